This is an optimization exercise on Yosys and OpenROAD, whose aim is small area, a short achievable clock period and few clock cycles per item, not a production implementation. At most, simulation tests tie the RTL to the original design; equivalence was not proved. The runs stand in the order in which they began. Some may have run side by side, so a run need not build on the results above it, and the first need not be the original design. Not every run is shown, and edits may drop behaviour that the tests do not exercise. For runs 2 to 8, 12 to 15, 17, 20 and 21, only the layout was checked, not whether the RTL still works.

`design/flow/design.v`:
```
module xtea_enc(
    input clock, reset, en, start,
    input[127:0] data_i, key,
    output ready,
    output[127:0] data_o
);
reg[127:0] d, k, result;
wire[31:0] y0, z0, y1, z1;
assign y0 = d[127:96], z0 = d[95:64],
       y1 = d[ 63:32], z1 = d[31:0];
reg[31:0] sum, delta;
wire[1:0] idx;
wire[31:0] key_at_idx;
reg[6:0] i;
reg[2:0] EA, PE;
always @(posedge clock, posedge reset)
begin
    if(reset) begin
        EA <= 3'b000;
    end
    else begin
        EA <= PE;
    end
end
always @*
begin
case(EA)
        3'b000:
            if(start && en) PE <= 3'b001;
            else            PE <= 3'b000;
        3'b001:
            if(i<32)    PE <= 3'b010;
            else        PE <= 3'b101;
        3'b010:      PE <= 3'b011;
        3'b011:      PE <= 3'b001;
        3'b101:          PE <= 3'b000;
        default:        PE <= 3'b000;
    endcase
end
always @(posedge clock, posedge reset)
begin
    if(reset) begin
        d <= 0;
        k <= 0;
        result <= 0;
        sum <= 0;
        delta <= 32'h9E3779B9;
        i <= 0;
    end
    else
        case(EA)
            3'b000:
            begin
                d <= {data_i[31:0], data_i[63:32], data_i[95:64], data_i[127:96]};
                k <= {key[31:0], key[63:32], key[95:64], key[127:96]};
                sum <= 0;
                delta <= 32'h9E3779B9;
                i <= 0;
            end
            3'b011:
            begin
                d[95:64] <= z0 + ((((y0 << 4) ^ (y0 >> 5)) + y0) ^ (sum + key_at_idx));
                d[31:0] <= z1 + ((((y1 << 4) ^ (y1 >> 5)) + y1) ^ (sum + key_at_idx));
                i <= i + 1;
            end
            3'b010:
            begin
                d[127:96] <= y0 + ((((z0 << 4) ^ (z0 >> 5)) + z0) ^ (sum + key_at_idx));
                d[63:32] <= y1 + ((((z1 << 4) ^ (z1 >> 5)) + z1) ^ (sum + key_at_idx));
                sum <= sum + delta;
            end
            3'b101:
                result <= d;
            default: begin 
            end
        endcase
end
assign ready = (EA == 3'b101) ? 1 : 0;
assign data_o = {result[31:0], result[63:32], result[95:64], result[127:96]};
assign idx = (EA == 3'b010) ? sum & 3 :
             (EA == 3'b011) ? (sum>>11) & 3 : 0;
assign key_at_idx = (idx == 0) ? k[127:96] :
                    (idx == 1) ? k[ 95:64] : 
                    (idx == 2) ? k[ 63:32] : k[31:0];
endmodule
module xtea_dec(
    input clock, reset, en, start,
    input[127:0] data_i, key,
    output ready,
    output[127:0] data_o
);
reg[127:0] d, k, result;
wire[31:0] y0, z0, y1, z1;
assign y0 = d[127:96], z0 = d[95:64],
       y1 = d[ 63:32], z1 = d[31:0];
reg[31:0] sum, delta;
wire[1:0] idx;
wire[31:0] key_at_idx;
reg[6:0] i;
reg[2:0] EA, PE;
always @(posedge clock, posedge reset)
begin
    if(reset) begin
        EA <= 3'b000;
    end
    else begin
        EA <= PE;
    end
end
always @*
begin
case(EA)
        3'b000:
            if(start && !en) PE <= 3'b001;
            else             PE <= 3'b000;
        3'b001:
            if(i<32)    PE <= 3'b011;
            else        PE <= 3'b101;
        3'b011:      PE <= 3'b010;
        3'b010:      PE <= 3'b001;
        3'b101:          PE <= 3'b000;
        default:        PE <= 3'b000;
    endcase
end
always @(posedge clock, posedge reset)
begin
    if(reset) begin
        d <= 0;
        k <= 0;
        result <= 0;
        sum <= 32'hC6EF3720;
        delta <= 32'h9E3779B9;
        i <= 0;
    end
    else
        case(EA)
            3'b000:
            begin
                d <= {data_i[31:0], data_i[63:32], data_i[95:64], data_i[127:96]};
                k <= {key[31:0], key[63:32], key[95:64], key[127:96]};
                sum <= 32'hC6EF3720;
                delta <= 32'h9E3779B9;
                i <= 0;
            end
            3'b010:
            begin
                d[127:96] <= y0 - ((((z0 << 4) ^ (z0 >> 5)) + z0) ^ (sum + key_at_idx));
                d[63:32] <= y1 - ((((z1 << 4) ^ (z1 >> 5)) + z1) ^ (sum + key_at_idx));
                i <= i + 1;
            end
            3'b011:
            begin
                d[95:64] <= z0 - ((((y0 << 4) ^ (y0 >> 5)) + y0) ^ (sum + key_at_idx));
                d[31:0] <= z1 - ((((y1 << 4) ^ (y1 >> 5)) + y1) ^ (sum + key_at_idx));
                sum <= sum - delta;
            end
            3'b101:
            begin
                result <= d;
            end
            default: begin 
            end
        endcase
end
assign ready = (EA == 3'b101) ? 1 : 0;
assign data_o = {result[31:0], result[63:32], result[95:64], result[127:96]};
assign idx = (EA == 3'b010) ? sum & 3 :
             (EA == 3'b011) ? (sum>>11) & 3 : 0;
assign key_at_idx = (idx == 0) ? k[127:96] :
                    (idx == 1) ? k[ 95:64] : 
                    (idx == 2) ? k[ 63:32] : k[31:0];
endmodule
module xtea_top(
    input clock, reset, cfg, start,
    input[127:0] data_i, key,
    output busy, ready,
    output[127:0] data_o
);
reg[2:0] EA, PE;
wire[127:0] enc_out, dec_out;
wire enc_r, dec_r;
always @(posedge clock, posedge reset)
begin
    if(reset) begin
        EA <= 3'b000;
    end
    else begin
        EA <= PE;
    end
end
always @*
begin
    case(EA)
        3'b000:
        begin
            if(start && cfg)   
                PE <= 3'b001;
            else if(start && !cfg) 
                    PE <= 3'b010;
                 else 
                    PE <= 3'b000;
        end
        3'b001:
            if(enc_r)   PE <= 3'b011;
            else        PE <= 3'b001;
        3'b010:
            if(dec_r)   PE <= 3'b100;
            else        PE <= 3'b010;
        3'b011:      PE <= 3'b000;
        3'b100:      PE <= 3'b000;
        default:        PE <= 3'b000;
    endcase
end
xtea_enc ENC_DRIVER(
    .clock(clock), .reset(reset), .en(cfg),
    .start(start && (EA == 3'b000)), .data_i(data_i), .key(key), 
    .ready(enc_r), .data_o(enc_out)
);
xtea_dec DEC_DRIVER(
    .clock(clock), .reset(reset), .en(cfg),
    .start(start && (EA == 3'b000)), .data_i(data_i), .key(key), 
    .ready(dec_r), .data_o(dec_out)
);
assign data_o = (EA == 3'b011) ? enc_out :
                (EA == 3'b100) ? dec_out : 0;
assign ready = (EA == 3'b011) || (EA == 3'b100);
assign busy = (EA != 3'b000) ? 1 : 0; 
endmodule
```
`design/flow/config.mk`:
```
export PLATFORM = sky130hd
export DESIGN_NAME = xtea_top
export DESIGN_NICKNAME = xtea_top
export VERILOG_FILES = /design/flow/design.v
export SDC_FILE = /design/flow/constraint.sdc
export NUM_CORES = 4
export LEC_CHECK = 0
export CAP_MARGIN = 20
export CORE_MARGIN = 2
export CORE_UTILIZATION = 40
export SLEW_MARGIN = 20
```
`design/flow/run.sh`:
```
#!/bin/bash
# synth_recipe.tcl (not shown) runs the flow's synth.tcl, then flattens the netlist and writes it again
# the make line also repeats each setting of config.mk as NAME=value (left out here)
make -C /OpenROAD-flow-scripts/flow DESIGN_CONFIG=/design/flow/config.mk WORK_HOME=/design/flow/orfs CLKGATE_MAP_FILE= SYNTH_SCRIPT=/design/flow/synth_recipe.tcl finish
```
`design/flow/constraint.sdc`:
```
create_clock -name core_clock -period 10.0 [get_ports {clock}]
set_input_delay 2.0000 -clock core_clock [delete_from_list [all_inputs] [get_ports {clock}]]
set_output_delay 2.0000 -clock core_clock [all_outputs]
set_load 0.01 [all_outputs]
```
==> results of run 1 <==
[metal layers]
layer | routed length [um] | track usage, % | vias to the layer above
li1 | - | - | 27200
met1 | 120000 | 42.9 | 29500
met2 | 118000 | 47.3 | 2325
met3 | 18700 | 4.68 | 488
met4 | 15100 | 15.4 | 2
met5 | 13 | 0 | -
[worst max-delay path by stage]
stage / slack (ns) / to / startpoint / depth (start not counted)
2_1_floorplan: -3.74 / DEC_DRIVER.EA[0]$_DFF_PP0_ / reset / 1
6_report: 1.35 / DEC_DRIVER.d[127]$_DFFE_PP0P_ / DEC_DRIVER.EA[0]$_DFF_PP0_ / 32
5_1_grt: 0.86 / DEC_DRIVER.d[127]$_DFFE_PP0P_ / DEC_DRIVER.EA[0]$_DFF_PP0_ / 32
4_1_cts: 1.53 / DEC_DRIVER.d[127]$_DFFE_PP0P_ / DEC_DRIVER.EA[0]$_DFF_PP0_ / 32
3_5_place_dp: 1.64 / DEC_DRIVER.d[127]$_DFFE_PP0P_ / DEC_DRIVER.EA[0]$_DFF_PP0_ / 32
3_3_place_gp: 1.72 / DEC_DRIVER.d[127]$_DFFE_PP0P_ / DEC_DRIVER.EA[0]$_DFF_PP0_ / 32
[per-stage QoR]
stage | setup WS [ns] | instances | hold slack (ns)
floorplan | -3.74 | 7339 | 0.437
global placement | 1.72 | 9755 | 0.451
detailed placement | 1.64 | 9755 | 0.454
CTS | 1.53 | 9947 | 0.469
global route | 0.859 | 9947 | 0.492
finish | 1.35 | 9951 | 0.469
[cell usage in the layout, fill, tap and decap left out, types with 318 or more instances in the layout]
master           instances
dfrtp_1                836
a21oi_1                497
mux2_2                 377
ha_1                   582
xor2_1                 402
nand2_1                925
xnor2_1                526
nor2_1                 318
clkdlybuf4s50_1        389
o21ai_0                505
[Yosys cell counts (all sizes together) (24+ instances only)]
cell / count
mux2: 377
nor2: 329
o21bai: 67
o211ai: 36
nor3: 79
inv: 134
a22oi: 114
nand4: 43
ha: 582
a22o: 148
nand3: 81
buf: 29
and3: 60
nand2: 929
nor2b: 64
clkbuf: 236
dfrtp: 838
or3: 24
o21ai: 526
nand2b: 92
o31ai: 34
a31oi: 111
xor2: 411
xnor2: 543
a21oi: 500
a21o: 247
and2: 86
a211oi: 126
o21a: 74
mux2i: 105
[area by class of cell]
| cell class | count | area share, % |
|---|---|---|
| multi-input cells | 6084 | 57.3 |
| flip-flops and latches | 855 | 27.7 |
| repair buffers | 477 | 5.97 |
| clock buffers | 149 | 3.81 |
| well taps | 2204 | 3.56 |
| clock inverters | 43 | 0.984 |
| inverters | 135 | 0.659 |
| diodes | 4 | 0.0129 |
[registers in the layout (all words and copies together) (netlist names), 7 cells and up]
| signal | count |
|---|---|
| ENC_DRIVER.result | 128 |
| DEC_DRIVER.d | 128 |
| DEC_DRIVER.sum | 32 |
| DEC_DRIVER.k | 128 |
| DEC_DRIVER.result | 128 |
| ENC_DRIVER.d | 128 |
| DEC_DRIVER.i | 7 |
| ENC_DRIVER.sum | 32 |
| ENC_DRIVER.k | 128 |
| ENC_DRIVER.i | 7 |
[kinds of logic after synthesis]
group / Yosys count / share of synthesized area (%)
XOR/XNOR: 955 / 12.5
AND/OR/NAND/NOR: 1871 / 12.6
flip-flops: 855 / 32.0
AO/OA/AOI/OAI: 2176 / 21.3
adder cells (fa/ha/maj): 600 / 11.4
buffers and inverters: 400 / 2.25
multiplexers: 482 / 7.91
[worst max-delay path: cells and delay by family, from the launching register on]
kind	cells	cell delay (ns)
AO/OA/AOI/OAI	16	3.24
flip-flops	1	0.54
multiplexers	1	0.40
XOR/XNOR	4	1.46
buffers and inverters	1	0.08
AND/OR/NAND/NOR	7	1.58
adder cells (fa/ha/maj)	3	1.09
==> impl_metrics.yaml, run 1 <==
clock_network:
  path_clk_slew_ns: 0.07
  cts_hold_buf: 0
  root_buffer: "clkbuf_16"
  max-clock-path-buffers: 3
  post_cts_buffers: 0
  clk_latency_ns: 0.79
  numCtsBuffers: 102
  cts_resized: 0
  clock_sinks: 855
  cts_tree: "built"
  ctsHtreeMaxLevel: 3
cells_and_area:
  area_growth_pct: 15.6
  multiInputGateArea_um2: 44400
  drive_above_1_share_pct: 9.91
  fill_cells: 16200
  regArea_um2: 21400
  finish.utilization_pct: 46.4
  fin_nets: 8515
  fin_area_um2: 77400
sta:
  tightest_slew_ns: 1.26
  finalClockSkew_ns: 0.0642
  timing.slew.headroom_pct: 15.2
  fin_crit_sh_pct: 86.5
  min_period_ns: 8.65
  grt_setup_unrepaired: "false"
  hold_viol_final: 0
  setup_tns_ns: 0
  fmax_mhz: 116
  slew_viol_final: 0
  setup_viol: 0
global_route:
  grt_pass1_wl_um: 392000
  grt_pass1_vias: 57000
  grt_overflow: 0
  antenna_found_initial: 6
  grt.total_usage_pct: 31.1
  grt_max_degree: 189
floorplan:
  ioPinCount: 390
  start_util_pct: 40.2
  core_um2: 167000
  die_x_um: 413
  dieArea_um2: 171000
  fp.dieH_um: 413
  placementRows: 150
synthesis:
  ys_seq_area_share_pct: 32.0
  ys_ff_latch: 855
  yosysWarnings: 3
  yosysTopAreaCell: "dfrtp_1"
  synthArstFlopShare_pct: 100
  netlist.area_leader.share_pct: 31.3
  syn_avg_cell_area_um2: 9.12
  synth_area_leaders: "dfrtp_1 (31%), ha_1 (11%), xnor2_1 (7.1%), mux2_2 (6.3%), xor2_1 (5.4%)"
  synth_area_um2: 67000
  synth_cell_types: 93
  synthCells: 7339
  synth-edff-count: 0
  synth_flop_cell: "dfrtp_1"
critical_path:
  end_kind: "register"
  regToRegEndpoint: "DEC_DRIVER.d[127]$_DFFE_PP0P_"
  critPathArrivalTime_ns: 9.22
  reg2reg_depth: 32
  slowest_delay_ns: 0.82
  critical_path_class: "reg -> reg"
  cp_slowest_cell: "xor2_2"
  reg2reg_setup_slack_ns: 1.35
  cp_max_fo: 34
  reg2reg_from: "DEC_DRIVER.EA[0]$_DFF_PP0_"
  setup.worst_path.start_class: "register"
  required_ns: 10.58
flow_run:
  drv_cap: 0
hold_path:
  holdPathStages: 2
  hp-class: "reg -> reg"
  hold_path_startpoint: "DEC_DRIVER.k[98]$_DFFE_PP0P_"
  holdPathEnd: "DEC_DRIVER.k[98]$_DFFE_PP0P_"
route:
  drcViolationCount: 0
  drtIter0Drc: 5803
  dr.pass1.iters: 6
  ant_nets: 0
  vias: 59500
  avgViaCountPerCell: 5.98
  totalWireLength_um: 271000
  wire_per_inst_um: 27.3
placement:
  port_buffers: 389
  gp_congestion: 1.02
  dp_hpwl_um: 209000
  placed_area_um2: 73700
status:
  status: "timing/DRC/antenna clean"
Testbench counts, summed over its fixed seeds: cycles 32,000, ops 320.
Power of run 1 is not shown: default switching activity piles up to over one toggle a cycle in this logic, so the estimate is an artifact.
==> run 2, diff against run 1 <==
==> design/flow/design.v (replaced) <==
module xtea_top(
    input clock, reset, cfg, start,
    input[127:0] data_i, key,
    output busy, ready,
    output[127:0] data_o
);
localparam [31:0] DELTA = 32'h9E3779B9;
reg        busy_r, ready_r;
reg        dec;
reg [6:0]  cnt;
reg [31:0] a0, b0, a1, b1;
reg [127:0] k;
reg [31:0] s;     
reg [31:0] skr;   
always @(posedge clock, posedge reset)
begin
    if(reset) begin
        busy_r  <= 1'b0;
        ready_r <= 1'b0;
    end
    else begin
        busy_r  <= busy_r ? !ready_r : start;
        ready_r <= busy_r && !ready_r && (cnt == 7'd64);
    end
end
assign busy  = busy_r;
assign ready = ready_r;
wire swp = dec ? (cnt == 7'd0) : (cnt == 7'd64);
wire [1:0]  idx = cnt[0] ? s[1:0] : s[12:11];
wire [31:0] kx  = (idx == 2'd0) ? k[ 31: 0] :
                  (idx == 2'd1) ? k[ 63:32] :
                  (idx == 2'd2) ? k[ 95:64] : k[127:96];
wire [31:0] sk_next = (s + kx) ^ {32{dec}};
wire        s_upd = cnt[0] ^ dec;
function [31:0] mix(input [31:0] v);
    mix = ((v << 4) ^ (v >> 5)) + v;
endfunction
wire [31:0] n0 = a0 + (mix(b0) ^ skr) + {31'd0, dec};
wire [31:0] n1 = a1 + (mix(b1) ^ skr) + {31'd0, dec};
always @(posedge clock)
begin
    if(!busy_r) begin
        a0  <= data_i[ 31: 0];
        b0  <= data_i[ 63:32];
        a1  <= data_i[ 95:64];
        b1  <= data_i[127:96];
        k   <= key;
        dec <= !cfg;
        cnt <= 7'd0;
        s   <= cfg ? DELTA : 32'hC6EF3720;
        skr <= key[31:0];
    end
    else begin
        a0  <= b0;
        a1  <= b1;
        b0  <= swp ? a0 : n0;
        b1  <= swp ? a1 : n1;
        cnt <= cnt + 7'd1;
        skr <= sk_next;
        if(s_upd)
            s <= dec ? s - DELTA : s + DELTA;
    end
end
assign data_o = {a1, b1, a0, b0};
endmodule
==> impl_metrics.yaml, run 2 <==
critical_path:
  setup.worst_path.start_class: "register"
  critical_path_class: "reg -> reg"
  cp_slowest_cell: "a2111oi_1"
  critPathArrivalTime_ns: 6.20
  reg2reg_depth: 22
  cp.depth: 22
  cp_max_fo: 6
  crit_family: "compound AO/OA/AOI/OAI gates"
  path_cells: "ha_1 -> fa_1 -> a21o_1 -> a21oi_1 -> o21ai_1 -> a2111oi_1 -> o31ai_1 -> a21oi_1 -> o21bai_1 -> a21oi_1 -> xnor2_1 -> ha_1 -> nand2_1 -> nor3_1 -> nand3_1 -> nor3_1 -> and3b_1 -> o31ai_1 -> xnor3_1 -> nand2_1 -> xor2_1 -> a21oi_1"
  cpMostUsedCell: "a21oi_1"
  end_kind: "register"
  cp_num_buf_inv: 0
  required_ns: 10.43
  slowest_delay_ns: 0.79
route:
  vias: 18300
  dr.pass1.iters: 5
  totalWireLength_um: 69400
  ant_nets: 0
  avgViaCountPerCell: 5.40
  drcViolationCount: 0
  drtIter0Drc: 1143
  wire_per_inst_um: 20.5
sta:
  finalClockSkew_ns: 0.0318
  hold_viol_final: 0
  grt_setup_unrepaired: "false"
  setup_viol: 0
  min_period_ns: 5.77
  tightest_slew_ns: 1.02
  timing.slew.headroom_pct: 32.1
  fmax_mhz: 173
  slew_viol_final: 0
  fin_crit_sh_pct: 57.7
  setup_tns_ns: 0
synthesis:
  syn_avg_cell_area_um2: 9.93
  synth_flop_cell: "dfxtp_1"
  yosysTopAreaCell: "edfxtp_1"
  ys_seq_area_share_pct: 37.1
  synth_area_um2: 22200
  synthArstFlopShare_pct: 0.606
  yosysWarnings: 1
  synth_area_leaders: "edfxtp_1 (22%), dfxtp_1 (15%), ha_1 (11%), xnor2_1 (7.1%), a21oi_1 (5.9%)"
  synth_cell_types: 93
  ys_ff_latch: 330
  synth-edff-count: 161
  netlist.area_leader.share_pct: 21.8
  yosys.cell_count.top_type: "a21oi_1"
  synthTopCellsByCount: "a21oi_1 (261), ha_1 (199), nor2_1 (199)"
  synthCells: 2233
clock_network:
  max-clock-path-buffers: 3
  clock_sinks: 330
  root_buffer: "clkbuf_16"
  cts_tree: "built"
  clk_latency_ns: 0.59
  ctsHtreeMaxLevel: 2
  path_clk_slew_ns: 0.06
  cts_resized: 0
  numCtsBuffers: 42
  post_cts_buffers: 0
  cts_hold_buf: 0
hold_path:
  hp-class: "reg -> reg"
  holdPathStages: 2
global_route:
  grt_overflow: 0
  grt.total_usage_pct: 23.5
  grt_max_degree: 98
  antenna_found_initial: 2
  grt_pass1_wl_um: 104000
  grt_pass1_vias: 18200
cells_and_area:
  drive_above_1_share_pct: 8.48
  fin_area_um2: 28200
  fill_cells: 5050
  largest_reg_flops: 128
  regMostFlops: "k"
  fin_nets: 3077
  final_cell_mix: "clkdlybuf4s50_1 (389), a21oi_1 (261), nor2_1 (199), ha_1 (199), xnor2_1 (179)"
  area_growth_pct: 27.3
  final_common_cell: "clkdlybuf4s50_1"
floorplan:
  core_um2: 55000
  dieArea_um2: 57300
  start_util_pct: 40.3
  placementRows: 86
  fp.dieH_um: 239
  ioPinCount: 390
  die_x_um: 239
flow_run:
  drv_cap: 0
placement:
  port_buffers: 389
  dp_hpwl_um: 53800
  gp_congestion: 0.921
  placed_area_um2: 26900
status:
  status: "timing/DRC/antenna clean"
## run 2: cell types whose count changed after synthesis, sizes merged, moves of 161 or more
cell    delta
edfxtp   +161
dfrtp    -836
xor2     -276
a21oi    -235
mux2     -301
dfxtp    +167
nand2    -813
ha       -383
o21ai    -430
xnor2    -364
clkbuf   -174
## run 2: worst reg2reg max path: cells and delay by family (launching register included)
kind | cells | cell delay, ns
compound gates | 10 | 2.60
simple gates | 6 | 1.09
fa+ha+maj | 3 | 1.05
xor+xnor | 3 | 0.52
flops | 1 | 0.38
## run 2: layer usage
layer | up-vias | part of all wire, % | global-route usage [%] | wire (um)
met5 | - | 0 | 0 | 0
met4 | 0 | 2.2 | 6.06 | 1540
li1 | 8967 | - | - | -
met1 | 8754 | 46 | 31.5 | 31600
met2 | 510 | 47 | 39.7 | 32700
met3 | 100 | 5.1 | 3.32 | 3570
## run 2: metrics by stage
stage	hold WS, ns	setup WS (ns)	utilization [%]	std cells
floorplan	0.502	5.22	-	2233
global placement	0.489	4.28	48.9	3314
detailed placement	0.500	4.24	48.9	3314
CTS	0.509	4.20	51.3	3390
global route	0.536	3.84	51.3	3392
finish	0.507	4.23	51.3	3392
## run 2: area by class of cell
class	count	area [um2]	area share [%]
clock inverter	23	206	0.732
antenna	2	5.00	0.0177
inverter	50	193	0.683
multi-input combinational	1787	13500	48.0
timing repair buffer	399	3970	14.1
clock buffer	53	1140	4.05
sequential	330	8230	29.2
tap	748	936	3.32
## run 2: cells by family after synthesis
group                      after synthesis  synth area share [%]
and+or+nand+nor                        511                  10.8
AOI/OAI and AO/OA                      642                  18.4
xor gates and xnor gates               315                  12.5
adders and majority gates              207                  11.9
DFF                                    330                  37.1
buffers and inverters                  116                  2.00
muxes                                  112                  7.29
## run 2: path summary, 6_finish.rpt
path	start	endpoint	slack (ns)
worst max-delay path	b0[5]$_DFF_P_	b0[31]$_DFF_P_	4.23
worst min-delay path	a0[0]$_DFF_P_	b0[0]$_DFF_P_	0.51
worst max register to register	b0[5]$_DFF_P_	b0[31]$_DFF_P_	4.23
worst min register to register	a0[0]$_DFF_P_	b0[0]$_DFF_P_	0.51
max in group asynchronous	reset	busy_r$_DFF_PP0_	8.24
min in group asynchronous	reset	ready_r$_DFF_PP0_	1.59
Power of run 2 is left out for the same reason.
==> run 3, diff against run 2 <==
--- a/design/flow/design.v
+++ b/design/flow/design.v
@@ -12,6 +12,7 @@
 reg [127:0] k;
 reg [31:0] s;     
 reg [31:0] skr;   
+reg [1:0]  idx;   
 always @(posedge clock, posedge reset)
 begin
     if(reset) begin
@@ -26,12 +27,13 @@
 assign busy  = busy_r;
 assign ready = ready_r;
 wire swp = dec ? (cnt == 7'd0) : (cnt == 7'd64);
-wire [1:0]  idx = cnt[0] ? s[1:0] : s[12:11];
 wire [31:0] kx  = (idx == 2'd0) ? k[ 31: 0] :
                   (idx == 2'd1) ? k[ 63:32] :
                   (idx == 2'd2) ? k[ 95:64] : k[127:96];
 wire [31:0] sk_next = (s + kx) ^ {32{dec}};
 wire        s_upd = cnt[0] ^ dec;
+wire [12:0] s_nx  = !s_upd ? s[12:0] : dec ? s[12:0] - DELTA[12:0] : s[12:0] + DELTA[12:0];
+wire [1:0]  idx_next = cnt[0] ? s_nx[12:11] : s_nx[1:0];
 function [31:0] mix(input [31:0] v);
     mix = ((v << 4) ^ (v >> 5)) + v;
 endfunction
@@ -49,6 +51,7 @@
         cnt <= 7'd0;
         s   <= cfg ? DELTA : 32'hC6EF3720;
         skr <= key[31:0];
+        idx <= {1'b1, cfg};
     end
     else begin
         a0  <= b0;
@@ -57,6 +60,7 @@
         b1  <= swp ? a1 : n1;
         cnt <= cnt + 7'd1;
         skr <= sk_next;
+        idx <= idx_next;
         if(s_upd)
             s <= dec ? s - DELTA : s + DELTA;
     end
--- a/design/flow/config.mk
+++ b/design/flow/config.mk
@@ -7,5 +7,6 @@
 export LEC_CHECK = 0
 export CAP_MARGIN = 20
 export CORE_MARGIN = 2
-export CORE_UTILIZATION = 40
+export CORE_UTILIZATION = 70
+export SETUP_SLACK_MARGIN = 5
 export SLEW_MARGIN = 20
==> impl_metrics.yaml, run 3 <==
cells_and_area:
  final_common_cell: "clkdlybuf4s50_1"
  regMostFlops: "k"
  drive_above_1_share_pct: 12.6
  largest_reg_flops: 128
  fin_nets: 3110
  area_growth_pct: 28.8
  finish.utilization_pct: 92.0
  fill_cells: 1110
  final_cell_mix: "clkdlybuf4s50_1 (389), a21oi_1 (219), ha_1 (186), nor2_1 (182), xnor2_1 (166)"
sta:
  setup_tns_ns: 0
  fin_crit_sh_pct: 51.6
  hold_viol_final: 0
  slew_viol_final: 0
  timing.slew.headroom_pct: 29.6
  tightest_slew_ns: 1.06
  fmax_mhz: 194
  min_period_ns: 5.16
  finalClockSkew_ns: 0.0269
  hold_ws_ns: 0.504
  setup_viol: 0
  setup_slack_ns: 4.84
  grt_setup_unrepaired: "true"
synthesis:
  yosys.cell_count.top_type: "a21oi_1"
  yosysTopAreaCell: "edfxtp_1"
  synth_flop_cell: "dfxtp_1"
  synth_area_um2: 22000
  ys_ff_latch: 332
  synthCells: 2230
  synthArstFlopShare_pct: 0.602
  synth_area_leaders: "edfxtp_1 (22%), dfxtp_1 (15%), ha_1 (11%), xnor2_1 (6.9%), xor2_1 (5.4%)"
  synth-edff-count: 161
  synth_cell_types: 71
  ys_seq_area_share_pct: 37.6
  netlist.area_leader.share_pct: 22.0
  yosysWarnings: 1
  synthTopCellsByCount: "a21oi_1 (235), ha_1 (199), nor2_1 (187)"
  syn_avg_cell_area_um2: 9.85
placement:
  pre_cts_ws_ns: 4.38
  gp_congestion: 0.963
  port_buffers: 389
  dp_hpwl_um: 52100
clock_network:
  ctsHtreeMaxLevel: 2
  cts_tree: "built"
  clock_sinks: 332
  clk_latency_ns: 0.55
  root_buffer: "clkbuf_16"
  path_clk_slew_ns: 0.06
  cts_hold_buf: 0
  numCtsBuffers: 37
  max-clock-path-buffers: 3
floorplan:
  fp.dieH_um: 181
  placementRows: 64
  die_x_um: 181
  dieArea_um2: 32800
  ioPinCount: 390
  core_um2: 30700
  start_util_pct: 71.4
route:
  ant_nets: 0
  wire_per_inst_um: 26.9
  dr.pass1.iters: 10
  avgViaCountPerCell: 7.10
  drtIter0Drc: 3538
  drcViolationCount: 0
  totalWireLength_um: 82500
  vias: 21800
global_route:
  grt_max_degree: 93
  grt_pass1_vias: 21600
  grt_overflow: 0
  antenna_found_initial: 2
  grt_pass1_wl_um: 120000
  grt.total_usage_pct: 46.5
critical_path:
  critical_path_class: "reg -> reg"
  setup.worst_path.start_class: "register"
  cp_max_fo: 5
  required_ns: 10.42
  critPathArrivalTime_ns: 5.58
  end_kind: "register"
flow_run:
  drv_cap: 0
status:
  status: "timing/DRC/antenna clean"
hold_path:
  hp-class: "reg -> reg"
-- run 3: metrics by stage --
step           std cells  instance area, um2
2_1_floorplan       2230               22000
3_3_place_gp        2955               26200
3_5_place_dp        2955               26200
4_1_cts             3033               27600
5_1_grt             3067               28300
6_report            3068               28300
-- run 3: worst paths after layout --
| kind | start | endpoint | slack, ns | cells after the start |
|---|---|---|---|---|
| min in group asynchronous | reset | busy_r$_DFF_PP0_ | 1.64 | 2 |
| min | a1[4]$_DFF_P_ | b1[4]$_DFF_P_ | 0.50 | 2 |
| min reg2reg | a1[4]$_DFF_P_ | b1[4]$_DFF_P_ | 0.50 | 2 |
| max in group asynchronous | reset | busy_r$_DFF_PP0_ | 8.21 | 2 |
| max | b0[8]$_DFF_P_ | b0[24]$_DFF_P_ | 4.84 | 20 |
| max reg2reg | b0[8]$_DFF_P_ | b0[24]$_DFF_P_ | 4.84 | 20 |
-- run 3: cell families after synthesis --
kind of cell	Yosys count	synth area share, %
compound gates	625	17.8
simple gates	523	10.8
flops	332	37.6
xor+xnor	310	12.4
fa+ha+maj	207	12.1
buf+inv	124	2.12
mux	109	7.20
-- run 3: repair_timing --
item,in CTS,in global routing
pin swaps,21,82
endpoints found under the setup margin,21,27
gates resized for setup,40,99
setup buffers,12,33
-- run 3: final cells by class --
cell class	instances	area (um2)	share of cell area [%]
Antenna cell	2	5.00	0.0177
Clock buffer	53	1060	3.74
Clock inverter	13	148	0.522
Inverter	52	200	0.708
Multi-Input combinational cell	1774	13700	48.5
Sequential cell	332	8330	29.5
Tap cell	396	495	1.75
Timing Repair Buffer	446	4330	15.3
-- run 3: critical path: stages (launching register included) --
cell and delay (ns):
dfxtp_2 0.36, ha_1 0.38, a21o_1 0.23, a31oi_2 0.25, o21bai_2 0.14, a21o_1 0.21, a21oi_1 0.24, xnor2_1 0.15
ha_1 0.39, a21oi_1 0.20, nor2b_1 0.08, o21ai_1 0.14, nand2b_1 0.08, a21o_1 0.23, o31a_1 0.41, a2111oi_4 0.32
nor2_1 0.13, or4b_4 0.53, a311o_1 0.33, a21oi_1 0.15, nor2_1 0.07
-- run 3: routing by layer --
metal	part of all wire, %	up-vias	wire length, um	global-route usage (%)
li1	-	8956	-	-
met4	9.3	2	7670	31.0
met2	46	2103	37900	77.9
met3	13	738	10500	10.8
met1	32	9997	26400	53.4
met5	0.013	-	11	0
Power of run 3 is left out for the same reason.
==> run 4, diff against run 3 <==
==> design/flow/flow/run.sh (new file) <==
#!/bin/bash
# Standard layout, except that the port buffers are the smallest buffer.
set -euo pipefail
export BUFFER_PORTS_ARGS="-buffer_cell sky130_fd_sc_hd__buf_1"
bash standard.sh > standard.log 2>&1
==> design/flow/standard.sh (new file) <==
#!/bin/bash
# synth_recipe.tcl (not shown) runs the flow's synth.tcl, then flattens the netlist and writes it again
# the make line also repeats each setting of config.mk as NAME=value (left out here)
make -C /OpenROAD-flow-scripts/flow DESIGN_CONFIG=/design/flow/config.mk WORK_HOME=/design/flow/orfs CLKGATE_MAP_FILE= SYNTH_SCRIPT=/design/flow/synth_recipe.tcl "${@:-finish}"
--- a/design/flow/config.mk
+++ b/design/flow/config.mk
@@ -8,5 +8,4 @@
 export CAP_MARGIN = 20
 export CORE_MARGIN = 2
 export CORE_UTILIZATION = 70
-export SETUP_SLACK_MARGIN = 5
 export SLEW_MARGIN = 20
removed: design/flow/run.sh
==> impl_metrics.yaml, run 4 <==
synthesis:
  synthCells: 2230
  netlist.area_leader.share_pct: 22.0
  yosysWarnings: 1
  yosys.cell_count.top_type: "a21oi_1"
  synth_flop_cell: "dfxtp_1"
  synth_cell_types: 71
  synthArstFlopShare_pct: 0.602
  yosysTopAreaCell: "edfxtp_1"
  ys_ff_latch: 332
  syn_avg_cell_area_um2: 9.85
  synth_area_um2: 22000
  synthTopCellsByCount: "a21oi_1 (235), ha_1 (199), nor2_1 (187)"
  ys_seq_area_share_pct: 37.6
  synth_area_leaders: "edfxtp_1 (22%), dfxtp_1 (15%), ha_1 (11%), xnor2_1 (6.9%), xor2_1 (5.4%)"
  synth-edff-count: 161
route:
  drcViolationCount: 0
  vias: 19200
  totalWireLength_um: 63100
  avgViaCountPerCell: 6.37
  wire_per_inst_um: 20.9
  ant_nets: 0
  dr.pass1.iters: 5
  drtIter0Drc: 1501
placement:
  pre_cts_ws_ns: 4.32
  port_buffers: 389
  dp_hpwl_um: 47000
  gp_congestion: 1.01
clock_network:
  cts_hold_buf: 0
  clk_latency_ns: 0.54
  root_buffer: "clkbuf_16"
  post_cts_buffers: 0
  max-clock-path-buffers: 3
  ctsHtreeMaxLevel: 2
  cts_tree: "built"
  cts_resized: 0
  clock_sinks: 332
  numCtsBuffers: 36
  path_clk_slew_ns: 0.06
cells_and_area:
  fin_nets: 3064
  largest_reg_flops: 128
  regMostFlops: "k"
  final_cell_mix: "buf_1 (389), a21oi_1 (235), ha_1 (199), nor2_1 (187), xnor2_1 (173)"
  n_antenna_cell: 0
  drive_above_1_share_pct: 7.16
  regArea_um2: 8270
  multiInputGateArea_um2: 13200
  area_growth_pct: 13.7
  fill_cells: 1927
  final_common_cell: "buf_1"
sta:
  fmax_mhz: 172
  setup_viol: 0
  tightest_slew_ns: 0.971
  fin_crit_sh_pct: 58.2
  finalClockSkew_ns: 0.0158
  hold_viol_final: 0
  grt_setup_unrepaired: "false"
  min_period_ns: 5.82
  setup_slack_ns: 4.18
  slew_viol_final: 0
  timing.slew.headroom_pct: 35.3
  setup_tns_ns: 0
hold_path:
  hp-class: "reg -> reg"
global_route:
  grt_pass1_wl_um: 97500
  antenna_found_initial: 3
  grt_pass1_vias: 19000
  grt_overflow: 0
  grt.total_usage_pct: 37.3
  grt_max_degree: 94
floorplan:
  die_x_um: 181
  fp.dieH_um: 181
  placementRows: 64
  ioPinCount: 390
  dieArea_um2: 32800
  core_um2: 30700
  start_util_pct: 71.4
critical_path:
  critical_path_class: "reg -> reg"
  required_ns: 10.45
  setup.worst_path.start_class: "register"
  critPathArrivalTime_ns: 6.27
  cp_max_fo: 6
  end_kind: "register"
flow_run:
  drv_cap: 0
status:
  status: "timing/DRC/antenna clean"
run 4: cell counts after synthesis:
Identical to the previous run, type by type.
run 4: critical path: stages (launching register included):
cell and delay (ns):
dfxtp_1 0.48, ha_1 0.29, a21o_1 0.18, a21o_1 0.20, a21o_1 0.20, a2111oi_0 0.66
nor2_1 0.21, a221oi_1 0.46, nor2_1 0.07, o21ai_1 0.11, and2_1 0.19, o21bai_1 0.09
a21oi_1 0.18, xnor2_1 0.09, ha_1 0.38, and2_1 0.18, nand2_1 0.07, or3_1 0.34
o21ai_1 0.33, a31oi_1 0.19, a211o_1 0.30, xnor2_1 0.19, xnor2_1 0.16, nand2_1 0.08
o211ai_1 0.09
run 4: cell families (layout without fill, tap and decap cells):
| group | after synthesis | in the layout | share of synthesized area (%) |
|---|---|---|---|
| fa+ha+maj | 207 | 207 | 12.1 |
| xor+xnor | 310 | 310 | 12.4 |
| mux | 109 | 109 | 7.20 |
| simple gates | 523 | 523 | 10.8 |
| compound gates | 625 | 625 | 17.8 |
| buf+inv | 124 | 518 | 2.12 |
| flops | 332 | 332 | 37.6 |
run 4: worst paths after layout:
path,cells past startpoint,slack (ns),end,startpoint
worst max-delay path,24,4.18,b1[31]$_DFF_P_,b1[6]$_DFF_P_
worst min-delay path,2,0.50,b1[27]$_DFF_P_,a1[27]$_DFF_P_
worst max register to register,24,4.18,b1[31]$_DFF_P_,b1[6]$_DFF_P_
worst min register to register,2,0.50,b1[27]$_DFF_P_,a1[27]$_DFF_P_
max in group asynchronous,2,8.57,busy_r$_DFF_PP0_,reset
min in group asynchronous,2,1.30,busy_r$_DFF_PP0_,reset
run 4: metrics by stage:
stage	area, um2	utilization, %	hold WS [ns]	std cells
after floorplan	22000	-	0.502	2230
after global placement	23800	77.2	0.482	2955
after detailed placement	23800	77.2	0.492	2955
after CTS	25000	81.2	0.500	3020
after global routing	25000	81.2	0.522	3020
final	25000	81.2	0.499	3020
run 4: metal layers:
metal	share of wire (%)	global-route usage, %	up-vias
met5	0.054	0	-
met4	4.7	17.0	6
met3	9.1	6.31	217
met2	48	63.7	1087
met1	39	46.4	9036
li1	-	-	8880
run 4: final cells by class:
type	instances	share of cell area, %
Multi-Input combinational cell	1774	53.0
Sequential cell	332	33.1
Timing Repair Buffer	401	6.21
Clock buffer	46	4.03
Tap cell	396	1.98
Clock inverter	19	0.847
Inverter	52	0.802
Power of run 4 is left out for the same reason.
==> run 5, diff against run 4 <==
--- a/design/flow/design.v
+++ b/design/flow/design.v
@@ -26,7 +26,8 @@
 end
 assign busy  = busy_r;
 assign ready = ready_r;
-wire swp = dec ? (cnt == 7'd0) : (cnt == 7'd64);
+reg swp;
+wire run = !swp;
 wire [31:0] kx  = (idx == 2'd0) ? k[ 31: 0] :
                   (idx == 2'd1) ? k[ 63:32] :
                   (idx == 2'd2) ? k[ 95:64] : k[127:96];
@@ -37,8 +38,8 @@
 function [31:0] mix(input [31:0] v);
     mix = ((v << 4) ^ (v >> 5)) + v;
 endfunction
-wire [31:0] n0 = a0 + (mix(b0) ^ skr) + {31'd0, dec};
-wire [31:0] n1 = a1 + (mix(b1) ^ skr) + {31'd0, dec};
+wire [31:0] n0 = a0 + ((mix(b0) ^ skr) & {32{run}}) + {31'd0, dec & run};
+wire [31:0] n1 = a1 + ((mix(b1) ^ skr) & {32{run}}) + {31'd0, dec & run};
 always @(posedge clock)
 begin
     if(!busy_r) begin
@@ -52,12 +53,14 @@
         s   <= cfg ? DELTA : 32'hC6EF3720;
         skr <= key[31:0];
         idx <= {1'b1, cfg};
+        swp <= !cfg;
     end
     else begin
         a0  <= b0;
         a1  <= b1;
-        b0  <= swp ? a0 : n0;
-        b1  <= swp ? a1 : n1;
+        b0  <= n0;
+        b1  <= n1;
+        swp <= !dec && (cnt == 7'd63);
         cnt <= cnt + 7'd1;
         skr <= sk_next;
         idx <= idx_next;
==> design/flow/flow/run.sh (replaced) <==
#!/bin/bash
# Standard layout, except that the port buffers are the smallest buffer and
# timing repair aims well below the clock period.
set -euo pipefail
export BUFFER_PORTS_ARGS="-buffer_cell sky130_fd_sc_hd__buf_1"
bash standard.sh SETUP_SLACK_MARGIN=6.5 finish > standard.log 2>&1
--- a/design/flow/config.mk
+++ b/design/flow/config.mk
@@ -7,5 +7,5 @@
 export LEC_CHECK = 0
 export CAP_MARGIN = 20
 export CORE_MARGIN = 2
-export CORE_UTILIZATION = 70
+export CORE_UTILIZATION = 60
 export SLEW_MARGIN = 20
==> impl_metrics.yaml, run 5 <==
synthesis:
  ys_ff_latch: 333
  synth_area_um2: 21500
  yosysTopAreaCell: "edfxtp_1"
  synth_flop_cell: "dfxtp_1"
  synthXorXnorAreaFrac_pct: 12.7
  yosysWarnings: 1
  synth_cell_types: 68
  ys_seq_area_share_pct: 38.6
  synthMuxAreaShare_pct: 9.59
  netlist.area_leader.share_pct: 22.5
  synthSimpleGateAreaFrac_pct: 9.40
  synthTopCellsByCount: "xnor2_1 (197), ha_1 (191), dfxtp_1 (170)"
  synth_top_family_by_area: "compound AO/OA/AOI/OAI gates"
  synthAdderAreaFrac_pct: 11.9
  synth_compound_area_share_pct: 16.2
  synth-edff-count: 161
  synthArstFlopShare_pct: 0.601
  yosys.cell_count.top_type: "xnor2_1"
  synthCells: 2055
  synth_area_leaders: "edfxtp_1 (23%), dfxtp_1 (16%), ha_1 (11%), xnor2_1 (8.0%), mux2_2 (6.1%)"
  syn_avg_cell_area_um2: 10.4
critical_path:
  critPathLaunch: "b0[0]$_DFF_P_"
  reg2reg_depth: 23
  setup.worst_path.start_class: "register"
  cp_max_fo: 4
  regToRegEndpoint: "b0[30]$_DFF_P_"
  critPathArrivalTime_ns: 5.71
  critical_path_class: "reg -> reg"
  reg2reg_from: "b0[0]$_DFF_P_"
  crit_path_end: "b0[30]$_DFF_P_"
  end_kind: "register"
  reg2reg_setup_slack_ns: 4.74
  required_ns: 10.45
sta:
  slew_viol_final: 0
  grt_setup_unrepaired: "true"
  hold_viol_final: 0
  finalClockSkew_ns: 0.0230
  fmax_mhz: 190
  setup_tns_ns: 0
  fin_crit_sh_pct: 52.6
  min_period_ns: 5.26
  timing.slew.headroom_pct: 22.9
  tightest_slew_ns: 1.15
  setup_viol: 0
clock_network:
  path_clk_slew_ns: 0.06
  numCtsBuffers: 39
  root_buffer: "clkbuf_16"
  ctsHtreeMaxLevel: 2
  clock_sinks: 333
  max-clock-path-buffers: 3
  cts_tree: "built"
  clk_latency_ns: 0.58
cells_and_area:
  final_common_cell: "buf_1"
  largest_reg_flops: 128
  area_growth_pct: 28.6
  regMostFlops: "k"
  final_cell_mix: "buf_1 (389), xnor2_1 (187), nor2_1 (161), edfxtp_1 (161), ha_1 (154)"
  drive_above_1_share_pct: 23.9
  fin_nets: 3038
hold_path:
  holdPathStages: 2
  hp-class: "reg -> reg"
route:
  dr.pass1.iters: 5
  ant_nets: 0
  vias: 18500
  drtIter0Drc: 1167
  avgViaCountPerCell: 6.01
  totalWireLength_um: 66500
  drcViolationCount: 0
  wire_per_inst_um: 21.6
placement:
  port_buffers: 389
  gp_congestion: 0.990
  dp_hpwl_um: 47300
global_route:
  antenna_found_initial: 7
  grt_pass1_vias: 17800
  grt_pass1_wl_um: 96300
  grt.total_usage_pct: 33.9
  grt_overflow: 0
  grt_max_degree: 117
floorplan:
  die_x_um: 193
  start_util_pct: 60.6
  fp.dieH_um: 193
  ioPinCount: 390
  placementRows: 69
  dieArea_um2: 37300
  core_um2: 35400
flow_run:
  drv_cap: 0
status:
  status: "timing/DRC/antenna clean"
## run 5: cell count changes after synthesis, sizes merged, moves of 13 or more
cell	before	now
a21oi	235	164
clkbuf	61	39
inv	52	39
mux2	72	117
nand2	152	104
nor2	187	169
o21ai	102	81
xnor2	173	197
xor2	136	114
## run 5: how the worst min path moves through the flow
stage / endpoint / slack (ns) / startpoint
after floorplan: ready_r$_DFF_PP0_ / 0.44 / cnt[6]$_SDFF_PN0_
after global placement: ready_r$_DFF_PP0_ / 0.48 / cnt[6]$_SDFF_PN0_
after detailed placement: ready_r$_DFF_PP0_ / 0.48 / cnt[6]$_SDFF_PN0_
after CTS: ready_r$_DFF_PP0_ / 0.49 / cnt[6]$_SDFF_PN0_
after global routing: ready_r$_DFF_PP0_ / 0.51 / cnt[6]$_SDFF_PN0_
final: ready_r$_DFF_PP0_ / 0.49 / cnt[6]$_SDFF_PN0_
## run 5: repair_timing
action,CTS,global route
pin swaps,129,110
setup buffers,92,43
gates resized for setup,184,119
cloned,3,1
endpoints found under the setup margin,79,73
hold buffers,0,0
## run 5: worst max-delay path, stage by stage, from the launching register on
cell,delay [ns]
dfxtp_2,0.39
xor2_1,0.21
ha_1,0.28
and2_4,0.19
a221oi_4,0.27
a211oi_2,0.13
or4b_4,0.58
a31oi_4,0.14
o21bai_1,0.10
a21o_1,0.17
a21oi_2,0.12
xnor2_1,0.12
nor2_1,0.07
ha_2,0.30
or2_1,0.23
a21o_1,0.16
a31o_2,0.19
a21o_1,0.15
a41o_1,0.21
a221o_1,0.35
a41o_1,0.21
o41a_1,0.33
xnor2_1,0.17
a21oi_1,0.08
## run 5: layer usage
metal	GRT usage, %	share of wire, %	vias to the layer above
li1	-	-	8698
met1	41.2	40	8939
met2	59.1	49	686
met3	4.67	5.8	174
met4	16.5	5.0	0
met5	0	0	-
## run 5: kinds of logic (layout without fill, tap and decap cells)
| kind of cell | Yosys count | after routing |
|---|---|---|
| AND/OR/NAND/NOR | 437 | 437 |
| XOR/XNOR | 311 | 311 |
| multiplexers | 151 | 151 |
| other | 0 | 7 |
| adder cells (fa/ha/maj) | 199 | 199 |
| buffers and inverters | 92 | 645 |
| flip-flops | 333 | 333 |
| AO/OA/AOI/OAI | 532 | 532 |
## run 5: layout make-up
type,count,area [um2]
clock buffers,52,1040
well taps,461,577
fillers,2354,7820
clock inverters,18,250
flip-flops and latches,333,8370
inverters,39,155
repair inverters,1,7.51
diodes,7,17.5
multi-input cells,1630,14400
repair buffers,535,2790
## run 5: metrics by stage
| stage | instance area [um2] | worst slack (ns) | std cells | hold WS [ns] | util (%) |
|---|---|---|---|---|---|
| global placement | 23700 | 4.56 | 2860 | 0.475 | 67.1 |
| global route | 27600 | 4.54 | 3076 | 0.513 | 77.9 |
| floorplan | 21900 | 4.87 | 2055 | 0.437 | - |
| CTS | 26700 | 4.89 | 3025 | 0.491 | 75.3 |
| finish | 27600 | 4.74 | 3076 | 0.490 | 77.9 |
| detailed placement | 23700 | 4.52 | 2860 | 0.479 | 67.1 |
Power of run 5 is left out for the same reason.
==> run 6, diff against run 5 <==
==> design/flow/design.v (replaced) <==
module xtea_sx(input [31:0] b, k, output [31:0] s, bk);
assign s[0] = b[5];
assign s[1] = b[6];
assign s[2] = b[7];
assign s[3] = b[8];
assign s[4] = b[0] ^ b[9];
assign s[5] = b[1] ^ b[10];
assign s[6] = b[2] ^ b[11];
assign s[7] = b[3] ^ b[12];
assign s[8] = b[4] ^ b[13];
assign s[9] = b[5] ^ b[14];
assign s[10] = b[6] ^ b[15];
assign s[11] = b[7] ^ b[16];
assign s[12] = b[8] ^ b[17];
assign s[13] = b[9] ^ b[18];
assign s[14] = b[10] ^ b[19];
assign s[15] = b[11] ^ b[20];
assign s[16] = b[12] ^ b[21];
assign s[17] = b[13] ^ b[22];
assign s[18] = b[14] ^ b[23];
assign s[19] = b[15] ^ b[24];
assign s[20] = b[16] ^ b[25];
assign s[21] = b[17] ^ b[26];
assign s[22] = b[18] ^ b[27];
assign s[23] = b[19] ^ b[28];
assign s[24] = b[20] ^ b[29];
assign s[25] = b[21] ^ b[30];
assign s[26] = b[22] ^ b[31];
assign s[27] = b[23];
assign s[28] = b[24];
assign s[29] = b[25];
assign s[30] = b[26];
assign s[31] = b[27];
assign bk = b ^ k;
endmodule
module xtea_pg1(input [31:0] s, b, bk, input go, output [30:0] gn, pn, output [31:0] hk);
assign gn = ~(s[30:0] & b[30:0] & {31{go}});
assign pn = ~(s[30:0] ^ b[30:0]);
assign hk = s ^ bk;
endmodule
module xtea_euv(input [31:0] a, hk, input go, output [31:0] e, u, v);
wire [31:0] hg = hk & {32{go}};
assign e = a ^ hg;
assign u = a & hg;
assign v = a & ~hg;
endmodule
module xtea_pg2(input [30:0] c, input [31:0] e, u, v, input cin, output [30:0] gn, pn, output p31);
assign pn[0] = ~e[0];
assign gn[0] = ~(u[0] | (e[0] & cin));
assign pn[1] = e[1] ^ c[0];
assign gn[1] = ~(c[0] ? u[1] : v[1]);
assign pn[2] = ~(e[2] ^ c[1]);
assign gn[2] = ~(c[1] ? v[2] : u[2]);
assign pn[3] = ~(e[3] ^ c[2]);
assign gn[3] = ~(c[2] ? v[3] : u[3]);
assign pn[4] = e[4] ^ c[3];
assign gn[4] = ~(c[3] ? u[4] : v[4]);
assign pn[5] = ~(e[5] ^ c[4]);
assign gn[5] = ~(c[4] ? v[5] : u[5]);
assign pn[6] = ~(e[6] ^ c[5]);
assign gn[6] = ~(c[5] ? v[6] : u[6]);
assign pn[7] = ~(e[7] ^ c[6]);
assign gn[7] = ~(c[6] ? v[7] : u[7]);
assign pn[8] = ~(e[8] ^ c[7]);
assign gn[8] = ~(c[7] ? v[8] : u[8]);
assign pn[9] = ~(e[9] ^ c[8]);
assign gn[9] = ~(c[8] ? v[9] : u[9]);
assign pn[10] = e[10] ^ c[9];
assign gn[10] = ~(c[9] ? u[10] : v[10]);
assign pn[11] = ~(e[11] ^ c[10]);
assign gn[11] = ~(c[10] ? v[11] : u[11]);
assign pn[12] = e[12] ^ c[11];
assign gn[12] = ~(c[11] ? u[12] : v[12]);
assign pn[13] = ~(e[13] ^ c[12]);
assign gn[13] = ~(c[12] ? v[13] : u[13]);
assign pn[14] = e[14] ^ c[13];
assign gn[14] = ~(c[13] ? u[14] : v[14]);
assign pn[15] = ~(e[15] ^ c[14]);
assign gn[15] = ~(c[14] ? v[15] : u[15]);
assign pn[16] = e[16] ^ c[15];
assign gn[16] = ~(c[15] ? u[16] : v[16]);
assign pn[17] = ~(e[17] ^ c[16]);
assign gn[17] = ~(c[16] ? v[17] : u[17]);
assign pn[18] = ~(e[18] ^ c[17]);
assign gn[18] = ~(c[17] ? v[18] : u[18]);
assign pn[19] = ~(e[19] ^ c[18]);
assign gn[19] = ~(c[18] ? v[19] : u[19]);
assign pn[20] = ~(e[20] ^ c[19]);
assign gn[20] = ~(c[19] ? v[20] : u[20]);
assign pn[21] = ~(e[21] ^ c[20]);
assign gn[21] = ~(c[20] ? v[21] : u[21]);
assign pn[22] = ~(e[22] ^ c[21]);
assign gn[22] = ~(c[21] ? v[22] : u[22]);
assign pn[23] = ~(e[23] ^ c[22]);
assign gn[23] = ~(c[22] ? v[23] : u[23]);
assign pn[24] = ~(e[24] ^ c[23]);
assign gn[24] = ~(c[23] ? v[24] : u[24]);
assign pn[25] = ~(e[25] ^ c[24]);
assign gn[25] = ~(c[24] ? v[25] : u[25]);
assign pn[26] = ~(e[26] ^ c[25]);
assign gn[26] = ~(c[25] ? v[26] : u[26]);
assign pn[27] = ~(e[27] ^ c[26]);
assign gn[27] = ~(c[26] ? v[27] : u[27]);
assign pn[28] = ~(e[28] ^ c[27]);
assign gn[28] = ~(c[27] ? v[28] : u[28]);
assign pn[29] = ~(e[29] ^ c[28]);
assign gn[29] = ~(c[28] ? v[29] : u[29]);
assign pn[30] = ~(e[30] ^ c[29]);
assign gn[30] = ~(c[29] ? v[30] : u[30]);
assign p31 = e[31] ^ c[30];
endmodule
module xtea_q(input [30:0] pn, input p31, input [31:0] d, input busy, output [31:0] q);
assign q[0] = busy ? ~pn[0] : d[0];
assign q[1] = busy ? ~pn[1] : d[1];
assign q[2] = busy ? ~pn[2] : d[2];
assign q[3] = busy ? ~pn[3] : d[3];
assign q[4] = busy ? ~pn[4] : d[4];
assign q[5] = busy ? ~pn[5] : d[5];
assign q[6] = busy ? ~pn[6] : d[6];
assign q[7] = busy ? ~pn[7] : d[7];
assign q[8] = busy ? ~pn[8] : d[8];
assign q[9] = busy ? ~pn[9] : d[9];
assign q[10] = busy ? ~pn[10] : d[10];
assign q[11] = busy ? ~pn[11] : d[11];
assign q[12] = busy ? ~pn[12] : d[12];
assign q[13] = busy ? ~pn[13] : d[13];
assign q[14] = busy ? ~pn[14] : d[14];
assign q[15] = busy ? ~pn[15] : d[15];
assign q[16] = busy ? ~pn[16] : d[16];
assign q[17] = busy ? ~pn[17] : d[17];
assign q[18] = busy ? ~pn[18] : d[18];
assign q[19] = busy ? ~pn[19] : d[19];
assign q[20] = busy ? ~pn[20] : d[20];
assign q[21] = busy ? ~pn[21] : d[21];
assign q[22] = busy ? ~pn[22] : d[22];
assign q[23] = busy ? ~pn[23] : d[23];
assign q[24] = busy ? ~pn[24] : d[24];
assign q[25] = busy ? ~pn[25] : d[25];
assign q[26] = busy ? ~pn[26] : d[26];
assign q[27] = busy ? ~pn[27] : d[27];
assign q[28] = busy ? ~pn[28] : d[28];
assign q[29] = busy ? ~pn[29] : d[29];
assign q[30] = busy ? ~pn[30] : d[30];
assign q[31] = busy ? p31 : d[31];
endmodule
module xtea_sum(input [31:0] q, input [30:0] C, input cin, output [31:0] n);
assign n[0] = q[0] ^ cin;
assign n[1] = ~(q[1] ^ C[0]);
assign n[2] = q[2] ^ C[1];
assign n[3] = q[3] ^ C[2];
assign n[4] = ~(q[4] ^ C[3]);
assign n[5] = q[5] ^ C[4];
assign n[6] = q[6] ^ C[5];
assign n[7] = q[7] ^ C[6];
assign n[8] = q[8] ^ C[7];
assign n[9] = q[9] ^ C[8];
assign n[10] = ~(q[10] ^ C[9]);
assign n[11] = q[11] ^ C[10];
assign n[12] = ~(q[12] ^ C[11]);
assign n[13] = q[13] ^ C[12];
assign n[14] = ~(q[14] ^ C[13]);
assign n[15] = q[15] ^ C[14];
assign n[16] = ~(q[16] ^ C[15]);
assign n[17] = q[17] ^ C[16];
assign n[18] = q[18] ^ C[17];
assign n[19] = q[19] ^ C[18];
assign n[20] = q[20] ^ C[19];
assign n[21] = q[21] ^ C[20];
assign n[22] = q[22] ^ C[21];
assign n[23] = q[23] ^ C[22];
assign n[24] = q[24] ^ C[23];
assign n[25] = q[25] ^ C[24];
assign n[26] = q[26] ^ C[25];
assign n[27] = q[27] ^ C[26];
assign n[28] = q[28] ^ C[27];
assign n[29] = q[29] ^ C[28];
assign n[30] = q[30] ^ C[29];
assign n[31] = q[31] ^ C[30];
endmodule
module xtea_step(input [31:0] a, b, k, d, input go, cin, busy, output [31:0] n);
wire [31:0] s, bk, hk, e, u, v, q;
wire [30:0] g1n, p1n, c, g2n, p2n, C;
wire p31;
xtea_sx  SX  (.b(b), .k(k), .s(s), .bk(bk));
xtea_pg1 PG1 (.s(s), .b(b), .bk(bk), .go(go), .gn(g1n), .pn(p1n), .hk(hk));
xtea_pfx_hc PF (.g(g1n), .p(p1n), .G(c));
xtea_euv EUV (.a(a), .hk(hk), .go(go), .e(e), .u(u), .v(v));
xtea_pg2 PG2 (.c(c), .e(e), .u(u), .v(v), .cin(cin), .gn(g2n), .pn(p2n), .p31(p31));
xtea_pfx_hc PS (.g(g2n), .p(p2n), .G(C));
xtea_q   Q   (.pn(p2n), .p31(p31), .d(d), .busy(busy), .q(q));
xtea_sum SUM (.q(q), .C(C), .cin(cin), .n(n));
endmodule
module xtea_add(input [31:0] x, y, input inv, output [31:0] r);
wire [30:0] gn = ~(x[30:0] & y[30:0]);
wire [30:0] pn = ~(x[30:0] ^ y[30:0]);
wire [30:0] G;
xtea_pfx_hc PF (.g(gn), .p(pn), .G(G));
assign r[0] = x[0] ^ y[0] ^ inv;
assign r[1] = ~(x[1] ^ y[1] ^ inv ^ G[0]);
assign r[2] = x[2] ^ y[2] ^ inv ^ G[1];
assign r[3] = x[3] ^ y[3] ^ inv ^ G[2];
assign r[4] = ~(x[4] ^ y[4] ^ inv ^ G[3]);
assign r[5] = x[5] ^ y[5] ^ inv ^ G[4];
assign r[6] = x[6] ^ y[6] ^ inv ^ G[5];
assign r[7] = x[7] ^ y[7] ^ inv ^ G[6];
assign r[8] = x[8] ^ y[8] ^ inv ^ G[7];
assign r[9] = x[9] ^ y[9] ^ inv ^ G[8];
assign r[10] = ~(x[10] ^ y[10] ^ inv ^ G[9]);
assign r[11] = x[11] ^ y[11] ^ inv ^ G[10];
assign r[12] = ~(x[12] ^ y[12] ^ inv ^ G[11]);
assign r[13] = x[13] ^ y[13] ^ inv ^ G[12];
assign r[14] = ~(x[14] ^ y[14] ^ inv ^ G[13]);
assign r[15] = x[15] ^ y[15] ^ inv ^ G[14];
assign r[16] = ~(x[16] ^ y[16] ^ inv ^ G[15]);
assign r[17] = x[17] ^ y[17] ^ inv ^ G[16];
assign r[18] = x[18] ^ y[18] ^ inv ^ G[17];
assign r[19] = x[19] ^ y[19] ^ inv ^ G[18];
assign r[20] = x[20] ^ y[20] ^ inv ^ G[19];
assign r[21] = x[21] ^ y[21] ^ inv ^ G[20];
assign r[22] = x[22] ^ y[22] ^ inv ^ G[21];
assign r[23] = x[23] ^ y[23] ^ inv ^ G[22];
assign r[24] = x[24] ^ y[24] ^ inv ^ G[23];
assign r[25] = x[25] ^ y[25] ^ inv ^ G[24];
assign r[26] = x[26] ^ y[26] ^ inv ^ G[25];
assign r[27] = x[27] ^ y[27] ^ inv ^ G[26];
assign r[28] = x[28] ^ y[28] ^ inv ^ G[27];
assign r[29] = x[29] ^ y[29] ^ inv ^ G[28];
assign r[30] = x[30] ^ y[30] ^ inv ^ G[29];
assign r[31] = x[31] ^ y[31] ^ inv ^ G[30];
endmodule
module xtea_top(
    input clock, reset, cfg, start,
    input[127:0] data_i, key,
    output busy, ready,
    output[127:0] data_o
);
localparam [31:0] DELTA = 32'h9E3779B9;
reg        busy_r, ready_r;
reg        dec;
reg        go;       
reg [6:0]  cnt;
reg [31:0] a0, b0, a1, b1;
reg [127:0] k;
reg [31:0] s;        
reg [31:0] skr;      
reg [3:0]  ksel;     
always @(posedge clock, posedge reset)
begin
    if(reset) begin
        busy_r  <= 1'b0;
        ready_r <= 1'b0;
        go      <= 1'b0;
    end
    else begin
        busy_r  <= busy_r ? !ready_r : start;
        ready_r <= busy_r && !ready_r && (cnt == 7'd64);
        go      <= busy_r ? !ready_r && !(!dec && cnt == 7'd63) : start && cfg;
    end
end
assign busy  = busy_r;
assign ready = ready_r;
wire cin = dec & go;
wire [31:0] kx = (k[ 31: 0] & {32{ksel[0]}}) | (k[ 63:32] & {32{ksel[1]}}) |
                 (k[ 95:64] & {32{ksel[2]}}) | (k[127:96] & {32{ksel[3]}});
wire [31:0] sk_next;
xtea_add SKA (.x(s), .y(kx), .inv(dec), .r(sk_next));
wire        s_upd = cnt[0] ^ dec;
wire [31:0] s_add;
xtea_add SDA (.x(s), .y(dec ? 32'h61C88647 : DELTA), .inv(1'b0), .r(s_add));
wire [31:0] s_nx = s_upd ? s_add : s;
wire [1:0]  idx_next = cnt[0] ? s_nx[12:11] : s_nx[1:0];
wire [31:0] n0, n1;
xtea_step STEP0 (.a(a0), .b(b0), .k(skr), .d(data_i[ 63:32]), .go(go), .cin(cin), .busy(busy_r), .n(n0));
xtea_step STEP1 (.a(a1), .b(b1), .k(skr), .d(data_i[127:96]), .go(go), .cin(cin), .busy(busy_r), .n(n1));
always @(posedge clock)
begin
    b0 <= n0;
    b1 <= n1;
    if(!busy_r) begin
        a0   <= data_i[ 31: 0];
        a1   <= data_i[ 95:64];
        k    <= key;
        dec  <= !cfg;
        cnt  <= 7'd0;
        s    <= cfg ? DELTA : 32'hC6EF3720;
        skr  <= key[31:0];
        ksel <= cfg ? 4'b1000 : 4'b0100;
    end
    else begin
        a0   <= b0;
        a1   <= b1;
        cnt  <= cnt + 7'd1;
        skr  <= sk_next;
        s    <= s_nx;
        ksel <= 4'b0001 << idx_next;
    end
end
assign data_o = {a1, b1, a0, b0};
endmodule
module xtea_pfx_hc_l1(
    input gh_1,
    input ph_1,
    input gl_1,
    output go_1,
    input gh_3,
    input ph_3,
    input gl_3,
    input pl_3,
    output go_3,
    output po_3,
    input gh_5,
    input ph_5,
    input gl_5,
    input pl_5,
    output go_5,
    output po_5,
    input gh_7,
    input ph_7,
    input gl_7,
    input pl_7,
    output go_7,
    output po_7,
    input gh_9,
    input ph_9,
    input gl_9,
    input pl_9,
    output go_9,
    output po_9,
    input gh_11,
    input ph_11,
    input gl_11,
    input pl_11,
    output go_11,
    output po_11,
    input gh_13,
    input ph_13,
    input gl_13,
    input pl_13,
    output go_13,
    output po_13,
    input gh_15,
    input ph_15,
    input gl_15,
    input pl_15,
    output go_15,
    output po_15,
    input gh_17,
    input ph_17,
    input gl_17,
    input pl_17,
    output go_17,
    output po_17,
    input gh_19,
    input ph_19,
    input gl_19,
    input pl_19,
    output go_19,
    output po_19,
    input gh_21,
    input ph_21,
    input gl_21,
    input pl_21,
    output go_21,
    output po_21,
    input gh_23,
    input ph_23,
    input gl_23,
    input pl_23,
    output go_23,
    output po_23,
    input gh_25,
    input ph_25,
    input gl_25,
    input pl_25,
    output go_25,
    output po_25,
    input gh_27,
    input ph_27,
    input gl_27,
    input pl_27,
    output go_27,
    output po_27,
    input gh_29,
    input ph_29,
    input gl_29,
    input pl_29,
    output go_29,
    output po_29
);
assign go_1 = (~gh_1 | (~ph_1 & ~gl_1));
assign go_3 = (~gh_3 | (~ph_3 & ~gl_3));
assign po_3 = (~ph_3 & ~pl_3);
assign go_5 = (~gh_5 | (~ph_5 & ~gl_5));
assign po_5 = (~ph_5 & ~pl_5);
assign go_7 = (~gh_7 | (~ph_7 & ~gl_7));
assign po_7 = (~ph_7 & ~pl_7);
assign go_9 = (~gh_9 | (~ph_9 & ~gl_9));
assign po_9 = (~ph_9 & ~pl_9);
assign go_11 = (~gh_11 | (~ph_11 & ~gl_11));
assign po_11 = (~ph_11 & ~pl_11);
assign go_13 = (~gh_13 | (~ph_13 & ~gl_13));
assign po_13 = (~ph_13 & ~pl_13);
assign go_15 = (~gh_15 | (~ph_15 & ~gl_15));
assign po_15 = (~ph_15 & ~pl_15);
assign go_17 = (~gh_17 | (~ph_17 & ~gl_17));
assign po_17 = (~ph_17 & ~pl_17);
assign go_19 = (~gh_19 | (~ph_19 & ~gl_19));
assign po_19 = (~ph_19 & ~pl_19);
assign go_21 = (~gh_21 | (~ph_21 & ~gl_21));
assign po_21 = (~ph_21 & ~pl_21);
assign go_23 = (~gh_23 | (~ph_23 & ~gl_23));
assign po_23 = (~ph_23 & ~pl_23);
assign go_25 = (~gh_25 | (~ph_25 & ~gl_25));
assign po_25 = (~ph_25 & ~pl_25);
assign go_27 = (~gh_27 | (~ph_27 & ~gl_27));
assign po_27 = (~ph_27 & ~pl_27);
assign go_29 = (~gh_29 | (~ph_29 & ~gl_29));
assign po_29 = (~ph_29 & ~pl_29);
endmodule
module xtea_pfx_hc_l2(
    input gh_3,
    input ph_3,
    input gl_3,
    output go_3,
    input gh_5,
    input ph_5,
    input gl_5,
    input pl_5,
    output go_5,
    output po_5,
    input gh_7,
    input ph_7,
    input gl_7,
    input pl_7,
    output go_7,
    output po_7,
    input gh_9,
    input ph_9,
    input gl_9,
    input pl_9,
    output go_9,
    output po_9,
    input gh_11,
    input ph_11,
    input gl_11,
    input pl_11,
    output go_11,
    output po_11,
    input gh_13,
    input ph_13,
    input gl_13,
    input pl_13,
    output go_13,
    output po_13,
    input gh_15,
    input ph_15,
    input gl_15,
    input pl_15,
    output go_15,
    output po_15,
    input gh_17,
    input ph_17,
    input gl_17,
    input pl_17,
    output go_17,
    output po_17,
    input gh_19,
    input ph_19,
    input gl_19,
    input pl_19,
    output go_19,
    output po_19,
    input gh_21,
    input ph_21,
    input gl_21,
    input pl_21,
    output go_21,
    output po_21,
    input gh_23,
    input ph_23,
    input gl_23,
    input pl_23,
    output go_23,
    output po_23,
    input gh_25,
    input ph_25,
    input gl_25,
    input pl_25,
    output go_25,
    output po_25,
    input gh_27,
    input ph_27,
    input gl_27,
    input pl_27,
    output go_27,
    output po_27,
    input gh_29,
    input ph_29,
    input gl_29,
    input pl_29,
    output go_29,
    output po_29
);
assign go_3 = ~(gh_3 | (ph_3 & gl_3));
assign go_5 = ~(gh_5 | (ph_5 & gl_5));
assign po_5 = ~(ph_5 & pl_5);
assign go_7 = ~(gh_7 | (ph_7 & gl_7));
assign po_7 = ~(ph_7 & pl_7);
assign go_9 = ~(gh_9 | (ph_9 & gl_9));
assign po_9 = ~(ph_9 & pl_9);
assign go_11 = ~(gh_11 | (ph_11 & gl_11));
assign po_11 = ~(ph_11 & pl_11);
assign go_13 = ~(gh_13 | (ph_13 & gl_13));
assign po_13 = ~(ph_13 & pl_13);
assign go_15 = ~(gh_15 | (ph_15 & gl_15));
assign po_15 = ~(ph_15 & pl_15);
assign go_17 = ~(gh_17 | (ph_17 & gl_17));
assign po_17 = ~(ph_17 & pl_17);
assign go_19 = ~(gh_19 | (ph_19 & gl_19));
assign po_19 = ~(ph_19 & pl_19);
assign go_21 = ~(gh_21 | (ph_21 & gl_21));
assign po_21 = ~(ph_21 & pl_21);
assign go_23 = ~(gh_23 | (ph_23 & gl_23));
assign po_23 = ~(ph_23 & pl_23);
assign go_25 = ~(gh_25 | (ph_25 & gl_25));
assign po_25 = ~(ph_25 & pl_25);
assign go_27 = ~(gh_27 | (ph_27 & gl_27));
assign po_27 = ~(ph_27 & pl_27);
assign go_29 = ~(gh_29 | (ph_29 & gl_29));
assign po_29 = ~(ph_29 & pl_29);
endmodule
module xtea_pfx_hc_l3(
    input gh_5,
    input ph_5,
    input gl_5,
    output go_5,
    input gh_7,
    input ph_7,
    input gl_7,
    output go_7,
    input gh_9,
    input ph_9,
    input gl_9,
    input pl_9,
    output go_9,
    output po_9,
    input gh_11,
    input ph_11,
    input gl_11,
    input pl_11,
    output go_11,
    output po_11,
    input gh_13,
    input ph_13,
    input gl_13,
    input pl_13,
    output go_13,
    output po_13,
    input gh_15,
    input ph_15,
    input gl_15,
    input pl_15,
    output go_15,
    output po_15,
    input gh_17,
    input ph_17,
    input gl_17,
    input pl_17,
    output go_17,
    output po_17,
    input gh_19,
    input ph_19,
    input gl_19,
    input pl_19,
    output go_19,
    output po_19,
    input gh_21,
    input ph_21,
    input gl_21,
    input pl_21,
    output go_21,
    output po_21,
    input gh_23,
    input ph_23,
    input gl_23,
    input pl_23,
    output go_23,
    output po_23,
    input gh_25,
    input ph_25,
    input gl_25,
    input pl_25,
    output go_25,
    output po_25,
    input gh_27,
    input ph_27,
    input gl_27,
    input pl_27,
    output go_27,
    output po_27,
    input gh_29,
    input ph_29,
    input gl_29,
    input pl_29,
    output go_29,
    output po_29
);
assign go_5 = (~gh_5 | (~ph_5 & gl_5));
assign go_7 = (~gh_7 | (~ph_7 & ~gl_7));
assign go_9 = (~gh_9 | (~ph_9 & ~gl_9));
assign po_9 = (~ph_9 & ~pl_9);
assign go_11 = (~gh_11 | (~ph_11 & ~gl_11));
assign po_11 = (~ph_11 & ~pl_11);
assign go_13 = (~gh_13 | (~ph_13 & ~gl_13));
assign po_13 = (~ph_13 & ~pl_13);
assign go_15 = (~gh_15 | (~ph_15 & ~gl_15));
assign po_15 = (~ph_15 & ~pl_15);
assign go_17 = (~gh_17 | (~ph_17 & ~gl_17));
assign po_17 = (~ph_17 & ~pl_17);
assign go_19 = (~gh_19 | (~ph_19 & ~gl_19));
assign po_19 = (~ph_19 & ~pl_19);
assign go_21 = (~gh_21 | (~ph_21 & ~gl_21));
assign po_21 = (~ph_21 & ~pl_21);
assign go_23 = (~gh_23 | (~ph_23 & ~gl_23));
assign po_23 = (~ph_23 & ~pl_23);
assign go_25 = (~gh_25 | (~ph_25 & ~gl_25));
assign po_25 = (~ph_25 & ~pl_25);
assign go_27 = (~gh_27 | (~ph_27 & ~gl_27));
assign po_27 = (~ph_27 & ~pl_27);
assign go_29 = (~gh_29 | (~ph_29 & ~gl_29));
assign po_29 = (~ph_29 & ~pl_29);
endmodule
module xtea_pfx_hc_l4(
    input gh_9,
    input ph_9,
    input gl_9,
    output go_9,
    input gh_11,
    input ph_11,
    input gl_11,
    output go_11,
    input gh_13,
    input ph_13,
    input gl_13,
    output go_13,
    input gh_15,
    input ph_15,
    input gl_15,
    output go_15,
    input gh_17,
    input ph_17,
    input gl_17,
    input pl_17,
    output go_17,
    output po_17,
    input gh_19,
    input ph_19,
    input gl_19,
    input pl_19,
    output go_19,
    output po_19,
    input gh_21,
    input ph_21,
    input gl_21,
    input pl_21,
    output go_21,
    output po_21,
    input gh_23,
    input ph_23,
    input gl_23,
    input pl_23,
    output go_23,
    output po_23,
    input gh_25,
    input ph_25,
    input gl_25,
    input pl_25,
    output go_25,
    output po_25,
    input gh_27,
    input ph_27,
    input gl_27,
    input pl_27,
    output go_27,
    output po_27,
    input gh_29,
    input ph_29,
    input gl_29,
    input pl_29,
    output go_29,
    output po_29
);
assign go_9 = ~(gh_9 | (ph_9 & gl_9));
assign go_11 = ~(gh_11 | (ph_11 & ~gl_11));
assign go_13 = ~(gh_13 | (ph_13 & gl_13));
assign go_15 = ~(gh_15 | (ph_15 & gl_15));
assign go_17 = ~(gh_17 | (ph_17 & gl_17));
assign po_17 = ~(ph_17 & pl_17);
assign go_19 = ~(gh_19 | (ph_19 & gl_19));
assign po_19 = ~(ph_19 & pl_19);
assign go_21 = ~(gh_21 | (ph_21 & gl_21));
assign po_21 = ~(ph_21 & pl_21);
assign go_23 = ~(gh_23 | (ph_23 & gl_23));
assign po_23 = ~(ph_23 & pl_23);
assign go_25 = ~(gh_25 | (ph_25 & gl_25));
assign po_25 = ~(ph_25 & pl_25);
assign go_27 = ~(gh_27 | (ph_27 & gl_27));
assign po_27 = ~(ph_27 & pl_27);
assign go_29 = ~(gh_29 | (ph_29 & gl_29));
assign po_29 = ~(ph_29 & pl_29);
endmodule
module xtea_pfx_hc_l5(
    input gh_17,
    input ph_17,
    input gl_17,
    output go_17,
    input gh_19,
    input ph_19,
    input gl_19,
    output go_19,
    input gh_21,
    input ph_21,
    input gl_21,
    output go_21,
    input gh_23,
    input ph_23,
    input gl_23,
    output go_23,
    input gh_25,
    input ph_25,
    input gl_25,
    output go_25,
    input gh_27,
    input ph_27,
    input gl_27,
    output go_27,
    input gh_29,
    input ph_29,
    input gl_29,
    output go_29
);
assign go_17 = (~gh_17 | (~ph_17 & gl_17));
assign go_19 = (~gh_19 | (~ph_19 & ~gl_19));
assign go_21 = (~gh_21 | (~ph_21 & gl_21));
assign go_23 = (~gh_23 | (~ph_23 & gl_23));
assign go_25 = (~gh_25 | (~ph_25 & ~gl_25));
assign go_27 = (~gh_27 | (~ph_27 & ~gl_27));
assign go_29 = (~gh_29 | (~ph_29 & ~gl_29));
endmodule
module xtea_pfx_hc_l6(
    input gh_2,
    input ph_2,
    input gl_2,
    output go_2,
    input gh_4,
    input ph_4,
    input gl_4,
    output go_4,
    input gh_6,
    input ph_6,
    input gl_6,
    output go_6,
    input gh_8,
    input ph_8,
    input gl_8,
    output go_8,
    input gh_10,
    input ph_10,
    input gl_10,
    output go_10,
    input gh_12,
    input ph_12,
    input gl_12,
    output go_12,
    input gh_14,
    input ph_14,
    input gl_14,
    output go_14,
    input gh_16,
    input ph_16,
    input gl_16,
    output go_16,
    input gh_18,
    input ph_18,
    input gl_18,
    output go_18,
    input gh_20,
    input ph_20,
    input gl_20,
    output go_20,
    input gh_22,
    input ph_22,
    input gl_22,
    output go_22,
    input gh_24,
    input ph_24,
    input gl_24,
    output go_24,
    input gh_26,
    input ph_26,
    input gl_26,
    output go_26,
    input gh_28,
    input ph_28,
    input gl_28,
    output go_28,
    input gh_30,
    input ph_30,
    input gl_30,
    output go_30
);
assign go_2 = (~gh_2 | (~ph_2 & gl_2));
assign go_4 = (~gh_4 | (~ph_4 & ~gl_4));
assign go_6 = (~gh_6 | (~ph_6 & gl_6));
assign go_8 = (~gh_8 | (~ph_8 & gl_8));
assign go_10 = (~gh_10 | (~ph_10 & ~gl_10));
assign go_12 = (~gh_12 | (~ph_12 & ~gl_12));
assign go_14 = (~gh_14 | (~ph_14 & ~gl_14));
assign go_16 = (~gh_16 | (~ph_16 & ~gl_16));
assign go_18 = (~gh_18 | (~ph_18 & gl_18));
assign go_20 = (~gh_20 | (~ph_20 & gl_20));
assign go_22 = (~gh_22 | (~ph_22 & gl_22));
assign go_24 = (~gh_24 | (~ph_24 & gl_24));
assign go_26 = (~gh_26 | (~ph_26 & gl_26));
assign go_28 = (~gh_28 | (~ph_28 & gl_28));
assign go_30 = (~gh_30 | (~ph_30 & gl_30));
endmodule
module xtea_pfx_hc(input [30:0] g, p, output [30:0] G);
wire G1_1, G1_3, G1_5, G1_7, G1_9, G1_11, G1_13, G1_15, G1_17, G1_19, G1_21, G1_23, G1_25, G1_27, G1_29, P1_3, P1_5, P1_7, P1_9, P1_11, P1_13, P1_15, P1_17, P1_19, P1_21, P1_23, P1_25, P1_27, P1_29, G2_3, G2_5, G2_7, G2_9, G2_11, G2_13, G2_15, G2_17, G2_19, G2_21, G2_23, G2_25, G2_27, G2_29, P2_5, P2_7, P2_9, P2_11, P2_13, P2_15, P2_17, P2_19, P2_21, P2_23, P2_25, P2_27, P2_29, G3_5, G3_7, G3_9, G3_11, G3_13, G3_15, G3_17, G3_19, G3_21, G3_23, G3_25, G3_27, G3_29, P3_9, P3_11, P3_13, P3_15, P3_17, P3_19, P3_21, P3_23, P3_25, P3_27, P3_29, G4_9, G4_11, G4_13, G4_15, G4_17, G4_19, G4_21, G4_23, G4_25, G4_27, G4_29, P4_17, P4_19, P4_21, P4_23, P4_25, P4_27, P4_29, G5_17, G5_19, G5_21, G5_23, G5_25, G5_27, G5_29, G6_2, G6_4, G6_6, G6_8, G6_10, G6_12, G6_14, G6_16, G6_18, G6_20, G6_22, G6_24, G6_26, G6_28, G6_30;
xtea_pfx_hc_l1 L1 (.gh_1(g[1]), .ph_1(p[1]), .gl_1(g[0]), .go_1(G1_1), .gh_3(g[3]), .ph_3(p[3]), .gl_3(g[2]), .pl_3(p[2]), .go_3(G1_3), .po_3(P1_3), .gh_5(g[5]), .ph_5(p[5]), .gl_5(g[4]), .pl_5(p[4]), .go_5(G1_5), .po_5(P1_5), .gh_7(g[7]), .ph_7(p[7]), .gl_7(g[6]), .pl_7(p[6]), .go_7(G1_7), .po_7(P1_7), .gh_9(g[9]), .ph_9(p[9]), .gl_9(g[8]), .pl_9(p[8]), .go_9(G1_9), .po_9(P1_9), .gh_11(g[11]), .ph_11(p[11]), .gl_11(g[10]), .pl_11(p[10]), .go_11(G1_11), .po_11(P1_11), .gh_13(g[13]), .ph_13(p[13]), .gl_13(g[12]), .pl_13(p[12]), .go_13(G1_13), .po_13(P1_13), .gh_15(g[15]), .ph_15(p[15]), .gl_15(g[14]), .pl_15(p[14]), .go_15(G1_15), .po_15(P1_15), .gh_17(g[17]), .ph_17(p[17]), .gl_17(g[16]), .pl_17(p[16]), .go_17(G1_17), .po_17(P1_17), .gh_19(g[19]), .ph_19(p[19]), .gl_19(g[18]), .pl_19(p[18]), .go_19(G1_19), .po_19(P1_19), .gh_21(g[21]), .ph_21(p[21]), .gl_21(g[20]), .pl_21(p[20]), .go_21(G1_21), .po_21(P1_21), .gh_23(g[23]), .ph_23(p[23]), .gl_23(g[22]), .pl_23(p[22]), .go_23(G1_23), .po_23(P1_23), .gh_25(g[25]), .ph_25(p[25]), .gl_25(g[24]), .pl_25(p[24]), .go_25(G1_25), .po_25(P1_25), .gh_27(g[27]), .ph_27(p[27]), .gl_27(g[26]), .pl_27(p[26]), .go_27(G1_27), .po_27(P1_27), .gh_29(g[29]), .ph_29(p[29]), .gl_29(g[28]), .pl_29(p[28]), .go_29(G1_29), .po_29(P1_29));
xtea_pfx_hc_l2 L2 (.gh_3(G1_3), .ph_3(P1_3), .gl_3(G1_1), .go_3(G2_3), .gh_5(G1_5), .ph_5(P1_5), .gl_5(G1_3), .pl_5(P1_3), .go_5(G2_5), .po_5(P2_5), .gh_7(G1_7), .ph_7(P1_7), .gl_7(G1_5), .pl_7(P1_5), .go_7(G2_7), .po_7(P2_7), .gh_9(G1_9), .ph_9(P1_9), .gl_9(G1_7), .pl_9(P1_7), .go_9(G2_9), .po_9(P2_9), .gh_11(G1_11), .ph_11(P1_11), .gl_11(G1_9), .pl_11(P1_9), .go_11(G2_11), .po_11(P2_11), .gh_13(G1_13), .ph_13(P1_13), .gl_13(G1_11), .pl_13(P1_11), .go_13(G2_13), .po_13(P2_13), .gh_15(G1_15), .ph_15(P1_15), .gl_15(G1_13), .pl_15(P1_13), .go_15(G2_15), .po_15(P2_15), .gh_17(G1_17), .ph_17(P1_17), .gl_17(G1_15), .pl_17(P1_15), .go_17(G2_17), .po_17(P2_17), .gh_19(G1_19), .ph_19(P1_19), .gl_19(G1_17), .pl_19(P1_17), .go_19(G2_19), .po_19(P2_19), .gh_21(G1_21), .ph_21(P1_21), .gl_21(G1_19), .pl_21(P1_19), .go_21(G2_21), .po_21(P2_21), .gh_23(G1_23), .ph_23(P1_23), .gl_23(G1_21), .pl_23(P1_21), .go_23(G2_23), .po_23(P2_23), .gh_25(G1_25), .ph_25(P1_25), .gl_25(G1_23), .pl_25(P1_23), .go_25(G2_25), .po_25(P2_25), .gh_27(G1_27), .ph_27(P1_27), .gl_27(G1_25), .pl_27(P1_25), .go_27(G2_27), .po_27(P2_27), .gh_29(G1_29), .ph_29(P1_29), .gl_29(G1_27), .pl_29(P1_27), .go_29(G2_29), .po_29(P2_29));
xtea_pfx_hc_l3 L3 (.gh_5(G2_5), .ph_5(P2_5), .gl_5(G1_1), .go_5(G3_5), .gh_7(G2_7), .ph_7(P2_7), .gl_7(G2_3), .go_7(G3_7), .gh_9(G2_9), .ph_9(P2_9), .gl_9(G2_5), .pl_9(P2_5), .go_9(G3_9), .po_9(P3_9), .gh_11(G2_11), .ph_11(P2_11), .gl_11(G2_7), .pl_11(P2_7), .go_11(G3_11), .po_11(P3_11), .gh_13(G2_13), .ph_13(P2_13), .gl_13(G2_9), .pl_13(P2_9), .go_13(G3_13), .po_13(P3_13), .gh_15(G2_15), .ph_15(P2_15), .gl_15(G2_11), .pl_15(P2_11), .go_15(G3_15), .po_15(P3_15), .gh_17(G2_17), .ph_17(P2_17), .gl_17(G2_13), .pl_17(P2_13), .go_17(G3_17), .po_17(P3_17), .gh_19(G2_19), .ph_19(P2_19), .gl_19(G2_15), .pl_19(P2_15), .go_19(G3_19), .po_19(P3_19), .gh_21(G2_21), .ph_21(P2_21), .gl_21(G2_17), .pl_21(P2_17), .go_21(G3_21), .po_21(P3_21), .gh_23(G2_23), .ph_23(P2_23), .gl_23(G2_19), .pl_23(P2_19), .go_23(G3_23), .po_23(P3_23), .gh_25(G2_25), .ph_25(P2_25), .gl_25(G2_21), .pl_25(P2_21), .go_25(G3_25), .po_25(P3_25), .gh_27(G2_27), .ph_27(P2_27), .gl_27(G2_23), .pl_27(P2_23), .go_27(G3_27), .po_27(P3_27), .gh_29(G2_29), .ph_29(P2_29), .gl_29(G2_25), .pl_29(P2_25), .go_29(G3_29), .po_29(P3_29));
xtea_pfx_hc_l4 L4 (.gh_9(G3_9), .ph_9(P3_9), .gl_9(G1_1), .go_9(G4_9), .gh_11(G3_11), .ph_11(P3_11), .gl_11(G2_3), .go_11(G4_11), .gh_13(G3_13), .ph_13(P3_13), .gl_13(G3_5), .go_13(G4_13), .gh_15(G3_15), .ph_15(P3_15), .gl_15(G3_7), .go_15(G4_15), .gh_17(G3_17), .ph_17(P3_17), .gl_17(G3_9), .pl_17(P3_9), .go_17(G4_17), .po_17(P4_17), .gh_19(G3_19), .ph_19(P3_19), .gl_19(G3_11), .pl_19(P3_11), .go_19(G4_19), .po_19(P4_19), .gh_21(G3_21), .ph_21(P3_21), .gl_21(G3_13), .pl_21(P3_13), .go_21(G4_21), .po_21(P4_21), .gh_23(G3_23), .ph_23(P3_23), .gl_23(G3_15), .pl_23(P3_15), .go_23(G4_23), .po_23(P4_23), .gh_25(G3_25), .ph_25(P3_25), .gl_25(G3_17), .pl_25(P3_17), .go_25(G4_25), .po_25(P4_25), .gh_27(G3_27), .ph_27(P3_27), .gl_27(G3_19), .pl_27(P3_19), .go_27(G4_27), .po_27(P4_27), .gh_29(G3_29), .ph_29(P3_29), .gl_29(G3_21), .pl_29(P3_21), .go_29(G4_29), .po_29(P4_29));
xtea_pfx_hc_l5 L5 (.gh_17(G4_17), .ph_17(P4_17), .gl_17(G1_1), .go_17(G5_17), .gh_19(G4_19), .ph_19(P4_19), .gl_19(G2_3), .go_19(G5_19), .gh_21(G4_21), .ph_21(P4_21), .gl_21(G3_5), .go_21(G5_21), .gh_23(G4_23), .ph_23(P4_23), .gl_23(G3_7), .go_23(G5_23), .gh_25(G4_25), .ph_25(P4_25), .gl_25(G4_9), .go_25(G5_25), .gh_27(G4_27), .ph_27(P4_27), .gl_27(G4_11), .go_27(G5_27), .gh_29(G4_29), .ph_29(P4_29), .gl_29(G4_13), .go_29(G5_29));
xtea_pfx_hc_l6 L6 (.gh_2(g[2]), .ph_2(p[2]), .gl_2(G1_1), .go_2(G6_2), .gh_4(g[4]), .ph_4(p[4]), .gl_4(G2_3), .go_4(G6_4), .gh_6(g[6]), .ph_6(p[6]), .gl_6(G3_5), .go_6(G6_6), .gh_8(g[8]), .ph_8(p[8]), .gl_8(G3_7), .go_8(G6_8), .gh_10(g[10]), .ph_10(p[10]), .gl_10(G4_9), .go_10(G6_10), .gh_12(g[12]), .ph_12(p[12]), .gl_12(G4_11), .go_12(G6_12), .gh_14(g[14]), .ph_14(p[14]), .gl_14(G4_13), .go_14(G6_14), .gh_16(g[16]), .ph_16(p[16]), .gl_16(G4_15), .go_16(G6_16), .gh_18(g[18]), .ph_18(p[18]), .gl_18(G5_17), .go_18(G6_18), .gh_20(g[20]), .ph_20(p[20]), .gl_20(G5_19), .go_20(G6_20), .gh_22(g[22]), .ph_22(p[22]), .gl_22(G5_21), .go_22(G6_22), .gh_24(g[24]), .ph_24(p[24]), .gl_24(G5_23), .go_24(G6_24), .gh_26(g[26]), .ph_26(p[26]), .gl_26(G5_25), .go_26(G6_26), .gh_28(g[28]), .ph_28(p[28]), .gl_28(G5_27), .go_28(G6_28), .gh_30(g[30]), .ph_30(p[30]), .gl_30(G5_29), .go_30(G6_30));
assign G[0] = g[0];
assign G[1] = G1_1;
assign G[2] = G6_2;
assign G[3] = G2_3;
assign G[4] = G6_4;
assign G[5] = G3_5;
assign G[6] = G6_6;
assign G[7] = G3_7;
assign G[8] = G6_8;
assign G[9] = G4_9;
assign G[10] = G6_10;
assign G[11] = G4_11;
assign G[12] = G6_12;
assign G[13] = G4_13;
assign G[14] = G6_14;
assign G[15] = G4_15;
assign G[16] = G6_16;
assign G[17] = G5_17;
assign G[18] = G6_18;
assign G[19] = G5_19;
assign G[20] = G6_20;
assign G[21] = G5_21;
assign G[22] = G6_22;
assign G[23] = G5_23;
assign G[24] = G6_24;
assign G[25] = G5_25;
assign G[26] = G6_26;
assign G[27] = G5_27;
assign G[28] = G6_28;
assign G[29] = G5_29;
assign G[30] = G6_30;
endmodule
==> design/flow/flow/run.sh (replaced) <==
#!/bin/bash
# Standard layout, except that the port buffers are the smallest buffer.
set -euo pipefail
export BUFFER_PORTS_ARGS="-buffer_cell sky130_fd_sc_hd__buf_1"
bash standard.sh finish > standard.log 2>&1
--- a/design/flow/config.mk
+++ b/design/flow/config.mk
@@ -9,3 +9,4 @@
 export CORE_MARGIN = 2
 export CORE_UTILIZATION = 60
 export SLEW_MARGIN = 20
+export SYNTH_HIERARCHICAL = 1
==> impl_metrics.yaml, run 6 <==
status:
  status: "timing/DRC/antenna clean"
placement:
  gp_congestion: 1.02
  place_inst: 3736
  pre_cts_ws_ns: 4.80
  dp_hpwl_um: 60800
  port_buffers: 389
floorplan:
  dieArea_um2: 47200
  start_util_pct: 60.5
  ioPinCount: 390
  placementRows: 78
  die_x_um: 217
  core_um2: 45100
  fp.dieH_um: 217
critical_path:
  critical_path_class: "reg -> reg"
  required_ns: 10.51
  end_kind: "register"
  critPathArrivalTime_ns: 5.92
  critPathLaunch: "go$_DFF_PP0_"
  crit_path_end: "b1[31]$_DFF_P_"
  reg2reg_from: "go$_DFF_PP0_"
  setup.worst_path.start_class: "register"
  reg2reg_depth: 16
  cp_max_fo: 81
  reg2reg_setup_slack_ns: 4.59
  regToRegEndpoint: "b1[31]$_DFF_P_"
route:
  ant_nets: 0
  avgViaCountPerCell: 5.42
  drcViolationCount: 0
  totalWireLength_um: 76800
  dr.pass1.iters: 6
  vias: 20600
  drtIter0Drc: 1380
  wire_per_inst_um: 20.2
sta:
  grt_setup_unrepaired: "false"
  slew_viol_final: 0
  finalClockSkew_ns: 0.0207
  setup_viol: 0
  min_period_ns: 5.41
  hold_viol_final: 0
  fmax_mhz: 185
  setup_slack_ns: 4.59
  fin_crit_sh_pct: 54.1
  setup_tns_ns: 0
  tightest_slew_ns: 1.11
  timing.slew.headroom_pct: 25.5
clock_network:
  clock_sinks: 335
  path_clk_slew_ns: 0.06
  max-clock-path-buffers: 3
  post_cts_buffers: 0
  cts_hold_buf: 0
  ctsHtreeMaxLevel: 2
  cts_tree: "built"
  root_buffer: "clkbuf_16"
  clk_latency_ns: 0.59
  cts_resized: 0
  numCtsBuffers: 40
global_route:
  grt.total_usage_pct: 32.1
  grt_overflow: 0
  antenna_found_initial: 0
  grt_max_degree: 144
  grt_pass1_wl_um: 115000
  grt_pass1_vias: 20400
hold_path:
  hp-class: "reg -> reg"
cells_and_area:
  fin_cells: 3806
  final_cell_mix: "inv_1 (407), buf_1 (389), nand2_1 (303), ha_1 (252), xor2_1 (245)"
  largest_reg_flops: 128
  fin_nets: 3690
  drive_above_1_share_pct: 12.1
  n_antenna_cell: 0
  regMostFlops: "k"
  area_growth_pct: 5.55
  fill_cells: 3936
  final_common_cell: "inv_1"
synthesis:
  syn_avg_cell_area_um2: 9.06
  synth_area_um2: 27300
  yosysWarnings: 7
  synthCells: 3008
flow_run:
  drv_cap: 0
## run 6: worst max-delay path, stage by stage, from the launching register on
cell and delay, ns:
dfrtp_4 0.61, buf_4 0.68, nand2_1 0.26, o21ai_1 0.59, a21oi_1 0.36, o21ai_1 0.54, a21oi_1 0.30, o21ai_1 0.30
xnor2_1 0.14, nor2_1 0.33, nand2_1 0.16, nor2_1 0.24, nand2_1 0.08, o21ai_1 0.30, inv_1 0.10, o21ai_2 0.13
xor2_1 0.13
## run 6: stage by stage
step	util, %	cell area [um2]	hold WS, ns
floorplan	-	27300	0.457
global placement	60.9	27500	0.479
detailed placement	60.9	27500	0.488
CTS	63.8	28800	0.504
global route	63.8	28800	0.538
finish	63.8	28800	0.509
## run 6: cell type report
| type | count | area [um2] | area share, % |
|---|---|---|---|
| Clock inverter | 14 | 221 | 0.770 |
| Sequential cell | 335 | 8300 | 28.8 |
| Tap cell | 600 | 751 | 2.61 |
| Timing Repair Buffer | 400 | 1560 | 5.40 |
| Multi-Input combinational cell | 1993 | 15300 | 53.2 |
| Inverter | 408 | 1530 | 5.33 |
| Clock buffer | 56 | 1090 | 3.79 |
## run 6: how the worst min path moves through the flow
stage / from / endpoint / slack (ns) / cells after the start
after floorplan: cnt[4]$_SDFF_PN0_ / ready_r$_DFF_PP0_ / 0.46 / 1
after detailed placement: cnt[4]$_SDFF_PN0_ / ready_r$_DFF_PP0_ / 0.49 / 1
final: cnt[4]$_SDFF_PN0_ / ready_r$_DFF_PP0_ / 0.51 / 1
after global routing: cnt[6]$_SDFF_PN0_ / cnt[6]$_SDFF_PN0_ / 0.54 / 2
after global placement: cnt[5]$_SDFF_PN0_ / cnt[5]$_SDFF_PN0_ / 0.48 / 2
after CTS: cnt[4]$_SDFF_PN0_ / ready_r$_DFF_PP0_ / 0.50 / 1
## run 6: layer usage
metal	routed length (um)	up-vias	global-route usage (%)	share of wire, %
li1	-	9997	-	-
met1	32300	9889	40.2	42
met2	37500	598	55.9	49
met3	4110	153	4.74	5.3
met4	2950	0	12.0	3.8
met5	0	-	0	0
Power of run 6 is left out for the same reason.
==> run 7, diff against run 6 <==
==> design/flow/design.v (replaced) <==
module xtea_sx(input [31:0] b, k, output [31:0] s, bk);
assign s[0] = b[5];
assign s[1] = b[6];
assign s[2] = b[7];
assign s[3] = b[8];
assign s[4] = b[0] ^ b[9];
assign s[5] = b[1] ^ b[10];
assign s[6] = b[2] ^ b[11];
assign s[7] = b[3] ^ b[12];
assign s[8] = b[4] ^ b[13];
assign s[9] = b[5] ^ b[14];
assign s[10] = b[6] ^ b[15];
assign s[11] = b[7] ^ b[16];
assign s[12] = b[8] ^ b[17];
assign s[13] = b[9] ^ b[18];
assign s[14] = b[10] ^ b[19];
assign s[15] = b[11] ^ b[20];
assign s[16] = b[12] ^ b[21];
assign s[17] = b[13] ^ b[22];
assign s[18] = b[14] ^ b[23];
assign s[19] = b[15] ^ b[24];
assign s[20] = b[16] ^ b[25];
assign s[21] = b[17] ^ b[26];
assign s[22] = b[18] ^ b[27];
assign s[23] = b[19] ^ b[28];
assign s[24] = b[20] ^ b[29];
assign s[25] = b[21] ^ b[30];
assign s[26] = b[22] ^ b[31];
assign s[27] = b[23];
assign s[28] = b[24];
assign s[29] = b[25];
assign s[30] = b[26];
assign s[31] = b[27];
assign bk = b ^ k;
endmodule
module xtea_pg1(input [31:0] s, b, bk, input go, output [30:0] gn, pn, output [31:0] hk);
assign gn = ~(s[30:0] & b[30:0] & {31{go}});
assign pn = ~(s[30:0] ^ b[30:0]);
assign hk = s ^ bk;
endmodule
module xtea_euv(input [31:0] a, hk, input go, output [31:0] e, u, v);
wire [31:0] hg = hk & {32{go}};
assign e = a ^ hg;
assign u = a & hg;
assign v = a & ~hg;
endmodule
module xtea_pg2(input [30:0] c, input [31:0] e, u, v, input cin, output [30:0] gn, pn, output p31);
assign pn[0] = ~e[0];
assign gn[0] = ~(u[0] | (e[0] & cin));
assign pn[1] = e[1] ^ c[0];
assign gn[1] = ~(c[0] ? u[1] : v[1]);
assign pn[2] = ~(e[2] ^ c[1]);
assign gn[2] = ~(c[1] ? v[2] : u[2]);
assign pn[3] = ~(e[3] ^ c[2]);
assign gn[3] = ~(c[2] ? v[3] : u[3]);
assign pn[4] = e[4] ^ c[3];
assign gn[4] = ~(c[3] ? u[4] : v[4]);
assign pn[5] = ~(e[5] ^ c[4]);
assign gn[5] = ~(c[4] ? v[5] : u[5]);
assign pn[6] = e[6] ^ c[5];
assign gn[6] = ~(c[5] ? u[6] : v[6]);
assign pn[7] = ~(e[7] ^ c[6]);
assign gn[7] = ~(c[6] ? v[7] : u[7]);
assign pn[8] = ~(e[8] ^ c[7]);
assign gn[8] = ~(c[7] ? v[8] : u[8]);
assign pn[9] = ~(e[9] ^ c[8]);
assign gn[9] = ~(c[8] ? v[9] : u[9]);
assign pn[10] = e[10] ^ c[9];
assign gn[10] = ~(c[9] ? u[10] : v[10]);
assign pn[11] = ~(e[11] ^ c[10]);
assign gn[11] = ~(c[10] ? v[11] : u[11]);
assign pn[12] = ~(e[12] ^ c[11]);
assign gn[12] = ~(c[11] ? v[12] : u[12]);
assign pn[13] = ~(e[13] ^ c[12]);
assign gn[13] = ~(c[12] ? v[13] : u[13]);
assign pn[14] = e[14] ^ c[13];
assign gn[14] = ~(c[13] ? u[14] : v[14]);
assign pn[15] = ~(e[15] ^ c[14]);
assign gn[15] = ~(c[14] ? v[15] : u[15]);
assign pn[16] = e[16] ^ c[15];
assign gn[16] = ~(c[15] ? u[16] : v[16]);
assign pn[17] = ~(e[17] ^ c[16]);
assign gn[17] = ~(c[16] ? v[17] : u[17]);
assign pn[18] = e[18] ^ c[17];
assign gn[18] = ~(c[17] ? u[18] : v[18]);
assign pn[19] = ~(e[19] ^ c[18]);
assign gn[19] = ~(c[18] ? v[19] : u[19]);
assign pn[20] = ~(e[20] ^ c[19]);
assign gn[20] = ~(c[19] ? v[20] : u[20]);
assign pn[21] = ~(e[21] ^ c[20]);
assign gn[21] = ~(c[20] ? v[21] : u[21]);
assign pn[22] = e[22] ^ c[21];
assign gn[22] = ~(c[21] ? u[22] : v[22]);
assign pn[23] = ~(e[23] ^ c[22]);
assign gn[23] = ~(c[22] ? v[23] : u[23]);
assign pn[24] = e[24] ^ c[23];
assign gn[24] = ~(c[23] ? u[24] : v[24]);
assign pn[25] = ~(e[25] ^ c[24]);
assign gn[25] = ~(c[24] ? v[25] : u[25]);
assign pn[26] = e[26] ^ c[25];
assign gn[26] = ~(c[25] ? u[26] : v[26]);
assign pn[27] = ~(e[27] ^ c[26]);
assign gn[27] = ~(c[26] ? v[27] : u[27]);
assign pn[28] = ~(e[28] ^ c[27]);
assign gn[28] = ~(c[27] ? v[28] : u[28]);
assign pn[29] = ~(e[29] ^ c[28]);
assign gn[29] = ~(c[28] ? v[29] : u[29]);
assign pn[30] = e[30] ^ c[29];
assign gn[30] = ~(c[29] ? u[30] : v[30]);
assign p31 = e[31] ^ c[30];
endmodule
module xtea_q(input [30:0] pn, input p31, input [31:0] d, input busy, output [31:0] q);
assign q[0] = busy ? ~pn[0] : d[0];
assign q[1] = busy ? ~pn[1] : d[1];
assign q[2] = busy ? ~pn[2] : d[2];
assign q[3] = busy ? ~pn[3] : d[3];
assign q[4] = busy ? ~pn[4] : d[4];
assign q[5] = busy ? ~pn[5] : d[5];
assign q[6] = busy ? ~pn[6] : d[6];
assign q[7] = busy ? ~pn[7] : d[7];
assign q[8] = busy ? ~pn[8] : d[8];
assign q[9] = busy ? ~pn[9] : d[9];
assign q[10] = busy ? ~pn[10] : d[10];
assign q[11] = busy ? ~pn[11] : d[11];
assign q[12] = busy ? ~pn[12] : d[12];
assign q[13] = busy ? ~pn[13] : d[13];
assign q[14] = busy ? ~pn[14] : d[14];
assign q[15] = busy ? ~pn[15] : d[15];
assign q[16] = busy ? ~pn[16] : d[16];
assign q[17] = busy ? ~pn[17] : d[17];
assign q[18] = busy ? ~pn[18] : d[18];
assign q[19] = busy ? ~pn[19] : d[19];
assign q[20] = busy ? ~pn[20] : d[20];
assign q[21] = busy ? ~pn[21] : d[21];
assign q[22] = busy ? ~pn[22] : d[22];
assign q[23] = busy ? ~pn[23] : d[23];
assign q[24] = busy ? ~pn[24] : d[24];
assign q[25] = busy ? ~pn[25] : d[25];
assign q[26] = busy ? ~pn[26] : d[26];
assign q[27] = busy ? ~pn[27] : d[27];
assign q[28] = busy ? ~pn[28] : d[28];
assign q[29] = busy ? ~pn[29] : d[29];
assign q[30] = busy ? ~pn[30] : d[30];
assign q[31] = busy ? p31 : d[31];
endmodule
module xtea_sum(input [31:0] q, input [30:0] C, input cin, output [31:0] n);
assign n[0] = q[0] ^ cin;
assign n[1] = ~(q[1] ^ C[0]);
assign n[2] = q[2] ^ C[1];
assign n[3] = q[3] ^ C[2];
assign n[4] = ~(q[4] ^ C[3]);
assign n[5] = q[5] ^ C[4];
assign n[6] = ~(q[6] ^ C[5]);
assign n[7] = q[7] ^ C[6];
assign n[8] = q[8] ^ C[7];
assign n[9] = q[9] ^ C[8];
assign n[10] = ~(q[10] ^ C[9]);
assign n[11] = q[11] ^ C[10];
assign n[12] = q[12] ^ C[11];
assign n[13] = q[13] ^ C[12];
assign n[14] = ~(q[14] ^ C[13]);
assign n[15] = q[15] ^ C[14];
assign n[16] = ~(q[16] ^ C[15]);
assign n[17] = q[17] ^ C[16];
assign n[18] = ~(q[18] ^ C[17]);
assign n[19] = q[19] ^ C[18];
assign n[20] = q[20] ^ C[19];
assign n[21] = q[21] ^ C[20];
assign n[22] = ~(q[22] ^ C[21]);
assign n[23] = q[23] ^ C[22];
assign n[24] = ~(q[24] ^ C[23]);
assign n[25] = q[25] ^ C[24];
assign n[26] = ~(q[26] ^ C[25]);
assign n[27] = q[27] ^ C[26];
assign n[28] = q[28] ^ C[27];
assign n[29] = q[29] ^ C[28];
assign n[30] = ~(q[30] ^ C[29]);
assign n[31] = q[31] ^ C[30];
endmodule
module xtea_step(input [31:0] a, b, k, d, input go, cin, busy, output [31:0] n);
wire [31:0] s, bk, hk, e, u, v, q;
wire [30:0] g1n, p1n, c, g2n, p2n, C;
wire p31;
xtea_sx  SX  (.b(b), .k(k), .s(s), .bk(bk));
xtea_pg1 PG1 (.s(s), .b(b), .bk(bk), .go(go), .gn(g1n), .pn(p1n), .hk(hk));
xtea_pfx_bk PF (.g(g1n), .p(p1n), .G(c));
xtea_euv EUV (.a(a), .hk(hk), .go(go), .e(e), .u(u), .v(v));
xtea_pg2 PG2 (.c(c), .e(e), .u(u), .v(v), .cin(cin), .gn(g2n), .pn(p2n), .p31(p31));
xtea_pfx_bk PS (.g(g2n), .p(p2n), .G(C));
xtea_q   Q   (.pn(p2n), .p31(p31), .d(d), .busy(busy), .q(q));
xtea_sum SUM (.q(q), .C(C), .cin(cin), .n(n));
endmodule
module xtea_add(input [31:0] x, y, input inv, output [31:0] r);
wire [30:0] gn = ~(x[30:0] & y[30:0]);
wire [30:0] pn = ~(x[30:0] ^ y[30:0]);
wire [30:0] G;
xtea_pfx_bk PF (.g(gn), .p(pn), .G(G));
assign r[0] = x[0] ^ y[0] ^ inv;
assign r[1] = ~(x[1] ^ y[1] ^ inv ^ G[0]);
assign r[2] = x[2] ^ y[2] ^ inv ^ G[1];
assign r[3] = x[3] ^ y[3] ^ inv ^ G[2];
assign r[4] = ~(x[4] ^ y[4] ^ inv ^ G[3]);
assign r[5] = x[5] ^ y[5] ^ inv ^ G[4];
assign r[6] = ~(x[6] ^ y[6] ^ inv ^ G[5]);
assign r[7] = x[7] ^ y[7] ^ inv ^ G[6];
assign r[8] = x[8] ^ y[8] ^ inv ^ G[7];
assign r[9] = x[9] ^ y[9] ^ inv ^ G[8];
assign r[10] = ~(x[10] ^ y[10] ^ inv ^ G[9]);
assign r[11] = x[11] ^ y[11] ^ inv ^ G[10];
assign r[12] = x[12] ^ y[12] ^ inv ^ G[11];
assign r[13] = x[13] ^ y[13] ^ inv ^ G[12];
assign r[14] = ~(x[14] ^ y[14] ^ inv ^ G[13]);
assign r[15] = x[15] ^ y[15] ^ inv ^ G[14];
assign r[16] = ~(x[16] ^ y[16] ^ inv ^ G[15]);
assign r[17] = x[17] ^ y[17] ^ inv ^ G[16];
assign r[18] = ~(x[18] ^ y[18] ^ inv ^ G[17]);
assign r[19] = x[19] ^ y[19] ^ inv ^ G[18];
assign r[20] = x[20] ^ y[20] ^ inv ^ G[19];
assign r[21] = x[21] ^ y[21] ^ inv ^ G[20];
assign r[22] = ~(x[22] ^ y[22] ^ inv ^ G[21]);
assign r[23] = x[23] ^ y[23] ^ inv ^ G[22];
assign r[24] = ~(x[24] ^ y[24] ^ inv ^ G[23]);
assign r[25] = x[25] ^ y[25] ^ inv ^ G[24];
assign r[26] = ~(x[26] ^ y[26] ^ inv ^ G[25]);
assign r[27] = x[27] ^ y[27] ^ inv ^ G[26];
assign r[28] = x[28] ^ y[28] ^ inv ^ G[27];
assign r[29] = x[29] ^ y[29] ^ inv ^ G[28];
assign r[30] = ~(x[30] ^ y[30] ^ inv ^ G[29]);
assign r[31] = x[31] ^ y[31] ^ inv ^ G[30];
endmodule
module xtea_top(
    input clock, reset, cfg, start,
    input[127:0] data_i, key,
    output busy, ready,
    output[127:0] data_o
);
localparam [31:0] DELTA = 32'h9E3779B9;
reg        busy_r, ready_r;
reg        dec;
reg        go;       
reg [6:0]  cnt;
reg [31:0] a0, b0, a1, b1;
reg [127:0] k;
reg [31:0] s;        
reg [31:0] skr;      
reg [3:0]  ksel;     
always @(posedge clock, posedge reset)
begin
    if(reset) begin
        busy_r  <= 1'b0;
        ready_r <= 1'b0;
        go      <= 1'b0;
    end
    else begin
        busy_r  <= busy_r ? !ready_r : start;
        ready_r <= busy_r && !ready_r && (cnt == 7'd64);
        go      <= busy_r ? !ready_r && !(!dec && cnt == 7'd63) : start && cfg;
    end
end
assign busy  = busy_r;
assign ready = ready_r;
wire cin = dec & go;
wire [31:0] kx = (k[ 31: 0] & {32{ksel[0]}}) | (k[ 63:32] & {32{ksel[1]}}) |
                 (k[ 95:64] & {32{ksel[2]}}) | (k[127:96] & {32{ksel[3]}});
wire [31:0] sk_next;
xtea_add SKA (.x(s), .y(kx), .inv(dec), .r(sk_next));
wire        s_upd = cnt[0] ^ dec;
wire [31:0] s_add;
xtea_add SDA (.x(s), .y(dec ? 32'h61C88647 : DELTA), .inv(1'b0), .r(s_add));
wire [31:0] s_nx = s_upd ? s_add : s;
wire [1:0]  idx_next = cnt[0] ? s_nx[12:11] : s_nx[1:0];
wire [31:0] n0, n1;
xtea_step STEP0 (.a(a0), .b(b0), .k(skr), .d(data_i[ 63:32]), .go(go), .cin(cin), .busy(busy_r), .n(n0));
xtea_step STEP1 (.a(a1), .b(b1), .k(skr), .d(data_i[127:96]), .go(go), .cin(cin), .busy(busy_r), .n(n1));
always @(posedge clock)
begin
    b0 <= n0;
    b1 <= n1;
    if(!busy_r) begin
        a0   <= data_i[ 31: 0];
        a1   <= data_i[ 95:64];
        k    <= key;
        dec  <= !cfg;
        cnt  <= 7'd0;
        s    <= cfg ? DELTA : 32'hC6EF3720;
        skr  <= key[31:0];
        ksel <= cfg ? 4'b1000 : 4'b0100;
    end
    else begin
        a0   <= b0;
        a1   <= b1;
        cnt  <= cnt + 7'd1;
        skr  <= sk_next;
        s    <= s_nx;
        ksel <= 4'b0001 << idx_next;
    end
end
assign data_o = {a1, b1, a0, b0};
endmodule
module xtea_pfx_bk_l1(
    input gh_1,
    input ph_1,
    input gl_1,
    output go_1,
    input gh_3,
    input ph_3,
    input gl_3,
    input pl_3,
    output go_3,
    output po_3,
    input gh_5,
    input ph_5,
    input gl_5,
    input pl_5,
    output go_5,
    output po_5,
    input gh_7,
    input ph_7,
    input gl_7,
    input pl_7,
    output go_7,
    output po_7,
    input gh_9,
    input ph_9,
    input gl_9,
    input pl_9,
    output go_9,
    output po_9,
    input gh_11,
    input ph_11,
    input gl_11,
    input pl_11,
    output go_11,
    output po_11,
    input gh_13,
    input ph_13,
    input gl_13,
    input pl_13,
    output go_13,
    output po_13,
    input gh_15,
    input ph_15,
    input gl_15,
    input pl_15,
    output go_15,
    output po_15,
    input gh_17,
    input ph_17,
    input gl_17,
    input pl_17,
    output go_17,
    output po_17,
    input gh_19,
    input ph_19,
    input gl_19,
    input pl_19,
    output go_19,
    output po_19,
    input gh_21,
    input ph_21,
    input gl_21,
    input pl_21,
    output go_21,
    output po_21,
    input gh_23,
    input ph_23,
    input gl_23,
    input pl_23,
    output go_23,
    output po_23,
    input gh_25,
    input ph_25,
    input gl_25,
    input pl_25,
    output go_25,
    output po_25,
    input gh_27,
    input ph_27,
    input gl_27,
    input pl_27,
    output go_27,
    output po_27,
    input gh_29,
    input ph_29,
    input gl_29,
    input pl_29,
    output go_29,
    output po_29
);
assign go_1 = (~gh_1 | (~ph_1 & ~gl_1));
assign go_3 = (~gh_3 | (~ph_3 & ~gl_3));
assign po_3 = (~ph_3 & ~pl_3);
assign go_5 = (~gh_5 | (~ph_5 & ~gl_5));
assign po_5 = (~ph_5 & ~pl_5);
assign go_7 = (~gh_7 | (~ph_7 & ~gl_7));
assign po_7 = (~ph_7 & ~pl_7);
assign go_9 = (~gh_9 | (~ph_9 & ~gl_9));
assign po_9 = (~ph_9 & ~pl_9);
assign go_11 = (~gh_11 | (~ph_11 & ~gl_11));
assign po_11 = (~ph_11 & ~pl_11);
assign go_13 = (~gh_13 | (~ph_13 & ~gl_13));
assign po_13 = (~ph_13 & ~pl_13);
assign go_15 = (~gh_15 | (~ph_15 & ~gl_15));
assign po_15 = (~ph_15 & ~pl_15);
assign go_17 = (~gh_17 | (~ph_17 & ~gl_17));
assign po_17 = (~ph_17 & ~pl_17);
assign go_19 = (~gh_19 | (~ph_19 & ~gl_19));
assign po_19 = (~ph_19 & ~pl_19);
assign go_21 = (~gh_21 | (~ph_21 & ~gl_21));
assign po_21 = (~ph_21 & ~pl_21);
assign go_23 = (~gh_23 | (~ph_23 & ~gl_23));
assign po_23 = (~ph_23 & ~pl_23);
assign go_25 = (~gh_25 | (~ph_25 & ~gl_25));
assign po_25 = (~ph_25 & ~pl_25);
assign go_27 = (~gh_27 | (~ph_27 & ~gl_27));
assign po_27 = (~ph_27 & ~pl_27);
assign go_29 = (~gh_29 | (~ph_29 & ~gl_29));
assign po_29 = (~ph_29 & ~pl_29);
endmodule
module xtea_pfx_bk_l2(
    input gh_3,
    input ph_3,
    input gl_3,
    output go_3,
    input gh_7,
    input ph_7,
    input gl_7,
    input pl_7,
    output go_7,
    output po_7,
    input gh_11,
    input ph_11,
    input gl_11,
    input pl_11,
    output go_11,
    output po_11,
    input gh_15,
    input ph_15,
    input gl_15,
    input pl_15,
    output go_15,
    output po_15,
    input gh_19,
    input ph_19,
    input gl_19,
    input pl_19,
    output go_19,
    output po_19,
    input gh_23,
    input ph_23,
    input gl_23,
    input pl_23,
    output go_23,
    output po_23,
    input gh_27,
    input ph_27,
    input gl_27,
    input pl_27,
    output go_27,
    output po_27
);
assign go_3 = ~(gh_3 | (ph_3 & gl_3));
assign go_7 = ~(gh_7 | (ph_7 & gl_7));
assign po_7 = ~(ph_7 & pl_7);
assign go_11 = ~(gh_11 | (ph_11 & gl_11));
assign po_11 = ~(ph_11 & pl_11);
assign go_15 = ~(gh_15 | (ph_15 & gl_15));
assign po_15 = ~(ph_15 & pl_15);
assign go_19 = ~(gh_19 | (ph_19 & gl_19));
assign po_19 = ~(ph_19 & pl_19);
assign go_23 = ~(gh_23 | (ph_23 & gl_23));
assign po_23 = ~(ph_23 & pl_23);
assign go_27 = ~(gh_27 | (ph_27 & gl_27));
assign po_27 = ~(ph_27 & pl_27);
endmodule
module xtea_pfx_bk_l3(
    input gh_7,
    input ph_7,
    input gl_7,
    output go_7,
    input gh_15,
    input ph_15,
    input gl_15,
    input pl_15,
    output go_15,
    output po_15,
    input gh_23,
    input ph_23,
    input gl_23,
    input pl_23,
    output go_23,
    output po_23
);
assign go_7 = (~gh_7 | (~ph_7 & ~gl_7));
assign go_15 = (~gh_15 | (~ph_15 & ~gl_15));
assign po_15 = (~ph_15 & ~pl_15);
assign go_23 = (~gh_23 | (~ph_23 & ~gl_23));
assign po_23 = (~ph_23 & ~pl_23);
endmodule
module xtea_pfx_bk_l4(
    input gh_15,
    input ph_15,
    input gl_15,
    output go_15
);
assign go_15 = ~(gh_15 | (ph_15 & gl_15));
endmodule
module xtea_pfx_bk_l5(
    input gh_23,
    input ph_23,
    input gl_23,
    output go_23
);
assign go_23 = ~(gh_23 | (ph_23 & ~gl_23));
endmodule
module xtea_pfx_bk_l6(
    input gh_11,
    input ph_11,
    input gl_11,
    output go_11,
    input gh_19,
    input ph_19,
    input gl_19,
    output go_19,
    input gh_27,
    input ph_27,
    input gl_27,
    output go_27
);
assign go_11 = (~gh_11 | (~ph_11 & gl_11));
assign go_19 = (~gh_19 | (~ph_19 & ~gl_19));
assign go_27 = (~gh_27 | (~ph_27 & ~gl_27));
endmodule
module xtea_pfx_bk_l7(
    input gh_5,
    input ph_5,
    input gl_5,
    output go_5,
    input gh_9,
    input ph_9,
    input gl_9,
    output go_9,
    input gh_13,
    input ph_13,
    input gl_13,
    output go_13,
    input gh_17,
    input ph_17,
    input gl_17,
    output go_17,
    input gh_21,
    input ph_21,
    input gl_21,
    output go_21,
    input gh_25,
    input ph_25,
    input gl_25,
    output go_25,
    input gh_29,
    input ph_29,
    input gl_29,
    output go_29
);
assign go_5 = ~(gh_5 | (ph_5 & ~gl_5));
assign go_9 = ~(gh_9 | (ph_9 & gl_9));
assign go_13 = ~(gh_13 | (ph_13 & gl_13));
assign go_17 = ~(gh_17 | (ph_17 & ~gl_17));
assign go_21 = ~(gh_21 | (ph_21 & gl_21));
assign go_25 = ~(gh_25 | (ph_25 & ~gl_25));
assign go_29 = ~(gh_29 | (ph_29 & gl_29));
endmodule
module xtea_pfx_bk_l8(
    input gh_2,
    input ph_2,
    input gl_2,
    output go_2,
    input gh_4,
    input ph_4,
    input gl_4,
    output go_4,
    input gh_6,
    input ph_6,
    input gl_6,
    output go_6,
    input gh_8,
    input ph_8,
    input gl_8,
    output go_8,
    input gh_10,
    input ph_10,
    input gl_10,
    output go_10,
    input gh_12,
    input ph_12,
    input gl_12,
    output go_12,
    input gh_14,
    input ph_14,
    input gl_14,
    output go_14,
    input gh_16,
    input ph_16,
    input gl_16,
    output go_16,
    input gh_18,
    input ph_18,
    input gl_18,
    output go_18,
    input gh_20,
    input ph_20,
    input gl_20,
    output go_20,
    input gh_22,
    input ph_22,
    input gl_22,
    output go_22,
    input gh_24,
    input ph_24,
    input gl_24,
    output go_24,
    input gh_26,
    input ph_26,
    input gl_26,
    output go_26,
    input gh_28,
    input ph_28,
    input gl_28,
    output go_28,
    input gh_30,
    input ph_30,
    input gl_30,
    output go_30
);
assign go_2 = (~gh_2 | (~ph_2 & gl_2));
assign go_4 = (~gh_4 | (~ph_4 & ~gl_4));
assign go_6 = (~gh_6 | (~ph_6 & ~gl_6));
assign go_8 = (~gh_8 | (~ph_8 & gl_8));
assign go_10 = (~gh_10 | (~ph_10 & ~gl_10));
assign go_12 = (~gh_12 | (~ph_12 & gl_12));
assign go_14 = (~gh_14 | (~ph_14 & ~gl_14));
assign go_16 = (~gh_16 | (~ph_16 & ~gl_16));
assign go_18 = (~gh_18 | (~ph_18 & ~gl_18));
assign go_20 = (~gh_20 | (~ph_20 & gl_20));
assign go_22 = (~gh_22 | (~ph_22 & ~gl_22));
assign go_24 = (~gh_24 | (~ph_24 & ~gl_24));
assign go_26 = (~gh_26 | (~ph_26 & ~gl_26));
assign go_28 = (~gh_28 | (~ph_28 & gl_28));
assign go_30 = (~gh_30 | (~ph_30 & ~gl_30));
endmodule
module xtea_pfx_bk(input [30:0] g, p, output [30:0] G);
wire G1_1, G1_3, G1_5, G1_7, G1_9, G1_11, G1_13, G1_15, G1_17, G1_19, G1_21, G1_23, G1_25, G1_27, G1_29, P1_3, P1_5, P1_7, P1_9, P1_11, P1_13, P1_15, P1_17, P1_19, P1_21, P1_23, P1_25, P1_27, P1_29, G2_3, G2_7, G2_11, G2_15, G2_19, G2_23, G2_27, P2_7, P2_11, P2_15, P2_19, P2_23, P2_27, G3_7, G3_15, G3_23, P3_15, P3_23, G4_15, G5_23, G6_11, G6_19, G6_27, G7_5, G7_9, G7_13, G7_17, G7_21, G7_25, G7_29, G8_2, G8_4, G8_6, G8_8, G8_10, G8_12, G8_14, G8_16, G8_18, G8_20, G8_22, G8_24, G8_26, G8_28, G8_30;
xtea_pfx_bk_l1 L1 (.gh_1(g[1]), .ph_1(p[1]), .gl_1(g[0]), .go_1(G1_1), .gh_3(g[3]), .ph_3(p[3]), .gl_3(g[2]), .pl_3(p[2]), .go_3(G1_3), .po_3(P1_3), .gh_5(g[5]), .ph_5(p[5]), .gl_5(g[4]), .pl_5(p[4]), .go_5(G1_5), .po_5(P1_5), .gh_7(g[7]), .ph_7(p[7]), .gl_7(g[6]), .pl_7(p[6]), .go_7(G1_7), .po_7(P1_7), .gh_9(g[9]), .ph_9(p[9]), .gl_9(g[8]), .pl_9(p[8]), .go_9(G1_9), .po_9(P1_9), .gh_11(g[11]), .ph_11(p[11]), .gl_11(g[10]), .pl_11(p[10]), .go_11(G1_11), .po_11(P1_11), .gh_13(g[13]), .ph_13(p[13]), .gl_13(g[12]), .pl_13(p[12]), .go_13(G1_13), .po_13(P1_13), .gh_15(g[15]), .ph_15(p[15]), .gl_15(g[14]), .pl_15(p[14]), .go_15(G1_15), .po_15(P1_15), .gh_17(g[17]), .ph_17(p[17]), .gl_17(g[16]), .pl_17(p[16]), .go_17(G1_17), .po_17(P1_17), .gh_19(g[19]), .ph_19(p[19]), .gl_19(g[18]), .pl_19(p[18]), .go_19(G1_19), .po_19(P1_19), .gh_21(g[21]), .ph_21(p[21]), .gl_21(g[20]), .pl_21(p[20]), .go_21(G1_21), .po_21(P1_21), .gh_23(g[23]), .ph_23(p[23]), .gl_23(g[22]), .pl_23(p[22]), .go_23(G1_23), .po_23(P1_23), .gh_25(g[25]), .ph_25(p[25]), .gl_25(g[24]), .pl_25(p[24]), .go_25(G1_25), .po_25(P1_25), .gh_27(g[27]), .ph_27(p[27]), .gl_27(g[26]), .pl_27(p[26]), .go_27(G1_27), .po_27(P1_27), .gh_29(g[29]), .ph_29(p[29]), .gl_29(g[28]), .pl_29(p[28]), .go_29(G1_29), .po_29(P1_29));
xtea_pfx_bk_l2 L2 (.gh_3(G1_3), .ph_3(P1_3), .gl_3(G1_1), .go_3(G2_3), .gh_7(G1_7), .ph_7(P1_7), .gl_7(G1_5), .pl_7(P1_5), .go_7(G2_7), .po_7(P2_7), .gh_11(G1_11), .ph_11(P1_11), .gl_11(G1_9), .pl_11(P1_9), .go_11(G2_11), .po_11(P2_11), .gh_15(G1_15), .ph_15(P1_15), .gl_15(G1_13), .pl_15(P1_13), .go_15(G2_15), .po_15(P2_15), .gh_19(G1_19), .ph_19(P1_19), .gl_19(G1_17), .pl_19(P1_17), .go_19(G2_19), .po_19(P2_19), .gh_23(G1_23), .ph_23(P1_23), .gl_23(G1_21), .pl_23(P1_21), .go_23(G2_23), .po_23(P2_23), .gh_27(G1_27), .ph_27(P1_27), .gl_27(G1_25), .pl_27(P1_25), .go_27(G2_27), .po_27(P2_27));
xtea_pfx_bk_l3 L3 (.gh_7(G2_7), .ph_7(P2_7), .gl_7(G2_3), .go_7(G3_7), .gh_15(G2_15), .ph_15(P2_15), .gl_15(G2_11), .pl_15(P2_11), .go_15(G3_15), .po_15(P3_15), .gh_23(G2_23), .ph_23(P2_23), .gl_23(G2_19), .pl_23(P2_19), .go_23(G3_23), .po_23(P3_23));
xtea_pfx_bk_l4 L4 (.gh_15(G3_15), .ph_15(P3_15), .gl_15(G3_7), .go_15(G4_15));
xtea_pfx_bk_l5 L5 (.gh_23(G3_23), .ph_23(P3_23), .gl_23(G4_15), .go_23(G5_23));
xtea_pfx_bk_l6 L6 (.gh_11(G2_11), .ph_11(P2_11), .gl_11(G3_7), .go_11(G6_11), .gh_19(G2_19), .ph_19(P2_19), .gl_19(G4_15), .go_19(G6_19), .gh_27(G2_27), .ph_27(P2_27), .gl_27(G5_23), .go_27(G6_27));
xtea_pfx_bk_l7 L7 (.gh_5(G1_5), .ph_5(P1_5), .gl_5(G2_3), .go_5(G7_5), .gh_9(G1_9), .ph_9(P1_9), .gl_9(G3_7), .go_9(G7_9), .gh_13(G1_13), .ph_13(P1_13), .gl_13(G6_11), .go_13(G7_13), .gh_17(G1_17), .ph_17(P1_17), .gl_17(G4_15), .go_17(G7_17), .gh_21(G1_21), .ph_21(P1_21), .gl_21(G6_19), .go_21(G7_21), .gh_25(G1_25), .ph_25(P1_25), .gl_25(G5_23), .go_25(G7_25), .gh_29(G1_29), .ph_29(P1_29), .gl_29(G6_27), .go_29(G7_29));
xtea_pfx_bk_l8 L8 (.gh_2(g[2]), .ph_2(p[2]), .gl_2(G1_1), .go_2(G8_2), .gh_4(g[4]), .ph_4(p[4]), .gl_4(G2_3), .go_4(G8_4), .gh_6(g[6]), .ph_6(p[6]), .gl_6(G7_5), .go_6(G8_6), .gh_8(g[8]), .ph_8(p[8]), .gl_8(G3_7), .go_8(G8_8), .gh_10(g[10]), .ph_10(p[10]), .gl_10(G7_9), .go_10(G8_10), .gh_12(g[12]), .ph_12(p[12]), .gl_12(G6_11), .go_12(G8_12), .gh_14(g[14]), .ph_14(p[14]), .gl_14(G7_13), .go_14(G8_14), .gh_16(g[16]), .ph_16(p[16]), .gl_16(G4_15), .go_16(G8_16), .gh_18(g[18]), .ph_18(p[18]), .gl_18(G7_17), .go_18(G8_18), .gh_20(g[20]), .ph_20(p[20]), .gl_20(G6_19), .go_20(G8_20), .gh_22(g[22]), .ph_22(p[22]), .gl_22(G7_21), .go_22(G8_22), .gh_24(g[24]), .ph_24(p[24]), .gl_24(G5_23), .go_24(G8_24), .gh_26(g[26]), .ph_26(p[26]), .gl_26(G7_25), .go_26(G8_26), .gh_28(g[28]), .ph_28(p[28]), .gl_28(G6_27), .go_28(G8_28), .gh_30(g[30]), .ph_30(p[30]), .gl_30(G7_29), .go_30(G8_30));
assign G[0] = g[0];
assign G[1] = G1_1;
assign G[2] = G8_2;
assign G[3] = G2_3;
assign G[4] = G8_4;
assign G[5] = G7_5;
assign G[6] = G8_6;
assign G[7] = G3_7;
assign G[8] = G8_8;
assign G[9] = G7_9;
assign G[10] = G8_10;
assign G[11] = G6_11;
assign G[12] = G8_12;
assign G[13] = G7_13;
assign G[14] = G8_14;
assign G[15] = G4_15;
assign G[16] = G8_16;
assign G[17] = G7_17;
assign G[18] = G8_18;
assign G[19] = G6_19;
assign G[20] = G8_20;
assign G[21] = G7_21;
assign G[22] = G8_22;
assign G[23] = G5_23;
assign G[24] = G8_24;
assign G[25] = G7_25;
assign G[26] = G8_26;
assign G[27] = G6_27;
assign G[28] = G8_28;
assign G[29] = G7_29;
assign G[30] = G8_30;
endmodule
==> impl_metrics.yaml, run 7 <==
status:
  status: "timing/DRC/antenna clean"
cells_and_area:
  area_growth_pct: 5.64
  drive_above_1_share_pct: 9.59
  regArea_um2: 8300
  n_antenna_cell: 0
  fill_cells: 3701
  finish.utilization_pct: 64.3
  final_cell_mix: "buf_1 (389), inv_1 (377), ha_1 (252), xor2_1 (245), nand2_1 (219)"
  multiInputGateArea_um2: 13700
  largest_reg_flops: 128
  final_common_cell: "buf_1"
  fin_nets: 3383
  regMostFlops: "k"
route:
  dr.pass1.iters: 5
  totalWireLength_um: 59200
  ant_nets: 0
  avgViaCountPerCell: 5.13
  vias: 17700
  drcViolationCount: 0
  drtIter0Drc: 844
  wire_per_inst_um: 17.2
global_route:
  grt_pass1_vias: 17400
  grtUsageMet2_pct: 45.0
  grt_overflow: 0
  grt.total_usage_pct: 26.6
  busiest_layer: "met2"
  grt_max_degree: 150
  grt_pass1_wl_um: 92100
  antenna_found_initial: 2
  grtUsageMet3_pct: 3.43
  met1_usage_pct: 35.8
placement:
  dp_hpwl_um: 45900
  port_buffers: 389
  pre_cts_ws_ns: 4.92
  gp_congestion: 0.905
clock_network:
  cts_tree: "built"
  ctsHtreeMaxLevel: 2
  cts_hold_buf: 0
  numCtsBuffers: 39
  path_clk_slew_ns: 0.06
  root_buffer: "clkbuf_16"
  clock_sinks: 335
  post_cts_buffers: 0
  cts_resized: 0
  max-clock-path-buffers: 3
  clk_latency_ns: 0.57
synthesis:
  syn_avg_cell_area_um2: 9.45
  synthCells: 2702
  synth_area_um2: 25500
  yosysWarnings: 7
floorplan:
  placementRows: 75
  start_util_pct: 60.9
  die_x_um: 210
  core_um2: 41900
  fp.dieH_um: 210
  dieArea_um2: 44200
  ioPinCount: 390
sta:
  hold_viol_final: 0
  fmax_mhz: 196
  timing.slew.headroom_pct: 24.1
  min_period_ns: 5.10
  setup_slack_ns: 4.90
  tightest_slew_ns: 1.14
  slew_viol_final: 0
  setup_tns_ns: 0
  finalClockSkew_ns: 0.0147
  fin_crit_sh_pct: 51.0
  hold_ws_ns: 0.499
  setup_viol: 0
  grt_setup_unrepaired: "false"
critical_path:
  setup.worst_path.start_class: "register"
  critPathArrivalTime_ns: 5.55
  critical_path_class: "reg -> reg"
  cp_max_fo: 68
  end_kind: "register"
  required_ns: 10.45
flow_run:
  drv_cap: 0
hold_path:
  hp-class: "reg -> reg"
run 7: path summary, 6_finish.rpt:
| check | start | to | slack, ns | depth (start not counted) |
|---|---|---|---|---|
| setup / recovery | go$_DFF_PP0_ | b0[31]$_DFF_P_ | 4.90 | 19 |
| hold / removal | cnt[5]$_SDFF_PN0_ | cnt[5]$_SDFF_PN0_ | 0.50 | 2 |
| setup reg to reg | go$_DFF_PP0_ | b0[31]$_DFF_P_ | 4.90 | 19 |
| max in group asynchronous | reset | busy_r$_DFF_PP0_ | 8.45 | 2 |
| min in group asynchronous | reset | go$_DFF_PP0_ | 1.33 | 2 |
| hold reg to reg | cnt[5]$_SDFF_PN0_ | cnt[5]$_SDFF_PN0_ | 0.50 | 2 |
run 7: metal layers:
metal	vias to the layer above	part of all wire, %
met5	-	0
met4	0	2.2
met3	80	4.7
met2	406	47
met1	8207	46
li1	8958	-
run 7: area by class of cell:
| class | instances | area share (%) |
|---|---|---|
| multi-input cells | 1717 | 50.8 |
| flip-flops and latches | 335 | 30.8 |
| repair buffers | 400 | 5.78 |
| inverters | 378 | 5.28 |
| clock buffers | 58 | 4.23 |
| well taps | 539 | 2.50 |
| clock inverters | 11 | 0.626 |
run 7: worst max-delay path: stages, from the launching register on:
cell     delay [ns]
dfrtp_4        0.84
nand2_1        0.24
o21ai_1        0.39
a21oi_1        0.26
o21ai_1        0.52
inv_1          0.12
o21ai_2        0.24
a21oi_1        0.18
o21ai_1        0.29
xnor2_1        0.21
nor2_1         0.11
a21oi_2        0.13
o21ai_1        0.08
a21oi_2        0.23
inv_1          0.08
a21oi_2        0.26
o21ai_1        0.19
a21oi_1        0.27
o21ai_1        0.14
xor2_1         0.17
run 7: through the flow:
stage,std cells,area (um2)
after global routing,3438,27000
after global placement,3369,25700
final,3438,27000
after detailed placement,3369,25700
after floorplan,2702,25500
after CTS,3438,27000
Power of run 7 is left out for the same reason.
==> run 8, diff against run 7 <==
--- a/design/flow/design.v
+++ b/design/flow/design.v
@@ -1,4 +1,4 @@
-module xtea_sx(input [31:0] b, k, output [31:0] s, bk);
+module xtea_sx(input [31:0] b, output [31:0] s);
 assign s[0] = b[5];
 assign s[1] = b[6];
 assign s[2] = b[7];
@@ -31,82 +31,79 @@
 assign s[29] = b[25];
 assign s[30] = b[26];
 assign s[31] = b[27];
-assign bk = b ^ k;
 endmodule
-module xtea_pg1(input [31:0] s, b, bk, input go, output [30:0] gn, pn, output [31:0] hk);
+module xtea_pg1(input [31:0] s, b, input go, output [30:0] gn, pn, output p31);
 assign gn = ~(s[30:0] & b[30:0] & {31{go}});
 assign pn = ~(s[30:0] ^ b[30:0]);
-assign hk = s ^ bk;
+assign p31 = s[31] ^ b[31];
 endmodule
-module xtea_euv(input [31:0] a, hk, input go, output [31:0] e, u, v);
-wire [31:0] hg = hk & {32{go}};
+module xtea_e(input [31:0] a, k, input [30:0] pn, input p31, go, output [31:0] e);
+wire [31:0] hg = ({p31, ~pn} ^ k) & {32{go}};
 assign e = a ^ hg;
-assign u = a & hg;
-assign v = a & ~hg;
 endmodule
-module xtea_pg2(input [30:0] c, input [31:0] e, u, v, input cin, output [30:0] gn, pn, output p31);
+module xtea_pg2(input [30:0] c, input [31:0] e, a, input cin, output [30:0] gn, pn, output p31);
 assign pn[0] = ~e[0];
-assign gn[0] = ~(u[0] | (e[0] & cin));
+assign gn[0] = ~((a[0] & ~e[0]) | (e[0] & cin));
 assign pn[1] = e[1] ^ c[0];
-assign gn[1] = ~(c[0] ? u[1] : v[1]);
+assign gn[1] = ~(a[1] & pn[1]);
 assign pn[2] = ~(e[2] ^ c[1]);
-assign gn[2] = ~(c[1] ? v[2] : u[2]);
+assign gn[2] = ~(a[2] & pn[2]);
 assign pn[3] = ~(e[3] ^ c[2]);
-assign gn[3] = ~(c[2] ? v[3] : u[3]);
+assign gn[3] = ~(a[3] & pn[3]);
 assign pn[4] = e[4] ^ c[3];
-assign gn[4] = ~(c[3] ? u[4] : v[4]);
+assign gn[4] = ~(a[4] & pn[4]);
 assign pn[5] = ~(e[5] ^ c[4]);
-assign gn[5] = ~(c[4] ? v[5] : u[5]);
-assign pn[6] = e[6] ^ c[5];
-assign gn[6] = ~(c[5] ? u[6] : v[6]);
+assign gn[5] = ~(a[5] & pn[5]);
+assign pn[6] = ~(e[6] ^ c[5]);
+assign gn[6] = ~(a[6] & pn[6]);
 assign pn[7] = ~(e[7] ^ c[6]);
-assign gn[7] = ~(c[6] ? v[7] : u[7]);
+assign gn[7] = ~(a[7] & pn[7]);
 assign pn[8] = ~(e[8] ^ c[7]);
-assign gn[8] = ~(c[7] ? v[8] : u[8]);
+assign gn[8] = ~(a[8] & pn[8]);
 assign pn[9] = ~(e[9] ^ c[8]);
-assign gn[9] = ~(c[8] ? v[9] : u[9]);
+assign gn[9] = ~(a[9] & pn[9]);
 assign pn[10] = e[10] ^ c[9];
-assign gn[10] = ~(c[9] ? u[10] : v[10]);
+assign gn[10] = ~(a[10] & pn[10]);
 assign pn[11] = ~(e[11] ^ c[10]);
-assign gn[11] = ~(c[10] ? v[11] : u[11]);
-assign pn[12] = ~(e[12] ^ c[11]);
-assign gn[12] = ~(c[11] ? v[12] : u[12]);
+assign gn[11] = ~(a[11] & pn[11]);
+assign pn[12] = e[12] ^ c[11];
+assign gn[12] = ~(a[12] & pn[12]);
 assign pn[13] = ~(e[13] ^ c[12]);
-assign gn[13] = ~(c[12] ? v[13] : u[13]);
+assign gn[13] = ~(a[13] & pn[13]);
 assign pn[14] = e[14] ^ c[13];
-assign gn[14] = ~(c[13] ? u[14] : v[14]);
+assign gn[14] = ~(a[14] & pn[14]);
 assign pn[15] = ~(e[15] ^ c[14]);
-assign gn[15] = ~(c[14] ? v[15] : u[15]);
+assign gn[15] = ~(a[15] & pn[15]);
 assign pn[16] = e[16] ^ c[15];
-assign gn[16] = ~(c[15] ? u[16] : v[16]);
+assign gn[16] = ~(a[16] & pn[16]);
 assign pn[17] = ~(e[17] ^ c[16]);
-assign gn[17] = ~(c[16] ? v[17] : u[17]);
-assign pn[18] = e[18] ^ c[17];
-assign gn[18] = ~(c[17] ? u[18] : v[18]);
+assign gn[17] = ~(a[17] & pn[17]);
+assign pn[18] = ~(e[18] ^ c[17]);
+assign gn[18] = ~(a[18] & pn[18]);
 assign pn[19] = ~(e[19] ^ c[18]);
-assign gn[19] = ~(c[18] ? v[19] : u[19]);
+assign gn[19] = ~(a[19] & pn[19]);
 assign pn[20] = ~(e[20] ^ c[19]);
-assign gn[20] = ~(c[19] ? v[20] : u[20]);
+assign gn[20] = ~(a[20] & pn[20]);
 assign pn[21] = ~(e[21] ^ c[20]);
-assign gn[21] = ~(c[20] ? v[21] : u[21]);
-assign pn[22] = e[22] ^ c[21];
-assign gn[22] = ~(c[21] ? u[22] : v[22]);
+assign gn[21] = ~(a[21] & pn[21]);
+assign pn[22] = ~(e[22] ^ c[21]);
+assign gn[22] = ~(a[22] & pn[22]);
 assign pn[23] = ~(e[23] ^ c[22]);
-assign gn[23] = ~(c[22] ? v[23] : u[23]);
-assign pn[24] = e[24] ^ c[23];
-assign gn[24] = ~(c[23] ? u[24] : v[24]);
+assign gn[23] = ~(a[23] & pn[23]);
+assign pn[24] = ~(e[24] ^ c[23]);
+assign gn[24] = ~(a[24] & pn[24]);
 assign pn[25] = ~(e[25] ^ c[24]);
-assign gn[25] = ~(c[24] ? v[25] : u[25]);
-assign pn[26] = e[26] ^ c[25];
-assign gn[26] = ~(c[25] ? u[26] : v[26]);
+assign gn[25] = ~(a[25] & pn[25]);
+assign pn[26] = ~(e[26] ^ c[25]);
+assign gn[26] = ~(a[26] & pn[26]);
 assign pn[27] = ~(e[27] ^ c[26]);
-assign gn[27] = ~(c[26] ? v[27] : u[27]);
+assign gn[27] = ~(a[27] & pn[27]);
 assign pn[28] = ~(e[28] ^ c[27]);
-assign gn[28] = ~(c[27] ? v[28] : u[28]);
+assign gn[28] = ~(a[28] & pn[28]);
 assign pn[29] = ~(e[29] ^ c[28]);
-assign gn[29] = ~(c[28] ? v[29] : u[29]);
-assign pn[30] = e[30] ^ c[29];
-assign gn[30] = ~(c[29] ? u[30] : v[30]);
+assign gn[29] = ~(a[29] & pn[29]);
+assign pn[30] = ~(e[30] ^ c[29]);
+assign gn[30] = ~(a[30] & pn[30]);
 assign p31 = e[31] ^ c[30];
 endmodule
 module xtea_q(input [30:0] pn, input p31, input [31:0] d, input busy, output [31:0] q);
@@ -150,83 +147,124 @@
 assign n[3] = q[3] ^ C[2];
 assign n[4] = ~(q[4] ^ C[3]);
 assign n[5] = q[5] ^ C[4];
-assign n[6] = ~(q[6] ^ C[5]);
+assign n[6] = q[6] ^ C[5];
 assign n[7] = q[7] ^ C[6];
 assign n[8] = q[8] ^ C[7];
 assign n[9] = q[9] ^ C[8];
 assign n[10] = ~(q[10] ^ C[9]);
 assign n[11] = q[11] ^ C[10];
-assign n[12] = q[12] ^ C[11];
+assign n[12] = ~(q[12] ^ C[11]);
 assign n[13] = q[13] ^ C[12];
 assign n[14] = ~(q[14] ^ C[13]);
 assign n[15] = q[15] ^ C[14];
 assign n[16] = ~(q[16] ^ C[15]);
 assign n[17] = q[17] ^ C[16];
-assign n[18] = ~(q[18] ^ C[17]);
+assign n[18] = q[18] ^ C[17];
 assign n[19] = q[19] ^ C[18];
 assign n[20] = q[20] ^ C[19];
 assign n[21] = q[21] ^ C[20];
-assign n[22] = ~(q[22] ^ C[21]);
+assign n[22] = q[22] ^ C[21];
 assign n[23] = q[23] ^ C[22];
-assign n[24] = ~(q[24] ^ C[23]);
+assign n[24] = q[24] ^ C[23];
 assign n[25] = q[25] ^ C[24];
-assign n[26] = ~(q[26] ^ C[25]);
+assign n[26] = q[26] ^ C[25];
 assign n[27] = q[27] ^ C[26];
 assign n[28] = q[28] ^ C[27];
 assign n[29] = q[29] ^ C[28];
-assign n[30] = ~(q[30] ^ C[29]);
+assign n[30] = q[30] ^ C[29];
 assign n[31] = q[31] ^ C[30];
 endmodule
 module xtea_step(input [31:0] a, b, k, d, input go, cin, busy, output [31:0] n);
-wire [31:0] s, bk, hk, e, u, v, q;
+wire [31:0] s, e, q;
 wire [30:0] g1n, p1n, c, g2n, p2n, C;
-wire p31;
-xtea_sx  SX  (.b(b), .k(k), .s(s), .bk(bk));
-xtea_pg1 PG1 (.s(s), .b(b), .bk(bk), .go(go), .gn(g1n), .pn(p1n), .hk(hk));
-xtea_pfx_bk PF (.g(g1n), .p(p1n), .G(c));
-xtea_euv EUV (.a(a), .hk(hk), .go(go), .e(e), .u(u), .v(v));
-xtea_pg2 PG2 (.c(c), .e(e), .u(u), .v(v), .cin(cin), .gn(g2n), .pn(p2n), .p31(p31));
-xtea_pfx_bk PS (.g(g2n), .p(p2n), .G(C));
+wire p31, f31;
+xtea_sx  SX  (.b(b), .s(s));
+xtea_pg1 PG1 (.s(s), .b(b), .go(go), .gn(g1n), .pn(p1n), .p31(f31));
+xtea_pfx_hc PF (.g(g1n), .p(p1n), .G(c));
+xtea_e   E   (.a(a), .k(k), .pn(p1n), .p31(f31), .go(go), .e(e));
+xtea_pg2 PG2 (.c(c), .e(e), .a(a), .cin(cin), .gn(g2n), .pn(p2n), .p31(p31));
+xtea_pfx_hc PS (.g(g2n), .p(p2n), .G(C));
 xtea_q   Q   (.pn(p2n), .p31(p31), .d(d), .busy(busy), .q(q));
 xtea_sum SUM (.q(q), .C(C), .cin(cin), .n(n));
 endmodule
 module xtea_add(input [31:0] x, y, input inv, output [31:0] r);
+wire [31:0] h = x ^ y ^ {32{inv}};
 wire [30:0] gn = ~(x[30:0] & y[30:0]);
 wire [30:0] pn = ~(x[30:0] ^ y[30:0]);
 wire [30:0] G;
 xtea_pfx_bk PF (.g(gn), .p(pn), .G(G));
-assign r[0] = x[0] ^ y[0] ^ inv;
-assign r[1] = ~(x[1] ^ y[1] ^ inv ^ G[0]);
-assign r[2] = x[2] ^ y[2] ^ inv ^ G[1];
-assign r[3] = x[3] ^ y[3] ^ inv ^ G[2];
-assign r[4] = ~(x[4] ^ y[4] ^ inv ^ G[3]);
-assign r[5] = x[5] ^ y[5] ^ inv ^ G[4];
-assign r[6] = ~(x[6] ^ y[6] ^ inv ^ G[5]);
-assign r[7] = x[7] ^ y[7] ^ inv ^ G[6];
-assign r[8] = x[8] ^ y[8] ^ inv ^ G[7];
-assign r[9] = x[9] ^ y[9] ^ inv ^ G[8];
-assign r[10] = ~(x[10] ^ y[10] ^ inv ^ G[9]);
-assign r[11] = x[11] ^ y[11] ^ inv ^ G[10];
-assign r[12] = x[12] ^ y[12] ^ inv ^ G[11];
-assign r[13] = x[13] ^ y[13] ^ inv ^ G[12];
-assign r[14] = ~(x[14] ^ y[14] ^ inv ^ G[13]);
-assign r[15] = x[15] ^ y[15] ^ inv ^ G[14];
-assign r[16] = ~(x[16] ^ y[16] ^ inv ^ G[15]);
-assign r[17] = x[17] ^ y[17] ^ inv ^ G[16];
-assign r[18] = ~(x[18] ^ y[18] ^ inv ^ G[17]);
-assign r[19] = x[19] ^ y[19] ^ inv ^ G[18];
-assign r[20] = x[20] ^ y[20] ^ inv ^ G[19];
-assign r[21] = x[21] ^ y[21] ^ inv ^ G[20];
-assign r[22] = ~(x[22] ^ y[22] ^ inv ^ G[21]);
-assign r[23] = x[23] ^ y[23] ^ inv ^ G[22];
-assign r[24] = ~(x[24] ^ y[24] ^ inv ^ G[23]);
-assign r[25] = x[25] ^ y[25] ^ inv ^ G[24];
-assign r[26] = ~(x[26] ^ y[26] ^ inv ^ G[25]);
-assign r[27] = x[27] ^ y[27] ^ inv ^ G[26];
-assign r[28] = x[28] ^ y[28] ^ inv ^ G[27];
-assign r[29] = x[29] ^ y[29] ^ inv ^ G[28];
-assign r[30] = ~(x[30] ^ y[30] ^ inv ^ G[29]);
-assign r[31] = x[31] ^ y[31] ^ inv ^ G[30];
+assign r[0] = h[0];
+assign r[1] = ~(h[1] ^ G[0]);
+assign r[2] = h[2] ^ G[1];
+assign r[3] = h[3] ^ G[2];
+assign r[4] = ~(h[4] ^ G[3]);
+assign r[5] = h[5] ^ G[4];
+assign r[6] = ~(h[6] ^ G[5]);
+assign r[7] = h[7] ^ G[6];
+assign r[8] = h[8] ^ G[7];
+assign r[9] = h[9] ^ G[8];
+assign r[10] = ~(h[10] ^ G[9]);
+assign r[11] = h[11] ^ G[10];
+assign r[12] = h[12] ^ G[11];
+assign r[13] = h[13] ^ G[12];
+assign r[14] = ~(h[14] ^ G[13]);
+assign r[15] = h[15] ^ G[14];
+assign r[16] = ~(h[16] ^ G[15]);
+assign r[17] = h[17] ^ G[16];
+assign r[18] = ~(h[18] ^ G[17]);
+assign r[19] = h[19] ^ G[18];
+assign r[20] = h[20] ^ G[19];
+assign r[21] = h[21] ^ G[20];
+assign r[22] = ~(h[22] ^ G[21]);
+assign r[23] = h[23] ^ G[22];
+assign r[24] = ~(h[24] ^ G[23]);
+assign r[25] = h[25] ^ G[24];
+assign r[26] = ~(h[26] ^ G[25]);
+assign r[27] = h[27] ^ G[26];
+assign r[28] = h[28] ^ G[27];
+assign r[29] = h[29] ^ G[28];
+assign r[30] = ~(h[30] ^ G[29]);
+assign r[31] = h[31] ^ G[30];
+endmodule
+module xtea_sadd(input [31:0] x, input dec, output [31:0] r);
+wire [31:0] y = dec ? 32'h61C88647 : 32'h9E3779B9;
+wire [31:0] h = x ^ y;
+wire [30:0] gn = ~(x[30:0] & y[30:0]);
+wire [30:0] pn = ~(x[30:0] ^ y[30:0]);
+wire [30:0] G;
+xtea_pfx_bk PF (.g(gn), .p(pn), .G(G));
+assign r[0] = h[0];
+assign r[1] = ~(h[1] ^ G[0]);
+assign r[2] = h[2] ^ G[1];
+assign r[3] = h[3] ^ G[2];
+assign r[4] = ~(h[4] ^ G[3]);
+assign r[5] = h[5] ^ G[4];
+assign r[6] = ~(h[6] ^ G[5]);
+assign r[7] = h[7] ^ G[6];
+assign r[8] = h[8] ^ G[7];
+assign r[9] = h[9] ^ G[8];
+assign r[10] = ~(h[10] ^ G[9]);
+assign r[11] = h[11] ^ G[10];
+assign r[12] = h[12] ^ G[11];
+assign r[13] = h[13] ^ G[12];
+assign r[14] = ~(h[14] ^ G[13]);
+assign r[15] = h[15] ^ G[14];
+assign r[16] = ~(h[16] ^ G[15]);
+assign r[17] = h[17] ^ G[16];
+assign r[18] = ~(h[18] ^ G[17]);
+assign r[19] = h[19] ^ G[18];
+assign r[20] = h[20] ^ G[19];
+assign r[21] = h[21] ^ G[20];
+assign r[22] = ~(h[22] ^ G[21]);
+assign r[23] = h[23] ^ G[22];
+assign r[24] = ~(h[24] ^ G[23]);
+assign r[25] = h[25] ^ G[24];
+assign r[26] = ~(h[26] ^ G[25]);
+assign r[27] = h[27] ^ G[26];
+assign r[28] = h[28] ^ G[27];
+assign r[29] = h[29] ^ G[28];
+assign r[30] = ~(h[30] ^ G[29]);
+assign r[31] = h[31] ^ G[30];
 endmodule
 module xtea_top(
     input clock, reset, cfg, start,
@@ -266,7 +304,7 @@
 xtea_add SKA (.x(s), .y(kx), .inv(dec), .r(sk_next));
 wire        s_upd = cnt[0] ^ dec;
 wire [31:0] s_add;
-xtea_add SDA (.x(s), .y(dec ? 32'h61C88647 : DELTA), .inv(1'b0), .r(s_add));
+xtea_sadd SDA (.x(s), .dec(dec), .r(s_add));
 wire [31:0] s_nx = s_upd ? s_add : s;
 wire [1:0]  idx_next = cnt[0] ? s_nx[12:11] : s_nx[1:0];
 wire [31:0] n0, n1;
@@ -297,6 +335,574 @@
 end
 assign data_o = {a1, b1, a0, b0};
 endmodule
+module xtea_pfx_hc_l1(
+    input gh_1,
+    input ph_1,
+    input gl_1,
+    output go_1,
+    input gh_3,
+    input ph_3,
+    input gl_3,
+    input pl_3,
+    output go_3,
+    output po_3,
+    input gh_5,
+    input ph_5,
+    input gl_5,
+    input pl_5,
+    output go_5,
+    output po_5,
+    input gh_7,
+    input ph_7,
+    input gl_7,
+    input pl_7,
+    output go_7,
+    output po_7,
+    input gh_9,
+    input ph_9,
+    input gl_9,
+    input pl_9,
+    output go_9,
+    output po_9,
+    input gh_11,
+    input ph_11,
+    input gl_11,
+    input pl_11,
+    output go_11,
+    output po_11,
+    input gh_13,
+    input ph_13,
+    input gl_13,
+    input pl_13,
+    output go_13,
+    output po_13,
+    input gh_15,
+    input ph_15,
+    input gl_15,
+    input pl_15,
+    output go_15,
+    output po_15,
+    input gh_17,
+    input ph_17,
+    input gl_17,
+    input pl_17,
+    output go_17,
+    output po_17,
+    input gh_19,
+    input ph_19,
+    input gl_19,
+    input pl_19,
+    output go_19,
+    output po_19,
+    input gh_21,
+    input ph_21,
+    input gl_21,
+    input pl_21,
+    output go_21,
+    output po_21,
+    input gh_23,
+    input ph_23,
+    input gl_23,
+    input pl_23,
+    output go_23,
+    output po_23,
+    input gh_25,
+    input ph_25,
+    input gl_25,
+    input pl_25,
+    output go_25,
+    output po_25,
+    input gh_27,
+    input ph_27,
+    input gl_27,
+    input pl_27,
+    output go_27,
+    output po_27,
+    input gh_29,
+    input ph_29,
+    input gl_29,
+    input pl_29,
+    output go_29,
+    output po_29
+);
+assign go_1 = (~gh_1 | (~ph_1 & ~gl_1));
+assign go_3 = (~gh_3 | (~ph_3 & ~gl_3));
+assign po_3 = (~ph_3 & ~pl_3);
+assign go_5 = (~gh_5 | (~ph_5 & ~gl_5));
+assign po_5 = (~ph_5 & ~pl_5);
+assign go_7 = (~gh_7 | (~ph_7 & ~gl_7));
+assign po_7 = (~ph_7 & ~pl_7);
+assign go_9 = (~gh_9 | (~ph_9 & ~gl_9));
+assign po_9 = (~ph_9 & ~pl_9);
+assign go_11 = (~gh_11 | (~ph_11 & ~gl_11));
+assign po_11 = (~ph_11 & ~pl_11);
+assign go_13 = (~gh_13 | (~ph_13 & ~gl_13));
+assign po_13 = (~ph_13 & ~pl_13);
+assign go_15 = (~gh_15 | (~ph_15 & ~gl_15));
+assign po_15 = (~ph_15 & ~pl_15);
+assign go_17 = (~gh_17 | (~ph_17 & ~gl_17));
+assign po_17 = (~ph_17 & ~pl_17);
+assign go_19 = (~gh_19 | (~ph_19 & ~gl_19));
+assign po_19 = (~ph_19 & ~pl_19);
+assign go_21 = (~gh_21 | (~ph_21 & ~gl_21));
+assign po_21 = (~ph_21 & ~pl_21);
+assign go_23 = (~gh_23 | (~ph_23 & ~gl_23));
+assign po_23 = (~ph_23 & ~pl_23);
+assign go_25 = (~gh_25 | (~ph_25 & ~gl_25));
+assign po_25 = (~ph_25 & ~pl_25);
+assign go_27 = (~gh_27 | (~ph_27 & ~gl_27));
+assign po_27 = (~ph_27 & ~pl_27);
+assign go_29 = (~gh_29 | (~ph_29 & ~gl_29));
+assign po_29 = (~ph_29 & ~pl_29);
+endmodule
+module xtea_pfx_hc_l2(
+    input gh_3,
+    input ph_3,
+    input gl_3,
+    output go_3,
+    input gh_5,
+    input ph_5,
+    input gl_5,
+    input pl_5,
+    output go_5,
+    output po_5,
+    input gh_7,
+    input ph_7,
+    input gl_7,
+    input pl_7,
+    output go_7,
+    output po_7,
+    input gh_9,
+    input ph_9,
+    input gl_9,
+    input pl_9,
+    output go_9,
+    output po_9,
+    input gh_11,
+    input ph_11,
+    input gl_11,
+    input pl_11,
+    output go_11,
+    output po_11,
+    input gh_13,
+    input ph_13,
+    input gl_13,
+    input pl_13,
+    output go_13,
+    output po_13,
+    input gh_15,
+    input ph_15,
+    input gl_15,
+    input pl_15,
+    output go_15,
+    output po_15,
+    input gh_17,
+    input ph_17,
+    input gl_17,
+    input pl_17,
+    output go_17,
+    output po_17,
+    input gh_19,
+    input ph_19,
+    input gl_19,
+    input pl_19,
+    output go_19,
+    output po_19,
+    input gh_21,
+    input ph_21,
+    input gl_21,
+    input pl_21,
+    output go_21,
+    output po_21,
+    input gh_23,
+    input ph_23,
+    input gl_23,
+    input pl_23,
+    output go_23,
+    output po_23,
+    input gh_25,
+    input ph_25,
+    input gl_25,
+    input pl_25,
+    output go_25,
+    output po_25,
+    input gh_27,
+    input ph_27,
+    input gl_27,
+    input pl_27,
+    output go_27,
+    output po_27,
+    input gh_29,
+    input ph_29,
+    input gl_29,
+    input pl_29,
+    output go_29,
+    output po_29
+);
+assign go_3 = ~(gh_3 | (ph_3 & gl_3));
+assign go_5 = ~(gh_5 | (ph_5 & gl_5));
+assign po_5 = ~(ph_5 & pl_5);
+assign go_7 = ~(gh_7 | (ph_7 & gl_7));
+assign po_7 = ~(ph_7 & pl_7);
+assign go_9 = ~(gh_9 | (ph_9 & gl_9));
+assign po_9 = ~(ph_9 & pl_9);
+assign go_11 = ~(gh_11 | (ph_11 & gl_11));
+assign po_11 = ~(ph_11 & pl_11);
+assign go_13 = ~(gh_13 | (ph_13 & gl_13));
+assign po_13 = ~(ph_13 & pl_13);
+assign go_15 = ~(gh_15 | (ph_15 & gl_15));
+assign po_15 = ~(ph_15 & pl_15);
+assign go_17 = ~(gh_17 | (ph_17 & gl_17));
+assign po_17 = ~(ph_17 & pl_17);
+assign go_19 = ~(gh_19 | (ph_19 & gl_19));
+assign po_19 = ~(ph_19 & pl_19);
+assign go_21 = ~(gh_21 | (ph_21 & gl_21));
+assign po_21 = ~(ph_21 & pl_21);
+assign go_23 = ~(gh_23 | (ph_23 & gl_23));
+assign po_23 = ~(ph_23 & pl_23);
+assign go_25 = ~(gh_25 | (ph_25 & gl_25));
+assign po_25 = ~(ph_25 & pl_25);
+assign go_27 = ~(gh_27 | (ph_27 & gl_27));
+assign po_27 = ~(ph_27 & pl_27);
+assign go_29 = ~(gh_29 | (ph_29 & gl_29));
+assign po_29 = ~(ph_29 & pl_29);
+endmodule
+module xtea_pfx_hc_l3(
+    input gh_5,
+    input ph_5,
+    input gl_5,
+    output go_5,
+    input gh_7,
+    input ph_7,
+    input gl_7,
+    output go_7,
+    input gh_9,
+    input ph_9,
+    input gl_9,
+    input pl_9,
+    output go_9,
+    output po_9,
+    input gh_11,
+    input ph_11,
+    input gl_11,
+    input pl_11,
+    output go_11,
+    output po_11,
+    input gh_13,
+    input ph_13,
+    input gl_13,
+    input pl_13,
+    output go_13,
+    output po_13,
+    input gh_15,
+    input ph_15,
+    input gl_15,
+    input pl_15,
+    output go_15,
+    output po_15,
+    input gh_17,
+    input ph_17,
+    input gl_17,
+    input pl_17,
+    output go_17,
+    output po_17,
+    input gh_19,
+    input ph_19,
+    input gl_19,
+    input pl_19,
+    output go_19,
+    output po_19,
+    input gh_21,
+    input ph_21,
+    input gl_21,
+    input pl_21,
+    output go_21,
+    output po_21,
+    input gh_23,
+    input ph_23,
+    input gl_23,
+    input pl_23,
+    output go_23,
+    output po_23,
+    input gh_25,
+    input ph_25,
+    input gl_25,
+    input pl_25,
+    output go_25,
+    output po_25,
+    input gh_27,
+    input ph_27,
+    input gl_27,
+    input pl_27,
+    output go_27,
+    output po_27,
+    input gh_29,
+    input ph_29,
+    input gl_29,
+    input pl_29,
+    output go_29,
+    output po_29
+);
+assign go_5 = (~gh_5 | (~ph_5 & gl_5));
+assign go_7 = (~gh_7 | (~ph_7 & ~gl_7));
+assign go_9 = (~gh_9 | (~ph_9 & ~gl_9));
+assign po_9 = (~ph_9 & ~pl_9);
+assign go_11 = (~gh_11 | (~ph_11 & ~gl_11));
+assign po_11 = (~ph_11 & ~pl_11);
+assign go_13 = (~gh_13 | (~ph_13 & ~gl_13));
+assign po_13 = (~ph_13 & ~pl_13);
+assign go_15 = (~gh_15 | (~ph_15 & ~gl_15));
+assign po_15 = (~ph_15 & ~pl_15);
+assign go_17 = (~gh_17 | (~ph_17 & ~gl_17));
+assign po_17 = (~ph_17 & ~pl_17);
+assign go_19 = (~gh_19 | (~ph_19 & ~gl_19));
+assign po_19 = (~ph_19 & ~pl_19);
+assign go_21 = (~gh_21 | (~ph_21 & ~gl_21));
+assign po_21 = (~ph_21 & ~pl_21);
+assign go_23 = (~gh_23 | (~ph_23 & ~gl_23));
+assign po_23 = (~ph_23 & ~pl_23);
+assign go_25 = (~gh_25 | (~ph_25 & ~gl_25));
+assign po_25 = (~ph_25 & ~pl_25);
+assign go_27 = (~gh_27 | (~ph_27 & ~gl_27));
+assign po_27 = (~ph_27 & ~pl_27);
+assign go_29 = (~gh_29 | (~ph_29 & ~gl_29));
+assign po_29 = (~ph_29 & ~pl_29);
+endmodule
+module xtea_pfx_hc_l4(
+    input gh_9,
+    input ph_9,
+    input gl_9,
+    output go_9,
+    input gh_11,
+    input ph_11,
+    input gl_11,
+    output go_11,
+    input gh_13,
+    input ph_13,
+    input gl_13,
+    output go_13,
+    input gh_15,
+    input ph_15,
+    input gl_15,
+    output go_15,
+    input gh_17,
+    input ph_17,
+    input gl_17,
+    input pl_17,
+    output go_17,
+    output po_17,
+    input gh_19,
+    input ph_19,
+    input gl_19,
+    input pl_19,
+    output go_19,
+    output po_19,
+    input gh_21,
+    input ph_21,
+    input gl_21,
+    input pl_21,
+    output go_21,
+    output po_21,
+    input gh_23,
+    input ph_23,
+    input gl_23,
+    input pl_23,
+    output go_23,
+    output po_23,
+    input gh_25,
+    input ph_25,
+    input gl_25,
+    input pl_25,
+    output go_25,
+    output po_25,
+    input gh_27,
+    input ph_27,
+    input gl_27,
+    input pl_27,
+    output go_27,
+    output po_27,
+    input gh_29,
+    input ph_29,
+    input gl_29,
+    input pl_29,
+    output go_29,
+    output po_29
+);
+assign go_9 = ~(gh_9 | (ph_9 & gl_9));
+assign go_11 = ~(gh_11 | (ph_11 & ~gl_11));
+assign go_13 = ~(gh_13 | (ph_13 & gl_13));
+assign go_15 = ~(gh_15 | (ph_15 & gl_15));
+assign go_17 = ~(gh_17 | (ph_17 & gl_17));
+assign po_17 = ~(ph_17 & pl_17);
+assign go_19 = ~(gh_19 | (ph_19 & gl_19));
+assign po_19 = ~(ph_19 & pl_19);
+assign go_21 = ~(gh_21 | (ph_21 & gl_21));
+assign po_21 = ~(ph_21 & pl_21);
+assign go_23 = ~(gh_23 | (ph_23 & gl_23));
+assign po_23 = ~(ph_23 & pl_23);
+assign go_25 = ~(gh_25 | (ph_25 & gl_25));
+assign po_25 = ~(ph_25 & pl_25);
+assign go_27 = ~(gh_27 | (ph_27 & gl_27));
+assign po_27 = ~(ph_27 & pl_27);
+assign go_29 = ~(gh_29 | (ph_29 & gl_29));
+assign po_29 = ~(ph_29 & pl_29);
+endmodule
+module xtea_pfx_hc_l5(
+    input gh_17,
+    input ph_17,
+    input gl_17,
+    output go_17,
+    input gh_19,
+    input ph_19,
+    input gl_19,
+    output go_19,
+    input gh_21,
+    input ph_21,
+    input gl_21,
+    output go_21,
+    input gh_23,
+    input ph_23,
+    input gl_23,
+    output go_23,
+    input gh_25,
+    input ph_25,
+    input gl_25,
+    output go_25,
+    input gh_27,
+    input ph_27,
+    input gl_27,
+    output go_27,
+    input gh_29,
+    input ph_29,
+    input gl_29,
+    output go_29
+);
+assign go_17 = (~gh_17 | (~ph_17 & gl_17));
+assign go_19 = (~gh_19 | (~ph_19 & ~gl_19));
+assign go_21 = (~gh_21 | (~ph_21 & gl_21));
+assign go_23 = (~gh_23 | (~ph_23 & gl_23));
+assign go_25 = (~gh_25 | (~ph_25 & ~gl_25));
+assign go_27 = (~gh_27 | (~ph_27 & ~gl_27));
+assign go_29 = (~gh_29 | (~ph_29 & ~gl_29));
+endmodule
+module xtea_pfx_hc_l6(
+    input gh_2,
+    input ph_2,
+    input gl_2,
+    output go_2,
+    input gh_4,
+    input ph_4,
+    input gl_4,
+    output go_4,
+    input gh_6,
+    input ph_6,
+    input gl_6,
+    output go_6,
+    input gh_8,
+    input ph_8,
+    input gl_8,
+    output go_8,
+    input gh_10,
+    input ph_10,
+    input gl_10,
+    output go_10,
+    input gh_12,
+    input ph_12,
+    input gl_12,
+    output go_12,
+    input gh_14,
+    input ph_14,
+    input gl_14,
+    output go_14,
+    input gh_16,
+    input ph_16,
+    input gl_16,
+    output go_16,
+    input gh_18,
+    input ph_18,
+    input gl_18,
+    output go_18,
+    input gh_20,
+    input ph_20,
+    input gl_20,
+    output go_20,
+    input gh_22,
+    input ph_22,
+    input gl_22,
+    output go_22,
+    input gh_24,
+    input ph_24,
+    input gl_24,
+    output go_24,
+    input gh_26,
+    input ph_26,
+    input gl_26,
+    output go_26,
+    input gh_28,
+    input ph_28,
+    input gl_28,
+    output go_28,
+    input gh_30,
+    input ph_30,
+    input gl_30,
+    output go_30
+);
+assign go_2 = (~gh_2 | (~ph_2 & gl_2));
+assign go_4 = (~gh_4 | (~ph_4 & ~gl_4));
+assign go_6 = (~gh_6 | (~ph_6 & gl_6));
+assign go_8 = (~gh_8 | (~ph_8 & gl_8));
+assign go_10 = (~gh_10 | (~ph_10 & ~gl_10));
+assign go_12 = (~gh_12 | (~ph_12 & ~gl_12));
+assign go_14 = (~gh_14 | (~ph_14 & ~gl_14));
+assign go_16 = (~gh_16 | (~ph_16 & ~gl_16));
+assign go_18 = (~gh_18 | (~ph_18 & gl_18));
+assign go_20 = (~gh_20 | (~ph_20 & gl_20));
+assign go_22 = (~gh_22 | (~ph_22 & gl_22));
+assign go_24 = (~gh_24 | (~ph_24 & gl_24));
+assign go_26 = (~gh_26 | (~ph_26 & gl_26));
+assign go_28 = (~gh_28 | (~ph_28 & gl_28));
+assign go_30 = (~gh_30 | (~ph_30 & gl_30));
+endmodule
+module xtea_pfx_hc(input [30:0] g, p, output [30:0] G);
+wire G1_1, G1_3, G1_5, G1_7, G1_9, G1_11, G1_13, G1_15, G1_17, G1_19, G1_21, G1_23, G1_25, G1_27, G1_29, P1_3, P1_5, P1_7, P1_9, P1_11, P1_13, P1_15, P1_17, P1_19, P1_21, P1_23, P1_25, P1_27, P1_29, G2_3, G2_5, G2_7, G2_9, G2_11, G2_13, G2_15, G2_17, G2_19, G2_21, G2_23, G2_25, G2_27, G2_29, P2_5, P2_7, P2_9, P2_11, P2_13, P2_15, P2_17, P2_19, P2_21, P2_23, P2_25, P2_27, P2_29, G3_5, G3_7, G3_9, G3_11, G3_13, G3_15, G3_17, G3_19, G3_21, G3_23, G3_25, G3_27, G3_29, P3_9, P3_11, P3_13, P3_15, P3_17, P3_19, P3_21, P3_23, P3_25, P3_27, P3_29, G4_9, G4_11, G4_13, G4_15, G4_17, G4_19, G4_21, G4_23, G4_25, G4_27, G4_29, P4_17, P4_19, P4_21, P4_23, P4_25, P4_27, P4_29, G5_17, G5_19, G5_21, G5_23, G5_25, G5_27, G5_29, G6_2, G6_4, G6_6, G6_8, G6_10, G6_12, G6_14, G6_16, G6_18, G6_20, G6_22, G6_24, G6_26, G6_28, G6_30;
+xtea_pfx_hc_l1 L1 (.gh_1(g[1]), .ph_1(p[1]), .gl_1(g[0]), .go_1(G1_1), .gh_3(g[3]), .ph_3(p[3]), .gl_3(g[2]), .pl_3(p[2]), .go_3(G1_3), .po_3(P1_3), .gh_5(g[5]), .ph_5(p[5]), .gl_5(g[4]), .pl_5(p[4]), .go_5(G1_5), .po_5(P1_5), .gh_7(g[7]), .ph_7(p[7]), .gl_7(g[6]), .pl_7(p[6]), .go_7(G1_7), .po_7(P1_7), .gh_9(g[9]), .ph_9(p[9]), .gl_9(g[8]), .pl_9(p[8]), .go_9(G1_9), .po_9(P1_9), .gh_11(g[11]), .ph_11(p[11]), .gl_11(g[10]), .pl_11(p[10]), .go_11(G1_11), .po_11(P1_11), .gh_13(g[13]), .ph_13(p[13]), .gl_13(g[12]), .pl_13(p[12]), .go_13(G1_13), .po_13(P1_13), .gh_15(g[15]), .ph_15(p[15]), .gl_15(g[14]), .pl_15(p[14]), .go_15(G1_15), .po_15(P1_15), .gh_17(g[17]), .ph_17(p[17]), .gl_17(g[16]), .pl_17(p[16]), .go_17(G1_17), .po_17(P1_17), .gh_19(g[19]), .ph_19(p[19]), .gl_19(g[18]), .pl_19(p[18]), .go_19(G1_19), .po_19(P1_19), .gh_21(g[21]), .ph_21(p[21]), .gl_21(g[20]), .pl_21(p[20]), .go_21(G1_21), .po_21(P1_21), .gh_23(g[23]), .ph_23(p[23]), .gl_23(g[22]), .pl_23(p[22]), .go_23(G1_23), .po_23(P1_23), .gh_25(g[25]), .ph_25(p[25]), .gl_25(g[24]), .pl_25(p[24]), .go_25(G1_25), .po_25(P1_25), .gh_27(g[27]), .ph_27(p[27]), .gl_27(g[26]), .pl_27(p[26]), .go_27(G1_27), .po_27(P1_27), .gh_29(g[29]), .ph_29(p[29]), .gl_29(g[28]), .pl_29(p[28]), .go_29(G1_29), .po_29(P1_29));
+xtea_pfx_hc_l2 L2 (.gh_3(G1_3), .ph_3(P1_3), .gl_3(G1_1), .go_3(G2_3), .gh_5(G1_5), .ph_5(P1_5), .gl_5(G1_3), .pl_5(P1_3), .go_5(G2_5), .po_5(P2_5), .gh_7(G1_7), .ph_7(P1_7), .gl_7(G1_5), .pl_7(P1_5), .go_7(G2_7), .po_7(P2_7), .gh_9(G1_9), .ph_9(P1_9), .gl_9(G1_7), .pl_9(P1_7), .go_9(G2_9), .po_9(P2_9), .gh_11(G1_11), .ph_11(P1_11), .gl_11(G1_9), .pl_11(P1_9), .go_11(G2_11), .po_11(P2_11), .gh_13(G1_13), .ph_13(P1_13), .gl_13(G1_11), .pl_13(P1_11), .go_13(G2_13), .po_13(P2_13), .gh_15(G1_15), .ph_15(P1_15), .gl_15(G1_13), .pl_15(P1_13), .go_15(G2_15), .po_15(P2_15), .gh_17(G1_17), .ph_17(P1_17), .gl_17(G1_15), .pl_17(P1_15), .go_17(G2_17), .po_17(P2_17), .gh_19(G1_19), .ph_19(P1_19), .gl_19(G1_17), .pl_19(P1_17), .go_19(G2_19), .po_19(P2_19), .gh_21(G1_21), .ph_21(P1_21), .gl_21(G1_19), .pl_21(P1_19), .go_21(G2_21), .po_21(P2_21), .gh_23(G1_23), .ph_23(P1_23), .gl_23(G1_21), .pl_23(P1_21), .go_23(G2_23), .po_23(P2_23), .gh_25(G1_25), .ph_25(P1_25), .gl_25(G1_23), .pl_25(P1_23), .go_25(G2_25), .po_25(P2_25), .gh_27(G1_27), .ph_27(P1_27), .gl_27(G1_25), .pl_27(P1_25), .go_27(G2_27), .po_27(P2_27), .gh_29(G1_29), .ph_29(P1_29), .gl_29(G1_27), .pl_29(P1_27), .go_29(G2_29), .po_29(P2_29));
+xtea_pfx_hc_l3 L3 (.gh_5(G2_5), .ph_5(P2_5), .gl_5(G1_1), .go_5(G3_5), .gh_7(G2_7), .ph_7(P2_7), .gl_7(G2_3), .go_7(G3_7), .gh_9(G2_9), .ph_9(P2_9), .gl_9(G2_5), .pl_9(P2_5), .go_9(G3_9), .po_9(P3_9), .gh_11(G2_11), .ph_11(P2_11), .gl_11(G2_7), .pl_11(P2_7), .go_11(G3_11), .po_11(P3_11), .gh_13(G2_13), .ph_13(P2_13), .gl_13(G2_9), .pl_13(P2_9), .go_13(G3_13), .po_13(P3_13), .gh_15(G2_15), .ph_15(P2_15), .gl_15(G2_11), .pl_15(P2_11), .go_15(G3_15), .po_15(P3_15), .gh_17(G2_17), .ph_17(P2_17), .gl_17(G2_13), .pl_17(P2_13), .go_17(G3_17), .po_17(P3_17), .gh_19(G2_19), .ph_19(P2_19), .gl_19(G2_15), .pl_19(P2_15), .go_19(G3_19), .po_19(P3_19), .gh_21(G2_21), .ph_21(P2_21), .gl_21(G2_17), .pl_21(P2_17), .go_21(G3_21), .po_21(P3_21), .gh_23(G2_23), .ph_23(P2_23), .gl_23(G2_19), .pl_23(P2_19), .go_23(G3_23), .po_23(P3_23), .gh_25(G2_25), .ph_25(P2_25), .gl_25(G2_21), .pl_25(P2_21), .go_25(G3_25), .po_25(P3_25), .gh_27(G2_27), .ph_27(P2_27), .gl_27(G2_23), .pl_27(P2_23), .go_27(G3_27), .po_27(P3_27), .gh_29(G2_29), .ph_29(P2_29), .gl_29(G2_25), .pl_29(P2_25), .go_29(G3_29), .po_29(P3_29));
+xtea_pfx_hc_l4 L4 (.gh_9(G3_9), .ph_9(P3_9), .gl_9(G1_1), .go_9(G4_9), .gh_11(G3_11), .ph_11(P3_11), .gl_11(G2_3), .go_11(G4_11), .gh_13(G3_13), .ph_13(P3_13), .gl_13(G3_5), .go_13(G4_13), .gh_15(G3_15), .ph_15(P3_15), .gl_15(G3_7), .go_15(G4_15), .gh_17(G3_17), .ph_17(P3_17), .gl_17(G3_9), .pl_17(P3_9), .go_17(G4_17), .po_17(P4_17), .gh_19(G3_19), .ph_19(P3_19), .gl_19(G3_11), .pl_19(P3_11), .go_19(G4_19), .po_19(P4_19), .gh_21(G3_21), .ph_21(P3_21), .gl_21(G3_13), .pl_21(P3_13), .go_21(G4_21), .po_21(P4_21), .gh_23(G3_23), .ph_23(P3_23), .gl_23(G3_15), .pl_23(P3_15), .go_23(G4_23), .po_23(P4_23), .gh_25(G3_25), .ph_25(P3_25), .gl_25(G3_17), .pl_25(P3_17), .go_25(G4_25), .po_25(P4_25), .gh_27(G3_27), .ph_27(P3_27), .gl_27(G3_19), .pl_27(P3_19), .go_27(G4_27), .po_27(P4_27), .gh_29(G3_29), .ph_29(P3_29), .gl_29(G3_21), .pl_29(P3_21), .go_29(G4_29), .po_29(P4_29));
+xtea_pfx_hc_l5 L5 (.gh_17(G4_17), .ph_17(P4_17), .gl_17(G1_1), .go_17(G5_17), .gh_19(G4_19), .ph_19(P4_19), .gl_19(G2_3), .go_19(G5_19), .gh_21(G4_21), .ph_21(P4_21), .gl_21(G3_5), .go_21(G5_21), .gh_23(G4_23), .ph_23(P4_23), .gl_23(G3_7), .go_23(G5_23), .gh_25(G4_25), .ph_25(P4_25), .gl_25(G4_9), .go_25(G5_25), .gh_27(G4_27), .ph_27(P4_27), .gl_27(G4_11), .go_27(G5_27), .gh_29(G4_29), .ph_29(P4_29), .gl_29(G4_13), .go_29(G5_29));
+xtea_pfx_hc_l6 L6 (.gh_2(g[2]), .ph_2(p[2]), .gl_2(G1_1), .go_2(G6_2), .gh_4(g[4]), .ph_4(p[4]), .gl_4(G2_3), .go_4(G6_4), .gh_6(g[6]), .ph_6(p[6]), .gl_6(G3_5), .go_6(G6_6), .gh_8(g[8]), .ph_8(p[8]), .gl_8(G3_7), .go_8(G6_8), .gh_10(g[10]), .ph_10(p[10]), .gl_10(G4_9), .go_10(G6_10), .gh_12(g[12]), .ph_12(p[12]), .gl_12(G4_11), .go_12(G6_12), .gh_14(g[14]), .ph_14(p[14]), .gl_14(G4_13), .go_14(G6_14), .gh_16(g[16]), .ph_16(p[16]), .gl_16(G4_15), .go_16(G6_16), .gh_18(g[18]), .ph_18(p[18]), .gl_18(G5_17), .go_18(G6_18), .gh_20(g[20]), .ph_20(p[20]), .gl_20(G5_19), .go_20(G6_20), .gh_22(g[22]), .ph_22(p[22]), .gl_22(G5_21), .go_22(G6_22), .gh_24(g[24]), .ph_24(p[24]), .gl_24(G5_23), .go_24(G6_24), .gh_26(g[26]), .ph_26(p[26]), .gl_26(G5_25), .go_26(G6_26), .gh_28(g[28]), .ph_28(p[28]), .gl_28(G5_27), .go_28(G6_28), .gh_30(g[30]), .ph_30(p[30]), .gl_30(G5_29), .go_30(G6_30));
+assign G[0] = g[0];
+assign G[1] = G1_1;
+assign G[2] = G6_2;
+assign G[3] = G2_3;
+assign G[4] = G6_4;
+assign G[5] = G3_5;
+assign G[6] = G6_6;
+assign G[7] = G3_7;
+assign G[8] = G6_8;
+assign G[9] = G4_9;
+assign G[10] = G6_10;
+assign G[11] = G4_11;
+assign G[12] = G6_12;
+assign G[13] = G4_13;
+assign G[14] = G6_14;
+assign G[15] = G4_15;
+assign G[16] = G6_16;
+assign G[17] = G5_17;
+assign G[18] = G6_18;
+assign G[19] = G5_19;
+assign G[20] = G6_20;
+assign G[21] = G5_21;
+assign G[22] = G6_22;
+assign G[23] = G5_23;
+assign G[24] = G6_24;
+assign G[25] = G5_25;
+assign G[26] = G6_26;
+assign G[27] = G5_27;
+assign G[28] = G6_28;
+assign G[29] = G5_29;
+assign G[30] = G6_30;
+endmodule
 module xtea_pfx_bk_l1(
     input gh_1,
     input ph_1,
==> design/flow/flow/run.sh (replaced) <==
#!/bin/bash
# Standard layout, except that the port buffers are the smallest buffer and
# timing repair aims well below the clock period.
set -euo pipefail
export BUFFER_PORTS_ARGS="-buffer_cell sky130_fd_sc_hd__buf_1"
bash standard.sh SETUP_SLACK_MARGIN=7 finish > standard.log 2>&1
==> impl_metrics.yaml, run 8 <==
clock_network:
  root_buffer: "clkbuf_16"
  ctsHtreeMaxLevel: 2
  cts_hold_buf: 0
  cts_tree: "built"
  max-clock-path-buffers: 3
  path_clk_slew_ns: 0.06
  clock_sinks: 335
  clk_latency_ns: 0.59
  numCtsBuffers: 38
cells_and_area:
  final_cell_mix: "buf_4 (269), buf_1 (259), inv_1 (254), nand2_1 (239), xnor2_1 (200)"
  final_common_cell: "buf_4"
  fin_nets: 3515
  n_antenna_cell: 0
  regMostFlops: "k"
  drive_above_1_share_pct: 48.8
  area_growth_pct: 42.0
  largest_reg_flops: 128
flow_run:
  drv_cap: 0
global_route:
  grt_overflow: 0
  grt_max_degree: 83
  grt_pass1_vias: 20300
  grt.total_usage_pct: 34.7
  grt_pass1_wl_um: 110000
  antenna_found_initial: 0
synthesis:
  synthCells: 2612
  yosysWarnings: 7
  synth_area_um2: 23700
  syn_avg_cell_area_um2: 9.08
sta:
  setup_viol: 0
  min_period_ns: 3.69
  finalClockSkew_ns: 0.0326
  fmax_mhz: 271
  setup_tns_ns: 0
  fin_crit_sh_pct: 36.9
  tightest_slew_ns: 1.04
  timing.slew.headroom_pct: 30.8
  grt_setup_unrepaired: "true"
  slew_viol_final: 0
  hold_viol_final: 0
critical_path:
  critPathArrivalTime_ns: 4.19
  critical_path_class: "reg -> reg"
  reg2reg_depth: 18
  required_ns: 10.50
  end_kind: "register"
  cp_max_fo: 4
  setup.worst_path.start_class: "register"
route:
  totalWireLength_um: 84800
  drtIter0Drc: 1515
  drcViolationCount: 0
  ant_nets: 0
  dr.pass1.iters: 5
  vias: 21300
  wire_per_inst_um: 23.1
  avgViaCountPerCell: 5.80
hold_path:
  holdPathStages: 2
  hp-class: "reg -> reg"
floorplan:
  start_util_pct: 61.1
  fp.dieH_um: 203
  ioPinCount: 390
  die_x_um: 203
  dieArea_um2: 41100
  placementRows: 72
  core_um2: 38800
placement:
  gp_congestion: 0.952
  dp_hpwl_um: 50300
  port_buffers: 389
status:
  status: "timing/DRC/antenna clean"
-- run 8: timing repair --
action,CTS,global route
endpoints found under the setup margin,233,201
pin swaps,189,248
gates resized for setup,922,410
cloned,5,4
endpoints found under the hold margin,0,0
setup buffers,199,130
-- run 8: final timing paths --
path	from	end	slack, ns
max	b1[12]$_DFF_P_	b1[29]$_DFF_P_	6.31
min	cnt[5]$_SDFF_PN0_	cnt[5]$_SDFF_PN0_	0.50
max reg2reg	b1[12]$_DFF_P_	b1[29]$_DFF_P_	6.31
min reg2reg	cnt[5]$_SDFF_PN0_	cnt[5]$_SDFF_PN0_	0.50
max in group asynchronous	reset	busy_r$_DFF_PP0_	8.46
min in group asynchronous	reset	go$_DFF_PP0_	1.29
-- run 8: cell type report --
type                       count  area, um2
multi-input combinational   1680      16100
sequential                   335       8690
timing repair buffer         739       5680
fill                        1885       5160
inverter                     336       1280
clock buffer                  47        995
tap                          518        648
clock inverter                20        226
-- run 8: through the flow --
stage	area, um2	utilization, %	setup slack, ns	cells	hold WS [ns]
2_1_floorplan	24100	-	6.53	2612	0.456
3_3_place_gp	24300	62.5	5.55	3270	0.482
3_5_place_dp	24300	62.5	5.56	3270	0.488
4_1_cts	30600	78.8	6.76	3541	0.499
5_1_grt	33700	86.7	6.24	3675	0.516
6_report	33700	86.7	6.31	3675	0.499
-- run 8: layer usage --
metal / up-vias / GRT usage, % / part of all wire (%)
met5: - / 0 / 0
met4: 0 / 20.7 / 8.2
met3: 454 / 5.23 / 7.5
met2: 1157 / 60.9 / 49
met1: 10300 / 40.2 / 35
li1: 9430 / - / -
-- run 8: worst max-delay path, stage by stage (launching register included) --
cell,delay [ns]
dfxtp_4,0.38
xor2_2,0.16
ha_1,0.31
inv_2,0.13
nor2_4,0.08
buf_6,0.13
a21oi_4,0.25
o21ai_4,0.15
a21oi_4,0.36
o21ai_2,0.11
xnor2_2,0.21
nor2_4,0.20
nand2_2,0.15
nor2_4,0.19
nand2_1,0.10
o21ai_2,0.26
inv_1,0.10
o21ai_2,0.16
xor2_1,0.16
Power of run 8 is left out for the same reason.
==> run 9, diff against run 8 <==
--- a/design/flow/design.v
+++ b/design/flow/design.v
@@ -54,7 +54,7 @@
 assign gn[4] = ~(a[4] & pn[4]);
 assign pn[5] = ~(e[5] ^ c[4]);
 assign gn[5] = ~(a[5] & pn[5]);
-assign pn[6] = ~(e[6] ^ c[5]);
+assign pn[6] = e[6] ^ c[5];
 assign gn[6] = ~(a[6] & pn[6]);
 assign pn[7] = ~(e[7] ^ c[6]);
 assign gn[7] = ~(a[7] & pn[7]);
@@ -66,7 +66,7 @@
 assign gn[10] = ~(a[10] & pn[10]);
 assign pn[11] = ~(e[11] ^ c[10]);
 assign gn[11] = ~(a[11] & pn[11]);
-assign pn[12] = e[12] ^ c[11];
+assign pn[12] = ~(e[12] ^ c[11]);
 assign gn[12] = ~(a[12] & pn[12]);
 assign pn[13] = ~(e[13] ^ c[12]);
 assign gn[13] = ~(a[13] & pn[13]);
@@ -78,7 +78,7 @@
 assign gn[16] = ~(a[16] & pn[16]);
 assign pn[17] = ~(e[17] ^ c[16]);
 assign gn[17] = ~(a[17] & pn[17]);
-assign pn[18] = ~(e[18] ^ c[17]);
+assign pn[18] = e[18] ^ c[17];
 assign gn[18] = ~(a[18] & pn[18]);
 assign pn[19] = ~(e[19] ^ c[18]);
 assign gn[19] = ~(a[19] & pn[19]);
@@ -86,15 +86,15 @@
 assign gn[20] = ~(a[20] & pn[20]);
 assign pn[21] = ~(e[21] ^ c[20]);
 assign gn[21] = ~(a[21] & pn[21]);
-assign pn[22] = ~(e[22] ^ c[21]);
+assign pn[22] = e[22] ^ c[21];
 assign gn[22] = ~(a[22] & pn[22]);
 assign pn[23] = ~(e[23] ^ c[22]);
 assign gn[23] = ~(a[23] & pn[23]);
-assign pn[24] = ~(e[24] ^ c[23]);
+assign pn[24] = e[24] ^ c[23];
 assign gn[24] = ~(a[24] & pn[24]);
 assign pn[25] = ~(e[25] ^ c[24]);
 assign gn[25] = ~(a[25] & pn[25]);
-assign pn[26] = ~(e[26] ^ c[25]);
+assign pn[26] = e[26] ^ c[25];
 assign gn[26] = ~(a[26] & pn[26]);
 assign pn[27] = ~(e[27] ^ c[26]);
 assign gn[27] = ~(a[27] & pn[27]);
@@ -102,7 +102,7 @@
 assign gn[28] = ~(a[28] & pn[28]);
 assign pn[29] = ~(e[29] ^ c[28]);
 assign gn[29] = ~(a[29] & pn[29]);
-assign pn[30] = ~(e[30] ^ c[29]);
+assign pn[30] = e[30] ^ c[29];
 assign gn[30] = ~(a[30] & pn[30]);
 assign p31 = e[31] ^ c[30];
 endmodule
@@ -147,31 +147,31 @@
 assign n[3] = q[3] ^ C[2];
 assign n[4] = ~(q[4] ^ C[3]);
 assign n[5] = q[5] ^ C[4];
-assign n[6] = q[6] ^ C[5];
+assign n[6] = ~(q[6] ^ C[5]);
 assign n[7] = q[7] ^ C[6];
 assign n[8] = q[8] ^ C[7];
 assign n[9] = q[9] ^ C[8];
 assign n[10] = ~(q[10] ^ C[9]);
 assign n[11] = q[11] ^ C[10];
-assign n[12] = ~(q[12] ^ C[11]);
+assign n[12] = q[12] ^ C[11];
 assign n[13] = q[13] ^ C[12];
 assign n[14] = ~(q[14] ^ C[13]);
 assign n[15] = q[15] ^ C[14];
 assign n[16] = ~(q[16] ^ C[15]);
 assign n[17] = q[17] ^ C[16];
-assign n[18] = q[18] ^ C[17];
+assign n[18] = ~(q[18] ^ C[17]);
 assign n[19] = q[19] ^ C[18];
 assign n[20] = q[20] ^ C[19];
 assign n[21] = q[21] ^ C[20];
-assign n[22] = q[22] ^ C[21];
+assign n[22] = ~(q[22] ^ C[21]);
 assign n[23] = q[23] ^ C[22];
-assign n[24] = q[24] ^ C[23];
+assign n[24] = ~(q[24] ^ C[23]);
 assign n[25] = q[25] ^ C[24];
-assign n[26] = q[26] ^ C[25];
+assign n[26] = ~(q[26] ^ C[25]);
 assign n[27] = q[27] ^ C[26];
 assign n[28] = q[28] ^ C[27];
 assign n[29] = q[29] ^ C[28];
-assign n[30] = q[30] ^ C[29];
+assign n[30] = ~(q[30] ^ C[29]);
 assign n[31] = q[31] ^ C[30];
 endmodule
 module xtea_step(input [31:0] a, b, k, d, input go, cin, busy, output [31:0] n);
@@ -180,10 +180,10 @@
 wire p31, f31;
 xtea_sx  SX  (.b(b), .s(s));
 xtea_pg1 PG1 (.s(s), .b(b), .go(go), .gn(g1n), .pn(p1n), .p31(f31));
-xtea_pfx_hc PF (.g(g1n), .p(p1n), .G(c));
+xtea_pfx_bk PF (.g(g1n), .p(p1n), .G(c));
 xtea_e   E   (.a(a), .k(k), .pn(p1n), .p31(f31), .go(go), .e(e));
 xtea_pg2 PG2 (.c(c), .e(e), .a(a), .cin(cin), .gn(g2n), .pn(p2n), .p31(p31));
-xtea_pfx_hc PS (.g(g2n), .p(p2n), .G(C));
+xtea_pfx_bk PS (.g(g2n), .p(p2n), .G(C));
 xtea_q   Q   (.pn(p2n), .p31(p31), .d(d), .busy(busy), .q(q));
 xtea_sum SUM (.q(q), .C(C), .cin(cin), .n(n));
 endmodule
@@ -335,574 +335,6 @@
 end
 assign data_o = {a1, b1, a0, b0};
 endmodule
-module xtea_pfx_hc_l1(
-    input gh_1,
-    input ph_1,
-    input gl_1,
-    output go_1,
-    input gh_3,
-    input ph_3,
-    input gl_3,
-    input pl_3,
-    output go_3,
-    output po_3,
-    input gh_5,
-    input ph_5,
-    input gl_5,
-    input pl_5,
-    output go_5,
-    output po_5,
-    input gh_7,
-    input ph_7,
-    input gl_7,
-    input pl_7,
-    output go_7,
-    output po_7,
-    input gh_9,
-    input ph_9,
-    input gl_9,
-    input pl_9,
-    output go_9,
-    output po_9,
-    input gh_11,
-    input ph_11,
-    input gl_11,
-    input pl_11,
-    output go_11,
-    output po_11,
-    input gh_13,
-    input ph_13,
-    input gl_13,
-    input pl_13,
-    output go_13,
-    output po_13,
-    input gh_15,
-    input ph_15,
-    input gl_15,
-    input pl_15,
-    output go_15,
-    output po_15,
-    input gh_17,
-    input ph_17,
-    input gl_17,
-    input pl_17,
-    output go_17,
-    output po_17,
-    input gh_19,
-    input ph_19,
-    input gl_19,
-    input pl_19,
-    output go_19,
-    output po_19,
-    input gh_21,
-    input ph_21,
-    input gl_21,
-    input pl_21,
-    output go_21,
-    output po_21,
-    input gh_23,
-    input ph_23,
-    input gl_23,
-    input pl_23,
-    output go_23,
-    output po_23,
-    input gh_25,
-    input ph_25,
-    input gl_25,
-    input pl_25,
-    output go_25,
-    output po_25,
-    input gh_27,
-    input ph_27,
-    input gl_27,
-    input pl_27,
-    output go_27,
-    output po_27,
-    input gh_29,
-    input ph_29,
-    input gl_29,
-    input pl_29,
-    output go_29,
-    output po_29
-);
-assign go_1 = (~gh_1 | (~ph_1 & ~gl_1));
-assign go_3 = (~gh_3 | (~ph_3 & ~gl_3));
-assign po_3 = (~ph_3 & ~pl_3);
-assign go_5 = (~gh_5 | (~ph_5 & ~gl_5));
-assign po_5 = (~ph_5 & ~pl_5);
-assign go_7 = (~gh_7 | (~ph_7 & ~gl_7));
-assign po_7 = (~ph_7 & ~pl_7);
-assign go_9 = (~gh_9 | (~ph_9 & ~gl_9));
-assign po_9 = (~ph_9 & ~pl_9);
-assign go_11 = (~gh_11 | (~ph_11 & ~gl_11));
-assign po_11 = (~ph_11 & ~pl_11);
-assign go_13 = (~gh_13 | (~ph_13 & ~gl_13));
-assign po_13 = (~ph_13 & ~pl_13);
-assign go_15 = (~gh_15 | (~ph_15 & ~gl_15));
-assign po_15 = (~ph_15 & ~pl_15);
-assign go_17 = (~gh_17 | (~ph_17 & ~gl_17));
-assign po_17 = (~ph_17 & ~pl_17);
-assign go_19 = (~gh_19 | (~ph_19 & ~gl_19));
-assign po_19 = (~ph_19 & ~pl_19);
-assign go_21 = (~gh_21 | (~ph_21 & ~gl_21));
-assign po_21 = (~ph_21 & ~pl_21);
-assign go_23 = (~gh_23 | (~ph_23 & ~gl_23));
-assign po_23 = (~ph_23 & ~pl_23);
-assign go_25 = (~gh_25 | (~ph_25 & ~gl_25));
-assign po_25 = (~ph_25 & ~pl_25);
-assign go_27 = (~gh_27 | (~ph_27 & ~gl_27));
-assign po_27 = (~ph_27 & ~pl_27);
-assign go_29 = (~gh_29 | (~ph_29 & ~gl_29));
-assign po_29 = (~ph_29 & ~pl_29);
-endmodule
-module xtea_pfx_hc_l2(
-    input gh_3,
-    input ph_3,
-    input gl_3,
-    output go_3,
-    input gh_5,
-    input ph_5,
-    input gl_5,
-    input pl_5,
-    output go_5,
-    output po_5,
-    input gh_7,
-    input ph_7,
-    input gl_7,
-    input pl_7,
-    output go_7,
-    output po_7,
-    input gh_9,
-    input ph_9,
-    input gl_9,
-    input pl_9,
-    output go_9,
-    output po_9,
-    input gh_11,
-    input ph_11,
-    input gl_11,
-    input pl_11,
-    output go_11,
-    output po_11,
-    input gh_13,
-    input ph_13,
-    input gl_13,
-    input pl_13,
-    output go_13,
-    output po_13,
-    input gh_15,
-    input ph_15,
-    input gl_15,
-    input pl_15,
-    output go_15,
-    output po_15,
-    input gh_17,
-    input ph_17,
-    input gl_17,
-    input pl_17,
-    output go_17,
-    output po_17,
-    input gh_19,
-    input ph_19,
-    input gl_19,
-    input pl_19,
-    output go_19,
-    output po_19,
-    input gh_21,
-    input ph_21,
-    input gl_21,
-    input pl_21,
-    output go_21,
-    output po_21,
-    input gh_23,
-    input ph_23,
-    input gl_23,
-    input pl_23,
-    output go_23,
-    output po_23,
-    input gh_25,
-    input ph_25,
-    input gl_25,
-    input pl_25,
-    output go_25,
-    output po_25,
-    input gh_27,
-    input ph_27,
-    input gl_27,
-    input pl_27,
-    output go_27,
-    output po_27,
-    input gh_29,
-    input ph_29,
-    input gl_29,
-    input pl_29,
-    output go_29,
-    output po_29
-);
-assign go_3 = ~(gh_3 | (ph_3 & gl_3));
-assign go_5 = ~(gh_5 | (ph_5 & gl_5));
-assign po_5 = ~(ph_5 & pl_5);
-assign go_7 = ~(gh_7 | (ph_7 & gl_7));
-assign po_7 = ~(ph_7 & pl_7);
-assign go_9 = ~(gh_9 | (ph_9 & gl_9));
-assign po_9 = ~(ph_9 & pl_9);
-assign go_11 = ~(gh_11 | (ph_11 & gl_11));
-assign po_11 = ~(ph_11 & pl_11);
-assign go_13 = ~(gh_13 | (ph_13 & gl_13));
-assign po_13 = ~(ph_13 & pl_13);
-assign go_15 = ~(gh_15 | (ph_15 & gl_15));
-assign po_15 = ~(ph_15 & pl_15);
-assign go_17 = ~(gh_17 | (ph_17 & gl_17));
-assign po_17 = ~(ph_17 & pl_17);
-assign go_19 = ~(gh_19 | (ph_19 & gl_19));
-assign po_19 = ~(ph_19 & pl_19);
-assign go_21 = ~(gh_21 | (ph_21 & gl_21));
-assign po_21 = ~(ph_21 & pl_21);
-assign go_23 = ~(gh_23 | (ph_23 & gl_23));
-assign po_23 = ~(ph_23 & pl_23);
-assign go_25 = ~(gh_25 | (ph_25 & gl_25));
-assign po_25 = ~(ph_25 & pl_25);
-assign go_27 = ~(gh_27 | (ph_27 & gl_27));
-assign po_27 = ~(ph_27 & pl_27);
-assign go_29 = ~(gh_29 | (ph_29 & gl_29));
-assign po_29 = ~(ph_29 & pl_29);
-endmodule
-module xtea_pfx_hc_l3(
-    input gh_5,
-    input ph_5,
-    input gl_5,
-    output go_5,
-    input gh_7,
-    input ph_7,
-    input gl_7,
-    output go_7,
-    input gh_9,
-    input ph_9,
-    input gl_9,
-    input pl_9,
-    output go_9,
-    output po_9,
-    input gh_11,
-    input ph_11,
-    input gl_11,
-    input pl_11,
-    output go_11,
-    output po_11,
-    input gh_13,
-    input ph_13,
-    input gl_13,
-    input pl_13,
-    output go_13,
-    output po_13,
-    input gh_15,
-    input ph_15,
-    input gl_15,
-    input pl_15,
-    output go_15,
-    output po_15,
-    input gh_17,
-    input ph_17,
-    input gl_17,
-    input pl_17,
-    output go_17,
-    output po_17,
-    input gh_19,
-    input ph_19,
-    input gl_19,
-    input pl_19,
-    output go_19,
-    output po_19,
-    input gh_21,
-    input ph_21,
-    input gl_21,
-    input pl_21,
-    output go_21,
-    output po_21,
-    input gh_23,
-    input ph_23,
-    input gl_23,
-    input pl_23,
-    output go_23,
-    output po_23,
-    input gh_25,
-    input ph_25,
-    input gl_25,
-    input pl_25,
-    output go_25,
-    output po_25,
-    input gh_27,
-    input ph_27,
-    input gl_27,
-    input pl_27,
-    output go_27,
-    output po_27,
-    input gh_29,
-    input ph_29,
-    input gl_29,
-    input pl_29,
-    output go_29,
-    output po_29
-);
-assign go_5 = (~gh_5 | (~ph_5 & gl_5));
-assign go_7 = (~gh_7 | (~ph_7 & ~gl_7));
-assign go_9 = (~gh_9 | (~ph_9 & ~gl_9));
-assign po_9 = (~ph_9 & ~pl_9);
-assign go_11 = (~gh_11 | (~ph_11 & ~gl_11));
-assign po_11 = (~ph_11 & ~pl_11);
-assign go_13 = (~gh_13 | (~ph_13 & ~gl_13));
-assign po_13 = (~ph_13 & ~pl_13);
-assign go_15 = (~gh_15 | (~ph_15 & ~gl_15));
-assign po_15 = (~ph_15 & ~pl_15);
-assign go_17 = (~gh_17 | (~ph_17 & ~gl_17));
-assign po_17 = (~ph_17 & ~pl_17);
-assign go_19 = (~gh_19 | (~ph_19 & ~gl_19));
-assign po_19 = (~ph_19 & ~pl_19);
-assign go_21 = (~gh_21 | (~ph_21 & ~gl_21));
-assign po_21 = (~ph_21 & ~pl_21);
-assign go_23 = (~gh_23 | (~ph_23 & ~gl_23));
-assign po_23 = (~ph_23 & ~pl_23);
-assign go_25 = (~gh_25 | (~ph_25 & ~gl_25));
-assign po_25 = (~ph_25 & ~pl_25);
-assign go_27 = (~gh_27 | (~ph_27 & ~gl_27));
-assign po_27 = (~ph_27 & ~pl_27);
-assign go_29 = (~gh_29 | (~ph_29 & ~gl_29));
-assign po_29 = (~ph_29 & ~pl_29);
-endmodule
-module xtea_pfx_hc_l4(
-    input gh_9,
-    input ph_9,
-    input gl_9,
-    output go_9,
-    input gh_11,
-    input ph_11,
-    input gl_11,
-    output go_11,
-    input gh_13,
-    input ph_13,
-    input gl_13,
-    output go_13,
-    input gh_15,
-    input ph_15,
-    input gl_15,
-    output go_15,
-    input gh_17,
-    input ph_17,
-    input gl_17,
-    input pl_17,
-    output go_17,
-    output po_17,
-    input gh_19,
-    input ph_19,
-    input gl_19,
-    input pl_19,
-    output go_19,
-    output po_19,
-    input gh_21,
-    input ph_21,
-    input gl_21,
-    input pl_21,
-    output go_21,
-    output po_21,
-    input gh_23,
-    input ph_23,
-    input gl_23,
-    input pl_23,
-    output go_23,
-    output po_23,
-    input gh_25,
-    input ph_25,
-    input gl_25,
-    input pl_25,
-    output go_25,
-    output po_25,
-    input gh_27,
-    input ph_27,
-    input gl_27,
-    input pl_27,
-    output go_27,
-    output po_27,
-    input gh_29,
-    input ph_29,
-    input gl_29,
-    input pl_29,
-    output go_29,
-    output po_29
-);
-assign go_9 = ~(gh_9 | (ph_9 & gl_9));
-assign go_11 = ~(gh_11 | (ph_11 & ~gl_11));
-assign go_13 = ~(gh_13 | (ph_13 & gl_13));
-assign go_15 = ~(gh_15 | (ph_15 & gl_15));
-assign go_17 = ~(gh_17 | (ph_17 & gl_17));
-assign po_17 = ~(ph_17 & pl_17);
-assign go_19 = ~(gh_19 | (ph_19 & gl_19));
-assign po_19 = ~(ph_19 & pl_19);
-assign go_21 = ~(gh_21 | (ph_21 & gl_21));
-assign po_21 = ~(ph_21 & pl_21);
-assign go_23 = ~(gh_23 | (ph_23 & gl_23));
-assign po_23 = ~(ph_23 & pl_23);
-assign go_25 = ~(gh_25 | (ph_25 & gl_25));
-assign po_25 = ~(ph_25 & pl_25);
-assign go_27 = ~(gh_27 | (ph_27 & gl_27));
-assign po_27 = ~(ph_27 & pl_27);
-assign go_29 = ~(gh_29 | (ph_29 & gl_29));
-assign po_29 = ~(ph_29 & pl_29);
-endmodule
-module xtea_pfx_hc_l5(
-    input gh_17,
-    input ph_17,
-    input gl_17,
-    output go_17,
-    input gh_19,
-    input ph_19,
-    input gl_19,
-    output go_19,
-    input gh_21,
-    input ph_21,
-    input gl_21,
-    output go_21,
-    input gh_23,
-    input ph_23,
-    input gl_23,
-    output go_23,
-    input gh_25,
-    input ph_25,
-    input gl_25,
-    output go_25,
-    input gh_27,
-    input ph_27,
-    input gl_27,
-    output go_27,
-    input gh_29,
-    input ph_29,
-    input gl_29,
-    output go_29
-);
-assign go_17 = (~gh_17 | (~ph_17 & gl_17));
-assign go_19 = (~gh_19 | (~ph_19 & ~gl_19));
-assign go_21 = (~gh_21 | (~ph_21 & gl_21));
-assign go_23 = (~gh_23 | (~ph_23 & gl_23));
-assign go_25 = (~gh_25 | (~ph_25 & ~gl_25));
-assign go_27 = (~gh_27 | (~ph_27 & ~gl_27));
-assign go_29 = (~gh_29 | (~ph_29 & ~gl_29));
-endmodule
-module xtea_pfx_hc_l6(
-    input gh_2,
-    input ph_2,
-    input gl_2,
-    output go_2,
-    input gh_4,
-    input ph_4,
-    input gl_4,
-    output go_4,
-    input gh_6,
-    input ph_6,
-    input gl_6,
-    output go_6,
-    input gh_8,
-    input ph_8,
-    input gl_8,
-    output go_8,
-    input gh_10,
-    input ph_10,
-    input gl_10,
-    output go_10,
-    input gh_12,
-    input ph_12,
-    input gl_12,
-    output go_12,
-    input gh_14,
-    input ph_14,
-    input gl_14,
-    output go_14,
-    input gh_16,
-    input ph_16,
-    input gl_16,
-    output go_16,
-    input gh_18,
-    input ph_18,
-    input gl_18,
-    output go_18,
-    input gh_20,
-    input ph_20,
-    input gl_20,
-    output go_20,
-    input gh_22,
-    input ph_22,
-    input gl_22,
-    output go_22,
-    input gh_24,
-    input ph_24,
-    input gl_24,
-    output go_24,
-    input gh_26,
-    input ph_26,
-    input gl_26,
-    output go_26,
-    input gh_28,
-    input ph_28,
-    input gl_28,
-    output go_28,
-    input gh_30,
-    input ph_30,
-    input gl_30,
-    output go_30
-);
-assign go_2 = (~gh_2 | (~ph_2 & gl_2));
-assign go_4 = (~gh_4 | (~ph_4 & ~gl_4));
-assign go_6 = (~gh_6 | (~ph_6 & gl_6));
-assign go_8 = (~gh_8 | (~ph_8 & gl_8));
-assign go_10 = (~gh_10 | (~ph_10 & ~gl_10));
-assign go_12 = (~gh_12 | (~ph_12 & ~gl_12));
-assign go_14 = (~gh_14 | (~ph_14 & ~gl_14));
-assign go_16 = (~gh_16 | (~ph_16 & ~gl_16));
-assign go_18 = (~gh_18 | (~ph_18 & gl_18));
-assign go_20 = (~gh_20 | (~ph_20 & gl_20));
-assign go_22 = (~gh_22 | (~ph_22 & gl_22));
-assign go_24 = (~gh_24 | (~ph_24 & gl_24));
-assign go_26 = (~gh_26 | (~ph_26 & gl_26));
-assign go_28 = (~gh_28 | (~ph_28 & gl_28));
-assign go_30 = (~gh_30 | (~ph_30 & gl_30));
-endmodule
-module xtea_pfx_hc(input [30:0] g, p, output [30:0] G);
-wire G1_1, G1_3, G1_5, G1_7, G1_9, G1_11, G1_13, G1_15, G1_17, G1_19, G1_21, G1_23, G1_25, G1_27, G1_29, P1_3, P1_5, P1_7, P1_9, P1_11, P1_13, P1_15, P1_17, P1_19, P1_21, P1_23, P1_25, P1_27, P1_29, G2_3, G2_5, G2_7, G2_9, G2_11, G2_13, G2_15, G2_17, G2_19, G2_21, G2_23, G2_25, G2_27, G2_29, P2_5, P2_7, P2_9, P2_11, P2_13, P2_15, P2_17, P2_19, P2_21, P2_23, P2_25, P2_27, P2_29, G3_5, G3_7, G3_9, G3_11, G3_13, G3_15, G3_17, G3_19, G3_21, G3_23, G3_25, G3_27, G3_29, P3_9, P3_11, P3_13, P3_15, P3_17, P3_19, P3_21, P3_23, P3_25, P3_27, P3_29, G4_9, G4_11, G4_13, G4_15, G4_17, G4_19, G4_21, G4_23, G4_25, G4_27, G4_29, P4_17, P4_19, P4_21, P4_23, P4_25, P4_27, P4_29, G5_17, G5_19, G5_21, G5_23, G5_25, G5_27, G5_29, G6_2, G6_4, G6_6, G6_8, G6_10, G6_12, G6_14, G6_16, G6_18, G6_20, G6_22, G6_24, G6_26, G6_28, G6_30;
-xtea_pfx_hc_l1 L1 (.gh_1(g[1]), .ph_1(p[1]), .gl_1(g[0]), .go_1(G1_1), .gh_3(g[3]), .ph_3(p[3]), .gl_3(g[2]), .pl_3(p[2]), .go_3(G1_3), .po_3(P1_3), .gh_5(g[5]), .ph_5(p[5]), .gl_5(g[4]), .pl_5(p[4]), .go_5(G1_5), .po_5(P1_5), .gh_7(g[7]), .ph_7(p[7]), .gl_7(g[6]), .pl_7(p[6]), .go_7(G1_7), .po_7(P1_7), .gh_9(g[9]), .ph_9(p[9]), .gl_9(g[8]), .pl_9(p[8]), .go_9(G1_9), .po_9(P1_9), .gh_11(g[11]), .ph_11(p[11]), .gl_11(g[10]), .pl_11(p[10]), .go_11(G1_11), .po_11(P1_11), .gh_13(g[13]), .ph_13(p[13]), .gl_13(g[12]), .pl_13(p[12]), .go_13(G1_13), .po_13(P1_13), .gh_15(g[15]), .ph_15(p[15]), .gl_15(g[14]), .pl_15(p[14]), .go_15(G1_15), .po_15(P1_15), .gh_17(g[17]), .ph_17(p[17]), .gl_17(g[16]), .pl_17(p[16]), .go_17(G1_17), .po_17(P1_17), .gh_19(g[19]), .ph_19(p[19]), .gl_19(g[18]), .pl_19(p[18]), .go_19(G1_19), .po_19(P1_19), .gh_21(g[21]), .ph_21(p[21]), .gl_21(g[20]), .pl_21(p[20]), .go_21(G1_21), .po_21(P1_21), .gh_23(g[23]), .ph_23(p[23]), .gl_23(g[22]), .pl_23(p[22]), .go_23(G1_23), .po_23(P1_23), .gh_25(g[25]), .ph_25(p[25]), .gl_25(g[24]), .pl_25(p[24]), .go_25(G1_25), .po_25(P1_25), .gh_27(g[27]), .ph_27(p[27]), .gl_27(g[26]), .pl_27(p[26]), .go_27(G1_27), .po_27(P1_27), .gh_29(g[29]), .ph_29(p[29]), .gl_29(g[28]), .pl_29(p[28]), .go_29(G1_29), .po_29(P1_29));
-xtea_pfx_hc_l2 L2 (.gh_3(G1_3), .ph_3(P1_3), .gl_3(G1_1), .go_3(G2_3), .gh_5(G1_5), .ph_5(P1_5), .gl_5(G1_3), .pl_5(P1_3), .go_5(G2_5), .po_5(P2_5), .gh_7(G1_7), .ph_7(P1_7), .gl_7(G1_5), .pl_7(P1_5), .go_7(G2_7), .po_7(P2_7), .gh_9(G1_9), .ph_9(P1_9), .gl_9(G1_7), .pl_9(P1_7), .go_9(G2_9), .po_9(P2_9), .gh_11(G1_11), .ph_11(P1_11), .gl_11(G1_9), .pl_11(P1_9), .go_11(G2_11), .po_11(P2_11), .gh_13(G1_13), .ph_13(P1_13), .gl_13(G1_11), .pl_13(P1_11), .go_13(G2_13), .po_13(P2_13), .gh_15(G1_15), .ph_15(P1_15), .gl_15(G1_13), .pl_15(P1_13), .go_15(G2_15), .po_15(P2_15), .gh_17(G1_17), .ph_17(P1_17), .gl_17(G1_15), .pl_17(P1_15), .go_17(G2_17), .po_17(P2_17), .gh_19(G1_19), .ph_19(P1_19), .gl_19(G1_17), .pl_19(P1_17), .go_19(G2_19), .po_19(P2_19), .gh_21(G1_21), .ph_21(P1_21), .gl_21(G1_19), .pl_21(P1_19), .go_21(G2_21), .po_21(P2_21), .gh_23(G1_23), .ph_23(P1_23), .gl_23(G1_21), .pl_23(P1_21), .go_23(G2_23), .po_23(P2_23), .gh_25(G1_25), .ph_25(P1_25), .gl_25(G1_23), .pl_25(P1_23), .go_25(G2_25), .po_25(P2_25), .gh_27(G1_27), .ph_27(P1_27), .gl_27(G1_25), .pl_27(P1_25), .go_27(G2_27), .po_27(P2_27), .gh_29(G1_29), .ph_29(P1_29), .gl_29(G1_27), .pl_29(P1_27), .go_29(G2_29), .po_29(P2_29));
-xtea_pfx_hc_l3 L3 (.gh_5(G2_5), .ph_5(P2_5), .gl_5(G1_1), .go_5(G3_5), .gh_7(G2_7), .ph_7(P2_7), .gl_7(G2_3), .go_7(G3_7), .gh_9(G2_9), .ph_9(P2_9), .gl_9(G2_5), .pl_9(P2_5), .go_9(G3_9), .po_9(P3_9), .gh_11(G2_11), .ph_11(P2_11), .gl_11(G2_7), .pl_11(P2_7), .go_11(G3_11), .po_11(P3_11), .gh_13(G2_13), .ph_13(P2_13), .gl_13(G2_9), .pl_13(P2_9), .go_13(G3_13), .po_13(P3_13), .gh_15(G2_15), .ph_15(P2_15), .gl_15(G2_11), .pl_15(P2_11), .go_15(G3_15), .po_15(P3_15), .gh_17(G2_17), .ph_17(P2_17), .gl_17(G2_13), .pl_17(P2_13), .go_17(G3_17), .po_17(P3_17), .gh_19(G2_19), .ph_19(P2_19), .gl_19(G2_15), .pl_19(P2_15), .go_19(G3_19), .po_19(P3_19), .gh_21(G2_21), .ph_21(P2_21), .gl_21(G2_17), .pl_21(P2_17), .go_21(G3_21), .po_21(P3_21), .gh_23(G2_23), .ph_23(P2_23), .gl_23(G2_19), .pl_23(P2_19), .go_23(G3_23), .po_23(P3_23), .gh_25(G2_25), .ph_25(P2_25), .gl_25(G2_21), .pl_25(P2_21), .go_25(G3_25), .po_25(P3_25), .gh_27(G2_27), .ph_27(P2_27), .gl_27(G2_23), .pl_27(P2_23), .go_27(G3_27), .po_27(P3_27), .gh_29(G2_29), .ph_29(P2_29), .gl_29(G2_25), .pl_29(P2_25), .go_29(G3_29), .po_29(P3_29));
-xtea_pfx_hc_l4 L4 (.gh_9(G3_9), .ph_9(P3_9), .gl_9(G1_1), .go_9(G4_9), .gh_11(G3_11), .ph_11(P3_11), .gl_11(G2_3), .go_11(G4_11), .gh_13(G3_13), .ph_13(P3_13), .gl_13(G3_5), .go_13(G4_13), .gh_15(G3_15), .ph_15(P3_15), .gl_15(G3_7), .go_15(G4_15), .gh_17(G3_17), .ph_17(P3_17), .gl_17(G3_9), .pl_17(P3_9), .go_17(G4_17), .po_17(P4_17), .gh_19(G3_19), .ph_19(P3_19), .gl_19(G3_11), .pl_19(P3_11), .go_19(G4_19), .po_19(P4_19), .gh_21(G3_21), .ph_21(P3_21), .gl_21(G3_13), .pl_21(P3_13), .go_21(G4_21), .po_21(P4_21), .gh_23(G3_23), .ph_23(P3_23), .gl_23(G3_15), .pl_23(P3_15), .go_23(G4_23), .po_23(P4_23), .gh_25(G3_25), .ph_25(P3_25), .gl_25(G3_17), .pl_25(P3_17), .go_25(G4_25), .po_25(P4_25), .gh_27(G3_27), .ph_27(P3_27), .gl_27(G3_19), .pl_27(P3_19), .go_27(G4_27), .po_27(P4_27), .gh_29(G3_29), .ph_29(P3_29), .gl_29(G3_21), .pl_29(P3_21), .go_29(G4_29), .po_29(P4_29));
-xtea_pfx_hc_l5 L5 (.gh_17(G4_17), .ph_17(P4_17), .gl_17(G1_1), .go_17(G5_17), .gh_19(G4_19), .ph_19(P4_19), .gl_19(G2_3), .go_19(G5_19), .gh_21(G4_21), .ph_21(P4_21), .gl_21(G3_5), .go_21(G5_21), .gh_23(G4_23), .ph_23(P4_23), .gl_23(G3_7), .go_23(G5_23), .gh_25(G4_25), .ph_25(P4_25), .gl_25(G4_9), .go_25(G5_25), .gh_27(G4_27), .ph_27(P4_27), .gl_27(G4_11), .go_27(G5_27), .gh_29(G4_29), .ph_29(P4_29), .gl_29(G4_13), .go_29(G5_29));
-xtea_pfx_hc_l6 L6 (.gh_2(g[2]), .ph_2(p[2]), .gl_2(G1_1), .go_2(G6_2), .gh_4(g[4]), .ph_4(p[4]), .gl_4(G2_3), .go_4(G6_4), .gh_6(g[6]), .ph_6(p[6]), .gl_6(G3_5), .go_6(G6_6), .gh_8(g[8]), .ph_8(p[8]), .gl_8(G3_7), .go_8(G6_8), .gh_10(g[10]), .ph_10(p[10]), .gl_10(G4_9), .go_10(G6_10), .gh_12(g[12]), .ph_12(p[12]), .gl_12(G4_11), .go_12(G6_12), .gh_14(g[14]), .ph_14(p[14]), .gl_14(G4_13), .go_14(G6_14), .gh_16(g[16]), .ph_16(p[16]), .gl_16(G4_15), .go_16(G6_16), .gh_18(g[18]), .ph_18(p[18]), .gl_18(G5_17), .go_18(G6_18), .gh_20(g[20]), .ph_20(p[20]), .gl_20(G5_19), .go_20(G6_20), .gh_22(g[22]), .ph_22(p[22]), .gl_22(G5_21), .go_22(G6_22), .gh_24(g[24]), .ph_24(p[24]), .gl_24(G5_23), .go_24(G6_24), .gh_26(g[26]), .ph_26(p[26]), .gl_26(G5_25), .go_26(G6_26), .gh_28(g[28]), .ph_28(p[28]), .gl_28(G5_27), .go_28(G6_28), .gh_30(g[30]), .ph_30(p[30]), .gl_30(G5_29), .go_30(G6_30));
-assign G[0] = g[0];
-assign G[1] = G1_1;
-assign G[2] = G6_2;
-assign G[3] = G2_3;
-assign G[4] = G6_4;
-assign G[5] = G3_5;
-assign G[6] = G6_6;
-assign G[7] = G3_7;
-assign G[8] = G6_8;
-assign G[9] = G4_9;
-assign G[10] = G6_10;
-assign G[11] = G4_11;
-assign G[12] = G6_12;
-assign G[13] = G4_13;
-assign G[14] = G6_14;
-assign G[15] = G4_15;
-assign G[16] = G6_16;
-assign G[17] = G5_17;
-assign G[18] = G6_18;
-assign G[19] = G5_19;
-assign G[20] = G6_20;
-assign G[21] = G5_21;
-assign G[22] = G6_22;
-assign G[23] = G5_23;
-assign G[24] = G6_24;
-assign G[25] = G5_25;
-assign G[26] = G6_26;
-assign G[27] = G5_27;
-assign G[28] = G6_28;
-assign G[29] = G5_29;
-assign G[30] = G6_30;
-endmodule
 module xtea_pfx_bk_l1(
     input gh_1,
     input ph_1,
==> impl_metrics.yaml, run 9 <==
sta:
  grt_setup_unrepaired: "true"
  timing.slew.headroom_pct: 30.5
  fmax_mhz: 283
  fin_crit_sh_pct: 35.3
  tightest_slew_ns: 1.04
  hold_viol_final: 0
  slew_viol_final: 0
  setup_tns_ns: 0
  min_period_ns: 3.53
  finalClockSkew_ns: 0.0248
  setup_viol: 0
placement:
  gp_congestion: 0.909
  place_inst: 3020
  placed_area_um2: 22900
  port_buffers: 389
  dp_hpwl_um: 42400
cells_and_area:
  regMostFlops: "k"
  area_growth_pct: 31.9
  final_cell_mix: "buf_1 (260), inv_1 (259), nand2_1 (249), buf_4 (221), xnor2_1 (214)"
  fin_area_um2: 29700
  finish.utilization_pct: 79.7
  fill_cells: 2346
  fin_cells: 3374
  largest_reg_flops: 128
  fin_nets: 3250
  drive_above_1_share_pct: 39.6
  final_common_cell: "buf_1"
synthesis:
  synthCells: 2408
  synth_area_um2: 22600
  syn_avg_cell_area_um2: 9.37
  yosysWarnings: 7
critical_path:
  critPathArrivalTime_ns: 4.00
  cp_max_fo: 4
  critical_path_class: "reg -> reg"
  setup.worst_path.start_class: "register"
  reg2reg_from: "b0[10]$_DFF_P_"
  end_kind: "register"
  required_ns: 10.47
  critPathLaunch: "b0[10]$_DFF_P_"
global_route:
  antenna_found_initial: 6
  grt_max_degree: 88
  grt_pass1_vias: 17500
  grt_overflow: 0
  grt.total_usage_pct: 31.4
  grt_pass1_wl_um: 94100
floorplan:
  ioPinCount: 390
  die_x_um: 198
  placementRows: 71
  fp.dieH_um: 198
  core_um2: 37300
  start_util_pct: 60.5
  dieArea_um2: 39200
route:
  wire_per_inst_um: 19.7
  vias: 18200
  drcViolationCount: 0
  totalWireLength_um: 66500
  dr.pass1.iters: 5
  ant_nets: 0
  avgViaCountPerCell: 5.38
  drtIter0Drc: 841
hold_path:
  hold_path_startpoint: "cnt[6]$_SDFF_PN0_"
  hp-class: "reg -> reg"
clock_network:
  path_clk_slew_ns: 0.06
  max-clock-path-buffers: 3
  clk_latency_ns: 0.58
  cts_tree: "built"
  root_buffer: "clkbuf_16"
  ctsHtreeMaxLevel: 2
  numCtsBuffers: 39
  cts_hold_buf: 0
  clock_sinks: 335
flow_run:
  drv_cap: 0
status:
  status: "timing/DRC/antenna clean"
-- run 9: worst max-delay path, cell delays in order (launching register included) --
cell and delay [ns]:
dfxtp_4 0.36, xor2_1 0.16, ha_1 0.29, inv_2 0.06, o21ai_2 0.23, a21oi_2 0.11
o21ai_4 0.12, inv_2 0.08, o21ai_4 0.19, a21oi_4 0.11, buf_12 0.14, xor2_4 0.16
nand2_2 0.12, o21ai_2 0.06, a21oi_2 0.14, o21ai_2 0.08, a21oi_2 0.20, inv_2 0.07
a21oi_4 0.24, o21ai_4 0.10, a21oi_2 0.14, o21ai_1 0.08, xor2_1 0.17
-- run 9: routing by layer --
layer / global-route usage [%] / routed length [um] / vias to the layer above
met2: 55.9 / 33900 / 608
met5: 0 / 0 / -
met1: 38.0 / 26000 / 8754
li1: - / - / 8617
met3: 4.04 / 3550 / 189
met4: 14.1 / 3060 / 0
-- run 9: repair_timing --
| item | 4_1_cts | 5_1_grt |
|---|---|---|
| cloned | 4 | 1 |
| pin swaps | 122 | 145 |
| setup buffers | 196 | 77 |
| setup endpoints to repair | 268 | 206 |
| gates resized for setup | 642 | 263 |
-- run 9: through the flow --
| step | hold slack, ns | setup WS (ns) |
|---|---|---|
| floorplan | 0.456 | 6.52 |
| global placement | 0.482 | 5.73 |
| detailed placement | 0.490 | 5.65 |
| CTS | 0.504 | 6.61 |
| global route | 0.520 | 6.30 |
| finish | 0.501 | 6.47 |
-- run 9: final timing paths --
kind	end	slack [ns]	cells past startpoint
hold / removal	cnt[6]$_SDFF_PN0_	0.50	2
min in group asynchronous	ready_r$_DFF_PP0_	1.34	2
setup / recovery	b0[31]$_DFF_P_	6.47	22
max in group asynchronous	go$_DFF_PP0_	8.46	2
setup reg to reg	b0[31]$_DFF_P_	6.47	22
hold reg to reg	cnt[6]$_SDFF_PN0_	0.50	2
-- run 9: cell type report --
class | instances | area (um2) | share of cell area (%)
multi-input combinational | 1496 | 13100 | 43.9
sequential | 335 | 8660 | 29.1
timing repair buffer | 677 | 4980 | 16.8
inverter | 316 | 1200 | 4.05
clock buffer | 51 | 1060 | 3.57
tap | 474 | 593 | 1.99
clock inverter | 19 | 174 | 0.585
antenna | 6 | 15.0 | 0.0505
Testbench counts for the RTL of run 9, summed over its fixed seeds: cycles 21,440, ops 320.
Power of run 9 is left out for the same reason.
==> run 10, diff against run 9 <==
==> design/flow/flow/run.sh (replaced) <==
#!/bin/bash
# Standard layout, except that the port buffers are the smallest buffer and
# timing repair aims well below the clock period.
set -euo pipefail
export BUFFER_PORTS_ARGS="-buffer_cell sky130_fd_sc_hd__buf_1"
bash standard.sh SETUP_SLACK_MARGIN=6.3 finish > standard.log 2>&1
==> impl_metrics.yaml, run 10 <==
placement:
  port_buffers: 389
  gp_congestion: 0.896
  dp_hpwl_um: 40800
floorplan:
  core_um2: 37300
  dieArea_um2: 39200
  die_x_um: 198
  ioPinCount: 390
  fp.dieH_um: 198
  start_util_pct: 60.5
  placementRows: 71
status:
  status: "timing/DRC/antenna clean"
cells_and_area:
  fin_nets: 3006
  area_growth_pct: 10.9
  regMostFlops: "k"
  final_common_cell: "buf_1"
  largest_reg_flops: 128
  fill_cells: 3129
  multiInputGateArea_um2: 11600
  regArea_um2: 8370
  final_cell_mix: "buf_1 (389), inv_1 (306), nand2_1 (277), xnor2_1 (236), edfxtp_1 (157)"
  drive_above_1_share_pct: 16.7
sta:
  fin_crit_sh_pct: 35.6
  finalClockSkew_ns: 0.0221
  fmax_mhz: 281
  timing.slew.headroom_pct: 34.1
  setup_viol: 0
  slew_viol_final: 0
  grt_setup_unrepaired: "true"
  hold_viol_final: 0
  setup_tns_ns: 0
  tightest_slew_ns: 0.987
  min_period_ns: 3.56
global_route:
  grt_max_degree: 90
  grt_overflow: 0
  grt_pass1_vias: 15500
  grt_pass1_wl_um: 82400
  grt.total_usage_pct: 27.2
  antenna_found_initial: 2
route:
  dr.pass1.iters: 5
  avgViaCountPerCell: 5.17
  totalWireLength_um: 54600
  wire_per_inst_um: 17.5
  vias: 16200
  ant_nets: 0
  drtIter0Drc: 633
  drcViolationCount: 0
synthesis:
  synthCells: 2408
  syn_avg_cell_area_um2: 9.37
  synth_area_um2: 22600
  yosysWarnings: 7
clock_network:
  clock_sinks: 335
  max-clock-path-buffers: 3
  clk_latency_ns: 0.57
  ctsHtreeMaxLevel: 2
  path_clk_slew_ns: 0.06
  root_buffer: "clkbuf_16"
  cts_tree: "built"
  numCtsBuffers: 38
critical_path:
  reg2reg_setup_slack_ns: 6.44
  required_ns: 10.46
  end_kind: "register"
  critPathArrivalTime_ns: 4.02
  setup.worst_path.start_class: "register"
  cp_max_fo: 5
  critical_path_class: "reg -> reg"
hold_path:
  hp-class: "reg -> reg"
flow_run:
  drv_cap: 0
==> run 10: area by class of cell <==
cell class | count | area share, %
Antenna cell | 3 | 0.0300
Clock buffer | 53 | 4.53
Clock inverter | 16 | 0.825
Inverter | 316 | 4.78
Multi-Input combinational cell | 1496 | 46.6
Sequential cell | 335 | 33.5
Tap cell | 474 | 2.37
Timing Repair Buffer | 434 | 7.45
==> run 10: repair_timing <==
action                                  CTS  global route
hold endpoints to repair                  0             0
hold buffers                              0             0
cloned                                    0             1
endpoints found under the setup margin   68            27
pin swaps                                 4            38
buffers inserted                          9            26
gates resized for setup                  48           121
==> run 10: final timing paths <==
check | endpoint | from | cells after the start
setup / recovery | b0[31]$_DFF_P_ | b0[10]$_DFF_P_ | 21
hold / removal | ready_r$_DFF_PP0_ | cnt[4]$_SDFF_PN0_ | 1
setup reg to reg | b0[31]$_DFF_P_ | b0[10]$_DFF_P_ | 21
hold reg to reg | ready_r$_DFF_PP0_ | cnt[4]$_SDFF_PN0_ | 1
max in group asynchronous | go$_DFF_PP0_ | reset | 2
min in group asynchronous | busy_r$_DFF_PP0_ | reset | 2
==> run 10: critical path, cell delays in order, from the launching register on <==
cell and delay [ns]:
dfxtp_2 0.36, xor2_1 0.18, ha_1 0.28, inv_1 0.08
nor2_2 0.16, nand2_2 0.09, o21ai_4 0.27, inv_2 0.08
o21ai_4 0.25, a21oi_4 0.11, o21ai_2 0.16, xnor2_2 0.17
nor2_2 0.08, a21oi_2 0.13, o21ai_1 0.08, a21oi_2 0.17
inv_2 0.07, a21oi_4 0.23, o21ai_4 0.11, a21oi_2 0.17
o21ai_1 0.10, xor2_1 0.16
==> run 10: per-stage QoR <==
stage | hold slack [ns] | worst slack (ns) | cells | utilization (%) | cell area (um2)
floorplan | 0.456 | 6.42 | 2408 | - | 22600
global placement | 0.481 | 5.66 | 3019 | 60.8 | 22700
detailed placement | 0.490 | 5.51 | 3019 | 60.8 | 22700
CTS | 0.493 | 6.22 | 3097 | 65.1 | 24300
global route | 0.523 | 6.21 | 3124 | 67.0 | 25000
finish | 0.498 | 6.44 | 3127 | 67.0 | 25000
==> run 10: per-layer routing <==
layer	global-route usage, %	routed length [um]
met1	37.0	24900
met2	45.6	25900
met3	3.22	2650
met4	8.10	1260
met5	0	0
Power of run 10 is left out for the same reason.
==> run 11, diff against run 10 <==
==> design/flow/flow/run.sh (replaced) <==
#!/bin/bash
# Standard layout, except that the port buffers are the smallest buffer and
# timing repair aims well below the clock period.
set -euo pipefail
export BUFFER_PORTS_ARGS="-buffer_cell sky130_fd_sc_hd__buf_1"
bash standard.sh SETUP_SLACK_MARGIN=6.6 finish > standard.log 2>&1
==> impl_metrics.yaml, run 11 <==
route:
  wire_per_inst_um: 18.4
  avgViaCountPerCell: 5.28
  dr.pass1.iters: 4
  totalWireLength_um: 58400
  drcViolationCount: 0
  vias: 16700
  ant_nets: 0
  drtIter0Drc: 650
clock_network:
  ctsHtreeMaxLevel: 2
  path_clk_slew_ns: 0.06
  clk_latency_ns: 0.57
  cts_tree: "built"
  root_buffer: "clkbuf_16"
  clock_sinks: 335
  max-clock-path-buffers: 3
  numCtsBuffers: 37
floorplan:
  dieArea_um2: 39200
  placementRows: 71
  fp.dieH_um: 198
  ioPinCount: 390
  start_util_pct: 60.5
  die_x_um: 198
  core_um2: 37300
global_route:
  grt_pass1_vias: 16100
  grt_overflow: 0
  grt_pass1_wl_um: 86700
  grt.total_usage_pct: 28.9
  antenna_found_initial: 2
  grt_max_degree: 75
cells_and_area:
  area_growth_pct: 14.7
  fin_nets: 3050
  fill_cells: 3048
  drive_above_1_share_pct: 21.0
  fin_cells: 3168
  final_cell_mix: "buf_1 (389), inv_1 (293), nand2_1 (273), xnor2_1 (226), edfxtp_1 (157)"
  final_common_cell: "buf_1"
  largest_reg_flops: 128
  regMostFlops: "k"
  n_antenna_cell: 0
critical_path:
  required_ns: 10.45
  cp_num_buf_inv: 4
  critPathArrivalTime_ns: 3.96
  slowest_delay_ns: 0.52
  critical_path_class: "reg -> reg"
  regToRegEndpoint: "b1[31]$_DFF_P_"
  end_kind: "register"
  reg2reg_depth: 20
  cp_slowest_cell: "dfrtp_4"
  crit_family: "compound AO/OA/AOI/OAI gates"
  cp_max_fo: 5
  reg2reg_setup_slack_ns: 6.49
  path_cells: "buf_6 -> buf_4 -> nand2_1 -> o21ai_4 -> a21oi_2 -> o21ai_4 -> buf_6 -> a21oi_4 -> inv_2 -> a21oi_4 -> o21ai_2 -> xnor2_2 -> nor2_2 -> a21oi_2 -> o21ai_2 -> a21oi_4 -> o21ai_4 -> a21oi_2 -> o21ai_1 -> xor2_1"
  setup.worst_path.start_class: "register"
  reg2reg_from: "go$_DFF_PP0_"
sta:
  fmax_mhz: 285
  hold_viol_final: 0
  min_period_ns: 3.51
  setup_tns_ns: 0
  finalClockSkew_ns: 0.0167
  grt_setup_unrepaired: "true"
  slew_viol_final: 0
  setup_slack_ns: 6.49
  setup_viol: 0
  timing.slew.headroom_pct: 34.8
  fin_crit_sh_pct: 35.1
  tightest_slew_ns: 0.978
synthesis:
  synthCells: 2408
  yosysWarnings: 7
  syn_avg_cell_area_um2: 9.37
  synth_area_um2: 22600
hold_path:
  hold_path_startpoint: "cnt[6]$_SDFF_PN0_"
  holdPathStages: 2
  hp-class: "reg -> reg"
  holdPathEnd: "cnt[6]$_SDFF_PN0_"
status:
  status: "timing/DRC/antenna clean"
placement:
  pre_cts_ws_ns: 5.61
  place_inst: 3022
  gp_congestion: 0.871
  port_buffers: 389
  dp_hpwl_um: 42500
flow_run:
  drv_cap: 0
-- run 11: cell types whose count changed in the layout (fill, tap and decap cells not counted), moves of 7 or more --
cell | before | now
dfxtp_2 | 32 | 22
o21ai_1 | 152 | 126
dfxtp_4 | 8 | 21
o21ai_2 | 56 | 74
xnor2_2 | 20 | 30
nor2_2 | 12 | 19
xnor2_1 | 236 | 226
a21oi_4 | 13 | 20
o21ai_4 | 8 | 16
inv_2 | 8 | 20
inv_1 | 306 | 293
nor2_1 | 91 | 80
a21oi_1 | 24 | 17
buf_4 | 37 | 70
-- run 11: layout make-up --
cell class	count	area (um2)	share of cell area, %
multi-input cells	1496	12100	46.7
flip-flops and latches	335	8410	32.5
repair buffers	479	2310	8.94
inverters	316	1190	4.62
clock buffers	56	1110	4.29
well taps	474	593	2.29
clock inverters	12	185	0.716
-- run 11: worst max-delay path by stage --
stage	start	slack, ns	depth (start not counted)	end
floorplan	dec$_DFFE_PN_	6.52	16	s[31]$_SDFFCE_PN1P_
global placement	go$_DFF_PP0_	5.75	18	b0[31]$_DFF_P_
detailed placement	go$_DFF_PP0_	5.61	18	b0[31]$_DFF_P_
CTS	b0[11]$_DFF_P_	6.54	22	b0[31]$_DFF_P_
global route	b1[10]$_DFF_P_	6.33	20	b1[31]$_DFF_P_
finish	go$_DFF_PP0_	6.49	20	b1[31]$_DFF_P_
-- run 11: what timing repair did --
item / 4_1_cts / 5_1_grt
buffers inserted: 44 / 32
hold buffers: 0 / 0
setup endpoints to repair: 70 / 38
resized for setup: 141 / 143
gates cloned: 0 / 1
pin swaps: 40 / 71
-- run 11: through the flow --
step                hold slack [ns]  area [um2]  util (%)
global placement              0.484       22800      61.1
finish                        0.503       25900      69.3
detailed placement            0.491       22800      61.1
floorplan                     0.456       22600         -
global route                  0.533       25900      69.3
CTS                           0.502       25000      67.0
-- run 11: worst register-to-register path: stages (launching register included) --
cell	delay, ns
dfrtp_4	0.52
buf_6	0.16
buf_4	0.16
nand2_1	0.10
o21ai_4	0.07
a21oi_2	0.17
o21ai_4	0.10
buf_6	0.13
a21oi_4	0.26
inv_2	0.08
a21oi_4	0.20
o21ai_2	0.10
xnor2_2	0.27
nor2_2	0.09
a21oi_2	0.19
o21ai_2	0.09
a21oi_4	0.20
o21ai_4	0.09
a21oi_2	0.18
o21ai_1	0.09
xor2_1	0.16
-- run 11: routing by layer --
layer | track usage [%] | wire length, um
met1 | 37.3 | 25200
met4 | 9.52 | 1850
met5 | 0 | 13
met2 | 49.6 | 28300
met3 | 4.31 | 3030
Power of run 11 is left out for the same reason.
==> run 12, diff against run 11 <==
--- a/design/flow/design.v
+++ b/design/flow/design.v
@@ -32,79 +32,79 @@
 assign s[30] = b[26];
 assign s[31] = b[27];
 endmodule
-module xtea_pg1(input [31:0] s, b, input go, output [30:0] gn, pn, output p31);
-assign gn = ~(s[30:0] & b[30:0] & {31{go}});
-assign pn = ~(s[30:0] ^ b[30:0]);
+module xtea_pg1(input [31:0] s, b, input go, output [30:0] g, p, output p31);
+assign g = s[30:0] & b[30:0] & {31{go}};
+assign p = s[30:0] ^ b[30:0];
 assign p31 = s[31] ^ b[31];
 endmodule
-module xtea_e(input [31:0] a, k, input [30:0] pn, input p31, go, output [31:0] e);
-wire [31:0] hg = ({p31, ~pn} ^ k) & {32{go}};
+module xtea_e(input [31:0] a, k, input [30:0] p, input p31, go, output [31:0] e);
+wire [31:0] hg = ({p31, p} ^ k) & {32{go}};
 assign e = a ^ hg;
 endmodule
 module xtea_pg2(input [30:0] c, input [31:0] e, a, input cin, output [30:0] gn, pn, output p31);
 assign pn[0] = ~e[0];
 assign gn[0] = ~((a[0] & ~e[0]) | (e[0] & cin));
-assign pn[1] = e[1] ^ c[0];
+assign pn[1] = ~(e[1] ^ c[0]);
 assign gn[1] = ~(a[1] & pn[1]);
-assign pn[2] = ~(e[2] ^ c[1]);
+assign pn[2] = e[2] ^ c[1];
 assign gn[2] = ~(a[2] & pn[2]);
-assign pn[3] = ~(e[3] ^ c[2]);
+assign pn[3] = e[3] ^ c[2];
 assign gn[3] = ~(a[3] & pn[3]);
-assign pn[4] = e[4] ^ c[3];
+assign pn[4] = ~(e[4] ^ c[3]);
 assign gn[4] = ~(a[4] & pn[4]);
-assign pn[5] = ~(e[5] ^ c[4]);
+assign pn[5] = e[5] ^ c[4];
 assign gn[5] = ~(a[5] & pn[5]);
-assign pn[6] = e[6] ^ c[5];
+assign pn[6] = ~(e[6] ^ c[5]);
 assign gn[6] = ~(a[6] & pn[6]);
-assign pn[7] = ~(e[7] ^ c[6]);
+assign pn[7] = e[7] ^ c[6];
 assign gn[7] = ~(a[7] & pn[7]);
-assign pn[8] = ~(e[8] ^ c[7]);
+assign pn[8] = e[8] ^ c[7];
 assign gn[8] = ~(a[8] & pn[8]);
-assign pn[9] = ~(e[9] ^ c[8]);
+assign pn[9] = e[9] ^ c[8];
 assign gn[9] = ~(a[9] & pn[9]);
-assign pn[10] = e[10] ^ c[9];
+assign pn[10] = ~(e[10] ^ c[9]);
 assign gn[10] = ~(a[10] & pn[10]);
-assign pn[11] = ~(e[11] ^ c[10]);
+assign pn[11] = e[11] ^ c[10];
 assign gn[11] = ~(a[11] & pn[11]);
-assign pn[12] = ~(e[12] ^ c[11]);
+assign pn[12] = e[12] ^ c[11];
 assign gn[12] = ~(a[12] & pn[12]);
-assign pn[13] = ~(e[13] ^ c[12]);
+assign pn[13] = e[13] ^ c[12];
 assign gn[13] = ~(a[13] & pn[13]);
-assign pn[14] = e[14] ^ c[13];
+assign pn[14] = ~(e[14] ^ c[13]);
 assign gn[14] = ~(a[14] & pn[14]);
-assign pn[15] = ~(e[15] ^ c[14]);
+assign pn[15] = e[15] ^ c[14];
 assign gn[15] = ~(a[15] & pn[15]);
-assign pn[16] = e[16] ^ c[15];
+assign pn[16] = ~(e[16] ^ c[15]);
 assign gn[16] = ~(a[16] & pn[16]);
-assign pn[17] = ~(e[17] ^ c[16]);
+assign pn[17] = e[17] ^ c[16];
 assign gn[17] = ~(a[17] & pn[17]);
-assign pn[18] = e[18] ^ c[17];
+assign pn[18] = ~(e[18] ^ c[17]);
 assign gn[18] = ~(a[18] & pn[18]);
-assign pn[19] = ~(e[19] ^ c[18]);
+assign pn[19] = e[19] ^ c[18];
 assign gn[19] = ~(a[19] & pn[19]);
-assign pn[20] = ~(e[20] ^ c[19]);
+assign pn[20] = e[20] ^ c[19];
 assign gn[20] = ~(a[20] & pn[20]);
-assign pn[21] = ~(e[21] ^ c[20]);
+assign pn[21] = e[21] ^ c[20];
 assign gn[21] = ~(a[21] & pn[21]);
-assign pn[22] = e[22] ^ c[21];
+assign pn[22] = ~(e[22] ^ c[21]);
 assign gn[22] = ~(a[22] & pn[22]);
-assign pn[23] = ~(e[23] ^ c[22]);
+assign pn[23] = e[23] ^ c[22];
 assign gn[23] = ~(a[23] & pn[23]);
-assign pn[24] = e[24] ^ c[23];
+assign pn[24] = ~(e[24] ^ c[23]);
 assign gn[24] = ~(a[24] & pn[24]);
-assign pn[25] = ~(e[25] ^ c[24]);
+assign pn[25] = e[25] ^ c[24];
 assign gn[25] = ~(a[25] & pn[25]);
-assign pn[26] = e[26] ^ c[25];
+assign pn[26] = ~(e[26] ^ c[25]);
 assign gn[26] = ~(a[26] & pn[26]);
-assign pn[27] = ~(e[27] ^ c[26]);
+assign pn[27] = e[27] ^ c[26];
 assign gn[27] = ~(a[27] & pn[27]);
-assign pn[28] = ~(e[28] ^ c[27]);
+assign pn[28] = e[28] ^ c[27];
 assign gn[28] = ~(a[28] & pn[28]);
-assign pn[29] = ~(e[29] ^ c[28]);
+assign pn[29] = e[29] ^ c[28];
 assign gn[29] = ~(a[29] & pn[29]);
-assign pn[30] = e[30] ^ c[29];
+assign pn[30] = ~(e[30] ^ c[29]);
 assign gn[30] = ~(a[30] & pn[30]);
-assign p31 = e[31] ^ c[30];
+assign p31 = ~(e[31] ^ c[30]);
 endmodule
 module xtea_q(input [30:0] pn, input p31, input [31:0] d, input busy, output [31:0] q);
 assign q[0] = busy ? ~pn[0] : d[0];
@@ -176,95 +176,95 @@
 endmodule
 module xtea_step(input [31:0] a, b, k, d, input go, cin, busy, output [31:0] n);
 wire [31:0] s, e, q;
-wire [30:0] g1n, p1n, c, g2n, p2n, C;
+wire [30:0] g1, p1, c, g2n, p2n, C;
 wire p31, f31;
 xtea_sx  SX  (.b(b), .s(s));
-xtea_pg1 PG1 (.s(s), .b(b), .go(go), .gn(g1n), .pn(p1n), .p31(f31));
-xtea_pfx_bk PF (.g(g1n), .p(p1n), .G(c));
-xtea_e   E   (.a(a), .k(k), .pn(p1n), .p31(f31), .go(go), .e(e));
+xtea_pg1 PG1 (.s(s), .b(b), .go(go), .g(g1), .p(p1), .p31(f31));
+xtea_pfx_bk_p0 PF (.g(g1), .p(p1), .G(c));
+xtea_e   E   (.a(a), .k(k), .p(p1), .p31(f31), .go(go), .e(e));
 xtea_pg2 PG2 (.c(c), .e(e), .a(a), .cin(cin), .gn(g2n), .pn(p2n), .p31(p31));
-xtea_pfx_bk PS (.g(g2n), .p(p2n), .G(C));
+xtea_pfx_bk_p1 PS (.g(g2n), .p(p2n), .G(C));
 xtea_q   Q   (.pn(p2n), .p31(p31), .d(d), .busy(busy), .q(q));
 xtea_sum SUM (.q(q), .C(C), .cin(cin), .n(n));
 endmodule
 module xtea_add(input [31:0] x, y, input inv, output [31:0] r);
 wire [31:0] h = x ^ y ^ {32{inv}};
-wire [30:0] gn = ~(x[30:0] & y[30:0]);
-wire [30:0] pn = ~(x[30:0] ^ y[30:0]);
+wire [30:0] g = x[30:0] & y[30:0];
+wire [30:0] p = x[30:0] ^ y[30:0];
 wire [30:0] G;
-xtea_pfx_bk PF (.g(gn), .p(pn), .G(G));
+xtea_pfx_bk_p0 PF (.g(g), .p(p), .G(G));
 assign r[0] = h[0];
-assign r[1] = ~(h[1] ^ G[0]);
-assign r[2] = h[2] ^ G[1];
-assign r[3] = h[3] ^ G[2];
-assign r[4] = ~(h[4] ^ G[3]);
-assign r[5] = h[5] ^ G[4];
-assign r[6] = ~(h[6] ^ G[5]);
-assign r[7] = h[7] ^ G[6];
-assign r[8] = h[8] ^ G[7];
-assign r[9] = h[9] ^ G[8];
-assign r[10] = ~(h[10] ^ G[9]);
-assign r[11] = h[11] ^ G[10];
-assign r[12] = h[12] ^ G[11];
-assign r[13] = h[13] ^ G[12];
-assign r[14] = ~(h[14] ^ G[13]);
-assign r[15] = h[15] ^ G[14];
-assign r[16] = ~(h[16] ^ G[15]);
-assign r[17] = h[17] ^ G[16];
-assign r[18] = ~(h[18] ^ G[17]);
-assign r[19] = h[19] ^ G[18];
-assign r[20] = h[20] ^ G[19];
-assign r[21] = h[21] ^ G[20];
-assign r[22] = ~(h[22] ^ G[21]);
-assign r[23] = h[23] ^ G[22];
-assign r[24] = ~(h[24] ^ G[23]);
-assign r[25] = h[25] ^ G[24];
-assign r[26] = ~(h[26] ^ G[25]);
-assign r[27] = h[27] ^ G[26];
-assign r[28] = h[28] ^ G[27];
-assign r[29] = h[29] ^ G[28];
-assign r[30] = ~(h[30] ^ G[29]);
-assign r[31] = h[31] ^ G[30];
+assign r[1] = h[1] ^ G[0];
+assign r[2] = ~(h[2] ^ G[1]);
+assign r[3] = ~(h[3] ^ G[2]);
+assign r[4] = h[4] ^ G[3];
+assign r[5] = ~(h[5] ^ G[4]);
+assign r[6] = h[6] ^ G[5];
+assign r[7] = ~(h[7] ^ G[6]);
+assign r[8] = ~(h[8] ^ G[7]);
+assign r[9] = ~(h[9] ^ G[8]);
+assign r[10] = h[10] ^ G[9];
+assign r[11] = ~(h[11] ^ G[10]);
+assign r[12] = ~(h[12] ^ G[11]);
+assign r[13] = ~(h[13] ^ G[12]);
+assign r[14] = h[14] ^ G[13];
+assign r[15] = ~(h[15] ^ G[14]);
+assign r[16] = h[16] ^ G[15];
+assign r[17] = ~(h[17] ^ G[16]);
+assign r[18] = h[18] ^ G[17];
+assign r[19] = ~(h[19] ^ G[18]);
+assign r[20] = ~(h[20] ^ G[19]);
+assign r[21] = ~(h[21] ^ G[20]);
+assign r[22] = h[22] ^ G[21];
+assign r[23] = ~(h[23] ^ G[22]);
+assign r[24] = h[24] ^ G[23];
+assign r[25] = ~(h[25] ^ G[24]);
+assign r[26] = h[26] ^ G[25];
+assign r[27] = ~(h[27] ^ G[26]);
+assign r[28] = ~(h[28] ^ G[27]);
+assign r[29] = ~(h[29] ^ G[28]);
+assign r[30] = h[30] ^ G[29];
+assign r[31] = ~(h[31] ^ G[30]);
 endmodule
 module xtea_sadd(input [31:0] x, input dec, output [31:0] r);
 wire [31:0] y = dec ? 32'h61C88647 : 32'h9E3779B9;
 wire [31:0] h = x ^ y;
-wire [30:0] gn = ~(x[30:0] & y[30:0]);
-wire [30:0] pn = ~(x[30:0] ^ y[30:0]);
+wire [30:0] g = x[30:0] & y[30:0];
+wire [30:0] p = x[30:0] ^ y[30:0];
 wire [30:0] G;
-xtea_pfx_bk PF (.g(gn), .p(pn), .G(G));
+xtea_pfx_bk_p0 PF (.g(g), .p(p), .G(G));
 assign r[0] = h[0];
-assign r[1] = ~(h[1] ^ G[0]);
-assign r[2] = h[2] ^ G[1];
-assign r[3] = h[3] ^ G[2];
-assign r[4] = ~(h[4] ^ G[3]);
-assign r[5] = h[5] ^ G[4];
-assign r[6] = ~(h[6] ^ G[5]);
-assign r[7] = h[7] ^ G[6];
-assign r[8] = h[8] ^ G[7];
-assign r[9] = h[9] ^ G[8];
-assign r[10] = ~(h[10] ^ G[9]);
-assign r[11] = h[11] ^ G[10];
-assign r[12] = h[12] ^ G[11];
-assign r[13] = h[13] ^ G[12];
-assign r[14] = ~(h[14] ^ G[13]);
-assign r[15] = h[15] ^ G[14];
-assign r[16] = ~(h[16] ^ G[15]);
-assign r[17] = h[17] ^ G[16];
-assign r[18] = ~(h[18] ^ G[17]);
-assign r[19] = h[19] ^ G[18];
-assign r[20] = h[20] ^ G[19];
-assign r[21] = h[21] ^ G[20];
-assign r[22] = ~(h[22] ^ G[21]);
-assign r[23] = h[23] ^ G[22];
-assign r[24] = ~(h[24] ^ G[23]);
-assign r[25] = h[25] ^ G[24];
-assign r[26] = ~(h[26] ^ G[25]);
-assign r[27] = h[27] ^ G[26];
-assign r[28] = h[28] ^ G[27];
-assign r[29] = h[29] ^ G[28];
-assign r[30] = ~(h[30] ^ G[29]);
-assign r[31] = h[31] ^ G[30];
+assign r[1] = h[1] ^ G[0];
+assign r[2] = ~(h[2] ^ G[1]);
+assign r[3] = ~(h[3] ^ G[2]);
+assign r[4] = h[4] ^ G[3];
+assign r[5] = ~(h[5] ^ G[4]);
+assign r[6] = h[6] ^ G[5];
+assign r[7] = ~(h[7] ^ G[6]);
+assign r[8] = ~(h[8] ^ G[7]);
+assign r[9] = ~(h[9] ^ G[8]);
+assign r[10] = h[10] ^ G[9];
+assign r[11] = ~(h[11] ^ G[10]);
+assign r[12] = ~(h[12] ^ G[11]);
+assign r[13] = ~(h[13] ^ G[12]);
+assign r[14] = h[14] ^ G[13];
+assign r[15] = ~(h[15] ^ G[14]);
+assign r[16] = h[16] ^ G[15];
+assign r[17] = ~(h[17] ^ G[16]);
+assign r[18] = h[18] ^ G[17];
+assign r[19] = ~(h[19] ^ G[18]);
+assign r[20] = ~(h[20] ^ G[19]);
+assign r[21] = ~(h[21] ^ G[20]);
+assign r[22] = h[22] ^ G[21];
+assign r[23] = ~(h[23] ^ G[22]);
+assign r[24] = h[24] ^ G[23];
+assign r[25] = ~(h[25] ^ G[24]);
+assign r[26] = h[26] ^ G[25];
+assign r[27] = ~(h[27] ^ G[26]);
+assign r[28] = ~(h[28] ^ G[27]);
+assign r[29] = ~(h[29] ^ G[28]);
+assign r[30] = h[30] ^ G[29];
+assign r[31] = ~(h[31] ^ G[30]);
 endmodule
 module xtea_top(
     input clock, reset, cfg, start,
@@ -335,7 +335,399 @@
 end
 assign data_o = {a1, b1, a0, b0};
 endmodule
-module xtea_pfx_bk_l1(
+module xtea_pfx_bk_p0_l1(
+    input gh_1,
+    input ph_1,
+    input gl_1,
+    output go_1,
+    input gh_3,
+    input ph_3,
+    input gl_3,
+    input pl_3,
+    output go_3,
+    output po_3,
+    input gh_5,
+    input ph_5,
+    input gl_5,
+    input pl_5,
+    output go_5,
+    output po_5,
+    input gh_7,
+    input ph_7,
+    input gl_7,
+    input pl_7,
+    output go_7,
+    output po_7,
+    input gh_9,
+    input ph_9,
+    input gl_9,
+    input pl_9,
+    output go_9,
+    output po_9,
+    input gh_11,
+    input ph_11,
+    input gl_11,
+    input pl_11,
+    output go_11,
+    output po_11,
+    input gh_13,
+    input ph_13,
+    input gl_13,
+    input pl_13,
+    output go_13,
+    output po_13,
+    input gh_15,
+    input ph_15,
+    input gl_15,
+    input pl_15,
+    output go_15,
+    output po_15,
+    input gh_17,
+    input ph_17,
+    input gl_17,
+    input pl_17,
+    output go_17,
+    output po_17,
+    input gh_19,
+    input ph_19,
+    input gl_19,
+    input pl_19,
+    output go_19,
+    output po_19,
+    input gh_21,
+    input ph_21,
+    input gl_21,
+    input pl_21,
+    output go_21,
+    output po_21,
+    input gh_23,
+    input ph_23,
+    input gl_23,
+    input pl_23,
+    output go_23,
+    output po_23,
+    input gh_25,
+    input ph_25,
+    input gl_25,
+    input pl_25,
+    output go_25,
+    output po_25,
+    input gh_27,
+    input ph_27,
+    input gl_27,
+    input pl_27,
+    output go_27,
+    output po_27,
+    input gh_29,
+    input ph_29,
+    input gl_29,
+    input pl_29,
+    output go_29,
+    output po_29
+);
+assign go_1 = ~(gh_1 | (ph_1 & gl_1));
+assign go_3 = ~(gh_3 | (ph_3 & gl_3));
+assign po_3 = ~(ph_3 & pl_3);
+assign go_5 = ~(gh_5 | (ph_5 & gl_5));
+assign po_5 = ~(ph_5 & pl_5);
+assign go_7 = ~(gh_7 | (ph_7 & gl_7));
+assign po_7 = ~(ph_7 & pl_7);
+assign go_9 = ~(gh_9 | (ph_9 & gl_9));
+assign po_9 = ~(ph_9 & pl_9);
+assign go_11 = ~(gh_11 | (ph_11 & gl_11));
+assign po_11 = ~(ph_11 & pl_11);
+assign go_13 = ~(gh_13 | (ph_13 & gl_13));
+assign po_13 = ~(ph_13 & pl_13);
+assign go_15 = ~(gh_15 | (ph_15 & gl_15));
+assign po_15 = ~(ph_15 & pl_15);
+assign go_17 = ~(gh_17 | (ph_17 & gl_17));
+assign po_17 = ~(ph_17 & pl_17);
+assign go_19 = ~(gh_19 | (ph_19 & gl_19));
+assign po_19 = ~(ph_19 & pl_19);
+assign go_21 = ~(gh_21 | (ph_21 & gl_21));
+assign po_21 = ~(ph_21 & pl_21);
+assign go_23 = ~(gh_23 | (ph_23 & gl_23));
+assign po_23 = ~(ph_23 & pl_23);
+assign go_25 = ~(gh_25 | (ph_25 & gl_25));
+assign po_25 = ~(ph_25 & pl_25);
+assign go_27 = ~(gh_27 | (ph_27 & gl_27));
+assign po_27 = ~(ph_27 & pl_27);
+assign go_29 = ~(gh_29 | (ph_29 & gl_29));
+assign po_29 = ~(ph_29 & pl_29);
+endmodule
+module xtea_pfx_bk_p0_l2(
+    input gh_3,
+    input ph_3,
+    input gl_3,
+    output go_3,
+    input gh_7,
+    input ph_7,
+    input gl_7,
+    input pl_7,
+    output go_7,
+    output po_7,
+    input gh_11,
+    input ph_11,
+    input gl_11,
+    input pl_11,
+    output go_11,
+    output po_11,
+    input gh_15,
+    input ph_15,
+    input gl_15,
+    input pl_15,
+    output go_15,
+    output po_15,
+    input gh_19,
+    input ph_19,
+    input gl_19,
+    input pl_19,
+    output go_19,
+    output po_19,
+    input gh_23,
+    input ph_23,
+    input gl_23,
+    input pl_23,
+    output go_23,
+    output po_23,
+    input gh_27,
+    input ph_27,
+    input gl_27,
+    input pl_27,
+    output go_27,
+    output po_27
+);
+assign go_3 = (~gh_3 | (~ph_3 & ~gl_3));
+assign go_7 = (~gh_7 | (~ph_7 & ~gl_7));
+assign po_7 = (~ph_7 & ~pl_7);
+assign go_11 = (~gh_11 | (~ph_11 & ~gl_11));
+assign po_11 = (~ph_11 & ~pl_11);
+assign go_15 = (~gh_15 | (~ph_15 & ~gl_15));
+assign po_15 = (~ph_15 & ~pl_15);
+assign go_19 = (~gh_19 | (~ph_19 & ~gl_19));
+assign po_19 = (~ph_19 & ~pl_19);
+assign go_23 = (~gh_23 | (~ph_23 & ~gl_23));
+assign po_23 = (~ph_23 & ~pl_23);
+assign go_27 = (~gh_27 | (~ph_27 & ~gl_27));
+assign po_27 = (~ph_27 & ~pl_27);
+endmodule
+module xtea_pfx_bk_p0_l3(
+    input gh_7,
+    input ph_7,
+    input gl_7,
+    output go_7,
+    input gh_15,
+    input ph_15,
+    input gl_15,
+    input pl_15,
+    output go_15,
+    output po_15,
+    input gh_23,
+    input ph_23,
+    input gl_23,
+    input pl_23,
+    output go_23,
+    output po_23
+);
+assign go_7 = ~(gh_7 | (ph_7 & gl_7));
+assign go_15 = ~(gh_15 | (ph_15 & gl_15));
+assign po_15 = ~(ph_15 & pl_15);
+assign go_23 = ~(gh_23 | (ph_23 & gl_23));
+assign po_23 = ~(ph_23 & pl_23);
+endmodule
+module xtea_pfx_bk_p0_l4(
+    input gh_15,
+    input ph_15,
+    input gl_15,
+    output go_15
+);
+assign go_15 = (~gh_15 | (~ph_15 & ~gl_15));
+endmodule
+module xtea_pfx_bk_p0_l5(
+    input gh_23,
+    input ph_23,
+    input gl_23,
+    output go_23
+);
+assign go_23 = (~gh_23 | (~ph_23 & gl_23));
+endmodule
+module xtea_pfx_bk_p0_l6(
+    input gh_11,
+    input ph_11,
+    input gl_11,
+    output go_11,
+    input gh_19,
+    input ph_19,
+    input gl_19,
+    output go_19,
+    input gh_27,
+    input ph_27,
+    input gl_27,
+    output go_27
+);
+assign go_11 = ~(gh_11 | (ph_11 & ~gl_11));
+assign go_19 = ~(gh_19 | (ph_19 & gl_19));
+assign go_27 = ~(gh_27 | (ph_27 & gl_27));
+endmodule
+module xtea_pfx_bk_p0_l7(
+    input gh_5,
+    input ph_5,
+    input gl_5,
+    output go_5,
+    input gh_9,
+    input ph_9,
+    input gl_9,
+    output go_9,
+    input gh_13,
+    input ph_13,
+    input gl_13,
+    output go_13,
+    input gh_17,
+    input ph_17,
+    input gl_17,
+    output go_17,
+    input gh_21,
+    input ph_21,
+    input gl_21,
+    output go_21,
+    input gh_25,
+    input ph_25,
+    input gl_25,
+    output go_25,
+    input gh_29,
+    input ph_29,
+    input gl_29,
+    output go_29
+);
+assign go_5 = (~gh_5 | (~ph_5 & gl_5));
+assign go_9 = (~gh_9 | (~ph_9 & ~gl_9));
+assign go_13 = (~gh_13 | (~ph_13 & ~gl_13));
+assign go_17 = (~gh_17 | (~ph_17 & gl_17));
+assign go_21 = (~gh_21 | (~ph_21 & ~gl_21));
+assign go_25 = (~gh_25 | (~ph_25 & gl_25));
+assign go_29 = (~gh_29 | (~ph_29 & ~gl_29));
+endmodule
+module xtea_pfx_bk_p0_l8(
+    input gh_2,
+    input ph_2,
+    input gl_2,
+    output go_2,
+    input gh_4,
+    input ph_4,
+    input gl_4,
+    output go_4,
+    input gh_6,
+    input ph_6,
+    input gl_6,
+    output go_6,
+    input gh_8,
+    input ph_8,
+    input gl_8,
+    output go_8,
+    input gh_10,
+    input ph_10,
+    input gl_10,
+    output go_10,
+    input gh_12,
+    input ph_12,
+    input gl_12,
+    output go_12,
+    input gh_14,
+    input ph_14,
+    input gl_14,
+    output go_14,
+    input gh_16,
+    input ph_16,
+    input gl_16,
+    output go_16,
+    input gh_18,
+    input ph_18,
+    input gl_18,
+    output go_18,
+    input gh_20,
+    input ph_20,
+    input gl_20,
+    output go_20,
+    input gh_22,
+    input ph_22,
+    input gl_22,
+    output go_22,
+    input gh_24,
+    input ph_24,
+    input gl_24,
+    output go_24,
+    input gh_26,
+    input ph_26,
+    input gl_26,
+    output go_26,
+    input gh_28,
+    input ph_28,
+    input gl_28,
+    output go_28,
+    input gh_30,
+    input ph_30,
+    input gl_30,
+    output go_30
+);
+assign go_2 = ~(gh_2 | (ph_2 & ~gl_2));
+assign go_4 = ~(gh_4 | (ph_4 & gl_4));
+assign go_6 = ~(gh_6 | (ph_6 & gl_6));
+assign go_8 = ~(gh_8 | (ph_8 & ~gl_8));
+assign go_10 = ~(gh_10 | (ph_10 & gl_10));
+assign go_12 = ~(gh_12 | (ph_12 & ~gl_12));
+assign go_14 = ~(gh_14 | (ph_14 & gl_14));
+assign go_16 = ~(gh_16 | (ph_16 & gl_16));
+assign go_18 = ~(gh_18 | (ph_18 & gl_18));
+assign go_20 = ~(gh_20 | (ph_20 & ~gl_20));
+assign go_22 = ~(gh_22 | (ph_22 & gl_22));
+assign go_24 = ~(gh_24 | (ph_24 & gl_24));
+assign go_26 = ~(gh_26 | (ph_26 & gl_26));
+assign go_28 = ~(gh_28 | (ph_28 & ~gl_28));
+assign go_30 = ~(gh_30 | (ph_30 & gl_30));
+endmodule
+module xtea_pfx_bk_p0(input [30:0] g, p, output [30:0] G);
+wire G1_1, G1_3, G1_5, G1_7, G1_9, G1_11, G1_13, G1_15, G1_17, G1_19, G1_21, G1_23, G1_25, G1_27, G1_29, P1_3, P1_5, P1_7, P1_9, P1_11, P1_13, P1_15, P1_17, P1_19, P1_21, P1_23, P1_25, P1_27, P1_29, G2_3, G2_7, G2_11, G2_15, G2_19, G2_23, G2_27, P2_7, P2_11, P2_15, P2_19, P2_23, P2_27, G3_7, G3_15, G3_23, P3_15, P3_23, G4_15, G5_23, G6_11, G6_19, G6_27, G7_5, G7_9, G7_13, G7_17, G7_21, G7_25, G7_29, G8_2, G8_4, G8_6, G8_8, G8_10, G8_12, G8_14, G8_16, G8_18, G8_20, G8_22, G8_24, G8_26, G8_28, G8_30;
+xtea_pfx_bk_p0_l1 L1 (.gh_1(g[1]), .ph_1(p[1]), .gl_1(g[0]), .go_1(G1_1), .gh_3(g[3]), .ph_3(p[3]), .gl_3(g[2]), .pl_3(p[2]), .go_3(G1_3), .po_3(P1_3), .gh_5(g[5]), .ph_5(p[5]), .gl_5(g[4]), .pl_5(p[4]), .go_5(G1_5), .po_5(P1_5), .gh_7(g[7]), .ph_7(p[7]), .gl_7(g[6]), .pl_7(p[6]), .go_7(G1_7), .po_7(P1_7), .gh_9(g[9]), .ph_9(p[9]), .gl_9(g[8]), .pl_9(p[8]), .go_9(G1_9), .po_9(P1_9), .gh_11(g[11]), .ph_11(p[11]), .gl_11(g[10]), .pl_11(p[10]), .go_11(G1_11), .po_11(P1_11), .gh_13(g[13]), .ph_13(p[13]), .gl_13(g[12]), .pl_13(p[12]), .go_13(G1_13), .po_13(P1_13), .gh_15(g[15]), .ph_15(p[15]), .gl_15(g[14]), .pl_15(p[14]), .go_15(G1_15), .po_15(P1_15), .gh_17(g[17]), .ph_17(p[17]), .gl_17(g[16]), .pl_17(p[16]), .go_17(G1_17), .po_17(P1_17), .gh_19(g[19]), .ph_19(p[19]), .gl_19(g[18]), .pl_19(p[18]), .go_19(G1_19), .po_19(P1_19), .gh_21(g[21]), .ph_21(p[21]), .gl_21(g[20]), .pl_21(p[20]), .go_21(G1_21), .po_21(P1_21), .gh_23(g[23]), .ph_23(p[23]), .gl_23(g[22]), .pl_23(p[22]), .go_23(G1_23), .po_23(P1_23), .gh_25(g[25]), .ph_25(p[25]), .gl_25(g[24]), .pl_25(p[24]), .go_25(G1_25), .po_25(P1_25), .gh_27(g[27]), .ph_27(p[27]), .gl_27(g[26]), .pl_27(p[26]), .go_27(G1_27), .po_27(P1_27), .gh_29(g[29]), .ph_29(p[29]), .gl_29(g[28]), .pl_29(p[28]), .go_29(G1_29), .po_29(P1_29));
+xtea_pfx_bk_p0_l2 L2 (.gh_3(G1_3), .ph_3(P1_3), .gl_3(G1_1), .go_3(G2_3), .gh_7(G1_7), .ph_7(P1_7), .gl_7(G1_5), .pl_7(P1_5), .go_7(G2_7), .po_7(P2_7), .gh_11(G1_11), .ph_11(P1_11), .gl_11(G1_9), .pl_11(P1_9), .go_11(G2_11), .po_11(P2_11), .gh_15(G1_15), .ph_15(P1_15), .gl_15(G1_13), .pl_15(P1_13), .go_15(G2_15), .po_15(P2_15), .gh_19(G1_19), .ph_19(P1_19), .gl_19(G1_17), .pl_19(P1_17), .go_19(G2_19), .po_19(P2_19), .gh_23(G1_23), .ph_23(P1_23), .gl_23(G1_21), .pl_23(P1_21), .go_23(G2_23), .po_23(P2_23), .gh_27(G1_27), .ph_27(P1_27), .gl_27(G1_25), .pl_27(P1_25), .go_27(G2_27), .po_27(P2_27));
+xtea_pfx_bk_p0_l3 L3 (.gh_7(G2_7), .ph_7(P2_7), .gl_7(G2_3), .go_7(G3_7), .gh_15(G2_15), .ph_15(P2_15), .gl_15(G2_11), .pl_15(P2_11), .go_15(G3_15), .po_15(P3_15), .gh_23(G2_23), .ph_23(P2_23), .gl_23(G2_19), .pl_23(P2_19), .go_23(G3_23), .po_23(P3_23));
+xtea_pfx_bk_p0_l4 L4 (.gh_15(G3_15), .ph_15(P3_15), .gl_15(G3_7), .go_15(G4_15));
+xtea_pfx_bk_p0_l5 L5 (.gh_23(G3_23), .ph_23(P3_23), .gl_23(G4_15), .go_23(G5_23));
+xtea_pfx_bk_p0_l6 L6 (.gh_11(G2_11), .ph_11(P2_11), .gl_11(G3_7), .go_11(G6_11), .gh_19(G2_19), .ph_19(P2_19), .gl_19(G4_15), .go_19(G6_19), .gh_27(G2_27), .ph_27(P2_27), .gl_27(G5_23), .go_27(G6_27));
+xtea_pfx_bk_p0_l7 L7 (.gh_5(G1_5), .ph_5(P1_5), .gl_5(G2_3), .go_5(G7_5), .gh_9(G1_9), .ph_9(P1_9), .gl_9(G3_7), .go_9(G7_9), .gh_13(G1_13), .ph_13(P1_13), .gl_13(G6_11), .go_13(G7_13), .gh_17(G1_17), .ph_17(P1_17), .gl_17(G4_15), .go_17(G7_17), .gh_21(G1_21), .ph_21(P1_21), .gl_21(G6_19), .go_21(G7_21), .gh_25(G1_25), .ph_25(P1_25), .gl_25(G5_23), .go_25(G7_25), .gh_29(G1_29), .ph_29(P1_29), .gl_29(G6_27), .go_29(G7_29));
+xtea_pfx_bk_p0_l8 L8 (.gh_2(g[2]), .ph_2(p[2]), .gl_2(G1_1), .go_2(G8_2), .gh_4(g[4]), .ph_4(p[4]), .gl_4(G2_3), .go_4(G8_4), .gh_6(g[6]), .ph_6(p[6]), .gl_6(G7_5), .go_6(G8_6), .gh_8(g[8]), .ph_8(p[8]), .gl_8(G3_7), .go_8(G8_8), .gh_10(g[10]), .ph_10(p[10]), .gl_10(G7_9), .go_10(G8_10), .gh_12(g[12]), .ph_12(p[12]), .gl_12(G6_11), .go_12(G8_12), .gh_14(g[14]), .ph_14(p[14]), .gl_14(G7_13), .go_14(G8_14), .gh_16(g[16]), .ph_16(p[16]), .gl_16(G4_15), .go_16(G8_16), .gh_18(g[18]), .ph_18(p[18]), .gl_18(G7_17), .go_18(G8_18), .gh_20(g[20]), .ph_20(p[20]), .gl_20(G6_19), .go_20(G8_20), .gh_22(g[22]), .ph_22(p[22]), .gl_22(G7_21), .go_22(G8_22), .gh_24(g[24]), .ph_24(p[24]), .gl_24(G5_23), .go_24(G8_24), .gh_26(g[26]), .ph_26(p[26]), .gl_26(G7_25), .go_26(G8_26), .gh_28(g[28]), .ph_28(p[28]), .gl_28(G6_27), .go_28(G8_28), .gh_30(g[30]), .ph_30(p[30]), .gl_30(G7_29), .go_30(G8_30));
+assign G[0] = g[0];
+assign G[1] = G1_1;
+assign G[2] = G8_2;
+assign G[3] = G2_3;
+assign G[4] = G8_4;
+assign G[5] = G7_5;
+assign G[6] = G8_6;
+assign G[7] = G3_7;
+assign G[8] = G8_8;
+assign G[9] = G7_9;
+assign G[10] = G8_10;
+assign G[11] = G6_11;
+assign G[12] = G8_12;
+assign G[13] = G7_13;
+assign G[14] = G8_14;
+assign G[15] = G4_15;
+assign G[16] = G8_16;
+assign G[17] = G7_17;
+assign G[18] = G8_18;
+assign G[19] = G6_19;
+assign G[20] = G8_20;
+assign G[21] = G7_21;
+assign G[22] = G8_22;
+assign G[23] = G5_23;
+assign G[24] = G8_24;
+assign G[25] = G7_25;
+assign G[26] = G8_26;
+assign G[27] = G6_27;
+assign G[28] = G8_28;
+assign G[29] = G7_29;
+assign G[30] = G8_30;
+endmodule
+module xtea_pfx_bk_p1_l1(
     input gh_1,
     input ph_1,
     input gl_1,
@@ -455,7 +847,7 @@
 assign go_29 = (~gh_29 | (~ph_29 & ~gl_29));
 assign po_29 = (~ph_29 & ~pl_29);
 endmodule
-module xtea_pfx_bk_l2(
+module xtea_pfx_bk_p1_l2(
     input gh_3,
     input ph_3,
     input gl_3,
@@ -511,7 +903,7 @@
 assign go_27 = ~(gh_27 | (ph_27 & gl_27));
 assign po_27 = ~(ph_27 & pl_27);
 endmodule
-module xtea_pfx_bk_l3(
+module xtea_pfx_bk_p1_l3(
     input gh_7,
     input ph_7,
     input gl_7,
@@ -535,7 +927,7 @@
 assign go_23 = (~gh_23 | (~ph_23 & ~gl_23));
 assign po_23 = (~ph_23 & ~pl_23);
 endmodule
-module xtea_pfx_bk_l4(
+module xtea_pfx_bk_p1_l4(
     input gh_15,
     input ph_15,
     input gl_15,
@@ -543,7 +935,7 @@
 );
 assign go_15 = ~(gh_15 | (ph_15 & gl_15));
 endmodule
-module xtea_pfx_bk_l5(
+module xtea_pfx_bk_p1_l5(
     input gh_23,
     input ph_23,
     input gl_23,
@@ -551,7 +943,7 @@
 );
 assign go_23 = ~(gh_23 | (ph_23 & ~gl_23));
 endmodule
-module xtea_pfx_bk_l6(
+module xtea_pfx_bk_p1_l6(
     input gh_11,
     input ph_11,
     input gl_11,
@@ -569,7 +961,7 @@
 assign go_19 = (~gh_19 | (~ph_19 & ~gl_19));
 assign go_27 = (~gh_27 | (~ph_27 & ~gl_27));
 endmodule
-module xtea_pfx_bk_l7(
+module xtea_pfx_bk_p1_l7(
     input gh_5,
     input ph_5,
     input gl_5,
@@ -607,7 +999,7 @@
 assign go_25 = ~(gh_25 | (ph_25 & ~gl_25));
 assign go_29 = ~(gh_29 | (ph_29 & gl_29));
 endmodule
-module xtea_pfx_bk_l8(
+module xtea_pfx_bk_p1_l8(
     input gh_2,
     input ph_2,
     input gl_2,
@@ -685,16 +1077,16 @@
 assign go_28 = (~gh_28 | (~ph_28 & gl_28));
 assign go_30 = (~gh_30 | (~ph_30 & ~gl_30));
 endmodule
-module xtea_pfx_bk(input [30:0] g, p, output [30:0] G);
+module xtea_pfx_bk_p1(input [30:0] g, p, output [30:0] G);
 wire G1_1, G1_3, G1_5, G1_7, G1_9, G1_11, G1_13, G1_15, G1_17, G1_19, G1_21, G1_23, G1_25, G1_27, G1_29, P1_3, P1_5, P1_7, P1_9, P1_11, P1_13, P1_15, P1_17, P1_19, P1_21, P1_23, P1_25, P1_27, P1_29, G2_3, G2_7, G2_11, G2_15, G2_19, G2_23, G2_27, P2_7, P2_11, P2_15, P2_19, P2_23, P2_27, G3_7, G3_15, G3_23, P3_15, P3_23, G4_15, G5_23, G6_11, G6_19, G6_27, G7_5, G7_9, G7_13, G7_17, G7_21, G7_25, G7_29, G8_2, G8_4, G8_6, G8_8, G8_10, G8_12, G8_14, G8_16, G8_18, G8_20, G8_22, G8_24, G8_26, G8_28, G8_30;
-xtea_pfx_bk_l1 L1 (.gh_1(g[1]), .ph_1(p[1]), .gl_1(g[0]), .go_1(G1_1), .gh_3(g[3]), .ph_3(p[3]), .gl_3(g[2]), .pl_3(p[2]), .go_3(G1_3), .po_3(P1_3), .gh_5(g[5]), .ph_5(p[5]), .gl_5(g[4]), .pl_5(p[4]), .go_5(G1_5), .po_5(P1_5), .gh_7(g[7]), .ph_7(p[7]), .gl_7(g[6]), .pl_7(p[6]), .go_7(G1_7), .po_7(P1_7), .gh_9(g[9]), .ph_9(p[9]), .gl_9(g[8]), .pl_9(p[8]), .go_9(G1_9), .po_9(P1_9), .gh_11(g[11]), .ph_11(p[11]), .gl_11(g[10]), .pl_11(p[10]), .go_11(G1_11), .po_11(P1_11), .gh_13(g[13]), .ph_13(p[13]), .gl_13(g[12]), .pl_13(p[12]), .go_13(G1_13), .po_13(P1_13), .gh_15(g[15]), .ph_15(p[15]), .gl_15(g[14]), .pl_15(p[14]), .go_15(G1_15), .po_15(P1_15), .gh_17(g[17]), .ph_17(p[17]), .gl_17(g[16]), .pl_17(p[16]), .go_17(G1_17), .po_17(P1_17), .gh_19(g[19]), .ph_19(p[19]), .gl_19(g[18]), .pl_19(p[18]), .go_19(G1_19), .po_19(P1_19), .gh_21(g[21]), .ph_21(p[21]), .gl_21(g[20]), .pl_21(p[20]), .go_21(G1_21), .po_21(P1_21), .gh_23(g[23]), .ph_23(p[23]), .gl_23(g[22]), .pl_23(p[22]), .go_23(G1_23), .po_23(P1_23), .gh_25(g[25]), .ph_25(p[25]), .gl_25(g[24]), .pl_25(p[24]), .go_25(G1_25), .po_25(P1_25), .gh_27(g[27]), .ph_27(p[27]), .gl_27(g[26]), .pl_27(p[26]), .go_27(G1_27), .po_27(P1_27), .gh_29(g[29]), .ph_29(p[29]), .gl_29(g[28]), .pl_29(p[28]), .go_29(G1_29), .po_29(P1_29));
-xtea_pfx_bk_l2 L2 (.gh_3(G1_3), .ph_3(P1_3), .gl_3(G1_1), .go_3(G2_3), .gh_7(G1_7), .ph_7(P1_7), .gl_7(G1_5), .pl_7(P1_5), .go_7(G2_7), .po_7(P2_7), .gh_11(G1_11), .ph_11(P1_11), .gl_11(G1_9), .pl_11(P1_9), .go_11(G2_11), .po_11(P2_11), .gh_15(G1_15), .ph_15(P1_15), .gl_15(G1_13), .pl_15(P1_13), .go_15(G2_15), .po_15(P2_15), .gh_19(G1_19), .ph_19(P1_19), .gl_19(G1_17), .pl_19(P1_17), .go_19(G2_19), .po_19(P2_19), .gh_23(G1_23), .ph_23(P1_23), .gl_23(G1_21), .pl_23(P1_21), .go_23(G2_23), .po_23(P2_23), .gh_27(G1_27), .ph_27(P1_27), .gl_27(G1_25), .pl_27(P1_25), .go_27(G2_27), .po_27(P2_27));
-xtea_pfx_bk_l3 L3 (.gh_7(G2_7), .ph_7(P2_7), .gl_7(G2_3), .go_7(G3_7), .gh_15(G2_15), .ph_15(P2_15), .gl_15(G2_11), .pl_15(P2_11), .go_15(G3_15), .po_15(P3_15), .gh_23(G2_23), .ph_23(P2_23), .gl_23(G2_19), .pl_23(P2_19), .go_23(G3_23), .po_23(P3_23));
-xtea_pfx_bk_l4 L4 (.gh_15(G3_15), .ph_15(P3_15), .gl_15(G3_7), .go_15(G4_15));
-xtea_pfx_bk_l5 L5 (.gh_23(G3_23), .ph_23(P3_23), .gl_23(G4_15), .go_23(G5_23));
-xtea_pfx_bk_l6 L6 (.gh_11(G2_11), .ph_11(P2_11), .gl_11(G3_7), .go_11(G6_11), .gh_19(G2_19), .ph_19(P2_19), .gl_19(G4_15), .go_19(G6_19), .gh_27(G2_27), .ph_27(P2_27), .gl_27(G5_23), .go_27(G6_27));
-xtea_pfx_bk_l7 L7 (.gh_5(G1_5), .ph_5(P1_5), .gl_5(G2_3), .go_5(G7_5), .gh_9(G1_9), .ph_9(P1_9), .gl_9(G3_7), .go_9(G7_9), .gh_13(G1_13), .ph_13(P1_13), .gl_13(G6_11), .go_13(G7_13), .gh_17(G1_17), .ph_17(P1_17), .gl_17(G4_15), .go_17(G7_17), .gh_21(G1_21), .ph_21(P1_21), .gl_21(G6_19), .go_21(G7_21), .gh_25(G1_25), .ph_25(P1_25), .gl_25(G5_23), .go_25(G7_25), .gh_29(G1_29), .ph_29(P1_29), .gl_29(G6_27), .go_29(G7_29));
-xtea_pfx_bk_l8 L8 (.gh_2(g[2]), .ph_2(p[2]), .gl_2(G1_1), .go_2(G8_2), .gh_4(g[4]), .ph_4(p[4]), .gl_4(G2_3), .go_4(G8_4), .gh_6(g[6]), .ph_6(p[6]), .gl_6(G7_5), .go_6(G8_6), .gh_8(g[8]), .ph_8(p[8]), .gl_8(G3_7), .go_8(G8_8), .gh_10(g[10]), .ph_10(p[10]), .gl_10(G7_9), .go_10(G8_10), .gh_12(g[12]), .ph_12(p[12]), .gl_12(G6_11), .go_12(G8_12), .gh_14(g[14]), .ph_14(p[14]), .gl_14(G7_13), .go_14(G8_14), .gh_16(g[16]), .ph_16(p[16]), .gl_16(G4_15), .go_16(G8_16), .gh_18(g[18]), .ph_18(p[18]), .gl_18(G7_17), .go_18(G8_18), .gh_20(g[20]), .ph_20(p[20]), .gl_20(G6_19), .go_20(G8_20), .gh_22(g[22]), .ph_22(p[22]), .gl_22(G7_21), .go_22(G8_22), .gh_24(g[24]), .ph_24(p[24]), .gl_24(G5_23), .go_24(G8_24), .gh_26(g[26]), .ph_26(p[26]), .gl_26(G7_25), .go_26(G8_26), .gh_28(g[28]), .ph_28(p[28]), .gl_28(G6_27), .go_28(G8_28), .gh_30(g[30]), .ph_30(p[30]), .gl_30(G7_29), .go_30(G8_30));
+xtea_pfx_bk_p1_l1 L1 (.gh_1(g[1]), .ph_1(p[1]), .gl_1(g[0]), .go_1(G1_1), .gh_3(g[3]), .ph_3(p[3]), .gl_3(g[2]), .pl_3(p[2]), .go_3(G1_3), .po_3(P1_3), .gh_5(g[5]), .ph_5(p[5]), .gl_5(g[4]), .pl_5(p[4]), .go_5(G1_5), .po_5(P1_5), .gh_7(g[7]), .ph_7(p[7]), .gl_7(g[6]), .pl_7(p[6]), .go_7(G1_7), .po_7(P1_7), .gh_9(g[9]), .ph_9(p[9]), .gl_9(g[8]), .pl_9(p[8]), .go_9(G1_9), .po_9(P1_9), .gh_11(g[11]), .ph_11(p[11]), .gl_11(g[10]), .pl_11(p[10]), .go_11(G1_11), .po_11(P1_11), .gh_13(g[13]), .ph_13(p[13]), .gl_13(g[12]), .pl_13(p[12]), .go_13(G1_13), .po_13(P1_13), .gh_15(g[15]), .ph_15(p[15]), .gl_15(g[14]), .pl_15(p[14]), .go_15(G1_15), .po_15(P1_15), .gh_17(g[17]), .ph_17(p[17]), .gl_17(g[16]), .pl_17(p[16]), .go_17(G1_17), .po_17(P1_17), .gh_19(g[19]), .ph_19(p[19]), .gl_19(g[18]), .pl_19(p[18]), .go_19(G1_19), .po_19(P1_19), .gh_21(g[21]), .ph_21(p[21]), .gl_21(g[20]), .pl_21(p[20]), .go_21(G1_21), .po_21(P1_21), .gh_23(g[23]), .ph_23(p[23]), .gl_23(g[22]), .pl_23(p[22]), .go_23(G1_23), .po_23(P1_23), .gh_25(g[25]), .ph_25(p[25]), .gl_25(g[24]), .pl_25(p[24]), .go_25(G1_25), .po_25(P1_25), .gh_27(g[27]), .ph_27(p[27]), .gl_27(g[26]), .pl_27(p[26]), .go_27(G1_27), .po_27(P1_27), .gh_29(g[29]), .ph_29(p[29]), .gl_29(g[28]), .pl_29(p[28]), .go_29(G1_29), .po_29(P1_29));
+xtea_pfx_bk_p1_l2 L2 (.gh_3(G1_3), .ph_3(P1_3), .gl_3(G1_1), .go_3(G2_3), .gh_7(G1_7), .ph_7(P1_7), .gl_7(G1_5), .pl_7(P1_5), .go_7(G2_7), .po_7(P2_7), .gh_11(G1_11), .ph_11(P1_11), .gl_11(G1_9), .pl_11(P1_9), .go_11(G2_11), .po_11(P2_11), .gh_15(G1_15), .ph_15(P1_15), .gl_15(G1_13), .pl_15(P1_13), .go_15(G2_15), .po_15(P2_15), .gh_19(G1_19), .ph_19(P1_19), .gl_19(G1_17), .pl_19(P1_17), .go_19(G2_19), .po_19(P2_19), .gh_23(G1_23), .ph_23(P1_23), .gl_23(G1_21), .pl_23(P1_21), .go_23(G2_23), .po_23(P2_23), .gh_27(G1_27), .ph_27(P1_27), .gl_27(G1_25), .pl_27(P1_25), .go_27(G2_27), .po_27(P2_27));
+xtea_pfx_bk_p1_l3 L3 (.gh_7(G2_7), .ph_7(P2_7), .gl_7(G2_3), .go_7(G3_7), .gh_15(G2_15), .ph_15(P2_15), .gl_15(G2_11), .pl_15(P2_11), .go_15(G3_15), .po_15(P3_15), .gh_23(G2_23), .ph_23(P2_23), .gl_23(G2_19), .pl_23(P2_19), .go_23(G3_23), .po_23(P3_23));
+xtea_pfx_bk_p1_l4 L4 (.gh_15(G3_15), .ph_15(P3_15), .gl_15(G3_7), .go_15(G4_15));
+xtea_pfx_bk_p1_l5 L5 (.gh_23(G3_23), .ph_23(P3_23), .gl_23(G4_15), .go_23(G5_23));
+xtea_pfx_bk_p1_l6 L6 (.gh_11(G2_11), .ph_11(P2_11), .gl_11(G3_7), .go_11(G6_11), .gh_19(G2_19), .ph_19(P2_19), .gl_19(G4_15), .go_19(G6_19), .gh_27(G2_27), .ph_27(P2_27), .gl_27(G5_23), .go_27(G6_27));
+xtea_pfx_bk_p1_l7 L7 (.gh_5(G1_5), .ph_5(P1_5), .gl_5(G2_3), .go_5(G7_5), .gh_9(G1_9), .ph_9(P1_9), .gl_9(G3_7), .go_9(G7_9), .gh_13(G1_13), .ph_13(P1_13), .gl_13(G6_11), .go_13(G7_13), .gh_17(G1_17), .ph_17(P1_17), .gl_17(G4_15), .go_17(G7_17), .gh_21(G1_21), .ph_21(P1_21), .gl_21(G6_19), .go_21(G7_21), .gh_25(G1_25), .ph_25(P1_25), .gl_25(G5_23), .go_25(G7_25), .gh_29(G1_29), .ph_29(P1_29), .gl_29(G6_27), .go_29(G7_29));
+xtea_pfx_bk_p1_l8 L8 (.gh_2(g[2]), .ph_2(p[2]), .gl_2(G1_1), .go_2(G8_2), .gh_4(g[4]), .ph_4(p[4]), .gl_4(G2_3), .go_4(G8_4), .gh_6(g[6]), .ph_6(p[6]), .gl_6(G7_5), .go_6(G8_6), .gh_8(g[8]), .ph_8(p[8]), .gl_8(G3_7), .go_8(G8_8), .gh_10(g[10]), .ph_10(p[10]), .gl_10(G7_9), .go_10(G8_10), .gh_12(g[12]), .ph_12(p[12]), .gl_12(G6_11), .go_12(G8_12), .gh_14(g[14]), .ph_14(p[14]), .gl_14(G7_13), .go_14(G8_14), .gh_16(g[16]), .ph_16(p[16]), .gl_16(G4_15), .go_16(G8_16), .gh_18(g[18]), .ph_18(p[18]), .gl_18(G7_17), .go_18(G8_18), .gh_20(g[20]), .ph_20(p[20]), .gl_20(G6_19), .go_20(G8_20), .gh_22(g[22]), .ph_22(p[22]), .gl_22(G7_21), .go_22(G8_22), .gh_24(g[24]), .ph_24(p[24]), .gl_24(G5_23), .go_24(G8_24), .gh_26(g[26]), .ph_26(p[26]), .gl_26(G7_25), .go_26(G8_26), .gh_28(g[28]), .ph_28(p[28]), .gl_28(G6_27), .go_28(G8_28), .gh_30(g[30]), .ph_30(p[30]), .gl_30(G7_29), .go_30(G8_30));
 assign G[0] = g[0];
 assign G[1] = G1_1;
 assign G[2] = G8_2;
==> design/flow/flow/run.sh (replaced) <==
#!/bin/bash
# Standard layout, except that the port buffers are the smallest buffer and
# timing repair aims well below the clock period.
set -euo pipefail
export BUFFER_PORTS_ARGS="-buffer_cell sky130_fd_sc_hd__buf_1"
bash standard.sh SETUP_SLACK_MARGIN=6.3 finish > standard.log 2>&1
==> impl_metrics.yaml, run 12 <==
clock_network:
  cts_tree: "built"
  cts_hold_buf: 0
  numCtsBuffers: 38
  max-clock-path-buffers: 3
  clk_latency_ns: 0.56
  root_buffer: "clkbuf_16"
  clock_sinks: 335
  ctsHtreeMaxLevel: 2
  path_clk_slew_ns: 0.06
synthesis:
  syn_avg_cell_area_um2: 9.95
  yosys.cell_count.top_type: "nand2_1"
  ys_seq_area_share_pct: 37.5
  synthArstFlopShare_pct: 0.896
  synth-edff-count: 157
  synth_area_um2: 22100
  netlist.area_leader.share_pct: 21.3
  synth_cell_types: 41
  ys_ff_latch: 335
  synth_flop_cell: "dfxtp_1"
  synth_area_leaders: "edfxtp_1 (21%), dfxtp_1 (16%), xor2_1 (8.9%), ha_1 (7.1%), buf_4 (7.0%)"
  synthCells: 2225
  yosysWarnings: 7
  yosysTopAreaCell: "edfxtp_1"
  synthTopCellsByCount: "nand2_1 (257), xor2_1 (225), buf_4 (207)"
floorplan:
  core_um2: 36400
  start_util_pct: 60.8
  ioPinCount: 390
  fp.dieH_um: 196
  placementRows: 70
  die_x_um: 196
  dieArea_um2: 38500
critical_path:
  crit_family: "compound AO/OA/AOI/OAI gates"
  slowest_delay_ns: 0.55
  critPathArrivalTime_ns: 4.03
  regToRegEndpoint: "b1[27]$_DFF_P_"
  reg2reg_depth: 20
  cp_slowest_cell: "dfrtp_4"
  cp_num_buf_inv: 4
  end_kind: "register"
  cp.depth: 20
  setup.worst_path.start_class: "register"
  critical_path_class: "reg -> reg"
  reg2reg_from: "go$_DFF_PP0_"
  critPathLaunch: "go$_DFF_PP0_"
  required_ns: 10.43
  reg2reg_setup_slack_ns: 6.40
  cpMostUsedCell: "a21oi_2"
  path_cells: "buf_6 -> buf_6 -> and2_1 -> a21oi_4 -> o21ai_1 -> a21oi_2 -> buf_4 -> o21ai_4 -> a21oi_4 -> o21ai_2 -> a21oi_2 -> xor2_1 -> nor2_1 -> a21oi_2 -> o21ai_1 -> a21oi_4 -> inv_2 -> a21oi_2 -> o21ai_1 -> xor2_1"
  crit_path_end: "b1[27]$_DFF_P_"
  cp_max_fo: 7
cells_and_area:
  area_growth_pct: 12.0
  drive_above_1_share_pct: 20.7
  fin_cells: 2958
  final_cell_mix: "buf_1 (389), nand2_1 (256), xor2_1 (209), xnor2_1 (171), edfxtp_1 (157)"
  largest_reg_flops: 128
  final_common_cell: "buf_1"
  regMostFlops: "k"
  fin_nets: 2846
global_route:
  grt_pass1_wl_um: 81700
  grt.total_usage_pct: 27.4
  grt_max_degree: 73
  grt_pass1_vias: 15300
  antenna_found_initial: 1
  grt_overflow: 0
status:
  status: "timing/DRC/antenna clean"
sta:
  tightest_slew_ns: 1.05
  setup_tns_ns: 0
  finalClockSkew_ns: 0.0211
  hold_viol_final: 0
  fmax_mhz: 278
  fin_crit_sh_pct: 36.0
  slew_viol_final: 0
  min_period_ns: 3.60
  timing.slew.headroom_pct: 30.2
  grt_setup_unrepaired: "true"
  setup_viol: 0
route:
  totalWireLength_um: 54000
  dr.pass1.iters: 5
  drcViolationCount: 0
  wire_per_inst_um: 18.3
  avgViaCountPerCell: 5.33
  vias: 15800
  drtIter0Drc: 697
  ant_nets: 0
flow_run:
  drv_cap: 0
placement:
  dp_hpwl_um: 39800
  place_inst: 2832
  gp_congestion: 0.885
  port_buffers: 389
hold_path:
  hp-class: "reg -> reg"
==> run 12: worst min path at each step <==
stage | startpoint | endpoint | cells after the start
finish | cnt[4]$_SDFF_PN0_ | ready_r$_DFF_PP0_ | 1
detailed placement | cnt[4]$_SDFF_PN0_ | ready_r$_DFF_PP0_ | 1
floorplan | cnt[4]$_SDFF_PN0_ | ready_r$_DFF_PP0_ | 1
global placement | cnt[4]$_SDFF_PN0_ | ready_r$_DFF_PP0_ | 1
global route | cnt[4]$_SDFF_PN0_ | ready_r$_DFF_PP0_ | 1
CTS | cnt[4]$_SDFF_PN0_ | ready_r$_DFF_PP0_ | 1
==> run 12: cells by family after synthesis <==
logic type / count (synthesis) / synth area share [%]
DFF: 335 / 37.5
AOI/OAI and AO/OA: 399 / 12.3
and+or+nand+nor: 403 / 7.89
muxes: 168 / 8.26
xor gates and xnor gates: 401 / 16.0
adders and majority gates: 125 / 7.06
buffers and inverters: 394 / 11.1
==> run 12: area by class of cell <==
class                   instances  area, um2
inverters                     133        508
flip-flops and latches        335       8360
repair buffers                457       2100
clock buffers                  51       1100
fillers                      2940      11600
diodes                          1       2.50
well taps                     468        586
clock inverters                17        263
multi-input cells            1496      11900
==> run 12: modules after synthesis, one instance, submodules excluded, excerpt <==
module | times used | flip-flops and latches | cells | cell area (um2)
xtea_pg2 | 2 | 0 | 63 | 398
xtea_add | 1 | 0 | 99 | 1020
xtea_sx | 2 | 0 | 32 | 269
xtea_pfx_bk_p1_l3 | 2 | 0 | 5 | 22.5
xtea_pfx_bk_p0 | 4 | 0 | 31 | 233
xtea_pfx_bk_p0_l6 | 4 | 0 | 4 | 22.5
xtea_pfx_bk_p1_l1 | 2 | 0 | 29 | 128
xtea_pfx_bk_p1_l2 | 2 | 0 | 13 | 80.1
xtea_sum | 2 | 0 | 32 | 280
xtea_pfx_bk_p0_l2 | 4 | 0 | 13 | 57.6
xtea_pfx_bk_p1_l6 | 2 | 0 | 4 | 22.5
xtea_pfx_bk_p1 | 2 | 0 | 31 | 233
xtea_pfx_bk_p0_l3 | 4 | 0 | 5 | 30.0
xtea_sadd | 1 | 0 | 64 | 677
==> run 12: repair_timing <==
item	in CTS	in global routing
cloned	1	2
setup endpoints to repair	54	32
endpoints found under the hold margin	0	0
resized for setup	44	113
buffers inserted	26	28
pin swaps	10	40
==> run 12: metrics by stage <==
stage	worst slack [ns]	hold WS (ns)	area (um2)	utilization [%]
global placement	5.50	0.482	22300	61.3
detailed placement	5.34	0.479	22300	61.3
CTS	6.25	0.490	24100	66.2
finish	6.40	0.489	24800	68.1
global route	6.21	0.538	24800	68.1
floorplan	6.35	0.456	22100	-
==> run 12: routing by layer <==
metal  track usage [%]  part of all wire, %  vias to the layer above
li1                  -                    -                     7797
met1              37.3                   45                     7460
met2              45.2                   47                      416
met3              3.46                  5.0                       86
met4              9.23                  2.6                        0
met5                 0                    0                        -
Power of run 12 is left out for the same reason.
## Run 13: large edit since run 12, in outline
design/flow/design.v: 1121 -> 1293 lines; modules unchanged: 3
  xtea_pg1: edited, 5 -> 5 lines
  xtea_e: edited, 4 -> 4 lines
  xtea_pg2: edited, 65 -> 65 lines, not shown
  xtea_sum: edited, 34 -> 34 lines
  xtea_step: edited, 13 -> 13 lines
  xtea_add: edited, 39 -> 39 lines, not shown
  xtea_sadd: edited, 40 -> 40 lines, not shown
  xtea_pfx_sklansky_l1: new, 120 lines, not shown
  xtea_pfx_sklansky_l2: new, 117 lines, not shown
  xtea_pfx_sklansky_l3: new, 111 lines, not shown
  xtea_pfx_sklansky_l4: new, 99 lines, not shown
  xtea_pfx_sklansky_l5: new, 78 lines, not shown
  xtea_pfx_sklansky: new, 39 lines, not shown
  xtea_pfx_bk_l1: new, 120 lines, not shown
  xtea_pfx_bk_l2: new, 56 lines, not shown
  xtea_pfx_bk_l3: new, 24 lines
  xtea_pfx_bk_l4: new, 8 lines
  xtea_pfx_bk_l5: new, 8 lines
  xtea_pfx_bk_l6: new, 18 lines
  xtea_pfx_bk_l7: new, 38 lines
  xtea_pfx_bk_l8: new, 78 lines, not shown
  xtea_pfx_bk: new, 42 lines, not shown
  removed: xtea_pfx_bk_p0_l1, xtea_pfx_bk_p0_l2, xtea_pfx_bk_p0_l3, xtea_pfx_bk_p0_l4, xtea_pfx_bk_p0_l5, xtea_pfx_bk_p0_l6, xtea_pfx_bk_p0_l7, xtea_pfx_bk_p0_l8, xtea_pfx_bk_p0, xtea_pfx_bk_p1_l1, xtea_pfx_bk_p1_l2, xtea_pfx_bk_p1_l3, xtea_pfx_bk_p1_l4, xtea_pfx_bk_p1_l5, xtea_pfx_bk_p1_l6, xtea_pfx_bk_p1_l7, xtea_pfx_bk_p1_l8, xtea_pfx_bk_p1
==> module xtea_pg1 as of run 13 <==
module xtea_pg1(input [31:0] s, b, input go, output [30:0] gn, pn, output p31);
assign gn = ~(s[30:0] & b[30:0] & {31{go}});
assign pn = ~(s[30:0] ^ b[30:0]);
assign p31 = s[31] ^ b[31];
endmodule
==> module xtea_e as of run 13 <==
module xtea_e(input [31:0] a, k, input [30:0] pn, input p31, go, output [31:0] e);
wire [31:0] hg = ({p31, ~pn} ^ k) & {32{go}};
assign e = a ^ hg;
endmodule
==> module xtea_sum as of run 13 <==
module xtea_sum(input [31:0] q, input [30:0] C, input cin, output [31:0] n);
assign n[0] = q[0] ^ cin;
assign n[1] = ~(q[1] ^ C[0]);
assign n[2] = q[2] ^ C[1];
assign n[3] = q[3] ^ C[2];
assign n[4] = ~(q[4] ^ C[3]);
assign n[5] = q[5] ^ C[4];
assign n[6] = ~(q[6] ^ C[5]);
assign n[7] = ~(q[7] ^ C[6]);
assign n[8] = q[8] ^ C[7];
assign n[9] = q[9] ^ C[8];
assign n[10] = ~(q[10] ^ C[9]);
assign n[11] = ~(q[11] ^ C[10]);
assign n[12] = q[12] ^ C[11];
assign n[13] = ~(q[13] ^ C[12]);
assign n[14] = q[14] ^ C[13];
assign n[15] = q[15] ^ C[14];
assign n[16] = ~(q[16] ^ C[15]);
assign n[17] = q[17] ^ C[16];
assign n[18] = ~(q[18] ^ C[17]);
assign n[19] = ~(q[19] ^ C[18]);
assign n[20] = q[20] ^ C[19];
assign n[21] = ~(q[21] ^ C[20]);
assign n[22] = q[22] ^ C[21];
assign n[23] = q[23] ^ C[22];
assign n[24] = ~(q[24] ^ C[23]);
assign n[25] = ~(q[25] ^ C[24]);
assign n[26] = q[26] ^ C[25];
assign n[27] = q[27] ^ C[26];
assign n[28] = ~(q[28] ^ C[27]);
assign n[29] = q[29] ^ C[28];
assign n[30] = ~(q[30] ^ C[29]);
assign n[31] = ~(q[31] ^ C[30]);
endmodule
==> module xtea_step as of run 13 <==
module xtea_step(input [31:0] a, b, k, d, input go, cin, busy, output [31:0] n);
wire [31:0] s, e, q;
wire [30:0] g1n, p1n, c, g2n, p2n, C;
wire p31, f31;
xtea_sx  SX  (.b(b), .s(s));
xtea_pg1 PG1 (.s(s), .b(b), .go(go), .gn(g1n), .pn(p1n), .p31(f31));
xtea_pfx_sklansky PF (.g(g1n), .p(p1n), .G(c));
xtea_e   E   (.a(a), .k(k), .pn(p1n), .p31(f31), .go(go), .e(e));
xtea_pg2 PG2 (.c(c), .e(e), .a(a), .cin(cin), .gn(g2n), .pn(p2n), .p31(p31));
xtea_pfx_sklansky PS (.g(g2n), .p(p2n), .G(C));
xtea_q   Q   (.pn(p2n), .p31(p31), .d(d), .busy(busy), .q(q));
xtea_sum SUM (.q(q), .C(C), .cin(cin), .n(n));
endmodule
==> module xtea_pfx_bk_l3 as of run 13 <==
module xtea_pfx_bk_l3(
    input gh_7,
    input ph_7,
    input gl_7,
    output go_7,
    input gh_15,
    input ph_15,
    input gl_15,
    input pl_15,
    output go_15,
    output po_15,
    input gh_23,
    input ph_23,
    input gl_23,
    input pl_23,
    output go_23,
    output po_23
);
assign go_7 = (~gh_7 | (~ph_7 & ~gl_7));
assign go_15 = (~gh_15 | (~ph_15 & ~gl_15));
assign po_15 = (~ph_15 & ~pl_15);
assign go_23 = (~gh_23 | (~ph_23 & ~gl_23));
assign po_23 = (~ph_23 & ~pl_23);
endmodule
==> module xtea_pfx_bk_l4 as of run 13 <==
module xtea_pfx_bk_l4(
    input gh_15,
    input ph_15,
    input gl_15,
    output go_15
);
assign go_15 = ~(gh_15 | (ph_15 & gl_15));
endmodule
==> module xtea_pfx_bk_l5 as of run 13 <==
module xtea_pfx_bk_l5(
    input gh_23,
    input ph_23,
    input gl_23,
    output go_23
);
assign go_23 = ~(gh_23 | (ph_23 & ~gl_23));
endmodule
==> module xtea_pfx_bk_l6 as of run 13 <==
module xtea_pfx_bk_l6(
    input gh_11,
    input ph_11,
    input gl_11,
    output go_11,
    input gh_19,
    input ph_19,
    input gl_19,
    output go_19,
    input gh_27,
    input ph_27,
    input gl_27,
    output go_27
);
assign go_11 = (~gh_11 | (~ph_11 & gl_11));
assign go_19 = (~gh_19 | (~ph_19 & ~gl_19));
assign go_27 = (~gh_27 | (~ph_27 & ~gl_27));
endmodule
==> module xtea_pfx_bk_l7 as of run 13 <==
module xtea_pfx_bk_l7(
    input gh_5,
    input ph_5,
    input gl_5,
    output go_5,
    input gh_9,
    input ph_9,
    input gl_9,
    output go_9,
    input gh_13,
    input ph_13,
    input gl_13,
    output go_13,
    input gh_17,
    input ph_17,
    input gl_17,
    output go_17,
    input gh_21,
    input ph_21,
    input gl_21,
    output go_21,
    input gh_25,
    input ph_25,
    input gl_25,
    output go_25,
    input gh_29,
    input ph_29,
    input gl_29,
    output go_29
);
assign go_5 = ~(gh_5 | (ph_5 & ~gl_5));
assign go_9 = ~(gh_9 | (ph_9 & gl_9));
assign go_13 = ~(gh_13 | (ph_13 & gl_13));
assign go_17 = ~(gh_17 | (ph_17 & ~gl_17));
assign go_21 = ~(gh_21 | (ph_21 & gl_21));
assign go_25 = ~(gh_25 | (ph_25 & ~gl_25));
assign go_29 = ~(gh_29 | (ph_29 & gl_29));
endmodule
==> impl_metrics.yaml, run 13 <==
critical_path:
  critical_path_class: "reg -> reg"
  required_ns: 10.46
  end_kind: "register"
  setup.worst_path.start_class: "register"
  critPathArrivalTime_ns: 4.02
  cp_max_fo: 8
  reg2reg_from: "b0[14]$_DFF_P_"
  critPathLaunch: "b0[14]$_DFF_P_"
placement:
  dp_hpwl_um: 44400
  port_buffers: 389
  gp_congestion: 0.909
global_route:
  grt_pass1_wl_um: 90700
  busiest_layer: "met2"
  grt_max_degree: 103
  grtUsageMet3_pct: 3.20
  grtUsageMet2_pct: 44.8
  grt_pass1_vias: 17100
  antenna_found_initial: 0
  grt_overflow: 0
  grt.total_usage_pct: 27.7
  met1_usage_pct: 37.9
cells_and_area:
  fin_nets: 3287
  final_common_cell: "inv_1"
  regMostFlops: "k"
  final_cell_mix: "inv_1 (402), buf_1 (389), nand2_1 (291), xnor2_1 (251), o21ai_1 (191)"
  area_growth_pct: 9.90
  largest_reg_flops: 128
  drive_above_1_share_pct: 16.3
status:
  status: "timing/DRC/antenna clean"
floorplan:
  dieArea_um2: 41900
  core_um2: 39700
  start_util_pct: 60.9
  ioPinCount: 390
  die_x_um: 205
  placementRows: 73
  fp.dieH_um: 205
clock_network:
  cts_hold_buf: 0
  cts_tree: "built"
  max-clock-path-buffers: 3
  root_buffer: "clkbuf_16"
  numCtsBuffers: 38
  path_clk_slew_ns: 0.07
  clock_sinks: 335
  clk_latency_ns: 0.58
  ctsHtreeMaxLevel: 2
sta:
  min_period_ns: 3.56
  grt_setup_unrepaired: "true"
  timing.slew.headroom_pct: 37.2
  tightest_slew_ns: 0.941
  fmax_mhz: 281
  setup_tns_ns: 0
  hold_viol_final: 0
  setup_viol: 0
  fin_crit_sh_pct: 35.6
  slew_viol_final: 0
  finalClockSkew_ns: 0.0204
synthesis:
  syn_avg_cell_area_um2: 9.02
  synthCells: 2680
  yosysWarnings: 7
  synth_area_um2: 24200
route:
  wire_per_inst_um: 17.4
  drtIter0Drc: 827
  avgViaCountPerCell: 5.18
  ant_nets: 0
  vias: 17900
  totalWireLength_um: 60000
  drcViolationCount: 0
  dr.pass1.iters: 7
hold_path:
  hold_path_startpoint: "cnt[5]$_SDFF_PN0_"
  hp-class: "reg -> reg"
flow_run:
  drv_cap: 0
-- run 13: metrics by stage --
step / cells / util, % / setup WS (ns) / area, um2 / hold WS [ns]
after floorplan: 2680 / - / 6.30 / 24200 / 0.456
after global placement: 3346 / 61.5 / 5.53 / 24400 / 0.479
after detailed placement: 3346 / 61.5 / 5.40 / 24400 / 0.495
after CTS: 3422 / 65.4 / 6.30 / 26000 / 0.507
after global routing: 3455 / 66.9 / 6.21 / 26600 / 0.544
final: 3456 / 66.9 / 6.44 / 26600 / 0.507
-- run 13: area by class of cell --
type / count / area, um2
Sequential cell: 335 / 8330
Fill cell: 3388 / 13200
Inverter: 404 / 1530
Multi-Input combinational cell: 1680 / 12700
Tap cell: 525 / 657
Clock inverter: 18 / 277
Clock buffer: 50 / 1070
Antenna cell: 1 / 2.50
Timing Repair Buffer: 443 / 2000
-- run 13: worst max-delay path, stage by stage, from the launching register on --
cell     delay, ns
dfxtp_2       0.46
xor2_1        0.18
ha_1          0.24
inv_1         0.13
o21ai_1       0.16
a21oi_2       0.24
o21ai_1       0.12
a21oi_4       0.15
buf_12        0.14
inv_1         0.05
a21oi_2       0.16
xor2_2        0.17
buf_4         0.15
nor2_1        0.06
a21oi_2       0.34
o21ai_4       0.17
buf_4         0.17
a21oi_2       0.10
o21ai_1       0.09
xor2_1        0.16
-- run 13: per-layer routing --
| layer | vias up | wire length, um |
|---|---|---|
| met5 | - | 0 |
| met4 | 0 | 2180 |
| met3 | 117 | 2900 |
| met2 | 467 | 27400 |
| met1 | 8363 | 27500 |
| li1 | 8969 | - |
-- run 13: final timing paths --
kind                                     end  slack (ns)  depth (start not counted)
hold reg to reg            cnt[5]$_SDFF_PN0_        0.51                          2
setup reg to reg              b0[29]$_DFF_P_        6.44                         19
setup / recovery              b0[29]$_DFF_P_        6.44                         19
hold / removal             cnt[5]$_SDFF_PN0_        0.51                          2
max in group asynchronous   busy_r$_DFF_PP0_        8.45                          2
min in group asynchronous       go$_DFF_PP0_        1.33                          2
-- run 13: what timing repair did --
item,CTS,global route
endpoints found under the setup margin,47,40
resized for setup,31,63
buffers inserted,8,32
gates cloned,0,1
pin swaps,2,12
Power of run 13 is left out for the same reason.
==> run 14, diff against run 13 <==
==> design/flow/design.v: back to that of run 12 <==
--- a/design/flow/config.mk
+++ b/design/flow/config.mk
@@ -8,5 +8,6 @@
 export CAP_MARGIN = 20
 export CORE_MARGIN = 2
 export CORE_UTILIZATION = 60
+export CTS_BUF_LIST = sky130_fd_sc_hd__clkbuf_4 sky130_fd_sc_hd__clkbuf_8
 export SLEW_MARGIN = 20
 export SYNTH_HIERARCHICAL = 1
==> impl_metrics.yaml, run 14 <==
status:
  status: "timing/DRC/antenna clean"
global_route:
  grt.total_usage_pct: 27.5
  grt_max_degree: 73
  grt_pass1_wl_um: 82000
  grt_overflow: 0
  grt_pass1_vias: 15400
  antenna_found_initial: 0
route:
  avgViaCountPerCell: 5.28
  drtIter0Drc: 590
  drcViolationCount: 0
  wire_per_inst_um: 18.0
  vias: 15800
  totalWireLength_um: 54000
  ant_nets: 0
  dr.pass1.iters: 5
cells_and_area:
  fin_nets: 2870
  drive_above_1_share_pct: 22.4
  largest_reg_flops: 128
  n_antenna_cell: 0
  final_common_cell: "buf_1"
  regMostFlops: "k"
  area_growth_pct: 11.6
  finish.utilization_pct: 67.8
  final_cell_mix: "buf_1 (389), nand2_1 (256), xor2_1 (209), xnor2_1 (169), edfxtp_1 (157)"
synthesis:
  ys_seq_area_share_pct: 37.5
  ys_ff_latch: 335
  synthAdderAreaFrac_pct: 7.06
  yosys.cell_count.top_type: "nand2_1"
  synth-edff-count: 157
  synth_cell_types: 41
  synthXorXnorAreaFrac_pct: 16.0
  synth_area_um2: 22100
  netlist.area_leader.share_pct: 21.3
  synthSimpleGateAreaFrac_pct: 7.89
  synth_flop_cell: "dfxtp_1"
  synthMuxAreaShare_pct: 8.26
  synth_top_family_by_area: "XOR/XNOR gates"
  synth_compound_area_share_pct: 12.3
  yosysWarnings: 7
  yosysTopAreaCell: "edfxtp_1"
  synthCells: 2225
  synth_area_leaders: "edfxtp_1 (21%), dfxtp_1 (16%), xor2_1 (8.9%), ha_1 (7.1%), buf_4 (7.0%)"
  synthArstFlopShare_pct: 0.896
  syn_avg_cell_area_um2: 9.95
  synthTopCellsByCount: "nand2_1 (257), xor2_1 (225), buf_4 (207)"
critical_path:
  setup.worst_path.start_class: "register"
  cp_max_fo: 12
  reg2reg_from: "go$_DFF_PP0_"
  required_ns: 10.53
  critPathArrivalTime_ns: 4.14
  reg2reg_depth: 20
  regToRegEndpoint: "b0[31]$_DFF_P_"
  reg2reg_setup_slack_ns: 6.39
  critical_path_class: "reg -> reg"
  end_kind: "register"
placement:
  gp_congestion: 0.885
  dp_hpwl_um: 39800
  port_buffers: 389
clock_network:
  clk_latency_ns: 0.67
  cts_tree: "built"
  cts_hold_buf: 0
  max-clock-path-buffers: 3
  path_clk_slew_ns: 0.06
  numCtsBuffers: 56
  clock_sinks: 335
  ctsHtreeMaxLevel: 2
  root_buffer: "clkbuf_8"
floorplan:
  dieArea_um2: 38500
  ioPinCount: 390
  fp.dieH_um: 196
  placementRows: 70
  die_x_um: 196
  core_um2: 36400
  start_util_pct: 60.8
sta:
  setup_tns_ns: 0
  grt_setup_unrepaired: "true"
  timing.slew.headroom_pct: 29.9
  min_period_ns: 3.61
  finalClockSkew_ns: 0.0348
  fmax_mhz: 277
  tightest_slew_ns: 1.05
  slew_viol_final: 0
  fin_crit_sh_pct: 36.1
  setup_viol: 0
  hold_viol_final: 0
flow_run:
  drv_cap: 0
hold_path:
  hp-class: "reg -> reg"
  hold_path_startpoint: "cnt[4]$_SDFF_PN0_"
  holdPathEnd: "ready_r$_DFF_PP0_"
  holdPathStages: 1
run 14: cell count changes in the layout (fill, tap and decap cells not counted), sizes merged, moves of 24 or more:
| cell | before | now |
|---|---|---|
| nor2b | 45 | 1 |
| nand2 | 291 | 257 |
| clkbuf | 52 | 87 |
| nor2 | 115 | 63 |
| xor2 | 140 | 226 |
| a21oi | 156 | 180 |
| o21ai | 256 | 140 |
| xnor2 | 260 | 174 |
| nand2b | 25 | 1 |
| inv | 404 | 133 |
| and2 | 4 | 66 |
run 14: area by class of cell:
type                       instances  area [um2]
sequential                       335        8360
clock inverter                    19         173
timing repair buffer             463        2140
clock buffer                      84        1050
inverter                         133         508
fill                            2954       11700
tap                              468         586
multi-input combinational       1496       11900
run 14: stage by stage:
stage	hold slack, ns	setup slack (ns)	area [um2]	cells
finish	0.493	6.39	24700	2998
global route	0.524	6.24	24700	2998
CTS	0.485	6.23	24000	2963
detailed placement	0.479	5.34	22300	2832
global placement	0.482	5.50	22300	2832
floorplan	0.456	6.35	22100	2225
run 14: logic make-up (layout without fill, tap and decap cells):
logic type | count (synthesis) | in the layout
and+or+nand+nor | 403 | 403
buffers and inverters | 394 | 699
xor gates and xnor gates | 401 | 401
AOI/OAI and AO/OA | 399 | 399
adders and majority gates | 125 | 125
muxes | 168 | 168
DFF | 335 | 335
run 14: modules after synthesis (local to each module, per instance), a selection:
| module | copies in the design | cells |
|---|---|---|
| xtea_pfx_bk_p0_l6 | 4 | 4 |
| xtea_pfx_bk_p0_l7 | 4 | 10 |
| xtea_pfx_bk_p1_l4 | 2 | 1 |
| xtea_pfx_bk_p1_l7 | 2 | 10 |
| xtea_pfx_bk_p1_l8 | 2 | 20 |
| xtea_sum | 2 | 32 |
run 14: worst max-delay path by stage:
stage | slack [ns] | depth (start not counted) | endpoint | from
floorplan | 6.35 | 22 | b0[31]$_DFF_P_ | go$_DFF_PP0_
global placement | 5.50 | 20 | b0[31]$_DFF_P_ | go$_DFF_PP0_
detailed placement | 5.34 | 20 | b0[31]$_DFF_P_ | go$_DFF_PP0_
CTS | 6.23 | 20 | b0[31]$_DFF_P_ | go$_DFF_PP0_
global route | 6.24 | 20 | b0[23]$_DFF_P_ | b0[10]$_DFF_P_
finish | 6.39 | 20 | b0[31]$_DFF_P_ | go$_DFF_PP0_
run 14: critical path, stage by stage, from the launching register on:
cell and delay, ns:
dfrtp_4 0.55, buf_16 0.17, and2_1 0.17, a21oi_2 0.20
o21ai_2 0.09, a21oi_4 0.21, inv_2 0.07, a21oi_4 0.21
o21ai_4 0.08, buf_4 0.15, xnor2_2 0.26, nor2_2 0.09
a21oi_2 0.15, o21ai_2 0.07, a21oi_2 0.18, inv_2 0.07
a21oi_4 0.23, o21ai_4 0.09, a21oi_2 0.17, o21ai_1 0.09
xor2_1 0.16
run 14: per-layer routing:
layer  part of all wire (%)  GRT usage (%)
met5                      0              0
met4                    2.4           8.14
met3                    5.8           4.52
met2                     47           45.3
met1                     45           37.2
run 14: timing repair:
action	CTS	global route
gates cloned	0	2
buffers inserted	28	33
resized for setup	57	108
setup endpoints to repair	57	30
pin swaps	12	44
Power of run 14 is left out for the same reason.
==> run 15, diff against run 14 <==
==> design/flow/flow/run.sh (replaced) <==
#!/bin/bash
# Standard layout, except that the port buffers are the smallest buffer and
# timing repair aims well below the clock period.
set -euo pipefail
export BUFFER_PORTS_ARGS="-buffer_cell sky130_fd_sc_hd__buf_1"
bash standard.sh SETUP_SLACK_MARGIN=6.0 finish > standard.log 2>&1
--- a/design/flow/config.mk
+++ b/design/flow/config.mk
@@ -8,6 +8,5 @@
 export CAP_MARGIN = 20
 export CORE_MARGIN = 2
 export CORE_UTILIZATION = 60
-export CTS_BUF_LIST = sky130_fd_sc_hd__clkbuf_4 sky130_fd_sc_hd__clkbuf_8
 export SLEW_MARGIN = 20
 export SYNTH_HIERARCHICAL = 1
==> impl_metrics.yaml, run 15 <==
sta:
  setup_viol: 0
  fmax_mhz: 259
  tightest_slew_ns: 1.01
  fin_crit_sh_pct: 38.6
  hold_viol_final: 0
  finalClockSkew_ns: 0.0234
  min_period_ns: 3.86
  timing.slew.headroom_pct: 32.5
  setup_tns_ns: 0
  setup_slack_ns: 6.14
  slew_viol_final: 0
  grt_setup_unrepaired: "true"
route:
  wire_per_inst_um: 18.4
  avgViaCountPerCell: 5.31
  drcViolationCount: 0
  ant_nets: 0
  totalWireLength_um: 53800
  dr.pass1.iters: 5
  drtIter0Drc: 687
  vias: 15500
global_route:
  antenna_found_initial: 2
  grt_pass1_vias: 15000
  grt_overflow: 0
  grt_pass1_wl_um: 81600
  grt_max_degree: 77
  grt.total_usage_pct: 27.4
floorplan:
  die_x_um: 196
  placementRows: 70
  dieArea_um2: 38500
  core_um2: 36400
  ioPinCount: 390
  start_util_pct: 60.8
  fp.dieH_um: 196
clock_network:
  clock_sinks: 335
  cts_tree: "built"
  max-clock-path-buffers: 3
  ctsHtreeMaxLevel: 2
  path_clk_slew_ns: 0.06
  cts_hold_buf: 0
  root_buffer: "clkbuf_16"
  clk_latency_ns: 0.57
  numCtsBuffers: 38
critical_path:
  cpMostUsedCell: "a21oi_2"
  cp_max_fo: 10
  cp_slowest_cell: "dfrtp_4"
  end_kind: "register"
  path_cells: "buf_4 -> and2_1 -> a21oi_4 -> o21ai_4 -> a21oi_4 -> inv_1 -> a21oi_2 -> o21ai_2 -> a21oi_2 -> xor2_2 -> buf_4 -> nand2_1 -> o21ai_1 -> a21oi_2 -> o21ai_1 -> a21oi_2 -> inv_2 -> a21oi_4 -> o21ai_4 -> a21oi_2 -> o21ai_1 -> xor2_1"
  required_ns: 10.44
  slowest_delay_ns: 0.55
  cp_num_buf_inv: 4
  critical_path_class: "reg -> reg"
  setup.worst_path.start_class: "register"
  critPathArrivalTime_ns: 4.31
  crit_family: "compound AO/OA/AOI/OAI gates"
synthesis:
  synth_area_leaders: "edfxtp_1 (21%), dfxtp_1 (16%), xor2_1 (8.9%), ha_1 (7.1%), buf_4 (7.0%)"
  synth_cell_types: 41
  ys_seq_area_share_pct: 37.5
  synth_flop_cell: "dfxtp_1"
  yosysWarnings: 7
  synthArstFlopShare_pct: 0.896
  yosysTopAreaCell: "edfxtp_1"
  netlist.area_leader.share_pct: 21.3
  ys_ff_latch: 335
  synthTopCellsByCount: "nand2_1 (257), xor2_1 (225), buf_4 (207)"
  synth_area_um2: 22100
  yosys.cell_count.top_type: "nand2_1"
  syn_avg_cell_area_um2: 9.95
  synth-edff-count: 157
  synthCells: 2225
cells_and_area:
  fill_cells: 3040
  largest_reg_flops: 128
  fin_cells: 2928
  finish.utilization_pct: 66.4
  final_common_cell: "buf_1"
  final_cell_mix: "buf_1 (389), nand2_1 (257), xor2_1 (222), xnor2_1 (173), edfxtp_1 (157)"
  fin_nets: 2817
  multiInputGateArea_um2: 11600
  regMostFlops: "k"
  drive_above_1_share_pct: 16.9
  regArea_um2: 8340
  area_growth_pct: 9.21
status:
  status: "timing/DRC/antenna clean"
placement:
  dp_hpwl_um: 40300
  gp_congestion: 0.880
  pre_cts_ws_ns: 5.32
  port_buffers: 389
  place_inst: 2832
hold_path:
  hp-class: "reg -> reg"
flow_run:
  drv_cap: 0
-- run 15: cell types whose count changed in the layout (fill, tap and decap cells not counted), sizes merged --
cell	previous run	this run
buf	460	426
bufinv	3	6
clkbuf	87	53
clkinv	13	8
clkinvlp	3	1
diode	0	1
inv	133	134
-- run 15: path summary, 6_finish.rpt --
path	slack, ns	endpoint	cells after the start	start
max in group asynchronous	8.43	go$_DFF_PP0_	2	reset
worst max-delay path	6.14	b1[31]$_DFF_P_	22	go$_DFF_PP0_
min in group asynchronous	1.33	busy_r$_DFF_PP0_	2	reset
worst max register to register	6.14	b1[31]$_DFF_P_	22	go$_DFF_PP0_
worst min-delay path	0.49	ready_r$_DFF_PP0_	1	cnt[4]$_SDFF_PN0_
worst min register to register	0.49	ready_r$_DFF_PP0_	1	cnt[4]$_SDFF_PN0_
-- run 15: routing by layer --
layer  wire (um)  part of all wire (%)  GRT usage [%]
met2       25300                    47           45.8
met5          13                 0.024              0
met4        1500                   2.8           9.26
met3        2660                   4.9           3.87
met1       24300                    45           36.7
-- run 15: per-module statistics from Yosys, one instance, submodules excluded, excerpt --
module	area, um2	copies in the design	flops+latches
xtea_pfx_bk_p1_l3	22.5	2	0
xtea_pfx_bk_p1_l5	12.5	2	0
xtea_pfx_bk_p0_l5	12.5	4	0
xtea_pfx_bk_p0	233	4	0
xtea_q	494	2	0
xtea_pfx_bk_p0_l6	22.5	4	0
xtea_sx	269	2	0
xtea_pfx_bk_p1_l6	22.5	2	0
xtea_pfx_bk_p1_l8	113	2	0
-- run 15: kinds of logic (layout without fill, tap and decap cells) --
| family | count (synthesis) | in the layout | share of synthesized area [%] |
|---|---|---|---|
| mux | 168 | 168 | 8.26 |
| buf+inv | 394 | 628 | 11.1 |
| simple gates | 403 | 403 | 7.89 |
| xor+xnor | 401 | 401 | 16.0 |
| flops | 335 | 335 | 37.5 |
| compound gates | 399 | 399 | 12.3 |
| fa+ha+maj | 125 | 125 | 7.06 |
| other cells | 0 | 1 | 0 |
-- run 15: repair_timing --
item	CTS	global route
resized for setup	19	54
buffers inserted	11	16
endpoints found under the setup margin	30	27
endpoints found under the hold margin	0	0
pin swaps	3	10
gates cloned	0	1
-- run 15: layout make-up --
class,count,share of cell area (%)
Antenna cell,1,0.0103
Clock buffer,51,4.43
Clock inverter,16,1.07
Inverter,133,2.10
Multi-Input combinational cell,1496,47.9
Sequential cell,335,34.5
Tap cell,468,2.42
Timing Repair Buffer,428,7.58
-- run 15: through the flow --
stage | hold slack (ns) | cell area (um2)
finish | 0.490 | 24200
global route | 0.534 | 24200
CTS | 0.484 | 23800
detailed placement | 0.471 | 22300
global placement | 0.480 | 22300
floorplan | 0.456 | 22100
Power of run 15 is left out for the same reason.
==> run 16, diff against run 15 <==
--- a/design/flow/design.v
+++ b/design/flow/design.v
@@ -32,8 +32,8 @@
 assign s[30] = b[26];
 assign s[31] = b[27];
 endmodule
-module xtea_pg1(input [31:0] s, b, input go, output [30:0] g, p, output p31);
-assign g = s[30:0] & b[30:0] & {31{go}};
+module xtea_pg1(input [31:0] s, b, input gfa, gfb, output [30:0] g, p, output p31);
+assign g = s[30:0] & b[30:0] & {{15{gfb}}, {16{gfa}}};
 assign p = s[30:0] ^ b[30:0];
 assign p31 = s[31] ^ b[31];
 endmodule
@@ -174,12 +174,12 @@
 assign n[30] = ~(q[30] ^ C[29]);
 assign n[31] = q[31] ^ C[30];
 endmodule
-module xtea_step(input [31:0] a, b, k, d, input go, cin, busy, output [31:0] n);
+module xtea_step(input [31:0] a, b, k, d, input go, gfa, gfb, cin, busy, output [31:0] n);
 wire [31:0] s, e, q;
 wire [30:0] g1, p1, c, g2n, p2n, C;
 wire p31, f31;
 xtea_sx  SX  (.b(b), .s(s));
-xtea_pg1 PG1 (.s(s), .b(b), .go(go), .g(g1), .p(p1), .p31(f31));
+xtea_pg1 PG1 (.s(s), .b(b), .gfa(gfa), .gfb(gfb), .g(g1), .p(p1), .p31(f31));
 xtea_pfx_bk_p0 PF (.g(g1), .p(p1), .G(c));
 xtea_e   E   (.a(a), .k(k), .p(p1), .p31(f31), .go(go), .e(e));
 xtea_pg2 PG2 (.c(c), .e(e), .a(a), .cin(cin), .gn(g2n), .pn(p2n), .p31(p31));
@@ -276,6 +276,7 @@
 reg        busy_r, ready_r;
 reg        dec;
 reg        go;       
+reg        gf0a, gf0b, gf1a, gf1b;
 reg [6:0]  cnt;
 reg [31:0] a0, b0, a1, b1;
 reg [127:0] k;
@@ -288,11 +289,19 @@
         busy_r  <= 1'b0;
         ready_r <= 1'b0;
         go      <= 1'b0;
+        gf0a    <= 1'b0;
+        gf0b    <= 1'b0;
+        gf1a    <= 1'b0;
+        gf1b    <= 1'b0;
     end
     else begin
         busy_r  <= busy_r ? !ready_r : start;
         ready_r <= busy_r && !ready_r && (cnt == 7'd64);
         go      <= busy_r ? !ready_r && !(!dec && cnt == 7'd63) : start && cfg;
+        gf0a    <= busy_r ? !ready_r && !(!dec && cnt == 7'd63) && !cnt[6] : start && cfg;
+        gf0b    <= busy_r ? !ready_r && !(!dec && cnt == 7'd63) && cnt != 7'd64 : start && cfg;
+        gf1a    <= busy_r ? !(!dec && cnt == 7'd63) && !cnt[6] : start && cfg;
+        gf1b    <= busy_r ? !(!dec && cnt == 7'd63) && cnt[6:1] != 6'd32 : start && cfg;
     end
 end
 assign busy  = busy_r;
@@ -308,8 +317,8 @@
 wire [31:0] s_nx = s_upd ? s_add : s;
 wire [1:0]  idx_next = cnt[0] ? s_nx[12:11] : s_nx[1:0];
 wire [31:0] n0, n1;
-xtea_step STEP0 (.a(a0), .b(b0), .k(skr), .d(data_i[ 63:32]), .go(go), .cin(cin), .busy(busy_r), .n(n0));
-xtea_step STEP1 (.a(a1), .b(b1), .k(skr), .d(data_i[127:96]), .go(go), .cin(cin), .busy(busy_r), .n(n1));
+xtea_step STEP0 (.a(a0), .b(b0), .k(skr), .d(data_i[ 63:32]), .go(go), .gfa(gf0a), .gfb(gf0b), .cin(cin), .busy(busy_r), .n(n0));
+xtea_step STEP1 (.a(a1), .b(b1), .k(skr), .d(data_i[127:96]), .go(go), .gfa(gf1a), .gfb(gf1b), .cin(cin), .busy(busy_r), .n(n1));
 always @(posedge clock)
 begin
     b0 <= n0;
==> design/flow/flow/run.sh (replaced) <==
#!/bin/bash
# Standard layout, except that the port buffers are the smallest buffer and
# timing repair aims well below the clock period.
set -euo pipefail
export BUFFER_PORTS_ARGS="-buffer_cell sky130_fd_sc_hd__buf_1"
bash standard.sh SETUP_SLACK_MARGIN=6.3 finish > standard.log 2>&1
--- a/design/flow/config.mk
+++ b/design/flow/config.mk
@@ -8,5 +8,7 @@
 export CAP_MARGIN = 20
 export CORE_MARGIN = 2
 export CORE_UTILIZATION = 60
+export CTS_CLUSTER_DIAMETER = 100
+export CTS_CLUSTER_SIZE = 30
 export SLEW_MARGIN = 20
 export SYNTH_HIERARCHICAL = 1
==> impl_metrics.yaml, run 16 <==
cells_and_area:
  regArea_um2: 8470
  drive_above_1_share_pct: 18.3
  largest_reg_flops: 128
  final_cell_mix: "buf_1 (389), nand2_1 (254), xor2_1 (213), xnor2_1 (171), edfxtp_1 (157)"
  area_growth_pct: 7.66
  fin_area_um2: 24000
  fill_cells: 3080
  final_common_cell: "buf_1"
  regMostFlops: "k"
  fin_nets: 2831
  multiInputGateArea_um2: 11900
  finish.utilization_pct: 65.5
critical_path:
  setup.worst_path.start_class: "register"
  required_ns: 10.43
  cp_max_fo: 5
  slowest_delay_ns: 0.37
  regToRegEndpoint: "b1[31]$_DFF_P_"
  critical_path_class: "reg -> reg"
  reg2reg_from: "b1[1]$_DFF_P_"
  path_cells: "xor2_1 -> ha_1 -> a21oi_4 -> o21ai_2 -> a21oi_4 -> inv_1 -> a21oi_2 -> o21ai_2 -> a21oi_2 -> xor2_2 -> buf_4 -> nand2_2 -> o21ai_2 -> a21oi_2 -> o21ai_1 -> a21oi_2 -> inv_2 -> a21oi_4 -> o21ai_4 -> a21oi_2 -> o21ai_2 -> xor2_1"
  cpMostUsedCell: "a21oi_2"
  reg2reg_depth: 22
  cp_slowest_cell: "dfxtp_4"
  critPathArrivalTime_ns: 4.01
  end_kind: "register"
  reg2reg_setup_slack_ns: 6.41
sta:
  hold_viol_final: 0
  slew_viol_final: 0
  hold_ws_ns: 0.538
  timing.slew.headroom_pct: 36.9
  min_period_ns: 3.59
  setup_tns_ns: 0
  tightest_slew_ns: 0.947
  grt_setup_unrepaired: "true"
  setup_viol: 0
  fin_crit_sh_pct: 35.9
  fmax_mhz: 279
  finalClockSkew_ns: 0.0374
hold_path:
  holdPathEnd: "cnt[5]$_SDFF_PN0_"
  hold_path_startpoint: "cnt[5]$_SDFF_PN0_"
  hp-class: "reg -> reg"
  holdPathStages: 2
clock_network:
  max-clock-path-buffers: 3
  clock_sinks: 339
  cts_tree: "built"
  clk_latency_ns: 0.55
  ctsHtreeMaxLevel: 1
  path_clk_slew_ns: 0.12
  cts_hold_buf: 0
  numCtsBuffers: 16
  root_buffer: "clkbuf_16"
synthesis:
  syn_avg_cell_area_um2: 9.97
  yosysTopAreaCell: "edfxtp_1"
  synth-edff-count: 157
  synth_area_um2: 22300
  synth_cell_types: 41
  yosys.cell_count.top_type: "nand2_1"
  ys_seq_area_share_pct: 37.7
  synth_area_leaders: "edfxtp_1 (21%), dfxtp_1 (16%), xor2_1 (8.9%), buf_4 (7.0%), ha_1 (7.0%)"
  synthArstFlopShare_pct: 2.06
  ys_ff_latch: 339
  netlist.area_leader.share_pct: 21.2
  yosysWarnings: 7
  synthCells: 2233
  synthTopCellsByCount: "nand2_1 (256), xor2_1 (225), buf_4 (209)"
  synth_flop_cell: "dfxtp_1"
status:
  status: "timing/DRC/antenna clean"
flow_run:
  drv_cap: 0
placement:
  placed_area_um2: 22500
  port_buffers: 389
  dp_hpwl_um: 40700
  gp_congestion: 0.905
floorplan:
  ioPinCount: 390
  dieArea_um2: 38700
  fp.dieH_um: 197
  placementRows: 70
  die_x_um: 197
  start_util_pct: 60.8
  core_um2: 36600
route:
  totalWireLength_um: 53300
  ant_nets: 0
  avgViaCountPerCell: 5.35
  drtIter0Drc: 670
  drcViolationCount: 0
  vias: 15700
  wire_per_inst_um: 18.2
  dr.pass1.iters: 5
global_route:
  grt.total_usage_pct: 26.6
  grt_max_degree: 88
  grt_pass1_wl_um: 80300
  antenna_found_initial: 0
  grt_overflow: 0
  grt_pass1_vias: 15000
-- run 16: through the flow --
step	setup WS, ns	std cells
after global placement	5.57	2843
final	6.41	2925
after CTS	6.27	2892
after detailed placement	5.49	2843
after global routing	6.21	2924
after floorplan	6.36	2233
-- run 16: worst max-delay path by stage --
stage | from | endpoint | cells after the start
finish | b1[1]$_DFF_P_ | b1[31]$_DFF_P_ | 22
detailed placement | dec$_DFFE_PN_ | s[31]$_SDFFCE_PN1P_ | 15
CTS | dec$_DFFE_PN_ | s[31]$_SDFFCE_PN1P_ | 16
global route | b1[1]$_DFF_P_ | b1[27]$_DFF_P_ | 22
floorplan | b0[6]$_DFF_P_ | b0[31]$_DFF_P_ | 22
global placement | dec$_DFFE_PN_ | s[31]$_SDFFCE_PN1P_ | 15
-- run 16: cell families after synthesis --
family,after synthesis,share of synthesized area [%]
xor gates and xnor gates,401,15.9
buffers and inverters,392,11.0
DFF,339,37.7
AOI/OAI and AO/OA,403,12.3
adders and majority gates,125,7.03
and+or+nand+nor,405,7.77
muxes,168,8.22
-- run 16: Yosys stat by module, one instance, submodules excluded, a selection --
| module | cell area (um2) | cells inside | times used |
|---|---|---|---|
| xtea_add | 1020 | 99 | 1 |
| xtea_e | 714 | 99 | 2 |
| xtea_pfx_bk_p0_l1 | 180 | 29 | 4 |
| xtea_pfx_bk_p0_l3 | 30.0 | 5 | 4 |
| xtea_pfx_bk_p1 | 233 | 31 | 2 |
| xtea_pfx_bk_p1_l3 | 22.5 | 5 | 2 |
| xtea_pfx_bk_p1_l5 | 12.5 | 2 | 2 |
| xtea_pfx_bk_p1_l6 | 22.5 | 4 | 2 |
| xtea_pfx_bk_p1_l7 | 57.6 | 10 | 2 |
| xtea_sum | 280 | 32 | 2 |
-- run 16: final cells by class --
| type | instances | share of cell area, % |
|---|---|---|
| clock buffers | 21 | 1.75 |
| repair buffers | 454 | 8.40 |
| diodes | 1 | 0.0104 |
| well taps | 468 | 2.44 |
| inverters | 133 | 2.12 |
| clock inverters | 7 | 0.402 |
| flip-flops and latches | 339 | 35.4 |
| multi-input cells | 1502 | 49.5 |
-- run 16: routing by layer --
| layer | part of all wire, % | wire (um) | GRT usage (%) | vias up |
|---|---|---|---|---|
| met4 | 1.7 | 916 | 5.29 | 0 |
| met2 | 48 | 25400 | 45.5 | 379 |
| met5 | 0 | 0 | 0 | - |
| met3 | 4.4 | 2370 | 3.13 | 44 |
| met1 | 46 | 24600 | 36.7 | 7457 |
| li1 | - | - | - | 7770 |
-- run 16: timing repair --
| action | CTS | global route |
|---|---|---|
| setup buffers | 21 | 32 |
| pin swaps | 16 | 50 |
| endpoints found under the hold margin | 0 | 0 |
| gates resized for setup | 62 | 91 |
| setup endpoints to repair | 59 | 26 |
| cloned | 0 | 0 |
-- run 16: critical path, delay by kind of cell, from the launching register on --
kind / cells / cell delay [ns]
xor+xnor: 3 / 0.42
flops: 1 / 0.37
fa+ha+maj: 1 / 0.34
simple gates: 1 / 0.06
compound gates: 14 / 1.96
buf+inv: 3 / 0.30
Testbench counts for the RTL of run 16, summed over its fixed seeds: cycles 21,440, ops 320.
Power of run 16 is left out for the same reason.
--- run 17: outline of the changes from run 16 ---
design/flow/design.v: 1130 -> 2650 lines; modules unchanged: 16
  xtea_pg2: edited, 65 -> 65 lines, not shown
  xtea_sum: edited, 34 -> 34 lines
  xtea_step: edited, 13 -> 13 lines
  xtea_pfx_ks_p0_l1: new, 240 lines, not shown
  xtea_pfx_ks_p0_l2: new, 229 lines, not shown
  xtea_pfx_ks_p0_l3: new, 207 lines, not shown
  xtea_pfx_ks_p0_l4: new, 163 lines, not shown
  xtea_pfx_ks_p0_l5: new, 78 lines
  xtea_pfx_ks_p0: new, 39 lines, not shown
  xtea_pfx_ks_p1_l1: new, 240 lines, not shown
  xtea_pfx_ks_p1_l2: new, 229 lines, not shown
  xtea_pfx_ks_p1_l3: new, 207 lines, not shown
  xtea_pfx_ks_p1_l4: new, 163 lines, not shown
  xtea_pfx_ks_p1_l5: new, 78 lines, not shown
  xtea_pfx_ks_p1: new, 39 lines, not shown
  removed: xtea_pfx_bk_p1_l1, xtea_pfx_bk_p1_l2, xtea_pfx_bk_p1_l3, xtea_pfx_bk_p1_l4, xtea_pfx_bk_p1_l5, xtea_pfx_bk_p1_l6, xtea_pfx_bk_p1_l7, xtea_pfx_bk_p1_l8, xtea_pfx_bk_p1
==> module xtea_sum as of run 17 <==
module xtea_sum(input [31:0] q, input [30:0] C, input cin, output [31:0] n);
assign n[0] = q[0] ^ cin;
assign n[1] = ~(q[1] ^ C[0]);
assign n[2] = q[2] ^ C[1];
assign n[3] = ~(q[3] ^ C[2]);
assign n[4] = ~(q[4] ^ C[3]);
assign n[5] = q[5] ^ C[4];
assign n[6] = q[6] ^ C[5];
assign n[7] = q[7] ^ C[6];
assign n[8] = q[8] ^ C[7];
assign n[9] = ~(q[9] ^ C[8]);
assign n[10] = ~(q[10] ^ C[9]);
assign n[11] = ~(q[11] ^ C[10]);
assign n[12] = ~(q[12] ^ C[11]);
assign n[13] = ~(q[13] ^ C[12]);
assign n[14] = ~(q[14] ^ C[13]);
assign n[15] = ~(q[15] ^ C[14]);
assign n[16] = ~(q[16] ^ C[15]);
assign n[17] = q[17] ^ C[16];
assign n[18] = q[18] ^ C[17];
assign n[19] = q[19] ^ C[18];
assign n[20] = q[20] ^ C[19];
assign n[21] = q[21] ^ C[20];
assign n[22] = q[22] ^ C[21];
assign n[23] = q[23] ^ C[22];
assign n[24] = q[24] ^ C[23];
assign n[25] = q[25] ^ C[24];
assign n[26] = q[26] ^ C[25];
assign n[27] = q[27] ^ C[26];
assign n[28] = q[28] ^ C[27];
assign n[29] = q[29] ^ C[28];
assign n[30] = q[30] ^ C[29];
assign n[31] = q[31] ^ C[30];
endmodule
==> module xtea_step as of run 17 <==
module xtea_step(input [31:0] a, b, k, d, input go, gfa, gfb, cin, busy, output [31:0] n);
wire [31:0] s, e, q;
wire [30:0] g1, p1, c, g2n, p2n, C;
wire p31, f31;
xtea_sx  SX  (.b(b), .s(s));
xtea_pg1 PG1 (.s(s), .b(b), .gfa(gfa), .gfb(gfb), .g(g1), .p(p1), .p31(f31));
xtea_pfx_ks_p0 PF (.g(g1), .p(p1), .G(c));
xtea_e   E   (.a(a), .k(k), .p(p1), .p31(f31), .go(go), .e(e));
xtea_pg2 PG2 (.c(c), .e(e), .a(a), .cin(cin), .gn(g2n), .pn(p2n), .p31(p31));
xtea_pfx_ks_p1 PS (.g(g2n), .p(p2n), .G(C));
xtea_q   Q   (.pn(p2n), .p31(p31), .d(d), .busy(busy), .q(q));
xtea_sum SUM (.q(q), .C(C), .cin(cin), .n(n));
endmodule
==> module xtea_pfx_ks_p0_l5 as of run 17 <==
module xtea_pfx_ks_p0_l5(
    input gh_16,
    input ph_16,
    input gl_16,
    output go_16,
    input gh_17,
    input ph_17,
    input gl_17,
    output go_17,
    input gh_18,
    input ph_18,
    input gl_18,
    output go_18,
    input gh_19,
    input ph_19,
    input gl_19,
    output go_19,
    input gh_20,
    input ph_20,
    input gl_20,
    output go_20,
    input gh_21,
    input ph_21,
    input gl_21,
    output go_21,
    input gh_22,
    input ph_22,
    input gl_22,
    output go_22,
    input gh_23,
    input ph_23,
    input gl_23,
    output go_23,
    input gh_24,
    input ph_24,
    input gl_24,
    output go_24,
    input gh_25,
    input ph_25,
    input gl_25,
    output go_25,
    input gh_26,
    input ph_26,
    input gl_26,
    output go_26,
    input gh_27,
    input ph_27,
    input gl_27,
    output go_27,
    input gh_28,
    input ph_28,
    input gl_28,
    output go_28,
    input gh_29,
    input ph_29,
    input gl_29,
    output go_29,
    input gh_30,
    input ph_30,
    input gl_30,
    output go_30
);
assign go_16 = ~(gh_16 | (ph_16 & gl_16));
assign go_17 = ~(gh_17 | (ph_17 & ~gl_17));
assign go_18 = ~(gh_18 | (ph_18 & gl_18));
assign go_19 = ~(gh_19 | (ph_19 & gl_19));
assign go_20 = ~(gh_20 | (ph_20 & ~gl_20));
assign go_21 = ~(gh_21 | (ph_21 & ~gl_21));
assign go_22 = ~(gh_22 | (ph_22 & ~gl_22));
assign go_23 = ~(gh_23 | (ph_23 & ~gl_23));
assign go_24 = ~(gh_24 | (ph_24 & gl_24));
assign go_25 = ~(gh_25 | (ph_25 & gl_25));
assign go_26 = ~(gh_26 | (ph_26 & gl_26));
assign go_27 = ~(gh_27 | (ph_27 & gl_27));
assign go_28 = ~(gh_28 | (ph_28 & gl_28));
assign go_29 = ~(gh_29 | (ph_29 & gl_29));
assign go_30 = ~(gh_30 | (ph_30 & gl_30));
endmodule
==> design/flow/flow/run.sh (replaced) <==
#!/bin/bash
# Standard layout, except that the port buffers are the smallest buffer and
# timing repair aims well below the clock period.
set -euo pipefail
export BUFFER_PORTS_ARGS="-buffer_cell sky130_fd_sc_hd__buf_1"
bash standard.sh SETUP_SLACK_MARGIN=6.8 finish > standard.log 2>&1
==> impl_metrics.yaml, run 17 <==
status:
  status: "timing/DRC/antenna clean"
sta:
  setup_viol: 0
  fmax_mhz: 305
  hold_viol_final: 0
  grt_setup_unrepaired: "true"
  min_period_ns: 3.27
  finalClockSkew_ns: 0.0515
  setup_slack_ns: 6.73
  timing.slew.headroom_pct: 32.2
  slew_viol_final: 0
  setup_tns_ns: 0
  fin_crit_sh_pct: 32.7
  hold_ws_ns: 0.514
  tightest_slew_ns: 1.02
synthesis:
  synth_area_um2: 25300
  synth_cell_types: 43
  yosysWarnings: 7
  yosysTopAreaCell: "edfxtp_1"
  synthMuxAreaShare_pct: 7.22
  ys_seq_area_share_pct: 33.1
  yosys.cell_count.top_type: "nand2_1"
  synth_compound_area_share_pct: 18.7
  synthCells: 2810
  netlist.area_leader.share_pct: 18.6
  synthArstFlopShare_pct: 2.06
  synthXorXnorAreaFrac_pct: 14.0
  ys_ff_latch: 339
  syn_avg_cell_area_um2: 9.01
  synth_flop_cell: "dfxtp_1"
  synth_top_family_by_area: "compound AO/OA/AOI/OAI gates"
  synthTopCellsByCount: "nand2_1 (400), a21oi_2 (252), o21ai_1 (252)"
  synthAdderAreaFrac_pct: 6.18
  synth-edff-count: 157
  synthSimpleGateAreaFrac_pct: 11.1
  synth_area_leaders: "edfxtp_1 (19%), dfxtp_1 (14%), a21oi_2 (8.7%), xor2_1 (7.8%), buf_4 (6.2%)"
critical_path:
  cp_num_buf_inv: 0
  required_ns: 10.50
  crit_family: "compound AO/OA/AOI/OAI gates"
  path_cells: "xor2_1 -> ha_1 -> a21oi_2 -> o21ai_2 -> a21oi_2 -> o21ai_1 -> a21oi_2 -> xor2_4 -> nand2_2 -> o21ai_2 -> a21oi_2 -> o21ai_1 -> a21oi_2 -> o21ai_2 -> xor2_1"
  cp_slowest_cell: "dfxtp_4"
  reg2reg_setup_slack_ns: 6.73
  cp.depth: 15
  regToRegEndpoint: "b0[25]$_DFF_P_"
  cp_max_fo: 5
  setup.worst_path.start_class: "register"
  crit_path_end: "b0[25]$_DFF_P_"
  slowest_delay_ns: 0.40
  end_kind: "register"
  reg2reg_from: "b0[11]$_DFF_P_"
  critical_path_class: "reg -> reg"
  reg2reg_depth: 15
  cpMostUsedCell: "a21oi_2"
  critPathLaunch: "b0[11]$_DFF_P_"
  critPathArrivalTime_ns: 3.77
route:
  drtIter0Drc: 1987
  drcViolationCount: 0
  ant_nets: 0
  vias: 21600
  wire_per_inst_um: 22.7
  totalWireLength_um: 82600
  avgViaCountPerCell: 5.94
  dr.pass1.iters: 5
clock_network:
  cts_tree: "built"
  max-clock-path-buffers: 3
  clk_latency_ns: 0.57
  cts_hold_buf: 0
  clock_sinks: 339
  ctsHtreeMaxLevel: 1
  root_buffer: "clkbuf_16"
  path_clk_slew_ns: 0.11
  numCtsBuffers: 18
floorplan:
  dieArea_um2: 43900
  ioPinCount: 390
  placementRows: 75
  die_x_um: 209
  core_um2: 41800
  fp.dieH_um: 209
  start_util_pct: 60.6
cells_and_area:
  final_common_cell: "buf_1"
  area_growth_pct: 20.9
  fill_cells: 3125
  drive_above_1_share_pct: 36.2
  largest_reg_flops: 128
  fin_nets: 3466
  regMostFlops: "k"
  final_cell_mix: "buf_1 (379), nand2_1 (346), a21oi_2 (254), xor2_1 (178), edfxtp_1 (157)"
  finish.utilization_pct: 73.3
placement:
  pre_cts_ws_ns: 5.71
  dp_hpwl_um: 61600
  port_buffers: 389
  gp_congestion: 1.01
global_route:
  grt.total_usage_pct: 35.2
  grt_pass1_vias: 20400
  grt_pass1_wl_um: 118000
  grt_overflow: 0
  grt_max_degree: 78
  antenna_found_initial: 1
hold_path:
  hold_path_startpoint: "cnt[5]$_SDFF_PN0_"
  hp-class: "reg -> reg"
flow_run:
  drv_cap: 0
run 17: cell types whose count changed after synthesis:
cell     before  now
a21oi_1      70   72
a21oi_2     110  252
a41o_1        0    1
and3_1        7    5
and4_1        0    1
nand2_1     256  400
nor2_1       63  209
nor4_1        2    1
o21ai_0       4    5
o21ai_1     108  252
o31ai_1       4    3
run 17: repair_timing:
action,4_1_cts,5_1_grt
gates resized for setup,291,514
setup endpoints to repair,185,84
buffers inserted,33,75
cloned,1,1
pin swaps,27,107
run 17: worst min-delay path by stage:
stage | end | slack (ns) | depth (start not counted)
after floorplan | cnt[5]$_SDFF_PN0_ | 0.47 | 2
after global placement | cnt[5]$_SDFF_PN0_ | 0.49 | 2
after detailed placement | cnt[5]$_SDFF_PN0_ | 0.49 | 2
after CTS | cnt[5]$_SDFF_PN0_ | 0.51 | 2
after global routing | cnt[5]$_SDFF_PN0_ | 0.55 | 2
final | cnt[5]$_SDFF_PN0_ | 0.51 | 2
run 17: stage by stage:
step,area (um2),std cells
after floorplan,25400,2810
after global placement,25600,3490
after detailed placement,25600,3490
after CTS,27700,3556
after global routing,30600,3632
final,30600,3633
run 17: logic make-up (layout without fill, tap and decap cells):
kind of cell / after synthesis / count (layout)
muxes: 168 / 168
and+or+nand+nor: 693 / 693
other: 0 / 1
DFF: 339 / 339
buffers and inverters: 392 / 675
AOI/OAI and AO/OA: 692 / 692
xor gates and xnor gates: 401 / 401
adders and majority gates: 125 / 125
run 17: cell type report:
class / instances / area (um2) / area share, %
Inverter: 133 / 508 / 1.66
Clock inverter: 8 / 180 / 0.589
Tap cell: 539 / 674 / 2.20
Timing Repair Buffer: 510 / 2520 / 8.25
Multi-Input combinational cell: 2079 / 17600 / 57.5
Clock buffer: 24 / 473 / 1.55
Sequential cell: 339 / 8630 / 28.2
Antenna cell: 1 / 2.50 / 0.00818
run 17: tightest hold or removal path, cell delays in order, from the launching register on:
cell     delay (ns)
dfxtp_1        0.35
o21ai_0        0.08
a21oi_1        0.06
run 17: per-module statistics from Yosys (local to each module, per instance), a selection:
module	cell area, um2	copies in the design	cells inside
xtea_pfx_bk_p0	233	2	31
xtea_pfx_ks_p0_l5	113	2	20
xtea_q	494	2	67
xtea_pfx_ks_p0_l3	315	2	51
xtea_pfx_ks_p0_l1	368	2	59
xtea_pg1	609	2	65
xtea_pfx_bk_p0_l5	12.5	2	2
xtea_pfx_ks_p0_l2	254	2	57
xtea_pfx_bk_p0_l3	30.0	2	5
xtea_pfx_ks_p0	233	2	31
xtea_pfx_bk_p0_l2	57.6	2	13
xtea_pfx_bk_p0_l8	113	2	20
run 17: routing by layer:
layer / up-vias / track usage, % / routed length (um)
li1: 9946 / - / -
met1: 10500 / 47.4 / 34100
met2: 935 / 58.0 / 39200
met3: 167 / 6.40 / 6390
met4: 0 / 10.2 / 2870
met5: - / 0 / 0
Power of run 17 is left out for the same reason.
==> run 18, diff against run 17 <==
==> design/flow/design.v: back to that of run 16 <==
==> design/flow/flow/run.sh (replaced) <==
#!/bin/bash
# Standard layout, except that the port buffers are the smallest buffer and
# timing repair aims well below the clock period, and synthesis maps for a
# light load (timing repair sizes up what needs it).
set -euo pipefail
export BUFFER_PORTS_ARGS="-buffer_cell sky130_fd_sc_hd__buf_1"
bash standard.sh SETUP_SLACK_MARGIN=6.3 ABC_LOAD_IN_FF=1 finish > standard.log 2>&1
==> impl_metrics.yaml, run 18 <==
floorplan:
  placementRows: 69
  fp.dieH_um: 195
  start_util_pct: 61.1
  ioPinCount: 390
  dieArea_um2: 37900
  die_x_um: 195
  core_um2: 35700
critical_path:
  critical_path_class: "reg -> reg"
  reg2reg_depth: 20
  crit_path_end: "b1[31]$_DFF_P_"
  reg2reg_from: "b1[10]$_DFF_P_"
  end_kind: "register"
  reg2reg_setup_slack_ns: 6.27
  setup.worst_path.start_class: "register"
  critPathLaunch: "b1[10]$_DFF_P_"
  required_ns: 10.41
  regToRegEndpoint: "b1[31]$_DFF_P_"
  critPathArrivalTime_ns: 4.14
  cp_max_fo: 5
cells_and_area:
  drive_above_1_share_pct: 15.7
  fin_nets: 2849
  fin_area_um2: 23700
  largest_reg_flops: 128
  regArea_um2: 8470
  final_common_cell: "buf_1"
  multiInputGateArea_um2: 11500
  fin_cells: 2938
  fill_cells: 3002
  final_cell_mix: "buf_1 (389), nand2_1 (254), xor2_1 (215), xnor2_1 (171), edfxtp_1 (157)"
  regMostFlops: "k"
  area_growth_pct: 8.76
synthesis:
  synth-edff-count: 157
  synth_area_leaders: "edfxtp_1 (22%), dfxtp_1 (16%), xor2_1 (9.0%), ha_1 (7.2%), buf_4 (7.1%)"
  synthXorXnorAreaFrac_pct: 16.2
  synthSimpleGateAreaFrac_pct: 8.10
  synthMuxAreaShare_pct: 8.43
  netlist.area_leader.share_pct: 21.6
  syn_avg_cell_area_um2: 9.76
  yosys.cell_count.top_type: "nand2_1"
  synthAdderAreaFrac_pct: 7.17
  synth_flop_cell: "dfxtp_1"
  synth_area_um2: 21800
  synth_cell_types: 42
  synthCells: 2233
  synthArstFlopShare_pct: 2.06
  ys_ff_latch: 339
  synthTopCellsByCount: "nand2_1 (256), xor2_1 (225), buf_4 (205)"
  synth_top_family_by_area: "XOR/XNOR gates"
  yosysWarnings: 7
  synth_compound_area_share_pct: 10.2
  yosysTopAreaCell: "edfxtp_1"
  ys_seq_area_share_pct: 38.5
sta:
  hold_viol_final: 0
  hold_ws_ns: 0.534
  fmax_mhz: 268
  setup_viol: 0
  tightest_slew_ns: 1.02
  fin_crit_sh_pct: 37.3
  slew_viol_final: 0
  setup_tns_ns: 0
  finalClockSkew_ns: 0.0579
  min_period_ns: 3.73
  timing.slew.headroom_pct: 31.9
  grt_setup_unrepaired: "true"
clock_network:
  cts_tree: "built"
  clk_latency_ns: 0.56
  root_buffer: "clkbuf_16"
  path_clk_slew_ns: 0.12
  ctsHtreeMaxLevel: 1
  clock_sinks: 339
  max-clock-path-buffers: 3
  numCtsBuffers: 16
status:
  status: "timing/DRC/antenna clean"
placement:
  port_buffers: 389
  placed_area_um2: 22000
  place_inst: 2835
  dp_hpwl_um: 40400
  gp_congestion: 0.876
route:
  dr.pass1.iters: 5
  avgViaCountPerCell: 5.37
  totalWireLength_um: 54200
  wire_per_inst_um: 18.5
  ant_nets: 0
  drcViolationCount: 0
  vias: 15800
  drtIter0Drc: 802
global_route:
  grt_overflow: 0
  grtUsageMet3_pct: 2.93
  met1_usage_pct: 37.5
  grt_pass1_vias: 15100
  grt.total_usage_pct: 27.4
  antenna_found_initial: 2
  grtUsageMet2_pct: 47.2
  grt_pass1_wl_um: 81700
  busiest_layer: "met2"
  grt_max_degree: 156
flow_run:
  drv_cap: 0
hold_path:
  hp-class: "reg -> reg"
[run 18: critical path: stages (launching register included)]
cell and delay [ns]:
dfxtp_4 0.38, xor2_1 0.17, ha_1 0.36, a21oi_4 0.15
o21ai_2 0.08, a21oi_4 0.21, inv_2 0.08, a21oi_4 0.19
inv_2 0.05, a21oi_2 0.16, xor2_1 0.28, o21ai_1 0.15
a21oi_1 0.20, o21ai_1 0.11, a21oi_2 0.20, inv_2 0.07
a21oi_4 0.23, o21ai_4 0.09, a21oi_2 0.19, o21ai_2 0.08
xor2_1 0.17
[run 18: what timing repair did]
item,4_1_cts,5_1_grt
cloned,0,1
setup endpoints to repair,62,27
gates resized for setup,75,127
pin swaps,16,62
buffers inserted,28,43
hold buffers,0,0
hold endpoints to repair,0,0
[run 18: cell families after synthesis]
logic type	Yosys count
DFF	339
xor gates and xnor gates	401
adders and majority gates	125
and+or+nand+nor	405
AOI/OAI and AO/OA	403
muxes	168
buffers and inverters	392
[run 18: area by class of cell]
cell class / count / area share (%)
Timing Repair Buffer: 472 / 9.00
Tap cell: 461 / 2.43
Antenna cell: 3 / 0.0317
Sequential cell: 339 / 35.7
Clock buffer: 24 / 1.91
Inverter: 133 / 2.14
Clock inverter: 4 / 0.201
Multi-Input combinational cell: 1502 / 48.5
[run 18: modules after synthesis, one instance, submodules excluded, a selection]
module / flops+latches / cells inside / copies in the design
xtea_sum: 0 / 32 / 2
xtea_top: 339 / 664 / 1
xtea_pfx_bk_p0_l1: 0 / 29 / 4
xtea_pfx_bk_p1_l3: 0 / 5 / 2
xtea_pfx_bk_p1_l1: 0 / 29 / 2
xtea_pfx_bk_p0_l5: 0 / 2 / 4
xtea_pfx_bk_p1_l6: 0 / 4 / 2
[run 18: per-stage QoR]
stage | utilization [%] | worst slack (ns)
after detailed placement | 61.8 | 5.38
after global placement | 61.8 | 5.55
after CTS | 64.3 | 6.26
after global routing | 66.5 | 6.12
after floorplan | - | 6.33
final | 66.5 | 6.27
[run 18: worst min-delay path by stage]
stage / startpoint / to / slack [ns] / depth (start not counted)
floorplan: cnt[5]$_SDFF_PN0_ / cnt[5]$_SDFF_PN0_ / 0.47 / 2
global placement: cnt[5]$_SDFF_PN0_ / cnt[5]$_SDFF_PN0_ / 0.49 / 2
detailed placement: cnt[5]$_SDFF_PN0_ / cnt[5]$_SDFF_PN0_ / 0.51 / 2
CTS: cnt[5]$_SDFF_PN0_ / cnt[5]$_SDFF_PN0_ / 0.53 / 2
global route: b1[0]$_DFF_P_ / a1[0]$_DFF_P_ / 0.58 / 1
finish: cnt[5]$_SDFF_PN0_ / cnt[5]$_SDFF_PN0_ / 0.53 / 2
[run 18: metal layers]
layer	share of wire (%)	vias to the layer above	wire, um
li1	-	7794	-
met1	44	7498	23900
met2	49	429	26300
met3	5.2	58	2840
met4	2.0	2	1110
met5	0.024	-	13
Testbench counts for the RTL of run 18, summed over its fixed seeds: cycles 21,440, ops 320.
Power of run 18 is left out for the same reason.
==> run 19, diff against run 18 <==
==> design/flow/flow/run.sh (replaced) <==
#!/bin/bash
# Standard layout, except that the port buffers are the smallest buffer and
# timing repair aims well below the clock period, and synthesis maps for a
# light load (timing repair sizes up what needs it).
set -euo pipefail
export BUFFER_PORTS_ARGS="-buffer_cell sky130_fd_sc_hd__buf_1"
bash standard.sh SETUP_SLACK_MARGIN=6.5 ABC_LOAD_IN_FF=1 finish > standard.log 2>&1
==> impl_metrics.yaml, run 19 <==
status:
  status: "timing/DRC/antenna clean"
cells_and_area:
  area_growth_pct: 12.5
  regMostFlops: "k"
  final_common_cell: "buf_1"
  drive_above_1_share_pct: 20.1
  largest_reg_flops: 128
  fin_nets: 2875
  final_cell_mix: "buf_1 (389), nand2_1 (248), xor2_1 (204), xnor2_1 (162), edfxtp_1 (157)"
clock_network:
  clock_sinks: 339
  cts_tree: "built"
  ctsHtreeMaxLevel: 1
  clk_latency_ns: 0.57
  cts_hold_buf: 0
  path_clk_slew_ns: 0.11
  max-clock-path-buffers: 3
  numCtsBuffers: 16
  root_buffer: "clkbuf_16"
critical_path:
  critPathArrivalTime_ns: 4.00
  setup.worst_path.start_class: "register"
  cp_max_fo: 5
  required_ns: 10.43
  end_kind: "register"
  critical_path_class: "reg -> reg"
global_route:
  grt.total_usage_pct: 27.4
  grt_pass1_vias: 15100
  grt_overflow: 0
  grt_pass1_wl_um: 81800
  antenna_found_initial: 4
  grt_max_degree: 144
floorplan:
  fp.dieH_um: 195
  dieArea_um2: 37900
  die_x_um: 195
  ioPinCount: 390
  start_util_pct: 61.1
  core_um2: 35700
  placementRows: 69
synthesis:
  yosysWarnings: 7
  syn_avg_cell_area_um2: 9.76
  synthArstFlopShare_pct: 2.06
  ys_ff_latch: 339
  yosysTopAreaCell: "edfxtp_1"
  synthTopCellsByCount: "nand2_1 (256), xor2_1 (225), buf_4 (205)"
  netlist.area_leader.share_pct: 21.6
  synthCells: 2233
  synth-edff-count: 157
  synth_area_leaders: "edfxtp_1 (22%), dfxtp_1 (16%), xor2_1 (9.0%), ha_1 (7.2%), buf_4 (7.1%)"
  synth_area_um2: 21800
  synth_cell_types: 42
  ys_seq_area_share_pct: 38.5
  yosys.cell_count.top_type: "nand2_1"
  synth_flop_cell: "dfxtp_1"
route:
  wire_per_inst_um: 18.8
  vias: 16100
  drcViolationCount: 0
  totalWireLength_um: 55600
  ant_nets: 0
  drtIter0Drc: 995
  dr.pass1.iters: 5
  avgViaCountPerCell: 5.43
sta:
  slew_viol_final: 0
  tightest_slew_ns: 0.919
  setup_tns_ns: 0
  timing.slew.headroom_pct: 38.8
  finalClockSkew_ns: 0.0433
  hold_viol_final: 0
  grt_setup_unrepaired: "true"
  fin_crit_sh_pct: 35.7
  min_period_ns: 3.57
  setup_viol: 0
  fmax_mhz: 280
hold_path:
  hp-class: "reg -> reg"
flow_run:
  drv_cap: 0
placement:
  gp_congestion: 0.881
  port_buffers: 389
  dp_hpwl_um: 40400
run 19: cell counts after synthesis:
Identical to the previous run, type by type.
run 19: path summary, 6_finish.rpt:
check | startpoint | endpoint | slack, ns | depth (start not counted)
setup / recovery | b1[15]$_DFF_P_ | b1[30]$_DFF_P_ | 6.43 | 18
hold / removal | cnt[5]$_SDFF_PN0_ | cnt[5]$_SDFF_PN0_ | 0.51 | 2
setup reg to reg | b1[15]$_DFF_P_ | b1[30]$_DFF_P_ | 6.43 | 18
hold reg to reg | cnt[5]$_SDFF_PN0_ | cnt[5]$_SDFF_PN0_ | 0.51 | 2
max in group asynchronous | reset | go$_DFF_PP0_ | 8.44 | 2
min in group asynchronous | reset | gf1b$_DFF_PP0_ | 1.31 | 2
run 19: what timing repair did:
| action | in CTS | in global routing |
|---|---|---|
| resized for setup | 131 | 182 |
| pin swaps | 42 | 100 |
| setup endpoints to repair | 64 | 35 |
| setup buffers | 51 | 45 |
| gates cloned | 0 | 1 |
run 19: layout make-up:
cell class	count	area (um2)
Timing Repair Buffer	498	2400
Tap cell	461	577
Multi-Input combinational cell	1502	12100
Clock inverter	7	67.6
Fill cell	2866	11100
Clock buffer	21	419
Antenna cell	2	5.00
Sequential cell	339	8500
Inverter	133	508
run 19: kinds of logic after synthesis:
group                      after synthesis  share of synthesized area, %
DFF                                    339                          38.5
buffers and inverters                  392                          11.3
adders and majority gates              125                          7.17
xor gates and xnor gates               401                          16.2
and+or+nand+nor                        405                          8.10
AOI/OAI and AO/OA                      403                          10.2
muxes                                  168                          8.43
run 19: per-layer routing:
| metal | GRT usage [%] | vias to the layer above | routed length (um) |
|---|---|---|---|
| met4 | 6.84 | 4 | 1330 |
| met3 | 3.18 | 72 | 3130 |
| met1 | 36.5 | 7666 | 24100 |
| li1 | - | 7839 | - |
| met2 | 47.6 | 501 | 27000 |
| met5 | 0 | - | 30 |
run 19: through the flow:
step           instances  instance area (um2)  setup WS [ns]  hold WS (ns)  utilization, %
3_5_place_dp        2836                22100           5.78         0.502            61.9
6_report            2963                24500           6.43         0.513            68.8
4_1_cts             2915                23300           6.45         0.517            65.5
2_1_floorplan       2233                21900           6.47         0.471               -
5_1_grt             2963                24500           6.23         0.562            68.8
3_3_place_gp        2836                22100           5.87         0.490            61.9
run 19: per-module statistics from Yosys, one instance, submodules excluded, excerpt:
module	cells	cell area, um2	times used
xtea_e	99	714	2
xtea_pfx_bk_p0_l3	5	22.5	4
xtea_pfx_bk_p0_l5	2	8.76	4
xtea_pfx_bk_p0_l6	4	18.8	4
xtea_pfx_bk_p0_l7	10	46.3	4
xtea_pfx_bk_p1_l1	29	128	2
xtea_pfx_bk_p1_l6	4	18.8	2
xtea_pfx_bk_p1_l8	20	93.8	2
xtea_pg1	65	629	2
xtea_q	67	498	2
xtea_sum	32	280	2
run 19: worst max-delay path: stages (launching register included):
cell     delay, ns
dfxtp_2       0.40
xor2_1        0.18
ha_1          0.34
nand2_1       0.12
nor2_2        0.25
nand2_2       0.11
o21ai_4       0.28
inv_2         0.08
o21ai_4       0.23
inv_1         0.10
o21ai_2       0.18
a21oi_2       0.09
xor2_2        0.17
nor2_1        0.23
nand2_1       0.14
o21ai_4       0.19
a21oi_2       0.09
buf_4         0.15
xnor2_2       0.12
Power of run 19 is left out for the same reason.
==> run 20, diff against run 19 <==
--- a/design/flow/design.v
+++ b/design/flow/design.v
@@ -56,7 +56,7 @@
 assign gn[5] = ~(a[5] & pn[5]);
 assign pn[6] = ~(e[6] ^ c[5]);
 assign gn[6] = ~(a[6] & pn[6]);
-assign pn[7] = e[7] ^ c[6];
+assign pn[7] = ~(e[7] ^ c[6]);
 assign gn[7] = ~(a[7] & pn[7]);
 assign pn[8] = e[8] ^ c[7];
 assign gn[8] = ~(a[8] & pn[8]);
@@ -64,13 +64,13 @@
 assign gn[9] = ~(a[9] & pn[9]);
 assign pn[10] = ~(e[10] ^ c[9]);
 assign gn[10] = ~(a[10] & pn[10]);
-assign pn[11] = e[11] ^ c[10];
+assign pn[11] = ~(e[11] ^ c[10]);
 assign gn[11] = ~(a[11] & pn[11]);
 assign pn[12] = e[12] ^ c[11];
 assign gn[12] = ~(a[12] & pn[12]);
-assign pn[13] = e[13] ^ c[12];
+assign pn[13] = ~(e[13] ^ c[12]);
 assign gn[13] = ~(a[13] & pn[13]);
-assign pn[14] = ~(e[14] ^ c[13]);
+assign pn[14] = e[14] ^ c[13];
 assign gn[14] = ~(a[14] & pn[14]);
 assign pn[15] = e[15] ^ c[14];
 assign gn[15] = ~(a[15] & pn[15]);
@@ -80,31 +80,31 @@
 assign gn[17] = ~(a[17] & pn[17]);
 assign pn[18] = ~(e[18] ^ c[17]);
 assign gn[18] = ~(a[18] & pn[18]);
-assign pn[19] = e[19] ^ c[18];
+assign pn[19] = ~(e[19] ^ c[18]);
 assign gn[19] = ~(a[19] & pn[19]);
 assign pn[20] = e[20] ^ c[19];
 assign gn[20] = ~(a[20] & pn[20]);
-assign pn[21] = e[21] ^ c[20];
+assign pn[21] = ~(e[21] ^ c[20]);
 assign gn[21] = ~(a[21] & pn[21]);
-assign pn[22] = ~(e[22] ^ c[21]);
+assign pn[22] = e[22] ^ c[21];
 assign gn[22] = ~(a[22] & pn[22]);
 assign pn[23] = e[23] ^ c[22];
 assign gn[23] = ~(a[23] & pn[23]);
 assign pn[24] = ~(e[24] ^ c[23]);
 assign gn[24] = ~(a[24] & pn[24]);
-assign pn[25] = e[25] ^ c[24];
+assign pn[25] = ~(e[25] ^ c[24]);
 assign gn[25] = ~(a[25] & pn[25]);
-assign pn[26] = ~(e[26] ^ c[25]);
+assign pn[26] = e[26] ^ c[25];
 assign gn[26] = ~(a[26] & pn[26]);
 assign pn[27] = e[27] ^ c[26];
 assign gn[27] = ~(a[27] & pn[27]);
-assign pn[28] = e[28] ^ c[27];
+assign pn[28] = ~(e[28] ^ c[27]);
 assign gn[28] = ~(a[28] & pn[28]);
 assign pn[29] = e[29] ^ c[28];
 assign gn[29] = ~(a[29] & pn[29]);
 assign pn[30] = ~(e[30] ^ c[29]);
 assign gn[30] = ~(a[30] & pn[30]);
-assign p31 = ~(e[31] ^ c[30]);
+assign p31 = e[31] ^ c[30];
 endmodule
 module xtea_q(input [30:0] pn, input p31, input [31:0] d, input busy, output [31:0] q);
 assign q[0] = busy ? ~pn[0] : d[0];
@@ -180,7 +180,7 @@
 wire p31, f31;
 xtea_sx  SX  (.b(b), .s(s));
 xtea_pg1 PG1 (.s(s), .b(b), .gfa(gfa), .gfb(gfb), .g(g1), .p(p1), .p31(f31));
-xtea_pfx_bk_p0 PF (.g(g1), .p(p1), .G(c));
+xtea_pfx_sklansky_p0 PF (.g(g1), .p(p1), .G(c));
 xtea_e   E   (.a(a), .k(k), .p(p1), .p31(f31), .go(go), .e(e));
 xtea_pg2 PG2 (.c(c), .e(e), .a(a), .cin(cin), .gn(g2n), .pn(p2n), .p31(p31));
 xtea_pfx_bk_p1 PS (.g(g2n), .p(p2n), .G(C));
@@ -344,7 +344,7 @@
 end
 assign data_o = {a1, b1, a0, b0};
 endmodule
-module xtea_pfx_bk_p0_l1(
+module xtea_pfx_sklansky_p0_l1(
     input gh_1,
     input ph_1,
     input gl_1,
@@ -464,277 +464,449 @@
 assign go_29 = ~(gh_29 | (ph_29 & gl_29));
 assign po_29 = ~(ph_29 & pl_29);
 endmodule
-module xtea_pfx_bk_p0_l2(
+module xtea_pfx_sklansky_p0_l2(
+    input gh_2,
+    input ph_2,
+    input gl_2,
+    output go_2,
     input gh_3,
     input ph_3,
     input gl_3,
     output go_3,
+    input gh_6,
+    input ph_6,
+    input gl_6,
+    input pl_6,
+    output go_6,
+    output po_6,
     input gh_7,
     input ph_7,
     input gl_7,
     input pl_7,
     output go_7,
     output po_7,
+    input gh_10,
+    input ph_10,
+    input gl_10,
+    input pl_10,
+    output go_10,
+    output po_10,
     input gh_11,
     input ph_11,
     input gl_11,
     input pl_11,
     output go_11,
     output po_11,
+    input gh_14,
+    input ph_14,
+    input gl_14,
+    input pl_14,
+    output go_14,
+    output po_14,
     input gh_15,
     input ph_15,
     input gl_15,
     input pl_15,
     output go_15,
     output po_15,
+    input gh_18,
+    input ph_18,
+    input gl_18,
+    input pl_18,
+    output go_18,
+    output po_18,
     input gh_19,
     input ph_19,
     input gl_19,
     input pl_19,
     output go_19,
     output po_19,
+    input gh_22,
+    input ph_22,
+    input gl_22,
+    input pl_22,
+    output go_22,
+    output po_22,
     input gh_23,
     input ph_23,
     input gl_23,
     input pl_23,
     output go_23,
     output po_23,
+    input gh_26,
+    input ph_26,
+    input gl_26,
+    input pl_26,
+    output go_26,
+    output po_26,
     input gh_27,
     input ph_27,
     input gl_27,
     input pl_27,
     output go_27,
-    output po_27
+    output po_27,
+    input gh_30,
+    input ph_30,
+    input gl_30,
+    input pl_30,
+    output go_30,
+    output po_30
 );
+assign go_2 = ~(gh_2 | (ph_2 & ~gl_2));
 assign go_3 = (~gh_3 | (~ph_3 & ~gl_3));
+assign go_6 = ~(gh_6 | (ph_6 & ~gl_6));
+assign po_6 = ~(ph_6 & ~pl_6);
 assign go_7 = (~gh_7 | (~ph_7 & ~gl_7));
 assign po_7 = (~ph_7 & ~pl_7);
+assign go_10 = ~(gh_10 | (ph_10 & ~gl_10));
+assign po_10 = ~(ph_10 & ~pl_10);
 assign go_11 = (~gh_11 | (~ph_11 & ~gl_11));
 assign po_11 = (~ph_11 & ~pl_11);
+assign go_14 = ~(gh_14 | (ph_14 & ~gl_14));
+assign po_14 = ~(ph_14 & ~pl_14);
 assign go_15 = (~gh_15 | (~ph_15 & ~gl_15));
 assign po_15 = (~ph_15 & ~pl_15);
+assign go_18 = ~(gh_18 | (ph_18 & ~gl_18));
+assign po_18 = ~(ph_18 & ~pl_18);
 assign go_19 = (~gh_19 | (~ph_19 & ~gl_19));
 assign po_19 = (~ph_19 & ~pl_19);
+assign go_22 = ~(gh_22 | (ph_22 & ~gl_22));
+assign po_22 = ~(ph_22 & ~pl_22);
 assign go_23 = (~gh_23 | (~ph_23 & ~gl_23));
 assign po_23 = (~ph_23 & ~pl_23);
+assign go_26 = ~(gh_26 | (ph_26 & ~gl_26));
+assign po_26 = ~(ph_26 & ~pl_26);
 assign go_27 = (~gh_27 | (~ph_27 & ~gl_27));
 assign po_27 = (~ph_27 & ~pl_27);
+assign go_30 = ~(gh_30 | (ph_30 & ~gl_30));
+assign po_30 = ~(ph_30 & ~pl_30);
 endmodule
-module xtea_pfx_bk_p0_l3(
+module xtea_pfx_sklansky_p0_l3(
+    input gh_4,
+    input ph_4,
+    input gl_4,
+    output go_4,
+    input gh_5,
+    input ph_5,
+    input gl_5,
+    output go_5,
+    input gh_6,
+    input ph_6,
+    input gl_6,
+    output go_6,
     input gh_7,
     input ph_7,
     input gl_7,
     output go_7,
+    input gh_12,
+    input ph_12,
+    input gl_12,
+    input pl_12,
+    output go_12,
+    output po_12,
+    input gh_13,
+    input ph_13,
+    input gl_13,
+    input pl_13,
+    output go_13,
+    output po_13,
+    input gh_14,
+    input ph_14,
+    input gl_14,
+    input pl_14,
+    output go_14,
+    output po_14,
     input gh_15,
     input ph_15,
     input gl_15,
     input pl_15,
     output go_15,
     output po_15,
+    input gh_20,
+    input ph_20,
+    input gl_20,
+    input pl_20,
+    output go_20,
+    output po_20,
+    input gh_21,
+    input ph_21,
+    input gl_21,
+    input pl_21,
+    output go_21,
+    output po_21,
+    input gh_22,
+    input ph_22,
+    input gl_22,
+    input pl_22,
+    output go_22,
+    output po_22,
     input gh_23,
     input ph_23,
     input gl_23,
     input pl_23,
     output go_23,
-    output po_23
+    output po_23,
+    input gh_28,
+    input ph_28,
+    input gl_28,
+    input pl_28,
+    output go_28,
+    output po_28,
+    input gh_29,
+    input ph_29,
+    input gl_29,
+    input pl_29,
+    output go_29,
+    output po_29,
+    input gh_30,
+    input ph_30,
+    input gl_30,
+    input pl_30,
+    output go_30,
+    output po_30
 );
+assign go_4 = ~(gh_4 | (ph_4 & gl_4));
+assign go_5 = (~gh_5 | (~ph_5 & gl_5));
+assign go_6 = (~gh_6 | (~ph_6 & gl_6));
 assign go_7 = ~(gh_7 | (ph_7 & gl_7));
+assign go_12 = ~(gh_12 | (ph_12 & gl_12));
+assign po_12 = ~(ph_12 & pl_12);
+assign go_13 = (~gh_13 | (~ph_13 & gl_13));
+assign po_13 = (~ph_13 & pl_13);
+assign go_14 = (~gh_14 | (~ph_14 & gl_14));
+assign po_14 = (~ph_14 & pl_14);
 assign go_15 = ~(gh_15 | (ph_15 & gl_15));
 assign po_15 = ~(ph_15 & pl_15);
+assign go_20 = ~(gh_20 | (ph_20 & gl_20));
+assign po_20 = ~(ph_20 & pl_20);
+assign go_21 = (~gh_21 | (~ph_21 & gl_21));
+assign po_21 = (~ph_21 & pl_21);
+assign go_22 = (~gh_22 | (~ph_22 & gl_22));
+assign po_22 = (~ph_22 & pl_22);
 assign go_23 = ~(gh_23 | (ph_23 & gl_23));
 assign po_23 = ~(ph_23 & pl_23);
+assign go_28 = ~(gh_28 | (ph_28 & gl_28));
+assign po_28 = ~(ph_28 & pl_28);
+assign go_29 = (~gh_29 | (~ph_29 & gl_29));
+assign po_29 = (~ph_29 & pl_29);
+assign go_30 = (~gh_30 | (~ph_30 & gl_30));
+assign po_30 = (~ph_30 & pl_30);
 endmodule
-module xtea_pfx_bk_p0_l4(
-    input gh_15,
-    input ph_15,
-    input gl_15,
-    output go_15
-);
-assign go_15 = (~gh_15 | (~ph_15 & ~gl_15));
-endmodule
-module xtea_pfx_bk_p0_l5(
-    input gh_23,
-    input ph_23,
-    input gl_23,
-    output go_23
-);
-assign go_23 = (~gh_23 | (~ph_23 & gl_23));
-endmodule
-module xtea_pfx_bk_p0_l6(
-    input gh_11,
-    input ph_11,
-    input gl_11,
-    output go_11,
-    input gh_19,
-    input ph_19,
-    input gl_19,
-    output go_19,
-    input gh_27,
-    input ph_27,
-    input gl_27,
-    output go_27
-);
-assign go_11 = ~(gh_11 | (ph_11 & ~gl_11));
-assign go_19 = ~(gh_19 | (ph_19 & gl_19));
-assign go_27 = ~(gh_27 | (ph_27 & gl_27));
-endmodule
-module xtea_pfx_bk_p0_l7(
-    input gh_5,
-    input ph_5,
-    input gl_5,
-    output go_5,
+module xtea_pfx_sklansky_p0_l4(
+    input gh_8,
+    input ph_8,
+    input gl_8,
+    output go_8,
     input gh_9,
     input ph_9,
     input gl_9,
     output go_9,
+    input gh_10,
+    input ph_10,
+    input gl_10,
+    output go_10,
+    input gh_11,
+    input ph_11,
+    input gl_11,
+    output go_11,
+    input gh_12,
+    input ph_12,
+    input gl_12,
+    output go_12,
     input gh_13,
     input ph_13,
     input gl_13,
     output go_13,
-    input gh_17,
-    input ph_17,
-    input gl_17,
-    output go_17,
-    input gh_21,
-    input ph_21,
-    input gl_21,
-    output go_21,
+    input gh_14,
+    input ph_14,
+    input gl_14,
+    output go_14,
+    input gh_15,
+    input ph_15,
+    input gl_15,
+    output go_15,
+    input gh_24,
+    input ph_24,
+    input gl_24,
+    input pl_24,
+    output go_24,
+    output po_24,
     input gh_25,
     input ph_25,
     input gl_25,
+    input pl_25,
     output go_25,
+    output po_25,
+    input gh_26,
+    input ph_26,
+    input gl_26,
+    input pl_26,
+    output go_26,
+    output po_26,
+    input gh_27,
+    input ph_27,
+    input gl_27,
+    input pl_27,
+    output go_27,
+    output po_27,
+    input gh_28,
+    input ph_28,
+    input gl_28,
+    input pl_28,
+    output go_28,
+    output po_28,
     input gh_29,
     input ph_29,
     input gl_29,
-    output go_29
+    input pl_29,
+    output go_29,
+    output po_29,
+    input gh_30,
+    input ph_30,
+    input gl_30,
+    input pl_30,
+    output go_30,
+    output po_30
 );
-assign go_5 = (~gh_5 | (~ph_5 & gl_5));
+assign go_8 = ~(gh_8 | (ph_8 & ~gl_8));
 assign go_9 = (~gh_9 | (~ph_9 & ~gl_9));
-assign go_13 = (~gh_13 | (~ph_13 & ~gl_13));
-assign go_17 = (~gh_17 | (~ph_17 & gl_17));
-assign go_21 = (~gh_21 | (~ph_21 & ~gl_21));
-assign go_25 = (~gh_25 | (~ph_25 & gl_25));
-assign go_29 = (~gh_29 | (~ph_29 & ~gl_29));
+assign go_10 = (~gh_10 | (~ph_10 & ~gl_10));
+assign go_11 = ~(gh_11 | (ph_11 & ~gl_11));
+assign go_12 = (~gh_12 | (~ph_12 & ~gl_12));
+assign go_13 = ~(gh_13 | (ph_13 & ~gl_13));
+assign go_14 = ~(gh_14 | (ph_14 & ~gl_14));
+assign go_15 = (~gh_15 | (~ph_15 & ~gl_15));
+assign go_24 = ~(gh_24 | (ph_24 & ~gl_24));
+assign po_24 = ~(ph_24 & ~pl_24);
+assign go_25 = (~gh_25 | (~ph_25 & ~gl_25));
+assign po_25 = (~ph_25 & ~pl_25);
+assign go_26 = (~gh_26 | (~ph_26 & ~gl_26));
+assign po_26 = (~ph_26 & ~pl_26);
+assign go_27 = ~(gh_27 | (ph_27 & ~gl_27));
+assign po_27 = ~(ph_27 & ~pl_27);
+assign go_28 = (~gh_28 | (~ph_28 & ~gl_28));
+assign po_28 = (~ph_28 & ~pl_28);
+assign go_29 = ~(gh_29 | (ph_29 & ~gl_29));
+assign po_29 = ~(ph_29 & ~pl_29);
+assign go_30 = ~(gh_30 | (ph_30 & ~gl_30));
+assign po_30 = ~(ph_30 & ~pl_30);
 endmodule
-module xtea_pfx_bk_p0_l8(
-    input gh_2,
-    input ph_2,
-    input gl_2,
-    output go_2,
-    input gh_4,
-    input ph_4,
-    input gl_4,
-    output go_4,
-    input gh_6,
-    input ph_6,
-    input gl_6,
-    output go_6,
-    input gh_8,
-    input ph_8,
-    input gl_8,
-    output go_8,
-    input gh_10,
-    input ph_10,
-    input gl_10,
-    output go_10,
-    input gh_12,
-    input ph_12,
-    input gl_12,
-    output go_12,
-    input gh_14,
-    input ph_14,
-    input gl_14,
-    output go_14,
+module xtea_pfx_sklansky_p0_l5(
     input gh_16,
     input ph_16,
     input gl_16,
     output go_16,
+    input gh_17,
+    input ph_17,
+    input gl_17,
+    output go_17,
     input gh_18,
     input ph_18,
     input gl_18,
     output go_18,
+    input gh_19,
+    input ph_19,
+    input gl_19,
+    output go_19,
     input gh_20,
     input ph_20,
     input gl_20,
     output go_20,
+    input gh_21,
+    input ph_21,
+    input gl_21,
+    output go_21,
     input gh_22,
     input ph_22,
     input gl_22,
     output go_22,
+    input gh_23,
+    input ph_23,
+    input gl_23,
+    output go_23,
     input gh_24,
     input ph_24,
     input gl_24,
     output go_24,
+    input gh_25,
+    input ph_25,
+    input gl_25,
+    output go_25,
     input gh_26,
     input ph_26,
     input gl_26,
     output go_26,
+    input gh_27,
+    input ph_27,
+    input gl_27,
+    output go_27,
     input gh_28,
     input ph_28,
     input gl_28,
     output go_28,
+    input gh_29,
+    input ph_29,
+    input gl_29,
+    output go_29,
     input gh_30,
     input ph_30,
     input gl_30,
     output go_30
 );
-assign go_2 = ~(gh_2 | (ph_2 & ~gl_2));
-assign go_4 = ~(gh_4 | (ph_4 & gl_4));
-assign go_6 = ~(gh_6 | (ph_6 & gl_6));
-assign go_8 = ~(gh_8 | (ph_8 & ~gl_8));
-assign go_10 = ~(gh_10 | (ph_10 & gl_10));
-assign go_12 = ~(gh_12 | (ph_12 & ~gl_12));
-assign go_14 = ~(gh_14 | (ph_14 & gl_14));
 assign go_16 = ~(gh_16 | (ph_16 & gl_16));
-assign go_18 = ~(gh_18 | (ph_18 & gl_18));
-assign go_20 = ~(gh_20 | (ph_20 & ~gl_20));
+assign go_17 = (~gh_17 | (~ph_17 & gl_17));
+assign go_18 = (~gh_18 | (~ph_18 & gl_18));
+assign go_19 = ~(gh_19 | (ph_19 & gl_19));
+assign go_20 = (~gh_20 | (~ph_20 & gl_20));
+assign go_21 = ~(gh_21 | (ph_21 & gl_21));
 assign go_22 = ~(gh_22 | (ph_22 & gl_22));
-assign go_24 = ~(gh_24 | (ph_24 & gl_24));
+assign go_23 = (~gh_23 | (~ph_23 & gl_23));
+assign go_24 = (~gh_24 | (~ph_24 & gl_24));
+assign go_25 = ~(gh_25 | (ph_25 & gl_25));
 assign go_26 = ~(gh_26 | (ph_26 & gl_26));
-assign go_28 = ~(gh_28 | (ph_28 & ~gl_28));
-assign go_30 = ~(gh_30 | (ph_30 & gl_30));
-endmodule
-module xtea_pfx_bk_p0(input [30:0] g, p, output [30:0] G);
-wire G1_1, G1_3, G1_5, G1_7, G1_9, G1_11, G1_13, G1_15, G1_17, G1_19, G1_21, G1_23, G1_25, G1_27, G1_29, P1_3, P1_5, P1_7, P1_9, P1_11, P1_13, P1_15, P1_17, P1_19, P1_21, P1_23, P1_25, P1_27, P1_29, G2_3, G2_7, G2_11, G2_15, G2_19, G2_23, G2_27, P2_7, P2_11, P2_15, P2_19, P2_23, P2_27, G3_7, G3_15, G3_23, P3_15, P3_23, G4_15, G5_23, G6_11, G6_19, G6_27, G7_5, G7_9, G7_13, G7_17, G7_21, G7_25, G7_29, G8_2, G8_4, G8_6, G8_8, G8_10, G8_12, G8_14, G8_16, G8_18, G8_20, G8_22, G8_24, G8_26, G8_28, G8_30;
-xtea_pfx_bk_p0_l1 L1 (.gh_1(g[1]), .ph_1(p[1]), .gl_1(g[0]), .go_1(G1_1), .gh_3(g[3]), .ph_3(p[3]), .gl_3(g[2]), .pl_3(p[2]), .go_3(G1_3), .po_3(P1_3), .gh_5(g[5]), .ph_5(p[5]), .gl_5(g[4]), .pl_5(p[4]), .go_5(G1_5), .po_5(P1_5), .gh_7(g[7]), .ph_7(p[7]), .gl_7(g[6]), .pl_7(p[6]), .go_7(G1_7), .po_7(P1_7), .gh_9(g[9]), .ph_9(p[9]), .gl_9(g[8]), .pl_9(p[8]), .go_9(G1_9), .po_9(P1_9), .gh_11(g[11]), .ph_11(p[11]), .gl_11(g[10]), .pl_11(p[10]), .go_11(G1_11), .po_11(P1_11), .gh_13(g[13]), .ph_13(p[13]), .gl_13(g[12]), .pl_13(p[12]), .go_13(G1_13), .po_13(P1_13), .gh_15(g[15]), .ph_15(p[15]), .gl_15(g[14]), .pl_15(p[14]), .go_15(G1_15), .po_15(P1_15), .gh_17(g[17]), .ph_17(p[17]), .gl_17(g[16]), .pl_17(p[16]), .go_17(G1_17), .po_17(P1_17), .gh_19(g[19]), .ph_19(p[19]), .gl_19(g[18]), .pl_19(p[18]), .go_19(G1_19), .po_19(P1_19), .gh_21(g[21]), .ph_21(p[21]), .gl_21(g[20]), .pl_21(p[20]), .go_21(G1_21), .po_21(P1_21), .gh_23(g[23]), .ph_23(p[23]), .gl_23(g[22]), .pl_23(p[22]), .go_23(G1_23), .po_23(P1_23), .gh_25(g[25]), .ph_25(p[25]), .gl_25(g[24]), .pl_25(p[24]), .go_25(G1_25), .po_25(P1_25), .gh_27(g[27]), .ph_27(p[27]), .gl_27(g[26]), .pl_27(p[26]), .go_27(G1_27), .po_27(P1_27), .gh_29(g[29]), .ph_29(p[29]), .gl_29(g[28]), .pl_29(p[28]), .go_29(G1_29), .po_29(P1_29));
-xtea_pfx_bk_p0_l2 L2 (.gh_3(G1_3), .ph_3(P1_3), .gl_3(G1_1), .go_3(G2_3), .gh_7(G1_7), .ph_7(P1_7), .gl_7(G1_5), .pl_7(P1_5), .go_7(G2_7), .po_7(P2_7), .gh_11(G1_11), .ph_11(P1_11), .gl_11(G1_9), .pl_11(P1_9), .go_11(G2_11), .po_11(P2_11), .gh_15(G1_15), .ph_15(P1_15), .gl_15(G1_13), .pl_15(P1_13), .go_15(G2_15), .po_15(P2_15), .gh_19(G1_19), .ph_19(P1_19), .gl_19(G1_17), .pl_19(P1_17), .go_19(G2_19), .po_19(P2_19), .gh_23(G1_23), .ph_23(P1_23), .gl_23(G1_21), .pl_23(P1_21), .go_23(G2_23), .po_23(P2_23), .gh_27(G1_27), .ph_27(P1_27), .gl_27(G1_25), .pl_27(P1_25), .go_27(G2_27), .po_27(P2_27));
-xtea_pfx_bk_p0_l3 L3 (.gh_7(G2_7), .ph_7(P2_7), .gl_7(G2_3), .go_7(G3_7), .gh_15(G2_15), .ph_15(P2_15), .gl_15(G2_11), .pl_15(P2_11), .go_15(G3_15), .po_15(P3_15), .gh_23(G2_23), .ph_23(P2_23), .gl_23(G2_19), .pl_23(P2_19), .go_23(G3_23), .po_23(P3_23));
-xtea_pfx_bk_p0_l4 L4 (.gh_15(G3_15), .ph_15(P3_15), .gl_15(G3_7), .go_15(G4_15));
-xtea_pfx_bk_p0_l5 L5 (.gh_23(G3_23), .ph_23(P3_23), .gl_23(G4_15), .go_23(G5_23));
-xtea_pfx_bk_p0_l6 L6 (.gh_11(G2_11), .ph_11(P2_11), .gl_11(G3_7), .go_11(G6_11), .gh_19(G2_19), .ph_19(P2_19), .gl_19(G4_15), .go_19(G6_19), .gh_27(G2_27), .ph_27(P2_27), .gl_27(G5_23), .go_27(G6_27));
-xtea_pfx_bk_p0_l7 L7 (.gh_5(G1_5), .ph_5(P1_5), .gl_5(G2_3), .go_5(G7_5), .gh_9(G1_9), .ph_9(P1_9), .gl_9(G3_7), .go_9(G7_9), .gh_13(G1_13), .ph_13(P1_13), .gl_13(G6_11), .go_13(G7_13), .gh_17(G1_17), .ph_17(P1_17), .gl_17(G4_15), .go_17(G7_17), .gh_21(G1_21), .ph_21(P1_21), .gl_21(G6_19), .go_21(G7_21), .gh_25(G1_25), .ph_25(P1_25), .gl_25(G5_23), .go_25(G7_25), .gh_29(G1_29), .ph_29(P1_29), .gl_29(G6_27), .go_29(G7_29));
-xtea_pfx_bk_p0_l8 L8 (.gh_2(g[2]), .ph_2(p[2]), .gl_2(G1_1), .go_2(G8_2), .gh_4(g[4]), .ph_4(p[4]), .gl_4(G2_3), .go_4(G8_4), .gh_6(g[6]), .ph_6(p[6]), .gl_6(G7_5), .go_6(G8_6), .gh_8(g[8]), .ph_8(p[8]), .gl_8(G3_7), .go_8(G8_8), .gh_10(g[10]), .ph_10(p[10]), .gl_10(G7_9), .go_10(G8_10), .gh_12(g[12]), .ph_12(p[12]), .gl_12(G6_11), .go_12(G8_12), .gh_14(g[14]), .ph_14(p[14]), .gl_14(G7_13), .go_14(G8_14), .gh_16(g[16]), .ph_16(p[16]), .gl_16(G4_15), .go_16(G8_16), .gh_18(g[18]), .ph_18(p[18]), .gl_18(G7_17), .go_18(G8_18), .gh_20(g[20]), .ph_20(p[20]), .gl_20(G6_19), .go_20(G8_20), .gh_22(g[22]), .ph_22(p[22]), .gl_22(G7_21), .go_22(G8_22), .gh_24(g[24]), .ph_24(p[24]), .gl_24(G5_23), .go_24(G8_24), .gh_26(g[26]), .ph_26(p[26]), .gl_26(G7_25), .go_26(G8_26), .gh_28(g[28]), .ph_28(p[28]), .gl_28(G6_27), .go_28(G8_28), .gh_30(g[30]), .ph_30(p[30]), .gl_30(G7_29), .go_30(G8_30));
+assign go_27 = (~gh_27 | (~ph_27 & gl_27));
+assign go_28 = ~(gh_28 | (ph_28 & gl_28));
+assign go_29 = (~gh_29 | (~ph_29 & gl_29));
+assign go_30 = (~gh_30 | (~ph_30 & gl_30));
+endmodule
+module xtea_pfx_sklansky_p0(input [30:0] g, p, output [30:0] G);
+wire G1_1, G1_3, G1_5, G1_7, G1_9, G1_11, G1_13, G1_15, G1_17, G1_19, G1_21, G1_23, G1_25, G1_27, G1_29, P1_3, P1_5, P1_7, P1_9, P1_11, P1_13, P1_15, P1_17, P1_19, P1_21, P1_23, P1_25, P1_27, P1_29, G2_2, G2_3, G2_6, G2_7, G2_10, G2_11, G2_14, G2_15, G2_18, G2_19, G2_22, G2_23, G2_26, G2_27, G2_30, P2_6, P2_7, P2_10, P2_11, P2_14, P2_15, P2_18, P2_19, P2_22, P2_23, P2_26, P2_27, P2_30, G3_4, G3_5, G3_6, G3_7, G3_12, G3_13, G3_14, G3_15, G3_20, G3_21, G3_22, G3_23, G3_28, G3_29, G3_30, P3_12, P3_13, P3_14, P3_15, P3_20, P3_21, P3_22, P3_23, P3_28, P3_29, P3_30, G4_8, G4_9, G4_10, G4_11, G4_12, G4_13, G4_14, G4_15, G4_24, G4_25, G4_26, G4_27, G4_28, G4_29, G4_30, P4_24, P4_25, P4_26, P4_27, P4_28, P4_29, P4_30, G5_16, G5_17, G5_18, G5_19, G5_20, G5_21, G5_22, G5_23, G5_24, G5_25, G5_26, G5_27, G5_28, G5_29, G5_30;
+xtea_pfx_sklansky_p0_l1 L1 (.gh_1(g[1]), .ph_1(p[1]), .gl_1(g[0]), .go_1(G1_1), .gh_3(g[3]), .ph_3(p[3]), .gl_3(g[2]), .pl_3(p[2]), .go_3(G1_3), .po_3(P1_3), .gh_5(g[5]), .ph_5(p[5]), .gl_5(g[4]), .pl_5(p[4]), .go_5(G1_5), .po_5(P1_5), .gh_7(g[7]), .ph_7(p[7]), .gl_7(g[6]), .pl_7(p[6]), .go_7(G1_7), .po_7(P1_7), .gh_9(g[9]), .ph_9(p[9]), .gl_9(g[8]), .pl_9(p[8]), .go_9(G1_9), .po_9(P1_9), .gh_11(g[11]), .ph_11(p[11]), .gl_11(g[10]), .pl_11(p[10]), .go_11(G1_11), .po_11(P1_11), .gh_13(g[13]), .ph_13(p[13]), .gl_13(g[12]), .pl_13(p[12]), .go_13(G1_13), .po_13(P1_13), .gh_15(g[15]), .ph_15(p[15]), .gl_15(g[14]), .pl_15(p[14]), .go_15(G1_15), .po_15(P1_15), .gh_17(g[17]), .ph_17(p[17]), .gl_17(g[16]), .pl_17(p[16]), .go_17(G1_17), .po_17(P1_17), .gh_19(g[19]), .ph_19(p[19]), .gl_19(g[18]), .pl_19(p[18]), .go_19(G1_19), .po_19(P1_19), .gh_21(g[21]), .ph_21(p[21]), .gl_21(g[20]), .pl_21(p[20]), .go_21(G1_21), .po_21(P1_21), .gh_23(g[23]), .ph_23(p[23]), .gl_23(g[22]), .pl_23(p[22]), .go_23(G1_23), .po_23(P1_23), .gh_25(g[25]), .ph_25(p[25]), .gl_25(g[24]), .pl_25(p[24]), .go_25(G1_25), .po_25(P1_25), .gh_27(g[27]), .ph_27(p[27]), .gl_27(g[26]), .pl_27(p[26]), .go_27(G1_27), .po_27(P1_27), .gh_29(g[29]), .ph_29(p[29]), .gl_29(g[28]), .pl_29(p[28]), .go_29(G1_29), .po_29(P1_29));
+xtea_pfx_sklansky_p0_l2 L2 (.gh_2(g[2]), .ph_2(p[2]), .gl_2(G1_1), .go_2(G2_2), .gh_3(G1_3), .ph_3(P1_3), .gl_3(G1_1), .go_3(G2_3), .gh_6(g[6]), .ph_6(p[6]), .gl_6(G1_5), .pl_6(P1_5), .go_6(G2_6), .po_6(P2_6), .gh_7(G1_7), .ph_7(P1_7), .gl_7(G1_5), .pl_7(P1_5), .go_7(G2_7), .po_7(P2_7), .gh_10(g[10]), .ph_10(p[10]), .gl_10(G1_9), .pl_10(P1_9), .go_10(G2_10), .po_10(P2_10), .gh_11(G1_11), .ph_11(P1_11), .gl_11(G1_9), .pl_11(P1_9), .go_11(G2_11), .po_11(P2_11), .gh_14(g[14]), .ph_14(p[14]), .gl_14(G1_13), .pl_14(P1_13), .go_14(G2_14), .po_14(P2_14), .gh_15(G1_15), .ph_15(P1_15), .gl_15(G1_13), .pl_15(P1_13), .go_15(G2_15), .po_15(P2_15), .gh_18(g[18]), .ph_18(p[18]), .gl_18(G1_17), .pl_18(P1_17), .go_18(G2_18), .po_18(P2_18), .gh_19(G1_19), .ph_19(P1_19), .gl_19(G1_17), .pl_19(P1_17), .go_19(G2_19), .po_19(P2_19), .gh_22(g[22]), .ph_22(p[22]), .gl_22(G1_21), .pl_22(P1_21), .go_22(G2_22), .po_22(P2_22), .gh_23(G1_23), .ph_23(P1_23), .gl_23(G1_21), .pl_23(P1_21), .go_23(G2_23), .po_23(P2_23), .gh_26(g[26]), .ph_26(p[26]), .gl_26(G1_25), .pl_26(P1_25), .go_26(G2_26), .po_26(P2_26), .gh_27(G1_27), .ph_27(P1_27), .gl_27(G1_25), .pl_27(P1_25), .go_27(G2_27), .po_27(P2_27), .gh_30(g[30]), .ph_30(p[30]), .gl_30(G1_29), .pl_30(P1_29), .go_30(G2_30), .po_30(P2_30));
+xtea_pfx_sklansky_p0_l3 L3 (.gh_4(g[4]), .ph_4(p[4]), .gl_4(G2_3), .go_4(G3_4), .gh_5(G1_5), .ph_5(P1_5), .gl_5(G2_3), .go_5(G3_5), .gh_6(G2_6), .ph_6(P2_6), .gl_6(G2_3), .go_6(G3_6), .gh_7(G2_7), .ph_7(P2_7), .gl_7(G2_3), .go_7(G3_7), .gh_12(g[12]), .ph_12(p[12]), .gl_12(G2_11), .pl_12(P2_11), .go_12(G3_12), .po_12(P3_12), .gh_13(G1_13), .ph_13(P1_13), .gl_13(G2_11), .pl_13(P2_11), .go_13(G3_13), .po_13(P3_13), .gh_14(G2_14), .ph_14(P2_14), .gl_14(G2_11), .pl_14(P2_11), .go_14(G3_14), .po_14(P3_14), .gh_15(G2_15), .ph_15(P2_15), .gl_15(G2_11), .pl_15(P2_11), .go_15(G3_15), .po_15(P3_15), .gh_20(g[20]), .ph_20(p[20]), .gl_20(G2_19), .pl_20(P2_19), .go_20(G3_20), .po_20(P3_20), .gh_21(G1_21), .ph_21(P1_21), .gl_21(G2_19), .pl_21(P2_19), .go_21(G3_21), .po_21(P3_21), .gh_22(G2_22), .ph_22(P2_22), .gl_22(G2_19), .pl_22(P2_19), .go_22(G3_22), .po_22(P3_22), .gh_23(G2_23), .ph_23(P2_23), .gl_23(G2_19), .pl_23(P2_19), .go_23(G3_23), .po_23(P3_23), .gh_28(g[28]), .ph_28(p[28]), .gl_28(G2_27), .pl_28(P2_27), .go_28(G3_28), .po_28(P3_28), .gh_29(G1_29), .ph_29(P1_29), .gl_29(G2_27), .pl_29(P2_27), .go_29(G3_29), .po_29(P3_29), .gh_30(G2_30), .ph_30(P2_30), .gl_30(G2_27), .pl_30(P2_27), .go_30(G3_30), .po_30(P3_30));
+xtea_pfx_sklansky_p0_l4 L4 (.gh_8(g[8]), .ph_8(p[8]), .gl_8(G3_7), .go_8(G4_8), .gh_9(G1_9), .ph_9(P1_9), .gl_9(G3_7), .go_9(G4_9), .gh_10(G2_10), .ph_10(P2_10), .gl_10(G3_7), .go_10(G4_10), .gh_11(G2_11), .ph_11(P2_11), .gl_11(G3_7), .go_11(G4_11), .gh_12(G3_12), .ph_12(P3_12), .gl_12(G3_7), .go_12(G4_12), .gh_13(G3_13), .ph_13(P3_13), .gl_13(G3_7), .go_13(G4_13), .gh_14(G3_14), .ph_14(P3_14), .gl_14(G3_7), .go_14(G4_14), .gh_15(G3_15), .ph_15(P3_15), .gl_15(G3_7), .go_15(G4_15), .gh_24(g[24]), .ph_24(p[24]), .gl_24(G3_23), .pl_24(P3_23), .go_24(G4_24), .po_24(P4_24), .gh_25(G1_25), .ph_25(P1_25), .gl_25(G3_23), .pl_25(P3_23), .go_25(G4_25), .po_25(P4_25), .gh_26(G2_26), .ph_26(P2_26), .gl_26(G3_23), .pl_26(P3_23), .go_26(G4_26), .po_26(P4_26), .gh_27(G2_27), .ph_27(P2_27), .gl_27(G3_23), .pl_27(P3_23), .go_27(G4_27), .po_27(P4_27), .gh_28(G3_28), .ph_28(P3_28), .gl_28(G3_23), .pl_28(P3_23), .go_28(G4_28), .po_28(P4_28), .gh_29(G3_29), .ph_29(P3_29), .gl_29(G3_23), .pl_29(P3_23), .go_29(G4_29), .po_29(P4_29), .gh_30(G3_30), .ph_30(P3_30), .gl_30(G3_23), .pl_30(P3_23), .go_30(G4_30), .po_30(P4_30));
+xtea_pfx_sklansky_p0_l5 L5 (.gh_16(g[16]), .ph_16(p[16]), .gl_16(G4_15), .go_16(G5_16), .gh_17(G1_17), .ph_17(P1_17), .gl_17(G4_15), .go_17(G5_17), .gh_18(G2_18), .ph_18(P2_18), .gl_18(G4_15), .go_18(G5_18), .gh_19(G2_19), .ph_19(P2_19), .gl_19(G4_15), .go_19(G5_19), .gh_20(G3_20), .ph_20(P3_20), .gl_20(G4_15), .go_20(G5_20), .gh_21(G3_21), .ph_21(P3_21), .gl_21(G4_15), .go_21(G5_21), .gh_22(G3_22), .ph_22(P3_22), .gl_22(G4_15), .go_22(G5_22), .gh_23(G3_23), .ph_23(P3_23), .gl_23(G4_15), .go_23(G5_23), .gh_24(G4_24), .ph_24(P4_24), .gl_24(G4_15), .go_24(G5_24), .gh_25(G4_25), .ph_25(P4_25), .gl_25(G4_15), .go_25(G5_25), .gh_26(G4_26), .ph_26(P4_26), .gl_26(G4_15), .go_26(G5_26), .gh_27(G4_27), .ph_27(P4_27), .gl_27(G4_15), .go_27(G5_27), .gh_28(G4_28), .ph_28(P4_28), .gl_28(G4_15), .go_28(G5_28), .gh_29(G4_29), .ph_29(P4_29), .gl_29(G4_15), .go_29(G5_29), .gh_30(G4_30), .ph_30(P4_30), .gl_30(G4_15), .go_30(G5_30));
 assign G[0] = g[0];
 assign G[1] = G1_1;
-assign G[2] = G8_2;
+assign G[2] = G2_2;
 assign G[3] = G2_3;
-assign G[4] = G8_4;
-assign G[5] = G7_5;
-assign G[6] = G8_6;
+assign G[4] = G3_4;
+assign G[5] = G3_5;
+assign G[6] = G3_6;
 assign G[7] = G3_7;
-assign G[8] = G8_8;
-assign G[9] = G7_9;
-assign G[10] = G8_10;
-assign G[11] = G6_11;
-assign G[12] = G8_12;
-assign G[13] = G7_13;
-assign G[14] = G8_14;
+assign G[8] = G4_8;
+assign G[9] = G4_9;
+assign G[10] = G4_10;
+assign G[11] = G4_11;
+assign G[12] = G4_12;
+assign G[13] = G4_13;
+assign G[14] = G4_14;
 assign G[15] = G4_15;
-assign G[16] = G8_16;
-assign G[17] = G7_17;
-assign G[18] = G8_18;
-assign G[19] = G6_19;
-assign G[20] = G8_20;
-assign G[21] = G7_21;
-assign G[22] = G8_22;
+assign G[16] = G5_16;
+assign G[17] = G5_17;
+assign G[18] = G5_18;
+assign G[19] = G5_19;
+assign G[20] = G5_20;
+assign G[21] = G5_21;
+assign G[22] = G5_22;
 assign G[23] = G5_23;
-assign G[24] = G8_24;
-assign G[25] = G7_25;
-assign G[26] = G8_26;
-assign G[27] = G6_27;
-assign G[28] = G8_28;
-assign G[29] = G7_29;
-assign G[30] = G8_30;
+assign G[24] = G5_24;
+assign G[25] = G5_25;
+assign G[26] = G5_26;
+assign G[27] = G5_27;
+assign G[28] = G5_28;
+assign G[29] = G5_29;
+assign G[30] = G5_30;
 endmodule
 module xtea_pfx_bk_p1_l1(
     input gh_1,
@@ -1099,6 +1271,398 @@
 assign G[0] = g[0];
 assign G[1] = G1_1;
 assign G[2] = G8_2;
+assign G[3] = G2_3;
+assign G[4] = G8_4;
+assign G[5] = G7_5;
+assign G[6] = G8_6;
+assign G[7] = G3_7;
+assign G[8] = G8_8;
+assign G[9] = G7_9;
+assign G[10] = G8_10;
+assign G[11] = G6_11;
+assign G[12] = G8_12;
+assign G[13] = G7_13;
+assign G[14] = G8_14;
+assign G[15] = G4_15;
+assign G[16] = G8_16;
+assign G[17] = G7_17;
+assign G[18] = G8_18;
+assign G[19] = G6_19;
+assign G[20] = G8_20;
+assign G[21] = G7_21;
+assign G[22] = G8_22;
+assign G[23] = G5_23;
+assign G[24] = G8_24;
+assign G[25] = G7_25;
+assign G[26] = G8_26;
+assign G[27] = G6_27;
+assign G[28] = G8_28;
+assign G[29] = G7_29;
+assign G[30] = G8_30;
+endmodule
+module xtea_pfx_bk_p0_l1(
+    input gh_1,
+    input ph_1,
+    input gl_1,
+    output go_1,
+    input gh_3,
+    input ph_3,
+    input gl_3,
+    input pl_3,
+    output go_3,
+    output po_3,
+    input gh_5,
+    input ph_5,
+    input gl_5,
+    input pl_5,
+    output go_5,
+    output po_5,
+    input gh_7,
+    input ph_7,
+    input gl_7,
+    input pl_7,
+    output go_7,
+    output po_7,
+    input gh_9,
+    input ph_9,
+    input gl_9,
+    input pl_9,
+    output go_9,
+    output po_9,
+    input gh_11,
+    input ph_11,
+    input gl_11,
+    input pl_11,
+    output go_11,
+    output po_11,
+    input gh_13,
+    input ph_13,
+    input gl_13,
+    input pl_13,
+    output go_13,
+    output po_13,
+    input gh_15,
+    input ph_15,
+    input gl_15,
+    input pl_15,
+    output go_15,
+    output po_15,
+    input gh_17,
+    input ph_17,
+    input gl_17,
+    input pl_17,
+    output go_17,
+    output po_17,
+    input gh_19,
+    input ph_19,
+    input gl_19,
+    input pl_19,
+    output go_19,
+    output po_19,
+    input gh_21,
+    input ph_21,
+    input gl_21,
+    input pl_21,
+    output go_21,
+    output po_21,
+    input gh_23,
+    input ph_23,
+    input gl_23,
+    input pl_23,
+    output go_23,
+    output po_23,
+    input gh_25,
+    input ph_25,
+    input gl_25,
+    input pl_25,
+    output go_25,
+    output po_25,
+    input gh_27,
+    input ph_27,
+    input gl_27,
+    input pl_27,
+    output go_27,
+    output po_27,
+    input gh_29,
+    input ph_29,
+    input gl_29,
+    input pl_29,
+    output go_29,
+    output po_29
+);
+assign go_1 = ~(gh_1 | (ph_1 & gl_1));
+assign go_3 = ~(gh_3 | (ph_3 & gl_3));
+assign po_3 = ~(ph_3 & pl_3);
+assign go_5 = ~(gh_5 | (ph_5 & gl_5));
+assign po_5 = ~(ph_5 & pl_5);
+assign go_7 = ~(gh_7 | (ph_7 & gl_7));
+assign po_7 = ~(ph_7 & pl_7);
+assign go_9 = ~(gh_9 | (ph_9 & gl_9));
+assign po_9 = ~(ph_9 & pl_9);
+assign go_11 = ~(gh_11 | (ph_11 & gl_11));
+assign po_11 = ~(ph_11 & pl_11);
+assign go_13 = ~(gh_13 | (ph_13 & gl_13));
+assign po_13 = ~(ph_13 & pl_13);
+assign go_15 = ~(gh_15 | (ph_15 & gl_15));
+assign po_15 = ~(ph_15 & pl_15);
+assign go_17 = ~(gh_17 | (ph_17 & gl_17));
+assign po_17 = ~(ph_17 & pl_17);
+assign go_19 = ~(gh_19 | (ph_19 & gl_19));
+assign po_19 = ~(ph_19 & pl_19);
+assign go_21 = ~(gh_21 | (ph_21 & gl_21));
+assign po_21 = ~(ph_21 & pl_21);
+assign go_23 = ~(gh_23 | (ph_23 & gl_23));
+assign po_23 = ~(ph_23 & pl_23);
+assign go_25 = ~(gh_25 | (ph_25 & gl_25));
+assign po_25 = ~(ph_25 & pl_25);
+assign go_27 = ~(gh_27 | (ph_27 & gl_27));
+assign po_27 = ~(ph_27 & pl_27);
+assign go_29 = ~(gh_29 | (ph_29 & gl_29));
+assign po_29 = ~(ph_29 & pl_29);
+endmodule
+module xtea_pfx_bk_p0_l2(
+    input gh_3,
+    input ph_3,
+    input gl_3,
+    output go_3,
+    input gh_7,
+    input ph_7,
+    input gl_7,
+    input pl_7,
+    output go_7,
+    output po_7,
+    input gh_11,
+    input ph_11,
+    input gl_11,
+    input pl_11,
+    output go_11,
+    output po_11,
+    input gh_15,
+    input ph_15,
+    input gl_15,
+    input pl_15,
+    output go_15,
+    output po_15,
+    input gh_19,
+    input ph_19,
+    input gl_19,
+    input pl_19,
+    output go_19,
+    output po_19,
+    input gh_23,
+    input ph_23,
+    input gl_23,
+    input pl_23,
+    output go_23,
+    output po_23,
+    input gh_27,
+    input ph_27,
+    input gl_27,
+    input pl_27,
+    output go_27,
+    output po_27
+);
+assign go_3 = (~gh_3 | (~ph_3 & ~gl_3));
+assign go_7 = (~gh_7 | (~ph_7 & ~gl_7));
+assign po_7 = (~ph_7 & ~pl_7);
+assign go_11 = (~gh_11 | (~ph_11 & ~gl_11));
+assign po_11 = (~ph_11 & ~pl_11);
+assign go_15 = (~gh_15 | (~ph_15 & ~gl_15));
+assign po_15 = (~ph_15 & ~pl_15);
+assign go_19 = (~gh_19 | (~ph_19 & ~gl_19));
+assign po_19 = (~ph_19 & ~pl_19);
+assign go_23 = (~gh_23 | (~ph_23 & ~gl_23));
+assign po_23 = (~ph_23 & ~pl_23);
+assign go_27 = (~gh_27 | (~ph_27 & ~gl_27));
+assign po_27 = (~ph_27 & ~pl_27);
+endmodule
+module xtea_pfx_bk_p0_l3(
+    input gh_7,
+    input ph_7,
+    input gl_7,
+    output go_7,
+    input gh_15,
+    input ph_15,
+    input gl_15,
+    input pl_15,
+    output go_15,
+    output po_15,
+    input gh_23,
+    input ph_23,
+    input gl_23,
+    input pl_23,
+    output go_23,
+    output po_23
+);
+assign go_7 = ~(gh_7 | (ph_7 & gl_7));
+assign go_15 = ~(gh_15 | (ph_15 & gl_15));
+assign po_15 = ~(ph_15 & pl_15);
+assign go_23 = ~(gh_23 | (ph_23 & gl_23));
+assign po_23 = ~(ph_23 & pl_23);
+endmodule
+module xtea_pfx_bk_p0_l4(
+    input gh_15,
+    input ph_15,
+    input gl_15,
+    output go_15
+);
+assign go_15 = (~gh_15 | (~ph_15 & ~gl_15));
+endmodule
+module xtea_pfx_bk_p0_l5(
+    input gh_23,
+    input ph_23,
+    input gl_23,
+    output go_23
+);
+assign go_23 = (~gh_23 | (~ph_23 & gl_23));
+endmodule
+module xtea_pfx_bk_p0_l6(
+    input gh_11,
+    input ph_11,
+    input gl_11,
+    output go_11,
+    input gh_19,
+    input ph_19,
+    input gl_19,
+    output go_19,
+    input gh_27,
+    input ph_27,
+    input gl_27,
+    output go_27
+);
+assign go_11 = ~(gh_11 | (ph_11 & ~gl_11));
+assign go_19 = ~(gh_19 | (ph_19 & gl_19));
+assign go_27 = ~(gh_27 | (ph_27 & gl_27));
+endmodule
+module xtea_pfx_bk_p0_l7(
+    input gh_5,
+    input ph_5,
+    input gl_5,
+    output go_5,
+    input gh_9,
+    input ph_9,
+    input gl_9,
+    output go_9,
+    input gh_13,
+    input ph_13,
+    input gl_13,
+    output go_13,
+    input gh_17,
+    input ph_17,
+    input gl_17,
+    output go_17,
+    input gh_21,
+    input ph_21,
+    input gl_21,
+    output go_21,
+    input gh_25,
+    input ph_25,
+    input gl_25,
+    output go_25,
+    input gh_29,
+    input ph_29,
+    input gl_29,
+    output go_29
+);
+assign go_5 = (~gh_5 | (~ph_5 & gl_5));
+assign go_9 = (~gh_9 | (~ph_9 & ~gl_9));
+assign go_13 = (~gh_13 | (~ph_13 & ~gl_13));
+assign go_17 = (~gh_17 | (~ph_17 & gl_17));
+assign go_21 = (~gh_21 | (~ph_21 & ~gl_21));
+assign go_25 = (~gh_25 | (~ph_25 & gl_25));
+assign go_29 = (~gh_29 | (~ph_29 & ~gl_29));
+endmodule
+module xtea_pfx_bk_p0_l8(
+    input gh_2,
+    input ph_2,
+    input gl_2,
+    output go_2,
+    input gh_4,
+    input ph_4,
+    input gl_4,
+    output go_4,
+    input gh_6,
+    input ph_6,
+    input gl_6,
+    output go_6,
+    input gh_8,
+    input ph_8,
+    input gl_8,
+    output go_8,
+    input gh_10,
+    input ph_10,
+    input gl_10,
+    output go_10,
+    input gh_12,
+    input ph_12,
+    input gl_12,
+    output go_12,
+    input gh_14,
+    input ph_14,
+    input gl_14,
+    output go_14,
+    input gh_16,
+    input ph_16,
+    input gl_16,
+    output go_16,
+    input gh_18,
+    input ph_18,
+    input gl_18,
+    output go_18,
+    input gh_20,
+    input ph_20,
+    input gl_20,
+    output go_20,
+    input gh_22,
+    input ph_22,
+    input gl_22,
+    output go_22,
+    input gh_24,
+    input ph_24,
+    input gl_24,
+    output go_24,
+    input gh_26,
+    input ph_26,
+    input gl_26,
+    output go_26,
+    input gh_28,
+    input ph_28,
+    input gl_28,
+    output go_28,
+    input gh_30,
+    input ph_30,
+    input gl_30,
+    output go_30
+);
+assign go_2 = ~(gh_2 | (ph_2 & ~gl_2));
+assign go_4 = ~(gh_4 | (ph_4 & gl_4));
+assign go_6 = ~(gh_6 | (ph_6 & gl_6));
+assign go_8 = ~(gh_8 | (ph_8 & ~gl_8));
+assign go_10 = ~(gh_10 | (ph_10 & gl_10));
+assign go_12 = ~(gh_12 | (ph_12 & ~gl_12));
+assign go_14 = ~(gh_14 | (ph_14 & gl_14));
+assign go_16 = ~(gh_16 | (ph_16 & gl_16));
+assign go_18 = ~(gh_18 | (ph_18 & gl_18));
+assign go_20 = ~(gh_20 | (ph_20 & ~gl_20));
+assign go_22 = ~(gh_22 | (ph_22 & gl_22));
+assign go_24 = ~(gh_24 | (ph_24 & gl_24));
+assign go_26 = ~(gh_26 | (ph_26 & gl_26));
+assign go_28 = ~(gh_28 | (ph_28 & ~gl_28));
+assign go_30 = ~(gh_30 | (ph_30 & gl_30));
+endmodule
+module xtea_pfx_bk_p0(input [30:0] g, p, output [30:0] G);
+wire G1_1, G1_3, G1_5, G1_7, G1_9, G1_11, G1_13, G1_15, G1_17, G1_19, G1_21, G1_23, G1_25, G1_27, G1_29, P1_3, P1_5, P1_7, P1_9, P1_11, P1_13, P1_15, P1_17, P1_19, P1_21, P1_23, P1_25, P1_27, P1_29, G2_3, G2_7, G2_11, G2_15, G2_19, G2_23, G2_27, P2_7, P2_11, P2_15, P2_19, P2_23, P2_27, G3_7, G3_15, G3_23, P3_15, P3_23, G4_15, G5_23, G6_11, G6_19, G6_27, G7_5, G7_9, G7_13, G7_17, G7_21, G7_25, G7_29, G8_2, G8_4, G8_6, G8_8, G8_10, G8_12, G8_14, G8_16, G8_18, G8_20, G8_22, G8_24, G8_26, G8_28, G8_30;
+xtea_pfx_bk_p0_l1 L1 (.gh_1(g[1]), .ph_1(p[1]), .gl_1(g[0]), .go_1(G1_1), .gh_3(g[3]), .ph_3(p[3]), .gl_3(g[2]), .pl_3(p[2]), .go_3(G1_3), .po_3(P1_3), .gh_5(g[5]), .ph_5(p[5]), .gl_5(g[4]), .pl_5(p[4]), .go_5(G1_5), .po_5(P1_5), .gh_7(g[7]), .ph_7(p[7]), .gl_7(g[6]), .pl_7(p[6]), .go_7(G1_7), .po_7(P1_7), .gh_9(g[9]), .ph_9(p[9]), .gl_9(g[8]), .pl_9(p[8]), .go_9(G1_9), .po_9(P1_9), .gh_11(g[11]), .ph_11(p[11]), .gl_11(g[10]), .pl_11(p[10]), .go_11(G1_11), .po_11(P1_11), .gh_13(g[13]), .ph_13(p[13]), .gl_13(g[12]), .pl_13(p[12]), .go_13(G1_13), .po_13(P1_13), .gh_15(g[15]), .ph_15(p[15]), .gl_15(g[14]), .pl_15(p[14]), .go_15(G1_15), .po_15(P1_15), .gh_17(g[17]), .ph_17(p[17]), .gl_17(g[16]), .pl_17(p[16]), .go_17(G1_17), .po_17(P1_17), .gh_19(g[19]), .ph_19(p[19]), .gl_19(g[18]), .pl_19(p[18]), .go_19(G1_19), .po_19(P1_19), .gh_21(g[21]), .ph_21(p[21]), .gl_21(g[20]), .pl_21(p[20]), .go_21(G1_21), .po_21(P1_21), .gh_23(g[23]), .ph_23(p[23]), .gl_23(g[22]), .pl_23(p[22]), .go_23(G1_23), .po_23(P1_23), .gh_25(g[25]), .ph_25(p[25]), .gl_25(g[24]), .pl_25(p[24]), .go_25(G1_25), .po_25(P1_25), .gh_27(g[27]), .ph_27(p[27]), .gl_27(g[26]), .pl_27(p[26]), .go_27(G1_27), .po_27(P1_27), .gh_29(g[29]), .ph_29(p[29]), .gl_29(g[28]), .pl_29(p[28]), .go_29(G1_29), .po_29(P1_29));
+xtea_pfx_bk_p0_l2 L2 (.gh_3(G1_3), .ph_3(P1_3), .gl_3(G1_1), .go_3(G2_3), .gh_7(G1_7), .ph_7(P1_7), .gl_7(G1_5), .pl_7(P1_5), .go_7(G2_7), .po_7(P2_7), .gh_11(G1_11), .ph_11(P1_11), .gl_11(G1_9), .pl_11(P1_9), .go_11(G2_11), .po_11(P2_11), .gh_15(G1_15), .ph_15(P1_15), .gl_15(G1_13), .pl_15(P1_13), .go_15(G2_15), .po_15(P2_15), .gh_19(G1_19), .ph_19(P1_19), .gl_19(G1_17), .pl_19(P1_17), .go_19(G2_19), .po_19(P2_19), .gh_23(G1_23), .ph_23(P1_23), .gl_23(G1_21), .pl_23(P1_21), .go_23(G2_23), .po_23(P2_23), .gh_27(G1_27), .ph_27(P1_27), .gl_27(G1_25), .pl_27(P1_25), .go_27(G2_27), .po_27(P2_27));
+xtea_pfx_bk_p0_l3 L3 (.gh_7(G2_7), .ph_7(P2_7), .gl_7(G2_3), .go_7(G3_7), .gh_15(G2_15), .ph_15(P2_15), .gl_15(G2_11), .pl_15(P2_11), .go_15(G3_15), .po_15(P3_15), .gh_23(G2_23), .ph_23(P2_23), .gl_23(G2_19), .pl_23(P2_19), .go_23(G3_23), .po_23(P3_23));
+xtea_pfx_bk_p0_l4 L4 (.gh_15(G3_15), .ph_15(P3_15), .gl_15(G3_7), .go_15(G4_15));
+xtea_pfx_bk_p0_l5 L5 (.gh_23(G3_23), .ph_23(P3_23), .gl_23(G4_15), .go_23(G5_23));
+xtea_pfx_bk_p0_l6 L6 (.gh_11(G2_11), .ph_11(P2_11), .gl_11(G3_7), .go_11(G6_11), .gh_19(G2_19), .ph_19(P2_19), .gl_19(G4_15), .go_19(G6_19), .gh_27(G2_27), .ph_27(P2_27), .gl_27(G5_23), .go_27(G6_27));
+xtea_pfx_bk_p0_l7 L7 (.gh_5(G1_5), .ph_5(P1_5), .gl_5(G2_3), .go_5(G7_5), .gh_9(G1_9), .ph_9(P1_9), .gl_9(G3_7), .go_9(G7_9), .gh_13(G1_13), .ph_13(P1_13), .gl_13(G6_11), .go_13(G7_13), .gh_17(G1_17), .ph_17(P1_17), .gl_17(G4_15), .go_17(G7_17), .gh_21(G1_21), .ph_21(P1_21), .gl_21(G6_19), .go_21(G7_21), .gh_25(G1_25), .ph_25(P1_25), .gl_25(G5_23), .go_25(G7_25), .gh_29(G1_29), .ph_29(P1_29), .gl_29(G6_27), .go_29(G7_29));
+xtea_pfx_bk_p0_l8 L8 (.gh_2(g[2]), .ph_2(p[2]), .gl_2(G1_1), .go_2(G8_2), .gh_4(g[4]), .ph_4(p[4]), .gl_4(G2_3), .go_4(G8_4), .gh_6(g[6]), .ph_6(p[6]), .gl_6(G7_5), .go_6(G8_6), .gh_8(g[8]), .ph_8(p[8]), .gl_8(G3_7), .go_8(G8_8), .gh_10(g[10]), .ph_10(p[10]), .gl_10(G7_9), .go_10(G8_10), .gh_12(g[12]), .ph_12(p[12]), .gl_12(G6_11), .go_12(G8_12), .gh_14(g[14]), .ph_14(p[14]), .gl_14(G7_13), .go_14(G8_14), .gh_16(g[16]), .ph_16(p[16]), .gl_16(G4_15), .go_16(G8_16), .gh_18(g[18]), .ph_18(p[18]), .gl_18(G7_17), .go_18(G8_18), .gh_20(g[20]), .ph_20(p[20]), .gl_20(G6_19), .go_20(G8_20), .gh_22(g[22]), .ph_22(p[22]), .gl_22(G7_21), .go_22(G8_22), .gh_24(g[24]), .ph_24(p[24]), .gl_24(G5_23), .go_24(G8_24), .gh_26(g[26]), .ph_26(p[26]), .gl_26(G7_25), .go_26(G8_26), .gh_28(g[28]), .ph_28(p[28]), .gl_28(G6_27), .go_28(G8_28), .gh_30(g[30]), .ph_30(p[30]), .gl_30(G7_29), .go_30(G8_30));
+assign G[0] = g[0];
+assign G[1] = G1_1;
+assign G[2] = G8_2;
 assign G[3] = G2_3;
 assign G[4] = G8_4;
 assign G[5] = G7_5;
==> design/flow/flow/run.sh (replaced) <==
#!/bin/bash
# Standard layout, except that the port buffers are the smallest buffer and
# timing repair aims well below the clock period.
set -euo pipefail
export BUFFER_PORTS_ARGS="-buffer_cell sky130_fd_sc_hd__buf_1"
bash standard.sh SETUP_SLACK_MARGIN=6.5 finish > standard.log 2>&1
==> impl_metrics.yaml, run 20 <==
status:
  status: "timing/DRC/antenna clean"
critical_path:
  slowest_delay_ns: 0.37
  cp_num_buf_inv: 6
  required_ns: 10.43
  reg2reg_depth: 21
  end_kind: "register"
  cp.depth: 21
  path_cells: "xor2_1 -> ha_1 -> a21oi_2 -> o21ai_2 -> a21oi_4 -> buf_12 -> buf_6 -> o21ai_4 -> buf_12 -> buf_16 -> a21oi_4 -> xor2_4 -> nor2_2 -> a21oi_2 -> o21ai_2 -> a21oi_4 -> buf_4 -> inv_1 -> a21oi_2 -> o21ai_1 -> xor2_1"
  reg2reg_setup_slack_ns: 6.55
  critPathArrivalTime_ns: 3.87
  cp_slowest_cell: "dfxtp_4"
  cp_max_fo: 7
  crit_family: "compound AO/OA/AOI/OAI gates"
  setup.worst_path.start_class: "register"
  critical_path_class: "reg -> reg"
synthesis:
  synth_area_um2: 23200
  yosysWarnings: 7
  synth_area_leaders: "edfxtp_1 (20%), dfxtp_1 (15%), xor2_1 (8.3%), buf_4 (6.8%), xnor2_1 (6.8%)"
  netlist.area_leader.share_pct: 20.3
  yosysTopAreaCell: "edfxtp_1"
  yosys.cell_count.top_type: "nand2_1"
  synthCells: 2369
  synth-edff-count: 157
  ys_seq_area_share_pct: 36.2
  synthArstFlopShare_pct: 2.06
  syn_avg_cell_area_um2: 9.78
  ys_ff_latch: 339
  synth_cell_types: 41
  synth_flop_cell: "dfxtp_1"
  synthTopCellsByCount: "nand2_1 (262), xor2_1 (219), buf_4 (209)"
clock_network:
  clk_latency_ns: 0.55
  clock_sinks: 339
  ctsHtreeMaxLevel: 1
  max-clock-path-buffers: 3
  numCtsBuffers: 16
  cts_tree: "built"
  root_buffer: "clkbuf_16"
  path_clk_slew_ns: 0.11
sta:
  hold_viol_final: 0
  timing.slew.headroom_pct: 35.5
  grt_setup_unrepaired: "true"
  setup_viol: 0
  tightest_slew_ns: 0.966
  setup_tns_ns: 0
  fmax_mhz: 290
  min_period_ns: 3.45
  slew_viol_final: 0
  fin_crit_sh_pct: 34.5
  finalClockSkew_ns: 0.0320
route:
  avgViaCountPerCell: 5.33
  top_layer_used: "met4"
  route.met3.wl_um: 2520
  drtIter0Drc: 933
  wire_per_inst_um: 18.3
  totalWireLength_um: 57000
  wl_met2_um: 27300
  wl_met1_um: 25600
  dr.pass1.iters: 5
  drcViolationCount: 0
  ant_nets: 0
  vias: 16600
floorplan:
  dieArea_um2: 40200
  core_um2: 37800
  start_util_pct: 61.2
  placementRows: 71
  die_x_um: 201
  ioPinCount: 390
  fp.dieH_um: 201
cells_and_area:
  final_cell_mix: "buf_1 (389), nand2_1 (256), xor2_1 (201), inv_1 (172), xnor2_1 (158)"
  drive_above_1_share_pct: 22.1
  largest_reg_flops: 128
  fin_nets: 2984
  regMostFlops: "k"
  final_common_cell: "buf_1"
  area_growth_pct: 10.1
global_route:
  grt_pass1_wl_um: 88000
  grt_max_degree: 143
  antenna_found_initial: 1
  grt_overflow: 0
  grt.total_usage_pct: 27.5
  grt_pass1_vias: 16300
flow_run:
  drv_cap: 0
hold_path:
  hp-class: "reg -> reg"
  holdPathStages: 2
placement:
  dp_hpwl_um: 42300
  port_buffers: 389
  gp_congestion: 0.895
## run 20: Yosys stat by module (local to each module, per instance), excerpt
module	flops+latches	area (um2)	cells	copies in the design
xtea_pg2	0	398	63	2
xtea_sum	0	280	32	2
xtea_pfx_bk_p1	0	233	31	2
xtea_pfx_bk_p0_l7	0	57.6	10	2
xtea_pfx_bk_p1_l5	0	12.5	2	2
xtea_sx	0	269	32	2
xtea_e	0	714	99	2
xtea_add	0	1020	99	1
xtea_pfx_bk_p1_l6	0	22.5	4	2
## run 20: cells by family (layout without fill, tap and decap cells)
group | count (synthesis) | after routing | share of synthesized area [%]
AND/OR/NAND/NOR | 451 | 451 | 8.58
AO/OA/AOI/OAI | 449 | 449 | 13.9
buffers and inverters | 436 | 676 | 11.3
XOR/XNOR | 401 | 401 | 15.3
flip-flops | 339 | 339 | 36.2
multiplexers | 168 | 168 | 7.90
adder cells (fa/ha/maj) | 125 | 125 | 6.75
other | 0 | 1 | 0
## run 20: worst paths after layout
path                              startpoint                 to
max                           b0[10]$_DFF_P_     b0[27]$_DFF_P_
min                        cnt[5]$_SDFF_PN0_  cnt[5]$_SDFF_PN0_
max reg2reg                   b0[10]$_DFF_P_     b0[27]$_DFF_P_
min reg2reg                cnt[5]$_SDFF_PN0_  cnt[5]$_SDFF_PN0_
max in group asynchronous              reset     gf1a$_DFF_PP0_
min in group asynchronous              reset   busy_r$_DFF_PP0_
## run 20: layout make-up
cell class | instances | area, um2
repair buffers | 471 | 2220
clock buffers | 21 | 429
multi-input cells | 1594 | 13000
fillers | 3080 | 12300
inverters | 177 | 673
flip-flops and latches | 339 | 8470
diodes | 1 | 2.50
clock inverters | 7 | 101
well taps | 511 | 639
## run 20: per-layer routing
layer,vias up,global-route usage [%]
met5,-,0
li1,8203,-
met4,0,6.75
met3,73,2.68
met1,7904,37.6
met2,450,46.9
## run 20: what timing repair did
action	CTS	global route
hold buffers	0	0
pin swaps	26	47
hold endpoints to repair	0	0
gates cloned	1	0
resized for setup	96	99
setup endpoints to repair	56	27
buffers inserted	42	30
## run 20: through the flow
step / instances / instance area (um2) / hold WS, ns / utilization (%) / setup slack [ns]
finish: 3121 / 25500 / 0.522 / 67.4 / 6.55
global route: 3121 / 25500 / 0.550 / 67.4 / 6.38
CTS: 3090 / 24800 / 0.518 / 65.6 / 6.42
detailed placement: 3019 / 23500 / 0.499 / 62.1 / 5.88
global placement: 3019 / 23500 / 0.490 / 62.1 / 5.97
floorplan: 2369 / 23300 / 0.471 / - / 6.51
## run 20: worst reg2reg max path: cells and delay by family (launching register included)
family | cells | cell delay (ns)
compound gates | 10 | 1.33
xor+xnor | 3 | 0.52
fa+ha+maj | 1 | 0.34
buf+inv | 6 | 0.69
flops | 1 | 0.37
simple gates | 1 | 0.07
Power of run 20 is left out for the same reason.
==> run 21: too many edits to list; what changed since run 20 <==
design/flow/design.v: 1694 -> 1302 lines; modules unchanged: 16
  xtea_pg2: edited, 65 -> 65 lines, not shown
  xtea_sum: edited, 34 -> 34 lines
  xtea_step: edited, 13 -> 13 lines
  xtea_pfx_sklansky_p1_l1: new, 120 lines, not shown
  xtea_pfx_sklansky_p1_l2: new, 117 lines, not shown
  xtea_pfx_sklansky_p1_l3: new, 111 lines, not shown
  xtea_pfx_sklansky_p1_l4: new, 99 lines, not shown
  xtea_pfx_sklansky_p1_l5: new, 78 lines
  xtea_pfx_sklansky_p1: new, 39 lines, not shown
  removed: xtea_pfx_sklansky_p0_l1, xtea_pfx_sklansky_p0_l2, xtea_pfx_sklansky_p0_l3, xtea_pfx_sklansky_p0_l4, xtea_pfx_sklansky_p0_l5, xtea_pfx_sklansky_p0, xtea_pfx_bk_p1_l1, xtea_pfx_bk_p1_l2, xtea_pfx_bk_p1_l3, xtea_pfx_bk_p1_l4, xtea_pfx_bk_p1_l5, xtea_pfx_bk_p1_l6, xtea_pfx_bk_p1_l7, xtea_pfx_bk_p1_l8, xtea_pfx_bk_p1
==> module xtea_sum as of run 21 <==
module xtea_sum(input [31:0] q, input [30:0] C, input cin, output [31:0] n);
assign n[0] = q[0] ^ cin;
assign n[1] = ~(q[1] ^ C[0]);
assign n[2] = q[2] ^ C[1];
assign n[3] = q[3] ^ C[2];
assign n[4] = ~(q[4] ^ C[3]);
assign n[5] = q[5] ^ C[4];
assign n[6] = ~(q[6] ^ C[5]);
assign n[7] = ~(q[7] ^ C[6]);
assign n[8] = q[8] ^ C[7];
assign n[9] = q[9] ^ C[8];
assign n[10] = ~(q[10] ^ C[9]);
assign n[11] = ~(q[11] ^ C[10]);
assign n[12] = q[12] ^ C[11];
assign n[13] = ~(q[13] ^ C[12]);
assign n[14] = q[14] ^ C[13];
assign n[15] = q[15] ^ C[14];
assign n[16] = ~(q[16] ^ C[15]);
assign n[17] = q[17] ^ C[16];
assign n[18] = ~(q[18] ^ C[17]);
assign n[19] = ~(q[19] ^ C[18]);
assign n[20] = q[20] ^ C[19];
assign n[21] = ~(q[21] ^ C[20]);
assign n[22] = q[22] ^ C[21];
assign n[23] = q[23] ^ C[22];
assign n[24] = ~(q[24] ^ C[23]);
assign n[25] = ~(q[25] ^ C[24]);
assign n[26] = q[26] ^ C[25];
assign n[27] = q[27] ^ C[26];
assign n[28] = ~(q[28] ^ C[27]);
assign n[29] = q[29] ^ C[28];
assign n[30] = ~(q[30] ^ C[29]);
assign n[31] = ~(q[31] ^ C[30]);
endmodule
==> module xtea_step as of run 21 <==
module xtea_step(input [31:0] a, b, k, d, input go, gfa, gfb, cin, busy, output [31:0] n);
wire [31:0] s, e, q;
wire [30:0] g1, p1, c, g2n, p2n, C;
wire p31, f31;
xtea_sx  SX  (.b(b), .s(s));
xtea_pg1 PG1 (.s(s), .b(b), .gfa(gfa), .gfb(gfb), .g(g1), .p(p1), .p31(f31));
xtea_pfx_bk_p0 PF (.g(g1), .p(p1), .G(c));
xtea_e   E   (.a(a), .k(k), .p(p1), .p31(f31), .go(go), .e(e));
xtea_pg2 PG2 (.c(c), .e(e), .a(a), .cin(cin), .gn(g2n), .pn(p2n), .p31(p31));
xtea_pfx_sklansky_p1 PS (.g(g2n), .p(p2n), .G(C));
xtea_q   Q   (.pn(p2n), .p31(p31), .d(d), .busy(busy), .q(q));
xtea_sum SUM (.q(q), .C(C), .cin(cin), .n(n));
endmodule
==> module xtea_pfx_sklansky_p1_l5 as of run 21 <==
module xtea_pfx_sklansky_p1_l5(
    input gh_16,
    input ph_16,
    input gl_16,
    output go_16,
    input gh_17,
    input ph_17,
    input gl_17,
    output go_17,
    input gh_18,
    input ph_18,
    input gl_18,
    output go_18,
    input gh_19,
    input ph_19,
    input gl_19,
    output go_19,
    input gh_20,
    input ph_20,
    input gl_20,
    output go_20,
    input gh_21,
    input ph_21,
    input gl_21,
    output go_21,
    input gh_22,
    input ph_22,
    input gl_22,
    output go_22,
    input gh_23,
    input ph_23,
    input gl_23,
    output go_23,
    input gh_24,
    input ph_24,
    input gl_24,
    output go_24,
    input gh_25,
    input ph_25,
    input gl_25,
    output go_25,
    input gh_26,
    input ph_26,
    input gl_26,
    output go_26,
    input gh_27,
    input ph_27,
    input gl_27,
    output go_27,
    input gh_28,
    input ph_28,
    input gl_28,
    output go_28,
    input gh_29,
    input ph_29,
    input gl_29,
    output go_29,
    input gh_30,
    input ph_30,
    input gl_30,
    output go_30
);
assign go_16 = (~gh_16 | (~ph_16 & ~gl_16));
assign go_17 = ~(gh_17 | (ph_17 & ~gl_17));
assign go_18 = ~(gh_18 | (ph_18 & ~gl_18));
assign go_19 = (~gh_19 | (~ph_19 & ~gl_19));
assign go_20 = ~(gh_20 | (ph_20 & ~gl_20));
assign go_21 = (~gh_21 | (~ph_21 & ~gl_21));
assign go_22 = (~gh_22 | (~ph_22 & ~gl_22));
assign go_23 = ~(gh_23 | (ph_23 & ~gl_23));
assign go_24 = ~(gh_24 | (ph_24 & ~gl_24));
assign go_25 = (~gh_25 | (~ph_25 & ~gl_25));
assign go_26 = (~gh_26 | (~ph_26 & ~gl_26));
assign go_27 = ~(gh_27 | (ph_27 & ~gl_27));
assign go_28 = (~gh_28 | (~ph_28 & ~gl_28));
assign go_29 = ~(gh_29 | (ph_29 & ~gl_29));
assign go_30 = ~(gh_30 | (ph_30 & ~gl_30));
endmodule
==> impl_metrics.yaml, run 21 <==
status:
  status: "timing/DRC/antenna clean"
synthesis:
  yosys.cell_count.top_type: "nand2_1"
  synthTopCellsByCount: "nand2_1 (262), xor2_1 (215), buf_4 (209)"
  ys_ff_latch: 339
  synth_cell_types: 41
  synth_area_leaders: "edfxtp_1 (20%), dfxtp_1 (15%), xor2_1 (8.2%), xnor2_1 (6.9%), buf_4 (6.8%)"
  netlist.area_leader.share_pct: 20.4
  ys_seq_area_share_pct: 36.4
  synth_flop_cell: "dfxtp_1"
  syn_avg_cell_area_um2: 9.74
  synthArstFlopShare_pct: 2.06
  synthCells: 2369
  yosysWarnings: 7
  synth_area_um2: 23100
  yosysTopAreaCell: "edfxtp_1"
  synth-edff-count: 157
route:
  vias: 16700
  ant_nets: 0
  avgViaCountPerCell: 5.31
  wire_per_inst_um: 18.2
  totalWireLength_um: 57200
  drtIter0Drc: 801
  drcViolationCount: 0
  dr.pass1.iters: 5
sta:
  min_period_ns: 3.42
  fin_crit_sh_pct: 34.2
  slew_viol_final: 0
  hold_viol_final: 0
  tightest_slew_ns: 1.06
  grt_setup_unrepaired: "true"
  setup_viol: 0
  timing.slew.headroom_pct: 28.9
  finalClockSkew_ns: 0.0350
  fmax_mhz: 293
  setup_tns_ns: 0
floorplan:
  start_util_pct: 61.1
  ioPinCount: 390
  fp.dieH_um: 200
  dieArea_um2: 40000
  placementRows: 71
  die_x_um: 200
  core_um2: 37800
cells_and_area:
  final_common_cell: "buf_1"
  final_cell_mix: "buf_1 (389), nand2_1 (246), xor2_1 (187), xnor2_1 (173), inv_1 (167)"
  fin_nets: 2999
  finish.utilization_pct: 67.9
  regMostFlops: "k"
  largest_reg_flops: 128
  area_growth_pct: 11.1
  drive_above_1_share_pct: 23.1
  fin_area_um2: 25600
global_route:
  grt_overflow: 0
  grt_pass1_wl_um: 82700
  antenna_found_initial: 2
  grt.total_usage_pct: 26.7
  grt_max_degree: 129
  grt_pass1_vias: 15600
clock_network:
  cts_tree: "built"
  cts_hold_buf: 0
  numCtsBuffers: 17
  ctsHtreeMaxLevel: 1
  path_clk_slew_ns: 0.12
  max-clock-path-buffers: 3
  clk_latency_ns: 0.56
  root_buffer: "clkbuf_16"
  clock_sinks: 339
critical_path:
  cp_max_fo: 8
  setup.worst_path.start_class: "register"
  critPathArrivalTime_ns: 3.85
  critical_path_class: "reg -> reg"
  required_ns: 10.44
  end_kind: "register"
placement:
  dp_hpwl_um: 42100
  placed_area_um2: 23400
  gp_congestion: 0.900
  port_buffers: 389
hold_path:
  hp-class: "reg -> reg"
flow_run:
  drv_cap: 0
[run 21: area by class of cell]
type	instances	area [um2]
clock buffer	22	444
sequential	339	8510
fill	3037	12100
inverter	177	673
clock inverter	7	88.8
timing repair buffer	485	2310
antenna	4	10.0
multi-input combinational	1594	13000
tap	511	639
[run 21: worst paths after layout]
| kind | startpoint | end | slack (ns) | cells after the start |
|---|---|---|---|---|
| worst max register to register | b0[7]$_DFF_P_ | b0[29]$_DFF_P_ | 6.58 | 18 |
| min in group asynchronous | reset | gf1b$_DFF_PP0_ | 1.33 | 2 |
| worst min-delay path | cnt[5]$_SDFF_PN0_ | cnt[5]$_SDFF_PN0_ | 0.54 | 2 |
| worst min register to register | cnt[5]$_SDFF_PN0_ | cnt[5]$_SDFF_PN0_ | 0.54 | 2 |
| max in group asynchronous | reset | busy_r$_DFF_PP0_ | 8.43 | 2 |
| worst max-delay path | b0[7]$_DFF_P_ | b0[29]$_DFF_P_ | 6.58 | 18 |
[run 21: Yosys stat by module (local to each module, per instance), a selection]
module	area [um2]	times used	cells inside
xtea_pfx_sklansky_p1	233	2	31
xtea_pfx_bk_p0_l2	57.6	4	13
xtea_sx	269	2	32
xtea_pfx_bk_p0_l5	12.5	4	2
xtea_pg2	398	2	63
xtea_pfx_bk_p0_l6	22.5	4	4
xtea_pfx_sklansky_p1_l5	135	2	23
xtea_pg1	609	2	65
xtea_pfx_bk_p0_l8	113	4	20
xtea_pfx_sklansky_p1_l3	191	2	34
[run 21: what timing repair did]
item / 4_1_cts / 5_1_grt
buffers inserted: 15 / 68
gates resized for setup: 67 / 188
endpoints found under the setup margin: 70 / 36
cloned: 0 / 2
pin swaps: 8 / 87
[run 21: layer usage]
metal  routed length (um)  vias up  track usage (%)
met2                27500      449             45.1
li1                     -     8220                -
met1                25200     7920             36.3
met4                 1370        0             8.31
met3                 3040       82             2.67
met5                    0        -                0
[run 21: worst max-delay path: stages, from the launching register on]
cell and delay, ns:
dfxtp_4 0.41, xor2_2 0.15, ha_1 0.35, buf_4 0.16, a21oi_2 0.17, o21ai_4 0.10
a21oi_2 0.19, o21ai_4 0.12, a21oi_4 0.21, o21ai_2 0.12, a21oi_2 0.20, xor2_2 0.25
nor2_2 0.10, a21oi_2 0.19, o21ai_4 0.09, buf_12 0.15, a21oi_2 0.10, o21ai_1 0.09
xor2_1 0.16
[run 21: logic make-up (layout without fill, tap and decap cells)]
group | after synthesis | after routing | synth area share [%]
buf+inv | 436 | 691 | 11.4
simple gates | 451 | 451 | 8.62
other cells | 0 | 4 | 0
compound gates | 449 | 449 | 13.6
fa+ha+maj | 125 | 125 | 6.78
flops | 339 | 339 | 36.4
mux | 168 | 168 | 7.93
xor+xnor | 401 | 401 | 15.4
[run 21: per-stage QoR]
stage               setup slack, ns  hold slack, ns  instances
detailed placement             5.80           0.520       3021
global route                   6.43           0.573       3137
floorplan                      6.52           0.471       2369
finish                         6.58           0.540       3139
CTS                            6.50           0.538       3065
global placement               5.90           0.494       3021
Power of run 21 is left out for the same reason.
==> run 22, diff against run 21 <==
==> design/flow/design.v: back to that of run 16 <==
==> design/flow/flow/run.sh (replaced) <==
#!/bin/bash
# Standard layout, except that the port buffers are the smallest buffer and
# timing repair aims well below the clock period.
set -euo pipefail
export BUFFER_PORTS_ARGS="-buffer_cell sky130_fd_sc_hd__buf_1"
bash standard.sh SETUP_SLACK_MARGIN=6.3 finish > standard.log 2>&1
--- a/design/flow/config.mk
+++ b/design/flow/config.mk
@@ -7,7 +7,7 @@
 export LEC_CHECK = 0
 export CAP_MARGIN = 20
 export CORE_MARGIN = 2
-export CORE_UTILIZATION = 60
+export CORE_UTILIZATION = 70
 export CTS_CLUSTER_DIAMETER = 100
 export CTS_CLUSTER_SIZE = 30
 export SLEW_MARGIN = 20
==> impl_metrics.yaml, run 22 <==
synthesis:
  synthArstFlopShare_pct: 2.06
  yosys.cell_count.top_type: "nand2_1"
  synth-edff-count: 157
  synth_cell_types: 41
  ys_seq_area_share_pct: 37.7
  synth_flop_cell: "dfxtp_1"
  syn_avg_cell_area_um2: 9.97
  synthCells: 2233
  yosysTopAreaCell: "edfxtp_1"
  synthTopCellsByCount: "nand2_1 (256), xor2_1 (225), buf_4 (209)"
  synth_area_leaders: "edfxtp_1 (21%), dfxtp_1 (16%), xor2_1 (8.9%), buf_4 (7.0%), ha_1 (7.0%)"
  synth_area_um2: 22300
  netlist.area_leader.share_pct: 21.2
  yosysWarnings: 7
  ys_ff_latch: 339
clock_network:
  numCtsBuffers: 16
  path_clk_slew_ns: 0.11
  cts_hold_buf: 0
  clock_sinks: 339
  root_buffer: "clkbuf_16"
  cts_tree: "built"
  clk_latency_ns: 0.54
  ctsHtreeMaxLevel: 1
  max-clock-path-buffers: 3
flow_run:
  drv_cap: 0
sta:
  hold_viol_final: 0
  setup_tns_ns: 0
  timing.slew.headroom_pct: 29.4
  setup_viol: 0
  fmax_mhz: 275
  tightest_slew_ns: 1.06
  slew_viol_final: 0
  grt_setup_unrepaired: "true"
  fin_crit_sh_pct: 36.4
  min_period_ns: 3.64
  finalClockSkew_ns: 0.0193
floorplan:
  fp.dieH_um: 182
  core_um2: 31500
  die_x_um: 182
  start_util_pct: 70.7
  dieArea_um2: 33200
  ioPinCount: 390
  placementRows: 65
critical_path:
  critical_path_class: "reg -> reg"
  end_kind: "register"
  required_ns: 10.43
  crit_family: "compound AO/OA/AOI/OAI gates"
  cp_num_buf_inv: 1
  cp_slowest_cell: "dfxtp_4"
  cp_max_fo: 5
  slowest_delay_ns: 0.41
  critPathArrivalTime_ns: 4.07
  setup.worst_path.start_class: "register"
  path_cells: "xor2_1 -> ha_1 -> nand2_1 -> nor2_2 -> nand2_1 -> o21ai_4 -> inv_1 -> o21ai_2 -> a21oi_1 -> xor2_1 -> o21ai_1 -> a21oi_2 -> o21ai_1 -> a21oi_4 -> o21ai_4 -> a21oi_2 -> o21ai_1 -> xor2_1"
global_route:
  grt_max_degree: 88
  grt_pass1_wl_um: 81000
  grt_overflow: 0
  grt_pass1_vias: 15300
  grtUsageMet3_pct: 3.23
  met1_usage_pct: 42.3
  grtUsageMet2_pct: 53.6
  grt.total_usage_pct: 31.0
  busiest_layer: "met2"
  antenna_found_initial: 3
route:
  dr.pass1.iters: 5
  vias: 15900
  avgViaCountPerCell: 5.58
  ant_nets: 0
  totalWireLength_um: 53600
  wire_per_inst_um: 18.9
  drcViolationCount: 0
  drtIter0Drc: 1005
hold_path:
  hp-class: "reg -> reg"
placement:
  port_buffers: 389
  dp_hpwl_um: 40000
  gp_congestion: 0.904
cells_and_area:
  drive_above_1_share_pct: 17.5
  fill_cells: 2337
  final_cell_mix: "buf_1 (389), nand2_1 (255), xor2_1 (214), xnor2_1 (170), edfxtp_1 (157)"
  area_growth_pct: 6.61
  fin_nets: 2815
  regMostFlops: "k"
  largest_reg_flops: 128
  final_common_cell: "buf_1"
status:
  status: "timing/DRC/antenna clean"
==> run 22: cell count changes in the layout (fill, tap and decap cells not counted), moves of 12 or more <==
| cell | previous run | this run |
|---|---|---|
| inv_1 | 167 | 126 |
| xor2_2 | 29 | 12 |
| buf_4 | 82 | 43 |
| nor2b_1 | 20 | 2 |
| xor2_1 | 187 | 214 |
| nand2_2 | 16 | 1 |
| a21oi_2 | 154 | 119 |
| dfxtp_1 | 130 | 142 |
| o21ai_2 | 55 | 43 |
| dfxtp_4 | 21 | 6 |
| a21oi_1 | 40 | 52 |
==> run 22: cell type report <==
| type | count | area (um2) | share of cell area (%) |
|---|---|---|---|
| clock buffer | 21 | 440 | 1.86 |
| antenna | 1 | 2.50 | 0.0105 |
| tap | 402 | 503 | 2.12 |
| sequential | 339 | 8460 | 35.6 |
| inverter | 133 | 508 | 2.14 |
| multi-input combinational | 1502 | 11900 | 49.9 |
| timing repair buffer | 438 | 1860 | 7.83 |
| clock inverter | 7 | 109 | 0.459 |
==> run 22: logic make-up after synthesis <==
family / count (synthesis) / synth area share (%)
AO/OA/AOI/OAI: 403 / 12.3
multiplexers: 168 / 8.22
XOR/XNOR: 401 / 15.9
adder cells (fa/ha/maj): 125 / 7.03
flip-flops: 339 / 37.7
buffers and inverters: 392 / 11.0
AND/OR/NAND/NOR: 405 / 7.77
==> run 22: through the flow <==
step	hold slack, ns	instances	instance area, um2	util (%)	setup WS (ns)
after detailed placement	0.512	2777	22400	71.1	5.64
after global routing	0.554	2842	23700	75.4	6.14
after floorplan	0.471	2233	22300	-	6.36
after global placement	0.494	2777	22400	71.1	5.81
final	0.540	2843	23700	75.4	6.36
after CTS	0.546	2822	23200	73.8	6.29
==> run 22: worst paths after layout <==
path / startpoint / endpoint / slack [ns] / cells past startpoint
max: b0[14]$_DFF_P_ / b0[31]$_DFF_P_ / 6.36 / 18
min: cnt[5]$_SDFF_PN0_ / cnt[5]$_SDFF_PN0_ / 0.54 / 2
max reg2reg: b0[14]$_DFF_P_ / b0[31]$_DFF_P_ / 6.36 / 18
min reg2reg: cnt[5]$_SDFF_PN0_ / cnt[5]$_SDFF_PN0_ / 0.54 / 2
max in group asynchronous: reset / busy_r$_DFF_PP0_ / 8.27 / 2
min in group asynchronous: reset / gf0b$_DFF_PP0_ / 1.46 / 2
==> run 22: timing repair <==
| action | CTS | global route |
|---|---|---|
| resized for setup | 52 | 88 |
| setup buffers | 17 | 20 |
| pin swaps | 10 | 38 |
| setup endpoints to repair | 43 | 28 |
==> run 22: Yosys stat by module, one instance, submodules excluded, a selection <==
module | area (um2) | flops+latches | copies in the design | cells inside
xtea_top | 10800 | 339 | 1 | 664
xtea_q | 494 | 0 | 2 | 67
xtea_pfx_bk_p0_l7 | 57.6 | 0 | 4 | 10
xtea_pfx_bk_p1_l6 | 22.5 | 0 | 2 | 4
xtea_pfx_bk_p1_l2 | 80.1 | 0 | 2 | 13
xtea_sum | 280 | 0 | 2 | 32
xtea_pfx_bk_p0_l4 | 5.00 | 0 | 4 | 1
xtea_pfx_bk_p0_l3 | 30.0 | 0 | 4 | 5
xtea_pfx_bk_p1_l8 | 113 | 0 | 2 | 20
xtea_pg1 | 609 | 0 | 2 | 65
xtea_sx | 269 | 0 | 2 | 32
xtea_pfx_bk_p0_l1 | 180 | 0 | 4 | 29
xtea_pg2 | 398 | 0 | 2 | 63
==> run 22: worst min-delay path, cell delays in order, from the launching register on <==
cell and delay, ns:
dfxtp_1 0.35, o21ai_0 0.09, a21oi_1 0.06
==> run 22: metal layers <==
layer  part of all wire, %  up-vias
met5                 0.045        -
met3                   5.5       65
met1                    44     7541
met2                    49      491
li1                      -     7749
met4                   1.9        4
Testbench counts for the RTL of run 22, summed over its fixed seeds: cycles 21,440, ops 320.
Power of run 22 is left out for the same reason.
==> run 23, diff against run 22 <==
--- a/design/flow/config.mk
+++ b/design/flow/config.mk
@@ -7,7 +7,7 @@
 export LEC_CHECK = 0
 export CAP_MARGIN = 20
 export CORE_MARGIN = 2
-export CORE_UTILIZATION = 70
+export CORE_UTILIZATION = 50
 export CTS_CLUSTER_DIAMETER = 100
 export CTS_CLUSTER_SIZE = 30
 export SLEW_MARGIN = 20
==> impl_metrics.yaml, run 23 <==
status:
  status: "timing/DRC/antenna clean"
clock_network:
  numCtsBuffers: 17
  ctsHtreeMaxLevel: 1
  cts_hold_buf: 0
  path_clk_slew_ns: 0.11
  max-clock-path-buffers: 3
  clk_latency_ns: 0.55
  cts_tree: "built"
  root_buffer: "clkbuf_16"
  clock_sinks: 339
cells_and_area:
  n_antenna_cell: 0
  final_common_cell: "buf_1"
  drive_above_1_share_pct: 17.5
  largest_reg_flops: 128
  multiInputGateArea_um2: 11800
  regMostFlops: "k"
  regArea_um2: 8470
  fill_cells: 4032
  fin_nets: 2820
  area_growth_pct: 7.84
  final_cell_mix: "buf_1 (389), nand2_1 (255), xor2_1 (216), xnor2_1 (170), edfxtp_1 (157)"
route:
  drcViolationCount: 0
  ant_nets: 0
  avgViaCountPerCell: 5.15
  wire_per_inst_um: 18.6
  dr.pass1.iters: 5
  totalWireLength_um: 56500
  drtIter0Drc: 868
  vias: 15600
hold_path:
  hold_path_startpoint: "cnt[5]$_SDFF_PN0_"
  holdPathEnd: "cnt[5]$_SDFF_PN0_"
  hp-class: "reg -> reg"
  holdPathStages: 2
sta:
  slew_viol_final: 0
  fmax_mhz: 277
  fin_crit_sh_pct: 36.1
  finalClockSkew_ns: 0.0306
  setup_viol: 0
  grt_setup_unrepaired: "true"
  setup_tns_ns: 0
  tightest_slew_ns: 0.979
  timing.slew.headroom_pct: 34.8
  min_period_ns: 3.61
  hold_viol_final: 0
critical_path:
  reg2reg_setup_slack_ns: 6.39
  reg2reg_from: "b0[10]$_DFF_P_"
  critPathArrivalTime_ns: 4.04
  setup.worst_path.start_class: "register"
  required_ns: 10.43
  end_kind: "register"
  regToRegEndpoint: "b0[31]$_DFF_P_"
  reg2reg_depth: 22
  cp_max_fo: 4
  critical_path_class: "reg -> reg"
floorplan:
  start_util_pct: 50.5
  fp.dieH_um: 215
  die_x_um: 215
  core_um2: 44100
  placementRows: 77
  dieArea_um2: 46200
  ioPinCount: 390
synthesis:
  synth_area_leaders: "edfxtp_1 (21%), dfxtp_1 (16%), xor2_1 (8.9%), buf_4 (7.0%), ha_1 (7.0%)"
  synthTopCellsByCount: "nand2_1 (256), xor2_1 (225), buf_4 (209)"
  synth_area_um2: 22300
  synth_flop_cell: "dfxtp_1"
  synth_cell_types: 41
  netlist.area_leader.share_pct: 21.2
  ys_ff_latch: 339
  yosys.cell_count.top_type: "nand2_1"
  synthCells: 2233
  syn_avg_cell_area_um2: 9.97
  synthArstFlopShare_pct: 2.06
  yosysWarnings: 7
  synth-edff-count: 157
  ys_seq_area_share_pct: 37.7
  yosysTopAreaCell: "edfxtp_1"
placement:
  port_buffers: 389
  gp_congestion: 0.906
  dp_hpwl_um: 42900
global_route:
  grt_overflow: 0
  grt_pass1_wl_um: 85500
  grt_max_degree: 76
  antenna_found_initial: 1
  grt.total_usage_pct: 23.5
  grt_pass1_vias: 15500
flow_run:
  drv_cap: 0
run 23: cell counts after synthesis:
No cell type changed its count.
run 23: per-stage QoR:
stage	cells	hold slack (ns)	utilization [%]	area [um2]	worst slack (ns)
6_report	3038	0.530	54.4	24000	6.39
5_1_grt	3038	0.540	54.4	24000	6.18
4_1_cts	3014	0.524	53.2	23500	6.29
3_5_place_dp	2968	0.506	51.3	22600	5.62
3_3_place_gp	2968	0.489	51.3	22600	5.80
2_1_floorplan	2233	0.471	-	22300	6.36
run 23: final cells by class:
class / instances / area share (%)
tap: 592 / 3.09
inverter: 133 / 2.12
multi-input combinational: 1502 / 49.2
sequential: 339 / 35.3
clock inverter: 8 / 0.469
clock buffer: 22 / 1.89
timing repair buffer: 442 / 8.00
run 23: how the worst max path moves through the flow:
stage,startpoint,end,depth (start not counted)
global route,b1[10]$_DFF_P_,b1[31]$_DFF_P_,20
global placement,b0[6]$_DFF_P_,b0[31]$_DFF_P_,19
floorplan,b0[6]$_DFF_P_,b0[31]$_DFF_P_,22
finish,b0[10]$_DFF_P_,b0[31]$_DFF_P_,22
detailed placement,b0[6]$_DFF_P_,b0[31]$_DFF_P_,19
CTS,b0[10]$_DFF_P_,b0[31]$_DFF_P_,22
run 23: modules after synthesis, one instance, submodules excluded, a selection:
module,cells inside,times used,cell area [um2],flops+latches
xtea_pfx_bk_p0_l2,13,4,57.6,0
xtea_pfx_bk_p0_l8,20,4,113,0
xtea_pg2,63,2,398,0
xtea_sx,32,2,269,0
xtea_sum,32,2,280,0
xtea_pfx_bk_p0_l3,5,4,30.0,0
xtea_pfx_bk_p0_l4,1,4,5.00,0
xtea_pfx_bk_p0,31,4,233,0
xtea_q,67,2,494,0
xtea_pfx_bk_p1_l5,2,2,12.5,0
xtea_sadd,64,1,677,0
xtea_e,99,2,714,0
xtea_pfx_bk_p1_l6,4,2,22.5,0
xtea_pfx_bk_p0_l5,2,4,12.5,0
xtea_pfx_bk_p1_l8,20,2,113,0
run 23: repair_timing:
| item | 4_1_cts | 5_1_grt |
|---|---|---|
| resized for setup | 55 | 86 |
| setup endpoints to repair | 41 | 34 |
| pin swaps | 9 | 35 |
| setup buffers | 16 | 24 |
| cloned | 0 | 0 |
run 23: per-layer routing:
| metal | track usage, % | routed length [um] | vias up |
|---|---|---|---|
| met2 | 40.5 | 27200 | 372 |
| met1 | 31.9 | 25700 | 7459 |
| met4 | 5.13 | 1260 | 0 |
| met5 | 0 | 0 | - |
| met3 | 2.56 | 2400 | 61 |
| li1 | - | - | 7740 |
run 23: logic make-up after synthesis:
family	Yosys count	synth area share, %
compound gates	403	12.3
xor+xnor	401	15.9
fa+ha+maj	125	7.03
buf+inv	392	11.0
flops	339	37.7
mux	168	8.22
simple gates	405	7.77
run 23: worst max-delay path, cell delays in order, from the launching register on:
cell and delay (ns):
dfxtp_4 0.39, xor2_1 0.16, ha_1 0.35, a21oi_2 0.21
o21ai_2 0.10, a21oi_4 0.19, inv_2 0.08, a21oi_4 0.19
o21ai_2 0.09, a21oi_2 0.16, xor2_1 0.11, buf_4 0.16
nand2_2 0.06, o21ai_1 0.07, a21oi_2 0.10, o21ai_1 0.08
a21oi_2 0.19, inv_2 0.08, a21oi_4 0.23, o21ai_4 0.09
a21oi_2 0.17, o21ai_2 0.07, xor2_1 0.14
Power of run 23 is left out for the same reason.
==> run 24, diff against run 23 <==
--- a/design/flow/design.v
+++ b/design/flow/design.v
@@ -188,12 +188,13 @@
 xtea_sum SUM (.q(q), .C(C), .cin(cin), .n(n));
 endmodule
 module xtea_add(input [31:0] x, y, input inv, output [31:0] r);
-wire [31:0] h = x ^ y ^ {32{inv}};
-wire [30:0] g = x[30:0] & y[30:0];
-wire [30:0] p = x[30:0] ^ y[30:0];
+wire [31:0] yi = y ^ {32{inv}};
+wire [31:0] h = x ^ yi;
+wire [30:0] g = x[30:0] & yi[30:0];
+wire [30:0] gc = {g[30:1], g[0] | (h[0] & inv)};
 wire [30:0] G;
-xtea_pfx_bk_p0 PF (.g(g), .p(p), .G(G));
-assign r[0] = h[0];
+xtea_pfx_bk_p0 PF (.g(gc), .p(h[30:0]), .G(G));
+assign r[0] = h[0] ^ inv;
 assign r[1] = h[1] ^ G[0];
 assign r[2] = ~(h[2] ^ G[1]);
 assign r[3] = ~(h[3] ^ G[2]);
@@ -226,13 +227,12 @@
 assign r[30] = h[30] ^ G[29];
 assign r[31] = ~(h[31] ^ G[30]);
 endmodule
-module xtea_sadd(input [31:0] x, input dec, output [31:0] r);
-wire [31:0] y = dec ? 32'h61C88647 : 32'h9E3779B9;
+module xtea_sadd(input [31:0] x, output [31:0] r);
+wire [31:0] y = 32'h9E3779B9;
 wire [31:0] h = x ^ y;
 wire [30:0] g = x[30:0] & y[30:0];
-wire [30:0] p = x[30:0] ^ y[30:0];
 wire [30:0] G;
-xtea_pfx_bk_p0 PF (.g(g), .p(p), .G(G));
+xtea_pfx_bk_p0 PF (.g(g), .p(h[30:0]), .G(G));
 assign r[0] = h[0];
 assign r[1] = h[1] ^ G[0];
 assign r[2] = ~(h[2] ^ G[1]);
@@ -313,9 +313,9 @@
 xtea_add SKA (.x(s), .y(kx), .inv(dec), .r(sk_next));
 wire        s_upd = cnt[0] ^ dec;
 wire [31:0] s_add;
-xtea_sadd SDA (.x(s), .dec(dec), .r(s_add));
+xtea_sadd SDA (.x(s), .r(s_add));
 wire [31:0] s_nx = s_upd ? s_add : s;
-wire [1:0]  idx_next = cnt[0] ? s_nx[12:11] : s_nx[1:0];
+wire [1:0]  idx_next = (cnt[0] ? s_nx[12:11] : s_nx[1:0]) ^ {2{dec}};
 wire [31:0] n0, n1;
 xtea_step STEP0 (.a(a0), .b(b0), .k(skr), .d(data_i[ 63:32]), .go(go), .gfa(gf0a), .gfb(gf0b), .cin(cin), .busy(busy_r), .n(n0));
 xtea_step STEP1 (.a(a1), .b(b1), .k(skr), .d(data_i[127:96]), .go(go), .gfa(gf1a), .gfb(gf1b), .cin(cin), .busy(busy_r), .n(n1));
@@ -329,7 +329,7 @@
         k    <= key;
         dec  <= !cfg;
         cnt  <= 7'd0;
-        s    <= cfg ? DELTA : 32'hC6EF3720;
+        s    <= cfg ? DELTA : 32'h3910C8DF;
         skr  <= key[31:0];
         ksel <= cfg ? 4'b1000 : 4'b0100;
     end
--- a/design/flow/config.mk
+++ b/design/flow/config.mk
@@ -7,7 +7,7 @@
 export LEC_CHECK = 0
 export CAP_MARGIN = 20
 export CORE_MARGIN = 2
-export CORE_UTILIZATION = 50
+export CORE_UTILIZATION = 60
 export CTS_CLUSTER_DIAMETER = 100
 export CTS_CLUSTER_SIZE = 30
 export SLEW_MARGIN = 20
==> impl_metrics.yaml, run 24 <==
status:
  status: "timing/DRC/antenna clean"
clock_network:
  path_clk_slew_ns: 0.11
  numCtsBuffers: 16
  cts_tree: "built"
  max-clock-path-buffers: 3
  clk_latency_ns: 0.55
  ctsHtreeMaxLevel: 1
  cts_hold_buf: 0
  clock_sinks: 339
  root_buffer: "clkbuf_16"
cells_and_area:
  final_cell_mix: "buf_1 (389), nand2_1 (250), xor2_1 (242), edfxtp_1 (157), inv_1 (150)"
  regMostFlops: "k"
  area_growth_pct: 7.58
  largest_reg_flops: 128
  drive_above_1_share_pct: 17.6
  finish.utilization_pct: 65.0
  fin_area_um2: 23600
  final_common_cell: "buf_1"
  fin_nets: 2789
global_route:
  grt.total_usage_pct: 26.7
  grt_max_degree: 149
  grt_pass1_wl_um: 79600
  grt_overflow: 0
  antenna_found_initial: 3
  grt_pass1_vias: 14500
critical_path:
  critical_path_class: "reg -> reg"
  reg2reg_setup_slack_ns: 6.36
  setup.worst_path.start_class: "register"
  critPathArrivalTime_ns: 4.07
  reg2reg_from: "b0[18]$_DFF_P_"
  end_kind: "register"
  reg2reg_depth: 18
  regToRegEndpoint: "b0[31]$_DFF_P_"
  cp_max_fo: 5
  required_ns: 10.43
synthesis:
  synthCells: 2223
  yosysWarnings: 7
  syn_avg_cell_area_um2: 9.88
  synth_area_um2: 22000
sta:
  fin_crit_sh_pct: 36.4
  setup_viol: 0
  grt_setup_unrepaired: "true"
  fmax_mhz: 275
  finalClockSkew_ns: 0.0357
  min_period_ns: 3.64
  hold_viol_final: 0
  timing.slew.headroom_pct: 32.4
  setup_tns_ns: 0
  tightest_slew_ns: 1.01
  setup_slack_ns: 6.36
  slew_viol_final: 0
floorplan:
  ioPinCount: 390
  die_x_um: 195
  fp.dieH_um: 195
  placementRows: 70
  dieArea_um2: 38100
  start_util_pct: 60.4
  core_um2: 36300
route:
  ant_nets: 0
  avgViaCountPerCell: 5.28
  drtIter0Drc: 756
  totalWireLength_um: 52600
  wire_per_inst_um: 18.0
  vias: 15400
  dr.pass1.iters: 5
  drcViolationCount: 0
hold_path:
  hp-class: "reg -> reg"
  holdPathEnd: "ready_r$_DFF_PP0_"
  hold_path_startpoint: "ready_r$_DFF_PP0_"
  holdPathStages: 1
flow_run:
  drv_cap: 0
placement:
  pre_cts_ws_ns: 5.65
  port_buffers: 389
  dp_hpwl_um: 39600
  gp_congestion: 0.896
  placed_area_um2: 22200
[run 24: cell types whose count changed in the layout (fill, tap and decap cells not counted), moves of 5 or more]
cell / before / now
conb_1: 0 / 17
ha_1: 125 / 93
inv_1: 127 / 150
nand2_1: 255 / 250
nor2_1: 56 / 50
xnor2_1: 170 / 141
xor2_1: 216 / 242
xor2_2: 10 / 15
[run 24: per-layer routing]
layer  share of wire (%)  global-route usage, %  vias to the layer above
met5               0.017                      0                        -
met4                 2.2                   6.42                        2
met3                 4.8                   2.83                       57
met2                  47                   45.0                      395
met1                  46                   36.9                     7286
li1                    -                      -                     7664
[run 24: timing repair]
action / 4_1_cts / 5_1_grt
pin swaps: 3 / 38
resized for setup: 56 / 98
endpoints found under the setup margin: 40 / 24
buffers inserted: 7 / 30
[run 24: cell type report]
class | instances | area [um2]
flip-flops and latches | 339 | 8470
diodes | 2 | 5.00
well taps | 468 | 586
fillers | 3034 | 12700
clock inverters | 4 | 85.1
inverters | 156 | 591
repair buffers | 437 | 1860
multi-input cells | 1485 | 11600
clock buffers | 24 | 440
[run 24: critical path, stage by stage, from the launching register on]
cell and delay [ns]:
dfxtp_2 0.41, xor2_1 0.19, ha_1 0.36, nand2_1 0.12
nor2_2 0.20, nand2_1 0.12, o21ai_4 0.27, inv_1 0.08
o21ai_2 0.19, a21oi_1 0.13, xor2_1 0.32, nor2_1 0.13
a21oi_2 0.21, o21ai_2 0.09, a21oi_4 0.19, o21ai_4 0.09
a21oi_2 0.18, o21ai_1 0.09, xor2_1 0.16
[run 24: worst max-delay path by stage]
stage                               from        endpoint  slack (ns)
after global placement     b0[6]$_DFF_P_  b0[31]$_DFF_P_        5.77
after floorplan            b0[6]$_DFF_P_  b0[31]$_DFF_P_        6.36
after detailed placement   b0[6]$_DFF_P_  b0[31]$_DFF_P_        5.65
after global routing      b0[18]$_DFF_P_  b0[31]$_DFF_P_        6.15
final                     b0[18]$_DFF_P_  b0[31]$_DFF_P_        6.36
after CTS                 b0[10]$_DFF_P_  b0[31]$_DFF_P_        6.29
[run 24: per-stage QoR]
step	hold WS [ns]	cells
3_3_place_gp	0.469	2848
2_1_floorplan	0.471	2239
6_report	0.498	2915
5_1_grt	0.529	2915
3_5_place_dp	0.482	2848
4_1_cts	0.497	2883
Testbench counts for the RTL of run 24, summed over its fixed seeds: cycles 21,440, ops 320.
Power of run 24 is left out for the same reason.
==> run 25, diff against run 24 <==
==> design/flow/flow/run.sh (replaced) <==
#!/bin/bash
# Standard layout, except that the port buffers are the smallest buffer and
# timing repair aims well below the clock period.
set -euo pipefail
export BUFFER_PORTS_ARGS="-buffer_cell sky130_fd_sc_hd__buf_1"
bash standard.sh SETUP_SLACK_MARGIN=6.45 finish > standard.log 2>&1
==> impl_metrics.yaml, run 25 <==
cells_and_area:
  fin_nets: 2824
  drive_above_1_share_pct: 20.7
  regMostFlops: "k"
  final_cell_mix: "buf_1 (389), nand2_1 (244), xor2_1 (239), edfxtp_1 (157), inv_1 (146)"
  area_growth_pct: 10.1
  largest_reg_flops: 128
  final_common_cell: "buf_1"
global_route:
  grt_pass1_wl_um: 81500
  grt_overflow: 0
  grt_max_degree: 74
  antenna_found_initial: 1
  grt_pass1_vias: 15000
  grt.total_usage_pct: 27.2
sta:
  setup_viol: 0
  grt_setup_unrepaired: "true"
  hold_ws_ns: 0.488
  fmax_mhz: 276
  min_period_ns: 3.62
  fin_crit_sh_pct: 36.2
  tightest_slew_ns: 0.852
  setup_tns_ns: 0
  finalClockSkew_ns: 0.0221
  slew_viol_final: 0
  timing.slew.headroom_pct: 43.0
  setup_slack_ns: 6.38
  hold_viol_final: 0
status:
  status: "timing/DRC/antenna clean"
critical_path:
  regToRegEndpoint: "b0[31]$_DFF_P_"
  setup.worst_path.start_class: "register"
  end_kind: "register"
  cp_num_buf_inv: 2
  slowest_delay_ns: 0.37
  path_cells: "buf_4 -> xor2_1 -> ha_1 -> nand2_2 -> nor2_2 -> buf_4 -> a21oi_2 -> o21ai_4 -> a21oi_4 -> o21ai_2 -> a21oi_2 -> xor2_2 -> nor2_2 -> a21oi_2 -> o21ai_2 -> a21oi_4 -> o21ai_4 -> a21oi_2 -> o21ai_2 -> xor2_1"
  crit_family: "compound AO/OA/AOI/OAI gates"
  critical_path_class: "reg -> reg"
  cpMostUsedCell: "a21oi_2"
  critPathArrivalTime_ns: 4.05
  cp_max_fo: 5
  reg2reg_setup_slack_ns: 6.38
  required_ns: 10.43
  cp_slowest_cell: "ha_1"
  reg2reg_depth: 20
  reg2reg_from: "b0[9]$_DFF_P_"
floorplan:
  core_um2: 36300
  dieArea_um2: 38100
  placementRows: 70
  start_util_pct: 60.4
  die_x_um: 195
  fp.dieH_um: 195
  ioPinCount: 390
clock_network:
  max-clock-path-buffers: 3
  numCtsBuffers: 17
  root_buffer: "clkbuf_16"
  cts_hold_buf: 0
  path_clk_slew_ns: 0.10
  clk_latency_ns: 0.54
  cts_tree: "built"
  ctsHtreeMaxLevel: 1
  clock_sinks: 339
route:
  wire_per_inst_um: 18.5
  vias: 15700
  dr.pass1.iters: 5
  totalWireLength_um: 54600
  avgViaCountPerCell: 5.31
  ant_nets: 0
  drtIter0Drc: 731
  drcViolationCount: 0
placement:
  pre_cts_ws_ns: 5.79
  dp_hpwl_um: 40300
  port_buffers: 389
  gp_congestion: 0.877
synthesis:
  synthCells: 2223
  synth_area_um2: 22000
  yosysWarnings: 7
  syn_avg_cell_area_um2: 9.88
hold_path:
  holdPathStages: 1
  hp-class: "reg -> reg"
  hold_path_startpoint: "ready_r$_DFF_PP0_"
  holdPathEnd: "ready_r$_DFF_PP0_"
flow_run:
  drv_cap: 0
run 25: cell type report:
cell class | instances | area [um2]
timing repair buffer | 471 | 2130
fill | 3011 | 12200
sequential | 339 | 8490
antenna | 2 | 5.00
inverter | 156 | 593
clock inverter | 9 | 118
clock buffer | 21 | 440
multi-input combinational | 1485 | 11800
tap | 468 | 586
run 25: worst max path at each step:
| stage | startpoint | depth (start not counted) | to |
|---|---|---|---|
| floorplan | b0[6]$_DFF_P_ | 22 | b0[31]$_DFF_P_ |
| global placement | ksel[2]$_DFF_P_ | 17 | skr[31]$_DFF_P_ |
| detailed placement | ksel[2]$_DFF_P_ | 17 | skr[31]$_DFF_P_ |
| CTS | ksel[1]$_SDFF_PN0_ | 17 | skr[31]$_DFF_P_ |
| global route | b0[9]$_DFF_P_ | 20 | b0[31]$_DFF_P_ |
| finish | b0[9]$_DFF_P_ | 20 | b0[31]$_DFF_P_ |
run 25: per-layer routing:
| layer | wire [um] | track usage, % | vias to the layer above |
|---|---|---|---|
| li1 | - | - | 7726 |
| met1 | 24600 | 37.7 | 7492 |
| met2 | 26600 | 46.6 | 398 |
| met3 | 2280 | 2.47 | 59 |
| met4 | 1060 | 5.32 | 0 |
| met5 | 0 | 0 | - |
run 25: what timing repair did:
item / in CTS / in global routing
resized for setup: 88 / 124
setup endpoints to repair: 35 / 29
setup buffers: 28 / 41
hold endpoints to repair: 0 / 0
pin swaps: 29 / 75
run 25: worst register-to-register path, cell delays in order (launching register included):
cell and delay [ns]:
dfxtp_4 0.36, buf_4 0.16, xor2_1 0.15, ha_1 0.37
nand2_2 0.13, nor2_2 0.05, buf_4 0.13, a21oi_2 0.21
o21ai_4 0.14, a21oi_4 0.23, o21ai_2 0.13, a21oi_2 0.20
xor2_2 0.24, nor2_2 0.08, a21oi_2 0.17, o21ai_2 0.09
a21oi_4 0.19, o21ai_4 0.09, a21oi_2 0.18, o21ai_2 0.08
xor2_1 0.16
run 25: metrics by stage:
step / util [%] / cells / instance area [um2]
3_3_place_gp: 61.2 / 2850 / 22200
2_1_floorplan: - / 2239 / 22000
4_1_cts: 64.2 / 2908 / 23300
6_report: 66.5 / 2951 / 24200
5_1_grt: 66.5 / 2950 / 24200
3_5_place_dp: 61.2 / 2850 / 22200
Power of run 25 is left out for the same reason.

==> static timing again, ports no longer ideal <==
The flow's constraints put no driver on any port. The routed layouts listed below were extracted and timed again, unchanged, in two steps.
Step 1: set_driving_cell puts a clkbuf_16 on clock and a buf_2 on each other input, an assumption about the parent block.
Step 2 times the ports against the registers' clock, not the clock port: input delays grow and output delays shrink by t, the midpoint of the rising clock arrivals with the driver on.
Three values: ideal ports, drivers, drivers and shift; two values: the first two.
run | shift t [ns] | setup WS [ns] | hold slack, ns
run 1 | 0.842 | 1.353 / 1.353 / 1.353 | 0.469 / 0.469 / 0.469
run 2 | 0.626 | 4.232 / 4.232 / 4.232 | 0.507 / 0.507 / 0.507
run 3 | 0.591 | 4.841 / 4.841 / 4.841 | 0.504 / 0.504 / 0.504
run 4 | 0.582 | 4.181 / 4.181 / 4.181 | 0.499 / 0.499 / 0.499
run 5 | 0.623 | 4.742 / 4.742 / 4.742 | 0.490 / 0.490 / 0.490
run 6 | 0.641 | 4.592 / 4.592 / 4.592 | 0.509 / 0.509 / 0.509
run 7 | 0.621 | 4.901 / 4.901 / 4.901 | 0.499 / 0.499 / 0.499
run 8 | 0.633 | 6.308 / 6.308 / 6.308 | 0.499 / 0.499 / 0.499
run 9 | 0.627 | 6.471 / 6.471 / 6.450 | 0.501 / 0.501 / 0.501
run 10 | 0.613 | 6.435 / 6.410 / 6.435 | 0.498 / 0.498 / 0.498
run 11 | 0.617 | 6.486 / 6.486 / 6.486 | 0.503 / 0.503 / 0.503
run 12 | 0.610 | 6.400 / 6.400 / 6.399 | 0.489 / 0.489 / 0.489
run 13 | 0.621 | 6.435 / 6.435 / 6.435 | 0.507 / 0.507 / 0.507
run 14 | 0.697 | 6.388 / 6.388 / 6.388 | 0.493 / 0.493 / 0.493
run 15 | 0.617 | 6.138 / 6.138 / 6.138 | 0.490 / 0.490 / 0.490
run 16 | 0.592 | 6.415 / 6.398 / 6.415 | 0.538 / 0.538 / 0.538
run 17 | 0.601 | 6.726 / 6.668 / 6.257 | 0.514 / 0.514 / 0.514
run 18 | 0.589 | 6.268 / 6.268 / 6.268 | 0.534 / 0.534 / 0.534
run 19 | 0.601 | 6.434 / 6.434 / 6.434 | 0.513 / 0.513 / 0.513
run 20 | 0.595 | 6.552 / 6.522 / 6.319 | 0.522 / 0.522 / 0.522
run 21 | 0.599 | 6.584 / 6.584 / 6.341 | 0.540 / 0.540 / 0.540
run 22 | 0.580 | 6.361 / 6.361 / 6.361 | 0.540 / 0.540 / 0.540
run 23 | 0.595 | 6.387 / 6.387 / 6.387 | 0.530 / 0.530 / 0.530
run 24 | 0.589 | 6.360 / 6.360 / 6.360 | 0.498 / 0.498 / 0.498
run 25 | 0.583 | 6.376 / 6.376 / 6.376 | 0.488 / 0.488 / 0.488
After both steps every run listed still meets setup and hold. The setup slack of run 17, which loses most, moves by -0.058 ns with the drivers and by -0.469 ns with both steps.
